From an optimization exercise on the open Yosys and OpenROAD flow, aimed at small area; shortcuts taken in it are not production practice. Where RTL was checked, it was by simulation tests only, not by an equivalence proof against the original. The runs stand in the order in which they began. Some may have run side by side, so a run need not build on the results above it, and the first need not be the original design. Not every run is shown, and edits may drop behaviour that the tests do not exercise. For runs 14, 18, 20, 27, 28, 34 and 37, only the layout was checked, not whether the RTL still works. The clock port is modelled as an ideal driver, which makes a skipped or thinned clock tree look cheaper than it is; a real chip needs a root buffer or a tree.

==> config.mk <==
export PLATFORM = sky130hd
export DESIGN_NAME = Simon
export DESIGN_NICKNAME = Simon
export VERILOG_FILES = /design/flow/design.v
export SDC_FILE = /design/flow/constraint.sdc
export NUM_CORES = 4
export LEC_CHECK = 0
export CAP_MARGIN = 20
export CORE_MARGIN = 2
export CORE_UTILIZATION = 40
export SLEW_MARGIN = 20
==> constraint.sdc <==
create_clock -name core_clock -period 10.0 [get_ports {clk}]
set_input_delay 2.0000 -clock core_clock [delete_from_list [all_inputs] [get_ports {clk}]]
set_output_delay 2.0000 -clock core_clock [all_outputs]
set_load 0.01 [all_outputs]
==> design.v <==
`timescale 1ns / 1ns
module Debounce(
    output level_out,
    input clk,
    input rst,
    input n_reset,
    input button_in
    ); 
reg DB_out;
   parameter N = 11 ;      
   reg  [N-1 : 0]  delaycount_reg;                     
   reg  [N-1 : 0]  delaycount_next;
   reg DFF1, DFF2;                                 
   wire q_add;                                     
   wire q_reset;
reg  delay_reg ;  
       always @ ( posedge clk )
       begin
           if(n_reset ==  0 || rst)  
               begin
                   DFF1 <= 1'b0;
                   DFF2 <= 1'b0;
                   delay_reg  <=  1'b0;
                   delaycount_reg <= { N {1'b0} };
               end
           else
               begin
                   DFF1 <= button_in;
                   DFF2 <= DFF1;
                   delaycount_reg <= delaycount_next;
                   delay_reg  <=  DB_out; 
               end
       end
   assign q_reset = (DFF1  ^ DFF2);  
   assign  q_add = ~(delaycount_reg[N-1]);  
   always @ ( q_reset, q_add, delaycount_reg)
       begin
           case( {q_reset , q_add})
               2'b00 :
                       delaycount_next = delaycount_reg;
               2'b01 :
                       delaycount_next = delaycount_reg + 1;
               default :
                       delaycount_next = { N {1'b0} };
           endcase   
       end
   always @ ( posedge clk )
       begin
           if(rst)
                   DB_out <= 1'b0;
           else if(delaycount_reg[N-1] == 1'b1)
                   DB_out <= DFF2;
           else
                   DB_out <= DB_out;
       end
   assign  level_out  =  (delay_reg)  &  (~DB_out);     
endmodule
`timescale 1ns / 1ps
module Random_number_generator(
    output [7:0]    bit_gen_sequence,
    input           clock,
    input           rst,
    input           enable,    
    input           start      
    );
reg [7:0] ran_bits;
reg [7:0] bit_gen_reg;
always @(posedge clock) begin
    if (rst) begin
        ran_bits    <= 0;
        bit_gen_reg <= 0;
        end
    else begin
        if(ran_bits == 8'hff) 
            ran_bits    <= 0;
        else 
            ran_bits    <= ran_bits + 1;
        if((start == 0) && (enable == 1)) 
            bit_gen_reg <= ran_bits;   
        end
    end
assign bit_gen_sequence = bit_gen_reg;
endmodule
`timescale 1ns / 1ps
module Display_flash_bits(          
    output [1:0]    led_flash,
    output          display_done,
    input           clock,
    input           rst,
    input           enable,
    input  [2:0]    bit_count,
    input  [7:0]    bit_gen
    );
parameter JW = 11;
reg [3:0]   i;
reg [JW-1:0] j;
reg [1:0]   led_stat;
reg         done;
assign led_flash    = led_stat;
assign display_done = done;
always @(posedge clock) begin
    if(rst) begin
        led_stat    <= 2'b00;
        i           <= 0;
        j           <= 0;
        done        <= 0;
        end
    else if(enable == 1) begin 
        if(i > bit_count) begin
            done        <= 1;
            led_stat    <= 2'b00;
            i           <= i;
            end
        else begin
            if (j < {JW{1'b1}}) begin
                j       <= j + 1;
                if(j[JW-1] == 1) begin 
                    if(bit_gen[i] == 1) 
                        led_stat    <= 2'b01;   
                    else if(bit_gen[i] == 0) 
                        led_stat    <= 2'b10;    
                    end
                else 
                    led_stat        <= 2'b00;
                end
            else if(j >= {JW{1'b1}}) begin
                i       <= i + 1;
                j       <= 0;
                end
            done    <= 0; 
            end
        end
    else if (enable == 0) begin
        led_stat    <= 2'b00;
        i           <= 0;
        done        <= 0;
        end
    end 
endmodule
module Display_message(
    output [3:0]    an_stat,
    output [6:0]    seg_stat,
    output          display_finish,   
    input           clock,
    input           rst,
    input           start,           
    input           win              
    );
parameter IW = 14;
reg [IW-1:0] i;    
reg [3:0]   an_reg;
reg [6:0]   seg_reg;   
reg         finish;
assign an_stat          = an_reg;
assign seg_stat         = seg_reg; 
assign display_finish   = finish;
always @(posedge clock) begin
    if(start == 0 || rst) begin
        an_reg  <= 4'b1111;
        seg_reg <= 7'b1111111;
        i       <= 0;
        finish  <= 0;
        end
    else if(start == 1) begin
        if(i < {IW{1'b1}}) begin
            case(i[9:8])
                2'b00:  begin
                    an_reg          <= 4'b0111;
                    if(win == 0)    
                        seg_reg     <= 7'b1000111;
                    else 
                        seg_reg     <= 7'b0011001;
                    end
                2'b01:  begin
                    an_reg          <= 4'b1011;
                    if(win == 0)    
                        seg_reg     <= 7'b1000000;
                    else 
                        seg_reg     <= 7'b0000110;
                    end
                2'b10:  begin
                    an_reg          <= 4'b1101;
                    if(win == 0)    
                        seg_reg     <= 7'b0010010;
                    else 
                        seg_reg     <= 7'b0001000;
                    end              
                2'b11:  begin
                    an_reg          <= 4'b1110;
                    if(win == 0)    
                        seg_reg     <= 7'b0000110;
                    else 
                        seg_reg     <= 7'b0001001;
                    end    
                default:begin
                    an_reg          <= 4'b1111;
                    seg_reg         <= 7'b1111111;
                    end
                endcase
            i       <= i + 1;
            finish  <= 0;
            end
        else begin
            an_reg  <= 4'b1111;
            seg_reg <= 7'b1111111;
            finish  <= 1;
            i       <= i;
            end
        end
    end  
 endmodule
`timescale 1ns / 1ps
module Simon(
    output [3:0]    an,
    output [6:0]    seg,
    output [15:0]   led,
    input  [3:0]    sw,
    input           clk,
    input           btnR,      
    input           btnL,      
    input           btnC       
    );
wire        rst = (sw[3] == 0);
wire        right_pressed;
wire        left_pressed;
wire        center_pressed;
reg         resetC;
reg         resetR;
reg         resetL;
wire [7:0]  ran_gen;
reg  [7:0]  bit_gen;
reg         ran_enable;
wire [1:0]  led_flash;
wire        flash_done;
reg         flash_enable;
reg         correct;
reg         ncorrect;
reg         bit_load;
wire [3:0]  an_stat;
wire [6:0]  seg_stat;
wire        display_finish;
reg         display_start;
reg  [2:0]  round;
reg  [2:0]  nround;
reg  [2:0]  count;   
reg  [2:0]  ncount;  
reg  [1:0]  state;
reg  [1:0]  nstate;
reg  [15:0] led_reg;
assign      led = led_reg;
assign      an  = an_stat;
assign      seg = seg_stat;
Debounce                    DR(right_pressed, clk, rst, resetR, btnR);
Debounce                    DL(left_pressed, clk, rst, resetL, btnL);
Debounce                    DC(center_pressed, clk, rst, resetC, btnC);
Random_number_generator     RNG(ran_gen, clk, rst, ran_enable, center_pressed);
Display_flash_bits          DB(led_flash, flash_done, clk, rst, flash_enable, round, bit_gen);
Display_message             DM(an_stat, seg_stat, display_finish, clk, rst, display_start, correct);
always @(posedge clk) begin
    if (sw[3] == 0) begin
        state           <= 2'b00;
        round           <= 3'b000;
        count           <= 3'b000;
        correct         <= 1'b1;
        bit_gen         <= 8'h00;
        end
    else begin
        state           <= nstate;
        round           <= nround;
        count           <= ncount;
        correct         <= ncorrect;
        if (bit_load)
            bit_gen     <= ran_gen;
        end   
    end
always @* begin
    nstate              = state;
    nround              = round;
    ncount              = count;
    ncorrect            = correct;
    bit_load            = 0;
    led_reg [5:4]       = led_flash; 
    led_reg [3]         = 0;
    if (sw[0] == 1)     led_reg [15:8]  = ran_gen;
    else                led_reg [15:8]  = 0;
    if (sw[1] == 1)     led_reg [7:6]   = state;
    else                led_reg [7:6]   = 0;
    if (sw[2] == 1)     led_reg [2:0]   = round;
    else                led_reg [2:0]   = count;
    case (state)
        0: begin
            nround              = 0;
            ncount              = 0;
            resetC              = 1;
            resetR              = 0;
            resetL              = 0;
            ran_enable          = 1;
            ncorrect            = 1;
            flash_enable        = 0;
            display_start       = 0;
            if (center_pressed == 1) begin
                bit_load        = 1;
                nstate          = 1; 
                end
            end
        1: begin
            nround              = round;
            ncount              = 0;
            resetC              = 0;
            resetR              = 0;
            resetL              = 0;
            ran_enable          = 0;
            flash_enable        = 1;
            display_start       = 0;
            if (flash_done == 1) begin
                nstate          = 2;
                end
            else
                nstate          = 1;
            end
        2: begin
            nround              = round;
            ncount              = count;
            resetC              = 0;
            resetR              = 1;
            resetL              = 1;
            ran_enable          = 0;
            flash_enable        = 0;
            display_start       = 0;    
            if ((right_pressed == 1 && bit_gen[count] == 0) || (left_pressed == 1 && bit_gen[count] == 1)) begin
                ncorrect        = 0;
                nstate          = 3;
                end
            else if (right_pressed == 0 && left_pressed == 0)
                nstate          = 2;
            else if (count == round) begin
                if (round == 7) begin
                    ncorrect    = 1;
                    nstate      = 3;
                    end
                else begin
                    nround      = round + 1;
                    nstate      = 1;
                    end 
                end
            else begin
                ncount          = count + 1;
                nstate          = 2;
                end  
            end 
        default: begin
            resetC              = 0;
            resetR              = 0;
            resetL              = 0;
            ran_enable          = 0;
            flash_enable        = 0;
            display_start       = 1;
            if (display_finish == 1) begin
                nstate          = 0;
                end
            else
                nstate          = 3;
            end
        endcase
    end
endmodule
==> run.sh <==
#!/bin/bash
# synth_recipe.tcl (not shown) runs the flow's synth.tcl, then flattens the netlist and writes it again
# the make line also repeats each setting of config.mk as NAME=value (left out here)
make -C /OpenROAD-flow-scripts/flow DESIGN_CONFIG=/design/flow/config.mk WORK_HOME=/design/flow/orfs CLKGATE_MAP_FILE= SYNTH_SCRIPT=/design/flow/synth_recipe.tcl finish
==> tab_implementation.tex, run 1 <==
\begin{tabular}{lr}
\hline
Metric & Value \\
\hline
\multicolumn{2}{l}{\textbf{Route}} \\
Vias per inst & 5.174 \\
Routed wirelength normalized by instance count & 13.15 um \\
Total vias in the final route & 4248 \\
Iteration-0 DRC count of the detailed router & 252 \\
Pre-Repair DR Iteration Count & 4 \\
Total Routed Length & 10800 um \\
Total DRC errors in the routed layout & 0 \\
Remaining number of nets flagged by the antenna check after routing & 0 \\
\multicolumn{2}{l}{\textbf{GRT}} \\
Number of antenna violations at the first check in global routing & 0 \\
Total congestion overflow after global routing & 0 \\
All-Layer GR Usage & 0.1592 \\
Vias in the first global route & 4097 \\
Pin count of the biggest net entering global routing & 32 \\
Global-route wire length before repair & 18860 um \\
\multicolumn{2}{l}{\textbf{Timing}} \\
Max-slew violation total from the final report & 0 \\
Slew of the pin with the lowest slew margin & 0.6970 ns \\
Worst slew margin & 0.5340 \\
Hold Violations, Final & 0 \\
Shortest period the worst path allows & 5.336 ns \\
Sum of negative setup slack & 0 ns \\
Number of setup violations in the final report & 0 \\
Clock skew after layout & 0.005821 ns \\
Fmax & 187.4 MHz \\
Setup repair after global routing missed its margin & no \\
Part of the cycle the worst path needs & 0.5336 \\
\multicolumn{2}{l}{\textbf{Die}} \\
Top-level I/O count & 35 \\
Initial core utilization & 0.4095 \\
Core Area & 13240 um2 \\
Floorplan die area & 14500 um2 \\
Number of standard-cell rows in the floorplan & 42 \\
Height of the die & 120.4 um \\
Horizontal extent of the die & 120.4 um \\
\multicolumn{2}{l}{\textbf{Layout}} \\
Register containing the most flip-flops in the final layout & DM.i \\
Flip-flop count of the largest register after layout & 14 \\
Proportion of layout cells with a drive suffix above 1 & 0.08062 \\
Final Net Count & 654 \\
Layout overhead on the synthesized area & 20.35\% \\
Diodes inserted & 0 \\
\multicolumn{2}{l}{\textbf{Clock network}} \\
CTS H-tree depth & 4 \\
Setup repair bufs after CTS & 0 \\
Master cell of the clock root buffer & clkbuf\_16 \\
Number of hold buffers added after cts & 0 \\
PostCTS Resize Cnt & 0 \\
Clock-pin transition on the worst setup and hold timing paths & 0.05 ns \\
CTS sink count & 122 \\
Clk Latency, worst-skew pair & 0.41 ns \\
Number of clock buffers inserted by TritonCTS & 17 \\
Clock tree from TritonCTS & built \\
Worst-case clock buffer depth & 2 \\
\multicolumn{2}{l}{\textbf{Synth}} \\
Most used DFF post-synth & dfxtp\_1 \\
Register bit total from synthesis & 122 \\
Yosys Warn Count & 5 \\
Post-Syn Nets & 624 \\
FFs w/ async S/R, synth & 0 \\
Area of the mapped netlist & 5423 um2 \\
Sequential cell area fraction in the yosys report & 0.4504 \\
Gate Count Post-Synth & 603 \\
Number of library cell types mapped by synthesis & 51 \\
Avg Synthesized Cell Area & 8.993 um2 \\
Count of flip-flops with a built-in enable after synthesis & 0 \\
\multicolumn{2}{l}{\textbf{Placed design}} \\
Post-detail-place hpwl & 7452 um \\
\# port buffers & 33 \\
Placer congestion estimate & 0.7971 \\
\multicolumn{2}{l}{\textbf{Run}} \\
Number of violations of the max-capacitance limit & 0 \\
\multicolumn{2}{l}{\textbf{Status}} \\
Status & timing/DRC/antenna clean \\
\multicolumn{2}{l}{\textbf{Critical path}} \\
Critical path startpoint category & primary input \\
Critical Path Fanout Max & 3 \\
Endpoint kind of the worst setup timing path & output pin \\
Path type of the worst setup path & in2out \\
CP Data Required Time & 8.00 ns \\
WP data arrival & 3.34 ns \\
\multicolumn{2}{l}{\textbf{Hold path}} \\
Tightest Hold Check Type & reg2reg \\
\hline
\end{tabular}
==> cells in the mapped netlist, types with 2 or more instances <==
master     instances  area share
dfxtp_1          122        0.45
nor2_1            71       0.049
nand2_1           67       0.046
nand3_1           40       0.037
xor2_1            34       0.055
a21oi_1           31       0.029
xnor2_1           23       0.037
and3_1            22       0.025
clkbuf_1          20       0.014
and2_1            15       0.017
ha_1              13       0.030
mux2i_1           13       0.024
o21ai_0           12       0.011
inv_1              9      0.0062
nand4_1            9       0.010
nor2b_1            9       0.010
nor3_1             8      0.0074
nand2b_1           7      0.0081
o31ai_1            7      0.0097
a211oi_1           6      0.0083
a31oi_1            5      0.0058
and4_1             5      0.0081
o211ai_1           5      0.0069
or2_2              5      0.0058
or4_1              5      0.0069
mux4_2             4       0.017
or3_1              4      0.0046
mux2_2             3      0.0062
o21ai_1            3      0.0028
a21boi_0           2      0.0028
o2111ai_1          2      0.0032
o21a_1             2      0.0028
o21ba_2            2      0.0037
==> stage by stage <==
| stage | area, um2 | cells | hold slack, ns | setup slack, ns | utilization |
|---|---|---|---|---|---|
| after floorplan | 5423 | 603 | 0.4405 | 5.665 | - |
| after global placement | 5883 | 790 | 0.4536 | 4.673 | 0.4443 |
| after detailed placement | 5883 | 790 | 0.4578 | 4.660 | 0.4443 |
| after CTS | 6526 | 821 | 0.4656 | 4.652 | 0.4928 |
| after global routing | 6526 | 821 | 0.4835 | 4.629 | 0.4928 |
| final | 6526 | 821 | 0.4609 | 4.664 | 0.4928 |
==> cell families after synthesis <==
| family | share of synthesized area |
|---|---|
| AO/OA/AOI/OAI | 0.1080 |
| XOR/XNOR | 0.09206 |
| adder cells (fa/ha/maj) | 0.03000 |
| buffers and inverters | 0.02423 |
| flip-flops | 0.4504 |
| multiplexers | 0.05099 |
| other | 0.0006915 |
| AND/OR/NAND/NOR | 0.2437 |
==> critical path: stages <==
cell             delay [ns]
clkdlybuf4s50_1        0.51
mux2_2                 0.35
clkdlybuf4s50_1        0.48
==> final timing paths <==
| check | start | to | slack (ns) | cells after the start |
|---|---|---|---|---|
| max | sw[2] | led[1] | 4.66 | 3 |
| min | DB.led_stat[1] | DB.led_stat[1] | 0.46 | 2 |
| max reg2reg | round[1] | DB.j[4] | 7.33 | 6 |
| min reg2reg | DB.led_stat[1] | DB.led_stat[1] | 0.46 | 2 |
==> routing by layer <==
layer | global-route usage | vias to the layer above | routed length, um
met3 | 0.04387 | 22 | 373
met1 | 0.1903 | 2011 | 5017
li1 | - | 2148 | -
met2 | 0.2687 | 67 | 5184
met4 | 0.06686 | 0 | 219
met5 | 0 | - | 0
==> layout make-up <==
type                            instances  area [um2]
Sequential cell                       122        2442
Fill cell                            1264        6716
Clock inverter                          8       165.2
Multi-Input combinational cell        449        2849
Clock buffer                           23       478.0
Timing Repair Buffer                   34       337.8
Tap cell                              176       220.2
Inverter                                9       33.78
==> cell usage in the layout (no fill, tap or decap), types with 17 or more instances in the layout <==
cell and n:
nand3_1 40, xor2_1 34, xnor2_1 23, and3_1 22, dfxtp_1 122, nor2_1 71
clkbuf_16 17, nand2_1 67, a21oi_1 31, clkdlybuf4s50_1 33
Power of run 1 is not shown: the default activity estimate is doubtful for this run.
==> run 2, diff against run 1 <==
==> design.v (replaced) <==
`timescale 1ns / 1ps
module Simon(
    output [3:0]    an,
    output [6:0]    seg,
    output [15:0]   led,
    input  [3:0]    sw,
    input           clk,
    input           btnR,      
    input           btnL,      
    input           btnC       
    );
wire        rst = ~sw[3];
reg  [1:0]  state;
reg  [2:0]  round;
reg  [2:0]  count;
reg  [7:0]  ran_bits;    
reg  [7:0]  bits;        
reg  [10:0] A;
reg  [10:0] B;
reg         P1, P2;      
reg         R1, R2;      
reg         dl;          
reg         dlR;         
reg         dbL, dbR;    
reg         X;           
wire s0 = (state == 2'd0);
wire s1 = (state == 2'd1);
wire s2 = (state == 2'd2);
wire s3 = (state == 2'd3);
wire center_pressed = dl  & ~X;
wire left_pressed   = dl  & ~dbL;
wire right_pressed  = dlR & ~dbR;
wire b          = bits[count];
wire wrong      = (right_pressed & ~b) | (left_pressed & b);
wire any        = right_pressed | left_pressed;
wire last       = (count == round);
wire a_ones     = &A;
wire a_zero     = ~|A;
wire [3:0] top  = B[3:0];
wire flash_done = a_zero & (top == {1'b0, round} + 4'd1);
wire msg_blank  = a_ones & (&top[2:0]);
wire msg_end    = msg_blank & ~top[3];
reg  [1:0]  nstate;
always @* begin
    nstate = state;
    case (state)
        2'd0: if (center_pressed) nstate = 2'd1;
        2'd1: if (flash_done)     nstate = 2'd2;
        2'd2: if (wrong)          nstate = 2'd3;
              else if (any && last) nstate = (round == 3'd7) ? 2'd3 : 2'd1;
        default: if (msg_end)     nstate = 2'd0;
    endcase
end
wire trans = (nstate != state);
wire a_inc = state[0] | ~A[10];
wire b_inc = state[0] ? a_ones : ~B[10];
wire a_clr = ~state[0] & (P1 ^ P2);
wire b_clr = ~state[0] & (R1 ^ R2);
wire l_upd = A[10] | (trans & (&A[9:0]) & ~(P1 ^ P2));
wire r_upd = B[10] | (trans & (&B[9:0]) & ~(R1 ^ R2));
always @(posedge clk) begin
    if (rst) begin
        state    <= 2'd0;
        round    <= 3'd0;
        count    <= 3'd0;
        ran_bits <= 8'd0;
        bits     <= 8'd0;
        A        <= 11'd0;
        B        <= 11'd0;
        P1       <= 1'b0;
        P2       <= 1'b0;
        R1       <= 1'b0;
        R2       <= 1'b0;
        dl       <= 1'b0;
        dlR      <= 1'b0;
        dbL      <= 1'b0;
        dbR      <= 1'b0;
        X        <= 1'b0;
    end else begin
        state    <= nstate;
        ran_bits <= ran_bits + 8'd1;
        if (s0 && !center_pressed)
            bits <= ran_bits;
        case (state)
            2'd0: begin round <= 3'd0; count <= 3'd0; end
            2'd1: count <= 3'd0;
            2'd2: if (!wrong && any) begin
                      if (!last)               count <= count + 3'd1;
                      else if (round != 3'd7)  round <= round + 3'd1;
                  end
            default: ;
        endcase
        if (trans) begin
            A <= {11{nstate[0]}};
            B <= {11{nstate[0]}};
        end else begin
            A <= a_clr ? 11'd0 : A + {10'd0, a_inc};
            B <= b_clr ? 11'd0 : B + {10'd0, b_inc};
        end
        P1  <= s0 ? btnC : (s2 & btnL);
        P2  <= ~state[0] & P1;
        R1  <= s2 & btnR;
        R2  <= s2 & R1;
        dl  <= s0 ? X : (s2 & dbL);
        dlR <= s2 & dbR;
        if (s2 && l_upd) dbL <= P2;
        if (s2 && r_upd) dbR <= R2;
        case (state)
            2'd0: if (A[10]) X <= P2;
            2'd1: ;
            2'd2: X <= ~wrong;
            default: if (msg_end) X <= 1'b0;
        endcase
    end
end
wire lit = s1 & ~top[3] & A[10];
wire fb  = bits[top[2:0]];
wire [1:0] led_flash = lit ? {~fb, fb} : 2'b00;
wire show = s3 & ~msg_blank;
reg  [3:0] an_d;
reg  [6:0] seg_d;
always @* begin
    case (A[9:8])
        2'b00: begin an_d = 4'b0111; seg_d = X ? 7'b0011001 : 7'b1000111; end
        2'b01: begin an_d = 4'b1011; seg_d = X ? 7'b0000110 : 7'b1000000; end
        2'b10: begin an_d = 4'b1101; seg_d = X ? 7'b0001000 : 7'b0010010; end
        default: begin an_d = 4'b1110; seg_d = X ? 7'b0001001 : 7'b0000110; end
    endcase
end
assign an  = show ? an_d  : 4'b1111;
assign seg = show ? seg_d : 7'b1111111;
assign led[15:8] = sw[0] ? bits : 8'd0;
assign led[7:6]  = sw[1] ? state : 2'd0;
assign led[5:4]  = led_flash;
assign led[3]    = 1'b0;
assign led[2:0]  = sw[2] ? round : count;
endmodule
==> run 2 against run 1 <==
  * Highest routed layer unchanged
  * Clock-buffer cell count down 17
  * First-iteration DRC count decreased by 60%
  * Clock skew increased by 0.0015 ns
  * Critical path type unchanged
  * Area after synthesis down 45%
  * Synthesized cell count decreased by 43%
==> tab_implementation.tex, run 2 <==
\begin{tabular}{lr}
\hline
Metric & Value \\
\hline
\multicolumn{2}{l}{\textbf{Status}} \\
Status & timing/DRC/antenna clean \\
\multicolumn{2}{l}{\textbf{Layout}} \\
Multi-input combinational cell area & 1755 um2 (-38\%) \\
Leading cell types in the layout, fill and taps excluded & 55 x dfxtp\_1, 36 x nor2\_1, 33 x clkdlybuf4s50\_1, 29 x nand2\_1, 29 x o21ai\_0 \\
Biggest regs & A (11), B (11) \\
FILL cells & 712 (-44\%) \\
Final Net Count & 386 (-41\%) \\
Proportion of layout cells with a drive suffix above 1 & 0.05121 (-0.02941) \\
Most common cell after layout, fill and taps aside & dfxtp\_1 \\
FF+latch area & 1101 um2 (-55\%) \\
Non-Filler Instances & 470 (-43\%) \\
Layout overhead on the synthesized area & 15.25\% \\
Diodes inserted & 0 (unchanged) \\
\multicolumn{2}{l}{\textbf{Critical path}} \\
WP data arrival & 3.34 ns (about the same) \\
CP Data Required Time & 8.00 ns (about the same) \\
Critical Path Fanout Max & 3 (unchanged) \\
Path type of the worst setup path & in2out \\
Critical path startpoint category & primary input \\
Endpoint kind of the worst setup timing path & output pin \\
\multicolumn{2}{l}{\textbf{Synth}} \\
Most frequently used cell type in the post-synthesis netlist & dfxtp\_1 \\
Area share of the largest cell type after synthesis & 0.3696 (-0.08080) \\
Number of library cell types mapped by synthesis & 45 (-12\%) \\
Avg Synthesized Cell Area & 8.610 um2 (-4.3\%) \\
Most used DFF post-synth & dfxtp\_1 \\
Yosys Warn Count & 1 (-4) \\
Register bit total from synthesis & 55 (-55\%) \\
FFs w/ async S/R, synth & 0 (unchanged) \\
Count of flip-flops with a built-in enable after synthesis & 0 (unchanged) \\
Most instantiated cells after synthesis & 55 x dfxtp\_1, 36 x nor2\_1, 29 x nand2\_1, 29 x o21ai\_0, 20 x xor2\_1 \\
Leading post-synthesis cells by cell area & dfxtp\_1 37\%, mux2i\_1 6.4\%, xor2\_1 5.9\%, xnor2\_1 5.0\%, o21ai\_0 4.9\% \\
Gate Count Post-Synth & 346 (-43\%) \\
Post-synth top area cell & dfxtp\_1 \\
Sequential cell area fraction in the yosys report & 0.3696 (-0.08080) \\
Post-Syn Nets & 362 (-42\%) \\
Area of the mapped netlist & 2979 um2 (-45\%) \\
\multicolumn{2}{l}{\textbf{GRT}} \\
Number of antenna violations at the first check in global routing & 0 (unchanged) \\
Vias in the first global route & 2345 (-43\%) \\
Total congestion overflow after global routing & 0 (unchanged) \\
Pin count of the biggest net entering global routing & 23 (-28\%) \\
Global-route wire length before repair & 11250 um (-40\%) \\
All-Layer GR Usage & 0.1662 (+0.006930) \\
\multicolumn{2}{l}{\textbf{Timing}} \\
Sum of negative setup slack & 0 ns (unchanged) \\
Number of setup violations in the final report & 0 (unchanged) \\
Fmax & 187.3 MHz (about the same) \\
Final setup margin & 4.660 ns (-0.003780 ns) \\
Part of the cycle the worst path needs & 0.5340 (about the same) \\
Worst hold-check slack & 0.4750 ns (+0.01402 ns) \\
Max-slew violation total from the final report & 0 (unchanged) \\
Setup repair after global routing missed its margin & no \\
Hold Violations, Final & 0 (unchanged) \\
Clock skew after layout & 0.007337 ns (+0.001515 ns) \\
Worst slew margin & 0.4945 (-0.03947) \\
Slew of the pin with the lowest slew margin & 0.7524 ns (+0.05537 ns) \\
Shortest period the worst path allows & 5.340 ns (+0.003780 ns) \\
\multicolumn{2}{l}{\textbf{Clock network}} \\
Worst-case clock buffer depth & 2 (unchanged) \\
CTS H-tree depth & 2 (-2) \\
Number of hold buffers added after cts & 0 (unchanged) \\
Clock-pin transition on the worst setup and hold timing paths & 0.09 ns (+0.04 ns) \\
Setup repair bufs after CTS & 0 (unchanged) \\
Clk Latency, worst-skew pair & 0.30 ns (-0.11 ns) \\
Clock tree from TritonCTS & built \\
PostCTS Resize Cnt & 0 (unchanged) \\
Number of clock buffers inserted by TritonCTS & 5 (-12) \\
CTS sink count & 55 (-55\%) \\
Master cell of the clock root buffer & clkbuf\_8 \\
\multicolumn{2}{l}{\textbf{Route}} \\
Total DRC errors in the routed layout & 0 (unchanged) \\
Total Routed Length & 6515 um (-40\%) \\
Pre-Repair DR Iteration Count & 4 (unchanged) \\
Routed wirelength normalized by instance count & 13.86 um (+5.4\%) \\
Remaining number of nets flagged by the antenna check after routing & 0 (unchanged) \\
Iteration-0 DRC count of the detailed router & 100 (-60\%) \\
Vias per inst & 5.172 (about the same) \\
Total vias in the final route & 2431 (-43\%) \\
\multicolumn{2}{l}{\textbf{Die}} \\
Core Area & 7214 um2 (-46\%) \\
Height of the die & 90.30 um (-25\%) \\
Horizontal extent of the die & 90.30 um (-25\%) \\
Floorplan die area & 8154 um2 (-44\%) \\
Number of standard-cell rows in the floorplan & 31 (-26\%) \\
Top-level I/O count & 35 (unchanged) \\
Initial core utilization & 0.4129 (+0.003452) \\
\multicolumn{2}{l}{\textbf{Run}} \\
Number of violations of the max-capacitance limit & 0 (unchanged) \\
\multicolumn{2}{l}{\textbf{Placed design}} \\
Post-detail-place hpwl & 4736 um (-36\%) \\
\# port buffers & 33 (unchanged) \\
Post-Place Cells & 462 (-42\%) \\
DP Worst Slack & 4.656 ns (-0.004000 ns) \\
Placer congestion estimate & 0.7954 (-0.21\%) \\
\multicolumn{2}{l}{\textbf{Hold path}} \\
Tightest Hold Check Type & reg2reg \\
\hline
\end{tabular}
run 2: worst paths after layout:
| check | from | end | slack [ns] | depth (start not counted) |
|---|---|---|---|---|
| setup reg to reg | A[9] | B[8] | 7.33 | 10 |
| hold / removal | ran_bits[0] | ran_bits[0] | 0.47 | 1 |
| setup / recovery | sw[2] | led[0] | 4.66 | 3 |
| hold reg to reg | ran_bits[0] | ran_bits[0] | 0.47 | 1 |
run 2: worst max-delay path: stages:
cell	delay [ns]
clkdlybuf4s50_1	0.52
mux2_2	0.34
clkdlybuf4s50_1	0.47
run 2: layout make-up:
| cell class | instances | area share |
|---|---|---|
| multi-input cells | 266 | 0.5113 |
| repair buffers | 34 | 0.09840 |
| flip-flops and latches | 55 | 0.3207 |
| clock inverters | 2 | 0.003644 |
| well taps | 99 | 0.03608 |
| clock buffers | 6 | 0.02114 |
| inverters | 8 | 0.008746 |
run 2: routing by layer:
| layer | track usage | share of wire | up-vias |
|---|---|---|---|
| li1 | - | - | 1250 |
| met1 | 0.2211 | 0.48 | 1125 |
| met2 | 0.2813 | 0.47 | 52 |
| met3 | 0.03172 | 0.046 | 4 |
| met4 | 0.03590 | 0.0071 | 0 |
| met5 | 0 | 0 | - |
run 2: metrics by stage:
stage | utilization | instance area [um2]
global route | 0.4759 | 3433
floorplan | - | 2979
finish | 0.4759 | 3433
detailed placement | 0.4641 | 3348
global placement | 0.4641 | 3348
CTS | 0.4759 | 3433
run 2: kinds of logic after synthesis:
group                      synth area share
and+or+nand+nor                      0.2369
DFF                                  0.3696
AOI/OAI and AO/OA                    0.1033
xor gates and xnor gates             0.1088
muxes                                0.1054
buffers and inverters               0.04116
adders and majority gates           0.03360
other                              0.001259
Power of run 2 is not shown: the default activity estimate is doubtful for this run.
==> run 3, diff against run 2 <==
--- a/design.v
+++ b/design.v
@@ -10,4 +10,5 @@
     input           btnC       
     );
+localparam N = 11;      
 wire        rst = ~sw[3];
 reg  [1:0]  state;
@@ -16,6 +17,6 @@
 reg  [7:0]  ran_bits;    
 reg  [7:0]  bits;        
-reg  [10:0] A;
-reg  [10:0] B;
+reg  [N-1:0] A;
+reg  [N-1:0] B;
 reg         P1, P2;      
 reg         R1, R2;      
@@ -53,10 +54,10 @@
 end
 wire trans = (nstate != state);
-wire a_inc = state[0] | ~A[10];
-wire b_inc = state[0] ? a_ones : ~B[10];
+wire a_inc = state[0] | ~A[N-1];
+wire b_inc = state[0] ? a_ones : ~B[N-1];
 wire a_clr = ~state[0] & (P1 ^ P2);
 wire b_clr = ~state[0] & (R1 ^ R2);
-wire l_upd = A[10] | (trans & (&A[9:0]) & ~(P1 ^ P2));
-wire r_upd = B[10] | (trans & (&B[9:0]) & ~(R1 ^ R2));
+wire l_upd = A[N-1] | (trans & (&A[N-2:0]) & ~(P1 ^ P2));
+wire r_upd = B[N-1] | (trans & (&B[N-2:0]) & ~(R1 ^ R2));
 always @(posedge clk) begin
     if (rst) begin
@@ -92,9 +93,9 @@
         endcase
         if (trans) begin
-            A <= {11{nstate[0]}};
-            B <= {11{nstate[0]}};
+            A <= {N{nstate[0]}};
+            B <= {N{nstate[0]}};
         end else begin
-            A <= a_clr ? 11'd0 : A + {10'd0, a_inc};
-            B <= b_clr ? 11'd0 : B + {10'd0, b_inc};
+            A <= a_clr ? {N{1'b0}} : A + {{(N-1){1'b0}}, a_inc};
+            B <= b_clr ? {N{1'b0}} : B + {{(N-1){1'b0}}, b_inc};
         end
         P1  <= s0 ? btnC : (s2 & btnL);
@@ -107,5 +108,5 @@
         if (s2 && r_upd) dbR <= R2;
         case (state)
-            2'd0: if (A[10]) X <= P2;
+            2'd0: if (A[N-1]) X <= P2;
             2'd1: ;
             2'd2: X <= ~wrong;
@@ -114,5 +115,5 @@
     end
 end
-wire lit = s1 & ~top[3] & A[10];
+wire lit = s1 & ~top[3] & A[N-1];
 wire fb  = bits[top[2:0]];
 wire [1:0] led_flash = lit ? {~fb, fb} : 2'b00;
@@ -121,5 +122,5 @@
 reg  [6:0] seg_d;
 always @* begin
-    case (A[9:8])
+    case (A[N-2:N-3])
         2'b00: begin an_d = 4'b0111; seg_d = X ? 7'b0011001 : 7'b1000111; end
         2'b01: begin an_d = 4'b1011; seg_d = X ? 7'b0000110 : 7'b1000000; end
==> flow/run.sh (new file) <==
#!/bin/bash
set -euo pipefail
export BUFFER_PORTS_ARGS="-buffer_cell sky130_fd_sc_hd__buf_1"
bash standard.sh > standard_flow.log 2>&1
==> standard.sh (new file) <==
#!/bin/bash
# synth_recipe.tcl (not shown) runs the flow's synth.tcl, then flattens the netlist and writes it again
# the make line also repeats each setting of config.mk as NAME=value (left out here)
make -C /OpenROAD-flow-scripts/flow DESIGN_CONFIG=/design/flow/config.mk WORK_HOME=/design/flow/orfs CLKGATE_MAP_FILE= SYNTH_SCRIPT=/design/flow/synth_recipe.tcl "${@:-finish}"
removed: run.sh
==> run 3 against run 2 <==
  * Still clean
  * Sequential share of layout area grew 1.6 points
  * Global-route usage decreased by 0.57 points
  * Worst hold slack improved by 0.0051 ns
  * Final cell count unchanged
  * Maximum frequency up 16%
  * Core utilization decreased by 2.2 points
  * Synthesized cell count is the same
  * Critical path depth is the same
  * Worst setup slack improved by 0.73 ns
  * Design area down 4.6%
  * Clock skew increased by 0.0010 ns
  * Largest cell class unchanged
  * Highest routed layer unchanged
==> tab_implementation.tex, run 3 <==
\begin{tabular}{lr}
\hline
Metric & Value \\
\hline
\multicolumn{2}{l}{\textbf{Critical path}} \\
CP Data Required Time & 8.00 ns (about the same) \\
WP data arrival & 2.61 ns (-0.73 ns) \\
Worst reg-to-reg path cell count & 10 (unchanged) \\
Path type of the worst setup path & in2out \\
Worst setup slack for register-to-register paths & 7.45 ns (+0.12 ns) \\
Critical register-to-register path startpoint & A[9] \\
Critical path startpoint category & primary input \\
Endpoint kind of the worst setup timing path & output pin \\
Critical Path Fanout Max & 3 (unchanged) \\
Endpoint of the worst register-to-register path & B[10] \\
\multicolumn{2}{l}{\textbf{Die}} \\
Top-level I/O count & 35 (unchanged) \\
Core Area & 7214 um2 (unchanged) \\
Number of standard-cell rows in the floorplan & 31 (unchanged) \\
Floorplan die area & 8154 um2 (unchanged) \\
Horizontal extent of the die & 90.30 um (unchanged) \\
Height of the die & 90.30 um (unchanged) \\
Initial core utilization & 0.4129 (unchanged) \\
\multicolumn{2}{l}{\textbf{Status}} \\
Status & timing/DRC/antenna clean \\
\multicolumn{2}{l}{\textbf{Layout}} \\
Share of the core filled with cells & 0.4539 (-0.02203) \\
Leading cell types in the layout, fill and taps excluded & 55 x dfxtp\_1, 36 x nor2\_1, 33 x buf\_1, 29 x nand2\_1, 29 x o21ai\_0 \\
Proportion of layout cells with a drive suffix above 1 & 0.05121 (unchanged) \\
Layout overhead on the synthesized area & 9.912\% \\
Biggest regs & A (11), B (11) \\
Final Net Count & 386 (unchanged) \\
Diodes inserted & 0 (unchanged) \\
Most common cell after layout, fill and taps aside & dfxtp\_1 \\
Non-Filler Instances & 470 (unchanged) \\
\multicolumn{2}{l}{\textbf{Placed design}} \\
Placer congestion estimate & 0.8087 (+1.7\%) \\
Post-Place Cells & 462 (unchanged) \\
\# port buffers & 33 (unchanged) \\
Post-detail-place hpwl & 4496 um (-5.1\%) \\
\multicolumn{2}{l}{\textbf{Timing}} \\
Shortest period the worst path allows & 4.614 ns (-0.7258 ns) \\
Sum of negative setup slack & 0 ns (unchanged) \\
Slew of the pin with the lowest slew margin & 0.7221 ns (-0.03027 ns) \\
Fmax & 216.7 MHz (+16\%) \\
Clock skew after layout & 0.008333 ns (+0.0009959 ns) \\
Hold Violations, Final & 0 (unchanged) \\
Max-slew violation total from the final report & 0 (unchanged) \\
Setup repair after global routing missed its margin & no \\
Worst slew margin & 0.5163 (+0.02179) \\
Number of setup violations in the final report & 0 (unchanged) \\
Part of the cycle the worst path needs & 0.4614 (-0.07258) \\
\multicolumn{2}{l}{\textbf{Synth}} \\
FFs w/ async S/R, synth & 0 (unchanged) \\
Post-Syn Nets & 362 (unchanged) \\
Area share of the largest cell type after synthesis & 0.3696 (unchanged) \\
Count of flip-flops with a built-in enable after synthesis & 0 (unchanged) \\
Yosys Warn Count & 1 (unchanged) \\
Post-synthesis xor/xnor area fraction & 0.1088 (unchanged) \\
Leading post-synthesis cells by cell area & dfxtp\_1 37\%, mux2i\_1 6.4\%, xor2\_1 5.9\%, xnor2\_1 5.0\%, o21ai\_0 4.9\% \\
Simple-gate share of the synthesized area & 0.2369 (unchanged) \\
Number of library cell types mapped by synthesis & 45 (unchanged) \\
Most used DFF post-synth & dfxtp\_1 \\
Avg Synthesized Cell Area & 8.610 um2 (unchanged) \\
Post-synth top area cell & dfxtp\_1 \\
Adder-cell share of the synthesized area & 0.03360 (unchanged) \\
Most instantiated cells after synthesis & 55 x dfxtp\_1, 36 x nor2\_1, 29 x nand2\_1, 29 x o21ai\_0, 20 x xor2\_1 \\
Area of the mapped netlist & 2979 um2 (unchanged) \\
Register bit total from synthesis & 55 (unchanged) \\
Dominant combinational cell family by area after synthesis & simple AND/OR/NAND/NOR gates \\
Gate Count Post-Synth & 346 (unchanged) \\
Sequential cell area fraction in the yosys report & 0.3696 (unchanged) \\
Multiplexer fraction of the synthesized cell area & 0.1054 (unchanged) \\
Most frequently used cell type in the post-synthesis netlist & dfxtp\_1 \\
Area fraction in compound gates after synthesis & 0.1033 (unchanged) \\
\multicolumn{2}{l}{\textbf{Clock network}} \\
Number of hold buffers added after cts & 0 (unchanged) \\
Number of clock buffers inserted by TritonCTS & 5 (unchanged) \\
CTS sink count & 55 (unchanged) \\
PostCTS Resize Cnt & 0 (unchanged) \\
Worst-case clock buffer depth & 2 (unchanged) \\
Setup repair bufs after CTS & 0 (unchanged) \\
Clock tree from TritonCTS & built \\
Clk Latency, worst-skew pair & 0.31 ns (about the same) \\
CTS H-tree depth & 2 (unchanged) \\
Master cell of the clock root buffer & clkbuf\_8 \\
Clock-pin transition on the worst setup and hold timing paths & 0.09 ns (about the same) \\
\multicolumn{2}{l}{\textbf{Route}} \\
Routed wirelength normalized by instance count & 13.24 um (-4.5\%) \\
Total vias in the final route & 2430 (-0.041\%) \\
Iteration-0 DRC count of the detailed router & 123 (+23\%) \\
Total Routed Length & 6222 um (-4.5\%) \\
Vias per inst & 5.170 (about the same) \\
Total DRC errors in the routed layout & 0 (unchanged) \\
Remaining number of nets flagged by the antenna check after routing & 0 (unchanged) \\
Pre-Repair DR Iteration Count & 4 (unchanged) \\
\multicolumn{2}{l}{\textbf{GRT}} \\
Number of antenna violations at the first check in global routing & 0 (unchanged) \\
Global-route wire length before repair & 10850 um (-3.6\%) \\
Pin count of the biggest net entering global routing & 23 (unchanged) \\
All-Layer GR Usage & 0.1605 (-0.005675) \\
Total congestion overflow after global routing & 0 (unchanged) \\
Met1 layer usage reported by global route & 0.2169 (-0.004191) \\
Most crowded layer after global routing & met2 \\
Met3 routing resource usage after global routing & 0.03088 (-0.0008347) \\
Met2 track demand over resource in global routing & 0.2607 (-0.02068) \\
Vias in the first global route & 2291 (-2.3\%) \\
\multicolumn{2}{l}{\textbf{Hold path}} \\
Worst Hold Depth & 1 (unchanged) \\
Hold\_sp & ran\_bits[0] \\
Tightest Hold Check Type & reg2reg \\
Hold-critical path endpoint & ran\_bits[0] \\
\multicolumn{2}{l}{\textbf{Run}} \\
Number of violations of the max-capacitance limit & 0 (unchanged) \\
\hline
\end{tabular}
==> run 3: cell counts after synthesis <==
Identical to the previous run, type by type.
==> run 3: layout make-up <==
type,count,area [um2]
multi-input cells,266,1755
well taps,99,123.9
clock inverters,2,60.06
repair buffers,34,131.4
flip-flops and latches,55,1101
clock buffers,6,72.57
fillers,752,3940
inverters,8,30.03
==> run 3: kinds of logic (layout without fill, tap and decap cells) <==
| logic type | after synthesis | count (layout) |
|---|---|---|
| other | 1 | 1 |
| AND/OR/NAND/NOR | 141 | 141 |
| multiplexers | 26 | 26 |
| adder cells (fa/ha/maj) | 8 | 8 |
| buffers and inverters | 25 | 50 |
| XOR/XNOR | 37 | 37 |
| flip-flops | 55 | 55 |
| AO/OA/AOI/OAI | 53 | 53 |
==> run 3: per-layer routing <==
metal	share of wire	wire length (um)	vias to the layer above
li1	-	-	1252
met1	0.48	2979	1108
met2	0.46	2857	61
met3	0.047	295	9
met4	0.014	89	0
met5	0	0	-
==> run 3: per-stage QoR <==
stage	hold slack [ns]	cell area, um2	setup slack [ns]
3_3_place_gp	0.4446	3142	5.408
5_1_grt	0.5043	3274	5.304
3_5_place_dp	0.4518	3142	5.388
2_1_floorplan	0.4249	2979	5.665
4_1_cts	0.4754	3274	5.387
6_report	0.4801	3274	5.386
==> run 3: critical path, stage by stage <==
cell	delay (ns)
buf_1	0.14
mux2_2	0.35
buf_1	0.13
==> run 3: worst max path at each step <==
stage | from | to | cells past startpoint
6_report | sw[2] | led[0] | 3
5_1_grt | A[9] | an[2] | 6
4_1_cts | sw[2] | led[0] | 3
3_5_place_dp | sw[2] | led[0] | 3
3_3_place_gp | sw[2] | led[0] | 3
2_1_floorplan | sw[2] | led[0] | 1
Power of run 3 is not shown: the default activity estimate is doubtful for this run.
==> run 4, diff against run 3 <==
--- a/config.mk
+++ b/config.mk
@@ -9,3 +9,5 @@
 export CORE_MARGIN = 2
 export CORE_UTILIZATION = 40
+export CTS_CLUSTER_DIAMETER = 300
+export CTS_CLUSTER_SIZE = 60
 export SLEW_MARGIN = 20
==> run 4 against run 3 <==
  * Clock skew stayed put
  * Clock-buffer cell count stayed put
  * Synthesized cell count stayed put
  * Still clean
  * Die area stayed put
==> tab_implementation.tex, run 4 <==
\begin{tabular}{lr}
\hline
Metric & Value \\
\hline
\multicolumn{2}{l}{\textbf{Status}} \\
Status & timing/DRC/antenna clean \\
\multicolumn{2}{l}{\textbf{Clock network}} \\
Clock tree from TritonCTS & built \\
CTS H-tree depth & 2 (unchanged) \\
Worst-case clock buffer depth & 2 (unchanged) \\
Master cell of the clock root buffer & clkbuf\_8 \\
Clk Latency, worst-skew pair & 0.31 ns (about the same) \\
PostCTS Resize Cnt & 0 (unchanged) \\
Number of clock buffers inserted by TritonCTS & 5 (unchanged) \\
CTS sink count & 55 (unchanged) \\
Number of hold buffers added after cts & 0 (unchanged) \\
Setup repair bufs after CTS & 0 (unchanged) \\
Clock-pin transition on the worst setup and hold timing paths & 0.09 ns (about the same) \\
\multicolumn{2}{l}{\textbf{Timing}} \\
Slew of the pin with the lowest slew margin & 0.7221 ns (unchanged) \\
Fmax & 216.7 MHz (unchanged) \\
Sum of negative setup slack & 0 ns (unchanged) \\
Shortest period the worst path allows & 4.614 ns (unchanged) \\
Worst slew margin & 0.5163 (unchanged) \\
Max-slew violation total from the final report & 0 (unchanged) \\
Worst hold-check slack & 0.4801 ns (unchanged) \\
Setup repair after global routing missed its margin & no \\
Hold Violations, Final & 0 (unchanged) \\
Clock skew after layout & 0.008333 ns (unchanged) \\
Part of the cycle the worst path needs & 0.4614 (unchanged) \\
Number of setup violations in the final report & 0 (unchanged) \\
\multicolumn{2}{l}{\textbf{Critical path}} \\
CP cell instances & buf\_1, mux2\_2, buf\_1 \\
Slowest stage cell, crit path & mux2\_2 \\
Most repeated library cell on the critical path & buf\_1 \\
WP data arrival & 2.61 ns (about the same) \\
CP Data Required Time & 8.00 ns (about the same) \\
Critical Path Fanout Max & 3 (unchanged) \\
Crit. Startpoint & sw[2] \\
Slowest cell delay on critical path & 0.35 ns (about the same) \\
Path type of the worst setup path & in2out \\
Critical register-to-register path startpoint & A[9] \\
Critical path startpoint category & primary input \\
Endpoint kind of the worst setup timing path & output pin \\
\multicolumn{2}{l}{\textbf{Synth}} \\
Most frequently used cell type in the post-synthesis netlist & dfxtp\_1 \\
Gate Count Post-Synth & 346 (unchanged) \\
Post-synth top area cell & dfxtp\_1 \\
Avg Synthesized Cell Area & 8.610 um2 (unchanged) \\
Number of library cell types mapped by synthesis & 45 (unchanged) \\
FFs w/ async S/R, synth & 0 (unchanged) \\
Yosys Warn Count & 1 (unchanged) \\
Count of flip-flops with a built-in enable after synthesis & 0 (unchanged) \\
Register bit total from synthesis & 55 (unchanged) \\
Area share of the largest cell type after synthesis & 0.3696 (unchanged) \\
Leading post-synthesis cells by cell area & dfxtp\_1 37\%, mux2i\_1 6.4\%, xor2\_1 5.9\%, xnor2\_1 5.0\%, o21ai\_0 4.9\% \\
Area of the mapped netlist & 2979 um2 (unchanged) \\
Most used DFF post-synth & dfxtp\_1 \\
Most instantiated cells after synthesis & 55 x dfxtp\_1, 36 x nor2\_1, 29 x nand2\_1, 29 x o21ai\_0, 20 x xor2\_1 \\
Sequential cell area fraction in the yosys report & 0.3696 (unchanged) \\
Post-Syn Nets & 362 (unchanged) \\
\multicolumn{2}{l}{\textbf{Layout}} \\
Final Net Count & 386 (unchanged) \\
Layout overhead on the synthesized area & 9.912\% (unchanged) \\
Leading cell types in the layout, fill and taps excluded & 55 x dfxtp\_1, 36 x nor2\_1, 33 x buf\_1, 29 x nand2\_1, 29 x o21ai\_0 \\
Non-Filler Instances & 470 (unchanged) \\
Diodes inserted & 0 (unchanged) \\
Share of the core filled with cells & 0.4539 (unchanged) \\
Biggest regs & A (11), B (11) \\
Most common cell after layout, fill and taps aside & dfxtp\_1 \\
Proportion of layout cells with a drive suffix above 1 & 0.05121 (unchanged) \\
\multicolumn{2}{l}{\textbf{GRT}} \\
Pin count of the biggest net entering global routing & 23 (unchanged) \\
All-Layer GR Usage & 0.1605 (unchanged) \\
Vias in the first global route & 2291 (unchanged) \\
Global-route wire length before repair & 10850 um (unchanged) \\
Total congestion overflow after global routing & 0 (unchanged) \\
Number of antenna violations at the first check in global routing & 0 (unchanged) \\
\multicolumn{2}{l}{\textbf{Route}} \\
Iteration-0 DRC count of the detailed router & 123 (unchanged) \\
Routed wirelength normalized by instance count & 13.24 um (unchanged) \\
Total vias in the final route & 2430 (unchanged) \\
Total DRC errors in the routed layout & 0 (unchanged) \\
Total Routed Length & 6222 um (unchanged) \\
Pre-Repair DR Iteration Count & 4 (unchanged) \\
Remaining number of nets flagged by the antenna check after routing & 0 (unchanged) \\
Vias per inst & 5.170 (unchanged) \\
\multicolumn{2}{l}{\textbf{Placed design}} \\
Placer congestion estimate & 0.8087 (unchanged) \\
Post-Place Cells & 462 (unchanged) \\
\# port buffers & 33 (unchanged) \\
Post-detail-place hpwl & 4496 um (unchanged) \\
\multicolumn{2}{l}{\textbf{Die}} \\
Initial core utilization & 0.4129 (unchanged) \\
Top-level I/O count & 35 (unchanged) \\
Core Area & 7214 um2 (unchanged) \\
Number of standard-cell rows in the floorplan & 31 (unchanged) \\
Horizontal extent of the die & 90.30 um (unchanged) \\
Height of the die & 90.30 um (unchanged) \\
Floorplan die area & 8154 um2 (unchanged) \\
\multicolumn{2}{l}{\textbf{Run}} \\
Number of violations of the max-capacitance limit & 0 (unchanged) \\
\multicolumn{2}{l}{\textbf{Hold path}} \\
Tightest Hold Check Type & reg2reg \\
Hold\_sp & ran\_bits[0] \\
\hline
\end{tabular}
run 4: critical path: cells and delay by family:
kind | cells | cell delay, ns
buffers and inverters | 2 | 0.27
muxes | 1 | 0.35
run 4: cell families after synthesis:
| group | after synthesis | share of synthesized area |
|---|---|---|
| simple gates | 141 | 0.2369 |
| flops | 55 | 0.3696 |
| compound gates | 53 | 0.1033 |
| xor+xnor | 37 | 0.1088 |
| mux | 26 | 0.1054 |
| buf+inv | 25 | 0.04116 |
| fa+ha+maj | 8 | 0.03360 |
| other cells | 1 | 0.001259 |
run 4: cell type report:
cell class / instances / area (um2)
Multi-Input combinational cell: 266 / 1755
Inverter: 8 / 30.03
Timing Repair Buffer: 34 / 131.4
Sequential cell: 55 / 1101
Fill cell: 752 / 3940
Clock inverter: 2 / 60.06
Tap cell: 99 / 123.9
Clock buffer: 6 / 72.57
run 4: metrics by stage:
stage / setup slack [ns] / area, um2
5_1_grt: 5.304 / 3274
2_1_floorplan: 5.665 / 2979
6_report: 5.386 / 3274
3_3_place_gp: 5.408 / 3142
4_1_cts: 5.387 / 3274
3_5_place_dp: 5.388 / 3142
run 4: routing by layer:
| metal | routed length, um | track usage | up-vias |
|---|---|---|---|
| li1 | - | - | 1252 |
| met1 | 2979 | 0.2169 | 1108 |
| met2 | 2857 | 0.2607 | 61 |
| met3 | 295 | 0.03088 | 9 |
| met4 | 89 | 0.04872 | 0 |
| met5 | 0 | 0 | - |
run 4: worst paths after layout:
path,end,slack (ns),cells past startpoint
setup / recovery,led[0],5.39,3
hold / removal,ran_bits[0],0.48,1
setup reg to reg,B[10],7.45,10
hold reg to reg,ran_bits[0],0.48,1
Power of run 4 is not shown: the default activity estimate is doubtful for this run.
==> run 5, diff against run 4 <==
==> flow/run.sh (replaced) <==
#!/bin/bash
set -euo pipefail
export BUFFER_PORTS_ARGS="-buffer_cell sky130_fd_sc_hd__buf_1"
export RECOVER_POWER=100
bash standard.sh > standard_flow.log 2>&1
--- a/config.mk
+++ b/config.mk
@@ -9,5 +9,3 @@
 export CORE_MARGIN = 2
 export CORE_UTILIZATION = 40
-export CTS_CLUSTER_DIAMETER = 300
-export CTS_CLUSTER_SIZE = 60
 export SLEW_MARGIN = 20
==> run 5 against run 4 <==
  * Still clean
  * Routed wire length grew 0.18%
  * Sequential cell count is the same
  * Clock skew grew 0.00096 ns
  * Global-route usage is the same
  * Sequential share of layout area grew 0.051 points
  * Design area shrank 0.15%
  * Via count grew 0.82%
  * Clock-buffer cell count is the same
  * Maximum frequency is essentially flat
  * Area after synthesis is the same
  * Die area is the same
  * Non-clock buffer count is the same
  * Critical endpoint unchanged
==> tab_implementation.tex, run 5 <==
\begin{tabular}{lr}
\hline
Metric & Value \\
\hline
\multicolumn{2}{l}{\textbf{Status}} \\
Status & timing/DRC/antenna clean \\
\multicolumn{2}{l}{\textbf{Critical path}} \\
Critical path startpoint category & primary input \\
WP data arrival & 2.61 ns (about the same) \\
Critical Path Fanout Max & 3 (unchanged) \\
Endpoint kind of the worst setup timing path & output pin \\
Path type of the worst setup path & in2out \\
Worst reg-to-reg path cell count & 10 (unchanged) \\
CP Data Required Time & 8.00 ns (about the same) \\
\multicolumn{2}{l}{\textbf{Timing}} \\
Final setup margin & 5.387 ns (+0.0009000 ns) \\
Worst slew margin & 0.5168 (+0.0005250) \\
Fmax & 216.8 MHz (about the same) \\
Max-slew violation total from the final report & 0 (unchanged) \\
Shortest period the worst path allows & 4.613 ns (-0.0009000 ns) \\
Clock skew after layout & 0.009294 ns (+0.0009615 ns) \\
Number of setup violations in the final report & 0 (unchanged) \\
Setup repair after global routing missed its margin & no \\
Slew of the pin with the lowest slew margin & 0.7214 ns (-0.0007836 ns) \\
Sum of negative setup slack & 0 ns (unchanged) \\
Hold Violations, Final & 0 (unchanged) \\
Part of the cycle the worst path needs & 0.4613 (about the same) \\
\multicolumn{2}{l}{\textbf{Die}} \\
Top-level I/O count & 35 (unchanged) \\
Floorplan die area & 8154 um2 (unchanged) \\
Core Area & 7214 um2 (unchanged) \\
Initial core utilization & 0.4129 (unchanged) \\
Horizontal extent of the die & 90.30 um (unchanged) \\
Height of the die & 90.30 um (unchanged) \\
Number of standard-cell rows in the floorplan & 31 (unchanged) \\
\multicolumn{2}{l}{\textbf{Clock network}} \\
CTS sink count & 55 (unchanged) \\
Clk Latency, worst-skew pair & 0.31 ns (about the same) \\
Worst-case clock buffer depth & 2 (unchanged) \\
Setup repair bufs after CTS & 0 (unchanged) \\
Clock-pin transition on the worst setup and hold timing paths & 0.09 ns (about the same) \\
Number of hold buffers added after cts & 0 (unchanged) \\
Number of clock buffers inserted by TritonCTS & 5 (unchanged) \\
PostCTS Resize Cnt & 0 (unchanged) \\
CTS H-tree depth & 2 (unchanged) \\
Master cell of the clock root buffer & clkbuf\_8 \\
Clock tree from TritonCTS & built \\
\multicolumn{2}{l}{\textbf{GRT}} \\
Met3 routing resource usage after global routing & 0.03088 (unchanged) \\
Met1 layer usage reported by global route & 0.2169 (unchanged) \\
Pin count of the biggest net entering global routing & 23 (unchanged) \\
Vias in the first global route & 2291 (unchanged) \\
Global-route wire length before repair & 10850 um (unchanged) \\
Total congestion overflow after global routing & 0 (unchanged) \\
Met2 track demand over resource in global routing & 0.2607 (unchanged) \\
All-Layer GR Usage & 0.1605 (unchanged) \\
Most crowded layer after global routing & met2 \\
Number of antenna violations at the first check in global routing & 0 (unchanged) \\
\multicolumn{2}{l}{\textbf{Synth}} \\
Most instantiated cells after synthesis & 55 x dfxtp\_1, 36 x nor2\_1, 29 x nand2\_1, 29 x o21ai\_0, 20 x xor2\_1 \\
Yosys Warn Count & 1 (unchanged) \\
Gate Count Post-Synth & 346 (unchanged) \\
Most frequently used cell type in the post-synthesis netlist & dfxtp\_1 \\
Avg Synthesized Cell Area & 8.610 um2 (unchanged) \\
Register bit total from synthesis & 55 (unchanged) \\
FFs w/ async S/R, synth & 0 (unchanged) \\
Post-Syn Nets & 362 (unchanged) \\
Post-synth top area cell & dfxtp\_1 \\
Count of flip-flops with a built-in enable after synthesis & 0 (unchanged) \\
Sequential cell area fraction in the yosys report & 0.3696 (unchanged) \\
Leading post-synthesis cells by cell area & dfxtp\_1 37\%, mux2i\_1 6.4\%, xor2\_1 5.9\%, xnor2\_1 5.0\%, o21ai\_0 4.9\% \\
Area share of the largest cell type after synthesis & 0.3696 (unchanged) \\
Number of library cell types mapped by synthesis & 45 (unchanged) \\
Most used DFF post-synth & dfxtp\_1 \\
Area of the mapped netlist & 2979 um2 (unchanged) \\
\multicolumn{2}{l}{\textbf{Run}} \\
Number of violations of the max-capacitance limit & 0 (unchanged) \\
\multicolumn{2}{l}{\textbf{Hold path}} \\
Worst Hold Depth & 1 (unchanged) \\
Tightest Hold Check Type & reg2reg \\
\multicolumn{2}{l}{\textbf{Route}} \\
Pre-Repair DR Iteration Count & 4 (unchanged) \\
Total DRC errors in the routed layout & 0 (unchanged) \\
Total vias in the final route & 2450 (+0.82\%) \\
Vias per inst & 5.213 (+0.82\%) \\
Total Routed Length & 6233 um (+0.18\%) \\
Routed wirelength normalized by instance count & 13.26 um (+0.18\%) \\
Remaining number of nets flagged by the antenna check after routing & 0 (unchanged) \\
Iteration-0 DRC count of the detailed router & 114 (-7.3\%) \\
\multicolumn{2}{l}{\textbf{Placed design}} \\
Post-Place Cells & 462 (unchanged) \\
\# port buffers & 33 (unchanged) \\
DP Worst Slack & 5.388 ns (unchanged) \\
Placer congestion estimate & 0.8087 (unchanged) \\
Post-detail-place hpwl & 4496 um (unchanged) \\
\multicolumn{2}{l}{\textbf{Layout}} \\
Diodes inserted & 0 (unchanged) \\
Leading cell types in the layout, fill and taps excluded & 55 x dfxtp\_1, 36 x nor2\_1, 31 x o21ai\_0, 31 x buf\_1, 29 x nand2\_1 \\
Final Net Count & 386 (unchanged) \\
Non-Filler Instances & 470 (unchanged) \\
FILL cells & 753 (+0.13\%) \\
Layout overhead on the synthesized area & 9.744\% \\
Biggest regs & A (11), B (11) \\
Proportion of layout cells with a drive suffix above 1 & 0.04852 (-0.002695) \\
Most common cell after layout, fill and taps aside & dfxtp\_1 \\
\hline
\end{tabular}
[run 5: cell families after synthesis]
| logic type | count (synthesis) | share of synthesized area |
|---|---|---|
| compound gates | 53 | 0.1033 |
| xor+xnor | 37 | 0.1088 |
| fa+ha+maj | 8 | 0.03360 |
| buf+inv | 25 | 0.04116 |
| flops | 55 | 0.3696 |
| mux | 26 | 0.1054 |
| other cells | 1 | 0.001259 |
| simple gates | 141 | 0.2369 |
[run 5: layer usage]
layer | routed length [um] | part of all wire
met5 | 0 | 0
met4 | 89 | 0.014
met3 | 297 | 0.048
met2 | 2851 | 0.46
met1 | 2995 | 0.48
[run 5: through the flow]
step / hold slack [ns] / instance area, um2 / util
6_report: 0.4809 / 3269 / 0.4532
5_1_grt: 0.5043 / 3269 / 0.4532
4_1_cts: 0.4754 / 3274 / 0.4539
3_5_place_dp: 0.4518 / 3142 / 0.4355
3_3_place_gp: 0.4446 / 3142 / 0.4355
2_1_floorplan: 0.4249 / 2979 / -
[run 5: layout make-up]
type / count / area [um2] / share of cell area
inverters: 8 / 30.03 / 0.009185
multi-input cells: 266 / 1750 / 0.5354
flip-flops and latches: 55 / 1101 / 0.3368
well taps: 99 / 123.9 / 0.03789
repair buffers: 34 / 131.4 / 0.04018
clock buffers: 6 / 72.57 / 0.02220
clock inverters: 2 / 60.06 / 0.01837
[run 5: worst paths after layout]
kind	slack [ns]	endpoint	startpoint
hold / removal	0.48	ran_bits[0]	ran_bits[0]
hold reg to reg	0.48	ran_bits[0]	ran_bits[0]
setup reg to reg	7.45	B[10]	A[9]
setup / recovery	5.39	led[0]	sw[2]
[run 5: worst max-delay path: stages]
cell,delay (ns)
buf_1,0.14
mux2_2,0.34
buf_1,0.13
Power of run 5 is not shown: the default activity estimate is doubtful for this run.
==> run 6, diff against run 5 <==
==> flow/run.sh (replaced) <==
#!/bin/bash
# The standard layout with two changes:
#  - port buffers use the smallest buffer cell (every port still gets one);
#  - after floorplan, the combinational logic is re-mapped for area with
#    OpenROAD's restructure (ABC); registers are left as synthesis made them.
set -euo pipefail
export BUFFER_PORTS_ARGS="-buffer_cell sky130_fd_sc_hd__buf_1"
export POST_FLOORPLAN_TCL="$(pwd)/flow/restructure.tcl"
bash standard.sh > standard_flow.log 2>&1
==> flow/restructure.tcl (new file) <==
# Re-map the combinational logic for area (registers are not touched).
set rmp_lib [lindex $::env(LIB_FILES) 0]
set rmp_lo "[lindex $::env(TIELO_CELL_AND_PORT) 0]/[lindex $::env(TIELO_CELL_AND_PORT) 1]"
set rmp_hi "[lindex $::env(TIEHI_CELL_AND_PORT) 0]/[lindex $::env(TIEHI_CELL_AND_PORT) 1]"
set rmp_dir $::env(OBJECTS_DIR)/restructure
file mkdir $rmp_dir
puts "restructure: before"
report_design_area
restructure -target area -liberty_file $rmp_lib -tielo_port $rmp_lo -tiehi_port $rmp_hi \
  -work_dir $rmp_dir -abc_logfile $::env(LOG_DIR)/2_1_restructure_abc.log
puts "restructure: after"
report_design_area
==> run 6 against run 5 <==
  * Core utilization shrank 4.0 points
  * Still clean
  * Clock-buffer cell count rose by 1
  * Design area shrank 8.9%
  * Critical path depth rose by 4
  * Global-route usage rose by 0.63 points
  * Final cell count rose by 3.4%
==> tab_implementation.tex, run 6 <==
\begin{tabular}{lr}
\hline
Metric & Value \\
\hline
\multicolumn{2}{l}{\textbf{Clock network}} \\
Clock tree from TritonCTS & built \\
PostCTS Resize Cnt & 0 (unchanged) \\
CTS H-tree depth & 2 (unchanged) \\
Setup repair bufs after CTS & 0 (unchanged) \\
Clock-pin transition on the worst setup and hold timing paths & 0.10 ns (about the same) \\
Number of clock buffers inserted by TritonCTS & 5 (unchanged) \\
CTS sink count & 55 (unchanged) \\
Master cell of the clock root buffer & clkbuf\_8 \\
Number of hold buffers added after cts & 0 (unchanged) \\
Worst-case clock buffer depth & 2 (unchanged) \\
Clk Latency, worst-skew pair & 0.31 ns (about the same) \\
\multicolumn{2}{l}{\textbf{GRT}} \\
Pin count of the biggest net entering global routing & 23 (unchanged) \\
Global-route wire length before repair & 11270 um (+3.8\%) \\
Vias in the first global route & 2342 (+2.2\%) \\
Total congestion overflow after global routing & 0 (unchanged) \\
Number of antenna violations at the first check in global routing & 0 (unchanged) \\
All-Layer GR Usage & 0.1668 (+0.006325) \\
\multicolumn{2}{l}{\textbf{Die}} \\
Initial core utilization & 0.4129 (unchanged) \\
Core Area & 7214 um2 (unchanged) \\
Horizontal extent of the die & 90.30 um (unchanged) \\
Top-level I/O count & 35 (unchanged) \\
Number of standard-cell rows in the floorplan & 31 (unchanged) \\
Height of the die & 90.30 um (unchanged) \\
Floorplan die area & 8154 um2 (unchanged) \\
\multicolumn{2}{l}{\textbf{Synth}} \\
Yosys Warn Count & 1 (unchanged) \\
Number of library cell types mapped by synthesis & 45 (unchanged) \\
Area share of the largest cell type after synthesis & 0.3696 (unchanged) \\
Leading post-synthesis cells by cell area & dfxtp\_1 37\%, mux2i\_1 6.4\%, xor2\_1 5.9\%, xnor2\_1 5.0\%, o21ai\_0 4.9\% \\
FFs w/ async S/R, synth & 0 (unchanged) \\
Post-synth top area cell & dfxtp\_1 \\
Sequential cell area fraction in the yosys report & 0.3696 (unchanged) \\
Most frequently used cell type in the post-synthesis netlist & dfxtp\_1 \\
Avg Synthesized Cell Area & 8.610 um2 (unchanged) \\
Area of the mapped netlist & 2979 um2 (unchanged) \\
Most instantiated cells after synthesis & 55 x dfxtp\_1, 36 x nor2\_1, 29 x nand2\_1, 29 x o21ai\_0, 20 x xor2\_1 \\
Gate Count Post-Synth & 346 (unchanged) \\
Post-Syn Nets & 362 (unchanged) \\
Most used DFF post-synth & dfxtp\_1 \\
Count of flip-flops with a built-in enable after synthesis & 0 (unchanged) \\
Register bit total from synthesis & 55 (unchanged) \\
\multicolumn{2}{l}{\textbf{Route}} \\
Total vias in the final route & 2608 (+6.4\%) \\
Iteration-0 DRC count of the detailed router & 196 (+72\%) \\
Total Routed Length & 6566 um (+5.3\%) \\
Vias per inst & 5.366 (+2.9\%) \\
Routed wirelength normalized by instance count & 13.51 um (+1.9\%) \\
Remaining number of nets flagged by the antenna check after routing & 0 (unchanged) \\
Pre-Repair DR Iteration Count & 4 (unchanged) \\
Total DRC errors in the routed layout & 0 (unchanged) \\
\multicolumn{2}{l}{\textbf{Layout}} \\
Diodes inserted & 0 (unchanged) \\
FILL cells & 780 (+3.6\%) \\
Leading cell types in the layout, fill and taps excluded & 60 x clkinv\_1, 55 x dfxtp\_1, 48 x o21ai\_0, 42 x nor2\_1, 33 x buf\_1 \\
Post-route design area & 2978 um2 (-8.9\%) \\
Biggest regs & A (11), B (11) \\
Layout overhead on the synthesized area & -0.04186\% \\
Final Net Count & 394 (+2.1\%) \\
Non-Filler Instances & 486 (+3.4\%) \\
Most common cell after layout, fill and taps aside & clkinv\_1 \\
Proportion of layout cells with a drive suffix above 1 & 0.02067 (-0.02785) \\
\multicolumn{2}{l}{\textbf{Critical path}} \\
CP cell instances & clkinv\_1, or3\_1, nand4b\_1, o311ai\_0, clkinv\_1, o311ai\_0, buf\_1 \\
Critical Path Fanout Max & 10 (+7) \\
Slowest stage cell, crit path & o311ai\_0 \\
WP data arrival & 2.64 ns (+0.03 ns) \\
Slowest cell delay on critical path & 0.50 ns (+0.16 ns) \\
Path type of the worst setup path & reg2out \\
Endpoint kind of the worst setup timing path & output pin \\
Critical path buffer and inverter count & 3 (+1) \\
CP Data Required Time & 8.00 ns (about the same) \\
CP top delay family & compound AO/OA/AOI/OAI gates \\
Critical path startpoint category & register \\
\multicolumn{2}{l}{\textbf{Timing}} \\
Max-slew violation total from the final report & 0 (unchanged) \\
Worst slew margin & 0.3243 (-0.1925) \\
Sum of negative setup slack & 0 ns (unchanged) \\
Setup repair after global routing missed its margin & no \\
Slew of the pin with the lowest slew margin & 1.003 ns (+0.2816 ns) \\
Number of setup violations in the final report & 0 (unchanged) \\
Shortest period the worst path allows & 4.637 ns (+0.02435 ns) \\
Part of the cycle the worst path needs & 0.4637 (+0.002435) \\
Hold Violations, Final & 0 (unchanged) \\
Clock skew after layout & 0.006697 ns (-0.002597 ns) \\
Fmax & 215.6 MHz (-0.52\%) \\
Final setup margin & 5.363 ns (-0.02435 ns) \\
\multicolumn{2}{l}{\textbf{Placed design}} \\
Total cell area at the placement stage & 2883 um2 (-8.2\%) \\
\# port buffers & 33 (unchanged) \\
Placer congestion estimate & 0.8340 (+3.1\%) \\
Post-detail-place hpwl & 4887 um (+8.7\%) \\
DP Worst Slack & 5.444 ns (+0.05517 ns) \\
Post-Place Cells & 478 (+3.5\%) \\
\multicolumn{2}{l}{\textbf{Status}} \\
Status & timing/DRC/antenna clean \\
\multicolumn{2}{l}{\textbf{Hold path}} \\
Tightest Hold Check Type & reg2reg \\
\multicolumn{2}{l}{\textbf{Run}} \\
Number of violations of the max-capacitance limit & 0 (unchanged) \\
\hline
\end{tabular}
run 6: cell count changes in the layout (fill, tap and decap cells not counted), sizes merged, moves of 10 or more:
cell | before | now
xor2 | 20 | 0
nand2 | 29 | 15
o21ai | 32 | 48
nand3 | 19 | 8
o221ai | 0 | 10
clkinv | 1 | 61
xnor2 | 17 | 3
and2 | 13 | 2
o22ai | 0 | 13
mux2i | 20 | 0
run 6: cell families (layout without fill, tap and decap cells):
group	after synthesis	after routing	synth area share
and+or+nand+nor	141	109	0.2369
DFF	55	55	0.3696
AOI/OAI and AO/OA	53	116	0.1033
xor gates and xnor gates	37	3	0.1088
muxes	26	0	0.1054
buffers and inverters	25	102	0.04116
adders and majority gates	8	0	0.03360
other	1	2	0.001259
run 6: path summary, 6_finish.rpt:
check / slack, ns / from / cells after the start / to
setup / recovery: 5.36 / A[5] / 7 / seg[0]
hold / removal: 0.45 / R1 / 2 / R2
setup reg to reg: 5.83 / state[0] / 10 / B[6]
hold reg to reg: 0.45 / R1 / 2 / R2
run 6: routing by layer:
metal | vias up | wire, um | GRT usage
met3 | 6 | 263 | 0.02922
met2 | 54 | 2913 | 0.2613
met1 | 1201 | 3310 | 0.2353
met5 | - | 0 | 0
met4 | 0 | 78 | 0.05000
li1 | 1347 | - | -
run 6: through the flow:
stage	hold slack, ns	utilization
detailed placement	0.4432	0.3996
CTS	0.4554	0.4128
finish	0.4542	0.4128
global placement	0.4393	0.3996
floorplan	0.4249	-
global route	0.4765	0.4128
run 6: cell type report:
| cell class | instances | area (um2) | area share |
|---|---|---|---|
| Tap cell | 99 | 123.9 | 0.04160 |
| Multi-Input combinational cell | 230 | 1301 | 0.4370 |
| Inverter | 60 | 225.2 | 0.07563 |
| Timing Repair Buffer | 34 | 131.4 | 0.04412 |
| Clock inverter | 1 | 8.758 | 0.002941 |
| Sequential cell | 55 | 1101 | 0.3697 |
| Clock buffer | 7 | 86.33 | 0.02899 |
run 6: worst register-to-register path, delay by kind of cell, from the launching register on:
| family | cells | cell delay [ns] |
|---|---|---|
| AND/OR/NAND/NOR | 4 | 1.10 |
| flip-flops | 1 | 0.71 |
| AO/OA/AOI/OAI | 4 | 1.51 |
| buffers and inverters | 2 | 0.76 |
Power of run 6 is not shown: the default activity estimate is doubtful for this run.
==> run 7, diff against run 6 <==
--- a/flow/run.sh
+++ b/flow/run.sh
@@ -7,3 +7,4 @@
 export BUFFER_PORTS_ARGS="-buffer_cell sky130_fd_sc_hd__buf_1"
 export POST_FLOORPLAN_TCL="$(pwd)/flow/restructure.tcl"
+export CTS_ARGS="-sink_clustering_enable -repair_clock_nets -dont_use_dummy_load"
 bash standard.sh > standard_flow.log 2>&1
==> run 7 against run 6 <==
  * Non-clock buffer count is the same
  * Final cell count shrank 0.62%
  * Synthesized cell count stayed put
  * Register-to-register slack better by 0.08 ns
  * Via count down 0.27%
  * Clock-buffer cell count down 2
  * First-iteration DRC count decreased by 18%
  * Design area decreased by 0.88%
  * Area after synthesis did not move
  * Worst hold slack got worse by 0.0028 ns
==> tab_implementation.tex, run 7 <==
\begin{tabular}{lr}
\hline
Metric & Value \\
\hline
\multicolumn{2}{l}{\textbf{Timing}} \\
Clock skew after layout & 0.01926 ns (+0.01257 ns) \\
Part of the cycle the worst path needs & 0.4656 (+0.001907) \\
Hold Violations, Final & 0 (unchanged) \\
Slew of the pin with the lowest slew margin & 1.027 ns (+0.02367 ns) \\
Shortest period the worst path allows & 4.656 ns (+0.01907 ns) \\
Fmax & 214.8 MHz (-0.41\%) \\
Sum of negative setup slack & 0 ns (unchanged) \\
Setup repair after global routing missed its margin & no \\
Max-slew violation total from the final report & 0 (unchanged) \\
Number of setup violations in the final report & 0 (unchanged) \\
Worst slew margin & 0.3084 (-0.01595) \\
Worst hold-check slack & 0.4514 ns (-0.002799 ns) \\
\multicolumn{2}{l}{\textbf{Clock network}} \\
Clk Latency, worst-skew pair & 0.31 ns (about the same) \\
Clock tree from TritonCTS & built \\
Number of clock buffers inserted by TritonCTS & 5 (unchanged) \\
Master cell of the clock root buffer & clkbuf\_8 \\
Number of hold buffers added after cts & 0 (unchanged) \\
Setup repair bufs after CTS & 0 (unchanged) \\
CTS sink count & 55 (unchanged) \\
PostCTS Resize Cnt & 0 (unchanged) \\
Worst-case clock buffer depth & 2 (unchanged) \\
CTS H-tree depth & 2 (unchanged) \\
Clock-pin transition on the worst setup and hold timing paths & 0.09 ns (about the same) \\
\multicolumn{2}{l}{\textbf{Route}} \\
Total DRC errors in the routed layout & 0 (unchanged) \\
Remaining number of nets flagged by the antenna check after routing & 0 (unchanged) \\
Total vias in the final route & 2601 (-0.27\%) \\
Vias per inst & 5.385 (+0.35\%) \\
Pre-Repair DR Iteration Count & 4 (unchanged) \\
Routed wirelength normalized by instance count & 13.39 um (-0.91\%) \\
Iteration-0 DRC count of the detailed router & 160 (-18\%) \\
Total Routed Length & 6466 um (-1.5\%) \\
\multicolumn{2}{l}{\textbf{Run}} \\
Number of violations of the max-capacitance limit & 0 (unchanged) \\
\multicolumn{2}{l}{\textbf{Die}} \\
Core Area & 7214 um2 (unchanged) \\
Height of the die & 90.30 um (unchanged) \\
Number of standard-cell rows in the floorplan & 31 (unchanged) \\
Top-level I/O count & 35 (unchanged) \\
Initial core utilization & 0.4129 (unchanged) \\
Horizontal extent of the die & 90.30 um (unchanged) \\
Floorplan die area & 8154 um2 (unchanged) \\
\multicolumn{2}{l}{\textbf{Status}} \\
Status & timing/DRC/antenna clean \\
\multicolumn{2}{l}{\textbf{Placed design}} \\
\# port buffers & 33 (unchanged) \\
Placer congestion estimate & 0.8340 (unchanged) \\
Post-detail-place hpwl & 4887 um (unchanged) \\
\multicolumn{2}{l}{\textbf{Synth}} \\
Leading post-synthesis cells by cell area & dfxtp\_1 37\%, mux2i\_1 6.4\%, xor2\_1 5.9\%, xnor2\_1 5.0\%, o21ai\_0 4.9\% \\
Area share of the largest cell type after synthesis & 0.3696 (unchanged) \\
Most used DFF post-synth & dfxtp\_1 \\
Yosys Warn Count & 1 (unchanged) \\
Post-synth top area cell & dfxtp\_1 \\
Number of library cell types mapped by synthesis & 45 (unchanged) \\
Post-Syn Nets & 362 (unchanged) \\
Avg Synthesized Cell Area & 8.610 um2 (unchanged) \\
Register bit total from synthesis & 55 (unchanged) \\
Area of the mapped netlist & 2979 um2 (unchanged) \\
Most instantiated cells after synthesis & 55 x dfxtp\_1, 36 x nor2\_1, 29 x nand2\_1, 29 x o21ai\_0, 20 x xor2\_1 \\
Sequential cell area fraction in the yosys report & 0.3696 (unchanged) \\
Most frequently used cell type in the post-synthesis netlist & dfxtp\_1 \\
FFs w/ async S/R, synth & 0 (unchanged) \\
Count of flip-flops with a built-in enable after synthesis & 0 (unchanged) \\
Gate Count Post-Synth & 346 (unchanged) \\
\multicolumn{2}{l}{\textbf{Layout}} \\
Proportion of layout cells with a drive suffix above 1 & 0.01563 (-0.005047) \\
FILL cells & 781 (+0.13\%) \\
Most common cell after layout, fill and taps aside & clkinv\_1 \\
Diodes inserted & 0 (unchanged) \\
Layout overhead on the synthesized area & -0.9240\% \\
Biggest regs & A (11), B (11) \\
Final Net Count & 394 (unchanged) \\
Leading cell types in the layout, fill and taps excluded & 60 x clkinv\_1, 55 x dfxtp\_1, 48 x o21ai\_0, 42 x nor2\_1, 33 x buf\_1 \\
\multicolumn{2}{l}{\textbf{Critical path}} \\
Critical Path Fanout Max & 10 (unchanged) \\
Path type of the worst setup path & reg2out \\
WP data arrival & 2.66 ns (+0.02 ns) \\
CP cell instances & clkinv\_1, or3\_1, nand4b\_1, o311ai\_0, clkinv\_1, o311ai\_0, buf\_1 \\
CP Data Required Time & 8.00 ns (about the same) \\
Endpoint kind of the worst setup timing path & output pin \\
Critical path startpoint category & register \\
Slowest stage cell, crit path & o311ai\_0 \\
Slowest cell delay on critical path & 0.52 ns (+0.02 ns) \\
\multicolumn{2}{l}{\textbf{GRT}} \\
Total congestion overflow after global routing & 0 (unchanged) \\
Vias in the first global route & 2347 (+0.21\%) \\
Global-route wire length before repair & 11210 um (-0.49\%) \\
Number of antenna violations at the first check in global routing & 0 (unchanged) \\
Pin count of the biggest net entering global routing & 23 (unchanged) \\
All-Layer GR Usage & 0.1663 (-0.0005313) \\
\multicolumn{2}{l}{\textbf{Hold path}} \\
Tightest Hold Check Type & reg2reg \\
\hline
\end{tabular}
==> run 7: worst max-delay path: cells and delay by family (launching register included) <==
family,cells,cell delay [ns]
flip-flops,1,0.37
AO/OA/AOI/OAI,2,0.70
AND/OR/NAND/NOR,2,0.62
buffers and inverters,3,0.66
==> run 7: cells by family after synthesis <==
logic type,share of synthesized area
and+or+nand+nor,0.2369
DFF,0.3696
AOI/OAI and AO/OA,0.1033
xor gates and xnor gates,0.1088
muxes,0.1054
buffers and inverters,0.04116
adders and majority gates,0.03360
other,0.001259
==> run 7: final cells by class <==
class | count | area (um2) | area share
multi-input combinational | 230 | 1301 | 0.4409
sequential | 55 | 1101 | 0.3730
inverter | 60 | 225.2 | 0.07630
timing repair buffer | 34 | 131.4 | 0.04451
tap | 99 | 123.9 | 0.04197
clock buffer | 5 | 68.82 | 0.02331
==> run 7: layer usage <==
| metal | global-route usage | routed length, um | share of wire | vias to the layer above |
|---|---|---|---|---|
| li1 | - | - | - | 1342 |
| met1 | 0.2353 | 3222 | 0.50 | 1199 |
| met2 | 0.2594 | 2888 | 0.45 | 54 |
| met3 | 0.02922 | 271 | 0.042 | 6 |
| met4 | 0.05000 | 84 | 0.013 | 0 |
| met5 | 0 | 0 | 0 | - |
==> run 7: worst paths after layout <==
kind / from / to / slack (ns) / cells past startpoint
worst max-delay path: A[5] / seg[0] / 5.34 / 7
worst min-delay path: R1 / R2 / 0.45 / 2
worst max register to register: state[0] / B[6] / 5.91 / 10
worst min register to register: R1 / R2 / 0.45 / 2
==> run 7: metrics by stage <==
step	instance area, um2	std cells	setup WS (ns)	utilization
after floorplan	2979	346	5.665	-
after global placement	2883	478	5.484	0.3996
after detailed placement	2883	478	5.444	0.3996
after CTS	2952	483	5.305	0.4091
after global routing	2952	483	5.022	0.4091
final	2952	483	5.344	0.4091
Power of run 7 is not shown: the default activity estimate is doubtful for this run.
==> run 8, diff against run 7 <==
--- a/config.mk
+++ b/config.mk
@@ -8,4 +8,4 @@
 export CAP_MARGIN = 20
 export CORE_MARGIN = 2
-export CORE_UTILIZATION = 40
+export CORE_UTILIZATION = 70
 export SLEW_MARGIN = 20
==> run 8 against run 7 <==
  * Still clean on timing, DRC and antenna
  * Via count rose by 1.4%
  * Core utilization rose by 30 points
  * Synthesized cell count stayed put
  * Worst setup slack improved by 0.024 ns
  * Die area decreased by 41%
  * First-iteration DRC count increased by 12%
  * Clock-buffer cell count did not move
  * Maximum frequency is 0.52% higher
  * Area after synthesis did not move
  * Sequential cell count is the same
  * Clock skew is 0.0085 ns higher
==> tab_implementation.tex, run 8 <==
\begin{tabular}{lr}
\hline
Metric & Value \\
\hline
\multicolumn{2}{l}{\textbf{Status}} \\
Status & timing/DRC/antenna clean \\
\multicolumn{2}{l}{\textbf{Timing}} \\
Clock skew after layout & 0.02777 ns (+0.008506 ns) \\
Number of setup violations in the final report & 0 (unchanged) \\
Setup repair after global routing missed its margin & no \\
Fmax & 215.9 MHz (+0.52\%) \\
Worst slew margin & 0.3629 (+0.05450) \\
Slew of the pin with the lowest slew margin & 0.9316 ns (-0.09500 ns) \\
Sum of negative setup slack & 0 ns (unchanged) \\
Worst hold-check slack & 0.4486 ns (-0.002784 ns) \\
Hold Violations, Final & 0 (unchanged) \\
Part of the cycle the worst path needs & 0.4632 (-0.002432) \\
Shortest period the worst path allows & 4.632 ns (-0.02432 ns) \\
Max-slew violation total from the final report & 0 (unchanged) \\
\multicolumn{2}{l}{\textbf{Synth}} \\
Yosys Warn Count & 1 (unchanged) \\
Most used DFF post-synth & dfxtp\_1 \\
Leading post-synthesis cells by cell area & dfxtp\_1 37\%, mux2i\_1 6.4\%, xor2\_1 5.9\%, xnor2\_1 5.0\%, o21ai\_0 4.9\% \\
Sequential cell area fraction in the yosys report & 0.3696 (unchanged) \\
Most instantiated cells after synthesis & 55 x dfxtp\_1, 36 x nor2\_1, 29 x nand2\_1, 29 x o21ai\_0, 20 x xor2\_1 \\
Post-Syn Nets & 362 (unchanged) \\
Area of the mapped netlist & 2979 um2 (unchanged) \\
Most frequently used cell type in the post-synthesis netlist & dfxtp\_1 \\
Count of flip-flops with a built-in enable after synthesis & 0 (unchanged) \\
Number of library cell types mapped by synthesis & 45 (unchanged) \\
Post-synth top area cell & dfxtp\_1 \\
FFs w/ async S/R, synth & 0 (unchanged) \\
Register bit total from synthesis & 55 (unchanged) \\
Gate Count Post-Synth & 346 (unchanged) \\
Avg Synthesized Cell Area & 8.610 um2 (unchanged) \\
Area share of the largest cell type after synthesis & 0.3696 (unchanged) \\
\multicolumn{2}{l}{\textbf{Route}} \\
Total Routed Length & 6093 um (-5.8\%) \\
Remaining number of nets flagged by the antenna check after routing & 0 (unchanged) \\
Total vias in the final route & 2637 (+1.4\%) \\
Iteration-0 DRC count of the detailed router & 179 (+12\%) \\
Met2 routed WL & 2729 um (-5.5\%) \\
Vias per inst & 6.076 (+13\%) \\
Pre-Repair DR Iteration Count & 5 (+1) \\
Routed wirelength normalized by instance count & 14.04 um (+4.9\%) \\
Top metal layer carrying routed signals & met4 \\
Met3 wire len & 346 um (+28\%) \\
Total DRC errors in the routed layout & 0 (unchanged) \\
Post-Route M1 WL & 2953 um (-8.3\%) \\
\multicolumn{2}{l}{\textbf{Run}} \\
Number of violations of the max-capacitance limit & 0 (unchanged) \\
\multicolumn{2}{l}{\textbf{Clock network}} \\
Number of hold buffers added after cts & 0 (unchanged) \\
Clock-pin transition on the worst setup and hold timing paths & 0.09 ns (about the same) \\
PostCTS Resize Cnt & 0 (unchanged) \\
Setup repair bufs after CTS & 0 (unchanged) \\
Worst-case clock buffer depth & 2 (unchanged) \\
Number of clock buffers inserted by TritonCTS & 5 (unchanged) \\
CTS H-tree depth & 2 (unchanged) \\
Clk Latency, worst-skew pair & 0.31 ns (about the same) \\
Master cell of the clock root buffer & clkbuf\_8 \\
Clock tree from TritonCTS & built \\
CTS sink count & 55 (unchanged) \\
\multicolumn{2}{l}{\textbf{Die}} \\
Top-level I/O count & 35 (unchanged) \\
Core Area & 4058 um2 (-44\%) \\
Height of the die & 69.24 um (-23\%) \\
Number of standard-cell rows in the floorplan & 23 (-26\%) \\
Horizontal extent of the die & 69.24 um (-23\%) \\
Floorplan die area & 4793 um2 (-41\%) \\
Initial core utilization & 0.7342 (+0.3213) \\
\multicolumn{2}{l}{\textbf{Placed design}} \\
Post-detail-place hpwl & 4549 um (-6.9\%) \\
Placer congestion estimate & 0.8634 (+3.5\%) \\
Post-Place Cells & 429 (-10\%) \\
\# port buffers & 33 (unchanged) \\
\multicolumn{2}{l}{\textbf{Layout}} \\
Most common cell after layout, fill and taps aside & clkinv\_1 \\
Proportion of layout cells with a drive suffix above 1 & 0.01563 (unchanged) \\
Biggest regs & A (11), B (11) \\
Final Net Count & 394 (unchanged) \\
Diodes inserted & 0 (unchanged) \\
Share of the core filled with cells & 0.7123 (+0.3032) \\
Leading cell types in the layout, fill and taps excluded & 60 x clkinv\_1, 55 x dfxtp\_1, 47 x o21ai\_0, 42 x nor2\_1, 33 x buf\_1 \\
Non-Filler Instances & 434 (-10\%) \\
Layout overhead on the synthesized area & -2.982\% \\
\multicolumn{2}{l}{\textbf{Critical path}} \\
Critical Path Fanout Max & 10 (unchanged) \\
Slowest cell delay on critical path & 0.49 ns (-0.03 ns) \\
Critical path buffer and inverter count & 3 (unchanged) \\
Slowest stage cell, crit path & o311ai\_0 \\
CP top delay family & compound AO/OA/AOI/OAI gates \\
CP Data Required Time & 8.00 ns (about the same) \\
Endpoint kind of the worst setup timing path & output pin \\
WP data arrival & 2.63 ns (-0.03 ns) \\
CP cell instances & clkinv\_1, or3\_1, nand4b\_1, o311ai\_0, clkinv\_1, o311ai\_0, buf\_1 \\
Critical path startpoint category & register \\
Path type of the worst setup path & reg2out \\
\multicolumn{2}{l}{\textbf{GRT}} \\
Vias in the first global route & 2330 (-0.72\%) \\
Pin count of the biggest net entering global routing & 23 (unchanged) \\
All-Layer GR Usage & 0.2635 (+0.09718) \\
Number of antenna violations at the first check in global routing & 0 (unchanged) \\
Global-route wire length before repair & 10480 um (-6.5\%) \\
Total congestion overflow after global routing & 0 (unchanged) \\
\multicolumn{2}{l}{\textbf{Hold path}} \\
Tightest Hold Check Type & reg2reg \\
\hline
\end{tabular}
## run 8: layout make-up
cell class | count | area, um2
Fill cell | 369 | 1167
Timing Repair Buffer | 34 | 131.4
Tap cell | 50 | 62.56
Inverter | 60 | 225.2
Multi-Input combinational cell | 230 | 1301
Sequential cell | 55 | 1101
Clock buffer | 5 | 68.82
## run 8: layer usage
metal	global-route usage	up-vias
li1	-	1332
met1	0.3708	1221
met2	0.4188	76
met3	0.05087	8
met4	0.06536	0
met5	0	-
## run 8: metrics by stage
stage          setup slack (ns)  instance area, um2
2_1_floorplan             5.665                2979
3_3_place_gp              5.457                2821
3_5_place_dp              5.430                2821
4_1_cts                   5.338                2890
5_1_grt                   5.083                2890
6_report                  5.368                2890
## run 8: path summary, 6_finish.rpt
| path | from | to | slack (ns) | cells after the start |
|---|---|---|---|---|
| setup / recovery | A[5] | seg[0] | 5.37 | 7 |
| hold / removal | P1 | P2 | 0.45 | 2 |
| setup reg to reg | state[0] | B[6] | 5.90 | 10 |
| hold reg to reg | P1 | P2 | 0.45 | 2 |
## run 8: tightest hold or removal path, stage by stage, from the launching register on
cell	delay, ns
dfxtp_1	0.30
clkinv_1	0.06
nor3_1	0.05
## run 8: cells by family (layout without fill, tap and decap cells)
kind of cell,count (synthesis),in the layout,synth area share
simple gates,141,109,0.2369
flops,55,55,0.3696
compound gates,53,116,0.1033
xor+xnor,37,3,0.1088
mux,26,0,0.1054
buf+inv,25,99,0.04116
fa+ha+maj,8,0,0.03360
other cells,1,2,0.001259
Power of run 8 is not shown: the default activity estimate is doubtful for this run.
==> run 9, diff against run 8 <==
--- a/flow/run.sh
+++ b/flow/run.sh
@@ -7,4 +7,4 @@
 export BUFFER_PORTS_ARGS="-buffer_cell sky130_fd_sc_hd__buf_1"
 export POST_FLOORPLAN_TCL="$(pwd)/flow/restructure.tcl"
-export CTS_ARGS="-sink_clustering_enable -repair_clock_nets -dont_use_dummy_load"
+export CTS_ARGS="-sink_clustering_enable -repair_clock_nets -dont_use_dummy_load -root_buf sky130_fd_sc_hd__clkbuf_8 -buf_list sky130_fd_sc_hd__clkbuf_4"
 bash standard.sh > standard_flow.log 2>&1
==> run 9 against run 8 <==
  * Synthesized cell count stayed put
  * Die area stayed put
  * Core utilization did not move
  * First-iteration DRC count stayed put
  * Highest routed layer unchanged
  * Final cell count did not move
  * Sequential cell count unchanged
  * Non-clock buffer count unchanged
  * Routed wire length stayed put
  * Still clean
  * Via count stayed put
  * Area after synthesis stayed put
  * Maximum frequency unchanged
==> tab_implementation.tex, run 9 <==
\begin{tabular}{lr}
\hline
Metric & Value \\
\hline
\multicolumn{2}{l}{\textbf{GRT}} \\
Global-route wire length before repair & 10480 um (unchanged) \\
Total congestion overflow after global routing & 0 (unchanged) \\
Number of antenna violations at the first check in global routing & 0 (unchanged) \\
All-Layer GR Usage & 0.2635 (unchanged) \\
Vias in the first global route & 2330 (unchanged) \\
Pin count of the biggest net entering global routing & 23 (unchanged) \\
\multicolumn{2}{l}{\textbf{Route}} \\
Remaining number of nets flagged by the antenna check after routing & 0 (unchanged) \\
Iteration-0 DRC count of the detailed router & 179 (unchanged) \\
Pre-Repair DR Iteration Count & 5 (unchanged) \\
Total DRC errors in the routed layout & 0 (unchanged) \\
Routed wirelength normalized by instance count & 14.04 um (unchanged) \\
Vias per inst & 6.076 (unchanged) \\
Total vias in the final route & 2637 (unchanged) \\
Total Routed Length & 6093 um (unchanged) \\
\multicolumn{2}{l}{\textbf{Critical path}} \\
Critical path startpoint category & register \\
Worst setup slack for register-to-register paths & 5.90 ns (about the same) \\
CP Data Required Time & 8.00 ns (about the same) \\
Endpoint kind of the worst setup timing path & output pin \\
Path type of the worst setup path & reg2out \\
Critical Path Fanout Max & 10 (unchanged) \\
WP data arrival & 2.63 ns (about the same) \\
\multicolumn{2}{l}{\textbf{Layout}} \\
Most common cell after layout, fill and taps aside & clkinv\_1 \\
Layout overhead on the synthesized area & -2.982\% (unchanged) \\
Leading cell types in the layout, fill and taps excluded & 60 x clkinv\_1, 55 x dfxtp\_1, 47 x o21ai\_0, 42 x nor2\_1, 33 x buf\_1 \\
Final Net Count & 394 (unchanged) \\
Proportion of layout cells with a drive suffix above 1 & 0.01563 (unchanged) \\
Diodes inserted & 0 (unchanged) \\
Biggest regs & A (11), B (11) \\
\multicolumn{2}{l}{\textbf{Clock network}} \\
Number of hold buffers added after cts & 0 (unchanged) \\
Clk Latency, worst-skew pair & 0.31 ns (about the same) \\
Clock-pin transition on the worst setup and hold timing paths & 0.09 ns (about the same) \\
Master cell of the clock root buffer & clkbuf\_8 \\
Clock tree from TritonCTS & built \\
Number of clock buffers inserted by TritonCTS & 5 (unchanged) \\
Worst-case clock buffer depth & 2 (unchanged) \\
CTS H-tree depth & 2 (unchanged) \\
PostCTS Resize Cnt & 0 (unchanged) \\
CTS sink count & 55 (unchanged) \\
Setup repair bufs after CTS & 0 (unchanged) \\
\multicolumn{2}{l}{\textbf{Timing}} \\
Fmax & 215.9 MHz (unchanged) \\
Setup repair after global routing missed its margin & no \\
Shortest period the worst path allows & 4.632 ns (unchanged) \\
Slew of the pin with the lowest slew margin & 0.9316 ns (unchanged) \\
Part of the cycle the worst path needs & 0.4632 (unchanged) \\
Worst slew margin & 0.3629 (unchanged) \\
Clock skew after layout & 0.02777 ns (unchanged) \\
Sum of negative setup slack & 0 ns (unchanged) \\
Max-slew violation total from the final report & 0 (unchanged) \\
Number of setup violations in the final report & 0 (unchanged) \\
Hold Violations, Final & 0 (unchanged) \\
\multicolumn{2}{l}{\textbf{Placed design}} \\
\# port buffers & 33 (unchanged) \\
Placer congestion estimate & 0.8634 (unchanged) \\
Post-detail-place hpwl & 4549 um (unchanged) \\
\multicolumn{2}{l}{\textbf{Synth}} \\
Yosys Warn Count & 1 (unchanged) \\
Register bit total from synthesis & 55 (unchanged) \\
Avg Synthesized Cell Area & 8.610 um2 (unchanged) \\
Post-Syn Nets & 362 (unchanged) \\
Count of flip-flops with a built-in enable after synthesis & 0 (unchanged) \\
Gate Count Post-Synth & 346 (unchanged) \\
Post-synth top area cell & dfxtp\_1 \\
Area share of the largest cell type after synthesis & 0.3696 (unchanged) \\
Most used DFF post-synth & dfxtp\_1 \\
Sequential cell area fraction in the yosys report & 0.3696 (unchanged) \\
FFs w/ async S/R, synth & 0 (unchanged) \\
Number of library cell types mapped by synthesis & 45 (unchanged) \\
Area of the mapped netlist & 2979 um2 (unchanged) \\
Most instantiated cells after synthesis & 55 x dfxtp\_1, 36 x nor2\_1, 29 x nand2\_1, 29 x o21ai\_0, 20 x xor2\_1 \\
Leading post-synthesis cells by cell area & dfxtp\_1 37\%, mux2i\_1 6.4\%, xor2\_1 5.9\%, xnor2\_1 5.0\%, o21ai\_0 4.9\% \\
Most frequently used cell type in the post-synthesis netlist & dfxtp\_1 \\
\multicolumn{2}{l}{\textbf{Die}} \\
Number of standard-cell rows in the floorplan & 23 (unchanged) \\
Floorplan die area & 4793 um2 (unchanged) \\
Initial core utilization & 0.7342 (unchanged) \\
Core Area & 4058 um2 (unchanged) \\
Horizontal extent of the die & 69.24 um (unchanged) \\
Top-level I/O count & 35 (unchanged) \\
Height of the die & 69.24 um (unchanged) \\
\multicolumn{2}{l}{\textbf{Status}} \\
Status & timing/DRC/antenna clean \\
\multicolumn{2}{l}{\textbf{Run}} \\
Number of violations of the max-capacitance limit & 0 (unchanged) \\
\multicolumn{2}{l}{\textbf{Hold path}} \\
Tightest Hold Check Type & reg2reg \\
\hline
\end{tabular}
==> run 9: worst paths after layout <==
| check | startpoint | endpoint | cells past startpoint |
|---|---|---|---|
| hold reg to reg | P1 | P2 | 2 |
| hold / removal | P1 | P2 | 2 |
| setup / recovery | A[5] | seg[0] | 7 |
| setup reg to reg | state[0] | B[6] | 10 |
==> run 9: cell type report <==
type                       count  area, um2
sequential                    55       1101
multi-input combinational    230       1301
inverter                      60      225.2
clock buffer                   5      68.82
fill                         369       1167
timing repair buffer          34      131.4
tap                           50      62.56
==> run 9: cell families after synthesis <==
family,share of synthesized area
DFF,0.3696
xor gates and xnor gates,0.1088
adders and majority gates,0.03360
AOI/OAI and AO/OA,0.1033
other,0.001259
and+or+nand+nor,0.2369
buffers and inverters,0.04116
muxes,0.1054
==> run 9: critical path: stages, from the launching register on <==
cell	delay [ns]
dfxtp_1	0.37
clkinv_1	0.11
or3_1	0.38
nand4b_1	0.24
o311ai_0	0.49
clkinv_1	0.36
o311ai_0	0.19
buf_1	0.19
==> run 9: layer usage <==
layer,global-route usage,part of all wire
met2,0.4188,0.45
met1,0.3708,0.48
met5,0,0
met3,0.05087,0.057
met4,0.06536,0.010
==> run 9: stage by stage <==
| step | instance area [um2] | worst slack (ns) | utilization | hold slack [ns] | cells |
|---|---|---|---|---|---|
| 2_1_floorplan | 2979 | 5.665 | - | 0.4249 | 346 |
| 3_3_place_gp | 2821 | 5.457 | 0.6953 | 0.4343 | 429 |
| 3_5_place_dp | 2821 | 5.430 | 0.6953 | 0.4356 | 429 |
| 4_1_cts | 2890 | 5.338 | 0.7123 | 0.4508 | 434 |
| 5_1_grt | 2890 | 5.083 | 0.7123 | 0.4775 | 434 |
| 6_report | 2890 | 5.368 | 0.7123 | 0.4486 | 434 |
Power of run 9 is not shown: the default activity estimate is doubtful for this run.
==> run 10, diff against run 9 <==
--- a/design.v
+++ b/design.v
@@ -11,4 +11,5 @@
     );
 localparam N = 11;      
+localparam LW = N - 3;  
 wire        rst = ~sw[3];
 reg  [1:0]  state;
@@ -36,6 +37,22 @@
 wire any        = right_pressed | left_pressed;
 wire last       = (count == round);
-wire a_ones     = &A;
-wire a_zero     = ~|A;
+wire [LW-1:0] lo = A[LW-1:0];
+wire lo_zero = ~|lo;
+wire lo_last = lo[LW-1] & ~|lo[LW-2:0];       
+wire lo_fb;
+generate
+    if (LW == 8)      assign lo_fb = lo[7] ^ lo[5] ^ lo[4] ^ lo[3] ^ ~|lo[6:0];
+    else if (LW == 3) assign lo_fb = lo[2] ^ lo[1] ^ ~|lo[1:0];
+    else if (LW == 2) assign lo_fb = lo[1] ^ lo[0] ^ ~lo[0];
+    else              assign lo_fb = ~lo[0];
+endgenerate
+wire [LW-1:0] lo_next;
+generate
+    if (LW > 1) assign lo_next = {lo[LW-2:0], lo_fb};
+    else        assign lo_next = lo_fb;
+endgenerate
+wire [2:0] hi = A[N-1:N-3];
+wire a_ones     = lo_last & (&hi);
+wire a_zero     = lo_zero & ~|hi;
 wire [3:0] top  = B[3:0];
 wire flash_done = a_zero & (top == {1'b0, round} + 4'd1);
@@ -54,9 +71,13 @@
 end
 wire trans = (nstate != state);
-wire a_inc = state[0] | ~A[N-1];
-wire b_inc = state[0] ? a_ones : ~B[N-1];
 wire a_clr = ~state[0] & (P1 ^ P2);
 wire b_clr = ~state[0] & (R1 ^ R2);
-wire l_upd = A[N-1] | (trans & (&A[N-2:0]) & ~(P1 ^ P2));
+wire [2:0] hi_inc = hi + {2'd0, lo_last};
+wire [2:0] hi_next = {hi_inc[2] | (hi[2] & ~state[0]), hi_inc[1:0]};
+wire b_cin = ~state[0] | a_ones;
+wire [N-1:0] b_inc = B + {{(N-1){1'b0}}, b_cin};
+wire [N-1:0] b_next = {b_inc[N-1] | (B[N-1] & ~state[0]), b_inc[N-2:0]};
+wire a_almost = lo_last & hi[1] & hi[0];           
+wire l_upd = A[N-1] | (trans & a_almost & ~(P1 ^ P2));
 wire r_upd = B[N-1] | (trans & (&B[N-2:0]) & ~(R1 ^ R2));
 always @(posedge clk) begin
@@ -67,6 +88,6 @@
         ran_bits <= 8'd0;
         bits     <= 8'd0;
-        A        <= 11'd0;
-        B        <= 11'd0;
+        A        <= {N{1'b0}};
+        B        <= {N{1'b0}};
         P1       <= 1'b0;
         P2       <= 1'b0;
@@ -93,9 +114,9 @@
         endcase
         if (trans) begin
-            A <= {N{nstate[0]}};
+            A <= {{(N-LW){nstate[0]}}, nstate[0], {(LW-1){1'b0}}};
             B <= {N{nstate[0]}};
         end else begin
-            A <= a_clr ? {N{1'b0}} : A + {{(N-1){1'b0}}, a_inc};
-            B <= b_clr ? {N{1'b0}} : B + {{(N-1){1'b0}}, b_inc};
+            A <= a_clr ? {N{1'b0}} : {hi_next, lo_next};
+            B <= b_clr ? {N{1'b0}} : b_next;
         end
         P1  <= s0 ? btnC : (s2 & btnL);
--- a/flow/run.sh
+++ b/flow/run.sh
@@ -7,4 +7,4 @@
 export BUFFER_PORTS_ARGS="-buffer_cell sky130_fd_sc_hd__buf_1"
 export POST_FLOORPLAN_TCL="$(pwd)/flow/restructure.tcl"
-export CTS_ARGS="-sink_clustering_enable -repair_clock_nets -dont_use_dummy_load -root_buf sky130_fd_sc_hd__clkbuf_8 -buf_list sky130_fd_sc_hd__clkbuf_4"
+export CTS_ARGS="-sink_clustering_enable -repair_clock_nets -dont_use_dummy_load"
 bash standard.sh > standard_flow.log 2>&1
--- a/config.mk
+++ b/config.mk
@@ -8,4 +8,4 @@
 export CAP_MARGIN = 20
 export CORE_MARGIN = 2
-export CORE_UTILIZATION = 70
+export CORE_UTILIZATION = 40
 export SLEW_MARGIN = 20
==> run 10 against run 9 <==
  * Sequential share of layout area rose by 0.12 points
  * Still clean on timing, DRC and antenna
  * Clock skew fell by 0.0019 ns
  * Non-clock buffer count fell by 1
  * Synthesized cell count fell by 1.2%
  * Global-route usage fell by 11 points
  * Worst hold slack got worse by 0.021 ns
  * First-iteration DRC count rose by 0.56%
==> tab_implementation.tex, run 10 <==
\begin{tabular}{lr}
\hline
Metric & Value \\
\hline
\multicolumn{2}{l}{\textbf{Synth}} \\
FFs w/ async S/R, synth & 0 (unchanged) \\
Most instantiated cells after synthesis & 55 x dfxtp\_1, 38 x nand2\_1, 23 x nand3\_1 \\
Most used DFF post-synth & dfxtp\_1 \\
Post-synth top area cell & dfxtp\_1 \\
Post-Syn Nets & 358 (-1.1\%) \\
Avg Synthesized Cell Area & 8.627 um2 (+0.19\%) \\
Leading post-synthesis cells by cell area & dfxtp\_1 37\%, nand2\_1 4.8\%, xor2\_1 4.7\%, xnor2\_1 4.5\%, nand3\_1 3.9\% \\
Area of the mapped netlist & 2950 um2 (-0.97\%) \\
Count of flip-flops with a built-in enable after synthesis & 0 (unchanged) \\
Register bit total from synthesis & 55 (unchanged) \\
Number of library cell types mapped by synthesis & 50 (+11\%) \\
Gate Count Post-Synth & 342 (-1.2\%) \\
Yosys Warn Count & 1 (unchanged) \\
Area share of the largest cell type after synthesis & 0.3732 (+0.003605) \\
Most frequently used cell type in the post-synthesis netlist & dfxtp\_1 \\
Sequential cell area fraction in the yosys report & 0.3732 (+0.003605) \\
\multicolumn{2}{l}{\textbf{Clock network}} \\
Number of clock buffers inserted by TritonCTS & 5 (unchanged) \\
Setup repair bufs after CTS & 0 (unchanged) \\
PostCTS Resize Cnt & 0 (unchanged) \\
Worst-case clock buffer depth & 2 (unchanged) \\
CTS H-tree depth & 2 (unchanged) \\
Clock tree from TritonCTS & built \\
Master cell of the clock root buffer & clkbuf\_8 \\
Number of hold buffers added after cts & 0 (unchanged) \\
Clock-pin transition on the worst setup and hold timing paths & 0.11 ns (+0.02 ns) \\
CTS sink count & 55 (unchanged) \\
Clk Latency, worst-skew pair & 0.32 ns (about the same) \\
\multicolumn{2}{l}{\textbf{Layout}} \\
Layout overhead on the synthesized area & -2.333\% \\
Post-route design area & 2882 um2 (-0.30\%) \\
Leading cell types in the layout, fill and taps excluded & 57 x clkinv\_1, 55 x dfxtp\_1, 48 x nor2\_1, 33 x buf\_1, 30 x o22ai\_1 \\
Proportion of layout cells with a drive suffix above 1 & 0.01337 (-0.002256) \\
Share of the core filled with cells & 0.3994 (-0.3129) \\
Final Net Count & 384 (-2.5\%) \\
Diodes inserted & 0 (unchanged) \\
Most common cell after layout, fill and taps aside & clkinv\_1 \\
Biggest regs & A (11), B (11) \\
\multicolumn{2}{l}{\textbf{GRT}} \\
All-Layer GR Usage & 0.1558 (-0.1076) \\
Vias in the first global route & 2213 (-5.0\%) \\
Pin count of the biggest net entering global routing & 30 (+30\%) \\
Total congestion overflow after global routing & 0 (unchanged) \\
Global-route wire length before repair & 10490 um (+0.12\%) \\
Number of antenna violations at the first check in global routing & 0 (unchanged) \\
\multicolumn{2}{l}{\textbf{Route}} \\
Met3 wire len & 379 um (+9.5\%) \\
Routed wirelength normalized by instance count & 13.04 um (-7.1\%) \\
Top metal layer carrying routed signals & met4 \\
Vias per inst & 5.275 (-13\%) \\
Post-Route M1 WL & 3148 um (+6.6\%) \\
Remaining number of nets flagged by the antenna check after routing & 0 (unchanged) \\
Iteration-0 DRC count of the detailed router & 180 (+0.56\%) \\
Met2 routed WL & 2608 um (-4.4\%) \\
Total DRC errors in the routed layout & 0 (unchanged) \\
Pre-Repair DR Iteration Count & 4 (-1) \\
Total vias in the final route & 2495 (-5.4\%) \\
Total Routed Length & 6168 um (+1.2\%) \\
\multicolumn{2}{l}{\textbf{Timing}} \\
Max-slew violation total from the final report & 0 (unchanged) \\
Worst slew margin & 0.3591 (-0.003795) \\
Fmax & 193.7 MHz (-10\%) \\
Clock skew after layout & 0.02586 ns (-0.001907 ns) \\
Final setup margin & 4.838 ns (-0.5297 ns) \\
Shortest period the worst path allows & 5.162 ns (+0.5297 ns) \\
Slew of the pin with the lowest slew margin & 0.9540 ns (+0.02244 ns) \\
Number of setup violations in the final report & 0 (unchanged) \\
Hold Violations, Final & 0 (unchanged) \\
Sum of negative setup slack & 0 ns (unchanged) \\
Part of the cycle the worst path needs & 0.5162 (+0.05297) \\
Setup repair after global routing missed its margin & no \\
\multicolumn{2}{l}{\textbf{Critical path}} \\
Crit. Startpoint & A[3] \\
Worst setup slack for register-to-register paths & 6.25 ns (+0.35 ns) \\
Path type of the worst setup path & reg2out \\
WP data arrival & 3.16 ns (+0.53 ns) \\
Endpoint of the worst register-to-register path & B[8] \\
Critical register-to-register path startpoint & A[3] \\
Endpoint kind of the worst setup timing path & output pin \\
Slowest stage cell, crit path & nor4\_1 \\
Crit path capture & seg[0] \\
CP Data Required Time & 8.00 ns (about the same) \\
Worst reg-to-reg path cell count & 17 (+7) \\
Critical path startpoint category & register \\
Critical Path Fanout Max & 11 (+1) \\
Most repeated library cell on the critical path & clkinv\_1 \\
CP cell instances & clkinv\_1, nand4\_1, nor4\_1, nor2b\_1, nand2\_1, nor2\_1, clkinv\_1, nor2\_1, clkinv\_1, nor4\_1, nor3\_1, o311ai\_0, buf\_1 \\
Slowest cell delay on critical path & 0.44 ns (-0.05 ns) \\
\multicolumn{2}{l}{\textbf{Die}} \\
Core Area & 7214 um2 (+78\%) \\
Top-level I/O count & 35 (unchanged) \\
Height of the die & 89.88 um (+30\%) \\
Horizontal extent of the die & 89.88 um (+30\%) \\
Initial core utilization & 0.4089 (-0.3252) \\
Floorplan die area & 8078 um2 (+69\%) \\
Number of standard-cell rows in the floorplan & 31 (+35\%) \\
\multicolumn{2}{l}{\textbf{Placed design}} \\
\# port buffers & 33 (unchanged) \\
Placer congestion estimate & 0.8523 (-1.3\%) \\
Post-detail-place hpwl & 4613 um (+1.4\%) \\
DP Worst Slack & 5.233 ns (-0.1973 ns) \\
Total cell area at the placement stage & 2813 um2 (-0.31\%) \\
\multicolumn{2}{l}{\textbf{Status}} \\
Status & timing/DRC/antenna clean \\
\multicolumn{2}{l}{\textbf{Run}} \\
Number of violations of the max-capacitance limit & 0 (unchanged) \\
\multicolumn{2}{l}{\textbf{Hold path}} \\
Tightest Hold Check Type & reg2reg \\
\hline
\end{tabular}
## run 10: cell count changes in the layout (fill, tap and decap cells not counted), moves of 6 or more
cell and change:
nor2_1 +6, nor2b_1 +7, o21a_1 +8, o21ai_0 -20, o221ai_1 -8, o22ai_1 +17
## run 10: layout make-up
class / count / area [um2]
Fill cell: 770 / 4333
Multi-Input combinational cell: 224 / 1250
Sequential cell: 55 / 1101
Inverter: 57 / 214.0
Timing Repair Buffer: 33 / 123.9
Tap cell: 99 / 123.9
Clock buffer: 5 / 68.82
## run 10: through the flow
step	std cells	hold slack, ns
finish	473	0.4271
global placement	468	0.4150
floorplan	342	0.4327
detailed placement	468	0.4148
CTS	473	0.4275
global route	473	0.4406
## run 10: critical path: cells and delay by family (launching register included)
| kind | cells | cell delay (ns) |
|---|---|---|
| AND/OR/NAND/NOR | 8 | 1.92 |
| buffers and inverters | 4 | 0.49 |
| AO/OA/AOI/OAI | 1 | 0.15 |
| flip-flops | 1 | 0.32 |
## run 10: logic make-up (layout without fill, tap and decap cells)
family | count (synthesis) | after routing | synth area share
AND/OR/NAND/NOR | 151 | 116 | 0.2706
buffers and inverters | 27 | 95 | 0.03604
multiplexers | 15 | 0 | 0.07337
flip-flops | 55 | 55 | 0.3732
other | 1 | 2 | 0.001271
XOR/XNOR | 31 | 0 | 0.09203
AO/OA/AOI/OAI | 54 | 106 | 0.1196
adder cells (fa/ha/maj) | 8 | 0 | 0.03393
## run 10: routing by layer
metal | up-vias | global-route usage
met1 | 1120 | 0.2308
met2 | 79 | 0.2292
li1 | 1291 | -
met5 | - | 0
met4 | 0 | 0.03205
met3 | 5 | 0.04023
## run 10: how the worst min path moves through the flow
stage	startpoint	to	slack (ns)	cells past startpoint
after floorplan	ran_bits[0]	ran_bits[0]	0.43	1
after global placement	A[2]	A[3]	0.41	2
after detailed placement	A[0]	A[1]	0.41	2
after CTS	P1	P2	0.43	2
after global routing	P1	P2	0.44	2
final	P1	P2	0.43	2
Power of run 10 is not shown: the default activity estimate is doubtful for this run.
==> run 11, diff against run 10 <==
==> design.v: back to that of run 3 <==
--- a/flow/run.sh
+++ b/flow/run.sh
@@ -7,4 +7,4 @@
 export BUFFER_PORTS_ARGS="-buffer_cell sky130_fd_sc_hd__buf_1"
 export POST_FLOORPLAN_TCL="$(pwd)/flow/restructure.tcl"
-export CTS_ARGS="-sink_clustering_enable -repair_clock_nets -dont_use_dummy_load"
+export CTS_ARGS="-repair_clock_nets -dont_use_dummy_load"
 bash standard.sh > standard_flow.log 2>&1
==> run 11 against run 10 <==
  * Non-clock buffer count up 1
  * Via count up 4.2%
  * Critical endpoint unchanged
  * Area after synthesis up 0.98%
  * Clock-buffer cell count unchanged
  * Sequential share of layout area down 0.91 points
  * Critical path type unchanged
  * Core utilization up 0.97 points
  * Global-route usage up 1.0 points
==> tab_implementation.tex, run 11 <==
\begin{tabular}{lr}
\hline
Metric & Value \\
\hline
\multicolumn{2}{l}{\textbf{Die}} \\
Initial core utilization & 0.4129 (+0.003989) \\
Horizontal extent of the die & 90.30 um (+0.47\%) \\
Top-level I/O count & 35 (unchanged) \\
Number of standard-cell rows in the floorplan & 31 (unchanged) \\
Core Area & 7214 um2 (unchanged) \\
Height of the die & 90.30 um (+0.47\%) \\
Floorplan die area & 8154 um2 (+0.94\%) \\
\multicolumn{2}{l}{\textbf{Critical path}} \\
Endpoint kind of the worst setup timing path & output pin \\
Slowest stage cell, crit path & o311ai\_0 \\
CP cell instances & clkinv\_1, or3\_1, nand4b\_1, o311ai\_0, clkinv\_1, o311ai\_0, buf\_1 \\
CP Data Required Time & 8.00 ns (about the same) \\
Levels on crit path & 7 (-6) \\
Slowest cell delay on critical path & 0.52 ns (+0.08 ns) \\
Critical path buffer and inverter count & 3 (-1) \\
Worst reg-to-reg path cell count & 10 (-7) \\
Critical path startpoint category & register \\
WP data arrival & 2.66 ns (-0.50 ns) \\
Path type of the worst setup path & reg2out \\
Critical Path Fanout Max & 10 (-1) \\
CP top delay family & compound AO/OA/AOI/OAI gates \\
\multicolumn{2}{l}{\textbf{Layout}} \\
Share of the core filled with cells & 0.4091 (+0.009712) \\
Layout overhead on the synthesized area & -0.9240\% \\
Final Net Count & 394 (+2.6\%) \\
Biggest regs & A (11), B (11) \\
FILL cells & 781 (+1.4\%) \\
Leading cell types in the layout, fill and taps excluded & 60 x clkinv\_1, 55 x dfxtp\_1, 48 x o21ai\_0, 42 x nor2\_1, 33 x buf\_1 \\
Most common cell after layout, fill and taps aside & clkinv\_1 \\
Non-Filler Instances & 483 (+2.1\%) \\
Diodes inserted & 0 (unchanged) \\
Proportion of layout cells with a drive suffix above 1 & 0.01563 (+0.002256) \\
\multicolumn{2}{l}{\textbf{Clock network}} \\
CTS H-tree depth & 2 (unchanged) \\
Worst-case clock buffer depth & 2 (unchanged) \\
Master cell of the clock root buffer & clkbuf\_8 \\
Number of hold buffers added after cts & 0 (unchanged) \\
Clk Latency, worst-skew pair & 0.31 ns (about the same) \\
Clock-pin transition on the worst setup and hold timing paths & 0.09 ns (-0.02 ns) \\
Clock tree from TritonCTS & built \\
Number of clock buffers inserted by TritonCTS & 5 (unchanged) \\
Setup repair bufs after CTS & 0 (unchanged) \\
CTS sink count & 55 (unchanged) \\
PostCTS Resize Cnt & 0 (unchanged) \\
\multicolumn{2}{l}{\textbf{GRT}} \\
Vias in the first global route & 2347 (+6.1\%) \\
Pin count of the biggest net entering global routing & 23 (-23\%) \\
All-Layer GR Usage & 0.1663 (+0.01045) \\
Total congestion overflow after global routing & 0 (unchanged) \\
Number of antenna violations at the first check in global routing & 0 (unchanged) \\
Global-route wire length before repair & 11210 um (+6.8\%) \\
\multicolumn{2}{l}{\textbf{Route}} \\
Remaining number of nets flagged by the antenna check after routing & 0 (unchanged) \\
Total Routed Length & 6466 um (+4.8\%) \\
Iteration-0 DRC count of the detailed router & 160 (-11\%) \\
Total DRC errors in the routed layout & 0 (unchanged) \\
Pre-Repair DR Iteration Count & 4 (unchanged) \\
Vias per inst & 5.385 (+2.1\%) \\
Routed wirelength normalized by instance count & 13.39 um (+2.7\%) \\
Total vias in the final route & 2601 (+4.2\%) \\
\multicolumn{2}{l}{\textbf{Status}} \\
Status & timing/DRC/antenna clean \\
\multicolumn{2}{l}{\textbf{Placed design}} \\
Post-detail-place hpwl & 4887 um (+5.9\%) \\
Post-Place Cells & 478 (+2.1\%) \\
\# port buffers & 33 (unchanged) \\
Placer congestion estimate & 0.8340 (-2.1\%) \\
\multicolumn{2}{l}{\textbf{Synth}} \\
Yosys Warn Count & 1 (unchanged) \\
Gate Count Post-Synth & 346 (+1.2\%) \\
Post-Syn Nets & 362 (+1.1\%) \\
Post-synth top area cell & dfxtp\_1 \\
Register bit total from synthesis & 55 (unchanged) \\
Number of library cell types mapped by synthesis & 45 (-10\%) \\
Sequential cell area fraction in the yosys report & 0.3696 (-0.003605) \\
Most frequently used cell type in the post-synthesis netlist & dfxtp\_1 \\
Avg Synthesized Cell Area & 8.610 um2 (-0.19\%) \\
Area of the mapped netlist & 2979 um2 (+0.98\%) \\
Area share of the largest cell type after synthesis & 0.3696 (-0.003605) \\
Count of flip-flops with a built-in enable after synthesis & 0 (unchanged) \\
FFs w/ async S/R, synth & 0 (unchanged) \\
Most used DFF post-synth & dfxtp\_1 \\
Leading post-synthesis cells by cell area & dfxtp\_1 37\%, mux2i\_1 6.4\%, xor2\_1 5.9\%, xnor2\_1 5.0\%, o21ai\_0 4.9\% \\
Most instantiated cells after synthesis & 55 x dfxtp\_1, 36 x nor2\_1, 29 x nand2\_1, 29 x o21ai\_0, 20 x xor2\_1 \\
\multicolumn{2}{l}{\textbf{Timing}} \\
Hold Violations, Final & 0 (unchanged) \\
Shortest period the worst path allows & 4.656 ns (-0.5054 ns) \\
Part of the cycle the worst path needs & 0.4656 (-0.05054) \\
Fmax & 214.8 MHz (+11\%) \\
Worst slew margin & 0.3084 (-0.05071) \\
Slew of the pin with the lowest slew margin & 1.027 ns (+0.07255 ns) \\
Setup repair after global routing missed its margin & no \\
Worst hold-check slack & 0.4514 ns (+0.02427 ns) \\
Sum of negative setup slack & 0 ns (unchanged) \\
Max-slew violation total from the final report & 0 (unchanged) \\
Clock skew after layout & 0.01926 ns (-0.006599 ns) \\
Number of setup violations in the final report & 0 (unchanged) \\
\multicolumn{2}{l}{\textbf{Hold path}} \\
Worst Hold Depth & 2 (unchanged) \\
Tightest Hold Check Type & reg2reg \\
\multicolumn{2}{l}{\textbf{Run}} \\
Number of violations of the max-capacitance limit & 0 (unchanged) \\
\hline
\end{tabular}
run 11: changes by cell type after synthesis, sizes merged, moves of 5 or more:
cell / before / now
a21boi: 9 / 0
mux2i: 8 / 20
nor2b: 9 / 1
nor2: 17 / 36
clkbuf: 18 / 13
nor3b: 6 / 0
o21ai: 20 / 32
nand2: 38 / 29
run 11: final cells by class:
type / count / area [um2] / share of cell area
Sequential cell: 55 / 1101 / 0.3730
Inverter: 60 / 225.2 / 0.07630
Multi-Input combinational cell: 230 / 1301 / 0.4409
Tap cell: 99 / 123.9 / 0.04197
Timing Repair Buffer: 34 / 131.4 / 0.04451
Clock buffer: 5 / 68.82 / 0.02331
run 11: final timing paths:
check | end | start | slack [ns]
worst max-delay path | seg[0] | A[5] | 5.34
worst min-delay path | R2 | R1 | 0.45
worst max register to register | B[6] | state[0] | 5.91
worst min register to register | R2 | R1 | 0.45
run 11: worst register-to-register path: stages, from the launching register on:
cell	delay [ns]
dfxtp_1	0.70
clkinv_1	0.43
or4_1	0.51
nor3_1	0.28
o221ai_1	0.16
a2111oi_0	0.71
nand2_1	0.11
and3_1	0.18
o21ai_0	0.33
clkinv_1	0.32
a31o_1	0.28
run 11: through the flow:
| stage | instance area (um2) | setup slack [ns] |
|---|---|---|
| finish | 2952 | 5.344 |
| global route | 2952 | 5.022 |
| global placement | 2883 | 5.484 |
| CTS | 2952 | 5.305 |
| floorplan | 2979 | 5.665 |
| detailed placement | 2883 | 5.444 |
run 11: logic make-up (layout without fill, tap and decap cells):
family                   after synthesis  after routing  synth area share
XOR/XNOR                              37              3            0.1088
AND/OR/NAND/NOR                      141            109            0.2369
AO/OA/AOI/OAI                         53            116            0.1033
flip-flops                            55             55            0.3696
adder cells (fa/ha/maj)                8              0           0.03360
other                                  1              2          0.001259
buffers and inverters                 25             99           0.04116
multiplexers                          26              0            0.1054
run 11: per-layer routing:
| layer | GRT usage | share of wire | up-vias |
|---|---|---|---|
| met5 | 0 | 0 | - |
| met4 | 0.05000 | 0.013 | 0 |
| met1 | 0.2353 | 0.50 | 1199 |
| li1 | - | - | 1342 |
| met2 | 0.2594 | 0.45 | 54 |
| met3 | 0.02922 | 0.042 | 6 |
Power of run 11 is not shown: the default activity estimate is doubtful for this run.
==> run 12, diff against run 11 <==
--- a/design.v
+++ b/design.v
@@ -11,4 +11,5 @@
     );
 localparam N = 11;      
+localparam LW = N - 3;  
 wire        rst = ~sw[3];
 reg  [1:0]  state;
@@ -36,6 +37,22 @@
 wire any        = right_pressed | left_pressed;
 wire last       = (count == round);
-wire a_ones     = &A;
-wire a_zero     = ~|A;
+wire [LW-1:0] lo = A[LW-1:0];
+wire lo_zero = ~|lo;
+wire lo_last = lo[LW-1] & ~|lo[LW-2:0];       
+wire lo_fb;
+generate
+    if (LW == 8)      assign lo_fb = lo[7] ^ lo[5] ^ lo[4] ^ lo[3] ^ ~|lo[6:0];
+    else if (LW == 3) assign lo_fb = lo[2] ^ lo[1] ^ ~|lo[1:0];
+    else if (LW == 2) assign lo_fb = lo[1] ^ lo[0] ^ ~lo[0];
+    else              assign lo_fb = ~lo[0];
+endgenerate
+wire [LW-1:0] lo_next;
+generate
+    if (LW > 1) assign lo_next = {lo[LW-2:0], lo_fb};
+    else        assign lo_next = lo_fb;
+endgenerate
+wire [2:0] hi = A[N-1:N-3];
+wire a_ones     = lo_last & (&hi);
+wire a_zero     = lo_zero & ~|hi;
 wire [3:0] top  = B[3:0];
 wire flash_done = a_zero & (top == {1'b0, round} + 4'd1);
@@ -54,9 +71,13 @@
 end
 wire trans = (nstate != state);
-wire a_inc = state[0] | ~A[N-1];
-wire b_inc = state[0] ? a_ones : ~B[N-1];
 wire a_clr = ~state[0] & (P1 ^ P2);
 wire b_clr = ~state[0] & (R1 ^ R2);
-wire l_upd = A[N-1] | (trans & (&A[N-2:0]) & ~(P1 ^ P2));
+wire [2:0] hi_inc = hi + {2'd0, lo_last};
+wire [2:0] hi_next = {hi_inc[2] | (hi[2] & ~state[0]), hi_inc[1:0]};
+wire b_cin = ~state[0] | a_ones;
+wire [N-1:0] b_inc = B + {{(N-1){1'b0}}, b_cin};
+wire [N-1:0] b_next = {b_inc[N-1] | B[N-1], b_inc[N-2:0]};
+wire a_almost = lo_last & hi[1] & hi[0];           
+wire l_upd = A[N-1] | (trans & a_almost & ~(P1 ^ P2));
 wire r_upd = B[N-1] | (trans & (&B[N-2:0]) & ~(R1 ^ R2));
 always @(posedge clk) begin
@@ -67,6 +88,6 @@
         ran_bits <= 8'd0;
         bits     <= 8'd0;
-        A        <= 11'd0;
-        B        <= 11'd0;
+        A        <= {N{1'b0}};
+        B        <= {N{1'b0}};
         P1       <= 1'b0;
         P2       <= 1'b0;
@@ -93,9 +114,9 @@
         endcase
         if (trans) begin
-            A <= {N{nstate[0]}};
-            B <= {N{nstate[0]}};
+            A <= {{(N-LW){~state[0]}}, ~state[0], {(LW-1){1'b0}}};
+            B <= {{(N-4){1'b0}}, {4{~state[0]}}};
         end else begin
-            A <= a_clr ? {N{1'b0}} : A + {{(N-1){1'b0}}, a_inc};
-            B <= b_clr ? {N{1'b0}} : B + {{(N-1){1'b0}}, b_inc};
+            A <= a_clr ? {N{1'b0}} : {hi_next, lo_next};
+            B <= b_clr ? {N{1'b0}} : b_next;
         end
         P1  <= s0 ? btnC : (s2 & btnL);
--- a/flow/run.sh
+++ b/flow/run.sh
@@ -7,4 +7,4 @@
 export BUFFER_PORTS_ARGS="-buffer_cell sky130_fd_sc_hd__buf_1"
 export POST_FLOORPLAN_TCL="$(pwd)/flow/restructure.tcl"
-export CTS_ARGS="-repair_clock_nets -dont_use_dummy_load"
+export CTS_ARGS="-sink_clustering_enable -repair_clock_nets -dont_use_dummy_load"
 bash standard.sh > standard_flow.log 2>&1
==> run 12 against run 11 <==
  * Critical path type unchanged
  * Clock skew is 0.00053 ns higher
  * Still clean on timing, DRC and antenna
  * Sequential share of layout area grew 1.7 points
  * Highest routed layer unchanged
  * Register-to-register slack better by 0.25 ns
  * Area after synthesis fell by 1.0%
  * Design area decreased by 4.3%
==> tab_implementation.tex, run 12 <==
\begin{tabular}{lr}
\hline
Metric & Value \\
\hline
\multicolumn{2}{l}{\textbf{Clock network}} \\
Setup repair bufs after CTS & 0 (unchanged) \\
Clk Latency, worst-skew pair & 0.30 ns (about the same) \\
CTS sink count & 55 (unchanged) \\
Master cell of the clock root buffer & clkbuf\_8 \\
Number of hold buffers added after cts & 0 (unchanged) \\
Worst-case clock buffer depth & 2 (unchanged) \\
Clock-pin transition on the worst setup and hold timing paths & 0.10 ns (about the same) \\
PostCTS Resize Cnt & 0 (unchanged) \\
Number of clock buffers inserted by TritonCTS & 5 (unchanged) \\
Clock tree from TritonCTS & built \\
CTS H-tree depth & 2 (unchanged) \\
\multicolumn{2}{l}{\textbf{Timing}} \\
Fmax & 210.5 MHz (-2.0\%) \\
Clock skew after layout & 0.01979 ns (+0.0005311 ns) \\
Part of the cycle the worst path needs & 0.4751 (+0.009483) \\
Final setup margin & 5.249 ns (-0.09483 ns) \\
Sum of negative setup slack & 0 ns (unchanged) \\
Setup repair after global routing missed its margin & no \\
Max-slew violation total from the final report & 0 (unchanged) \\
Slew of the pin with the lowest slew margin & 0.7533 ns (-0.2733 ns) \\
Shortest period the worst path allows & 4.751 ns (+0.09483 ns) \\
Worst slew margin & 0.4945 (+0.1861) \\
Number of setup violations in the final report & 0 (unchanged) \\
Hold Violations, Final & 0 (unchanged) \\
\multicolumn{2}{l}{\textbf{Run}} \\
Number of violations of the max-capacitance limit & 0 (unchanged) \\
\multicolumn{2}{l}{\textbf{Synth}} \\
Area of the mapped netlist & 2948 um2 (-1.0\%) \\
Yosys Warn Count & 1 (unchanged) \\
Most frequently used cell type in the post-synthesis netlist & dfxtp\_1 \\
Area share of the largest cell type after synthesis & 0.3735 (+0.003922) \\
Register bit total from synthesis & 55 (unchanged) \\
Most instantiated cells after synthesis & 55 x dfxtp\_1, 24 x and2\_1, 23 x nor2\_1 \\
Post-Syn Nets & 344 (-5.0\%) \\
Post-synth top area cell & dfxtp\_1 \\
Number of library cell types mapped by synthesis & 51 (+13\%) \\
FFs w/ async S/R, synth & 0 (unchanged) \\
Count of flip-flops with a built-in enable after synthesis & 0 (unchanged) \\
Gate Count Post-Synth & 328 (-5.2\%) \\
Avg Synthesized Cell Area & 8.987 um2 (+4.4\%) \\
Most used DFF post-synth & dfxtp\_1 \\
Leading post-synthesis cells by cell area & dfxtp\_1 37\%, xnor2\_1 5.3\%, and2\_1 5.1\%, mux2i\_1 5.1\%, xor2\_1 3.6\% \\
Sequential cell area fraction in the yosys report & 0.3735 (+0.003922) \\
\multicolumn{2}{l}{\textbf{GRT}} \\
Vias in the first global route & 2122 (-9.6\%) \\
Global-route wire length before repair & 10120 um (-9.7\%) \\
Pin count of the biggest net entering global routing & 21 (-8.7\%) \\
Number of antenna violations at the first check in global routing & 0 (unchanged) \\
Total congestion overflow after global routing & 0 (unchanged) \\
All-Layer GR Usage & 0.1494 (-0.01684) \\
\multicolumn{2}{l}{\textbf{Layout}} \\
Final Net Count & 380 (-3.6\%) \\
Proportion of layout cells with a drive suffix above 1 & 0.01622 (+0.0005912) \\
Share of the core filled with cells & 0.3937 (-0.01540) \\
Most common cell after layout, fill and taps aside & clkinv\_1 \\
Biggest regs & A (11), B (11) \\
Leading cell types in the layout, fill and taps excluded & 64 x clkinv\_1, 55 x dfxtp\_1, 52 x nor2\_1, 33 x buf\_1, 30 x o21ai\_0 \\
Layout overhead on the synthesized area & -4.160\% \\
Diodes inserted & 0 (unchanged) \\
\multicolumn{2}{l}{\textbf{Placed design}} \\
\# port buffers & 33 (unchanged) \\
Post-detail-place hpwl & 4395 um (-10\%) \\
Placer congestion estimate & 0.8389 (+0.59\%) \\
DP Worst Slack & 5.419 ns (-0.02513 ns) \\
\multicolumn{2}{l}{\textbf{Critical path}} \\
CP Data Required Time & 8.00 ns (about the same) \\
WP data arrival & 2.75 ns (+0.09 ns) \\
Path type of the worst setup path & reg2out \\
Endpoint kind of the worst setup timing path & output pin \\
Critical Path Fanout Max & 8 (-2) \\
Critical path startpoint category & register \\
\multicolumn{2}{l}{\textbf{Route}} \\
Total Routed Length & 5871 um (-9.2\%) \\
Remaining number of nets flagged by the antenna check after routing & 0 (unchanged) \\
Total vias in the final route & 2383 (-8.4\%) \\
Vias per inst & 5.081 (-5.6\%) \\
Iteration-0 DRC count of the detailed router & 148 (-7.5\%) \\
Routed wirelength normalized by instance count & 12.52 um (-6.5\%) \\
Total DRC errors in the routed layout & 0 (unchanged) \\
Pre-Repair DR Iteration Count & 4 (unchanged) \\
\multicolumn{2}{l}{\textbf{Die}} \\
Height of the die & 89.85 um (-0.50\%) \\
Horizontal extent of the die & 89.85 um (-0.50\%) \\
Initial core utilization & 0.4108 (-0.002127) \\
Top-level I/O count & 35 (unchanged) \\
Number of standard-cell rows in the floorplan & 31 (unchanged) \\
Core Area & 7176 um2 (-0.54\%) \\
Floorplan die area & 8072 um2 (-1.0\%) \\
\multicolumn{2}{l}{\textbf{Status}} \\
Status & timing/DRC/antenna clean \\
\multicolumn{2}{l}{\textbf{Hold path}} \\
Tightest Hold Check Type & reg2reg \\
\hline
\end{tabular}
run 12: cell types whose count changed in the layout (fill, tap and decap cells not counted), moves of 4 or more:
| cell | before | now |
|---|---|---|
| o21ai_0 | 48 | 30 |
| o22ai_1 | 13 | 17 |
| clkinv_1 | 60 | 64 |
| a211oi_1 | 0 | 12 |
| nor2_1 | 42 | 52 |
run 12: cells by family after synthesis:
logic type | Yosys count | share of synthesized area
AO/OA/AOI/OAI | 47 | 0.1099
XOR/XNOR | 30 | 0.08913
adder cells (fa/ha/maj) | 8 | 0.03396
buffers and inverters | 22 | 0.03523
flip-flops | 55 | 0.3735
multiplexers | 22 | 0.09295
other | 1 | 0.001272
AND/OR/NAND/NOR | 143 | 0.2640
run 12: area by class of cell:
class	instances	area (um2)
fillers	768	4350
multi-input cells	212	1160
flip-flops and latches	55	1101
inverters	64	240.2
repair buffers	34	131.4
well taps	99	123.9
clock buffers	5	68.82
run 12: worst paths after layout:
kind             to  startpoint  slack [ns]  cells past startpoint
max          seg[0]        A[0]        5.25                     12
min            A[6]        A[5]        0.46                      2
max reg2reg    B[9]        A[0]        6.16                     22
min reg2reg    A[6]        A[5]        0.46                      2
run 12: layer usage:
metal / routed length (um) / track usage / up-vias
li1: - / - / 1265
met1: 2893 / 0.2099 / 1067
met2: 2629 / 0.2285 / 43
met3: 254 / 0.03269 / 8
met4: 93 / 0.05000 / 0
met5: 0 / 0 / -
run 12: through the flow:
stage	instances	hold slack [ns]	area [um2]
floorplan	328	0.4200	2948
global placement	464	0.4357	2756
detailed placement	464	0.4438	2756
CTS	469	0.4602	2825
global route	469	0.4841	2825
finish	469	0.4562	2825
run 12: worst max-delay path: stages, from the launching register on:
cell and delay [ns]:
dfxtp_1 0.33, nor4_1 0.28, nand4_1 0.24, nor2_1 0.18
nand2_1 0.10, nor2_1 0.16, clkinv_1 0.14, nor2_1 0.26
clkinv_1 0.14, nor2_1 0.16, nor2_1 0.14, o311ai_0 0.11
buf_1 0.20
Power of run 12 is not shown: the default activity estimate is doubtful for this run.
==> run 13, diff against run 12 <==
--- a/flow/run.sh
+++ b/flow/run.sh
@@ -6,5 +6,5 @@
 set -euo pipefail
 export BUFFER_PORTS_ARGS="-buffer_cell sky130_fd_sc_hd__buf_1"
-export POST_FLOORPLAN_TCL="$(pwd)/flow/restructure.tcl"
+export PRE_FLOORPLAN_TCL="$(pwd)/flow/restructure.tcl"
 export CTS_ARGS="-sink_clustering_enable -repair_clock_nets -dont_use_dummy_load"
 bash standard.sh > standard_flow.log 2>&1
==> run 13 against run 12 <==
  * The flow now stops in floorplan (2_1_floorplan)
  * Synthesized cell count increased by 0.61%
  * Area after synthesis decreased by 15%
==> tab_implementation.tex, run 13 <==
\begin{tabular}{lr}
\hline
Metric & Value \\
\hline
\multicolumn{2}{l}{\textbf{Status}} \\
Status & did not finish \\
Stop stage & floorplan (2\_1\_floorplan) \\
Stop Error & [ERROR EST-0104] inconsistent parasitics state \\
\multicolumn{2}{l}{\textbf{Synth}} \\
Area of the mapped netlist & 2497 um2 (-15\%) \\
Avg Synthesized Cell Area & 7.568 um2 (-16\%) \\
Gate Count Post-Synth & 330 (+0.61\%) \\
Yosys Warn Count & 1 (unchanged) \\
\multicolumn{2}{l}{\textbf{Die}} \\
Height of the die & 83.02 um (-7.6\%) \\
Initial core utilization & 0.4169 (+0.006065) \\
Number of standard-cell rows in the floorplan & 28 (-9.7\%) \\
Horizontal extent of the die & 83.02 um (-7.6\%) \\
\hline
\end{tabular}
==> run 14, diff against run 13 <==
--- a/design.v
+++ b/design.v
@@ -89,11 +89,7 @@
         bits     <= 8'd0;
         A        <= {N{1'b0}};
-        B        <= {N{1'b0}};
         P1       <= 1'b0;
         P2       <= 1'b0;
-        R1       <= 1'b0;
-        R2       <= 1'b0;
         dl       <= 1'b0;
-        dlR      <= 1'b0;
         dbL      <= 1'b0;
         dbR      <= 1'b0;
@@ -113,17 +109,11 @@
             default: ;
         endcase
-        if (trans) begin
+        if (trans)
             A <= {{(N-LW){~state[0]}}, ~state[0], {(LW-1){1'b0}}};
-            B <= {{(N-4){1'b0}}, {4{~state[0]}}};
-        end else begin
+        else
             A <= a_clr ? {N{1'b0}} : {hi_next, lo_next};
-            B <= b_clr ? {N{1'b0}} : b_next;
-        end
         P1  <= s0 ? btnC : (s2 & btnL);
         P2  <= ~state[0] & P1;
-        R1  <= s2 & btnR;
-        R2  <= s2 & R1;
         dl  <= s0 ? X : (s2 & dbL);
-        dlR <= s2 & dbR;
         if (s2 && l_upd) dbL <= P2;
         if (s2 && r_upd) dbR <= R2;
@@ -135,4 +125,13 @@
         endcase
     end
+end
+always @(posedge clk) begin
+    if (trans)
+        B <= {{(N-4){1'b0}}, {4{~state[0]}}};
+    else
+        B <= b_clr ? {N{1'b0}} : b_next;
+    R1  <= s2 & btnR;
+    R2  <= s2 & R1;
+    dlR <= s2 & dbR;
 end
 wire lit = s1 & ~top[3] & A[N-1];
--- a/flow/run.sh
+++ b/flow/run.sh
@@ -6,5 +6,5 @@
 set -euo pipefail
 export BUFFER_PORTS_ARGS="-buffer_cell sky130_fd_sc_hd__buf_1"
-export PRE_FLOORPLAN_TCL="$(pwd)/flow/restructure.tcl"
+export POST_FLOORPLAN_TCL="$(pwd)/flow/restructure.tcl"
 export CTS_ARGS="-sink_clustering_enable -repair_clock_nets -dont_use_dummy_load"
 bash standard.sh > standard_flow.log 2>&1
==> run 14 against run 13 <==
  * The run now finishes clean
  * Synthesized cell count fell by 1.2%
  * Area after synthesis rose by 22%
==> tab_implementation.tex, run 14 <==
\begin{tabular}{lr}
\hline
Metric & Value \\
\hline
\multicolumn{2}{l}{\textbf{Status}} \\
Status & timing/DRC/antenna clean \\
\multicolumn{2}{l}{\textbf{Clock network}} \\
CTS H-tree depth & 2 \\
PostCTS Resize Cnt & 0 \\
Clk Latency, worst-skew pair & 0.32 ns \\
Clock-pin transition on the worst setup and hold timing paths & 0.10 ns \\
Number of hold buffers added after cts & 0 \\
Master cell of the clock root buffer & clkbuf\_8 \\
Worst-case clock buffer depth & 2 \\
Clock tree from TritonCTS & built \\
Number of clock buffers inserted by TritonCTS & 5 \\
Setup repair bufs after CTS & 0 \\
CTS sink count & 55 \\
\multicolumn{2}{l}{\textbf{Layout}} \\
Non-Filler Instances & 474 \\
FF+latch area & 1101 um2 \\
Share of the core filled with cells & 0.3941 \\
Biggest regs & A (11), B (11) \\
FILL cells & 810 \\
Diodes inserted & 0 \\
Final Net Count & 385 \\
Proportion of layout cells with a drive suffix above 1 & 0.01333 \\
Most common cell after layout, fill and taps aside & clkinv\_1 \\
Layout overhead on the synthesized area & -5.551\% \\
Multi-input combinational cell area & 1246 um2 \\
Leading cell types in the layout, fill and taps excluded & 56 x clkinv\_1, 55 x dfxtp\_1, 49 x nor2\_1, 33 x buf\_1, 27 x o21ai\_0 \\
\multicolumn{2}{l}{\textbf{Route}} \\
Total DRC errors in the routed layout & 0 \\
Iteration-0 DRC count of the detailed router & 162 \\
Routed wirelength normalized by instance count & 12.66 um \\
Vias per inst & 5.230 \\
Remaining number of nets flagged by the antenna check after routing & 0 \\
Total Routed Length & 6000 um \\
Pre-Repair DR Iteration Count & 4 \\
Total vias in the final route & 2479 \\
\multicolumn{2}{l}{\textbf{Critical path}} \\
CP Data Required Time & 8.00 ns \\
WP data arrival & 2.82 ns \\
Critical register-to-register path startpoint & count[1] \\
Endpoint kind of the worst setup timing path & output pin \\
Crit. Startpoint & state[0] \\
Critical Path Fanout Max & 20 \\
Path type of the worst setup path & reg2out \\
Critical path startpoint category & register \\
\multicolumn{2}{l}{\textbf{GRT}} \\
Vias in the first global route & 2200 \\
Pin count of the biggest net entering global routing & 26 \\
All-Layer GR Usage & 0.1530 \\
Total congestion overflow after global routing & 0 \\
Global-route wire length before repair & 10430 um \\
Number of antenna violations at the first check in global routing & 0 \\
\multicolumn{2}{l}{\textbf{Timing}} \\
Clock skew after layout & 0.02509 ns \\
Sum of negative setup slack & 0 ns \\
Hold Violations, Final & 0 \\
Setup repair after global routing missed its margin & no \\
Worst slew margin & 0.3005 \\
Max-slew violation total from the final report & 0 \\
Part of the cycle the worst path needs & 0.4816 \\
Number of setup violations in the final report & 0 \\
Slew of the pin with the lowest slew margin & 1.045 ns \\
Fmax & 207.6 MHz \\
Shortest period the worst path allows & 4.816 ns \\
\multicolumn{2}{l}{\textbf{Synth}} \\
Gate Count Post-Synth & 326 (-1.2\%) \\
Most frequently used cell type in the post-synthesis netlist & dfxtp\_1 \\
FFs w/ async S/R, synth & 0 \\
Most instantiated cells after synthesis & 55 x dfxtp\_1, 26 x nand2\_1, 25 x and2\_1 \\
Most used DFF post-synth & dfxtp\_1 \\
Number of library cell types mapped by synthesis & 52 \\
Post-Syn Nets & 342 \\
Post-synth top area cell & dfxtp\_1 \\
Area of the mapped netlist & 3043 um2 (+22\%) \\
Yosys Warn Count & 1 (unchanged) \\
Leading post-synthesis cells by cell area & dfxtp\_1 36\%, and2\_1 5.1\%, xnor2\_1 4.9\%, mux2i\_1 4.3\%, xor2\_1 4.0\% \\
Sequential cell area fraction in the yosys report & 0.3618 \\
Register bit total from synthesis & 55 \\
Count of flip-flops with a built-in enable after synthesis & 0 \\
Avg Synthesized Cell Area & 9.334 um2 (+23\%) \\
Area share of the largest cell type after synthesis & 0.3618 \\
\multicolumn{2}{l}{\textbf{Die}} \\
Initial core utilization & 0.4173 (+0.0004203) \\
Horizontal extent of the die & 91.22 um (+9.9\%) \\
Number of standard-cell rows in the floorplan & 31 (+11\%) \\
Top-level I/O count & 35 \\
Height of the die & 91.22 um (+9.9\%) \\
Floorplan die area & 8321 um2 \\
Core Area & 7292 um2 \\
\multicolumn{2}{l}{\textbf{Placed design}} \\
Placer congestion estimate & 0.8216 \\
Post-Place Cells & 469 \\
Post-detail-place hpwl & 4475 um \\
\# port buffers & 33 \\
\multicolumn{2}{l}{\textbf{Run}} \\
Number of violations of the max-capacitance limit & 0 \\
\multicolumn{2}{l}{\textbf{Hold path}} \\
Tightest Hold Check Type & reg2reg \\
Hold\_sp & A[0] \\
\hline
\end{tabular}
## run 14: metal layers
layer  vias to the layer above  GRT usage  wire [um]
met5                         -          0          0
met4                         0    0.05682         99
met3                         8    0.02573        393
met2                        71     0.2309       2522
met1                      1102     0.2188       2985
li1                       1298          -          -
## run 14: area by class of cell
type,count,area share
well taps,99,0.04310
repair buffers,33,0.04310
flip-flops and latches,55,0.3831
clock buffers,5,0.02394
multi-input cells,226,0.4336
inverters,56,0.07314
## run 14: worst paths after layout
path	endpoint	slack, ns	cells past startpoint
worst max-delay path	seg[0]	5.18	4
worst min-delay path	A[1]	0.43	2
worst max register to register	A[4]	6.26	13
worst min register to register	A[1]	0.43	2
## run 14: cells by family after synthesis
kind of cell,after synthesis,synth area share
adder cells (fa/ha/maj),8,0.03290
multiplexers,22,0.09539
AND/OR/NAND/NOR,147,0.2796
other,1,0.001232
AO/OA/AOI/OAI,42,0.1090
XOR/XNOR,31,0.08923
flip-flops,55,0.3618
buffers and inverters,20,0.03084
## run 14: critical path, cell delays in order (launching register included)
cell and delay [ns]:
dfxtp_1 0.76, clkinv_1 0.50, nor3_1 0.76, o311ai_0 0.30, buf_1 0.19
## run 14: stage by stage
stage / setup slack, ns / hold WS (ns) / cell area [um2]
2_1_floorplan: 5.665 / 0.4279 / 3043
3_3_place_gp: 5.438 / 0.4229 / 2805
3_5_place_dp: 5.415 / 0.4299 / 2805
4_1_cts: 5.184 / 0.4218 / 2874
5_1_grt: 4.764 / 0.4369 / 2874
6_report: 5.184 / 0.4257 / 2874
Power of run 14 is not shown: the default activity estimate is doubtful for this run.
==> run 15, diff against run 14 <==
--- a/design.v
+++ b/design.v
@@ -89,7 +89,11 @@
         bits     <= 8'd0;
         A        <= {N{1'b0}};
+        B        <= {N{1'b0}};
         P1       <= 1'b0;
         P2       <= 1'b0;
+        R1       <= 1'b0;
+        R2       <= 1'b0;
         dl       <= 1'b0;
+        dlR      <= 1'b0;
         dbL      <= 1'b0;
         dbR      <= 1'b0;
@@ -109,11 +113,17 @@
             default: ;
         endcase
-        if (trans)
+        if (trans) begin
             A <= {{(N-LW){~state[0]}}, ~state[0], {(LW-1){1'b0}}};
-        else
+            B <= {{(N-4){1'b0}}, {4{~state[0]}}};
+        end else begin
             A <= a_clr ? {N{1'b0}} : {hi_next, lo_next};
+            B <= b_clr ? {N{1'b0}} : b_next;
+        end
         P1  <= s0 ? btnC : (s2 & btnL);
         P2  <= ~state[0] & P1;
+        R1  <= s2 & btnR;
+        R2  <= s2 & R1;
         dl  <= s0 ? X : (s2 & dbL);
+        dlR <= s2 & dbR;
         if (s2 && l_upd) dbL <= P2;
         if (s2 && r_upd) dbR <= R2;
@@ -125,13 +135,4 @@
         endcase
     end
-end
-always @(posedge clk) begin
-    if (trans)
-        B <= {{(N-4){1'b0}}, {4{~state[0]}}};
-    else
-        B <= b_clr ? {N{1'b0}} : b_next;
-    R1  <= s2 & btnR;
-    R2  <= s2 & R1;
-    dlR <= s2 & dbR;
 end
 wire lit = s1 & ~top[3] & A[N-1];
--- a/config.mk
+++ b/config.mk
@@ -6,4 +6,5 @@
 export NUM_CORES = 4
 export LEC_CHECK = 0
+export ABC_AREA = 1
 export CAP_MARGIN = 20
 export CORE_MARGIN = 2
==> run 15 against run 14 <==
  * Via count up 0.65%
  * Worst hold slack improved by 0.011 ns
  * Non-clock buffer count is 2 higher
  * Critical path depth up 6
  * Still clean
  * Global-route usage fell by 0.33 points
  * Sequential cell count unchanged
  * Final cell count is 0.21% lower
  * Routed wire length grew 3.4%
  * Sequential share of layout area is 0.12 points lower
  * Maximum frequency increased by 2.5%
  * Critical path type unchanged
==> tab_implementation.tex, run 15 <==
\begin{tabular}{lr}
\hline
Metric & Value \\
\hline
\multicolumn{2}{l}{\textbf{Synth}} \\
Most instantiated cells after synthesis & 88 x nand2\_1, 57 x inv\_1, 55 x dfxtp\_1 \\
Sequential cell area fraction in the yosys report & 0.3580 (-0.003827) \\
Area of the mapped netlist & 3075 um2 (+1.1\%) \\
Post-Syn Nets & 461 (+35\%) \\
Number of library cell types mapped by synthesis & 40 (-23\%) \\
Most used DFF post-synth & dfxtp\_1 \\
Register bit total from synthesis & 55 (unchanged) \\
Gate Count Post-Synth & 445 (+37\%) \\
Post-synth top area cell & dfxtp\_1 \\
Leading post-synthesis cells by cell area & dfxtp\_1 36\%, nand2\_1 11\%, inv\_1 7.0\%, nor2\_1 5.9\%, nand3\_1 5.4\% \\
Area share of the largest cell type after synthesis & 0.3580 (-0.003827) \\
Count of flip-flops with a built-in enable after synthesis & 0 (unchanged) \\
Avg Synthesized Cell Area & 6.911 um2 (-26\%) \\
Yosys Warn Count & 1 (unchanged) \\
Most frequently used cell type in the post-synthesis netlist & nand2\_1 \\
FFs w/ async S/R, synth & 0 (unchanged) \\
\multicolumn{2}{l}{\textbf{Timing}} \\
Number of setup violations in the final report & 0 (unchanged) \\
Shortest period the worst path allows & 4.699 ns (-0.1172 ns) \\
Worst hold-check slack & 0.4368 ns (+0.01105 ns) \\
Clock skew after layout & 0.01440 ns (-0.01068 ns) \\
Max-slew violation total from the final report & 0 (unchanged) \\
Worst slew margin & 0.3884 (+0.08789) \\
Slew of the pin with the lowest slew margin & 0.9104 ns (-0.1342 ns) \\
Part of the cycle the worst path needs & 0.4699 (-0.01172) \\
Sum of negative setup slack & 0 ns (unchanged) \\
Fmax & 212.8 MHz (+2.5\%) \\
Hold Violations, Final & 0 (unchanged) \\
Setup repair after global routing missed its margin & no \\
\multicolumn{2}{l}{\textbf{Clock network}} \\
Number of hold buffers added after cts & 0 (unchanged) \\
PostCTS Resize Cnt & 0 (unchanged) \\
CTS H-tree depth & 2 (unchanged) \\
Clock-pin transition on the worst setup and hold timing paths & 0.10 ns (about the same) \\
Worst-case clock buffer depth & 2 (unchanged) \\
Setup repair bufs after CTS & 0 (unchanged) \\
Master cell of the clock root buffer & clkbuf\_8 \\
Clk Latency, worst-skew pair & 0.31 ns (about the same) \\
CTS sink count & 55 (unchanged) \\
Clock tree from TritonCTS & built \\
Number of clock buffers inserted by TritonCTS & 5 (unchanged) \\
\multicolumn{2}{l}{\textbf{Critical path}} \\
CP cell instances & clkinv\_1, nand4\_1, or4\_1, nor2\_1, nand2\_1, nor4\_1, nor3\_1, clkinv\_1, a311o\_1, buf\_1 \\
WP data arrival & 2.70 ns (-0.12 ns) \\
Slowest stage cell, crit path & nor3\_1 \\
Critical path startpoint category & register \\
Path type of the worst setup path & reg2out \\
CP Data Required Time & 8.00 ns (about the same) \\
Worst reg-to-reg path cell count & 12 (-1) \\
Endpoint kind of the worst setup timing path & output pin \\
Critical Path Fanout Max & 10 (-50\%) \\
Most repeated library cell on the critical path & clkinv\_1 \\
Levels on crit path & 10 (+6) \\
CP top delay family & simple AND/OR/NAND/NOR gates \\
Critical path buffer and inverter count & 3 (+1) \\
Slowest cell delay on critical path & 0.70 ns (-0.06 ns) \\
\multicolumn{2}{l}{\textbf{Placed design}} \\
Post-detail-place hpwl & 4724 um (+5.6\%) \\
Post-Place Cells & 468 (-0.21\%) \\
\# port buffers & 33 (unchanged) \\
Total cell area at the placement stage & 2814 um2 (+0.31\%) \\
Placer congestion estimate & 0.8513 (+3.6\%) \\
\multicolumn{2}{l}{\textbf{Hold path}} \\
Worst Hold Depth & 2 (unchanged) \\
Tightest Hold Check Type & reg2reg \\
\multicolumn{2}{l}{\textbf{Route}} \\
Total vias in the final route & 2495 (+0.65\%) \\
Remaining number of nets flagged by the antenna check after routing & 0 (unchanged) \\
Total DRC errors in the routed layout & 0 (unchanged) \\
Routed wirelength normalized by instance count & 13.12 um (+3.6\%) \\
Pre-Repair DR Iteration Count & 4 (unchanged) \\
Vias per inst & 5.275 (+0.86\%) \\
Iteration-0 DRC count of the detailed router & 203 (+25\%) \\
Total Routed Length & 6205 um (+3.4\%) \\
\multicolumn{2}{l}{\textbf{Layout}} \\
Non-Filler Instances & 473 (-0.21\%) \\
Post-route design area & 2883 um2 (+0.30\%) \\
Most common cell after layout, fill and taps aside & clkinv\_1 \\
Proportion of layout cells with a drive suffix above 1 & 0.01872 (+0.005383) \\
Layout overhead on the synthesized area & -6.265\% \\
Biggest regs & A (11), B (11) \\
Leading cell types in the layout, fill and taps excluded & 58 x clkinv\_1, 57 x nor2\_1, 55 x dfxtp\_1, 33 x buf\_1, 22 x a21oi\_1 \\
Diodes inserted & 0 (unchanged) \\
Final Net Count & 384 (-0.26\%) \\
\multicolumn{2}{l}{\textbf{Die}} \\
Core Area & 7331 um2 (+0.53\%) \\
Height of the die & 91.69 um (+0.51\%) \\
Initial core utilization & 0.4195 (+0.002230) \\
Top-level I/O count & 35 (unchanged) \\
Horizontal extent of the die & 91.69 um (+0.51\%) \\
Number of standard-cell rows in the floorplan & 31 (unchanged) \\
Floorplan die area & 8406 um2 (+1.0\%) \\
\multicolumn{2}{l}{\textbf{Run}} \\
Number of violations of the max-capacitance limit & 0 (unchanged) \\
\multicolumn{2}{l}{\textbf{GRT}} \\
Vias in the first global route & 2262 (+2.8\%) \\
All-Layer GR Usage & 0.1497 (-0.003299) \\
Pin count of the biggest net entering global routing & 28 (+7.7\%) \\
Global-route wire length before repair & 10220 um (-2.0\%) \\
Total congestion overflow after global routing & 0 (unchanged) \\
Number of antenna violations at the first check in global routing & 0 (unchanged) \\
\multicolumn{2}{l}{\textbf{Status}} \\
Status & timing/DRC/antenna clean \\
\hline
\end{tabular}
[run 15: cell count changes in the layout (fill, tap and decap cells not counted), sizes merged, moves of 4 or more]
cell | previous run | this run
and3 | 7 | 2
o22ai | 20 | 8
a31o | 4 | 0
o221ai | 4 | 9
nand3 | 6 | 11
a211oi | 5 | 10
nor2 | 49 | 57
o21ai | 27 | 17
a31oi | 1 | 6
nor3 | 20 | 15
[run 15: worst paths after layout]
check / startpoint / end / slack [ns]
setup / recovery: A[5] / seg[0] / 5.30
setup reg to reg: state[0] / dbL / 6.33
hold / removal: A[1] / A[2] / 0.44
hold reg to reg: A[1] / A[2] / 0.44
[run 15: layout make-up]
cell class                      instances  area [um2]
Fill cell                             774        4448
Multi-Input combinational cell        221        1232
Sequential cell                        55        1101
Inverter                               58       217.7
Timing Repair Buffer                   35       138.9
Tap cell                               99       123.9
Clock buffer                            5       68.82
[run 15: cell families after synthesis]
logic type               share of synthesized area
AND/OR/NAND/NOR                             0.3214
XOR/XNOR                                   0.03987
flip-flops                                  0.3580
AO/OA/AOI/OAI                               0.1294
adder cells (fa/ha/maj)                    0.03255
buffers and inverters                       0.1176
other                                     0.001219
[run 15: stage by stage]
step,util,setup slack (ns)
after floorplan,-,5.633
after global placement,0.3839,5.413
after detailed placement,0.3839,5.367
after CTS,0.3932,5.306
after global routing,0.3932,5.127
final,0.3932,5.301
[run 15: worst min-delay path, stage by stage (launching register included)]
cell      delay [ns]
dfxtp_1         0.32
clkinv_1        0.05
nor2_1          0.04
[run 15: metal layers]
| metal | vias to the layer above | wire length, um | global-route usage |
|---|---|---|---|
| li1 | 1285 | - | - |
| met1 | 1148 | 2907 | 0.1920 |
| met2 | 53 | 2887 | 0.2463 |
| met3 | 9 | 290 | 0.03369 |
| met4 | 0 | 120 | 0.05429 |
| met5 | - | 0 | 0 |
Power of run 15 is not shown: the default activity estimate is doubtful for this run.
==> run 16, diff against run 15 <==
==> flow/run.sh (replaced) <==
#!/bin/bash
# The standard layout with these changes:
#  - port buffers use the smallest buffer cell (every port still gets one);
#  - after floorplan, the combinational logic is re-mapped for area with
#    OpenROAD's restructure (ABC); registers are left as synthesis made them;
set -euo pipefail
export BUFFER_PORTS_ARGS="-buffer_cell sky130_fd_sc_hd__buf_1"
export POST_FLOORPLAN_TCL="$(pwd)/flow/restructure.tcl"
export CTS_ARGS="-sink_clustering_enable -repair_clock_nets -dont_use_dummy_load"
export POST_CTS_TCL="$(pwd)/flow/post_cts.tcl"
bash standard.sh > standard_flow.log 2>&1
==> flow/post_cts.tcl (new file) <==
set pc_block [ord::get_db_block]
set pc_root [$pc_block findInst clkbuf_0_clk]
if { $pc_root ne "NULL" && $pc_root ne "" } {
  set pc_in [[$pc_root findITerm A] getNet]
  set pc_out [[$pc_root findITerm X] getNet]
  set pc_loads {}
  foreach it [$pc_out getITerms] {
    if { [$it getInst] ne $pc_root } { lappend pc_loads $it }
  }
  set pc_ok [expr { [llength $pc_loads] <= 4 && [llength [$pc_out getBTerms]] == 0 }]
  foreach it $pc_loads {
    if { ![string match "sky130_fd_sc_hd__clkbuf_*" [[[$it getInst] getMaster] getName]] } { set pc_ok 0 }
  }
  if { $pc_ok } {
    puts "post_cts: removing [$pc_root getName], [llength $pc_loads] leaf buffers now driven by [$pc_in getName]"
    foreach it $pc_loads { $it disconnect; $it connect $pc_in }
    odb::dbInst_destroy $pc_root
    odb::dbNet_destroy $pc_out
    estimate_parasitics -placement
  } else {
    puts "post_cts: root buffer kept"
  }
}
--- a/flow/restructure.tcl
+++ b/flow/restructure.tcl
@@ -11,2 +11,15 @@
 puts "restructure: after"
 report_design_area
+# restructure can leave a tie cell whose output drives nothing: remove it
+foreach inst [[ord::get_db_block] getInsts] {
+  if { [[$inst getMaster] getName] ne [lindex $::env(TIELO_CELL_AND_PORT) 0] } { continue }
+  set used 0
+  foreach it [$inst getITerms] {
+    set n [$it getNet]
+    if { $n ne "NULL" && $n ne "" && ([llength [$n getITerms]] > 1 || [llength [$n getBTerms]] > 0) } { set used 1 }
+  }
+  if { !$used } {
+    puts "restructure: removing unused tie cell [$inst getName]"
+    odb::dbInst_destroy $inst
+  }
+}
--- a/config.mk
+++ b/config.mk
@@ -6,5 +6,4 @@
 export NUM_CORES = 4
 export LEC_CHECK = 0
-export ABC_AREA = 1
 export CAP_MARGIN = 20
 export CORE_MARGIN = 2
==> run 16 against run 15 <==
  * Clock skew grew 0.0065 ns
  * Core utilization shrank 0.30 points
  * Design area fell by 2.9%
  * Routed wire length down 5.4%
  * Synthesized cell count is 26% lower
  * Worst setup slack improved by 0.14 ns
  * Critical path depth is 2 higher
  * Die area is 4.0% lower
  * Area after synthesis is 4.1% lower
  * Register-to-register slack worse by 0.24 ns
==> tab_implementation.tex, run 16 <==
\begin{tabular}{lr}
\hline
Metric & Value \\
\hline
\multicolumn{2}{l}{\textbf{Synth}} \\
Most instantiated cells after synthesis & 55 x dfxtp\_1, 24 x and2\_1, 23 x nor2\_1 \\
Register bit total from synthesis & 55 (unchanged) \\
Count of flip-flops with a built-in enable after synthesis & 0 (unchanged) \\
Leading post-synthesis cells by cell area & dfxtp\_1 37\%, xnor2\_1 5.3\%, and2\_1 5.1\%, mux2i\_1 5.1\%, xor2\_1 3.6\% \\
Post-Syn Nets & 344 (-25\%) \\
FFs w/ async S/R, synth & 0 (unchanged) \\
Most used DFF post-synth & dfxtp\_1 \\
Yosys Warn Count & 1 (unchanged) \\
Post-synth top area cell & dfxtp\_1 \\
Most frequently used cell type in the post-synthesis netlist & dfxtp\_1 \\
Avg Synthesized Cell Area & 8.987 um2 (+30\%) \\
Gate Count Post-Synth & 328 (-26\%) \\
Sequential cell area fraction in the yosys report & 0.3735 (+0.01550) \\
Number of library cell types mapped by synthesis & 51 (+28\%) \\
Area share of the largest cell type after synthesis & 0.3735 (+0.01550) \\
Area of the mapped netlist & 2948 um2 (-4.1\%) \\
\multicolumn{2}{l}{\textbf{Run}} \\
Number of violations of the max-capacitance limit & 0 (unchanged) \\
\multicolumn{2}{l}{\textbf{Die}} \\
Floorplan die area & 8072 um2 (-4.0\%) \\
Number of standard-cell rows in the floorplan & 31 (unchanged) \\
Horizontal extent of the die & 89.85 um (-2.0\%) \\
Core Area & 7176 um2 (-2.1\%) \\
Initial core utilization & 0.4108 (-0.008715) \\
Top-level I/O count & 35 (unchanged) \\
Height of the die & 89.85 um (-2.0\%) \\
\multicolumn{2}{l}{\textbf{Timing}} \\
Hold Violations, Final & 0 (unchanged) \\
Shortest period the worst path allows & 4.564 ns (-0.1354 ns) \\
Max-slew violation total from the final report & 0 (unchanged) \\
Part of the cycle the worst path needs & 0.4564 (-0.01354) \\
Setup repair after global routing missed its margin & no \\
Fmax & 219.1 MHz (+3.0\%) \\
Number of setup violations in the final report & 0 (unchanged) \\
Slew of the pin with the lowest slew margin & 1.021 ns (+0.1103 ns) \\
Worst slew margin & 0.3143 (-0.07409) \\
Sum of negative setup slack & 0 ns (unchanged) \\
Clock skew after layout & 0.02094 ns (+0.006530 ns) \\
\multicolumn{2}{l}{\textbf{Layout}} \\
Proportion of layout cells with a drive suffix above 1 & 0.01090 (-0.007817) \\
Final Net Count & 378 (-1.6\%) \\
Multi-input combinational cell area & 1156 um2 (-6.2\%) \\
FILL cells & 755 (-2.5\%) \\
Most common cell after layout, fill and taps aside & clkinv\_1 \\
Leading cell types in the layout, fill and taps excluded & 64 x clkinv\_1, 55 x dfxtp\_1, 52 x nor2\_1, 33 x buf\_1, 30 x o21ai\_0 \\
Biggest regs & A (11), B (11) \\
FF+latch area & 1101 um2 (unchanged) \\
Diodes inserted & 0 (unchanged) \\
Layout overhead on the synthesized area & -5.008\% \\
\multicolumn{2}{l}{\textbf{Route}} \\
Remaining number of nets flagged by the antenna check after routing & 0 (unchanged) \\
Iteration-0 DRC count of the detailed router & 109 (-46\%) \\
Vias per inst & 5.155 (-2.3\%) \\
Total vias in the final route & 2402 (-3.7\%) \\
Total Routed Length & 5873 um (-5.4\%) \\
Routed wirelength normalized by instance count & 12.60 um (-3.9\%) \\
Total DRC errors in the routed layout & 0 (unchanged) \\
Pre-Repair DR Iteration Count & 4 (unchanged) \\
\multicolumn{2}{l}{\textbf{Hold path}} \\
Tightest Hold Check Type & reg2reg \\
Hold-critical path endpoint & ran\_bits[7] \\
Hold\_sp & ran\_bits[7] \\
Worst Hold Depth & 1 (-1) \\
\multicolumn{2}{l}{\textbf{GRT}} \\
Global-route wire length before repair & 10080 um (-1.4\%) \\
Number of antenna violations at the first check in global routing & 0 (unchanged) \\
Pin count of the biggest net entering global routing & 21 (-25\%) \\
Total congestion overflow after global routing & 0 (unchanged) \\
All-Layer GR Usage & 0.1487 (-0.001057) \\
Vias in the first global route & 2114 (-6.5\%) \\
\multicolumn{2}{l}{\textbf{Placed design}} \\
Placer congestion estimate & 0.8838 (+3.8\%) \\
\# port buffers & 33 (unchanged) \\
Post-detail-place hpwl & 4451 um (-5.8\%) \\
\multicolumn{2}{l}{\textbf{Critical path}} \\
Crit. Startpoint & A[0] \\
Path type of the worst setup path & reg2out \\
Worst reg-to-reg path cell count & 22 (+10) \\
Critical path startpoint category & register \\
Worst setup slack for register-to-register paths & 6.09 ns (-0.24 ns) \\
Critical register-to-register path startpoint & A[0] \\
CP Data Required Time & 8.00 ns (about the same) \\
WP data arrival & 2.56 ns (-0.14 ns) \\
Critical Path Fanout Max & 8 (-2) \\
Endpoint of the worst register-to-register path & B[9] \\
Endpoint kind of the worst setup timing path & output pin \\
\multicolumn{2}{l}{\textbf{Clock network}} \\
CTS sink count & 55 (unchanged) \\
Clk Latency, worst-skew pair & 0.16 ns (-0.15 ns) \\
Clock-pin transition on the worst setup and hold timing paths & 0.10 ns (about the same) \\
\multicolumn{2}{l}{\textbf{Status}} \\
Status & timing/DRC/antenna clean \\
\hline
\end{tabular}
==> run 16: logic make-up after synthesis <==
family,Yosys count,synth area share
multiplexers,22,0.09295
buffers and inverters,22,0.03523
other,1,0.001272
AO/OA/AOI/OAI,47,0.1099
AND/OR/NAND/NOR,143,0.2640
XOR/XNOR,30,0.08913
flip-flops,55,0.3735
adder cells (fa/ha/maj),8,0.03396
==> run 16: worst max path at each step <==
stage	slack (ns)	endpoint	cells after the start
floorplan	5.66	led[0]	1
global placement	5.45	led[8]	4
detailed placement	5.42	led[9]	4
global route	5.18	seg[0]	12
finish	5.44	seg[0]	12
==> run 16: area by class of cell <==
cell class                      instances  area share
Multi-Input combinational cell        211      0.4129
Sequential cell                        55      0.3932
Inverter                               64     0.08579
Timing Repair Buffer                   33     0.04424
Tap cell                               99     0.04424
Clock buffer                            4     0.01966
==> run 16: critical path, stage by stage, from the launching register on <==
cell and delay [ns]:
dfxtp_1 0.32, nor4_1 0.28, nand4_1 0.26, nor2_1 0.19, nand2_1 0.11, nor2_1 0.16
clkinv_1 0.13, nor2_1 0.24, clkinv_1 0.13, nor2_1 0.13, nor2_1 0.13, o311ai_0 0.12
buf_1 0.20
==> run 16: per-layer routing <==
metal,wire length [um],GRT usage
met2,2711,0.2393
met4,62,0.03590
met1,2880,0.2097
met5,0,0
met3,218,0.02431
==> run 16: metrics by stage <==
step | area [um2] | setup WS [ns] | hold WS, ns | util | std cells
2_1_floorplan | 2948 | 5.665 | 0.4200 | - | 328
3_3_place_gp | 2745 | 5.448 | 0.4371 | 0.3826 | 462
3_5_place_dp | 2745 | 5.425 | 0.4452 | 0.3826 | 462
5_1_grt | 2800 | 5.180 | 0.4819 | 0.3902 | 466
6_report | 2800 | 5.436 | 0.4573 | 0.3902 | 466
Power of run 16 is not shown: the default activity estimate is doubtful for this run.
==> run 17, diff against run 16 <==
--- a/flow/restructure.tcl
+++ b/flow/restructure.tcl
@@ -1,8 +1,30 @@
 # Re-map the combinational logic for area (registers are not touched).
-set rmp_lib [lindex $::env(LIB_FILES) 0]
+# restructure reads the liberty file itself and ignores set_dont_use, so it
+# gets a copy of the library without the platform's don't-use cells.
+set rmp_dir $::env(OBJECTS_DIR)/restructure
+file mkdir $rmp_dir
+set rmp_lib $rmp_dir/restructure.lib
+set rmp_fi [open [lindex $::env(LIB_FILES) 0] r]
+set rmp_fo [open $rmp_lib w]
+set rmp_skip 0
+set rmp_dropped 0
+while { [gets $rmp_fi rmp_line] >= 0 } {
+  if { $rmp_skip } {
+    if { $rmp_line eq "    \}" } { set rmp_skip 0 }
+    continue
+  }
+  if { [regexp {^    cell \("([^"]+)"\) \{} $rmp_line -> rmp_name] } {
+    foreach rmp_pat $::env(DONT_USE_CELLS) {
+      if { [string match $rmp_pat $rmp_name] } { set rmp_skip 1; break }
+    }
+    if { $rmp_skip } { incr rmp_dropped; continue }
+  }
+  puts $rmp_fo $rmp_line
+}
+close $rmp_fi
+close $rmp_fo
+puts "restructure: library without $rmp_dropped don't-use cells"
 set rmp_lo "[lindex $::env(TIELO_CELL_AND_PORT) 0]/[lindex $::env(TIELO_CELL_AND_PORT) 1]"
 set rmp_hi "[lindex $::env(TIEHI_CELL_AND_PORT) 0]/[lindex $::env(TIEHI_CELL_AND_PORT) 1]"
-set rmp_dir $::env(OBJECTS_DIR)/restructure
-file mkdir $rmp_dir
 puts "restructure: before"
 report_design_area
@@ -24,2 +46,9 @@
   }
 }
+# no cell the platform marks don't-use may remain
+foreach inst [[ord::get_db_block] getInsts] {
+  set m [[$inst getMaster] getName]
+  foreach pat $::env(DONT_USE_CELLS) {
+    if { [string match $pat $m] } { error "restructure left don't-use cell $m ([$inst getName])" }
+  }
+}
==> run 17 against run 16 <==
  * Area after synthesis unchanged
  * Clock skew increased by 0.019 ns
  * Routed wire length grew 1.3%
  * Worst hold slack got worse by 0.032 ns
  * Design area increased by 0.63%
  * First-iteration DRC count is 51% higher
  * Final cell count up 0.43%
  * Synthesized cell count unchanged
  * Register-to-register slack worse by 0.10 ns
  * Critical endpoint is now seg[3]
  * Largest cell class unchanged
==> tab_implementation.tex, run 17 <==
\begin{tabular}{lr}
\hline
Metric & Value \\
\hline
\multicolumn{2}{l}{\textbf{GRT}} \\
Pin count of the biggest net entering global routing & 24 (+14\%) \\
Number of antenna violations at the first check in global routing & 0 (unchanged) \\
Global-route wire length before repair & 10250 um (+1.7\%) \\
All-Layer GR Usage & 0.1507 (+0.002003) \\
Total congestion overflow after global routing & 0 (unchanged) \\
Vias in the first global route & 2211 (+4.6\%) \\
\multicolumn{2}{l}{\textbf{Synth}} \\
Count of flip-flops with a built-in enable after synthesis & 0 (unchanged) \\
Yosys Warn Count & 1 (unchanged) \\
Most used DFF post-synth & dfxtp\_1 \\
Area share of the largest cell type after synthesis & 0.3735 (unchanged) \\
Number of library cell types mapped by synthesis & 51 (unchanged) \\
Leading post-synthesis cells by cell area & dfxtp\_1 37\%, xnor2\_1 5.3\%, and2\_1 5.1\%, mux2i\_1 5.1\%, xor2\_1 3.6\% \\
Avg Synthesized Cell Area & 8.987 um2 (unchanged) \\
FFs w/ async S/R, synth & 0 (unchanged) \\
Sequential cell area fraction in the yosys report & 0.3735 (unchanged) \\
Post-Syn Nets & 344 (unchanged) \\
Area of the mapped netlist & 2948 um2 (unchanged) \\
Gate Count Post-Synth & 328 (unchanged) \\
Post-synth top area cell & dfxtp\_1 \\
Register bit total from synthesis & 55 (unchanged) \\
Most frequently used cell type in the post-synthesis netlist & dfxtp\_1 \\
Most instantiated cells after synthesis & 55 x dfxtp\_1, 24 x and2\_1, 23 x nor2\_1 \\
\multicolumn{2}{l}{\textbf{Timing}} \\
Slew of the pin with the lowest slew margin & 0.7349 ns (-0.2857 ns) \\
Hold Violations, Final & 0 (unchanged) \\
Max-slew violation total from the final report & 0 (unchanged) \\
Setup repair after global routing missed its margin & no \\
Final setup margin & 5.288 ns (-0.1486 ns) \\
Number of setup violations in the final report & 0 (unchanged) \\
Shortest period the worst path allows & 4.712 ns (+0.1486 ns) \\
Fmax & 212.2 MHz (-3.2\%) \\
Clock skew after layout & 0.03946 ns (+0.01852 ns) \\
Worst slew margin & 0.5068 (+0.1924) \\
Sum of negative setup slack & 0 ns (unchanged) \\
Part of the cycle the worst path needs & 0.4712 (+0.01486) \\
\multicolumn{2}{l}{\textbf{Clock network}} \\
Clk Latency, worst-skew pair & 0.17 ns (about the same) \\
Clock-pin transition on the worst setup and hold timing paths & 0.08 ns (-0.02 ns) \\
CTS sink count & 55 (unchanged) \\
\multicolumn{2}{l}{\textbf{Route}} \\
Total DRC errors in the routed layout & 0 (unchanged) \\
Remaining number of nets flagged by the antenna check after routing & 0 (unchanged) \\
Pre-Repair DR Iteration Count & 4 (unchanged) \\
Total vias in the final route & 2398 (-0.17\%) \\
Total Routed Length & 5950 um (+1.3\%) \\
Routed wirelength normalized by instance count & 12.71 um (+0.88\%) \\
Iteration-0 DRC count of the detailed router & 165 (+51\%) \\
Vias per inst & 5.124 (-0.59\%) \\
\multicolumn{2}{l}{\textbf{Layout}} \\
Most common cell after layout, fill and taps aside & clkinv\_1 \\
FF+latch area & 1101 um2 (unchanged) \\
Multi-input combinational cell area & 1155 um2 (-0.11\%) \\
Layout overhead on the synthesized area & -4.414\% \\
Leading cell types in the layout, fill and taps excluded & 67 x clkinv\_1, 56 x nor2\_1, 55 x dfxtp\_1, 33 x buf\_1, 32 x o21ai\_0 \\
Final Net Count & 380 (+0.53\%) \\
FILL cells & 757 (+0.26\%) \\
Proportion of layout cells with a drive suffix above 1 & 0.01355 (+0.002651) \\
Non-Filler Instances & 468 (+0.43\%) \\
Diodes inserted & 0 (unchanged) \\
Biggest regs & A (11), B (11) \\
\multicolumn{2}{l}{\textbf{Die}} \\
Core Area & 7176 um2 (unchanged) \\
Height of the die & 89.85 um (unchanged) \\
Horizontal extent of the die & 89.85 um (unchanged) \\
Initial core utilization & 0.4108 (unchanged) \\
Number of standard-cell rows in the floorplan & 31 (unchanged) \\
Floorplan die area & 8072 um2 (unchanged) \\
Top-level I/O count & 35 (unchanged) \\
\multicolumn{2}{l}{\textbf{Placed design}} \\
Post-Place Cells & 464 (+0.43\%) \\
Placer congestion estimate & 0.8299 (-6.1\%) \\
DP Worst Slack & 5.411 ns (-0.01373 ns) \\
\# port buffers & 33 (unchanged) \\
Post-detail-place hpwl & 4454 um (about the same) \\
\multicolumn{2}{l}{\textbf{Critical path}} \\
Critical path startpoint category & register \\
CP Data Required Time & 8.00 ns (about the same) \\
Critical Path Fanout Max & 7 (-1) \\
Path type of the worst setup path & reg2out \\
WP data arrival & 2.71 ns (+0.15 ns) \\
Endpoint kind of the worst setup timing path & output pin \\
\multicolumn{2}{l}{\textbf{Hold path}} \\
Tightest Hold Check Type & reg2reg \\
\multicolumn{2}{l}{\textbf{Status}} \\
Status & timing/DRC/antenna clean \\
\multicolumn{2}{l}{\textbf{Run}} \\
Number of violations of the max-capacitance limit & 0 (unchanged) \\
\hline
\end{tabular}
run 17: changes by cell type in the layout (fill, tap and decap cells not counted), sizes merged, moves of 3 or more:
cell    change
nor2        +4
clkinv      +3
o221ai      -3
nand2       -8
run 17: stage by stage:
step / hold slack [ns] / util / instance area, um2
5_1_grt: 0.4486 / 0.3927 / 2818
3_3_place_gp: 0.4099 / 0.3850 / 2763
6_report: 0.4252 / 0.3927 / 2818
3_5_place_dp: 0.4183 / 0.3850 / 2763
2_1_floorplan: 0.4200 / - / 2948
run 17: metal layers:
| layer | GRT usage | vias to the layer above | wire length, um |
|---|---|---|---|
| li1 | - | 1256 | - |
| met1 | 0.2081 | 1060 | 2929 |
| met2 | 0.2462 | 75 | 2640 |
| met3 | 0.02431 | 7 | 308 |
| met4 | 0.03974 | 0 | 72 |
| met5 | 0 | - | 0 |
run 17: kinds of logic after synthesis:
logic type                 count (synthesis)  synth area share
AOI/OAI and AO/OA                         47            0.1099
adders and majority gates                  8           0.03396
DFF                                       55            0.3735
xor gates and xnor gates                  30           0.08913
muxes                                     22           0.09295
other                                      1          0.001272
and+or+nand+nor                          143            0.2640
buffers and inverters                     22           0.03523
run 17: area by class of cell:
cell class | instances | area share
Inverter | 67 | 0.08925
Sequential cell | 55 | 0.3908
Timing Repair Buffer | 34 | 0.04663
Clock buffer | 4 | 0.01954
Multi-Input combinational cell | 209 | 0.4099
Tap cell | 99 | 0.04396
run 17: critical path, cell delays in order, from the launching register on:
cell,delay (ns)
dfxtp_1,0.32
clkinv_1,0.07
nand4_1,0.08
or4_1,0.46
nor2_1,0.17
clkinv_1,0.12
nor3_1,0.28
clkinv_1,0.19
nor2_1,0.18
clkinv_1,0.10
nor2_1,0.13
nor2_1,0.14
clkinv_1,0.08
or2_0,0.10
buf_1,0.15
run 17: worst paths after layout:
| kind | startpoint | endpoint | slack [ns] | cells after the start |
|---|---|---|---|---|
| max reg2reg | A[4] | B[9] | 5.99 | 24 |
| max | A[4] | seg[3] | 5.29 | 14 |
| min | A[1] | A[2] | 0.43 | 2 |
| min reg2reg | A[1] | A[2] | 0.43 | 2 |
Power of run 17 is not shown: the default activity estimate is doubtful for this run.
==> run 18, diff against run 17 <==
--- a/design.v
+++ b/design.v
@@ -89,11 +89,7 @@
         bits     <= 8'd0;
         A        <= {N{1'b0}};
-        B        <= {N{1'b0}};
         P1       <= 1'b0;
         P2       <= 1'b0;
-        R1       <= 1'b0;
-        R2       <= 1'b0;
         dl       <= 1'b0;
-        dlR      <= 1'b0;
         dbL      <= 1'b0;
         dbR      <= 1'b0;
@@ -113,17 +109,11 @@
             default: ;
         endcase
-        if (trans) begin
+        if (trans)
             A <= {{(N-LW){~state[0]}}, ~state[0], {(LW-1){1'b0}}};
-            B <= {{(N-4){1'b0}}, {4{~state[0]}}};
-        end else begin
+        else
             A <= a_clr ? {N{1'b0}} : {hi_next, lo_next};
-            B <= b_clr ? {N{1'b0}} : b_next;
-        end
         P1  <= s0 ? btnC : (s2 & btnL);
         P2  <= ~state[0] & P1;
-        R1  <= s2 & btnR;
-        R2  <= s2 & R1;
         dl  <= s0 ? X : (s2 & dbL);
-        dlR <= s2 & dbR;
         if (s2 && l_upd) dbL <= P2;
         if (s2 && r_upd) dbR <= R2;
@@ -135,4 +125,13 @@
         endcase
     end
+end
+always @(posedge clk) begin
+    if (trans)
+        B <= {{(N-4){1'b0}}, {4{~state[0]}}};
+    else
+        B <= b_clr ? {N{1'b0}} : b_next;
+    R1  <= s2 & btnR;
+    R2  <= s2 & R1;
+    dlR <= s2 & dbR;
 end
 wire lit = s1 & ~top[3] & A[N-1];
==> run 18 against run 17 <==
  * Area after synthesis grew 3.2%
  * Sequential share of layout area shrank 0.63 points
  * Synthesized cell count shrank 0.61%
  * Sequential cell count is the same
  * Register-to-register slack gained 0.13 ns
  * Global-route usage grew 0.067 points
  * Critical path type unchanged
  * Largest cell class unchanged
  * Non-clock buffer count is the same
  * Core utilization is essentially flat
  * Final cell count grew 1.1%
  * Via count grew 4.2%
  * Still clean on timing, DRC and antenna
  * Critical path depth shrank 3
==> tab_implementation.tex, run 18 <==
\begin{tabular}{lr}
\hline
Metric & Value \\
\hline
\multicolumn{2}{l}{\textbf{Status}} \\
Status & timing/DRC/antenna clean \\
\multicolumn{2}{l}{\textbf{Timing}} \\
Max-slew violation total from the final report & 0 (unchanged) \\
Part of the cycle the worst path needs & 0.4697 (-0.001486) \\
Clock skew after layout & 0.03445 ns (-0.005008 ns) \\
Worst slew margin & 0.3069 (-0.1999) \\
Hold Violations, Final & 0 (unchanged) \\
Fmax & 212.9 MHz (+0.32\%) \\
Setup repair after global routing missed its margin & no \\
Number of setup violations in the final report & 0 (unchanged) \\
Shortest period the worst path allows & 4.697 ns (-0.01486 ns) \\
Sum of negative setup slack & 0 ns (unchanged) \\
Slew of the pin with the lowest slew margin & 1.035 ns (+0.3002 ns) \\
\multicolumn{2}{l}{\textbf{Route}} \\
Total vias in the final route & 2499 (+4.2\%) \\
Vias per inst & 5.283 (+3.1\%) \\
Routed wirelength normalized by instance count & 13.03 um (+2.5\%) \\
Pre-Repair DR Iteration Count & 4 (unchanged) \\
Total DRC errors in the routed layout & 0 (unchanged) \\
Iteration-0 DRC count of the detailed router & 105 (-36\%) \\
Total Routed Length & 6161 um (+3.5\%) \\
Remaining number of nets flagged by the antenna check after routing & 0 (unchanged) \\
\multicolumn{2}{l}{\textbf{Layout}} \\
Most common cell after layout, fill and taps aside & clkinv\_1 \\
Biggest regs & A (11), B (11) \\
Final Net Count & 385 (+1.3\%) \\
Layout overhead on the synthesized area & -5.880\% \\
Diodes inserted & 0 (unchanged) \\
Leading cell types in the layout, fill and taps excluded & 56 x clkinv\_1, 55 x dfxtp\_1, 49 x nor2\_1, 33 x buf\_1, 27 x o21ai\_0 \\
Proportion of layout cells with a drive suffix above 1 & 0.01337 (-0.0001812) \\
\multicolumn{2}{l}{\textbf{Die}} \\
Top-level I/O count & 35 (unchanged) \\
Floorplan die area & 8321 um2 (+3.1\%) \\
Initial core utilization & 0.4173 (+0.006485) \\
Core Area & 7292 um2 (+1.6\%) \\
Height of the die & 91.22 um (+1.5\%) \\
Horizontal extent of the die & 91.22 um (+1.5\%) \\
Number of standard-cell rows in the floorplan & 31 (unchanged) \\
\multicolumn{2}{l}{\textbf{Critical path}} \\
Critical path buffer and inverter count & 4 (-2) \\
Slowest stage cell, crit path & nor4\_1 \\
WP data arrival & 2.70 ns (about the same) \\
CP cell instances & clkinv\_1, nand4\_1, nor4\_1, nand2\_1, nor3\_1, clkinv\_1, nor3\_1, nor3\_1, clkinv\_1, or2\_0, buf\_1 \\
CP top delay family & simple AND/OR/NAND/NOR gates \\
Critical path startpoint category & register \\
Endpoint kind of the worst setup timing path & output pin \\
CP Data Required Time & 8.00 ns (about the same) \\
Worst reg-to-reg path cell count & 13 (-46\%) \\
Path type of the worst setup path & reg2out \\
Levels on crit path & 11 (-3) \\
Slowest cell delay on critical path & 0.48 ns (+0.02 ns) \\
Critical Path Fanout Max & 7 (unchanged) \\
\multicolumn{2}{l}{\textbf{Synth}} \\
Avg Synthesized Cell Area & 9.334 um2 (+3.9\%) \\
Register bit total from synthesis & 55 (unchanged) \\
Most instantiated cells after synthesis & 55 x dfxtp\_1, 26 x nand2\_1, 25 x and2\_1 \\
Most used DFF post-synth & dfxtp\_1 \\
Area share of the largest cell type after synthesis & 0.3618 (-0.01167) \\
Gate Count Post-Synth & 326 (-0.61\%) \\
Post-synth top area cell & dfxtp\_1 \\
Yosys Warn Count & 1 (unchanged) \\
Number of library cell types mapped by synthesis & 52 (+2.0\%) \\
Sequential cell area fraction in the yosys report & 0.3618 (-0.01167) \\
Area of the mapped netlist & 3043 um2 (+3.2\%) \\
Most frequently used cell type in the post-synthesis netlist & dfxtp\_1 \\
Count of flip-flops with a built-in enable after synthesis & 0 (unchanged) \\
Leading post-synthesis cells by cell area & dfxtp\_1 36\%, and2\_1 5.1\%, xnor2\_1 4.9\%, mux2i\_1 4.3\%, xor2\_1 4.0\% \\
Post-Syn Nets & 342 (-0.58\%) \\
FFs w/ async S/R, synth & 0 (unchanged) \\
\multicolumn{2}{l}{\textbf{Hold path}} \\
Tightest Hold Check Type & reg2reg \\
Worst Hold Depth & 2 (unchanged) \\
\multicolumn{2}{l}{\textbf{GRT}} \\
Total congestion overflow after global routing & 0 (unchanged) \\
All-Layer GR Usage & 0.1514 (+0.0006711) \\
Number of antenna violations at the first check in global routing & 0 (unchanged) \\
Global-route wire length before repair & 10410 um (+1.5\%) \\
Pin count of the biggest net entering global routing & 26 (+8.3\%) \\
Vias in the first global route & 2140 (-3.2\%) \\
\multicolumn{2}{l}{\textbf{Run}} \\
Number of violations of the max-capacitance limit & 0 (unchanged) \\
\multicolumn{2}{l}{\textbf{Clock network}} \\
Clock-pin transition on the worst setup and hold timing paths & 0.11 ns (+0.03 ns) \\
CTS sink count & 55 (unchanged) \\
Clk Latency, worst-skew pair & 0.17 ns (about the same) \\
\multicolumn{2}{l}{\textbf{Placed design}} \\
Post-detail-place hpwl & 4583 um (+2.9\%) \\
\# port buffers & 33 (unchanged) \\
Placer congestion estimate & 0.8415 (+1.4\%) \\
\hline
\end{tabular}
-- run 18: cell types whose count changed in the layout (fill, tap and decap cells not counted), moves of 3 or more --
cell and change:
a31o_1 +4, or4_1 -3, nor3_1 +9, clkinv_1 -11
nor2b_1 -4, a211oi_1 -5, o21a_1 +5, a22oi_1 +3
o21ai_0 -5, nand2_1 +5, and3_1 +4, a21oi_1 +9
nor2_1 -7
-- run 18: stage by stage --
| stage | util | worst slack (ns) | hold slack, ns | cells | instance area [um2] |
|---|---|---|---|---|---|
| floorplan | - | 5.665 | 0.4279 | 326 | 3043 |
| finish | 0.3928 | 5.303 | 0.4087 | 473 | 2864 |
| global route | 0.3928 | 5.049 | 0.4391 | 473 | 2864 |
| detailed placement | 0.3852 | 5.419 | 0.4287 | 469 | 2809 |
| global placement | 0.3852 | 5.437 | 0.4227 | 469 | 2809 |
-- run 18: kinds of logic after synthesis --
group / after synthesis / share of synthesized area
other cells: 1 / 0.001232
flops: 55 / 0.3618
mux: 22 / 0.09539
buf+inv: 20 / 0.03084
compound gates: 42 / 0.1090
simple gates: 147 / 0.2796
fa+ha+maj: 8 / 0.03290
xor+xnor: 31 / 0.08923
-- run 18: cell type report --
| cell class | count | area, um2 |
|---|---|---|
| Fill cell | 808 | 4428 |
| Multi-Input combinational cell | 225 | 1242 |
| Tap cell | 99 | 123.9 |
| Timing Repair Buffer | 34 | 131.4 |
| Sequential cell | 55 | 1101 |
| Clock buffer | 4 | 55.05 |
| Inverter | 56 | 210.2 |
-- run 18: layer usage --
metal | GRT usage | share of wire | wire (um)
met5 | 0 | 0 | 0
met4 | 0.03030 | 0.0088 | 54
met2 | 0.2346 | 0.42 | 2603
met3 | 0.03237 | 0.056 | 345
met1 | 0.2173 | 0.51 | 3158
-- run 18: final timing paths --
check	startpoint	end	slack, ns
worst max register to register	count[1]	A[3]	6.12
worst min register to register	A[0]	A[1]	0.41
worst min-delay path	A[0]	A[1]	0.41
worst max-delay path	A[1]	seg[3]	5.30
-- run 18: worst min-delay path: stages, from the launching register on --
cell and delay [ns]:
dfxtp_1 0.31, clkinv_1 0.06, nor3_1 0.05
Power of run 18 is not shown: the default activity estimate is doubtful for this run.
==> run 19, diff against run 18 <==
--- a/design.v
+++ b/design.v
@@ -33,5 +33,6 @@
 wire left_pressed   = dl  & ~dbL;
 wire right_pressed  = dlR & ~dbR;
-wire b          = bits[count];
+wire [2:0] bidx = state[0] ? B[2:0] : count;
+wire b          = bits[bidx];
 wire wrong      = (right_pressed & ~b) | (left_pressed & b);
 wire any        = right_pressed | left_pressed;
@@ -89,7 +90,11 @@
         bits     <= 8'd0;
         A        <= {N{1'b0}};
+        B        <= {N{1'b0}};
         P1       <= 1'b0;
         P2       <= 1'b0;
+        R1       <= 1'b0;
+        R2       <= 1'b0;
         dl       <= 1'b0;
+        dlR      <= 1'b0;
         dbL      <= 1'b0;
         dbR      <= 1'b0;
@@ -109,11 +114,17 @@
             default: ;
         endcase
-        if (trans)
+        if (trans) begin
             A <= {{(N-LW){~state[0]}}, ~state[0], {(LW-1){1'b0}}};
-        else
+            B <= {{(N-4){1'b0}}, {4{~state[0]}}};
+        end else begin
             A <= a_clr ? {N{1'b0}} : {hi_next, lo_next};
+            B <= b_clr ? {N{1'b0}} : b_next;
+        end
         P1  <= s0 ? btnC : (s2 & btnL);
         P2  <= ~state[0] & P1;
+        R1  <= s2 & btnR;
+        R2  <= s2 & R1;
         dl  <= s0 ? X : (s2 & dbL);
+        dlR <= s2 & dbR;
         if (s2 && l_upd) dbL <= P2;
         if (s2 && r_upd) dbR <= R2;
@@ -126,15 +137,6 @@
     end
 end
-always @(posedge clk) begin
-    if (trans)
-        B <= {{(N-4){1'b0}}, {4{~state[0]}}};
-    else
-        B <= b_clr ? {N{1'b0}} : b_next;
-    R1  <= s2 & btnR;
-    R2  <= s2 & R1;
-    dlR <= s2 & dbR;
-end
 wire lit = s1 & ~top[3] & A[N-1];
-wire fb  = bits[top[2:0]];
+wire fb  = b;
 wire [1:0] led_flash = lit ? {~fb, fb} : 2'b00;
 wire show = s3 & ~msg_blank;
==> run 19 against run 18 <==
  * Sequential cell count unchanged
  * Worst setup slack got worse by 0.099 ns
  * Register-to-register slack got worse by 0.56 ns
  * Core utilization decreased by 0.29 points
  * Routed wire length decreased by 4.7%
  * Final cell count decreased by 0.21%
  * Design area decreased by 1.8%
  * Worst hold slack improved by 0.033 ns
  * Clock-buffer cell count unchanged
  * Critical path depth decreased by 3
  * Critical path type unchanged
  * Critical endpoint is now led[4]
==> tab_implementation.tex, run 19 <==
\begin{tabular}{lr}
\hline
Metric & Value \\
\hline
\multicolumn{2}{l}{\textbf{Status}} \\
Status & timing/DRC/antenna clean \\
\multicolumn{2}{l}{\textbf{GRT}} \\
Pin count of the biggest net entering global routing & 24 (-7.7\%) \\
Vias in the first global route & 2208 (+3.2\%) \\
Number of antenna violations at the first check in global routing & 0 (unchanged) \\
Total congestion overflow after global routing & 0 (unchanged) \\
All-Layer GR Usage & 0.1485 (-0.002815) \\
Global-route wire length before repair & 10120 um (-2.8\%) \\
\multicolumn{2}{l}{\textbf{Timing}} \\
Shortest period the worst path allows & 4.796 ns (+0.09850 ns) \\
Number of setup violations in the final report & 0 (unchanged) \\
Max-slew violation total from the final report & 0 (unchanged) \\
Hold Violations, Final & 0 (unchanged) \\
Setup repair after global routing missed its margin & no \\
Fmax & 208.5 MHz (-2.1\%) \\
Worst slew margin & 0.3505 (+0.04361) \\
Clock skew after layout & 0.02738 ns (-0.007063 ns) \\
Slew of the pin with the lowest slew margin & 0.9700 ns (-0.06513 ns) \\
Sum of negative setup slack & 0 ns (unchanged) \\
Part of the cycle the worst path needs & 0.4796 (+0.009850) \\
\multicolumn{2}{l}{\textbf{Critical path}} \\
Endpoint kind of the worst setup timing path & output pin \\
Most repeated library cell on the critical path & o22ai\_1 \\
Slowest cell delay on critical path & 0.67 ns (+0.19 ns) \\
Critical path startpoint category & register \\
Critical Path Fanout Max & 17 (+10) \\
WP data arrival & 2.80 ns (+0.10 ns) \\
CP cell instances & clkinv\_1, o22ai\_1, clkinv\_1, o22ai\_1, o21ai\_0, o22ai\_1, nor2b\_1, buf\_1 \\
Path type of the worst setup path & reg2out \\
Slowest stage cell, crit path & dfxtp\_1 \\
CP Data Required Time & 8.00 ns (about the same) \\
\multicolumn{2}{l}{\textbf{Die}} \\
Height of the die & 90.28 um (-1.0\%) \\
Core Area & 7214 um2 (-1.1\%) \\
Horizontal extent of the die & 90.28 um (-1.0\%) \\
Initial core utilization & 0.4128 (-0.004531) \\
Floorplan die area & 8150 um2 (-2.1\%) \\
Number of standard-cell rows in the floorplan & 31 (unchanged) \\
Top-level I/O count & 35 (unchanged) \\
\multicolumn{2}{l}{\textbf{Synth}} \\
Sequential cell area fraction in the yosys report & 0.3697 (+0.007906) \\
Leading post-synthesis cells by cell area & dfxtp\_1 37\%, mux2i\_1 5.0\%, xor2\_1 4.7\%, and2\_1 4.6\%, xnor2\_1 4.4\% \\
Register bit total from synthesis & 55 (unchanged) \\
Most used DFF post-synth & dfxtp\_1 \\
Area of the mapped netlist & 2978 um2 (-2.1\%) \\
Yosys Warn Count & 1 (unchanged) \\
Area share of the largest cell type after synthesis & 0.3697 (+0.007906) \\
Most instantiated cells after synthesis & 55 x dfxtp\_1, 26 x nand2\_1, 22 x and2\_1, 22 x nand3\_1, 18 x nor2\_1 \\
Count of flip-flops with a built-in enable after synthesis & 0 (unchanged) \\
Most frequently used cell type in the post-synthesis netlist & dfxtp\_1 \\
Gate Count Post-Synth & 326 (unchanged) \\
Avg Synthesized Cell Area & 9.135 um2 (-2.1\%) \\
FFs w/ async S/R, synth & 0 (unchanged) \\
Post-synth top area cell & dfxtp\_1 \\
Post-Syn Nets & 342 (unchanged) \\
Number of library cell types mapped by synthesis & 51 (-1.9\%) \\
\multicolumn{2}{l}{\textbf{Clock network}} \\
Clock-pin transition on the worst setup and hold timing paths & 0.09 ns (-0.02 ns) \\
CTS sink count & 55 (unchanged) \\
Clk Latency, worst-skew pair & 0.16 ns (about the same) \\
\multicolumn{2}{l}{\textbf{Layout}} \\
Most common cell after layout, fill and taps aside & clkinv\_1 \\
Final Net Count & 384 (-0.26\%) \\
FILL cells & 801 (-0.87\%) \\
Diodes inserted & 0 (unchanged) \\
Layout overhead on the synthesized area & -5.546\% \\
Multi-input combinational cell area & 1150 um2 (-7.5\%) \\
Proportion of layout cells with a drive suffix above 1 & 0.01072 (-0.002645) \\
Biggest regs & A (11), B (11) \\
FF+latch area & 1101 um2 (unchanged) \\
Leading cell types in the layout, fill and taps excluded & 69 x clkinv\_1, 55 x dfxtp\_1, 53 x nor2\_1, 33 x buf\_1, 32 x o21ai\_0 \\
\multicolumn{2}{l}{\textbf{Route}} \\
Iteration-0 DRC count of the detailed router & 127 (+21\%) \\
Total Routed Length & 5871 um (-4.7\%) \\
Pre-Repair DR Iteration Count & 8 (+4) \\
Total DRC errors in the routed layout & 0 (unchanged) \\
Total vias in the final route & 2439 (-2.4\%) \\
Vias per inst & 5.167 (-2.2\%) \\
Routed wirelength normalized by instance count & 12.44 um (-4.5\%) \\
Remaining number of nets flagged by the antenna check after routing & 0 (unchanged) \\
\multicolumn{2}{l}{\textbf{Placed design}} \\
Placer congestion estimate & 0.8636 (+2.6\%) \\
Post-detail-place hpwl & 4593 um (+0.22\%) \\
\# port buffers & 33 (unchanged) \\
\multicolumn{2}{l}{\textbf{Run}} \\
Number of violations of the max-capacitance limit & 0 (unchanged) \\
\multicolumn{2}{l}{\textbf{Hold path}} \\
Tightest Hold Check Type & reg2reg \\
\hline
\end{tabular}
[run 19: area by class of cell]
cell class	count	share of cell area
multi-input combinational	212	0.4088
sequential	55	0.3915
inverter	69	0.09208
timing repair buffer	33	0.04404
tap	99	0.04404
clock buffer	4	0.01957
[run 19: cell families after synthesis]
kind of cell               after synthesis  synth area share
buffers and inverters                   21           0.03277
other                                    1          0.001259
muxes                                   23           0.09663
DFF                                     55            0.3697
adders and majority gates                8           0.03361
xor gates and xnor gates                31           0.09118
AOI/OAI and AO/OA                       44            0.1164
and+or+nand+nor                        143            0.2584
[run 19: path summary, 6_finish.rpt]
check	slack (ns)	end	from	cells after the start
max	5.20	led[4]	state[0]	8
min	0.44	A[3]	A[2]	2
max reg2reg	5.56	A[10]	state[0]	13
min reg2reg	0.44	A[3]	A[2]	2
[run 19: layer usage]
layer,GRT usage,routed length (um)
met1,0.2052,2950
met2,0.2444,2692
met3,0.02337,175
met4,0.03462,53
met5,0,0
[run 19: per-stage QoR]
step / std cells / setup slack [ns] / hold WS (ns) / util / instance area, um2
2_1_floorplan: 326 / 5.665 / 0.4321 / - / 2978
3_3_place_gp: 468 / 5.421 / 0.4217 / 0.3822 / 2758
3_5_place_dp: 468 / 5.307 / 0.4233 / 0.3822 / 2758
5_1_grt: 472 / 4.874 / 0.4633 / 0.3899 / 2813
6_report: 472 / 5.204 / 0.4415 / 0.3899 / 2813
[run 19: critical path: cells and delay by family, from the launching register on]
kind                   cells  cell delay (ns)
and+or+nand+nor            1             0.20
DFF                        1             0.67
AOI/OAI and AO/OA          4             1.00
buffers and inverters      3             0.78
Power of run 19 is not shown: the default activity estimate is doubtful for this run.
==> run 20, diff against run 19 <==
--- a/design.v
+++ b/design.v
@@ -33,6 +33,5 @@
 wire left_pressed   = dl  & ~dbL;
 wire right_pressed  = dlR & ~dbR;
-wire [2:0] bidx = state[0] ? B[2:0] : count;
-wire b          = bits[bidx];
+wire b          = bits[count];
 wire wrong      = (right_pressed & ~b) | (left_pressed & b);
 wire any        = right_pressed | left_pressed;
@@ -90,11 +89,7 @@
         bits     <= 8'd0;
         A        <= {N{1'b0}};
-        B        <= {N{1'b0}};
         P1       <= 1'b0;
         P2       <= 1'b0;
-        R1       <= 1'b0;
-        R2       <= 1'b0;
         dl       <= 1'b0;
-        dlR      <= 1'b0;
         dbL      <= 1'b0;
         dbR      <= 1'b0;
@@ -114,17 +109,11 @@
             default: ;
         endcase
-        if (trans) begin
+        if (trans)
             A <= {{(N-LW){~state[0]}}, ~state[0], {(LW-1){1'b0}}};
-            B <= {{(N-4){1'b0}}, {4{~state[0]}}};
-        end else begin
+        else
             A <= a_clr ? {N{1'b0}} : {hi_next, lo_next};
-            B <= b_clr ? {N{1'b0}} : b_next;
-        end
         P1  <= s0 ? btnC : (s2 & btnL);
         P2  <= ~state[0] & P1;
-        R1  <= s2 & btnR;
-        R2  <= s2 & R1;
         dl  <= s0 ? X : (s2 & dbL);
-        dlR <= s2 & dbR;
         if (s2 && l_upd) dbL <= P2;
         if (s2 && r_upd) dbR <= R2;
@@ -137,6 +126,15 @@
     end
 end
+always @(posedge clk) begin
+    if (trans)
+        B <= {{(N-4){1'b0}}, {4{~state[0]}}};
+    else
+        B <= b_clr ? {N{1'b0}} : b_next;
+    R1  <= s2 & btnR;
+    R2  <= s2 & R1;
+    dlR <= s2 & dbR;
+end
 wire lit = s1 & ~top[3] & A[N-1];
-wire fb  = b;
+wire fb  = bits[top[2:0]];
 wire [1:0] led_flash = lit ? {~fb, fb} : 2'b00;
 wire show = s3 & ~msg_blank;
==> flow/restructure.tcl (replaced) <==
# Re-map the combinational logic for area (registers are not touched).
set rmp_lib [lindex $::env(LIB_FILES) 0]
set rmp_lo "[lindex $::env(TIELO_CELL_AND_PORT) 0]/[lindex $::env(TIELO_CELL_AND_PORT) 1]"
set rmp_hi "[lindex $::env(TIEHI_CELL_AND_PORT) 0]/[lindex $::env(TIEHI_CELL_AND_PORT) 1]"
set rmp_dir $::env(OBJECTS_DIR)/restructure
file mkdir $rmp_dir
puts "restructure: before"
report_design_area
restructure -target area -liberty_file $rmp_lib -tielo_port $rmp_lo -tiehi_port $rmp_hi \
  -work_dir $rmp_dir -abc_logfile $::env(LOG_DIR)/2_1_restructure_abc.log
puts "restructure: after"
report_design_area
# restructure can leave a tie cell whose output drives nothing: remove it
foreach inst [[ord::get_db_block] getInsts] {
  if { [[$inst getMaster] getName] ne [lindex $::env(TIELO_CELL_AND_PORT) 0] } { continue }
  set used 0
  foreach it [$inst getITerms] {
    set n [$it getNet]
    if { $n ne "NULL" && $n ne "" && ([llength [$n getITerms]] > 1 || [llength [$n getBTerms]] > 0) } { set used 1 }
  }
  if { !$used } {
    puts "restructure: removing unused tie cell [$inst getName]"
    odb::dbInst_destroy $inst
  }
}
==> run 20 against run 19 <==
  * Critical endpoint is now seg[0]
  * Design area up 1.6%
  * Maximum frequency up 2.3%
  * Core utilization up 0.19 points
  * Sequential cell count unchanged
  * Critical path type unchanged
  * Area after synthesis up 2.2%
  * Still clean on timing, DRC and antenna
  * Largest cell class unchanged
  * Worst hold slack worse by 0.032 ns
  * Die area up 2.1%
==> tab_implementation.tex, run 20 <==
\begin{tabular}{lr}
\hline
Metric & Value \\
\hline
\multicolumn{2}{l}{\textbf{Status}} \\
Status & timing/DRC/antenna clean \\
\multicolumn{2}{l}{\textbf{Layout}} \\
Leading cell types in the layout, fill and taps excluded & 56 x clkinv\_1, 55 x dfxtp\_1, 49 x nor2\_1, 33 x buf\_1, 27 x o21ai\_0 \\
Biggest regs & A (11), B (11) \\
Most common cell after layout, fill and taps aside & clkinv\_1 \\
Final Net Count & 384 (unchanged) \\
Non-Filler Instances & 472 (unchanged) \\
Share of the core filled with cells & 0.3917 (+0.001858) \\
FILL cells & 787 (-1.7\%) \\
Layout overhead on the synthesized area & -6.127\% \\
Diodes inserted & 0 (unchanged) \\
Proportion of layout cells with a drive suffix above 1 & 0.01072 (unchanged) \\
\multicolumn{2}{l}{\textbf{Route}} \\
Remaining number of nets flagged by the antenna check after routing & 0 (unchanged) \\
Total DRC errors in the routed layout & 0 (unchanged) \\
Total vias in the final route & 2493 (+2.2\%) \\
Total Routed Length & 6094 um (+3.8\%) \\
Iteration-0 DRC count of the detailed router & 133 (+4.7\%) \\
Vias per inst & 5.282 (+2.2\%) \\
Routed wirelength normalized by instance count & 12.91 um (+3.8\%) \\
Pre-Repair DR Iteration Count & 4 (-4) \\
\multicolumn{2}{l}{\textbf{Placed design}} \\
DP Worst Slack & 5.416 ns (+0.1093 ns) \\
\# port buffers & 33 (unchanged) \\
Placer congestion estimate & 0.8261 (-4.3\%) \\
Post-detail-place hpwl & 4520 um (-1.6\%) \\
Post-Place Cells & 468 (unchanged) \\
\multicolumn{2}{l}{\textbf{Die}} \\
Top-level I/O count & 35 (unchanged) \\
Horizontal extent of the die & 91.22 um (+1.0\%) \\
Core Area & 7292 um2 (+1.1\%) \\
Height of the die & 91.22 um (+1.0\%) \\
Number of standard-cell rows in the floorplan & 31 (unchanged) \\
Floorplan die area & 8321 um2 (+2.1\%) \\
Initial core utilization & 0.4173 (+0.004531) \\
\multicolumn{2}{l}{\textbf{Clock network}} \\
Clock-pin transition on the worst setup and hold timing paths & 0.11 ns (+0.02 ns) \\
CTS sink count & 55 (unchanged) \\
Clk Latency, worst-skew pair & 0.16 ns (about the same) \\
\multicolumn{2}{l}{\textbf{Synth}} \\
Number of library cell types mapped by synthesis & 52 (+2.0\%) \\
Leading post-synthesis cells by cell area & dfxtp\_1 36\%, and2\_1 5.1\%, xnor2\_1 4.9\%, mux2i\_1 4.3\%, xor2\_1 4.0\% \\
Most used DFF post-synth & dfxtp\_1 \\
Register bit total from synthesis & 55 (unchanged) \\
Post-Syn Nets & 342 (unchanged) \\
Most frequently used cell type in the post-synthesis netlist & dfxtp\_1 \\
Area share of the largest cell type after synthesis & 0.3618 (-0.007906) \\
Yosys Warn Count & 1 (unchanged) \\
Sequential cell area fraction in the yosys report & 0.3618 (-0.007906) \\
Most instantiated cells after synthesis & 55 x dfxtp\_1, 26 x nand2\_1, 25 x and2\_1 \\
Post-synth top area cell & dfxtp\_1 \\
Area of the mapped netlist & 3043 um2 (+2.2\%) \\
FFs w/ async S/R, synth & 0 (unchanged) \\
Count of flip-flops with a built-in enable after synthesis & 0 (unchanged) \\
Avg Synthesized Cell Area & 9.334 um2 (+2.2\%) \\
Gate Count Post-Synth & 326 (unchanged) \\
\multicolumn{2}{l}{\textbf{Timing}} \\
Max-slew violation total from the final report & 0 (unchanged) \\
Part of the cycle the worst path needs & 0.4688 (-0.01078) \\
Sum of negative setup slack & 0 ns (unchanged) \\
Final setup margin & 5.312 ns (+0.1079 ns) \\
Number of setup violations in the final report & 0 (unchanged) \\
Shortest period the worst path allows & 4.688 ns (-0.1079 ns) \\
Slew of the pin with the lowest slew margin & 1.092 ns (+0.1223 ns) \\
Clock skew after layout & 0.03404 ns (+0.006659 ns) \\
Fmax & 213.3 MHz (+2.3\%) \\
Hold Violations, Final & 0 (unchanged) \\
Worst slew margin & 0.2686 (-0.08190) \\
Setup repair after global routing missed its margin & no \\
\multicolumn{2}{l}{\textbf{Critical path}} \\
CP Data Required Time & 8.00 ns (about the same) \\
Critical Path Fanout Max & 8 (-9) \\
Endpoint kind of the worst setup timing path & output pin \\
Path type of the worst setup path & reg2out \\
Critical path startpoint category & register \\
WP data arrival & 2.69 ns (-0.11 ns) \\
\multicolumn{2}{l}{\textbf{GRT}} \\
Number of antenna violations at the first check in global routing & 0 (unchanged) \\
All-Layer GR Usage & 0.1472 (-0.001353) \\
Pin count of the biggest net entering global routing & 26 (+8.3\%) \\
Vias in the first global route & 2204 (-0.18\%) \\
Global-route wire length before repair & 10200 um (+0.82\%) \\
Total congestion overflow after global routing & 0 (unchanged) \\
\multicolumn{2}{l}{\textbf{Run}} \\
Number of violations of the max-capacitance limit & 0 (unchanged) \\
\multicolumn{2}{l}{\textbf{Hold path}} \\
Tightest Hold Check Type & reg2reg \\
\hline
\end{tabular}
==> run 20: cell type report <==
| cell class | count | area (um2) | share of cell area |
|---|---|---|---|
| clock buffers | 4 | 55.05 | 0.01927 |
| inverters | 56 | 210.2 | 0.07359 |
| multi-input cells | 225 | 1242 | 0.4350 |
| flip-flops and latches | 55 | 1101 | 0.3855 |
| well taps | 99 | 123.9 | 0.04336 |
| repair buffers | 33 | 123.9 | 0.04336 |
==> run 20: worst paths after layout <==
path / startpoint / cells after the start / slack [ns] / end
worst min register to register: A[0] / 2 / 0.41 / A[1]
worst max register to register: A[1] / 18 / 6.23 / B[10]
worst max-delay path: A[1] / 10 / 5.31 / seg[0]
worst min-delay path: A[0] / 2 / 0.41 / A[1]
==> run 20: worst max-delay path, cell delays in order, from the launching register on <==
cell and delay [ns]:
dfxtp_1 0.32, clkinv_1 0.05, nand4_1 0.09, nor4_1 0.50, nand2_1 0.20, nor3_1 0.34, clkinv_1 0.19, nor3_1 0.31
nor3_1 0.20, o311ai_0 0.14, buf_1 0.19
==> run 20: per-layer routing <==
metal | track usage | share of wire | vias up
met2 | 0.2370 | 0.43 | 43
li1 | - | - | 1297
met1 | 0.2089 | 0.53 | 1149
met5 | 0 | 0 | -
met4 | 0.03409 | 0.0084 | 0
met3 | 0.02075 | 0.033 | 4
==> run 20: cell families (layout without fill, tap and decap cells) <==
group           count (synthesis)  count (layout)  synth area share
other cells                     1               1          0.001232
fa+ha+maj                       8               0           0.03290
xor+xnor                       31               0           0.08923
flops                          55              55            0.3618
buf+inv                        20              93           0.03084
simple gates                  147             115            0.2796
compound gates                 42             109            0.1090
mux                            22               0           0.09539
==> run 20: metrics by stage <==
step,instance area [um2],hold slack [ns]
2_1_floorplan,3043,0.4279
6_report,2856,0.4098
5_1_grt,2856,0.4391
3_3_place_gp,2801,0.4245
3_5_place_dp,2801,0.4270
Power of run 20 is not shown: the default activity estimate is doubtful for this run.
==> run 21, diff against run 20 <==
--- a/design.v
+++ b/design.v
@@ -33,5 +33,6 @@
 wire left_pressed   = dl  & ~dbL;
 wire right_pressed  = dlR & ~dbR;
-wire b          = bits[count];
+wire [2:0] bidx = state[0] ? B[2:0] : count;
+wire b          = bits[bidx];
 wire wrong      = (right_pressed & ~b) | (left_pressed & b);
 wire any        = right_pressed | left_pressed;
@@ -89,7 +90,11 @@
         bits     <= 8'd0;
         A        <= {N{1'b0}};
+        B        <= {N{1'b0}};
         P1       <= 1'b0;
         P2       <= 1'b0;
+        R1       <= 1'b0;
+        R2       <= 1'b0;
         dl       <= 1'b0;
+        dlR      <= 1'b0;
         dbL      <= 1'b0;
         dbR      <= 1'b0;
@@ -109,11 +114,17 @@
             default: ;
         endcase
-        if (trans)
+        if (trans) begin
             A <= {{(N-LW){~state[0]}}, ~state[0], {(LW-1){1'b0}}};
-        else
+            B <= {{(N-4){1'b0}}, {4{~state[0]}}};
+        end else begin
             A <= a_clr ? {N{1'b0}} : {hi_next, lo_next};
+            B <= b_clr ? {N{1'b0}} : b_next;
+        end
         P1  <= s0 ? btnC : (s2 & btnL);
         P2  <= ~state[0] & P1;
+        R1  <= s2 & btnR;
+        R2  <= s2 & R1;
         dl  <= s0 ? X : (s2 & dbL);
+        dlR <= s2 & dbR;
         if (s2 && l_upd) dbL <= P2;
         if (s2 && r_upd) dbR <= R2;
@@ -126,15 +137,6 @@
     end
 end
-always @(posedge clk) begin
-    if (trans)
-        B <= {{(N-4){1'b0}}, {4{~state[0]}}};
-    else
-        B <= b_clr ? {N{1'b0}} : b_next;
-    R1  <= s2 & btnR;
-    R2  <= s2 & R1;
-    dlR <= s2 & dbR;
-end
 wire lit = s1 & ~top[3] & A[N-1];
-wire fb  = bits[top[2:0]];
+wire fb  = b;
 wire [1:0] led_flash = lit ? {~fb, fb} : 2'b00;
 wire show = s3 & ~msg_blank;
==> run 21 against run 20 <==
  * Clock-buffer cell count stayed put
  * Synthesized cell count did not move
  * Design area decreased by 1.7%
  * Clock skew is 0.022 ns lower
  * Final cell count stayed put
  * Via count fell by 2.4%
  * Register-to-register slack worse by 1.0 ns
  * Area after synthesis is 2.1% lower
  * Worst hold slack gained 0.024 ns
  * Sequential share of layout area rose by 0.65 points
  * Core utilization decreased by 0.24 points
  * Die area fell by 2.1%
==> tab_implementation.tex, run 21 <==
\begin{tabular}{lr}
\hline
Metric & Value \\
\hline
\multicolumn{2}{l}{\textbf{Synth}} \\
Gate Count Post-Synth & 326 (unchanged) \\
Avg Synthesized Cell Area & 9.135 um2 (-2.1\%) \\
Post-synth top area cell & dfxtp\_1 \\
Number of library cell types mapped by synthesis & 51 (-1.9\%) \\
Dominant combinational cell family by area after synthesis & simple AND/OR/NAND/NOR gates \\
Sequential cell area fraction in the yosys report & 0.3697 (+0.007906) \\
Simple-gate share of the synthesized area & 0.2584 (-0.02120) \\
Yosys Warn Count & 1 (unchanged) \\
Most used DFF post-synth & dfxtp\_1 \\
Most instantiated cells after synthesis & 55 x dfxtp\_1, 26 x nand2\_1, 22 x and2\_1, 22 x nand3\_1, 18 x nor2\_1 \\
Area of the mapped netlist & 2978 um2 (-2.1\%) \\
Post-Syn Nets & 342 (unchanged) \\
Adder-cell share of the synthesized area & 0.03361 (+0.0007187) \\
Register bit total from synthesis & 55 (unchanged) \\
Multiplexer fraction of the synthesized cell area & 0.09664 (+0.001244) \\
Area share of the largest cell type after synthesis & 0.3697 (+0.007906) \\
Post-synthesis xor/xnor area fraction & 0.09118 (+0.001949) \\
Count of flip-flops with a built-in enable after synthesis & 0 (unchanged) \\
Area fraction in compound gates after synthesis & 0.1164 (+0.007423) \\
Leading post-synthesis cells by cell area & dfxtp\_1 37\%, mux2i\_1 5.0\%, xor2\_1 4.7\%, and2\_1 4.6\%, xnor2\_1 4.4\% \\
Most frequently used cell type in the post-synthesis netlist & dfxtp\_1 \\
FFs w/ async S/R, synth & 0 (unchanged) \\
\multicolumn{2}{l}{\textbf{Critical path}} \\
Crit. Startpoint & state[0] \\
Critical path startpoint category & register \\
Worst setup slack for register-to-register paths & 5.19 ns (-1.04 ns) \\
Endpoint kind of the worst setup timing path & output pin \\
Critical register-to-register path startpoint & state[0] \\
Critical Path Fanout Max & 17 (+9) \\
Path type of the worst setup path & reg2out \\
Endpoint of the worst register-to-register path & A[10] \\
WP data arrival & 2.83 ns (+0.14 ns) \\
CP Data Required Time & 8.00 ns (about the same) \\
Crit path capture & led[4] \\
Worst reg-to-reg path cell count & 13 (-5) \\
\multicolumn{2}{l}{\textbf{Layout}} \\
Proportion of layout cells with a drive suffix above 1 & 0.01072 (unchanged) \\
Biggest regs & A (11), B (11) \\
Diodes inserted & 0 (unchanged) \\
Non-Filler Instances & 472 (unchanged) \\
Most common cell after layout, fill and taps aside & clkinv\_1 \\
FILL cells & 766 (-2.7\%) \\
Leading cell types in the layout, fill and taps excluded & 68 x clkinv\_1, 55 x dfxtp\_1, 53 x nor2\_1, 33 x buf\_1, 33 x o21ai\_0 \\
Layout overhead on the synthesized area & -5.672\% \\
Final Net Count & 384 (unchanged) \\
\multicolumn{2}{l}{\textbf{Die}} \\
Horizontal extent of the die & 90.28 um (-1.0\%) \\
Top-level I/O count & 35 (unchanged) \\
Height of the die & 90.28 um (-1.0\%) \\
Number of standard-cell rows in the floorplan & 31 (unchanged) \\
Core Area & 7214 um2 (-1.1\%) \\
Floorplan die area & 8150 um2 (-2.1\%) \\
Initial core utilization & 0.4128 (-0.004531) \\
\multicolumn{2}{l}{\textbf{Run}} \\
Number of violations of the max-capacitance limit & 0 (unchanged) \\
\multicolumn{2}{l}{\textbf{Timing}} \\
Number of setup violations in the final report & 0 (unchanged) \\
Fmax & 207.0 MHz (-2.9\%) \\
Part of the cycle the worst path needs & 0.4830 (+0.01419) \\
Max-slew violation total from the final report & 0 (unchanged) \\
Setup repair after global routing missed its margin & no \\
Worst slew margin & 0.2805 (+0.01190) \\
Hold Violations, Final & 0 (unchanged) \\
Slew of the pin with the lowest slew margin & 1.068 ns (-0.02434 ns) \\
Shortest period the worst path allows & 4.830 ns (+0.1419 ns) \\
Sum of negative setup slack & 0 ns (unchanged) \\
Clock skew after layout & 0.01203 ns (-0.02202 ns) \\
\multicolumn{2}{l}{\textbf{Route}} \\
Iteration-0 DRC count of the detailed router & 175 (+32\%) \\
Total Routed Length & 5895 um (-3.3\%) \\
Total vias in the final route & 2434 (-2.4\%) \\
Vias per inst & 5.157 (-2.4\%) \\
Remaining number of nets flagged by the antenna check after routing & 0 (unchanged) \\
Pre-Repair DR Iteration Count & 5 (+1) \\
Routed wirelength normalized by instance count & 12.49 um (-3.3\%) \\
Total DRC errors in the routed layout & 0 (unchanged) \\
\multicolumn{2}{l}{\textbf{Clock network}} \\
Clk Latency, worst-skew pair & 0.15 ns (about the same) \\
CTS sink count & 55 (unchanged) \\
Clock-pin transition on the worst setup and hold timing paths & 0.09 ns (-0.02 ns) \\
\multicolumn{2}{l}{\textbf{Status}} \\
Status & timing/DRC/antenna clean \\
\multicolumn{2}{l}{\textbf{Hold path}} \\
Tightest Hold Check Type & reg2reg \\
\multicolumn{2}{l}{\textbf{GRT}} \\
Total congestion overflow after global routing & 0 (unchanged) \\
Global-route wire length before repair & 10090 um (-1.1\%) \\
Vias in the first global route & 2179 (-1.1\%) \\
Pin count of the biggest net entering global routing & 24 (-7.7\%) \\
Number of antenna violations at the first check in global routing & 0 (unchanged) \\
All-Layer GR Usage & 0.1475 (+0.0003504) \\
\multicolumn{2}{l}{\textbf{Placed design}} \\
Placer congestion estimate & 0.8271 (+0.12\%) \\
Post-Place Cells & 468 (unchanged) \\
Post-detail-place hpwl & 4548 um (+0.63\%) \\
\# port buffers & 33 (unchanged) \\
\hline
\end{tabular}
-- run 21: how the worst min path moves through the flow --
stage	cells past startpoint	end	startpoint	slack [ns]
floorplan	1	ran_bits[0]	ran_bits[0]	0.43
global placement	2	A[3]	A[2]	0.42
detailed placement	2	A[3]	A[2]	0.42
global route	2	A[3]	A[2]	0.48
finish	2	A[3]	A[2]	0.43
-- run 21: metrics by stage --
| stage | util | worst slack (ns) | hold WS (ns) | area (um2) |
|---|---|---|---|---|
| 2_1_floorplan | - | 5.665 | 0.4321 | 2978 |
| 6_report | 0.3894 | 5.170 | 0.4341 | 2809 |
| 3_5_place_dp | 0.3817 | 5.266 | 0.4198 | 2754 |
| 5_1_grt | 0.3894 | 4.701 | 0.4796 | 2809 |
| 3_3_place_gp | 0.3817 | 5.441 | 0.4160 | 2754 |
-- run 21: logic make-up (layout without fill, tap and decap cells) --
kind of cell / after synthesis / after routing
xor+xnor: 31 / 0
fa+ha+maj: 8 / 0
mux: 23 / 0
simple gates: 143 / 108
compound gates: 44 / 104
buf+inv: 21 / 105
flops: 55 / 55
other cells: 1 / 1
-- run 21: metal layers --
layer,up-vias,track usage,wire length (um)
met3,6,0.02922,441
met4,0,0.03590,70
li1,1269,-,-
met2,73,0.2293,2515
met5,-,0,0
met1,1086,0.2109,2868
-- run 21: layout make-up --
class	count	area, um2	share of cell area
multi-input combinational	213	1150	0.4094
sequential	55	1101	0.3920
inverter	68	255.2	0.09087
timing repair buffer	33	123.9	0.04410
tap	99	123.9	0.04410
clock buffer	4	55.05	0.01960
-- run 21: critical path: stages (launching register included) --
cell and delay [ns]:
dfxtp_1 0.66, clkinv_1 0.42, o22ai_1 0.47, clkinv_1 0.23
o22ai_1 0.22, o22ai_1 0.11, o22ai_1 0.20, nor2b_1 0.20
buf_1 0.17
Power of run 21 is not shown: the default activity estimate is doubtful for this run.
==> run 22, diff against run 21 <==
--- a/design.v
+++ b/design.v
@@ -33,6 +33,5 @@
 wire left_pressed   = dl  & ~dbL;
 wire right_pressed  = dlR & ~dbR;
-wire [2:0] bidx = state[0] ? B[2:0] : count;
-wire b          = bits[bidx];
+wire b          = bits[count];
 wire wrong      = (right_pressed & ~b) | (left_pressed & b);
 wire any        = right_pressed | left_pressed;
@@ -138,5 +137,5 @@
 end
 wire lit = s1 & ~top[3] & A[N-1];
-wire fb  = b;
+wire fb  = bits[top[2:0]];
 wire [1:0] led_flash = lit ? {~fb, fb} : 2'b00;
 wire show = s3 & ~msg_blank;
--- a/config.mk
+++ b/config.mk
@@ -10,2 +10,3 @@
 export CORE_UTILIZATION = 40
 export SLEW_MARGIN = 20
+export SYNTH_HIERARCHICAL = 1
==> run 22 against run 21 <==
  * Non-clock buffer count stayed put
  * Global-route usage increased by 0.11 points
  * Via count is 1.3% lower
  * Worst setup slack improved by 0.27 ns
  * Sequential cell count stayed put
  * Final cell count down 1.3%
  * First-iteration DRC count decreased by 38%
==> tab_implementation.tex, run 22 <==
\begin{tabular}{lr}
\hline
Metric & Value \\
\hline
\multicolumn{2}{l}{\textbf{Status}} \\
Status & timing/DRC/antenna clean \\
\multicolumn{2}{l}{\textbf{Critical path}} \\
CP cell instances & nor4\_1, nand4\_1, nor2\_1, nand2\_1, nor2\_1, clkinv\_1, nor2\_1, clkinv\_1, nor2\_1, nor2\_1, o311ai\_0, buf\_1 \\
Most repeated library cell on the critical path & nor2\_1 \\
Critical Path Fanout Max & 8 (-9) \\
Endpoint kind of the worst setup timing path & output pin \\
Path type of the worst setup path & reg2out \\
WP data arrival & 2.56 ns (-0.27 ns) \\
Crit. Startpoint & A[0] \\
Slowest cell delay on critical path & 0.32 ns (-0.34 ns) \\
Crit path capture & seg[0] \\
Critical path startpoint category & register \\
Endpoint of the worst register-to-register path & B[9] \\
Worst setup slack for register-to-register paths & 6.09 ns (+0.90 ns) \\
Critical register-to-register path startpoint & A[0] \\
Slowest stage cell, crit path & dfxtp\_1 \\
Worst reg-to-reg path cell count & 22 (+9) \\
CP Data Required Time & 8.00 ns (about the same) \\
\multicolumn{2}{l}{\textbf{Timing}} \\
Worst slew margin & 0.3143 (+0.03381) \\
Setup repair after global routing missed its margin & no \\
Part of the cycle the worst path needs & 0.4564 (-0.02664) \\
Sum of negative setup slack & 0 ns (unchanged) \\
Slew of the pin with the lowest slew margin & 1.021 ns (-0.04729 ns) \\
Hold Violations, Final & 0 (unchanged) \\
Shortest period the worst path allows & 4.564 ns (-0.2664 ns) \\
Fmax & 219.1 MHz (+5.8\%) \\
Number of setup violations in the final report & 0 (unchanged) \\
Max-slew violation total from the final report & 0 (unchanged) \\
Clock skew after layout & 0.02094 ns (+0.008910 ns) \\
\multicolumn{2}{l}{\textbf{Route}} \\
Top metal layer carrying routed signals & met4 \\
Post-Route M1 WL & 2880 um (+0.42\%) \\
Total Routed Length & 5873 um (-0.37\%) \\
Met3 wire len & 218 um (-51\%) \\
Total vias in the final route & 2402 (-1.3\%) \\
Iteration-0 DRC count of the detailed router & 109 (-38\%) \\
Pre-Repair DR Iteration Count & 4 (-1) \\
Routed wirelength normalized by instance count & 12.60 um (+0.91\%) \\
Vias per inst & 5.155 (about the same) \\
Met2 routed WL & 2711 um (+7.8\%) \\
Total DRC errors in the routed layout & 0 (unchanged) \\
Remaining number of nets flagged by the antenna check after routing & 0 (unchanged) \\
\multicolumn{2}{l}{\textbf{Synth}} \\
Gate Count Post-Synth & 328 (+0.61\%) \\
FFs w/ async S/R, synth & 0 (unchanged) \\
Avg Synthesized Cell Area & 8.987 um2 (-1.6\%) \\
Number of library cell types mapped by synthesis & 51 (unchanged) \\
Area share of the largest cell type after synthesis & 0.3735 (+0.003767) \\
Leading post-synthesis cells by cell area & dfxtp\_1 37\%, xnor2\_1 5.3\%, and2\_1 5.1\%, mux2i\_1 5.1\%, xor2\_1 3.6\% \\
Sequential cell area fraction in the yosys report & 0.3735 (+0.003767) \\
Area of the mapped netlist & 2948 um2 (-1.0\%) \\
Post-synthesis xor/xnor area fraction & 0.08913 (-0.002042) \\
Register bit total from synthesis & 55 (unchanged) \\
Simple-gate share of the synthesized area & 0.2640 (+0.005603) \\
Most instantiated cells after synthesis & 55 x dfxtp\_1, 24 x and2\_1, 23 x nor2\_1 \\
Dominant combinational cell family by area after synthesis & simple AND/OR/NAND/NOR gates \\
Adder-cell share of the synthesized area & 0.03396 (+0.0003424) \\
Area fraction in compound gates after synthesis & 0.1099 (-0.006454) \\
Post-synth top area cell & dfxtp\_1 \\
Most used DFF post-synth & dfxtp\_1 \\
Yosys Warn Count & 7 (+6) \\
Multiplexer fraction of the synthesized cell area & 0.09295 (-0.003684) \\
Most frequently used cell type in the post-synthesis netlist & dfxtp\_1 \\
Post-Syn Nets & 344 (+0.58\%) \\
Count of flip-flops with a built-in enable after synthesis & 0 (unchanged) \\
\multicolumn{2}{l}{\textbf{Placed design}} \\
Post-detail-place hpwl & 4451 um (-2.2\%) \\
Total cell area at the placement stage & 2745 um2 (-0.32\%) \\
\# port buffers & 33 (unchanged) \\
Placer congestion estimate & 0.8838 (+6.9\%) \\
\multicolumn{2}{l}{\textbf{Die}} \\
Core Area & 7176 um2 (-0.54\%) \\
Horizontal extent of the die & 89.85 um (-0.48\%) \\
Height of the die & 89.85 um (-0.48\%) \\
Top-level I/O count & 35 (unchanged) \\
Floorplan die area & 8072 um2 (-0.96\%) \\
Number of standard-cell rows in the floorplan & 31 (unchanged) \\
Initial core utilization & 0.4108 (-0.001954) \\
\multicolumn{2}{l}{\textbf{Hold path}} \\
Tightest Hold Check Type & reg2reg \\
Hold\_sp & ran\_bits[7] \\
Worst Hold Depth & 1 (-1) \\
\multicolumn{2}{l}{\textbf{Layout}} \\
Proportion of layout cells with a drive suffix above 1 & 0.01090 (+0.0001753) \\
Layout overhead on the synthesized area & -5.008\% \\
Most common cell after layout, fill and taps aside & clkinv\_1 \\
Final Net Count & 378 (-1.6\%) \\
Leading cell types in the layout, fill and taps excluded & 64 x clkinv\_1, 55 x dfxtp\_1, 52 x nor2\_1, 33 x buf\_1, 30 x o21ai\_0 \\
Biggest regs & A (11), B (11) \\
FILL cells & 755 (-1.4\%) \\
Post-route design area & 2800 um2 (-0.31\%) \\
Diodes inserted & 0 (unchanged) \\
\multicolumn{2}{l}{\textbf{GRT}} \\
Pin count of the biggest net entering global routing & 21 (-13\%) \\
Global-route wire length before repair & 10080 um (about the same) \\
All-Layer GR Usage & 0.1487 (+0.001144) \\
Total congestion overflow after global routing & 0 (unchanged) \\
Vias in the first global route & 2114 (-3.0\%) \\
Number of antenna violations at the first check in global routing & 0 (unchanged) \\
\multicolumn{2}{l}{\textbf{Clock network}} \\
Clk Latency, worst-skew pair & 0.16 ns (about the same) \\
Clock-pin transition on the worst setup and hold timing paths & 0.10 ns (about the same) \\
CTS sink count & 55 (unchanged) \\
\multicolumn{2}{l}{\textbf{Run}} \\
Number of violations of the max-capacitance limit & 0 (unchanged) \\
\hline
\end{tabular}
## run 22: cell types whose count changed in the layout (fill, tap and decap cells not counted), moves of 3 or more
cell | before | now
nor2b_1 | 2 | 6
a21oi_1 | 15 | 11
clkinv_1 | 68 | 64
nor3_1 | 15 | 12
o22ai_1 | 21 | 17
o221ai_1 | 1 | 7
o21ai_0 | 33 | 30
nand2_1 | 12 | 17
a211oi_1 | 6 | 12
o21a_1 | 3 | 0
nand3_1 | 8 | 5
## run 22: how the worst min path moves through the flow
stage                       end  slack, ns
floorplan                    P2       0.42
global placement           A[6]       0.44
detailed placement         A[6]       0.45
global route               A[4]       0.48
finish              ran_bits[7]       0.46
## run 22: through the flow
step	cells	util	worst slack (ns)	hold WS, ns
5_1_grt	466	0.3902	5.180	0.4819
6_report	466	0.3902	5.436	0.4573
2_1_floorplan	328	-	5.665	0.4200
3_3_place_gp	462	0.3826	5.448	0.4371
3_5_place_dp	462	0.3826	5.425	0.4452
## run 22: routing by layer
layer  global-route usage  vias up
met1               0.2097     1087
met4              0.03590        0
met2               0.2393       46
met5                    0        -
li1                     -     1263
met3              0.02431        6
## run 22: worst max-delay path, delay by kind of cell, from the launching register on
kind                   cells  cell delay, ns
buffers and inverters      3            0.46
DFF                        1            0.32
and+or+nand+nor            8            1.50
AOI/OAI and AO/OA          1            0.12
## run 22: cells by family after synthesis
family                     count (synthesis)
DFF                                       55
buffers and inverters                     22
AOI/OAI and AO/OA                         47
adders and majority gates                  8
other                                      1
muxes                                     22
and+or+nand+nor                          143
xor gates and xnor gates                  30
## run 22: area by class of cell
cell class | instances | area [um2] | share of cell area
inverter | 64 | 240.2 | 0.08579
tap | 99 | 123.9 | 0.04424
multi-input combinational | 211 | 1156 | 0.4129
sequential | 55 | 1101 | 0.3932
timing repair buffer | 33 | 123.9 | 0.04424
clock buffer | 4 | 55.05 | 0.01966
Power of run 22 is not shown: the default activity estimate is doubtful for this run.
==> run 23, diff against run 22 <==
--- a/config.mk
+++ b/config.mk
@@ -8,5 +8,4 @@
 export CAP_MARGIN = 20
 export CORE_MARGIN = 2
-export CORE_UTILIZATION = 40
+export CORE_UTILIZATION = 60
 export SLEW_MARGIN = 20
-export SYNTH_HIERARCHICAL = 1
==> run 23 against run 22 <==
  * First-iteration DRC count decreased by 4.6%
  * Sequential share of layout area increased by 0.57 points
  * Maximum frequency increased by 0.11%
  * Worst setup slack improved by 0.0049 ns
  * Non-clock buffer count unchanged
  * Register-to-register slack improved by 0.17 ns
  * Clock-buffer cell count unchanged
  * Critical path depth decreased by 8
  * Still clean
  * Design area decreased by 1.4%
  * Critical path type is now in2out
==> tab_implementation.tex, run 23 <==
\begin{tabular}{lr}
\hline
Metric & Value \\
\hline
\multicolumn{2}{l}{\textbf{Status}} \\
Status & timing/DRC/antenna clean \\
\multicolumn{2}{l}{\textbf{Layout}} \\
FILL cells & 478 (-37\%) \\
Final Net Count & 378 (unchanged) \\
Proportion of layout cells with a drive suffix above 1 & 0.01090 (unchanged) \\
Share of the core filled with cells & 0.5844 (+0.1941) \\
Leading cell types in the layout, fill and taps excluded & 64 x clkinv\_1, 55 x dfxtp\_1, 52 x nor2\_1, 33 x buf\_1, 30 x o21ai\_0 \\
Biggest regs & A (11), B (11) \\
Most common cell after layout, fill and taps aside & clkinv\_1 \\
Diodes inserted & 0 (unchanged) \\
Layout overhead on the synthesized area & -6.367\% \\
\multicolumn{2}{l}{\textbf{Die}} \\
Top-level I/O count & 35 (unchanged) \\
Height of the die & 74.10 um (-18\%) \\
Number of standard-cell rows in the floorplan & 25 (-19\%) \\
Core Area & 4723 um2 (-34\%) \\
Initial core utilization & 0.6241 (+0.2133) \\
Floorplan die area & 5490 um2 (-32\%) \\
Horizontal extent of the die & 74.10 um (-18\%) \\
\multicolumn{2}{l}{\textbf{GRT}} \\
Pin count of the biggest net entering global routing & 21 (unchanged) \\
Met1 layer usage reported by global route & 0.3153 (+0.1056) \\
Global-route wire length before repair & 9929 um (-1.5\%) \\
Met3 routing resource usage after global routing & 0.04065 (+0.01634) \\
All-Layer GR Usage & 0.2290 (+0.08037) \\
Vias in the first global route & 2133 (+0.90\%) \\
Most crowded layer after global routing & met2 \\
Met2 track demand over resource in global routing & 0.3681 (+0.1288) \\
Total congestion overflow after global routing & 0 (unchanged) \\
Number of antenna violations at the first check in global routing & 0 (unchanged) \\
\multicolumn{2}{l}{\textbf{Timing}} \\
Fmax & 219.4 MHz (+0.11\%) \\
Sum of negative setup slack & 0 ns (unchanged) \\
Part of the cycle the worst path needs & 0.4559 (-0.0004900) \\
Worst slew margin & 0.3870 (+0.07268) \\
Setup repair after global routing missed its margin & no \\
Slew of the pin with the lowest slew margin & 0.9125 ns (-0.1082 ns) \\
Hold Violations, Final & 0 (unchanged) \\
Number of setup violations in the final report & 0 (unchanged) \\
Max-slew violation total from the final report & 0 (unchanged) \\
Shortest period the worst path allows & 4.559 ns (-0.004900 ns) \\
Clock skew after layout & 0.01321 ns (-0.007720 ns) \\
\multicolumn{2}{l}{\textbf{Synth}} \\
Leading post-synthesis cells by cell area & dfxtp\_1 37\%, xnor2\_1 5.3\%, and2\_1 5.1\%, mux2i\_1 5.1\%, xor2\_1 3.6\% \\
Avg Synthesized Cell Area & 8.987 um2 (unchanged) \\
Post-synthesis xor/xnor area fraction & 0.08913 (unchanged) \\
Most instantiated cells after synthesis & 55 x dfxtp\_1, 24 x and2\_1, 23 x nor2\_1 \\
Most frequently used cell type in the post-synthesis netlist & dfxtp\_1 \\
Post-Syn Nets & 344 (unchanged) \\
Register bit total from synthesis & 55 (unchanged) \\
Area share of the largest cell type after synthesis & 0.3735 (unchanged) \\
Post-synth top area cell & dfxtp\_1 \\
Sequential cell area fraction in the yosys report & 0.3735 (unchanged) \\
Area fraction in compound gates after synthesis & 0.1099 (unchanged) \\
Multiplexer fraction of the synthesized cell area & 0.09295 (unchanged) \\
Count of flip-flops with a built-in enable after synthesis & 0 (unchanged) \\
Yosys Warn Count & 1 (-6) \\
Most used DFF post-synth & dfxtp\_1 \\
Simple-gate share of the synthesized area & 0.2640 (unchanged) \\
Adder-cell share of the synthesized area & 0.03396 (unchanged) \\
Area of the mapped netlist & 2948 um2 (unchanged) \\
FFs w/ async S/R, synth & 0 (unchanged) \\
Dominant combinational cell family by area after synthesis & simple AND/OR/NAND/NOR gates \\
Number of library cell types mapped by synthesis & 51 (unchanged) \\
Gate Count Post-Synth & 328 (unchanged) \\
\multicolumn{2}{l}{\textbf{Critical path}} \\
Endpoint kind of the worst setup timing path & output pin \\
CP Data Required Time & 8.00 ns (about the same) \\
Critical register-to-register path startpoint & A[0] \\
Critical path startpoint category & primary input \\
Path type of the worst setup path & in2out \\
Worst setup slack for register-to-register paths & 6.26 ns (+0.17 ns) \\
Critical Path Fanout Max & 8 (unchanged) \\
Endpoint of the worst register-to-register path & B[9] \\
WP data arrival & 2.56 ns (about the same) \\
Worst reg-to-reg path cell count & 22 (unchanged) \\
\multicolumn{2}{l}{\textbf{Hold path}} \\
Hold\_sp & dbR \\
Tightest Hold Check Type & reg2reg \\
Hold-critical path endpoint & dlR \\
Worst Hold Depth & 2 (+1) \\
\multicolumn{2}{l}{\textbf{Route}} \\
Pre-Repair DR Iteration Count & 4 (unchanged) \\
Total vias in the final route & 2413 (+0.46\%) \\
Iteration-0 DRC count of the detailed router & 104 (-4.6\%) \\
Remaining number of nets flagged by the antenna check after routing & 0 (unchanged) \\
Total Routed Length & 5887 um (+0.24\%) \\
Vias per inst & 5.560 (+7.9\%) \\
Routed wirelength normalized by instance count & 13.56 um (+7.6\%) \\
Total DRC errors in the routed layout & 0 (unchanged) \\
\multicolumn{2}{l}{\textbf{Placed design}} \\
Placer congestion estimate & 0.9136 (+3.4\%) \\
Post-detail-place hpwl & 4441 um (-0.22\%) \\
\# port buffers & 33 (unchanged) \\
\multicolumn{2}{l}{\textbf{Clock network}} \\
Clock-pin transition on the worst setup and hold timing paths & 0.09 ns (about the same) \\
CTS sink count & 55 (unchanged) \\
Clk Latency, worst-skew pair & 0.15 ns (about the same) \\
\multicolumn{2}{l}{\textbf{Run}} \\
Number of violations of the max-capacitance limit & 0 (unchanged) \\
\hline
\end{tabular}
[run 23: per-stage QoR]
stage | setup WS (ns) | hold slack (ns) | instances | instance area [um2]
floorplan | 5.665 | 0.4200 | 328 | 2948
global route | 5.225 | 0.4634 | 434 | 2760
detailed placement | 5.437 | 0.4467 | 430 | 2705
global placement | 5.463 | 0.4394 | 430 | 2705
finish | 5.441 | 0.4533 | 434 | 2760
[run 23: routing by layer]
layer  vias up  wire [um]
met5         -          0
met4         0         73
met3         8        315
met2        67       2694
met1      1077       2804
li1       1261          -
[run 23: layout make-up]
cell class | count | area [um2] | share of cell area
flip-flops and latches | 55 | 1101 | 0.3989
multi-input cells | 211 | 1156 | 0.4189
clock buffers | 4 | 55.05 | 0.01995
repair buffers | 33 | 123.9 | 0.04488
inverters | 64 | 240.2 | 0.08704
well taps | 67 | 83.83 | 0.03037
[run 23: logic make-up after synthesis]
kind of cell    after synthesis
buf+inv                      22
simple gates                143
mux                          22
fa+ha+maj                     8
compound gates               47
other cells                   1
xor+xnor                     30
flops                        55
[run 23: worst max-delay path by stage]
stage                      from      end  slack, ns
after global routing       A[0]   seg[0]       5.23
after detailed placement  sw[0]   led[8]       5.44
after global placement    sw[0]  led[11]       5.46
after floorplan           sw[2]   led[0]       5.66
final                     sw[0]  led[15]       5.44
[run 23: critical path, stage by stage]
cell and delay [ns]:
buf_1 0.08, clkinv_1 0.18, nor2_1 0.14, buf_1 0.16
Power of run 23 is not shown: the default activity estimate is doubtful for this run.
==> run 24, diff against run 23 <==
--- a/flow/run.sh
+++ b/flow/run.sh
@@ -9,3 +9,4 @@
 export CTS_ARGS="-sink_clustering_enable -repair_clock_nets -dont_use_dummy_load"
 export POST_CTS_TCL="$(pwd)/flow/post_cts.tcl"
+export RECOVER_POWER=100
 bash standard.sh > standard_flow.log 2>&1
--- a/config.mk
+++ b/config.mk
@@ -8,4 +8,4 @@
 export CAP_MARGIN = 20
 export CORE_MARGIN = 2
-export CORE_UTILIZATION = 60
+export CORE_UTILIZATION = 40
 export SLEW_MARGIN = 20
==> run 24 against run 23 <==
  * Still clean on timing, DRC and antenna
  * First-iteration DRC count increased by 20%
  * Core utilization shrank 19 points
  * Register-to-register slack got worse by 0.18 ns
  * Die area is 47% higher
  * Maximum frequency shrank 0.10%
  * Clock-buffer cell count unchanged
  * Critical path depth unchanged
  * Design area rose by 1.5%
  * Final cell count rose by 7.4%
  * Critical path type unchanged
==> tab_implementation.tex, run 24 <==
\begin{tabular}{lr}
\hline
Metric & Value \\
\hline
\multicolumn{2}{l}{\textbf{Synth}} \\
Sequential cell area fraction in the yosys report & 0.3735 (unchanged) \\
Area share of the largest cell type after synthesis & 0.3735 (unchanged) \\
Leading post-synthesis cells by cell area & dfxtp\_1 37\%, xnor2\_1 5.3\%, and2\_1 5.1\%, mux2i\_1 5.1\%, xor2\_1 3.6\% \\
FFs w/ async S/R, synth & 0 (unchanged) \\
Post-synth top area cell & dfxtp\_1 \\
Number of library cell types mapped by synthesis & 51 (unchanged) \\
Most frequently used cell type in the post-synthesis netlist & dfxtp\_1 \\
Most instantiated cells after synthesis & 55 x dfxtp\_1, 24 x and2\_1, 23 x nor2\_1 \\
Most used DFF post-synth & dfxtp\_1 \\
Post-Syn Nets & 344 (unchanged) \\
Gate Count Post-Synth & 328 (unchanged) \\
Count of flip-flops with a built-in enable after synthesis & 0 (unchanged) \\
Avg Synthesized Cell Area & 8.987 um2 (unchanged) \\
Area of the mapped netlist & 2948 um2 (unchanged) \\
Register bit total from synthesis & 55 (unchanged) \\
Yosys Warn Count & 1 (unchanged) \\
\multicolumn{2}{l}{\textbf{Critical path}} \\
Critical register-to-register path startpoint & A[0] \\
Critical Path Fanout Max & 8 (unchanged) \\
Path type of the worst setup path & in2out \\
WP data arrival & 2.56 ns (about the same) \\
Worst setup slack for register-to-register paths & 6.08 ns (-0.18 ns) \\
Critical path startpoint category & primary input \\
Endpoint of the worst register-to-register path & B[9] \\
Worst reg-to-reg path cell count & 22 (unchanged) \\
Endpoint kind of the worst setup timing path & output pin \\
CP Data Required Time & 8.00 ns (about the same) \\
\multicolumn{2}{l}{\textbf{Die}} \\
Floorplan die area & 8072 um2 (+47\%) \\
Horizontal extent of the die & 89.85 um (+21\%) \\
Number of standard-cell rows in the floorplan & 31 (+24\%) \\
Top-level I/O count & 35 (unchanged) \\
Height of the die & 89.85 um (+21\%) \\
Core Area & 7176 um2 (+52\%) \\
Initial core utilization & 0.4108 (-0.2133) \\
\multicolumn{2}{l}{\textbf{Layout}} \\
Most common cell after layout, fill and taps aside & clkinv\_1 \\
Final Net Count & 378 (unchanged) \\
Biggest regs & A (11), B (11) \\
Layout overhead on the synthesized area & -5.008\% \\
Leading cell types in the layout, fill and taps excluded & 64 x clkinv\_1, 55 x dfxtp\_1, 52 x nor2\_1, 32 x buf\_1, 32 x o21ai\_0 \\
Diodes inserted & 0 (unchanged) \\
FILL cells & 755 (+58\%) \\
Proportion of layout cells with a drive suffix above 1 & 0.01090 (unchanged) \\
Share of the core filled with cells & 0.3902 (-0.1941) \\
\multicolumn{2}{l}{\textbf{Placed design}} \\
Placer congestion estimate & 0.8838 (-3.3\%) \\
\# port buffers & 33 (unchanged) \\
Post-detail-place hpwl & 4451 um (+0.23\%) \\
\multicolumn{2}{l}{\textbf{Clock network}} \\
CTS sink count & 55 (unchanged) \\
Clk Latency, worst-skew pair & 0.16 ns (about the same) \\
Clock-pin transition on the worst setup and hold timing paths & 0.07 ns (-0.02 ns) \\
\multicolumn{2}{l}{\textbf{GRT}} \\
All-Layer GR Usage & 0.1487 (-0.08037) \\
Number of antenna violations at the first check in global routing & 0 (unchanged) \\
Pin count of the biggest net entering global routing & 21 (unchanged) \\
Total congestion overflow after global routing & 0 (unchanged) \\
Global-route wire length before repair & 10080 um (+1.5\%) \\
Vias in the first global route & 2114 (-0.89\%) \\
\multicolumn{2}{l}{\textbf{Status}} \\
Status & timing/DRC/antenna clean \\
\multicolumn{2}{l}{\textbf{Route}} \\
Remaining number of nets flagged by the antenna check after routing & 0 (unchanged) \\
Total vias in the final route & 2411 (-0.083\%) \\
Total Routed Length & 5902 um (+0.25\%) \\
Iteration-0 DRC count of the detailed router & 125 (+20\%) \\
Vias per inst & 5.174 (-6.9\%) \\
Pre-Repair DR Iteration Count & 4 (unchanged) \\
Routed wirelength normalized by instance count & 12.67 um (-6.6\%) \\
Total DRC errors in the routed layout & 0 (unchanged) \\
\multicolumn{2}{l}{\textbf{Hold path}} \\
Hold-critical path endpoint & ran\_bits[7] \\
Worst Hold Depth & 1 (-1) \\
Hold\_sp & ran\_bits[7] \\
Tightest Hold Check Type & reg2reg \\
\multicolumn{2}{l}{\textbf{Timing}} \\
Max-slew violation total from the final report & 0 (unchanged) \\
Worst slew margin & 0.2353 (-0.1518) \\
Number of setup violations in the final report & 0 (unchanged) \\
Shortest period the worst path allows & 4.563 ns (+0.004610 ns) \\
Slew of the pin with the lowest slew margin & 1.135 ns (+0.2227 ns) \\
Clock skew after layout & 0.02308 ns (+0.009870 ns) \\
Fmax & 219.1 MHz (-0.10\%) \\
Sum of negative setup slack & 0 ns (unchanged) \\
Part of the cycle the worst path needs & 0.4563 (+0.0004610) \\
Hold Violations, Final & 0 (unchanged) \\
Setup repair after global routing missed its margin & no \\
\multicolumn{2}{l}{\textbf{Run}} \\
Number of violations of the max-capacitance limit & 0 (unchanged) \\
\hline
\end{tabular}
-- run 24: cell counts after synthesis --
Identical to the previous run, type by type.
-- run 24: area by class of cell --
type                    count  area (um2)  share of cell area
repair buffers             33       123.9             0.04424
multi-input cells         211        1156              0.4129
well taps                  99       123.9             0.04424
flip-flops and latches     55        1101              0.3932
clock buffers               4       55.05             0.01966
inverters                  64       240.2             0.08579
-- run 24: per-stage QoR --
stage          hold WS (ns)  std cells  setup WS (ns)  area (um2)
2_1_floorplan        0.4200        328          5.665        2948
5_1_grt              0.4819        466          5.180        2800
6_report             0.4574        466          5.437        2800
3_5_place_dp         0.4452        462          5.425        2745
3_3_place_gp         0.4371        462          5.448        2745
-- run 24: logic make-up (layout without fill, tap and decap cells) --
kind of cell / count (synthesis) / in the layout / synth area share
DFF: 55 / 55 / 0.3735
buffers and inverters: 22 / 101 / 0.03523
xor gates and xnor gates: 30 / 0 / 0.08913
adders and majority gates: 8 / 0 / 0.03396
and+or+nand+nor: 143 / 106 / 0.2640
other: 1 / 1 / 0.001272
AOI/OAI and AO/OA: 47 / 104 / 0.1099
muxes: 22 / 0 / 0.09295
-- run 24: worst max-delay path by stage --
stage | startpoint | end | slack [ns] | cells past startpoint
6_report | sw[0] | led[8] | 5.44 | 4
3_5_place_dp | sw[0] | led[9] | 5.42 | 4
3_3_place_gp | sw[0] | led[8] | 5.45 | 4
5_1_grt | A[0] | seg[0] | 5.18 | 12
2_1_floorplan | sw[2] | led[0] | 5.66 | 1
-- run 24: worst max-delay path, cell delays in order --
cell	delay, ns
buf_1	0.07
clkinv_1	0.18
nor2_1	0.14
buf_1	0.17
-- run 24: routing by layer --
| layer | part of all wire | track usage | up-vias |
|---|---|---|---|
| met2 | 0.46 | 0.2393 | 47 |
| met3 | 0.036 | 0.02431 | 10 |
| met4 | 0.016 | 0.03590 | 0 |
| met1 | 0.49 | 0.2097 | 1090 |
| li1 | - | - | 1264 |
| met5 | 0 | 0 | - |
Power of run 24 is not shown: the default activity estimate is doubtful for this run.
==> run 25, diff against run 24 <==
--- a/flow/run.sh
+++ b/flow/run.sh
@@ -9,4 +9,3 @@
 export CTS_ARGS="-sink_clustering_enable -repair_clock_nets -dont_use_dummy_load"
 export POST_CTS_TCL="$(pwd)/flow/post_cts.tcl"
-export RECOVER_POWER=100
 bash standard.sh > standard_flow.log 2>&1
--- a/flow/restructure.tcl
+++ b/flow/restructure.tcl
@@ -1,8 +1,33 @@
 # Re-map the combinational logic for area (registers are not touched).
-set rmp_lib [lindex $::env(LIB_FILES) 0]
+# restructure reads the liberty file itself and ignores set_dont_use, so it
+# gets a copy of the library without the platform's don't-use cells.
+set rmp_dir $::env(OBJECTS_DIR)/restructure
+file mkdir $rmp_dir
+set rmp_lib $rmp_dir/restructure.lib
+set rmp_fi [open [lindex $::env(LIB_FILES) 0] r]
+set rmp_fo [open $rmp_lib w]
+set rmp_skip 0
+set rmp_dropped 0
+while { [gets $rmp_fi rmp_line] >= 0 } {
+  if { $rmp_skip } {
+    if { $rmp_line eq "    \}" } { set rmp_skip 0 }
+    continue
+  }
+  if { [regexp {^    cell \("([^"]+)"\) \{} $rmp_line -> rmp_name] } {
+    foreach rmp_pat $::env(DONT_USE_CELLS) {
+      if { [string match $rmp_pat $rmp_name] } { set rmp_skip 1; break }
+    }
+    foreach rmp_pat {*_2 *_4 *_8 *_12 *_16 *_6 *_3} {
+      if { [string match $rmp_pat $rmp_name] } { set rmp_skip 1; break }
+    }
+    if { $rmp_skip } { incr rmp_dropped; continue }
+  }
+  puts $rmp_fo $rmp_line
+}
+close $rmp_fi
+close $rmp_fo
+puts "restructure: library without $rmp_dropped don't-use cells"
 set rmp_lo "[lindex $::env(TIELO_CELL_AND_PORT) 0]/[lindex $::env(TIELO_CELL_AND_PORT) 1]"
 set rmp_hi "[lindex $::env(TIEHI_CELL_AND_PORT) 0]/[lindex $::env(TIEHI_CELL_AND_PORT) 1]"
-set rmp_dir $::env(OBJECTS_DIR)/restructure
-file mkdir $rmp_dir
 puts "restructure: before"
 report_design_area
@@ -24,2 +49,9 @@
   }
 }
+# no cell the platform marks don't-use may remain
+foreach inst [[ord::get_db_block] getInsts] {
+  set m [[$inst getMaster] getName]
+  foreach pat $::env(DONT_USE_CELLS) {
+    if { [string match $pat $m] } { error "restructure left don't-use cell $m ([$inst getName])" }
+  }
+}
==> run 25 against run 24 <==
  * The run now fails in floorplan (2_1_floorplan)
  * Area after synthesis stayed put
  * Synthesized cell count stayed put
==> tab_implementation.tex, run 25 <==
\begin{tabular}{lr}
\hline
Metric & Value \\
\hline
\multicolumn{2}{l}{\textbf{Synth}} \\
Avg Synthesized Cell Area & 8.987 um2 (unchanged) \\
FFs w/ async S/R, synth & 0 (unchanged) \\
Most frequently used cell type in the post-synthesis netlist & dfxtp\_1 \\
Post-synthesis xor/xnor area fraction & 0.08913 (unchanged) \\
Post-synth top area cell & dfxtp\_1 \\
Area of the mapped netlist & 2948 um2 (unchanged) \\
Number of library cell types mapped by synthesis & 51 (unchanged) \\
Count of flip-flops with a built-in enable after synthesis & 0 (unchanged) \\
Gate Count Post-Synth & 328 (unchanged) \\
Dominant combinational cell family by area after synthesis & simple AND/OR/NAND/NOR gates \\
Area share of the largest cell type after synthesis & 0.3735 (unchanged) \\
Multiplexer fraction of the synthesized cell area & 0.09295 (unchanged) \\
Most used DFF post-synth & dfxtp\_1 \\
Simple-gate share of the synthesized area & 0.2640 (unchanged) \\
Yosys Warn Count & 1 (unchanged) \\
Register bit total from synthesis & 55 (unchanged) \\
Most instantiated cells after synthesis & 55 x dfxtp\_1, 24 x and2\_1, 23 x nor2\_1 \\
Post-Syn Nets & 344 (unchanged) \\
Adder-cell share of the synthesized area & 0.03396 (unchanged) \\
Leading post-synthesis cells by cell area & dfxtp\_1 37\%, xnor2\_1 5.3\%, and2\_1 5.1\%, mux2i\_1 5.1\%, xor2\_1 3.6\% \\
Sequential cell area fraction in the yosys report & 0.3735 (unchanged) \\
Area fraction in compound gates after synthesis & 0.1099 (unchanged) \\
\multicolumn{2}{l}{\textbf{Die}} \\
Initial core utilization & 0.4108 (unchanged) \\
Height of the die & 89.85 um (unchanged) \\
Horizontal extent of the die & 89.85 um (unchanged) \\
Number of standard-cell rows in the floorplan & 31 (unchanged) \\
\multicolumn{2}{l}{\textbf{Status}} \\
Stop Error & [ERROR RMP-0006] Error executing ABC command source /design/flow/orfs/objects/sky130hd/Simon/base/restructure/Simon0ord\_abc\_script.tcl. \\
Status & did not finish \\
Stop stage & floorplan (2\_1\_floorplan) \\
\hline
\end{tabular}
[run 25: cell counts after synthesis]
Identical to the previous run, type by type.
[run 25: cells by family after synthesis]
logic type,after synthesis
mux,22
simple gates,143
xor+xnor,30
compound gates,47
fa+ha+maj,8
buf+inv,22
flops,55
other cells,1
==> run 26, diff against run 25 <==
--- a/flow/restructure.tcl
+++ b/flow/restructure.tcl
@@ -18,5 +18,5 @@
       if { [string match $rmp_pat $rmp_name] } { set rmp_skip 1; break }
     }
-    foreach rmp_pat {*_2 *_4 *_8 *_12 *_16 *_6 *_3} {
+    foreach rmp_pat {*xor* *xnor* *mux*} {
       if { [string match $rmp_pat $rmp_name] } { set rmp_skip 1; break }
     }
==> run 26 against run 25 <==
  * Area after synthesis unchanged
  * The flow again stops in floorplan (2_1_floorplan)
  * Synthesized cell count unchanged
==> tab_implementation.tex, run 26 <==
\begin{tabular}{lr}
\hline
Metric & Value \\
\hline
\multicolumn{2}{l}{\textbf{Die}} \\
Number of standard-cell rows in the floorplan & 31 (unchanged) \\
Initial core utilization & 0.4108 (unchanged) \\
Height of the die & 89.85 um (unchanged) \\
Horizontal extent of the die & 89.85 um (unchanged) \\
\multicolumn{2}{l}{\textbf{Synth}} \\
Post-synth top area cell & dfxtp\_1 \\
Area of the mapped netlist & 2948 um2 (unchanged) \\
Count of flip-flops with a built-in enable after synthesis & 0 (unchanged) \\
Gate Count Post-Synth & 328 (unchanged) \\
Post-Syn Nets & 344 (unchanged) \\
Leading post-synthesis cells by cell area & dfxtp\_1 37\%, xnor2\_1 5.3\%, and2\_1 5.1\%, mux2i\_1 5.1\%, xor2\_1 3.6\% \\
Sequential cell area fraction in the yosys report & 0.3735 (unchanged) \\
Most frequently used cell type in the post-synthesis netlist & dfxtp\_1 \\
Yosys Warn Count & 1 (unchanged) \\
Area share of the largest cell type after synthesis & 0.3735 (unchanged) \\
Most instantiated cells after synthesis & 55 x dfxtp\_1, 24 x and2\_1, 23 x nor2\_1 \\
Avg Synthesized Cell Area & 8.987 um2 (unchanged) \\
FFs w/ async S/R, synth & 0 (unchanged) \\
Number of library cell types mapped by synthesis & 51 (unchanged) \\
Register bit total from synthesis & 55 (unchanged) \\
Most used DFF post-synth & dfxtp\_1 \\
\multicolumn{2}{l}{\textbf{Status}} \\
Stop stage & floorplan (2\_1\_floorplan) \\
Status & did not finish \\
Stop Error & [ERROR RMP-0006] Error executing ABC command source /design/flow/orfs/objects/sky130hd/Simon/base/restructure/Simon0ord\_abc\_script.tcl. \\
\hline
\end{tabular}
## run 26: kinds of logic after synthesis
group	synth area share
simple gates	0.2640
flops	0.3735
compound gates	0.1099
xor+xnor	0.08913
mux	0.09295
buf+inv	0.03523
fa+ha+maj	0.03396
other cells	0.001272
==> run 27, diff against run 26 <==
--- a/design.v
+++ b/design.v
@@ -33,5 +33,6 @@
 wire left_pressed   = dl  & ~dbL;
 wire right_pressed  = dlR & ~dbR;
-wire b          = bits[count];
+wire [2:0] bidx = state[0] ? B[2:0] : count;
+wire b          = bits[bidx];
 wire wrong      = (right_pressed & ~b) | (left_pressed & b);
 wire any        = right_pressed | left_pressed;
@@ -121,9 +122,9 @@
         end
         P1  <= s0 ? btnC : (s2 & btnL);
-        P2  <= ~state[0] & P1;
+        P2  <= P1;               
         R1  <= s2 & btnR;
-        R2  <= s2 & R1;
+        R2  <= R1;               
         dl  <= s0 ? X : (s2 & dbL);
-        dlR <= s2 & dbR;
+        dlR <= dbR;              
         if (s2 && l_upd) dbL <= P2;
         if (s2 && r_upd) dbR <= R2;
@@ -137,5 +138,5 @@
 end
 wire lit = s1 & ~top[3] & A[N-1];
-wire fb  = bits[top[2:0]];
+wire fb  = b;
 wire [1:0] led_flash = lit ? {~fb, fb} : 2'b00;
 wire show = s3 & ~msg_blank;
==> flow/restructure.tcl (replaced) <==
# Re-map the combinational logic for area (registers are not touched).
set rmp_lib [lindex $::env(LIB_FILES) 0]
set rmp_lo "[lindex $::env(TIELO_CELL_AND_PORT) 0]/[lindex $::env(TIELO_CELL_AND_PORT) 1]"
set rmp_hi "[lindex $::env(TIEHI_CELL_AND_PORT) 0]/[lindex $::env(TIEHI_CELL_AND_PORT) 1]"
set rmp_dir $::env(OBJECTS_DIR)/restructure
file mkdir $rmp_dir
puts "restructure: before"
report_design_area
restructure -target area -liberty_file $rmp_lib -tielo_port $rmp_lo -tiehi_port $rmp_hi \
  -work_dir $rmp_dir -abc_logfile $::env(LOG_DIR)/2_1_restructure_abc.log
puts "restructure: after"
report_design_area
# restructure can leave a tie cell whose output drives nothing: remove it
foreach inst [[ord::get_db_block] getInsts] {
  if { [[$inst getMaster] getName] ne [lindex $::env(TIELO_CELL_AND_PORT) 0] } { continue }
  set used 0
  foreach it [$inst getITerms] {
    set n [$it getNet]
    if { $n ne "NULL" && $n ne "" && ([llength [$n getITerms]] > 1 || [llength [$n getBTerms]] > 0) } { set used 1 }
  }
  if { !$used } {
    puts "restructure: removing unused tie cell [$inst getName]"
    odb::dbInst_destroy $inst
  }
}
==> run 27 against run 26 <==
  * Now clean on timing, DRC and antenna
  * Synthesized cell count fell by 0.91%
  * Area after synthesis decreased by 2.6%
==> tab_implementation.tex, run 27 <==
\begin{tabular}{lr}
\hline
Metric & Value \\
\hline
\multicolumn{2}{l}{\textbf{GRT}} \\
Global-route wire length before repair & 9687 um \\
Number of antenna violations at the first check in global routing & 0 \\
Vias in the first global route & 2047 \\
Total congestion overflow after global routing & 0 \\
Pin count of the biggest net entering global routing & 25 \\
All-Layer GR Usage & 0.1559 \\
\multicolumn{2}{l}{\textbf{Timing}} \\
Setup repair after global routing missed its margin & no \\
Max-slew violation total from the final report & 0 \\
Hold Violations, Final & 0 \\
Number of setup violations in the final report & 0 \\
Fmax & 209.0 MHz \\
Sum of negative setup slack & 0 ns \\
Worst slew margin & 0.5021 \\
Shortest period the worst path allows & 4.785 ns \\
Clock skew after layout & 0.02935 ns \\
Part of the cycle the worst path needs & 0.4785 \\
Slew of the pin with the lowest slew margin & 0.7419 ns \\
Final setup margin & 5.215 ns \\
\multicolumn{2}{l}{\textbf{Synth}} \\
Dominant combinational cell family by area after synthesis & simple AND/OR/NAND/NOR gates \\
Area of the mapped netlist & 2870 um2 (-2.6\%) \\
Most used DFF post-synth & dfxtp\_1 \\
Count of flip-flops with a built-in enable after synthesis & 0 (unchanged) \\
Adder-cell share of the synthesized area & 0.03487 (+0.0009177) \\
Register bit total from synthesis & 55 (unchanged) \\
Post-Syn Nets & 341 (-0.87\%) \\
Number of library cell types mapped by synthesis & 47 (-7.8\%) \\
Post-synthesis xor/xnor area fraction & 0.09765 (+0.008512) \\
Avg Synthesized Cell Area & 8.832 um2 (-1.7\%) \\
Gate Count Post-Synth & 325 (-0.91\%) \\
Area share of the largest cell type after synthesis & 0.3836 (+0.01009) \\
Post-synth top area cell & dfxtp\_1 \\
Most frequently used cell type in the post-synthesis netlist & dfxtp\_1 \\
Sequential cell area fraction in the yosys report & 0.3836 (+0.01009) \\
Most instantiated cells after synthesis & 55 x dfxtp\_1, 31 x nor2\_1, 22 x nand2\_1 \\
Area fraction in compound gates after synthesis & 0.08675 (-0.02318) \\
Simple-gate share of the synthesized area & 0.2755 (+0.01149) \\
FFs w/ async S/R, synth & 0 (unchanged) \\
Multiplexer fraction of the synthesized cell area & 0.09111 (-0.001847) \\
Yosys Warn Count & 1 (unchanged) \\
Leading post-synthesis cells by cell area & dfxtp\_1 38\%, xnor2\_1 5.8\%, mux2i\_1 5.6\%, and2\_1 4.6\%, nor2\_1 4.1\% \\
\multicolumn{2}{l}{\textbf{Clock network}} \\
Clk Latency, worst-skew pair & 0.16 ns \\
CTS sink count & 55 \\
Clock-pin transition on the worst setup and hold timing paths & 0.10 ns \\
\multicolumn{2}{l}{\textbf{Route}} \\
Total Routed Length & 5789 um \\
Iteration-0 DRC count of the detailed router & 161 \\
Vias per inst & 5.095 \\
Total DRC errors in the routed layout & 0 \\
Remaining number of nets flagged by the antenna check after routing & 0 \\
Total vias in the final route & 2369 \\
Pre-Repair DR Iteration Count & 4 \\
Routed wirelength normalized by instance count & 12.45 um \\
\multicolumn{2}{l}{\textbf{Layout}} \\
Final Net Count & 380 \\
Biggest regs & A (11), B (11) \\
Layout overhead on the synthesized area & -2.092\% \\
Proportion of layout cells with a drive suffix above 1 & 0.01084 \\
Most common cell after layout, fill and taps aside & clkinv\_1 \\
Leading cell types in the layout, fill and taps excluded & 65 x clkinv\_1, 57 x nor2\_1, 55 x dfxtp\_1, 33 x buf\_1, 28 x o21ai\_0 \\
Diodes inserted & 0 \\
\multicolumn{2}{l}{\textbf{Critical path}} \\
Worst setup slack for register-to-register paths & 5.82 ns \\
Critical Path Fanout Max & 16 \\
WP data arrival & 2.79 ns \\
Critical path startpoint category & register \\
Path type of the worst setup path & reg2out \\
Endpoint kind of the worst setup timing path & output pin \\
CP Data Required Time & 8.00 ns \\
\multicolumn{2}{l}{\textbf{Placed design}} \\
DP Worst Slack & 5.437 ns \\
\# port buffers & 33 \\
Placer congestion estimate & 0.8811 \\
Post-detail-place hpwl & 4445 um \\
\multicolumn{2}{l}{\textbf{Die}} \\
Number of standard-cell rows in the floorplan & 30 (-3.2\%) \\
Core Area & 6869 um2 \\
Horizontal extent of the die & 88.71 um (-1.3\%) \\
Top-level I/O count & 35 \\
Initial core utilization & 0.4179 (+0.007040) \\
Floorplan die area & 7869 um2 \\
Height of the die & 88.71 um (-1.3\%) \\
\multicolumn{2}{l}{\textbf{Status}} \\
Status & timing/DRC/antenna clean \\
\multicolumn{2}{l}{\textbf{Hold path}} \\
Tightest Hold Check Type & reg2reg \\
\multicolumn{2}{l}{\textbf{Run}} \\
Number of violations of the max-capacitance limit & 0 \\
\hline
\end{tabular}
## run 27: logic make-up after synthesis
kind of cell	after synthesis
simple gates	149
flops	55
compound gates	37
xor+xnor	32
mux	22
buf+inv	21
fa+ha+maj	8
other cells	1
## run 27: through the flow
stage                     utilization  cells  hold slack (ns)  area, um2
after floorplan                     -    325           0.4279       2870
after global placement         0.4011    461           0.4078       2755
after detailed placement       0.4011    461           0.4158       2755
after global routing           0.4091    465           0.4581       2810
final                          0.4091    465           0.4031       2810
## run 27: final timing paths
check	to	start	depth (start not counted)
setup / recovery	led[4]	state[0]	8
hold / removal	P2	P1	2
setup reg to reg	A[8]	state[0]	14
hold reg to reg	P2	P1	2
## run 27: worst max-delay path: stages (launching register included)
cell	delay (ns)
dfxtp_1	0.67
clkinv_1	0.48
o22ai_1	0.47
o22ai_1	0.12
o22a_1	0.21
o22ai_1	0.25
clkinv_1	0.15
nor2_1	0.13
buf_1	0.17
## run 27: layout make-up
| cell class | count | area (um2) |
|---|---|---|
| fill | 722 | 4059 |
| multi-input combinational | 212 | 1166 |
| sequential | 55 | 1101 |
| inverter | 65 | 244.0 |
| timing repair buffer | 33 | 123.9 |
| tap | 96 | 120.1 |
| clock buffer | 4 | 55.05 |
## run 27: per-layer routing
metal | GRT usage | wire [um] | part of all wire
met4 | 0.03857 | 59 | 0.010
met2 | 0.2388 | 2456 | 0.42
met3 | 0.02332 | 255 | 0.044
met5 | 0 | 0 | 0
met1 | 0.2297 | 3016 | 0.52
Power of run 27 is not shown: the default activity estimate is doubtful for this run.
==> run 28, diff against run 27 <==
--- a/design.v
+++ b/design.v
@@ -33,6 +33,5 @@
 wire left_pressed   = dl  & ~dbL;
 wire right_pressed  = dlR & ~dbR;
-wire [2:0] bidx = state[0] ? B[2:0] : count;
-wire b          = bits[bidx];
+wire b          = bits[count];
 wire wrong      = (right_pressed & ~b) | (left_pressed & b);
 wire any        = right_pressed | left_pressed;
@@ -138,5 +137,5 @@
 end
 wire lit = s1 & ~top[3] & A[N-1];
-wire fb  = b;
+wire fb  = bits[top[2:0]];
 wire [1:0] led_flash = lit ? {~fb, fb} : 2'b00;
 wire show = s3 & ~msg_blank;
==> run 28 against run 27 <==
  * Still clean
  * Via count rose by 4.5%
  * Synthesized cell count is 2.2% higher
  * Routed wire length grew 9.5%
  * Register-to-register slack improved by 0.71 ns
  * Global-route usage grew 0.43 points
  * Critical path type unchanged
  * Critical endpoint is now seg[0]
  * Largest cell class unchanged
==> tab_implementation.tex, run 28 <==
\begin{tabular}{lr}
\hline
Metric & Value \\
\hline
\multicolumn{2}{l}{\textbf{Die}} \\
Top-level I/O count & 35 (unchanged) \\
Floorplan die area & 8184 um2 (+4.0\%) \\
Number of standard-cell rows in the floorplan & 31 (+3.3\%) \\
Horizontal extent of the die & 90.47 um (+2.0\%) \\
Core Area & 7253 um2 (+5.6\%) \\
Height of the die & 90.47 um (+2.0\%) \\
Initial core utilization & 0.4123 (-0.005568) \\
\multicolumn{2}{l}{\textbf{Synth}} \\
Number of library cell types mapped by synthesis & 54 (+15\%) \\
Register bit total from synthesis & 55 (unchanged) \\
Count of flip-flops with a built-in enable after synthesis & 0 (unchanged) \\
FFs w/ async S/R, synth & 0 (unchanged) \\
Area of the mapped netlist & 2990 um2 (+4.2\%) \\
Yosys Warn Count & 1 (unchanged) \\
Area share of the largest cell type after synthesis & 0.3682 (-0.01541) \\
Avg Synthesized Cell Area & 9.007 um2 (+2.0\%) \\
Most frequently used cell type in the post-synthesis netlist & dfxtp\_1 \\
Post-Syn Nets & 348 (+2.1\%) \\
Most instantiated cells after synthesis & 55 x dfxtp\_1, 26 x and2\_1, 25 x nor2\_1 \\
Most used DFF post-synth & dfxtp\_1 \\
Gate Count Post-Synth & 332 (+2.2\%) \\
Sequential cell area fraction in the yosys report & 0.3682 (-0.01541) \\
Leading post-synthesis cells by cell area & dfxtp\_1 37\%, and2\_1 5.4\%, xnor2\_1 5.0\%, nor2b\_1 4.4\%, mux2i\_1 4.4\% \\
Post-synth top area cell & dfxtp\_1 \\
\multicolumn{2}{l}{\textbf{Clock network}} \\
Clock-pin transition on the worst setup and hold timing paths & 0.10 ns (about the same) \\
CTS sink count & 55 (unchanged) \\
Clk Latency, worst-skew pair & 0.15 ns (about the same) \\
\multicolumn{2}{l}{\textbf{Route}} \\
Remaining number of nets flagged by the antenna check after routing & 0 (unchanged) \\
Vias per inst & 5.257 (+3.2\%) \\
Top metal layer carrying routed signals & met4 \\
Met3 wire len & 179 um (-30\%) \\
Total DRC errors in the routed layout & 0 (unchanged) \\
Met2 routed WL & 2946 um (+20\%) \\
Routed wirelength normalized by instance count & 13.45 um (+8.1\%) \\
Pre-Repair DR Iteration Count & 4 (unchanged) \\
Iteration-0 DRC count of the detailed router & 160 (-0.62\%) \\
Post-Route M1 WL & 3142 um (+4.2\%) \\
Total Routed Length & 6337 um (+9.5\%) \\
Total vias in the final route & 2476 (+4.5\%) \\
\multicolumn{2}{l}{\textbf{Timing}} \\
Worst hold-check slack & 0.4236 ns (+0.02053 ns) \\
Setup repair after global routing missed its margin & no \\
Number of setup violations in the final report & 0 (unchanged) \\
Shortest period the worst path allows & 4.605 ns (-0.1798 ns) \\
Part of the cycle the worst path needs & 0.4605 (-0.01798) \\
Slew of the pin with the lowest slew margin & 0.8246 ns (+0.08277 ns) \\
Sum of negative setup slack & 0 ns (unchanged) \\
Max-slew violation total from the final report & 0 (unchanged) \\
Hold Violations, Final & 0 (unchanged) \\
Fmax & 217.1 MHz (+3.9\%) \\
Worst slew margin & 0.4460 (-0.05609) \\
Clock skew after layout & 0.01078 ns (-0.01857 ns) \\
\multicolumn{2}{l}{\textbf{GRT}} \\
Pin count of the biggest net entering global routing & 31 (+24\%) \\
Global-route wire length before repair & 10940 um (+13\%) \\
Vias in the first global route & 2313 (+13\%) \\
All-Layer GR Usage & 0.1602 (+0.004264) \\
Total congestion overflow after global routing & 0 (unchanged) \\
Number of antenna violations at the first check in global routing & 0 (unchanged) \\
\multicolumn{2}{l}{\textbf{Critical path}} \\
Slowest stage cell, crit path & nor4\_1 \\
CP top delay family & simple AND/OR/NAND/NOR gates \\
Crit. Startpoint & A[4] \\
Worst reg-to-reg path cell count & 10 (-4) \\
Most repeated library cell on the critical path & clkinv\_1 \\
Critical path buffer and inverter count & 4 (+1) \\
Path type of the worst setup path & reg2out \\
CP cell instances & clkinv\_1, nand4\_1, nor4\_1, nand2\_1, nor3\_1, clkinv\_1, nor3\_1, nor2\_1, clkinv\_1, a311o\_1, buf\_1 \\
Slowest cell delay on critical path & 0.52 ns (-0.15 ns) \\
Worst setup slack for register-to-register paths & 6.53 ns (+0.71 ns) \\
Critical register-to-register path startpoint & state[1] \\
WP data arrival & 2.61 ns (-0.18 ns) \\
Endpoint kind of the worst setup timing path & output pin \\
Levels on crit path & 11 (+3) \\
Endpoint of the worst register-to-register path & B[0] \\
Critical Path Fanout Max & 8 (-8) \\
Critical path startpoint category & register \\
CP Data Required Time & 8.00 ns (about the same) \\
Crit path capture & seg[0] \\
\multicolumn{2}{l}{\textbf{Status}} \\
Status & timing/DRC/antenna clean \\
\multicolumn{2}{l}{\textbf{Placed design}} \\
Post-Place Cells & 467 (+1.3\%) \\
\# port buffers & 33 (unchanged) \\
Post-detail-place hpwl & 4733 um (+6.5\%) \\
Placer congestion estimate & 0.8796 (-0.17\%) \\
\multicolumn{2}{l}{\textbf{Layout}} \\
Proportion of layout cells with a drive suffix above 1 & 0.01344 (+0.002601) \\
Leading cell types in the layout, fill and taps excluded & 59 x clkinv\_1, 55 x dfxtp\_1, 49 x nor2\_1, 33 x buf\_1, 23 x nand2\_1 \\
FILL cells & 794 (+10\%) \\
Layout overhead on the synthesized area & -4.142\% \\
Biggest regs & A (11), B (11) \\
Final Net Count & 383 (+0.79\%) \\
Non-Filler Instances & 471 (+1.3\%) \\
Diodes inserted & 0 (unchanged) \\
Most common cell after layout, fill and taps aside & clkinv\_1 \\
\multicolumn{2}{l}{\textbf{Run}} \\
Number of violations of the max-capacitance limit & 0 (unchanged) \\
\multicolumn{2}{l}{\textbf{Hold path}} \\
Tightest Hold Check Type & reg2reg \\
\hline
\end{tabular}
## run 28: cell type report
cell class                 count  area [um2]  share of cell area
multi-input combinational    220        1234              0.4304
inverter                      59       221.5             0.07726
clock buffer                   4       55.05             0.01921
tap                           99       123.9             0.04321
timing repair buffer          34       131.4             0.04583
sequential                    55        1101              0.3841
## run 28: cells by family after synthesis
logic type	share of synthesized area
and+or+nand+nor	0.2866
DFF	0.3682
AOI/OAI and AO/OA	0.08954
xor gates and xnor gates	0.09079
buffers and inverters	0.03515
muxes	0.09497
adders and majority gates	0.03347
other	0.001254
## run 28: how the worst min path moves through the flow
stage	startpoint	to	slack, ns	cells after the start
after floorplan	A[0]	A[1]	0.43	1
after global placement	A[1]	A[2]	0.42	2
after detailed placement	A[1]	A[2]	0.41	2
after global routing	A[0]	A[1]	0.45	2
final	A[1]	A[2]	0.42	2
## run 28: worst min-delay path, stage by stage, from the launching register on
cell and delay [ns]:
dfxtp_1 0.31, clkinv_1 0.04, nor2_1 0.04
## run 28: per-stage QoR
step | worst slack [ns] | util | instance area (um2)
after floorplan | 5.665 | - | 2990
after global placement | 5.485 | 0.3876 | 2811
after detailed placement | 5.442 | 0.3876 | 2811
after global routing | 5.089 | 0.3952 | 2867
final | 5.395 | 0.3952 | 2867
## run 28: routing by layer
| metal | up-vias | global-route usage |
|---|---|---|
| met5 | - | 0 |
| met4 | 0 | 0.03590 |
| met3 | 6 | 0.02588 |
| met2 | 38 | 0.2662 |
| met1 | 1146 | 0.2183 |
| li1 | 1286 | - |
Power of run 28 is not shown: the default activity estimate is doubtful for this run.
==> run 29, diff against run 28 <==
--- a/design.v
+++ b/design.v
@@ -121,9 +121,9 @@
         end
         P1  <= s0 ? btnC : (s2 & btnL);
-        P2  <= P1;               
+        P2  <= ~state[0] & P1;
         R1  <= s2 & btnR;
-        R2  <= R1;               
+        R2  <= s2 & R1;
         dl  <= s0 ? X : (s2 & dbL);
-        dlR <= dbR;              
+        dlR <= s2 & dbR;
         if (s2 && l_upd) dbL <= P2;
         if (s2 && r_upd) dbR <= R2;
--- a/flow/post_cts.tcl
+++ b/flow/post_cts.tcl
@@ -22,2 +22,37 @@
   }
 }
+
+# The leaf buffers drive only about 14 flip-flops each: use a smaller buffer
+# when the estimated flip-flop clock-pin slew stays under 120 ps.
+proc pc_max_clk_slew { } {
+  set mx 0
+  foreach p [get_pins -hierarchical */CLK] {
+    set s [get_property $p slew_max]
+    if { $s > $mx } { set mx $s }
+  }
+  return $mx
+}
+set pc_clk [[ord::get_db_block] findNet clk]
+if { $pc_clk ne "NULL" && $pc_clk ne "" && [llength [$pc_clk getITerms]] <= 4 } {
+  set pc_leaves {}
+  set pc_masters {}
+  foreach it [$pc_clk getITerms] {
+    set inst [$it getInst]
+    if { [string match "sky130_fd_sc_hd__clkbuf_*" [[$inst getMaster] getName]] } {
+      lappend pc_leaves [$inst getName]
+      lappend pc_masters [[$inst getMaster] getName]
+    }
+  }
+  if { [llength $pc_leaves] == [llength [$pc_clk getITerms]] } {
+    foreach i $pc_leaves { replace_cell $i sky130_fd_sc_hd__buf_6 }
+    estimate_parasitics -placement
+    set pc_s [pc_max_clk_slew]
+    if { $pc_s < 0.120 } {
+      puts "post_cts: leaf buffers now sky130_fd_sc_hd__buf_6, max clock-pin slew $pc_s"
+    } else {
+      foreach i $pc_leaves m $pc_masters { replace_cell $i $m }
+      estimate_parasitics -placement
+      puts "post_cts: leaf buffers kept ($pc_s with sky130_fd_sc_hd__buf_6)"
+    }
+  }
+}
==> run 29 against run 28 <==
  * First-iteration DRC count is 7.5% lower
  * Routed wire length is 7.1% lower
  * Die area is 1.4% lower
  * Worst setup slack better by 0.033 ns
  * Synthesized cell count is 1.2% lower
  * Sequential share of layout area is 1.1 points higher
  * Via count is 2.3% lower
  * Register-to-register slack worse by 0.38 ns
  * Worst hold slack better by 0.034 ns
  * Area after synthesis is 1.4% lower
  * Critical path type is now in2out
  * Highest routed layer unchanged
==> tab_implementation.tex, run 29 <==
\begin{tabular}{lr}
\hline
Metric & Value \\
\hline
\multicolumn{2}{l}{\textbf{Critical path}} \\
CP cell instances & buf\_1, clkinv\_1, nor2\_1, buf\_1 \\
CP Data Required Time & 8.00 ns (about the same) \\
Critical path buffer and inverter count & 3 (-1) \\
Most repeated library cell on the critical path & buf\_1 \\
WP data arrival & 2.57 ns (-0.04 ns) \\
Slowest stage cell, crit path & clkinv\_1 \\
Critical Path Fanout Max & 8 (unchanged) \\
CP top delay family & buffers and inverters \\
Endpoint kind of the worst setup timing path & output pin \\
Critical path startpoint category & primary input \\
Slowest cell delay on critical path & 0.19 ns (-0.33 ns) \\
Path type of the worst setup path & in2out \\
\multicolumn{2}{l}{\textbf{Timing}} \\
Hold Violations, Final & 0 (unchanged) \\
Part of the cycle the worst path needs & 0.4572 (-0.003335) \\
Max-slew violation total from the final report & 0 (unchanged) \\
Setup repair after global routing missed its margin & no \\
Sum of negative setup slack & 0 ns (unchanged) \\
Fmax & 218.7 MHz (+0.73\%) \\
Slew of the pin with the lowest slew margin & 1.015 ns (+0.1900 ns) \\
Clock skew after layout & 0.02400 ns (+0.01322 ns) \\
Number of setup violations in the final report & 0 (unchanged) \\
Worst slew margin & 0.3183 (-0.1277) \\
Worst hold-check slack & 0.4579 ns (+0.03431 ns) \\
Shortest period the worst path allows & 4.572 ns (-0.03335 ns) \\
\multicolumn{2}{l}{\textbf{Synth}} \\
Post-synth top area cell & dfxtp\_1 \\
Area of the mapped netlist & 2948 um2 (-1.4\%) \\
Avg Synthesized Cell Area & 8.987 um2 (-0.22\%) \\
Adder-cell share of the synthesized area & 0.03396 (+0.0004831) \\
Sequential cell area fraction in the yosys report & 0.3735 (+0.005314) \\
Post-synthesis xor/xnor area fraction & 0.08913 (-0.001661) \\
Area fraction in compound gates after synthesis & 0.1099 (+0.02039) \\
FFs w/ async S/R, synth & 0 (unchanged) \\
Area share of the largest cell type after synthesis & 0.3735 (+0.005314) \\
Most frequently used cell type in the post-synthesis netlist & dfxtp\_1 \\
Simple-gate share of the synthesized area & 0.2640 (-0.02260) \\
Most used DFF post-synth & dfxtp\_1 \\
Count of flip-flops with a built-in enable after synthesis & 0 (unchanged) \\
Yosys Warn Count & 1 (unchanged) \\
Dominant combinational cell family by area after synthesis & simple AND/OR/NAND/NOR gates \\
Register bit total from synthesis & 55 (unchanged) \\
Multiplexer fraction of the synthesized cell area & 0.09295 (-0.002025) \\
Number of library cell types mapped by synthesis & 51 (-5.6\%) \\
Most instantiated cells after synthesis & 55 x dfxtp\_1, 24 x and2\_1, 23 x nor2\_1 \\
Gate Count Post-Synth & 328 (-1.2\%) \\
Post-Syn Nets & 344 (-1.1\%) \\
Leading post-synthesis cells by cell area & dfxtp\_1 37\%, xnor2\_1 5.3\%, and2\_1 5.1\%, mux2i\_1 5.1\%, xor2\_1 3.6\% \\
\multicolumn{2}{l}{\textbf{Route}} \\
Iteration-0 DRC count of the detailed router & 148 (-7.5\%) \\
Routed wirelength normalized by instance count & 12.63 um (-6.1\%) \\
Total Routed Length & 5887 um (-7.1\%) \\
Total vias in the final route & 2420 (-2.3\%) \\
Vias per inst & 5.193 (-1.2\%) \\
Post-Route M1 WL & 2892 um (-8.0\%) \\
Pre-Repair DR Iteration Count & 5 (+1) \\
Met3 wire len & 217 um (+21\%) \\
Remaining number of nets flagged by the antenna check after routing & 0 (unchanged) \\
Total DRC errors in the routed layout & 0 (unchanged) \\
Met2 routed WL & 2714 um (-7.9\%) \\
Top metal layer carrying routed signals & met4 \\
\multicolumn{2}{l}{\textbf{Layout}} \\
FF+latch area & 1101 um2 (unchanged) \\
Diodes inserted & 0 (unchanged) \\
Most common cell after layout, fill and taps aside & clkinv\_1 \\
FILL cells & 759 (-4.4\%) \\
Final Net Count & 378 (-1.3\%) \\
Multi-input combinational cell area & 1156 um2 (-6.3\%) \\
Leading cell types in the layout, fill and taps excluded & 64 x clkinv\_1, 55 x dfxtp\_1, 52 x nor2\_1, 33 x buf\_1, 30 x o21ai\_0 \\
Layout overhead on the synthesized area & -5.348\% \\
Biggest regs & A (11), B (11) \\
Proportion of layout cells with a drive suffix above 1 & 0.01090 (-0.002542) \\
\multicolumn{2}{l}{\textbf{GRT}} \\
Pin count of the biggest net entering global routing & 21 (-32\%) \\
All-Layer GR Usage & 0.1487 (-0.01149) \\
Number of antenna violations at the first check in global routing & 0 (unchanged) \\
Total congestion overflow after global routing & 0 (unchanged) \\
Vias in the first global route & 2114 (-8.6\%) \\
Global-route wire length before repair & 10080 um (-7.8\%) \\
\multicolumn{2}{l}{\textbf{Hold path}} \\
Tightest Hold Check Type & reg2reg \\
\multicolumn{2}{l}{\textbf{Die}} \\
Horizontal extent of the die & 89.85 um (-0.69\%) \\
Top-level I/O count & 35 (unchanged) \\
Number of standard-cell rows in the floorplan & 31 (unchanged) \\
Floorplan die area & 8072 um2 (-1.4\%) \\
Height of the die & 89.85 um (-0.69\%) \\
Initial core utilization & 0.4108 (-0.001471) \\
Core Area & 7176 um2 (-1.1\%) \\
\multicolumn{2}{l}{\textbf{Clock network}} \\
Clk Latency, worst-skew pair & 0.14 ns (about the same) \\
CTS sink count & 55 (unchanged) \\
Clock-pin transition on the worst setup and hold timing paths & 0.08 ns (-0.02 ns) \\
\multicolumn{2}{l}{\textbf{Status}} \\
Status & timing/DRC/antenna clean \\
\multicolumn{2}{l}{\textbf{Run}} \\
Number of violations of the max-capacitance limit & 0 (unchanged) \\
\multicolumn{2}{l}{\textbf{Placed design}} \\
Post-detail-place hpwl & 4451 um (-6.0\%) \\
Placer congestion estimate & 0.8838 (+0.48\%) \\
\# port buffers & 33 (unchanged) \\
\hline
\end{tabular}
run 29: cell count changes in the layout (fill, tap and decap cells not counted), moves of 3 or more:
cell,change
o221ai_1,+4
a21oi_1,-3
buf_6,+4
o21ai_0,+8
clkinv_1,+5
clkbuf_8,-4
o21a_1,-8
a211oi_1,+5
o22ai_1,-4
nand2_1,-6
nor2_1,+3
nor4_1,-3
run 29: worst paths after layout:
path | startpoint | endpoint | slack [ns] | depth (start not counted)
worst min-delay path | ran_bits[7] | ran_bits[7] | 0.46 | 1
worst min register to register | ran_bits[7] | ran_bits[7] | 0.46 | 1
worst max-delay path | sw[0] | led[8] | 5.43 | 4
worst max register to register | A[0] | B[9] | 6.15 | 22
run 29: kinds of logic after synthesis:
logic type	after synthesis
simple gates	143
xor+xnor	30
flops	55
other cells	1
fa+ha+maj	8
buf+inv	22
compound gates	47
mux	22
run 29: per-stage QoR:
step	cells	worst slack, ns	instance area, um2	utilization
after floorplan	328	5.665	2948	-
after global placement	462	5.448	2745	0.3826
after detailed placement	462	5.425	2745	0.3826
after global routing	466	5.196	2790	0.3888
final	466	5.428	2790	0.3888
run 29: worst reg2reg max path: cells and delay by family (launching register included):
family / cells / cell delay [ns]
and+or+nand+nor: 14 / 2.49
DFF: 1 / 0.33
AOI/OAI and AO/OA: 2 / 0.24
buffers and inverters: 6 / 0.64
run 29: final cells by class:
cell class,count,area share
timing repair buffer,33,0.04439
multi-input combinational,211,0.4143
tap,99,0.04439
clock buffer,4,0.01614
sequential,55,0.3946
inverter,64,0.08610
run 29: metal layers:
metal  GRT usage  vias to the layer above
li1            -                     1263
met1      0.2097                     1101
met2      0.2393                       49
met3     0.02431                        7
met4     0.03590                        0
met5           0                        -
Power of run 29 is not shown: the default activity estimate is doubtful for this run.
==> run 30, diff against run 29 <==
==> flow/post_cts.tcl (replaced) <==
set pc_block [ord::get_db_block]
set pc_root [$pc_block findInst clkbuf_0_clk]
if { $pc_root ne "NULL" && $pc_root ne "" } {
  set pc_in [[$pc_root findITerm A] getNet]
  set pc_out [[$pc_root findITerm X] getNet]
  set pc_loads {}
  foreach it [$pc_out getITerms] {
    if { [$it getInst] ne $pc_root } { lappend pc_loads $it }
  }
  set pc_ok [expr { [llength $pc_loads] <= 4 && [llength [$pc_out getBTerms]] == 0 }]
  foreach it $pc_loads {
    if { ![string match "sky130_fd_sc_hd__clkbuf_*" [[[$it getInst] getMaster] getName]] } { set pc_ok 0 }
  }
  if { $pc_ok } {
    puts "post_cts: removing [$pc_root getName], [llength $pc_loads] leaf buffers now driven by [$pc_in getName]"
    foreach it $pc_loads { $it disconnect; $it connect $pc_in }
    odb::dbInst_destroy $pc_root
    odb::dbNet_destroy $pc_out
    estimate_parasitics -placement
  } else {
    puts "post_cts: root buffer kept"
  }
}

# Each leaf buffer drives only 10 to 20 flip-flops: give each the smallest
# buffer that keeps the estimated clock-pin slew of its flip-flops under 120 ps.
proc pc_leaf_slew { inst } {
  set mx 0
  set net [[$inst findITerm X] getNet]
  foreach it [$net getITerms] {
    if { [$it getInst] eq $inst } { continue }
    set p [get_pins [[$it getInst] getName]/[[$it getMTerm] getName]]
    set s [get_property $p slew_max]
    if { $s > $mx } { set mx $s }
  }
  return $mx
}
set pc_clk [[ord::get_db_block] findNet clk]
if { $pc_clk ne "NULL" && $pc_clk ne "" && [llength [$pc_clk getITerms]] <= 4 } {
  foreach it [$pc_clk getITerms] {
    set inst [$it getInst]
    set orig [[$inst getMaster] getName]
    if { ![string match "sky130_fd_sc_hd__clkbuf_*" $orig] } { continue }
    set name [$inst getName]
    set done 0
    foreach cell {sky130_fd_sc_hd__buf_4 sky130_fd_sc_hd__buf_6} {
      replace_cell $name $cell
      estimate_parasitics -placement
      set s [pc_leaf_slew $inst]
      if { $s < 0.120 } {
        puts "post_cts: $name is now $cell, max clock-pin slew $s"
        set done 1
        break
      }
    }
    if { !$done } {
      replace_cell $name $orig
      estimate_parasitics -placement
      puts "post_cts: $name kept as $orig"
    }
  }
}
==> run 30 against run 29 <==
  * Core utilization is 0.052 points lower
  * Critical endpoint unchanged
  * Critical path depth stayed put
  * Design area is 0.13% lower
  * Sequential share of layout area is 0.053 points higher
  * Still clean
  * Global-route usage stayed put
  * Area after synthesis stayed put
  * Non-clock buffer count stayed put
  * Synthesized cell count stayed put
  * Worst setup slack hardly changed
  * Worst hold slack better by 0.0029 ns
  * Die area stayed put
==> tab_implementation.tex, run 30 <==
\begin{tabular}{lr}
\hline
Metric & Value \\
\hline
\multicolumn{2}{l}{\textbf{Status}} \\
Status & timing/DRC/antenna clean \\
\multicolumn{2}{l}{\textbf{Die}} \\
Height of the die & 89.85 um (unchanged) \\
Core Area & 7176 um2 (unchanged) \\
Top-level I/O count & 35 (unchanged) \\
Number of standard-cell rows in the floorplan & 31 (unchanged) \\
Initial core utilization & 0.4108 (unchanged) \\
Floorplan die area & 8072 um2 (unchanged) \\
Horizontal extent of the die & 89.85 um (unchanged) \\
\multicolumn{2}{l}{\textbf{Critical path}} \\
CP Data Required Time & 8.00 ns (about the same) \\
Crit. Startpoint & sw[0] \\
WP data arrival & 2.57 ns (about the same) \\
Crit path capture & led[8] \\
Worst setup slack for register-to-register paths & 6.15 ns (about the same) \\
Endpoint kind of the worst setup timing path & output pin \\
Critical Path Fanout Max & 8 (unchanged) \\
Worst reg-to-reg path cell count & 22 (unchanged) \\
Path type of the worst setup path & in2out \\
Endpoint of the worst register-to-register path & B[9] \\
Critical register-to-register path startpoint & A[0] \\
Critical path startpoint category & primary input \\
\multicolumn{2}{l}{\textbf{Synth}} \\
Leading post-synthesis cells by cell area & dfxtp\_1 37\%, xnor2\_1 5.3\%, and2\_1 5.1\%, mux2i\_1 5.1\%, xor2\_1 3.6\% \\
Sequential cell area fraction in the yosys report & 0.3735 (unchanged) \\
Area of the mapped netlist & 2948 um2 (unchanged) \\
Number of library cell types mapped by synthesis & 51 (unchanged) \\
Simple-gate share of the synthesized area & 0.2640 (unchanged) \\
Area fraction in compound gates after synthesis & 0.1099 (unchanged) \\
Yosys Warn Count & 1 (unchanged) \\
Area share of the largest cell type after synthesis & 0.3735 (unchanged) \\
Adder-cell share of the synthesized area & 0.03396 (unchanged) \\
Most used DFF post-synth & dfxtp\_1 \\
Dominant combinational cell family by area after synthesis & simple AND/OR/NAND/NOR gates \\
Post-Syn Nets & 344 (unchanged) \\
Post-synthesis xor/xnor area fraction & 0.08913 (unchanged) \\
Post-synth top area cell & dfxtp\_1 \\
Register bit total from synthesis & 55 (unchanged) \\
Count of flip-flops with a built-in enable after synthesis & 0 (unchanged) \\
Multiplexer fraction of the synthesized cell area & 0.09295 (unchanged) \\
Gate Count Post-Synth & 328 (unchanged) \\
Avg Synthesized Cell Area & 8.987 um2 (unchanged) \\
Most frequently used cell type in the post-synthesis netlist & dfxtp\_1 \\
FFs w/ async S/R, synth & 0 (unchanged) \\
Most instantiated cells after synthesis & 55 x dfxtp\_1, 24 x and2\_1, 23 x nor2\_1 \\
\multicolumn{2}{l}{\textbf{Timing}} \\
Max-slew violation total from the final report & 0 (unchanged) \\
Number of setup violations in the final report & 0 (unchanged) \\
Worst slew margin & 0.3165 (-0.001845) \\
Sum of negative setup slack & 0 ns (unchanged) \\
Fmax & 218.7 MHz (about the same) \\
Slew of the pin with the lowest slew margin & 1.017 ns (+0.002746 ns) \\
Setup repair after global routing missed its margin & no \\
Part of the cycle the worst path needs & 0.4572 (about the same) \\
Hold Violations, Final & 0 (unchanged) \\
Shortest period the worst path allows & 4.572 ns (+0.0001400 ns) \\
Clock skew after layout & 0.02437 ns (+0.0003689 ns) \\
\multicolumn{2}{l}{\textbf{Clock network}} \\
CTS sink count & 55 (unchanged) \\
Clock-pin transition on the worst setup and hold timing paths & 0.10 ns (+0.02 ns) \\
Clk Latency, worst-skew pair & 0.14 ns (about the same) \\
\multicolumn{2}{l}{\textbf{Placed design}} \\
Post-detail-place hpwl & 4451 um (unchanged) \\
\# port buffers & 33 (unchanged) \\
Placer congestion estimate & 0.8838 (unchanged) \\
\multicolumn{2}{l}{\textbf{Layout}} \\
Leading cell types in the layout, fill and taps excluded & 64 x clkinv\_1, 55 x dfxtp\_1, 52 x nor2\_1, 33 x buf\_1, 30 x o21ai\_0 \\
Layout overhead on the synthesized area & -5.475\% \\
Biggest regs & A (11), B (11) \\
Final Net Count & 378 (unchanged) \\
Most common cell after layout, fill and taps aside & clkinv\_1 \\
Diodes inserted & 0 (unchanged) \\
Proportion of layout cells with a drive suffix above 1 & 0.01090 (unchanged) \\
\multicolumn{2}{l}{\textbf{Route}} \\
Total vias in the final route & 2405 (-0.62\%) \\
Pre-Repair DR Iteration Count & 4 (-1) \\
Total Routed Length & 5879 um (-0.14\%) \\
Routed wirelength normalized by instance count & 12.62 um (-0.14\%) \\
Remaining number of nets flagged by the antenna check after routing & 0 (unchanged) \\
Iteration-0 DRC count of the detailed router & 148 (unchanged) \\
Total DRC errors in the routed layout & 0 (unchanged) \\
Vias per inst & 5.161 (-0.62\%) \\
\multicolumn{2}{l}{\textbf{Run}} \\
Number of violations of the max-capacitance limit & 0 (unchanged) \\
\multicolumn{2}{l}{\textbf{GRT}} \\
All-Layer GR Usage & 0.1487 (unchanged) \\
Global-route wire length before repair & 10080 um (unchanged) \\
Vias in the first global route & 2114 (unchanged) \\
Total congestion overflow after global routing & 0 (unchanged) \\
Pin count of the biggest net entering global routing & 21 (unchanged) \\
Number of antenna violations at the first check in global routing & 0 (unchanged) \\
\multicolumn{2}{l}{\textbf{Hold path}} \\
Tightest Hold Check Type & reg2reg \\
\hline
\end{tabular}
-- run 30: changes by cell type in the layout (fill, tap and decap cells not counted) --
cell,delta
buf_4,+1
buf_6,-1
-- run 30: metal layers --
metal  vias up  routed length [um]  track usage
met3         6                 237      0.02431
met4         0                  56      0.03590
met2        52                2702       0.2393
li1       1259                   -            -
met1      1088                2882       0.2097
met5         -                   0            0
-- run 30: final cells by class --
class	count	area [um2]
fillers	760	4389
multi-input cells	211	1156
flip-flops and latches	55	1101
inverters	64	240.2
repair buffers	33	123.9
well taps	99	123.9
clock buffers	4	41.29
-- run 30: through the flow --
step	cells	cell area, um2	setup WS [ns]	hold WS [ns]	utilization
final	466	2786	5.428	0.4608	0.3883
after global routing	466	2786	5.196	0.4831	0.3883
after detailed placement	462	2745	5.425	0.4452	0.3826
after global placement	462	2745	5.448	0.4371	0.3826
after floorplan	328	2948	5.665	0.4200	-
-- run 30: worst min-delay path by stage --
stage,depth (start not counted),endpoint,start,slack (ns)
finish,2,A[4],A[3],0.46
detailed placement,2,A[6],A[5],0.45
floorplan,2,P2,P1,0.42
global placement,2,A[6],A[5],0.44
global route,2,A[4],A[3],0.48
-- run 30: logic make-up (layout without fill, tap and decap cells) --
kind of cell / count (synthesis) / in the layout
compound gates: 47 / 104
xor+xnor: 30 / 0
fa+ha+maj: 8 / 0
buf+inv: 22 / 101
flops: 55 / 55
mux: 22 / 0
other cells: 1 / 1
simple gates: 143 / 106
-- run 30: worst max-delay path, cell delays in order --
cell and delay [ns]:
buf_1 0.07, clkinv_1 0.19, nor2_1 0.15, buf_1 0.17
Power of run 30 is not shown: the default activity estimate is doubtful for this run.
==> run 31, diff against run 30 <==
==> flow/run.sh (replaced) <==
#!/bin/bash
# The standard layout with these changes:
#  - after the standard synthesis, the combinational logic between the
#    flip-flops is re-mapped for area with Yosys/ABC (deepsyn, dch, amap),
#    trying a few random seeds and keeping the smallest netlist; the
#    flip-flops are untouched (see remap.ys);
#  - port buffers use the smallest buffer cell (every port still gets one);
set -euo pipefail
W=$(pwd)
P=$FLOW_PLATFORM
PD=$FLOW_HOME/platforms/$P
LIB=$(ls $PD/lib/sky130_fd_sc_hd__tt_025C_1v80.lib)
YOSYS=$FLOW_HOME/../tools/install/yosys/bin/yosys
RES=$W/orfs/results/$P/Simon/base

export BUFFER_PORTS_ARGS="-buffer_cell sky130_fd_sc_hd__buf_1"
export CTS_ARGS="-sink_clustering_enable -repair_clock_nets -dont_use_dummy_load"
export POST_CTS_TCL="$W/flow/post_cts.tcl"

# 1. the standard synthesis
bash standard.sh synth > standard_synth.log 2>&1

# 2. re-map the combinational logic
D=$W/remap
mkdir -p $D
python3 $W/flow/split_lib.py $PD/config.mk $LIB $D > $D/split_lib.log 2>&1
cp $RES/1_2_yosys.v $D/1_2_yosys.standard.v
best=""
best_area=""
for seed in 0 1 2 3 4 5; do
  printf 'strash\n&get -n\n&deepsyn -T 10 -S %s\n&put\ndch -f\namap -m -Q 0.1 -F 20 -A 20 -C 5000\ntopo\n' $seed > $D/abc_$seed.script
  sed -e "s#@DIR@#$D#g" -e "s#@TOP@#$FLOW_TOP#g" -e "s#@SEED@#$seed#g" $W/flow/remap.ys > $D/remap_$seed.ys
  if $YOSYS -s $D/remap_$seed.ys > $D/yosys_$seed.log 2>&1; then
    area=$(grep "Chip area" $D/yosys_$seed.log | tail -1 | awk '{print $NF}')
    echo "seed $seed: $area" >> $D/areas.log
    if [[ -z "$best" ]] || awk -v a="$area" -v b="$best_area" 'BEGIN { exit !(a < b) }'; then
      best=$seed
      best_area=$area
    fi
  fi
done
if [[ -n "$best" ]]; then
  echo "using seed $best: $best_area" >> $D/areas.log
  cp $D/remap_$best.v $RES/1_2_yosys.v
fi

# 3. the rest of the standard layout, from the re-mapped netlist
bash standard.sh > standard_flow.log 2>&1
==> flow/remap.ys (new file) <==
# Re-map the combinational logic of the standard synthesis for area.
# The flip-flops are read as black boxes, so they stay exactly as the
# standard synthesis made them (same instances, names and cell types).
read_liberty -lib @DIR@/ff.lib
read_liberty -ignore_miss_func @DIR@/comb.lib
read_verilog @DIR@/1_2_yosys.standard.v
hierarchy -top @TOP@
flatten
opt_clean -purge
abc -liberty @DIR@/all.lib -script @DIR@/abc_@SEED@.script
opt_clean -purge
hilomap -singleton -hicell sky130_fd_sc_hd__conb_1 HI -locell sky130_fd_sc_hd__conb_1 LO
insbuf -buf sky130_fd_sc_hd__buf_1 A X
opt_clean -purge
stat -liberty @DIR@/all.lib
write_verilog -noattr -noexpr -nohex -nodec @DIR@/remap_@SEED@.v
==> flow/split_lib.py (new file) <==
#!/usr/bin/env python3
"""Split the platform liberty file for the combinational re-mapping step.

usage: split_lib.py PLATFORM_CONFIG_MK LIBERTY OUTDIR
Writes OUTDIR/ff.lib (sequential cells), OUTDIR/comb.lib (combinational
cells) and OUTDIR/all.lib (both), each without the cells the platform's
config.mk lists in DONT_USE_CELLS.
"""
import fnmatch
import re
import sys

cfg, lib, out = sys.argv[1:4]

# DONT_USE_CELLS from the platform config (export DONT_USE_CELLS += a b \ ...)
dont_use = []
lines = open(cfg).read().split("\n")
i = 0
while i < len(lines):
    if re.match(r"\s*export\s+DONT_USE_CELLS\s*\+?=", lines[i]):
        text = lines[i].split("=", 1)[1]
        while text.rstrip().endswith("\\") and i + 1 < len(lines):
            i += 1
            text = text.rstrip()[:-1] + " " + lines[i]
        dont_use += text.split()
    i += 1

src = open(lib).read().split("\n")
first = next(k for k, l in enumerate(src) if re.match(r'^    cell \("', l))
header = "\n".join(src[:first])
cells = []
cur = None
for line in src[first:]:
    m = re.match(r'^    cell \("([^"]+)"\) \{', line)
    if cur is None:
        if m:
            cur = [m.group(1), [line]]
        continue
    cur[1].append(line)
    if line == "    }":
        cells.append(cur)
        cur = None

kept = [c for c in cells if not any(fnmatch.fnmatch(c[0], p) for p in dont_use)]
seq = [c for c in kept if re.search(r"^\s*(ff|latch|statetable)\s*\(", "\n".join(c[1]), re.M)]
comb = [c for c in kept if c not in seq]


def write(name, group):
    with open(f"{out}/{name}", "w") as f:
        f.write(header + "\n" + "\n".join("\n".join(c[1]) for c in group) + "\n}\n")


write("ff.lib", seq)
write("comb.lib", comb)
write("all.lib", comb + seq)
print(f"split_lib: {len(dont_use)} don't-use patterns, {len(cells) - len(kept)} cells dropped, "
      f"{len(comb)} combinational, {len(seq)} sequential")
removed: flow/restructure.tcl
==> run 31 against run 30 <==
  * Still clean on timing, DRC and antenna
  * Non-clock buffer count did not move
  * Die area fell by 17%
  * Via count fell by 4.6%
  * Critical endpoint is now led[1]
==> tab_implementation.tex, run 31 <==
\begin{tabular}{lr}
\hline
Metric & Value \\
\hline
\multicolumn{2}{l}{\textbf{Status}} \\
Status & timing/DRC/antenna clean \\
\multicolumn{2}{l}{\textbf{Critical path}} \\
CP cell instances & buf\_1, clkinv\_1, o22ai\_1, buf\_1 \\
Most repeated library cell on the critical path & buf\_1 \\
Slowest stage cell, crit path & buf\_1 \\
Slowest cell delay on critical path & 0.17 ns (-0.02 ns) \\
Critical register-to-register path startpoint & A[4] \\
WP data arrival & 2.59 ns (+0.02 ns) \\
Endpoint kind of the worst setup timing path & output pin \\
Worst reg-to-reg path cell count & 18 (-18\%) \\
Critical Path Fanout Max & 4 (-4) \\
CP Data Required Time & 8.00 ns (about the same) \\
Worst setup slack for register-to-register paths & 6.89 ns (+0.74 ns) \\
Endpoint of the worst register-to-register path & B[10] \\
Path type of the worst setup path & in2out \\
Critical path startpoint category & primary input \\
\multicolumn{2}{l}{\textbf{Layout}} \\
Non-Filler Instances & 431 (-7.5\%) \\
Final Net Count & 366 (-3.2\%) \\
Diodes inserted & 0 (unchanged) \\
Layout overhead on the synthesized area & 10.50\% \\
Proportion of layout cells with a drive suffix above 1 & 0.01124 (+0.0003368) \\
Share of the core filled with cells & 0.4562 (+0.06789) \\
Most common cell after layout, fill and taps aside & clkinv\_1 \\
Leading cell types in the layout, fill and taps excluded & 68 x clkinv\_1, 55 x dfxtp\_1, 55 x nor2\_1, 33 x buf\_1, 27 x o21ai\_0 \\
Biggest regs & A (11), B (11) \\
\multicolumn{2}{l}{\textbf{Die}} \\
Number of standard-cell rows in the floorplan & 28 (-9.7\%) \\
Top-level I/O count & 35 (unchanged) \\
Height of the die & 81.94 um (-8.8\%) \\
Horizontal extent of the die & 81.94 um (-8.8\%) \\
Initial core utilization & 0.4128 (+0.002029) \\
Core Area & 5886 um2 (-18\%) \\
Floorplan die area & 6714 um2 (-17\%) \\
\multicolumn{2}{l}{\textbf{Placed design}} \\
Placer congestion estimate & 0.8493 (-3.9\%) \\
Post-detail-place hpwl & 4377 um (-1.6\%) \\
\# port buffers & 33 (unchanged) \\
DP Worst Slack & 5.401 ns (-0.02349 ns) \\
Post-Place Cells & 427 (-7.6\%) \\
\multicolumn{2}{l}{\textbf{Timing}} \\
Final setup margin & 5.406 ns (-0.02220 ns) \\
Fmax & 217.7 MHz (-0.48\%) \\
Worst slew margin & 0.2773 (-0.03918) \\
Clock skew after layout & 0.02822 ns (+0.003847 ns) \\
Part of the cycle the worst path needs & 0.4594 (+0.002220) \\
Shortest period the worst path allows & 4.594 ns (+0.02220 ns) \\
Max-slew violation total from the final report & 0 (unchanged) \\
Slew of the pin with the lowest slew margin & 1.073 ns (+0.05526 ns) \\
Number of setup violations in the final report & 0 (unchanged) \\
Setup repair after global routing missed its margin & no \\
Sum of negative setup slack & 0 ns (unchanged) \\
Hold Violations, Final & 0 (unchanged) \\
\multicolumn{2}{l}{\textbf{GRT}} \\
Number of antenna violations at the first check in global routing & 0 (unchanged) \\
Total congestion overflow after global routing & 0 (unchanged) \\
Global-route wire length before repair & 9342 um (-7.3\%) \\
Vias in the first global route & 1990 (-5.9\%) \\
All-Layer GR Usage & 0.1806 (+0.03194) \\
Pin count of the biggest net entering global routing & 18 (-14\%) \\
\multicolumn{2}{l}{\textbf{Route}} \\
Pre-Repair DR Iteration Count & 4 (unchanged) \\
Iteration-0 DRC count of the detailed router & 153 (+3.4\%) \\
Vias per inst & 5.323 (+3.1\%) \\
Remaining number of nets flagged by the antenna check after routing & 0 (unchanged) \\
Total vias in the final route & 2294 (-4.6\%) \\
Total Routed Length & 5695 um (-3.1\%) \\
Routed wirelength normalized by instance count & 13.21 um (+4.7\%) \\
Total DRC errors in the routed layout & 0 (unchanged) \\
\multicolumn{2}{l}{\textbf{Hold path}} \\
Tightest Hold Check Type & reg2reg \\
Worst Hold Depth & 2 (unchanged) \\
Hold-critical path endpoint & A[2] \\
Hold\_sp & A[1] \\
\multicolumn{2}{l}{\textbf{Synth}} \\
Yosys Warn Count & 1 (unchanged) \\
Gate Count Post-Synth & 320 (-2.4\%) \\
Post-Syn Nets & 328 (-4.7\%) \\
Avg Synthesized Cell Area & 7.593 um2 (-16\%) \\
Area of the mapped netlist & 2430 um2 (-18\%) \\
\multicolumn{2}{l}{\textbf{Clock network}} \\
Clk Latency, worst-skew pair & 0.15 ns (about the same) \\
CTS sink count & 55 (unchanged) \\
Clock-pin transition on the worst setup and hold timing paths & 0.10 ns (about the same) \\
\multicolumn{2}{l}{\textbf{Run}} \\
Number of violations of the max-capacitance limit & 0 (unchanged) \\
\hline
\end{tabular}
[run 31: per-stage QoR]
step / hold WS, ns / cell area [um2]
after floorplan: 0.4033 / 2430
after global placement: 0.4229 / 2644
final: 0.4385 / 2685
after global routing: 0.4631 / 2685
after detailed placement: 0.4241 / 2644
[run 31: cell type report]
| class | count | area, um2 |
|---|---|---|
| clock buffer | 4 | 41.29 |
| inverter | 68 | 255.2 |
| timing repair buffer | 33 | 123.9 |
| sequential | 55 | 1101 |
| fill | 608 | 3201 |
| multi-input combinational | 196 | 1070 |
| tap | 75 | 93.84 |
[run 31: worst max path at each step]
stage               startpoint  endpoint  slack [ns]  depth (start not counted)
finish                   sw[2]    led[1]        5.41                          4
global route              A[4]    seg[0]        5.15                         14
detailed placement       sw[2]    led[2]        5.40                          4
global placement         sw[2]    led[1]        5.44                          4
floorplan                sw[0]   led[10]        5.67                          2
[run 31: critical path, delay by kind of cell]
family | cells | cell delay [ns]
compound gates | 1 | 0.16
buf+inv | 3 | 0.44
[run 31: metal layers]
layer,up-vias,GRT usage,part of all wire
met5,-,0,0
met4,0,0.05333,0.0088
met1,1037,0.2583,0.51
li1,1198,-,-
met3,4,0.02747,0.044
met2,55,0.2805,0.44
Power of run 31 is not shown: the default activity estimate is doubtful for this run.
==> run 32, diff against run 31 <==
--- a/flow/run.sh
+++ b/flow/run.sh
@@ -17,4 +17,5 @@
 export CTS_ARGS="-sink_clustering_enable -repair_clock_nets -dont_use_dummy_load"
 export POST_CTS_TCL="$W/flow/post_cts.tcl"
+export POST_FLOORPLAN_TCL="$W/flow/restructure.tcl"
 
 # 1. the standard synthesis
==> flow/restructure.tcl (new file) <==
# Re-map the combinational logic for area (registers are not touched).
# restructure reads the liberty file itself and ignores set_dont_use, so it
# gets a copy of the library without the platform's don't-use cells.
set rmp_dir $::env(OBJECTS_DIR)/restructure
file mkdir $rmp_dir
set rmp_lib $rmp_dir/restructure.lib
set rmp_fi [open [lindex $::env(LIB_FILES) 0] r]
set rmp_fo [open $rmp_lib w]
set rmp_skip 0
set rmp_dropped 0
while { [gets $rmp_fi rmp_line] >= 0 } {
  if { $rmp_skip } {
    if { $rmp_line eq "    \}" } { set rmp_skip 0 }
    continue
  }
  if { [regexp {^    cell \("([^"]+)"\) \{} $rmp_line -> rmp_name] } {
    foreach rmp_pat $::env(DONT_USE_CELLS) {
      if { [string match $rmp_pat $rmp_name] } { set rmp_skip 1; break }
    }
    if { $rmp_skip } { incr rmp_dropped; continue }
  }
  puts $rmp_fo $rmp_line
}
close $rmp_fi
close $rmp_fo
puts "restructure: library without $rmp_dropped don't-use cells"
set rmp_lo "[lindex $::env(TIELO_CELL_AND_PORT) 0]/[lindex $::env(TIELO_CELL_AND_PORT) 1]"
set rmp_hi "[lindex $::env(TIEHI_CELL_AND_PORT) 0]/[lindex $::env(TIEHI_CELL_AND_PORT) 1]"
puts "restructure: before"
report_design_area
restructure -target area -liberty_file $rmp_lib -tielo_port $rmp_lo -tiehi_port $rmp_hi \
  -work_dir $rmp_dir -abc_logfile $::env(LOG_DIR)/2_1_restructure_abc.log
puts "restructure: after"
report_design_area
# restructure can leave a tie cell whose output drives nothing: remove it
foreach inst [[ord::get_db_block] getInsts] {
  if { [[$inst getMaster] getName] ne [lindex $::env(TIELO_CELL_AND_PORT) 0] } { continue }
  set used 0
  foreach it [$inst getITerms] {
    set n [$it getNet]
    if { $n ne "NULL" && $n ne "" && ([llength [$n getITerms]] > 1 || [llength [$n getBTerms]] > 0) } { set used 1 }
  }
  if { !$used } {
    puts "restructure: removing unused tie cell [$inst getName]"
    odb::dbInst_destroy $inst
  }
}
# no cell the platform marks don't-use may remain
foreach inst [[ord::get_db_block] getInsts] {
  set m [[$inst getMaster] getName]
  foreach pat $::env(DONT_USE_CELLS) {
    if { [string match $pat $m] } { error "restructure left don't-use cell $m ([$inst getName])" }
  }
}
==> run 32 against run 31 <==
  * Area after synthesis is the same
  * Critical endpoint is now A[8]
  * Clock-buffer cell count is the same
  * Clock skew shrank 0.0088 ns
==> tab_implementation.tex, run 32 <==
\begin{tabular}{lr}
\hline
Metric & Value \\
\hline
\multicolumn{2}{l}{\textbf{Clock network}} \\
Clk Latency, worst-skew pair & 0.15 ns (about the same) \\
CTS sink count & 55 (unchanged) \\
Clock-pin transition on the worst setup and hold timing paths & 0.11 ns (about the same) \\
\multicolumn{2}{l}{\textbf{Synth}} \\
Gate Count Post-Synth & 320 (unchanged) \\
Area of the mapped netlist & 2430 um2 (unchanged) \\
Post-Syn Nets & 328 (unchanged) \\
Avg Synthesized Cell Area & 7.593 um2 (unchanged) \\
Yosys Warn Count & 1 (unchanged) \\
\multicolumn{2}{l}{\textbf{Timing}} \\
Clock skew after layout & 0.01943 ns (-0.008794 ns) \\
Worst hold-check slack & 0.4289 ns (-0.009516 ns) \\
Setup repair after global routing missed its margin & no \\
Hold Violations, Final & 0 (unchanged) \\
Slew of the pin with the lowest slew margin & 1.055 ns (-0.01759 ns) \\
Part of the cycle the worst path needs & 0.4690 (+0.009564) \\
Worst slew margin & 0.2892 (+0.01185) \\
Number of setup violations in the final report & 0 (unchanged) \\
Max-slew violation total from the final report & 0 (unchanged) \\
Sum of negative setup slack & 0 ns (unchanged) \\
Fmax & 213.2 MHz (-2.0\%) \\
Shortest period the worst path allows & 4.690 ns (+0.09564 ns) \\
\multicolumn{2}{l}{\textbf{Placed design}} \\
Total cell area at the placement stage & 2674 um2 (+1.1\%) \\
Post-detail-place hpwl & 4387 um (+0.23\%) \\
\# port buffers & 33 (unchanged) \\
Placer congestion estimate & 0.8243 (-2.9\%) \\
\multicolumn{2}{l}{\textbf{Hold path}} \\
Tightest Hold Check Type & reg2reg \\
Worst Hold Depth & 2 (unchanged) \\
\multicolumn{2}{l}{\textbf{Layout}} \\
Diodes inserted & 0 (unchanged) \\
Final Net Count & 366 (unchanged) \\
Post-route design area & 2711 um2 (+0.98\%) \\
FF+latch area & 1101 um2 (unchanged) \\
FILL cells & 625 (+2.8\%) \\
Most common cell after layout, fill and taps aside & clkinv\_1 \\
Leading cell types in the layout, fill and taps excluded & 70 x clkinv\_1, 55 x dfxtp\_1, 47 x nor2\_1, 33 x buf\_1, 26 x o21ai\_0 \\
Multi-input combinational cell area & 1092 um2 (+2.1\%) \\
Layout overhead on the synthesized area & 11.59\% \\
Proportion of layout cells with a drive suffix above 1 & 0.01127 (+0.00003165) \\
Biggest regs & A (11), B (11) \\
\multicolumn{2}{l}{\textbf{GRT}} \\
Number of antenna violations at the first check in global routing & 0 (unchanged) \\
All-Layer GR Usage & 0.1776 (-0.003066) \\
Vias in the first global route & 2002 (+0.60\%) \\
Pin count of the biggest net entering global routing & 18 (unchanged) \\
Global-route wire length before repair & 9370 um (+0.30\%) \\
Total congestion overflow after global routing & 0 (unchanged) \\
\multicolumn{2}{l}{\textbf{Die}} \\
Horizontal extent of the die & 81.94 um (unchanged) \\
Top-level I/O count & 35 (unchanged) \\
Floorplan die area & 6714 um2 (unchanged) \\
Initial core utilization & 0.4128 (unchanged) \\
Height of the die & 81.94 um (unchanged) \\
Number of standard-cell rows in the floorplan & 28 (unchanged) \\
Core Area & 5886 um2 (unchanged) \\
\multicolumn{2}{l}{\textbf{Critical path}} \\
Worst reg-to-reg path cell count & 23 (+5) \\
Slowest stage cell, crit path & nor3\_1 \\
CP top delay family & compound AO/OA/AOI/OAI gates \\
Endpoint kind of the worst setup timing path & register \\
Path type of the worst setup path & in2reg \\
Critical path buffer and inverter count & 3 (unchanged) \\
Slowest cell delay on critical path & 0.73 ns (+0.56 ns) \\
Critical Path Fanout Max & 15 (+11) \\
WP data arrival & 4.69 ns (+2.10 ns) \\
Most repeated library cell on the critical path & clkinv\_1 \\
Critical path startpoint category & primary input \\
Levels on crit path & 8 (+4) \\
CP Data Required Time & 10.00 ns (+2.00 ns) \\
CP cell instances & buf\_1, clkinv\_1, nor3\_1, clkinv\_1, o32ai\_1, nor2b\_1, o21ai\_1, o21ai\_0 \\
\multicolumn{2}{l}{\textbf{Route}} \\
Vias per inst & 5.335 (+0.23\%) \\
Total vias in the final route & 2294 (unchanged) \\
Pre-Repair DR Iteration Count & 4 (unchanged) \\
Iteration-0 DRC count of the detailed router & 111 (-27\%) \\
Total Routed Length & 5692 um (about the same) \\
Total DRC errors in the routed layout & 0 (unchanged) \\
Remaining number of nets flagged by the antenna check after routing & 0 (unchanged) \\
Routed wirelength normalized by instance count & 13.24 um (+0.18\%) \\
\multicolumn{2}{l}{\textbf{Status}} \\
Status & timing/DRC/antenna clean \\
\multicolumn{2}{l}{\textbf{Run}} \\
Number of violations of the max-capacitance limit & 0 (unchanged) \\
\hline
\end{tabular}
[run 32: changes by cell type in the layout (fill, tap and decap cells not counted), sizes merged, moves of 3 or more]
cell / previous run / this run
nor2: 55 / 47
o221ai: 3 / 8
nand2: 14 / 10
o211a: 0 / 4
a221oi: 4 / 1
nand3: 3 / 6
o22ai: 21 / 18
[run 32: cell type report]
cell class | instances | share of cell area
Timing Repair Buffer | 33 | 0.04569
Clock buffer | 4 | 0.01384
Inverter | 70 | 0.09691
Sequential cell | 55 | 0.4061
Multi-Input combinational cell | 193 | 0.4029
Tap cell | 75 | 0.03461
[run 32: final timing paths]
path / to / from / slack (ns)
worst min register to register: A[2] / A[1] / 0.43
worst min-delay path: A[2] / A[1] / 0.43
worst max register to register: B[10] / A[3] / 6.19
worst max-delay path: A[8] / sw[3] / 5.31
[run 32: per-stage QoR]
| step | utilization | worst slack (ns) | cells |
|---|---|---|---|
| final | 0.4607 | 5.310 | 430 |
| after global routing | 0.4607 | 5.053 | 430 |
| after detailed placement | 0.4543 | 5.115 | 426 |
| after global placement | 0.4543 | 5.344 | 426 |
| after floorplan | - | 5.671 | 320 |
[run 32: layer usage]
layer,routed length [um],track usage,share of wire
met1,2832,0.2515,0.50
met4,58,0.04000,0.010
met5,0,0,0
met3,337,0.02747,0.059
met2,2463,0.2846,0.43
[run 32: worst min-delay path: stages (launching register included)]
cell and delay, ns:
dfxtp_1 0.32, clkinv_1 0.05, nor2_1 0.04
Power of run 32 is not shown: the default activity estimate is doubtful for this run.
==> run 33, diff against run 32 <==
==> flow/run.sh (replaced) <==
#!/bin/bash
# The standard layout with these changes:
#  - after the standard synthesis, the combinational logic between the
#    flip-flops is re-mapped for area with Yosys/ABC (deepsyn, dch, amap),
#    trying a few random seeds and keeping the smallest netlist that Yosys
#    proves equivalent to the standard one; the flip-flops are untouched
#    (remap.ys, remap_check.ys);
#  - port buffers use the smallest buffer cell (every port still gets one);
set -euo pipefail
W=$(pwd)
P=$FLOW_PLATFORM
PD=$FLOW_HOME/platforms/$P
LIB=$(ls $PD/lib/sky130_fd_sc_hd__tt_025C_1v80.lib)
YOSYS=$FLOW_HOME/../tools/install/yosys/bin/yosys
RES=$W/orfs/results/$P/Simon/base

export BUFFER_PORTS_ARGS="-buffer_cell sky130_fd_sc_hd__buf_1"
export CTS_ARGS="-sink_clustering_enable -repair_clock_nets -dont_use_dummy_load"
export POST_CTS_TCL="$W/flow/post_cts.tcl"

# 1. the standard synthesis
bash standard.sh synth > standard_synth.log 2>&1

# 2. re-map the combinational logic
D=$W/remap
mkdir -p $D
python3 $W/flow/split_lib.py $PD/config.mk $LIB $D > $D/split_lib.log 2>&1
cp $RES/1_2_yosys.v $D/1_2_yosys.standard.v
remap_seed() {
  local seed=$1
  printf 'strash\n&get -n\n&deepsyn -T 10 -S %s\n&put\ndch -f\namap -m -Q 0.1 -F 20 -A 20 -C 5000\ntopo\n' $seed > $D/abc_$seed.script
  for f in remap remap_check; do
    sed -e "s#@DIR@#$D#g" -e "s#@FLOW@#$W/flow#g" -e "s#@TOP@#$FLOW_TOP#g" -e "s#@SEED@#$seed#g" \
      $W/flow/$f.ys > $D/${f}_$seed.ys
  done
  if $YOSYS -s $D/remap_$seed.ys > $D/yosys_$seed.log 2>&1 &&
     $YOSYS -s $D/remap_check_$seed.ys > $D/yosys_check_$seed.log 2>&1; then
    echo "$seed $(grep 'Chip area' $D/yosys_$seed.log | tail -1 | awk '{print $NF}')" > $D/area_$seed.txt
  fi
}
for batch in "0 1 2 3" "4 5 6 7"; do
  for seed in $batch; do remap_seed $seed & done
  wait
done
# keep the smallest netlist that was proved equivalent (else the standard one)
cat $D/area_*.txt > $D/areas.log 2>/dev/null || true
best=$(sort -k2 -g $D/areas.log | head -1 | awk '{print $1}')
if [[ -n "$best" ]]; then
  echo "using seed $best" >> $D/areas.log
  cp $D/remap_$best.v $RES/1_2_yosys.v
fi

# 3. the rest of the standard layout, from the re-mapped netlist
bash standard.sh > standard_flow.log 2>&1
==> flow/dff_model.v (new file) <==
// Behaviour of the platform's flip-flop cell, for the equivalence check of
// the re-mapped netlist against the standard synthesis (remap_check.ys).
module sky130_fd_sc_hd__dfxtp_1 (input CLK, input D, output reg Q);
  always @(posedge CLK) Q <= D;
endmodule
==> flow/remap_check.ys (new file) <==
# Prove the re-mapped netlist equivalent to the standard synthesis: the
# flip-flops are the same instances with the same names in both, so the
# signals are paired by name and each flip-flop input is proved equal.
read_liberty -ignore_miss_func @DIR@/comb.lib
read_verilog @FLOW@/dff_model.v
read_verilog @DIR@/1_2_yosys.standard.v
rename @TOP@ gold
read_verilog @DIR@/remap_@SEED@.v
rename @TOP@ gate
proc
flatten gold gate
rename -hide gold/w:_*
rename -hide gate/w:_*
opt_clean
equiv_make gold gate equiv
hierarchy -top equiv
equiv_simple -seq 2
equiv_induct
equiv_status -assert
removed: flow/restructure.tcl
==> run 33 against run 32 <==
  * Routed wire length is essentially flat
  * First-iteration DRC count grew 38%
  * Worst setup slack gained 0.096 ns
  * Design area shrank 0.97%
  * Area after synthesis is the same
  * Final cell count grew 0.23%
  * Critical endpoint is now led[1]
  * Sequential share of layout area grew 0.40 points
==> tab_implementation.tex, run 33 <==
\begin{tabular}{lr}
\hline
Metric & Value \\
\hline
\multicolumn{2}{l}{\textbf{Hold path}} \\
Worst Hold Depth & 2 (unchanged) \\
Tightest Hold Check Type & reg2reg \\
\multicolumn{2}{l}{\textbf{GRT}} \\
All-Layer GR Usage & 0.1806 (+0.003066) \\
Vias in the first global route & 1990 (-0.60\%) \\
Pin count of the biggest net entering global routing & 18 (unchanged) \\
Global-route wire length before repair & 9342 um (-0.30\%) \\
Number of antenna violations at the first check in global routing & 0 (unchanged) \\
Total congestion overflow after global routing & 0 (unchanged) \\
\multicolumn{2}{l}{\textbf{Clock network}} \\
Clk Latency, worst-skew pair & 0.15 ns (about the same) \\
Clock-pin transition on the worst setup and hold timing paths & 0.10 ns (about the same) \\
CTS sink count & 55 (unchanged) \\
\multicolumn{2}{l}{\textbf{Run}} \\
Number of violations of the max-capacitance limit & 0 (unchanged) \\
\multicolumn{2}{l}{\textbf{Die}} \\
Height of the die & 81.94 um (unchanged) \\
Initial core utilization & 0.4128 (unchanged) \\
Number of standard-cell rows in the floorplan & 28 (unchanged) \\
Horizontal extent of the die & 81.94 um (unchanged) \\
Floorplan die area & 6714 um2 (unchanged) \\
Top-level I/O count & 35 (unchanged) \\
Core Area & 5886 um2 (unchanged) \\
\multicolumn{2}{l}{\textbf{Critical path}} \\
Critical path buffer and inverter count & 3 (unchanged) \\
Worst reg-to-reg path cell count & 18 (-22\%) \\
Endpoint kind of the worst setup timing path & output pin \\
CP top delay family & buffers and inverters \\
CP Data Required Time & 8.00 ns (-2.00 ns) \\
Slowest cell delay on critical path & 0.17 ns (-0.56 ns) \\
WP data arrival & 2.59 ns (-2.10 ns) \\
Slowest stage cell, crit path & buf\_1 \\
Path type of the worst setup path & in2out \\
Critical path startpoint category & primary input \\
Critical Path Fanout Max & 4 (-11) \\
Levels on crit path & 4 (-4) \\
Most repeated library cell on the critical path & buf\_1 \\
CP cell instances & buf\_1, clkinv\_1, o22ai\_1, buf\_1 \\
\multicolumn{2}{l}{\textbf{Timing}} \\
Max-slew violation total from the final report & 0 (unchanged) \\
Sum of negative setup slack & 0 ns (unchanged) \\
Worst slew margin & 0.2773 (-0.01185) \\
Slew of the pin with the lowest slew margin & 1.073 ns (+0.01759 ns) \\
Clock skew after layout & 0.02822 ns (+0.008794 ns) \\
Number of setup violations in the final report & 0 (unchanged) \\
Fmax & 217.7 MHz (+2.1\%) \\
Part of the cycle the worst path needs & 0.4594 (-0.009564) \\
Shortest period the worst path allows & 4.594 ns (-0.09564 ns) \\
Hold Violations, Final & 0 (unchanged) \\
Setup repair after global routing missed its margin & no \\
\multicolumn{2}{l}{\textbf{Route}} \\
Iteration-0 DRC count of the detailed router & 153 (+38\%) \\
Total DRC errors in the routed layout & 0 (unchanged) \\
Remaining number of nets flagged by the antenna check after routing & 0 (unchanged) \\
Routed wirelength normalized by instance count & 13.21 um (-0.18\%) \\
Total Routed Length & 5695 um (about the same) \\
Pre-Repair DR Iteration Count & 4 (unchanged) \\
Vias per inst & 5.323 (-0.23\%) \\
Total vias in the final route & 2294 (unchanged) \\
\multicolumn{2}{l}{\textbf{Layout}} \\
Leading cell types in the layout, fill and taps excluded & 68 x clkinv\_1, 55 x dfxtp\_1, 55 x nor2\_1, 33 x buf\_1, 27 x o21ai\_0 \\
Diodes inserted & 0 (unchanged) \\
Biggest regs & A (11), B (11) \\
Final Net Count & 366 (unchanged) \\
Proportion of layout cells with a drive suffix above 1 & 0.01124 (-0.00003165) \\
Most common cell after layout, fill and taps aside & clkinv\_1 \\
Layout overhead on the synthesized area & 10.50\% \\
FILL cells & 608 (-2.7\%) \\
\multicolumn{2}{l}{\textbf{Placed design}} \\
Post-detail-place hpwl & 4377 um (-0.23\%) \\
Placer congestion estimate & 0.8493 (+3.0\%) \\
\# port buffers & 33 (unchanged) \\
\multicolumn{2}{l}{\textbf{Status}} \\
Status & timing/DRC/antenna clean \\
\multicolumn{2}{l}{\textbf{Synth}} \\
Yosys Warn Count & 1 (unchanged) \\
Avg Synthesized Cell Area & 7.593 um2 (unchanged) \\
Post-Syn Nets & 328 (unchanged) \\
Gate Count Post-Synth & 320 (unchanged) \\
Area of the mapped netlist & 2430 um2 (unchanged) \\
\hline
\end{tabular}
## run 33: layout make-up
class,instances,area [um2],share of cell area
sequential,55,1101,0.4101
tap,75,93.84,0.03495
timing repair buffer,33,123.9,0.04613
multi-input combinational,196,1070,0.3984
clock buffer,4,41.29,0.01538
inverter,68,255.2,0.09506
## run 33: tightest hold or removal path, delay by kind of cell, from the launching register on
kind	cells	cell delay, ns
and+or+nand+nor	1	0.04
buffers and inverters	1	0.05
DFF	1	0.32
## run 33: final timing paths
| check | to | slack (ns) | start |
|---|---|---|---|
| setup / recovery | led[1] | 5.41 | sw[2] |
| hold / removal | A[2] | 0.44 | A[1] |
| setup reg to reg | B[10] | 6.89 | A[4] |
| hold reg to reg | A[2] | 0.44 | A[1] |
## run 33: per-stage QoR
| stage | cells | cell area, um2 | utilization | hold WS, ns | setup WS [ns] |
|---|---|---|---|---|---|
| after floorplan | 320 | 2430 | - | 0.4033 | 5.671 |
| after global placement | 427 | 2644 | 0.4492 | 0.4229 | 5.442 |
| after detailed placement | 427 | 2644 | 0.4492 | 0.4241 | 5.401 |
| after global routing | 431 | 2685 | 0.4562 | 0.4631 | 5.148 |
| final | 431 | 2685 | 0.4562 | 0.4385 | 5.406 |
## run 33: metal layers
metal  up-vias  GRT usage  part of all wire
met2        55     0.2805              0.44
met1      1037     0.2583              0.51
met5         -          0                 0
met4         0    0.05333            0.0088
li1       1198          -                 -
met3         4    0.02747             0.044
Power of run 33 is not shown: the default activity estimate is doubtful for this run.
==> run 34, diff against run 33 <==
--- a/design.v
+++ b/design.v
@@ -33,5 +33,6 @@
 wire left_pressed   = dl  & ~dbL;
 wire right_pressed  = dlR & ~dbR;
-wire b          = bits[count];
+wire [2:0] bidx = state[0] ? B[2:0] : count;
+wire b          = bits[bidx];
 wire wrong      = (right_pressed & ~b) | (left_pressed & b);
 wire any        = right_pressed | left_pressed;
@@ -121,9 +122,9 @@
         end
         P1  <= s0 ? btnC : (s2 & btnL);
-        P2  <= ~state[0] & P1;
+        P2  <= P1;               
         R1  <= s2 & btnR;
-        R2  <= s2 & R1;
+        R2  <= R1;               
         dl  <= s0 ? X : (s2 & dbL);
-        dlR <= s2 & dbR;
+        dlR <= dbR;              
         if (s2 && l_upd) dbL <= P2;
         if (s2 && r_upd) dbR <= R2;
@@ -137,5 +138,5 @@
 end
 wire lit = s1 & ~top[3] & A[N-1];
-wire fb  = bits[top[2:0]];
+wire fb  = b;
 wire [1:0] led_flash = lit ? {~fb, fb} : 2'b00;
 wire show = s3 & ~msg_blank;
--- a/flow/run.sh
+++ b/flow/run.sh
@@ -29,5 +29,5 @@
 remap_seed() {
   local seed=$1
-  printf 'strash\n&get -n\n&deepsyn -T 10 -S %s\n&put\ndch -f\namap -m -Q 0.1 -F 20 -A 20 -C 5000\ntopo\n' $seed > $D/abc_$seed.script
+  printf 'strash\n&get -n\n&deepsyn -J 50 -T 60 -S %s\n&put\ndch -f\namap -m -Q 0.1 -F 20 -A 20 -C 5000\ntopo\n' $seed > $D/abc_$seed.script
   for f in remap remap_check; do
     sed -e "s#@DIR@#$D#g" -e "s#@FLOW@#$W/flow#g" -e "s#@TOP@#$FLOW_TOP#g" -e "s#@SEED@#$seed#g" \
==> run 34 against run 33 <==
  * Still clean
  * Critical path depth up 5
  * Area after synthesis unchanged
  * Routed wire length down 4.9%
  * Worst setup slack worse by 0.40 ns
  * Synthesized cell count down 0.31%
  * Core utilization up 0.17 points
  * Global-route usage down 1.1 points
  * First-iteration DRC count down 1.3%
  * Design area up 0.37%
  * Critical endpoint is now led[5]
==> tab_implementation.tex, run 34 <==
\begin{tabular}{lr}
\hline
Metric & Value \\
\hline
\multicolumn{2}{l}{\textbf{Timing}} \\
Max-slew violation total from the final report & 0 (unchanged) \\
Hold Violations, Final & 0 (unchanged) \\
Clock skew after layout & 0.03876 ns (+0.01054 ns) \\
Number of setup violations in the final report & 0 (unchanged) \\
Sum of negative setup slack & 0 ns (unchanged) \\
Slew of the pin with the lowest slew margin & 0.5328 ns (-0.5399 ns) \\
Shortest period the worst path allows & 4.996 ns (+0.4012 ns) \\
Setup repair after global routing missed its margin & no \\
Fmax & 200.2 MHz (-8.0\%) \\
Worst slew margin & 0.6443 (+0.3670) \\
Part of the cycle the worst path needs & 0.4996 (+0.04012) \\
\multicolumn{2}{l}{\textbf{Critical path}} \\
Endpoint of the worst register-to-register path & A[9] \\
Worst setup slack for register-to-register paths & 5.64 ns (-1.25 ns) \\
Critical Path Fanout Max & 16 (+12) \\
Most repeated library cell on the critical path & clkinv\_1 \\
Path type of the worst setup path & reg2out \\
CP top delay family & compound AO/OA/AOI/OAI gates \\
CP cell instances & clkinv\_1, o22ai\_1, clkinv\_1, a22oi\_1, o22ai\_1, o21ai\_0, clkinv\_1, nor2\_1, buf\_1 \\
Critical path startpoint category & register \\
Slowest stage cell, crit path & dfxtp\_1 \\
WP data arrival & 3.00 ns (+0.41 ns) \\
Endpoint kind of the worst setup timing path & output pin \\
CP Data Required Time & 8.00 ns (about the same) \\
Critical register-to-register path startpoint & state[0] \\
Worst reg-to-reg path cell count & 15 (-3) \\
Critical path buffer and inverter count & 4 (+1) \\
Slowest cell delay on critical path & 0.67 ns (+0.50 ns) \\
\multicolumn{2}{l}{\textbf{Hold path}} \\
Worst Hold Depth & 2 (unchanged) \\
Hold-critical path endpoint & P2 \\
Tightest Hold Check Type & reg2reg \\
Hold\_sp & P1 \\
\multicolumn{2}{l}{\textbf{Die}} \\
Number of standard-cell rows in the floorplan & 28 (unchanged) \\
Top-level I/O count & 35 (unchanged) \\
Initial core utilization & 0.4128 (unchanged) \\
Height of the die & 81.94 um (unchanged) \\
Floorplan die area & 6714 um2 (unchanged) \\
Horizontal extent of the die & 81.94 um (unchanged) \\
Core Area & 5886 um2 (unchanged) \\
\multicolumn{2}{l}{\textbf{GRT}} \\
Pin count of the biggest net entering global routing & 19 (+1) \\
Global-route wire length before repair & 8997 um (-3.7\%) \\
All-Layer GR Usage & 0.1696 (-0.01103) \\
Vias in the first global route & 2029 (+2.0\%) \\
Number of antenna violations at the first check in global routing & 0 (unchanged) \\
Total congestion overflow after global routing & 0 (unchanged) \\
\multicolumn{2}{l}{\textbf{Route}} \\
Total DRC errors in the routed layout & 0 (unchanged) \\
Vias per inst & 5.271 (-0.96\%) \\
Total Routed Length & 5416 um (-4.9\%) \\
Top metal layer carrying routed signals & met4 \\
Remaining number of nets flagged by the antenna check after routing & 0 (unchanged) \\
Post-Route M1 WL & 2705 um (-6.9\%) \\
Met2 routed WL & 2442 um (-1.8\%) \\
Met3 wire len & 224 um (-10\%) \\
Iteration-0 DRC count of the detailed router & 151 (-1.3\%) \\
Pre-Repair DR Iteration Count & 4 (unchanged) \\
Total vias in the final route & 2272 (-0.96\%) \\
Routed wirelength normalized by instance count & 12.57 um (-4.9\%) \\
\multicolumn{2}{l}{\textbf{Run}} \\
Number of violations of the max-capacitance limit & 0 (unchanged) \\
\multicolumn{2}{l}{\textbf{Synth}} \\
Yosys Warn Count & 1 (unchanged) \\
Gate Count Post-Synth & 319 (-0.31\%) \\
Area of the mapped netlist & 2430 um2 (unchanged) \\
Avg Synthesized Cell Area & 7.617 um2 (+0.31\%) \\
Post-Syn Nets & 327 (-0.30\%) \\
\multicolumn{2}{l}{\textbf{Placed design}} \\
Post-detail-place hpwl & 4191 um (-4.2\%) \\
Total cell area at the placement stage & 2651 um2 (+0.28\%) \\
Placer congestion estimate & 0.8394 (-1.2\%) \\
\# port buffers & 33 (unchanged) \\
\multicolumn{2}{l}{\textbf{Layout}} \\
Leading cell types in the layout, fill and taps excluded & 59 x clkinv\_1, 55 x dfxtp\_1, 50 x nor2\_1, 33 x buf\_1, 30 x o21ai\_0 \\
Share of the core filled with cells & 0.4579 (+0.001701) \\
Proportion of layout cells with a drive suffix above 1 & 0.01404 (+0.002809) \\
FILL cells & 621 (+2.1\%) \\
Final Net Count & 366 (unchanged) \\
Post-route design area & 2695 um2 (+0.37\%) \\
Diodes inserted & 0 (unchanged) \\
Most common cell after layout, fill and taps aside & clkinv\_1 \\
Layout overhead on the synthesized area & 10.92\% \\
Biggest regs & A (11), B (11) \\
\multicolumn{2}{l}{\textbf{Clock network}} \\
Clock-pin transition on the worst setup and hold timing paths & 0.11 ns (about the same) \\
Clk Latency, worst-skew pair & 0.16 ns (about the same) \\
CTS sink count & 55 (unchanged) \\
\multicolumn{2}{l}{\textbf{Status}} \\
Status & timing/DRC/antenna clean \\
\hline
\end{tabular}
-- run 34: layer usage --
layer	track usage	up-vias
met3	0.03516	4
met4	0.03667	0
met2	0.2797	35
met1	0.2286	1035
met5	0	-
li1	-	1198
-- run 34: how the worst max path moves through the flow --
stage / startpoint / end / slack (ns) / cells past startpoint
floorplan: sw[0] / led[10] / 5.67 / 2
global placement: state[0] / led[5] / 5.34 / 9
detailed placement: state[0] / led[5] / 5.21 / 9
global route: state[0] / led[5] / 4.60 / 9
finish: state[0] / led[5] / 5.00 / 9
-- run 34: stage by stage --
stage                     setup WS, ns  cells  hold WS (ns)
after floorplan                  5.671    319        0.4033
after global placement           5.338    427        0.4248
final                            5.004    431        0.4036
after detailed placement         5.209    427        0.4291
after global routing             4.596    431        0.4165
-- run 34: cell type report --
type,count,area [um2],area share
timing repair buffer,34,131.4,0.04875
inverter,59,221.5,0.08217
multi-input combinational,204,1104,0.4095
tap,75,93.84,0.03482
sequential,55,1101,0.4085
clock buffer,4,43.79,0.01625
-- run 34: tightest hold or removal path: cells and delay by family, from the launching register on --
kind	cells	cell delay [ns]
AND/OR/NAND/NOR	1	0.04
buffers and inverters	1	0.06
flip-flops	1	0.31
Power of run 34 is not shown: the default activity estimate is doubtful for this run.
==> run 35, diff against run 34 <==
--- a/design.v
+++ b/design.v
@@ -33,6 +33,5 @@
 wire left_pressed   = dl  & ~dbL;
 wire right_pressed  = dlR & ~dbR;
-wire [2:0] bidx = state[0] ? B[2:0] : count;
-wire b          = bits[bidx];
+wire b          = bits[count];
 wire wrong      = (right_pressed & ~b) | (left_pressed & b);
 wire any        = right_pressed | left_pressed;
@@ -122,9 +121,9 @@
         end
         P1  <= s0 ? btnC : (s2 & btnL);
-        P2  <= P1;               
+        P2  <= ~state[0] & P1;
         R1  <= s2 & btnR;
-        R2  <= R1;               
+        R2  <= s2 & R1;
         dl  <= s0 ? X : (s2 & dbL);
-        dlR <= dbR;              
+        dlR <= s2 & dbR;
         if (s2 && l_upd) dbL <= P2;
         if (s2 && r_upd) dbR <= R2;
@@ -138,5 +137,5 @@
 end
 wire lit = s1 & ~top[3] & A[N-1];
-wire fb  = b;
+wire fb  = bits[top[2:0]];
 wire [1:0] led_flash = lit ? {~fb, fb} : 2'b00;
 wire show = s3 & ~msg_blank;
==> run 35 against run 34 <==
  * Still clean on timing, DRC and antenna
  * Sequential share of layout area is 0.15 points higher
  * Non-clock buffer count is 1 lower
  * Clock skew is 0.011 ns lower
  * Core utilization is 0.17 points lower
  * Sequential cell count stayed put
  * Critical path depth is 5 lower
  * Global-route usage is 1.1 points higher
  * First-iteration DRC count is 1.3% higher
  * Area after synthesis stayed put
  * Via count is 0.97% higher
  * Register-to-register slack better by 1.3 ns
  * Final cell count stayed put
  * Highest routed layer unchanged
==> tab_implementation.tex, run 35 <==
\begin{tabular}{lr}
\hline
Metric & Value \\
\hline
\multicolumn{2}{l}{\textbf{Timing}} \\
Shortest period the worst path allows & 4.594 ns (-0.4012 ns) \\
Slew of the pin with the lowest slew margin & 1.073 ns (+0.5399 ns) \\
Setup repair after global routing missed its margin & no \\
Sum of negative setup slack & 0 ns (unchanged) \\
Fmax & 217.7 MHz (+8.7\%) \\
Hold Violations, Final & 0 (unchanged) \\
Number of setup violations in the final report & 0 (unchanged) \\
Worst slew margin & 0.2773 (-0.3670) \\
Max-slew violation total from the final report & 0 (unchanged) \\
Part of the cycle the worst path needs & 0.4594 (-0.04012) \\
Clock skew after layout & 0.02822 ns (-0.01054 ns) \\
\multicolumn{2}{l}{\textbf{Route}} \\
Vias per inst & 5.323 (+0.97\%) \\
Total DRC errors in the routed layout & 0 (unchanged) \\
Remaining number of nets flagged by the antenna check after routing & 0 (unchanged) \\
Routed wirelength normalized by instance count & 13.21 um (+5.2\%) \\
Iteration-0 DRC count of the detailed router & 153 (+1.3\%) \\
Total Routed Length & 5695 um (+5.2\%) \\
Pre-Repair DR Iteration Count & 4 (unchanged) \\
Total vias in the final route & 2294 (+0.97\%) \\
\multicolumn{2}{l}{\textbf{Layout}} \\
FF+latch area & 1101 um2 (unchanged) \\
Biggest regs & A (11), B (11) \\
Layout overhead on the synthesized area & 10.50\% \\
Proportion of layout cells with a drive suffix above 1 & 0.01124 (-0.002809) \\
FILL cells & 608 (-2.1\%) \\
Multi-input combinational cell area & 1070 um2 (-3.1\%) \\
Diodes inserted & 0 (unchanged) \\
Final Net Count & 366 (unchanged) \\
Most common cell after layout, fill and taps aside & clkinv\_1 \\
Leading cell types in the layout, fill and taps excluded & 68 x clkinv\_1, 55 x dfxtp\_1, 55 x nor2\_1, 33 x buf\_1, 27 x o21ai\_0 \\
\multicolumn{2}{l}{\textbf{Clock network}} \\
Clk Latency, worst-skew pair & 0.15 ns (about the same) \\
Clock-pin transition on the worst setup and hold timing paths & 0.10 ns (about the same) \\
CTS sink count & 55 (unchanged) \\
\multicolumn{2}{l}{\textbf{Critical path}} \\
CP cell instances & buf\_1, clkinv\_1, o22ai\_1, buf\_1 \\
Slowest cell delay on critical path & 0.17 ns (-0.50 ns) \\
CP top delay family & buffers and inverters \\
Critical path buffer and inverter count & 3 (-1) \\
Endpoint kind of the worst setup timing path & output pin \\
CP Data Required Time & 8.00 ns (about the same) \\
Path type of the worst setup path & in2out \\
Slowest stage cell, crit path & buf\_1 \\
WP data arrival & 2.59 ns (-0.41 ns) \\
Critical Path Fanout Max & 4 (-12) \\
Most repeated library cell on the critical path & buf\_1 \\
Critical path startpoint category & primary input \\
\multicolumn{2}{l}{\textbf{Placed design}} \\
Placer congestion estimate & 0.8493 (+1.2\%) \\
\# port buffers & 33 (unchanged) \\
Post-detail-place hpwl & 4377 um (+4.4\%) \\
\multicolumn{2}{l}{\textbf{GRT}} \\
Met3 routing resource usage after global routing & 0.02747 (-0.007692) \\
Global-route wire length before repair & 9342 um (+3.8\%) \\
Total congestion overflow after global routing & 0 (unchanged) \\
Met2 track demand over resource in global routing & 0.2805 (+0.0008130) \\
Met1 layer usage reported by global route & 0.2583 (+0.02968) \\
Pin count of the biggest net entering global routing & 18 (-1) \\
All-Layer GR Usage & 0.1806 (+0.01103) \\
Vias in the first global route & 1990 (-1.9\%) \\
Number of antenna violations at the first check in global routing & 0 (unchanged) \\
Most crowded layer after global routing & met2 \\
\multicolumn{2}{l}{\textbf{Die}} \\
Horizontal extent of the die & 81.94 um (unchanged) \\
Number of standard-cell rows in the floorplan & 28 (unchanged) \\
Floorplan die area & 6714 um2 (unchanged) \\
Top-level I/O count & 35 (unchanged) \\
Initial core utilization & 0.4128 (unchanged) \\
Height of the die & 81.94 um (unchanged) \\
Core Area & 5886 um2 (unchanged) \\
\multicolumn{2}{l}{\textbf{Synth}} \\
Gate Count Post-Synth & 320 (+0.31\%) \\
Post-Syn Nets & 328 (+0.31\%) \\
Area of the mapped netlist & 2430 um2 (unchanged) \\
Yosys Warn Count & 1 (unchanged) \\
Avg Synthesized Cell Area & 7.593 um2 (-0.31\%) \\
\multicolumn{2}{l}{\textbf{Hold path}} \\
Tightest Hold Check Type & reg2reg \\
\multicolumn{2}{l}{\textbf{Status}} \\
Status & timing/DRC/antenna clean \\
\multicolumn{2}{l}{\textbf{Run}} \\
Number of violations of the max-capacitance limit & 0 (unchanged) \\
\hline
\end{tabular}
run 35: cell type report:
cell class              instances  share of cell area
repair buffers                 33             0.04613
clock buffers                   4             0.01538
multi-input cells             196              0.3984
well taps                      75             0.03495
inverters                      68             0.09506
flip-flops and latches         55              0.4101
run 35: worst min-delay path: cells and delay by family (launching register included):
kind | cells | cell delay, ns
buf+inv | 1 | 0.05
flops | 1 | 0.32
simple gates | 1 | 0.04
run 35: path summary, 6_finish.rpt:
check / startpoint / to / slack [ns] / cells past startpoint
max: sw[2] / led[1] / 5.41 / 4
min reg2reg: A[1] / A[2] / 0.44 / 2
min: A[1] / A[2] / 0.44 / 2
max reg2reg: A[4] / B[10] / 6.89 / 18
run 35: stage by stage:
step	util	cells	setup slack, ns	cell area [um2]	hold slack [ns]
after global routing	0.4562	431	5.148	2685	0.4631
final	0.4562	431	5.406	2685	0.4385
after global placement	0.4492	427	5.442	2644	0.4229
after floorplan	-	320	5.671	2430	0.4033
after detailed placement	0.4492	427	5.401	2644	0.4241
run 35: per-layer routing:
metal,routed length (um),up-vias,share of wire
li1,-,1198,-
met1,2906,1037,0.51
met2,2488,55,0.44
met3,250,4,0.044
met4,50,0,0.0088
met5,0,-,0
Power of run 35 is not shown: the default activity estimate is doubtful for this run.
==> run 36, diff against run 35 <==
--- a/design.v
+++ b/design.v
@@ -33,5 +33,6 @@
 wire left_pressed   = dl  & ~dbL;
 wire right_pressed  = dlR & ~dbR;
-wire b          = bits[count];
+wire [2:0] bidx = state[0] ? B[2:0] : count;
+wire b          = bits[bidx];
 wire wrong      = (right_pressed & ~b) | (left_pressed & b);
 wire any        = right_pressed | left_pressed;
@@ -137,5 +138,5 @@
 end
 wire lit = s1 & ~top[3] & A[N-1];
-wire fb  = bits[top[2:0]];
+wire fb  = b;
 wire [1:0] led_flash = lit ? {~fb, fb} : 2'b00;
 wire show = s3 & ~msg_blank;
==> run 36 against run 35 <==
  * Area after synthesis decreased by 0.82%
  * Largest cell class unchanged
  * Synthesized cell count decreased by 0.31%
  * Still clean
  * Non-clock buffer count increased by 1
  * Critical path type is now reg2out
  * Critical path depth increased by 5
==> tab_implementation.tex, run 36 <==
\begin{tabular}{lr}
\hline
Metric & Value \\
\hline
\multicolumn{2}{l}{\textbf{Layout}} \\
Proportion of layout cells with a drive suffix above 1 & 0.01404 (+0.002809) \\
Diodes inserted & 0 (unchanged) \\
Final Net Count & 366 (unchanged) \\
Biggest regs & A (11), B (11) \\
Post-route design area & 2673 um2 (-0.47\%) \\
FILL cells & 607 (-0.16\%) \\
Layout overhead on the synthesized area & 10.90\% \\
Most common cell after layout, fill and taps aside & clkinv\_1 \\
Leading cell types in the layout, fill and taps excluded & 66 x clkinv\_1, 55 x dfxtp\_1, 54 x nor2\_1, 33 x buf\_1, 26 x o21ai\_0 \\
\multicolumn{2}{l}{\textbf{Critical path}} \\
Critical path buffer and inverter count & 4 (+1) \\
WP data arrival & 2.98 ns (+0.39 ns) \\
Endpoint kind of the worst setup timing path & output pin \\
CP Data Required Time & 8.00 ns (about the same) \\
Most repeated library cell on the critical path & clkinv\_1 \\
CP top delay family & compound AO/OA/AOI/OAI gates \\
Critical path startpoint category & register \\
Critical Path Fanout Max & 15 (+11) \\
Slowest cell delay on critical path & 0.57 ns (+0.40 ns) \\
Path type of the worst setup path & reg2out \\
Slowest stage cell, crit path & dfxtp\_1 \\
CP cell instances & clkinv\_1, o22ai\_1, clkinv\_1, a221oi\_1, nor3\_1, a31oi\_1, clkinv\_1, nor2\_1, buf\_1 \\
\multicolumn{2}{l}{\textbf{Die}} \\
Number of standard-cell rows in the floorplan & 28 (unchanged) \\
Horizontal extent of the die & 81.62 um (-0.40\%) \\
Top-level I/O count & 35 (unchanged) \\
Initial core utilization & 0.4094 (-0.003401) \\
Core Area & 5886 um2 (unchanged) \\
Height of the die & 81.62 um (-0.40\%) \\
Floorplan die area & 6661 um2 (-0.79\%) \\
\multicolumn{2}{l}{\textbf{Synth}} \\
Avg Synthesized Cell Area & 7.554 um2 (-0.51\%) \\
Post-Syn Nets & 327 (-0.30\%) \\
Area of the mapped netlist & 2410 um2 (-0.82\%) \\
Yosys Warn Count & 1 (unchanged) \\
Gate Count Post-Synth & 319 (-0.31\%) \\
\multicolumn{2}{l}{\textbf{Route}} \\
Iteration-0 DRC count of the detailed router & 118 (-23\%) \\
Pre-Repair DR Iteration Count & 4 (unchanged) \\
Routed wirelength normalized by instance count & 12.37 um (-6.4\%) \\
Vias per inst & 5.162 (-3.0\%) \\
Total Routed Length & 5332 um (-6.4\%) \\
Remaining number of nets flagged by the antenna check after routing & 0 (unchanged) \\
Total DRC errors in the routed layout & 0 (unchanged) \\
Total vias in the final route & 2225 (-3.0\%) \\
\multicolumn{2}{l}{\textbf{Placed design}} \\
Total cell area at the placement stage & 2631 um2 (-0.47\%) \\
DP Worst Slack & 5.218 ns (-0.1836 ns) \\
Placer congestion estimate & 0.8316 (-2.1\%) \\
Post-detail-place hpwl & 4127 um (-5.7\%) \\
\# port buffers & 33 (unchanged) \\
\multicolumn{2}{l}{\textbf{Timing}} \\
Part of the cycle the worst path needs & 0.4980 (+0.03855) \\
Max-slew violation total from the final report & 0 (unchanged) \\
Slew of the pin with the lowest slew margin & 0.6441 ns (-0.4285 ns) \\
Setup repair after global routing missed its margin & no \\
Shortest period the worst path allows & 4.980 ns (+0.3855 ns) \\
Final setup margin & 5.020 ns (-0.3855 ns) \\
Number of setup violations in the final report & 0 (unchanged) \\
Clock skew after layout & 0.02836 ns (+0.0001431 ns) \\
Fmax & 200.8 MHz (-7.7\%) \\
Hold Violations, Final & 0 (unchanged) \\
Sum of negative setup slack & 0 ns (unchanged) \\
Worst slew margin & 0.5692 (+0.2919) \\
\multicolumn{2}{l}{\textbf{Clock network}} \\
CTS sink count & 55 (unchanged) \\
Clk Latency, worst-skew pair & 0.15 ns (about the same) \\
Clock-pin transition on the worst setup and hold timing paths & 0.09 ns (about the same) \\
\multicolumn{2}{l}{\textbf{GRT}} \\
Global-route wire length before repair & 8749 um (-6.3\%) \\
Total congestion overflow after global routing & 0 (unchanged) \\
Number of antenna violations at the first check in global routing & 0 (unchanged) \\
Pin count of the biggest net entering global routing & 17 (-1) \\
Vias in the first global route & 1944 (-2.3\%) \\
All-Layer GR Usage & 0.1674 (-0.01326) \\
\multicolumn{2}{l}{\textbf{Status}} \\
Status & timing/DRC/antenna clean \\
\multicolumn{2}{l}{\textbf{Run}} \\
Number of violations of the max-capacitance limit & 0 (unchanged) \\
\multicolumn{2}{l}{\textbf{Hold path}} \\
Tightest Hold Check Type & reg2reg \\
\hline
\end{tabular}
==> run 36: per-stage QoR <==
step | utilization | hold slack (ns) | std cells
2_1_floorplan | - | 0.4140 | 319
3_3_place_gp | 0.4471 | 0.4261 | 427
3_5_place_dp | 0.4471 | 0.4343 | 427
5_1_grt | 0.4541 | 0.4693 | 431
6_report | 0.4541 | 0.4453 | 431
==> run 36: final cells by class <==
type                    count  area (um2)  share of cell area
multi-input cells         197        1057              0.3956
repair buffers             34       131.4             0.04916
clock buffers               4       41.29             0.01545
well taps                  75       93.84             0.03511
flip-flops and latches     55        1101              0.4120
inverters                  66       247.7             0.09270
==> run 36: worst paths after layout <==
check	startpoint	to	slack, ns	cells past startpoint
setup / recovery	state[0]	led[4]	5.02	9
hold / removal	R1	R2	0.45	2
setup reg to reg	state[0]	A[10]	5.85	13
hold reg to reg	R1	R2	0.45	2
==> run 36: metal layers <==
metal	share of wire	up-vias	track usage
met4	0	0	0.03500
li1	-	1187	-
met5	0	-	0
met1	0.50	999	0.2275
met2	0.46	39	0.2795
met3	0.033	0	0.02967
==> run 36: worst min-delay path, delay by kind of cell (launching register included) <==
family,cells,cell delay [ns]
buffers and inverters,1,0.06
DFF,1,0.31
and+or+nand+nor,1,0.04
Power of run 36 is not shown: the default activity estimate is doubtful for this run.
==> run 37, diff against run 36 <==
--- a/design.v
+++ b/design.v
@@ -33,6 +33,5 @@
 wire left_pressed   = dl  & ~dbL;
 wire right_pressed  = dlR & ~dbR;
-wire [2:0] bidx = state[0] ? B[2:0] : count;
-wire b          = bits[bidx];
+wire b          = bits[count];
 wire wrong      = (right_pressed & ~b) | (left_pressed & b);
 wire any        = right_pressed | left_pressed;
@@ -90,11 +89,7 @@
         bits     <= 8'd0;
         A        <= {N{1'b0}};
-        B        <= {N{1'b0}};
         P1       <= 1'b0;
         P2       <= 1'b0;
-        R1       <= 1'b0;
-        R2       <= 1'b0;
         dl       <= 1'b0;
-        dlR      <= 1'b0;
         dbL      <= 1'b0;
         dbR      <= 1'b0;
@@ -114,17 +109,11 @@
             default: ;
         endcase
-        if (trans) begin
+        if (trans)
             A <= {{(N-LW){~state[0]}}, ~state[0], {(LW-1){1'b0}}};
-            B <= {{(N-4){1'b0}}, {4{~state[0]}}};
-        end else begin
+        else
             A <= a_clr ? {N{1'b0}} : {hi_next, lo_next};
-            B <= b_clr ? {N{1'b0}} : b_next;
-        end
         P1  <= s0 ? btnC : (s2 & btnL);
         P2  <= ~state[0] & P1;
-        R1  <= s2 & btnR;
-        R2  <= s2 & R1;
         dl  <= s0 ? X : (s2 & dbL);
-        dlR <= s2 & dbR;
         if (s2 && l_upd) dbL <= P2;
         if (s2 && r_upd) dbR <= R2;
@@ -137,6 +126,15 @@
     end
 end
+always @(posedge clk) begin
+    if (trans)
+        B <= {{(N-4){1'b0}}, {4{~state[0]}}};
+    else
+        B <= b_clr ? {N{1'b0}} : b_next;
+    R1  <= s2 & btnR;
+    R2  <= s2 & R1;
+    dlR <= s2 & dbR;
+end
 wire lit = s1 & ~top[3] & A[N-1];
-wire fb  = b;
+wire fb  = bits[top[2:0]];
 wire [1:0] led_flash = lit ? {~fb, fb} : 2'b00;
 wire show = s3 & ~msg_blank;
==> run 37 against run 36 <==
  * Area after synthesis increased by 1.6%
  * Sequential share of layout area shrank 0.53 points
  * Clock-buffer cell count did not move
  * Largest cell class is now multi-input combinational cells
  * Worst setup slack better by 0.37 ns
  * First-iteration DRC count shrank 21%
  * Design area is 1.3% higher
  * Register-to-register slack better by 0.52 ns
  * Clock skew is 0.020 ns lower
  * Global-route usage rose by 0.74 points
  * Non-clock buffer count shrank 1
  * Synthesized cell count decreased by 0.94%
  * Worst hold slack better by 0.0059 ns
==> tab_implementation.tex, run 37 <==
\begin{tabular}{lr}
\hline
Metric & Value \\
\hline
\multicolumn{2}{l}{\textbf{Critical path}} \\
CP top delay family & buffers and inverters \\
Critical Path Fanout Max & 4 (-11) \\
CP Data Required Time & 8.00 ns (about the same) \\
Worst setup slack for register-to-register paths & 6.37 ns (+0.52 ns) \\
Levels on crit path & 4 (-5) \\
CP cell instances & buf\_1, clkinv\_1, o22ai\_1, buf\_1 \\
WP data arrival & 2.61 ns (-0.37 ns) \\
Critical path startpoint category & primary input \\
Slowest cell delay on critical path & 0.17 ns (-0.40 ns) \\
Most repeated library cell on the critical path & buf\_1 \\
Critical path buffer and inverter count & 3 (-1) \\
Worst reg-to-reg path cell count & 18 (+5) \\
Critical register-to-register path startpoint & A[3] \\
Path type of the worst setup path & in2out \\
Crit. Startpoint & sw[2] \\
Crit path capture & led[0] \\
Slowest stage cell, crit path & o22ai\_1 \\
Endpoint of the worst register-to-register path & B[9] \\
Endpoint kind of the worst setup timing path & output pin \\
\multicolumn{2}{l}{\textbf{Layout}} \\
Biggest regs & A (11), B (11) \\
Share of the core filled with cells & 0.4573 (+0.003230) \\
FILL cells & 602 (-0.82\%) \\
Final Net Count & 362 (-1.1\%) \\
Leading cell types in the layout, fill and taps excluded & 60 x clkinv\_1, 55 x dfxtp\_1, 50 x nor2\_1, 33 x buf\_1, 27 x o21ai\_0 \\
Most common cell after layout, fill and taps aside & clkinv\_1 \\
Layout overhead on the synthesized area & 10.58\% \\
Proportion of layout cells with a drive suffix above 1 & 0.01136 (-0.002681) \\
Diodes inserted & 0 (unchanged) \\
\multicolumn{2}{l}{\textbf{Timing}} \\
Slew of the pin with the lowest slew margin & 1.038 ns (+0.3942 ns) \\
Part of the cycle the worst path needs & 0.4614 (-0.03662) \\
Hold Violations, Final & 0 (unchanged) \\
Number of setup violations in the final report & 0 (unchanged) \\
Sum of negative setup slack & 0 ns (unchanged) \\
Fmax & 216.7 MHz (+7.9\%) \\
Clock skew after layout & 0.008841 ns (-0.01952 ns) \\
Worst slew margin & 0.2987 (-0.2705) \\
Max-slew violation total from the final report & 0 (unchanged) \\
Shortest period the worst path allows & 4.614 ns (-0.3662 ns) \\
Setup repair after global routing missed its margin & no \\
\multicolumn{2}{l}{\textbf{Clock network}} \\
Clock-pin transition on the worst setup and hold timing paths & 0.09 ns (about the same) \\
CTS sink count & 55 (unchanged) \\
Clk Latency, worst-skew pair & 0.13 ns (-0.02 ns) \\
\multicolumn{2}{l}{\textbf{Die}} \\
Floorplan die area & 6763 um2 (+1.5\%) \\
Height of the die & 82.24 um (+0.77\%) \\
Initial core utilization & 0.4136 (+0.004128) \\
Top-level I/O count & 35 (unchanged) \\
Number of standard-cell rows in the floorplan & 28 (unchanged) \\
Horizontal extent of the die & 82.24 um (+0.77\%) \\
Core Area & 5921 um2 (+0.60\%) \\
\multicolumn{2}{l}{\textbf{GRT}} \\
Global-route wire length before repair & 9232 um (+5.5\%) \\
Pin count of the biggest net entering global routing & 16 (-1) \\
Vias in the first global route & 1974 (+1.5\%) \\
Number of antenna violations at the first check in global routing & 0 (unchanged) \\
All-Layer GR Usage & 0.1747 (+0.007368) \\
Total congestion overflow after global routing & 0 (unchanged) \\
\multicolumn{2}{l}{\textbf{Synth}} \\
Gate Count Post-Synth & 316 (-0.94\%) \\
Post-Syn Nets & 324 (-0.92\%) \\
Avg Synthesized Cell Area & 7.749 um2 (+2.6\%) \\
Area of the mapped netlist & 2449 um2 (+1.6\%) \\
Yosys Warn Count & 1 (unchanged) \\
\multicolumn{2}{l}{\textbf{Route}} \\
Total DRC errors in the routed layout & 0 (unchanged) \\
Remaining number of nets flagged by the antenna check after routing & 0 (unchanged) \\
Vias per inst & 5.438 (+5.3\%) \\
Total vias in the final route & 2322 (+4.4\%) \\
Total Routed Length & 5641 um (+5.8\%) \\
Iteration-0 DRC count of the detailed router & 93 (-21\%) \\
Routed wirelength normalized by instance count & 13.21 um (+6.8\%) \\
Pre-Repair DR Iteration Count & 4 (unchanged) \\
\multicolumn{2}{l}{\textbf{Placed design}} \\
Placer congestion estimate & 0.8434 (+1.4\%) \\
\# port buffers & 33 (unchanged) \\
Post-detail-place hpwl & 4340 um (+5.2\%) \\
\multicolumn{2}{l}{\textbf{Run}} \\
Number of violations of the max-capacitance limit & 0 (unchanged) \\
\multicolumn{2}{l}{\textbf{Status}} \\
Status & timing/DRC/antenna clean \\
\multicolumn{2}{l}{\textbf{Hold path}} \\
Tightest Hold Check Type & reg2reg \\
\hline
\end{tabular}
-- run 37: changes by cell type in the layout (fill, tap and decap cells not counted), moves of 4 or more --
cell / delta
nor3_1: +4
nor2_1: -4
clkinv_1: -6
nand2_1: -7
a211oi_1: -5
-- run 37: per-stage QoR --
stage	hold slack (ns)	cells	area (um2)	setup slack, ns
after floorplan	0.4140	316	2449	5.671
final	0.4512	427	2708	5.386
after detailed placement	0.4376	423	2663	5.397
after global routing	0.4817	427	2708	5.046
after global placement	0.4319	423	2663	5.446
-- run 37: area by class of cell --
type / count / area, um2 / area share
Multi-Input combinational cell: 200 / 1119 / 0.4131
Sequential cell: 55 / 1101 / 0.4067
Inverter: 60 / 225.2 / 0.08318
Timing Repair Buffer: 33 / 123.9 / 0.04575
Tap cell: 75 / 93.84 / 0.03466
Clock buffer: 4 / 45.04 / 0.01664
-- run 37: metal layers --
metal,wire length [um],global-route usage,vias to the layer above
li1,-,-,1194
met2,2433,0.2581,53
met4,78,0.04333,0
met5,0,0,-
met3,267,0.03043,8
met1,2862,0.2620,1067
-- run 37: worst min-delay path by stage --
stage	startpoint	end	depth (start not counted)	slack, ns
2_1_floorplan	ran_bits[0]	ran_bits[0]	1	0.41
3_3_place_gp	ran_bits[0]	ran_bits[0]	1	0.43
3_5_place_dp	P1	P2	2	0.44
5_1_grt	P1	P2	2	0.48
6_report	P1	P2	2	0.45
-- run 37: worst register-to-register path, delay by kind of cell, from the launching register on --
kind	cells	cell delay, ns
and+or+nand+nor	13	2.69
DFF	1	0.31
AOI/OAI and AO/OA	2	0.29
buffers and inverters	3	0.27
Power of run 37 is not shown: the default activity estimate is doubtful for this run.
==> run 38, diff against run 37 <==
--- a/design.v
+++ b/design.v
@@ -33,5 +33,6 @@
 wire left_pressed   = dl  & ~dbL;
 wire right_pressed  = dlR & ~dbR;
-wire b          = bits[count];
+wire [2:0] bidx = state[0] ? B[2:0] : count;
+wire b          = bits[bidx];
 wire wrong      = (right_pressed & ~b) | (left_pressed & b);
 wire any        = right_pressed | left_pressed;
@@ -89,7 +90,11 @@
         bits     <= 8'd0;
         A        <= {N{1'b0}};
+        B        <= {N{1'b0}};
         P1       <= 1'b0;
         P2       <= 1'b0;
+        R1       <= 1'b0;
+        R2       <= 1'b0;
         dl       <= 1'b0;
+        dlR      <= 1'b0;
         dbL      <= 1'b0;
         dbR      <= 1'b0;
@@ -109,11 +114,17 @@
             default: ;
         endcase
-        if (trans)
+        if (trans) begin
             A <= {{(N-LW){~state[0]}}, ~state[0], {(LW-1){1'b0}}};
-        else
+            B <= {{(N-4){1'b0}}, {4{~state[0]}}};
+        end else begin
             A <= a_clr ? {N{1'b0}} : {hi_next, lo_next};
+            B <= b_clr ? {N{1'b0}} : b_next;
+        end
         P1  <= s0 ? btnC : (s2 & btnL);
         P2  <= ~state[0] & P1;
+        R1  <= s2 & btnR;
+        R2  <= s2 & R1;
         dl  <= s0 ? X : (s2 & dbL);
+        dlR <= s2 & dbR;
         if (s2 && l_upd) dbL <= P2;
         if (s2 && r_upd) dbR <= R2;
@@ -126,15 +137,6 @@
     end
 end
-always @(posedge clk) begin
-    if (trans)
-        B <= {{(N-4){1'b0}}, {4{~state[0]}}};
-    else
-        B <= b_clr ? {N{1'b0}} : b_next;
-    R1  <= s2 & btnR;
-    R2  <= s2 & R1;
-    dlR <= s2 & dbR;
-end
 wire lit = s1 & ~top[3] & A[N-1];
-wire fb  = bits[top[2:0]];
+wire fb  = b;
 wire [1:0] led_flash = lit ? {~fb, fb} : 2'b00;
 wire show = s3 & ~msg_blank;
--- a/flow/run.sh
+++ b/flow/run.sh
@@ -2,5 +2,5 @@
 # The standard layout with these changes:
 #  - after the standard synthesis, the combinational logic between the
-#    flip-flops is re-mapped for area with Yosys/ABC (deepsyn, dch, amap),
+#    flip-flops is re-mapped for area with Yosys/ABC (deepsyn, dc2, dch, amap),
 #    trying a few random seeds and keeping the smallest netlist that Yosys
 #    proves equivalent to the standard one; the flip-flops are untouched
@@ -27,18 +27,28 @@
 python3 $W/flow/split_lib.py $PD/config.mk $LIB $D > $D/split_lib.log 2>&1
 cp $RES/1_2_yosys.v $D/1_2_yosys.standard.v
-remap_seed() {
-  local seed=$1
-  printf 'strash\n&get -n\n&deepsyn -J 50 -T 60 -S %s\n&put\ndch -f\namap -m -Q 0.1 -F 20 -A 20 -C 5000\ntopo\n' $seed > $D/abc_$seed.script
+# candidate ABC scripts: deepsyn with a random seed, then dc2, dch and amap
+abc_script() {
+  local seed=$1 amap=$2
+  printf 'strash\n&get -n\n&deepsyn -J 50 -T 60 -S %s\n&put\ndc2\ndch -f\namap -m %s\ntopo\n' "$seed" "$amap"
+}
+remap_one() {
+  local id=$1 seed=$2 amap=$3
+  abc_script $seed "$amap" > $D/abc_$id.script
   for f in remap remap_check; do
-    sed -e "s#@DIR@#$D#g" -e "s#@FLOW@#$W/flow#g" -e "s#@TOP@#$FLOW_TOP#g" -e "s#@SEED@#$seed#g" \
-      $W/flow/$f.ys > $D/${f}_$seed.ys
+    sed -e "s#@DIR@#$D#g" -e "s#@FLOW@#$W/flow#g" -e "s#@TOP@#$FLOW_TOP#g" -e "s#@SEED@#$id#g" \
+      $W/flow/$f.ys > $D/${f}_$id.ys
   done
-  if $YOSYS -s $D/remap_$seed.ys > $D/yosys_$seed.log 2>&1 &&
-     $YOSYS -s $D/remap_check_$seed.ys > $D/yosys_check_$seed.log 2>&1; then
-    echo "$seed $(grep 'Chip area' $D/yosys_$seed.log | tail -1 | awk '{print $NF}')" > $D/area_$seed.txt
+  if $YOSYS -s $D/remap_$id.ys > $D/yosys_$id.log 2>&1 &&
+     $YOSYS -s $D/remap_check_$id.ys > $D/yosys_check_$id.log 2>&1; then
+    echo "$id $(grep 'Chip area' $D/yosys_$id.log | tail -1 | awk '{print $NF}')" > $D/area_$id.txt
   fi
 }
-for batch in "0 1 2 3" "4 5 6 7"; do
-  for seed in $batch; do remap_seed $seed & done
+A1="-Q 0.1 -F 20 -A 20 -C 5000"
+A2="-Q 0 -F 40 -A 40 -C 10000"
+# 12 candidates: seeds 0-5 with each of the two amap settings, 4 at a time
+for batch in "0 1 2 3" "4 5 6 7" "8 9 10 11"; do
+  for id in $batch; do
+    if (( id < 6 )); then remap_one $id $id "$A1" & else remap_one $id $((id - 6)) "$A2" & fi
+  done
   wait
 done
==> run 38 against run 37 <==
  * Die area is 1.9% lower
  * Design area is 1.8% lower
  * First-iteration DRC count is 28% higher
  * Sequential cell count stayed put
  * Maximum frequency is 3.7% lower
  * Routed wire length is 3.7% lower
  * Synthesized cell count stayed put
  * Clock skew is 0.0028 ns higher
  * Global-route usage hardly changed
  * Clock-buffer cell count stayed put
  * Worst setup slack worse by 0.18 ns
  * Core utilization is 0.26 points lower
  * Largest cell class is now registers
  * Highest routed layer unchanged
==> tab_implementation.tex, run 38 <==
\begin{tabular}{lr}
\hline
Metric & Value \\
\hline
\multicolumn{2}{l}{\textbf{Critical path}} \\
CP top delay family & compound AO/OA/AOI/OAI gates \\
Endpoint kind of the worst setup timing path & output pin \\
Path type of the worst setup path & reg2out \\
Critical Path Fanout Max & 16 (+12) \\
WP data arrival & 2.79 ns (+0.18 ns) \\
CP cell instances & clkinv\_1, o22ai\_1, clkinv\_1, a22oi\_1, o21ai\_0, o32ai\_1, clkinv\_1, nor2\_1, buf\_1 \\
Critical path buffer and inverter count & 4 (+1) \\
CP Data Required Time & 8.00 ns (about the same) \\
Slowest cell delay on critical path & 0.50 ns (+0.33 ns) \\
Critical path startpoint category & register \\
Slowest stage cell, crit path & dfxtp\_1 \\
Most repeated library cell on the critical path & clkinv\_1 \\
\multicolumn{2}{l}{\textbf{Route}} \\
Vias per inst & 5.213 (-4.1\%) \\
Remaining number of nets flagged by the antenna check after routing & 0 (unchanged) \\
Routed wirelength normalized by instance count & 12.72 um (-3.7\%) \\
Total vias in the final route & 2226 (-4.1\%) \\
Pre-Repair DR Iteration Count & 6 (+2) \\
Total DRC errors in the routed layout & 0 (unchanged) \\
Total Routed Length & 5431 um (-3.7\%) \\
Iteration-0 DRC count of the detailed router & 119 (+28\%) \\
\multicolumn{2}{l}{\textbf{Hold path}} \\
Tightest Hold Check Type & reg2reg \\
\multicolumn{2}{l}{\textbf{Timing}} \\
Fmax & 208.8 MHz (-3.7\%) \\
Worst slew margin & 0.3201 (+0.02137) \\
Number of setup violations in the final report & 0 (unchanged) \\
Hold Violations, Final & 0 (unchanged) \\
Max-slew violation total from the final report & 0 (unchanged) \\
Part of the cycle the worst path needs & 0.4790 (+0.01765) \\
Clock skew after layout & 0.01167 ns (+0.002831 ns) \\
Shortest period the worst path allows & 4.790 ns (+0.1765 ns) \\
Setup repair after global routing missed its margin & no \\
Sum of negative setup slack & 0 ns (unchanged) \\
Slew of the pin with the lowest slew margin & 1.009 ns (-0.02913 ns) \\
\multicolumn{2}{l}{\textbf{Layout}} \\
Leading cell types in the layout, fill and taps excluded & 65 x clkinv\_1, 55 x dfxtp\_1, 55 x nor2\_1, 33 x buf\_1 \\
Most common cell after layout, fill and taps aside & clkinv\_1 \\
FILL cells & 601 (-0.17\%) \\
Proportion of layout cells with a drive suffix above 1 & 0.01136 (unchanged) \\
Final Net Count & 362 (unchanged) \\
Layout overhead on the synthesized area & 10.79\% \\
Biggest regs & A (11), B (11) \\
Diodes inserted & 0 (unchanged) \\
\multicolumn{2}{l}{\textbf{Synth}} \\
Gate Count Post-Synth & 316 (unchanged) \\
Yosys Warn Count & 1 (unchanged) \\
Area of the mapped netlist & 2401 um2 (-1.9\%) \\
Post-Syn Nets & 324 (unchanged) \\
Avg Synthesized Cell Area & 7.598 um2 (-1.9\%) \\
\multicolumn{2}{l}{\textbf{Clock network}} \\
Clk Latency, worst-skew pair & 0.13 ns (about the same) \\
CTS sink count & 55 (unchanged) \\
Clock-pin transition on the worst setup and hold timing paths & 0.09 ns (about the same) \\
\multicolumn{2}{l}{\textbf{Placed design}} \\
Placer congestion estimate & 0.8468 (+0.40\%) \\
\# port buffers & 33 (unchanged) \\
Post-detail-place hpwl & 4223 um (-2.7\%) \\
\multicolumn{2}{l}{\textbf{Die}} \\
Core Area & 5851 um2 (-1.2\%) \\
Top-level I/O count & 35 (unchanged) \\
Initial core utilization & 0.4104 (-0.003174) \\
Height of the die & 81.48 um (-0.93\%) \\
Number of standard-cell rows in the floorplan & 28 (unchanged) \\
Horizontal extent of the die & 81.48 um (-0.93\%) \\
Floorplan die area & 6638 um2 (-1.9\%) \\
\multicolumn{2}{l}{\textbf{Status}} \\
Status & timing/DRC/antenna clean \\
\multicolumn{2}{l}{\textbf{GRT}} \\
Number of antenna violations at the first check in global routing & 0 (unchanged) \\
Global-route wire length before repair & 9108 um (-1.3\%) \\
Pin count of the biggest net entering global routing & 17 (+1) \\
All-Layer GR Usage & 0.1750 (+0.0002753) \\
Vias in the first global route & 2044 (+3.5\%) \\
Total congestion overflow after global routing & 0 (unchanged) \\
\multicolumn{2}{l}{\textbf{Run}} \\
Number of violations of the max-capacitance limit & 0 (unchanged) \\
\hline
\end{tabular}
==> run 38: cell count changes in the layout (fill, tap and decap cells not counted), sizes merged, moves of 3 or more <==
cell    before  now
o21ai       27   21
nor2b        5    1
a21oi       12    8
o22ai       18   21
clkinv      60   65
a211oi       7   16
nand2       11   19
nor2        50   55
or2          3    0
==> run 38: metrics by stage <==
step,std cells,hold WS (ns),setup slack (ns),utilization,instance area (um2)
after global routing,427,0.4606,4.795,0.4547,2660
after detailed placement,423,0.4172,5.409,0.4470,2615
after floorplan,316,0.4030,5.671,-,2401
final,427,0.4292,5.210,0.4547,2660
after global placement,423,0.4094,5.447,0.4470,2615
==> run 38: path summary, 6_finish.rpt <==
kind	from	slack, ns	end	cells past startpoint
setup / recovery	state[0]	5.21	led[5]	9
setup reg to reg	state[0]	5.36	A[0]	14
hold reg to reg	A[2]	0.43	A[3]	2
hold / removal	A[2]	0.43	A[3]	2
==> run 38: routing by layer <==
layer / share of wire / vias up / global-route usage / routed length [um]
met5: 0 / - / 0 / 0
met4: 0.022 / 0 / 0.07288 / 119
met3: 0.042 / 9 / 0.03846 / 226
met2: 0.46 / 43 / 0.2836 / 2503
met1: 0.48 / 993 / 0.2251 / 2582
li1: - / 1181 / - / -
==> run 38: worst register-to-register path, stage by stage (launching register included) <==
cell and delay (ns):
dfxtp_1 0.50, clkinv_1 0.44, o22ai_1 0.49, clkinv_1 0.22
a22oi_1 0.22, o21ai_0 0.10, o32ai_1 0.24, clkinv_1 0.18
o22ai_1 0.25, clkinv_1 0.16, o32ai_1 0.51, nor2_1 0.22
a211oi_1 0.46, clkinv_1 0.35, a211oi_1 0.24
==> run 38: layout make-up <==
type | instances | area (um2) | share of cell area
clock buffer | 4 | 45.04 | 0.01693
multi-input combinational | 195 | 1052 | 0.3956
timing repair buffer | 33 | 123.9 | 0.04657
sequential | 55 | 1101 | 0.4139
inverter | 65 | 244.0 | 0.09172
tap | 75 | 93.84 | 0.03528
Power of run 38 is not shown: the default activity estimate is doubtful for this run.
==> run 39, diff against run 38 <==
--- a/flow/run.sh
+++ b/flow/run.sh
@@ -46,8 +46,8 @@
 A1="-Q 0.1 -F 20 -A 20 -C 5000"
 A2="-Q 0 -F 40 -A 40 -C 10000"
-# 12 candidates: seeds 0-5 with each of the two amap settings, 4 at a time
-for batch in "0 1 2 3" "4 5 6 7" "8 9 10 11"; do
+# 24 candidates: seeds 0-11 with each of the two amap settings, 4 at a time
+for batch in "0 1 2 3" "4 5 6 7" "8 9 10 11" "12 13 14 15" "16 17 18 19" "20 21 22 23"; do
   for id in $batch; do
-    if (( id < 6 )); then remap_one $id $id "$A1" & else remap_one $id $((id - 6)) "$A2" & fi
+    if (( id < 12 )); then remap_one $id $id "$A1" & else remap_one $id $((id - 12)) "$A2" & fi
   done
   wait
==> run 39 against run 38 <==
  * Area after synthesis did not move
  * Worst hold slack unchanged
  * Core utilization did not move
  * Largest cell class unchanged
  * Worst setup slack unchanged
  * Sequential share of layout area stayed put
  * Maximum frequency unchanged
  * Via count unchanged
  * Register-to-register slack is essentially flat
  * Die area stayed put
  * Design area unchanged
  * Synthesized cell count did not move
==> tab_implementation.tex, run 39 <==
\begin{tabular}{lr}
\hline
Metric & Value \\
\hline
\multicolumn{2}{l}{\textbf{Status}} \\
Status & timing/DRC/antenna clean \\
\multicolumn{2}{l}{\textbf{Timing}} \\
Hold Violations, Final & 0 (unchanged) \\
Max-slew violation total from the final report & 0 (unchanged) \\
Clock skew after layout & 0.01167 ns (unchanged) \\
Part of the cycle the worst path needs & 0.4790 (unchanged) \\
Fmax & 208.8 MHz (unchanged) \\
Slew of the pin with the lowest slew margin & 1.009 ns (unchanged) \\
Sum of negative setup slack & 0 ns (unchanged) \\
Shortest period the worst path allows & 4.790 ns (unchanged) \\
Final setup margin & 5.210 ns (unchanged) \\
Number of setup violations in the final report & 0 (unchanged) \\
Worst slew margin & 0.3201 (unchanged) \\
Setup repair after global routing missed its margin & no \\
\multicolumn{2}{l}{\textbf{Critical path}} \\
Critical Path Fanout Max & 16 (unchanged) \\
Endpoint kind of the worst setup timing path & output pin \\
Slowest cell delay on critical path & 0.50 ns (about the same) \\
CP top delay family & compound AO/OA/AOI/OAI gates \\
Most repeated library cell on the critical path & clkinv\_1 \\
Worst reg-to-reg path cell count & 14 (unchanged) \\
Levels on crit path & 9 (unchanged) \\
Critical register-to-register path startpoint & state[0] \\
Crit. Startpoint & state[0] \\
CP Data Required Time & 8.00 ns (about the same) \\
Critical path startpoint category & register \\
Slowest stage cell, crit path & dfxtp\_1 \\
Path type of the worst setup path & reg2out \\
WP data arrival & 2.79 ns (about the same) \\
CP cell instances & clkinv\_1, o22ai\_1, clkinv\_1, a22oi\_1, o21ai\_0, o32ai\_1, clkinv\_1, nor2\_1, buf\_1 \\
Critical path buffer and inverter count & 4 (unchanged) \\
\multicolumn{2}{l}{\textbf{Die}} \\
Core Area & 5851 um2 (unchanged) \\
Horizontal extent of the die & 81.48 um (unchanged) \\
Top-level I/O count & 35 (unchanged) \\
Height of the die & 81.48 um (unchanged) \\
Initial core utilization & 0.4104 (unchanged) \\
Number of standard-cell rows in the floorplan & 28 (unchanged) \\
Floorplan die area & 6638 um2 (unchanged) \\
\multicolumn{2}{l}{\textbf{Synth}} \\
Yosys Warn Count & 1 (unchanged) \\
Gate Count Post-Synth & 316 (unchanged) \\
Post-Syn Nets & 324 (unchanged) \\
Area of the mapped netlist & 2401 um2 (unchanged) \\
Avg Synthesized Cell Area & 7.598 um2 (unchanged) \\
\multicolumn{2}{l}{\textbf{GRT}} \\
Vias in the first global route & 2044 (unchanged) \\
All-Layer GR Usage & 0.1750 (unchanged) \\
Number of antenna violations at the first check in global routing & 0 (unchanged) \\
Global-route wire length before repair & 9108 um (unchanged) \\
Total congestion overflow after global routing & 0 (unchanged) \\
Pin count of the biggest net entering global routing & 17 (unchanged) \\
\multicolumn{2}{l}{\textbf{Route}} \\
Met2 routed WL & 2503 um (unchanged) \\
Total vias in the final route & 2226 (unchanged) \\
Routed wirelength normalized by instance count & 12.72 um (unchanged) \\
Iteration-0 DRC count of the detailed router & 119 (unchanged) \\
Remaining number of nets flagged by the antenna check after routing & 0 (unchanged) \\
Met3 wire len & 226 um (unchanged) \\
Post-Route M1 WL & 2582 um (unchanged) \\
Total DRC errors in the routed layout & 0 (unchanged) \\
Total Routed Length & 5431 um (unchanged) \\
Top metal layer carrying routed signals & met4 \\
Vias per inst & 5.213 (unchanged) \\
Pre-Repair DR Iteration Count & 6 (unchanged) \\
\multicolumn{2}{l}{\textbf{Run}} \\
Number of violations of the max-capacitance limit & 0 (unchanged) \\
\multicolumn{2}{l}{\textbf{Hold path}} \\
Tightest Hold Check Type & reg2reg \\
Worst Hold Depth & 2 (unchanged) \\
Hold\_sp & A[2] \\
\multicolumn{2}{l}{\textbf{Layout}} \\
Post-route design area & 2660 um2 (unchanged) \\
Final Net Count & 362 (unchanged) \\
Proportion of layout cells with a drive suffix above 1 & 0.01136 (unchanged) \\
Leading cell types in the layout, fill and taps excluded & 65 x clkinv\_1, 55 x dfxtp\_1, 55 x nor2\_1, 33 x buf\_1 \\
Layout overhead on the synthesized area & 10.79\% (unchanged) \\
FILL cells & 601 (unchanged) \\
Diodes inserted & 0 (unchanged) \\
Most common cell after layout, fill and taps aside & clkinv\_1 \\
Biggest regs & A (11), B (11) \\
\multicolumn{2}{l}{\textbf{Placed design}} \\
Post-detail-place hpwl & 4223 um (unchanged) \\
\# port buffers & 33 (unchanged) \\
Total cell area at the placement stage & 2615 um2 (unchanged) \\
DP Worst Slack & 5.409 ns (unchanged) \\
Placer congestion estimate & 0.8468 (unchanged) \\
\multicolumn{2}{l}{\textbf{Clock network}} \\
CTS sink count & 55 (unchanged) \\
Clock-pin transition on the worst setup and hold timing paths & 0.09 ns (about the same) \\
Clk Latency, worst-skew pair & 0.13 ns (about the same) \\
\hline
\end{tabular}
## run 39: worst register-to-register path, stage by stage (launching register included)
cell	delay [ns]
dfxtp_1	0.50
clkinv_1	0.44
o22ai_1	0.49
clkinv_1	0.22
a22oi_1	0.22
o21ai_0	0.10
o32ai_1	0.24
clkinv_1	0.18
o22ai_1	0.25
clkinv_1	0.16
o32ai_1	0.51
nor2_1	0.22
a211oi_1	0.46
clkinv_1	0.35
a211oi_1	0.24
## run 39: final cells by class
cell class	count	area, um2	area share
tap	75	93.84	0.03528
clock buffer	4	45.04	0.01693
multi-input combinational	195	1052	0.3956
timing repair buffer	33	123.9	0.04657
sequential	55	1101	0.4139
inverter	65	244.0	0.09172
## run 39: path summary, 6_finish.rpt
check | to | slack [ns]
setup / recovery | led[5] | 5.21
hold / removal | A[3] | 0.43
setup reg to reg | A[0] | 5.36
hold reg to reg | A[3] | 0.43
## run 39: per-stage QoR
step / utilization / instances / hold WS [ns]
3_3_place_gp: 0.4470 / 423 / 0.4094
5_1_grt: 0.4547 / 427 / 0.4606
2_1_floorplan: - / 316 / 0.4030
3_5_place_dp: 0.4470 / 423 / 0.4172
6_report: 0.4547 / 427 / 0.4292
## run 39: layer usage
layer,GRT usage,vias up
li1,-,1181
met1,0.2251,993
met2,0.2836,43
met3,0.03846,9
met4,0.07288,0
met5,0,-
Power of run 39 is not shown: the default activity estimate is doubtful for this run.
==> run 40, diff against run 39 <==
--- a/design.v
+++ b/design.v
@@ -16,6 +16,8 @@
 reg  [2:0]  round;
 reg  [2:0]  count;
-reg  [7:0]  ran_bits;    
-reg  [7:0]  bits;        
+reg  [7:0]  ran_n;       
+reg  [7:0]  bits_n;      
+wire [7:0]  ran_bits = ~ran_n;
+wire [7:0]  bits = ~bits_n;
 reg  [N-1:0] A;
 reg  [N-1:0] B;
@@ -38,5 +40,6 @@
 wire any        = right_pressed | left_pressed;
 wire last       = (count == round);
-wire [LW-1:0] lo = A[LW-1:0];
+localparam [LW-1:0] LMASK = {(LW+1)/2{2'b10}};
+wire [LW-1:0] lo = A[LW-1:0] ^ LMASK;
 wire lo_zero = ~|lo;
 wire lo_last = lo[LW-1] & ~|lo[LW-2:0];       
@@ -87,7 +90,7 @@
         round    <= 3'd0;
         count    <= 3'd0;
-        ran_bits <= 8'd0;
-        bits     <= 8'd0;
-        A        <= {N{1'b0}};
+        ran_n    <= 8'hff;
+        bits_n   <= 8'hff;
+        A        <= {{(N-LW){1'b0}}, LMASK};
         B        <= {N{1'b0}};
         P1       <= 1'b0;
@@ -102,7 +105,7 @@
     end else begin
         state    <= nstate;
-        ran_bits <= ran_bits + 8'd1;
+        ran_n    <= ran_n - 8'd1;
         if (s0 && !center_pressed)
-            bits <= ran_bits;
+            bits_n <= ran_n;
         case (state)
             2'd0: begin round <= 3'd0; count <= 3'd0; end
@@ -115,8 +118,8 @@
         endcase
         if (trans) begin
-            A <= {{(N-LW){~state[0]}}, ~state[0], {(LW-1){1'b0}}};
+            A <= {{(N-LW){~state[0]}}, {~state[0], {(LW-1){1'b0}}} ^ LMASK};
             B <= {{(N-4){1'b0}}, {4{~state[0]}}};
         end else begin
-            A <= a_clr ? {N{1'b0}} : {hi_next, lo_next};
+            A <= a_clr ? {{(N-LW){1'b0}}, LMASK} : {hi_next, lo_next ^ LMASK};
             B <= b_clr ? {N{1'b0}} : b_next;
         end
--- a/flow/run.sh
+++ b/flow/run.sh
@@ -46,8 +46,8 @@
 A1="-Q 0.1 -F 20 -A 20 -C 5000"
 A2="-Q 0 -F 40 -A 40 -C 10000"
-# 24 candidates: seeds 0-11 with each of the two amap settings, 4 at a time
-for batch in "0 1 2 3" "4 5 6 7" "8 9 10 11" "12 13 14 15" "16 17 18 19" "20 21 22 23"; do
+# 12 candidates: seeds 0-5 with each of the two amap settings, 4 at a time
+for batch in "0 1 2 3" "4 5 6 7" "8 9 10 11"; do
   for id in $batch; do
-    if (( id < 12 )); then remap_one $id $id "$A1" & else remap_one $id $((id - 12)) "$A2" & fi
+    if (( id < 6 )); then remap_one $id $id "$A1" & else remap_one $id $((id - 6)) "$A2" & fi
   done
   wait
==> run 40 against run 39 <==
  * Via count down 0.58%
  * Global-route usage is 0.69 points higher
  * Clock skew up 0.0053 ns
  * Maximum frequency down 5.7%
  * Final cell count decreased by 2.6%
==> tab_implementation.tex, run 40 <==
\begin{tabular}{lr}
\hline
Metric & Value \\
\hline
\multicolumn{2}{l}{\textbf{Status}} \\
Status & timing/DRC/antenna clean \\
\multicolumn{2}{l}{\textbf{Clock network}} \\
Clk Latency, worst-skew pair & 0.14 ns (about the same) \\
Clock-pin transition on the worst setup and hold timing paths & 0.11 ns (+0.02 ns) \\
CTS sink count & 55 (unchanged) \\
\multicolumn{2}{l}{\textbf{Placed design}} \\
Post-detail-place hpwl & 4401 um (+4.2\%) \\
Placer congestion estimate & 0.8419 (-0.58\%) \\
Post-Place Cells & 411 (-2.8\%) \\
DP Worst Slack & 5.073 ns (-0.3354 ns) \\
\# port buffers & 33 (unchanged) \\
\multicolumn{2}{l}{\textbf{Layout}} \\
Share of the core filled with cells & 0.4542 (about the same) \\
Non-Filler Instances & 416 (-2.6\%) \\
Layout overhead on the synthesized area & 10.86\% (about the same) \\
Diodes inserted & 0 (unchanged) \\
Leading cell types in the layout, fill and taps excluded & 55 x dfxtp\_1, 50 x clkinv\_1, 46 x nor2\_1, 33 x buf\_1, 27 x o21ai\_0 \\
Most common cell after layout, fill and taps aside & dfxtp\_1 \\
Biggest regs & A (11), B (11) \\
Final Net Count & 351 (-3.0\%) \\
Proportion of layout cells with a drive suffix above 1 & 0.01466 (+0.003299) \\
\multicolumn{2}{l}{\textbf{Timing}} \\
Setup repair after global routing missed its margin & no \\
Hold Violations, Final & 0 (unchanged) \\
Number of setup violations in the final report & 0 (unchanged) \\
Final setup margin & 4.919 ns (-0.2906 ns) \\
Worst slew margin & 0.5510 (+0.2309) \\
Clock skew after layout & 0.01695 ns (+0.005282 ns) \\
Shortest period the worst path allows & 5.081 ns (+0.2906 ns) \\
Sum of negative setup slack & 0 ns (unchanged) \\
Slew of the pin with the lowest slew margin & 0.6683 ns (-0.3409 ns) \\
Fmax & 196.8 MHz (-5.7\%) \\
Part of the cycle the worst path needs & 0.5081 (+0.02907) \\
Max-slew violation total from the final report & 0 (unchanged) \\
\multicolumn{2}{l}{\textbf{Critical path}} \\
Critical path startpoint category & register \\
Endpoint kind of the worst setup timing path & output pin \\
WP data arrival & 3.08 ns (+0.29 ns) \\
Crit. Startpoint & A[4] \\
Critical Path Fanout Max & 7 (-9) \\
CP Data Required Time & 8.00 ns (about the same) \\
Critical register-to-register path startpoint & state[0] \\
Path type of the worst setup path & reg2out \\
\multicolumn{2}{l}{\textbf{GRT}} \\
Pin count of the biggest net entering global routing & 19 (+2) \\
Number of antenna violations at the first check in global routing & 0 (unchanged) \\
Vias in the first global route & 1955 (-4.4\%) \\
Total congestion overflow after global routing & 0 (unchanged) \\
Global-route wire length before repair & 9349 um (+2.6\%) \\
All-Layer GR Usage & 0.1819 (+0.006897) \\
\multicolumn{2}{l}{\textbf{Die}} \\
Top-level I/O count & 35 (unchanged) \\
Height of the die & 81.42 um (about the same) \\
Number of standard-cell rows in the floorplan & 28 (unchanged) \\
Floorplan die area & 6628 um2 (-0.15\%) \\
Core Area & 5851 um2 (unchanged) \\
Horizontal extent of the die & 81.42 um (about the same) \\
Initial core utilization & 0.4098 (-0.0006416) \\
\multicolumn{2}{l}{\textbf{Synth}} \\
Area of the mapped netlist & 2397 um2 (-0.16\%) \\
Yosys Warn Count & 1 (unchanged) \\
Gate Count Post-Synth & 304 (-3.8\%) \\
Avg Synthesized Cell Area & 7.886 um2 (+3.8\%) \\
Post-Syn Nets & 312 (-3.7\%) \\
\multicolumn{2}{l}{\textbf{Route}} \\
Total Routed Length & 5753 um (+5.9\%) \\
Total vias in the final route & 2213 (-0.58\%) \\
Pre-Repair DR Iteration Count & 4 (-2) \\
Total DRC errors in the routed layout & 0 (unchanged) \\
Routed wirelength normalized by instance count & 13.83 um (+8.7\%) \\
Iteration-0 DRC count of the detailed router & 129 (+8.4\%) \\
Remaining number of nets flagged by the antenna check after routing & 0 (unchanged) \\
Vias per inst & 5.320 (+2.0\%) \\
\multicolumn{2}{l}{\textbf{Hold path}} \\
Tightest Hold Check Type & reg2reg \\
Hold\_sp & A[1] \\
\multicolumn{2}{l}{\textbf{Run}} \\
Number of violations of the max-capacitance limit & 0 (unchanged) \\
\hline
\end{tabular}
==> run 40: path summary, 6_finish.rpt <==
path / depth (start not counted) / end / slack [ns]
setup / recovery: 18 / seg[0] / 4.92
hold / removal: 1 / A[2] / 0.43
setup reg to reg: 15 / A[1] / 5.02
hold reg to reg: 1 / A[2] / 0.43
==> run 40: area by class of cell <==
| class | instances | area [um2] |
|---|---|---|
| Inverter | 50 | 187.7 |
| Multi-Input combinational cell | 198 | 1105 |
| Fill cell | 595 | 3193 |
| Tap cell | 75 | 93.84 |
| Sequential cell | 55 | 1101 |
| Clock buffer | 4 | 41.29 |
| Timing Repair Buffer | 34 | 128.9 |
==> run 40: stage by stage <==
step	instance area (um2)	hold WS [ns]
global placement	2611	0.4103
global route	2658	0.4475
floorplan	2397	0.3916
finish	2658	0.4316
detailed placement	2611	0.4107
==> run 40: worst max-delay path, stage by stage (launching register included) <==
cell	delay, ns
dfxtp_1	0.33
clkinv_1	0.09
nand4_1	0.08
or3_1	0.17
nor2_1	0.07
nand2_1	0.11
nor2_1	0.07
clkinv_1	0.07
o21ai_0	0.10
nand2_1	0.14
nor2_1	0.07
nand2_1	0.12
clkinv_1	0.10
nor3_1	0.53
clkinv_1	0.26
nor3_1	0.29
clkinv_1	0.12
o21a_1	0.11
buf_1	0.12
==> run 40: routing by layer <==
layer  vias to the layer above  GRT usage  wire length (um)
met3                         4    0.03626               283
met1                      1001     0.2666              3020
li1                       1157          -                 -
met5                         -          0                 0
met2                        51     0.2730              2409
met4                         0    0.04576                39
Power of run 40 is not shown: the default activity estimate is doubtful for this run.

[port drivers added, routing unchanged]
The flow's constraints put no driver on any port. The routed layouts listed below were extracted and timed again, unchanged, in two steps.
Step 1 sets driving cells, clkbuf_16 on the clock port and buf_2 on the other inputs (assumed; they add their load-dependent delay and slew).
Step 2 times the ports against the registers' clock, not the clock port: input delays grow and output delays shrink by t, the midpoint of the rising clock arrivals with the driver on.
Slacks: ideal ports / drivers / drivers and shift; pairs: ideal ports / drivers.
| run | t, ns | setup slack, ns | worst register clock-pin slew, ns | worst data-port slew with drivers (ns) |
|---|---|---|---|---|
| run 1 | 0.448 | 4.664 / 4.638 / 4.638 | 0.05 / 0.05 | 0.05 |
| run 2 | 0.327 | 4.660 / 4.637 / 4.637 | 0.10 / 0.10 | 0.04 |
| run 3 | 0.333 | 5.386 / 5.365 / 5.365 | 0.10 / 0.10 | 0.03 |
| run 4 | 0.333 | 5.386 / 5.365 / 5.365 | 0.10 / 0.10 | 0.03 |
| run 5 | 0.335 | 5.387 / 5.366 / 5.366 | 0.10 / 0.10 | 0.03 |
| run 6 | 0.339 | 5.363 / 5.331 / 5.410 | 0.10 / 0.10 | 0.04 |
| run 7 | 0.332 | 5.344 / 5.312 / 5.410 | 0.09 / 0.09 | 0.04 |
| run 8 | 0.324 | 5.368 / 5.342 / 5.407 | 0.10 / 0.10 | 0.03 |
| run 9 | 0.324 | 5.368 / 5.342 / 5.407 | 0.10 / 0.10 | 0.03 |
| run 10 | 0.331 | 4.838 / 4.813 / 5.144 | 0.11 / 0.11 | 0.03 |
| run 11 | 0.332 | 5.344 / 5.312 / 5.410 | 0.09 / 0.09 | 0.04 |
| run 12 | 0.324 | 5.249 / 5.219 / 5.392 | 0.10 / 0.10 | 0.03 |
| run 14 | 0.339 | 5.184 / 5.154 / 5.405 | 0.10 / 0.10 | 0.03 |
| run 15 | 0.337 | 5.301 / 5.269 / 5.349 | 0.10 / 0.10 | 0.03 |
| run 16 | 0.199 | 5.436 / 5.384 / 5.416 | 0.10 / 0.10 | 0.03 |
| run 17 | 0.203 | 5.288 / 5.234 / 5.410 | 0.12 / 0.12 | 0.03 |
| run 18 | 0.209 | 5.303 / 5.245 / 5.404 | 0.11 / 0.11 | 0.03 |
| run 19 | 0.200 | 5.204 / 5.150 / 5.349 | 0.10 / 0.10 | 0.03 |
| run 20 | 0.202 | 5.312 / 5.257 / 5.395 | 0.11 / 0.11 | 0.03 |
| run 21 | 0.199 | 5.170 / 5.116 / 5.195 | 0.09 / 0.09 | 0.03 |
| run 22 | 0.199 | 5.436 / 5.384 / 5.416 | 0.10 / 0.10 | 0.03 |
| run 23 | 0.198 | 5.441 / 5.417 / 5.417 | 0.09 / 0.09 | 0.03 |
| run 24 | 0.200 | 5.437 / 5.400 / 5.415 | 0.10 / 0.10 | 0.03 |
| run 27 | 0.196 | 5.215 / 5.163 / 5.359 | 0.10 / 0.10 | 0.03 |
| run 28 | 0.200 | 5.395 / 5.342 / 5.416 | 0.10 / 0.10 | 0.03 |
| run 29 | 0.178 | 5.428 / 5.406 / 5.406 | 0.11 / 0.11 | 0.03 |
| run 30 | 0.182 | 5.428 / 5.406 / 5.406 | 0.11 / 0.11 | 0.03 |
| run 31 | 0.188 | 5.406 / 5.381 / 5.381 | 0.11 / 0.11 | 0.03 |
| run 32 | 0.189 | 5.310 / 5.286 / 5.145 | 0.11 / 0.11 | 0.04 |
| run 33 | 0.188 | 5.406 / 5.381 / 5.381 | 0.11 / 0.11 | 0.03 |
| run 34 | 0.194 | 5.004 / 4.953 / 5.147 | 0.11 / 0.11 | 0.03 |
| run 35 | 0.188 | 5.406 / 5.381 / 5.381 | 0.11 / 0.11 | 0.03 |
| run 36 | 0.185 | 5.020 / 4.967 / 5.153 | 0.11 / 0.11 | 0.03 |
| run 37 | 0.179 | 5.386 / 5.358 / 5.361 | 0.10 / 0.10 | 0.03 |
| run 38 | 0.180 | 5.210 / 5.154 / 5.334 | 0.10 / 0.10 | 0.03 |
| run 39 | 0.180 | 5.210 / 5.154 / 5.334 | 0.10 / 0.10 | 0.03 |
| run 40 | 0.185 | 4.919 / 4.864 / 5.017 | 0.11 / 0.11 | 0.03 |
After both steps setup and hold are still met in every run listed. The setup slack of run 32, which loses most, moves by -0.024 ns with the drivers and by -0.165 ns with both steps.
